What follows belongs to an exercise in optimizing a design on an open flow for small area, a short achievable clock period and few clock cycles per item; a production flow would make more cautious choices.
Where RTL was checked, it was by simulation tests only, not by an equivalence proof against the original.
Runs are listed by start time; runs that overlapped did not see each other's results, and the first one shown may already differ from the original design.
The series may have gaps, and a smaller design here may also do less where the tests do not look.
Only the layout flow was run in runs 4 and 5; the RTL was not checked for function there.
Power and IR drop assume default switching activity.

==> flow/design.v <==
module HAMMING_IP #(parameter IP_BIT = 8) (
    IN_code,
    OUT_code
);
input [IP_BIT+4-1:0]  IN_code;
output reg [IP_BIT-1:0] OUT_code;
reg [3:0] hamming_code;
reg [IP_BIT+4-1:0] true_IN_code;
generate
    case(IP_BIT)
        5:
        begin: HAMMING_5
            always @ (*)
            begin
                hamming_code[0] = IN_code[0] ^ IN_code[2] ^ IN_code[4] ^ IN_code[6] ^ IN_code[8];
                hamming_code[1] = IN_code[2] ^ IN_code[3] ^ IN_code[6] ^ IN_code[7];
                hamming_code[2] = IN_code[2] ^ IN_code[3] ^ IN_code[4] ^ IN_code[5];
                hamming_code[3] = IN_code[0] ^ IN_code[1];
                true_IN_code = IN_code;
                if(hamming_code != 4'd0)
                begin
                    true_IN_code[9-hamming_code] = !IN_code[9-hamming_code];
                end
                OUT_code = {true_IN_code[6], true_IN_code[4:2], true_IN_code[0]};
            end
        end
        6:
        begin: HAMMING_6
            always @ (*)
            begin
                hamming_code[0] = IN_code[1] ^ IN_code[3] ^ IN_code[5] ^ IN_code[7] ^ IN_code[9];
                hamming_code[1] = IN_code[0] ^ IN_code[3] ^ IN_code[4] ^ IN_code[7] ^ IN_code[8];
                hamming_code[2] = IN_code[3] ^ IN_code[4] ^ IN_code[5] ^ IN_code[6];
                hamming_code[3] = IN_code[0] ^ IN_code[1] ^ IN_code[2];
                true_IN_code = IN_code;
                if(hamming_code != 4'd0)
                begin
                    true_IN_code[10-hamming_code] = !IN_code[10-hamming_code];
                end
                OUT_code = {true_IN_code[7], true_IN_code[5:3], true_IN_code[1:0]};
            end
        end
        7:
        begin: HAMMING_7
            always @ (*)
            begin
                hamming_code[0] = IN_code[0] ^ IN_code[2] ^ IN_code[4] ^ IN_code[6] ^ IN_code[8] ^ IN_code[10];
                hamming_code[1] = IN_code[0] ^ IN_code[1] ^ IN_code[4] ^ IN_code[5] ^ IN_code[8] ^ IN_code[9];
                hamming_code[2] = IN_code[4] ^ IN_code[5] ^ IN_code[6] ^ IN_code[7];
                hamming_code[3] = IN_code[0] ^ IN_code[1] ^ IN_code[2] ^ IN_code[3];
                true_IN_code = IN_code;
                if(hamming_code != 4'd0)
                begin
                    true_IN_code[11-hamming_code] = !IN_code[11-hamming_code];
                end
                OUT_code = {true_IN_code[8], true_IN_code[6:4], true_IN_code[2:0]};
            end
        end
        8:
        begin: HAMMING_8
            always @ (*)
            begin
                hamming_code[0] = IN_code[1] ^ IN_code[3] ^ IN_code[5] ^ IN_code[7] ^ IN_code[9] ^ IN_code[11];
                hamming_code[1] = IN_code[1] ^ IN_code[2] ^ IN_code[5] ^ IN_code[6] ^ IN_code[9] ^ IN_code[10];
                hamming_code[2] = IN_code[0] ^ IN_code[5] ^ IN_code[6] ^ IN_code[7] ^ IN_code[8];
                hamming_code[3] = IN_code[0] ^ IN_code[1] ^ IN_code[2] ^ IN_code[3] ^ IN_code[4];
                true_IN_code = IN_code;
                if(hamming_code != 4'd0)
                begin
                    true_IN_code[12-hamming_code] = !IN_code[12-hamming_code];
                end
                OUT_code = {true_IN_code[9], true_IN_code[7:5], true_IN_code[3:0]};
            end
        end
        9:
        begin: HAMMING_9
            always @ (*)
            begin
                hamming_code[0] = IN_code[0] ^ IN_code[2] ^ IN_code[4] ^ IN_code[6] ^ IN_code[8] ^ IN_code[10] ^ IN_code[12];
                hamming_code[1] = IN_code[2] ^ IN_code[3] ^ IN_code[6] ^ IN_code[7] ^ IN_code[10] ^ IN_code[11];
                hamming_code[2] = IN_code[0] ^ IN_code[1] ^ IN_code[6] ^ IN_code[7] ^ IN_code[8] ^ IN_code[9];
                hamming_code[3] = IN_code[0] ^ IN_code[1] ^ IN_code[2] ^ IN_code[3] ^ IN_code[4] ^ IN_code[5];
                true_IN_code = IN_code;
                if(hamming_code != 4'd0)
                begin
                    true_IN_code[13-hamming_code] = !IN_code[13-hamming_code];
                end
                OUT_code = {true_IN_code[10], true_IN_code[8:6], true_IN_code[4:0]};
            end
        end
        10:
        begin: HAMMING_10
            always @ (*)
            begin
                hamming_code[0] = IN_code[1] ^ IN_code[3] ^ IN_code[5] ^ IN_code[7] ^ IN_code[9] ^ IN_code[11] ^ IN_code[13];
                hamming_code[1] = IN_code[0] ^ IN_code[3] ^ IN_code[4] ^ IN_code[7] ^ IN_code[8] ^ IN_code[11] ^ IN_code[12];
                hamming_code[2] = IN_code[0] ^ IN_code[1] ^ IN_code[2] ^ IN_code[7] ^ IN_code[8] ^ IN_code[9] ^ IN_code[10];
                hamming_code[3] = IN_code[0] ^ IN_code[1] ^ IN_code[2] ^ IN_code[3] ^ IN_code[4] ^ IN_code[5] ^ IN_code[6];
                true_IN_code = IN_code;
                if(hamming_code != 4'd0)
                begin
                    true_IN_code[14-hamming_code] = !IN_code[14-hamming_code];
                end
                OUT_code = {true_IN_code[11], true_IN_code[9:7], true_IN_code[5:0]};
            end
        end
        default:
        begin: HAMMING_11
            always @ (*)
            begin
                hamming_code[0] = IN_code[0] ^ IN_code[2] ^ IN_code[4] ^ IN_code[6] ^ IN_code[8] ^ IN_code[10] ^ IN_code[12] ^ IN_code[14];
                hamming_code[1] = IN_code[0] ^ IN_code[1] ^ IN_code[4] ^ IN_code[5] ^ IN_code[8] ^ IN_code[9] ^ IN_code[12] ^ IN_code[13];
                hamming_code[2] = IN_code[0] ^ IN_code[1] ^ IN_code[2] ^ IN_code[3] ^ IN_code[8] ^ IN_code[9] ^ IN_code[10] ^ IN_code[11];
                hamming_code[3] = IN_code[0] ^ IN_code[1] ^ IN_code[2] ^ IN_code[3] ^ IN_code[4] ^ IN_code[5] ^ IN_code[6] ^ IN_code[7];
                true_IN_code = IN_code;
                if(hamming_code != 4'd0)
                begin
                    true_IN_code[15-hamming_code] = !IN_code[15-hamming_code];
                end
                OUT_code = {true_IN_code[12], true_IN_code[10:8], true_IN_code[6:0]};
            end
        end
    endcase
endgenerate
endmodule
module MDC(
    clk,
	rst_n,
	in_valid,
    in_data, 
	in_mode,
    out_valid, 
	out_data
);
input clk, rst_n, in_valid;
input [8:0] in_mode;
input [14:0] in_data;
output reg out_valid;
output reg [206:0] out_data;
parameter IDLE = 2'd0;
parameter CAL = 2'd1;
parameter WAIT = 2'd2;
parameter OUT = 2'd3;
integer i;
reg [1:0] state;
reg [1:0] next_state;
reg [3:0] counter;
reg [3:0] next_counter;
reg [8:0] in_mode_reg;
reg [8:0] next_in_mode_reg;
reg [14:0] in_data_reg;
reg [14:0] next_in_data_reg;
reg [8:0] in_mode_ip_in;
reg [4:0] in_mode_ip_out;
reg [14:0] in_data_ip_in;
reg [10:0] in_data_ip_out;
reg [4:0] true_in_mode_reg;
reg [4:0] next_true_in_mode_reg;
reg [10:0] true_in_data_reg [15:0];
reg [10:0] next_true_in_data_reg [15:0];
reg [10:0] in_0_0, in_0_1, in_0_2, in_1_0, in_1_1, in_1_2, in_2_0, in_2_1, in_2_2;
reg signed [22:0] z_2;
reg signed [35:0] z_3;
reg [35:0] a_mac;
reg [10:0] b_mac;
reg [48:0] c_mac;
reg [48:0] z_mac;
reg [206:0] out_reg;
reg [206:0] next_out_reg;
HAMMING_IP #(.IP_BIT(5)) HAMMING_IP_1 (.IN_code(in_mode_ip_in), .OUT_code(in_mode_ip_out));
HAMMING_IP #(.IP_BIT(11)) HAMMING_IP_0 (.IN_code(in_data_ip_in), .OUT_code(in_data_ip_out));
DET_3 DET_3(.in_0_0(in_0_0), .in_0_1(in_0_1), .in_0_2(in_0_2), 
            .in_1_0(in_1_0), .in_1_1(in_1_1), .in_1_2(in_1_2), 
            .in_2_0(in_2_0), .in_2_1(in_2_1), .in_2_2(in_2_2), 
            .z_2(z_2), .z_3(z_3));
MAC_4 MAC_4(.a_mac(a_mac), .b_mac(b_mac), .c_mac(c_mac), .z_mac(z_mac));
always @ (posedge clk or negedge rst_n)
begin
    if(!rst_n)
    begin
        state <= IDLE;
        counter <= 4'd0;
        true_in_mode_reg <= 5'd0;
        for(i = 0; i < 16; i = i + 1)
        begin
            true_in_data_reg[i] <= 11'd0;
        end
        out_reg <= 207'd0;
    end
    else
    begin
        state <= next_state;
        counter <= next_counter;
        true_in_mode_reg <= next_true_in_mode_reg;
        for(i = 0; i < 16; i = i + 1)
        begin
            true_in_data_reg[i] <= next_true_in_data_reg[i];
        end
        out_reg <= next_out_reg;
    end
end
always @ (*)
begin
    case(state)
    IDLE:
    begin
        if(in_valid) next_state = CAL;
        else next_state = IDLE;
    end
    CAL:
    begin
        if(counter == 4'd15) next_state = WAIT;
        else next_state = CAL;
    end
    WAIT:
    begin
        next_state = OUT;
    end
    OUT:
    begin
        next_state = IDLE;
    end
    default:
    begin
        next_state = IDLE;
    end
    endcase
end
always @ (*)
begin
    if(in_valid) next_counter = counter + 4'd1;
    else next_counter = 4'd0;
end
always @ (*)
begin
    in_mode_ip_in = in_mode;
end
always @ (*)
begin
    in_data_ip_in = in_data;
end
always @ (*)
begin
    if(in_valid && (counter == 4'd0)) next_true_in_mode_reg = in_mode_ip_out;
    else next_true_in_mode_reg = true_in_mode_reg;
end
always @ (*)
begin
    for(i = 0; i < 16; i = i + 1)
    begin
        next_true_in_data_reg[i] = true_in_data_reg[i];
    end
    if(in_valid)
    begin
        next_true_in_data_reg[counter] = in_data_ip_out;
    end
end
always @ (*)
begin
    if(state == WAIT)
    begin
        if(true_in_mode_reg == 5'b00100)  
        begin
            in_0_0 = true_in_data_reg[10];
            in_0_1 = true_in_data_reg[11];
            in_0_2 = 11'd0;
            in_1_0 = true_in_data_reg[14];
            in_1_1 = true_in_data_reg[15];
            in_1_2 = 11'd0;
            in_2_0 = 11'd0;
            in_2_1 = 11'd0;
            in_2_2 = 11'd0;
        end
        else  
        begin
            in_0_0 = true_in_data_reg[5];
            in_0_1 = true_in_data_reg[6];
            in_0_2 = true_in_data_reg[7];
            in_1_0 = true_in_data_reg[9];
            in_1_1 = true_in_data_reg[10];
            in_1_2 = true_in_data_reg[11];
            in_2_0 = true_in_data_reg[13];
            in_2_1 = true_in_data_reg[14];
            in_2_2 = true_in_data_reg[15];
        end
    end
    else
    begin
        case(counter)
        4'd6:  
        begin
            in_0_0 = true_in_data_reg[0];
            in_0_1 = true_in_data_reg[1];
            in_0_2 = 11'd0;
            in_1_0 = true_in_data_reg[4];
            in_1_1 = true_in_data_reg[5];
            in_1_2 = 11'd0;
            in_2_0 = 11'd0;
            in_2_1 = 11'd0;
            in_2_2 = 11'd0;
        end
        4'd7:  
        begin
            in_0_0 = true_in_data_reg[1];
            in_0_1 = true_in_data_reg[2];
            in_0_2 = 11'd0;
            in_1_0 = true_in_data_reg[5];
            in_1_1 = true_in_data_reg[6];
            in_1_2 = 11'd0;
            in_2_0 = 11'd0;
            in_2_1 = 11'd0;
            in_2_2 = 11'd0;
        end
        4'd8:  
        begin
            in_0_0 = true_in_data_reg[2];
            in_0_1 = true_in_data_reg[3];
            in_0_2 = 11'd0;
            in_1_0 = true_in_data_reg[6];
            in_1_1 = true_in_data_reg[7];
            in_1_2 = 11'd0;
            in_2_0 = 11'd0;
            in_2_1 = 11'd0;
            in_2_2 = 11'd0;
        end
        4'd10:  
        begin
            in_0_0 = true_in_data_reg[4];
            in_0_1 = true_in_data_reg[5];
            in_0_2 = 11'd0;
            in_1_0 = true_in_data_reg[8];
            in_1_1 = true_in_data_reg[9];
            in_1_2 = 11'd0;
            in_2_0 = 11'd0;
            in_2_1 = 11'd0;
            in_2_2 = 11'd0;
        end
        4'd11:
        begin
            if(true_in_mode_reg == 5'b00100)  
            begin
                in_0_0 = true_in_data_reg[5];
                in_0_1 = true_in_data_reg[6];
                in_0_2 = 11'd0;
                in_1_0 = true_in_data_reg[9];
                in_1_1 = true_in_data_reg[10];
                in_1_2 = 11'd0;
                in_2_0 = 11'd0;
                in_2_1 = 11'd0;
                in_2_2 = 11'd0;
            end
            else  
            begin
                in_0_0 = true_in_data_reg[0];
                in_0_1 = true_in_data_reg[1];
                in_0_2 = true_in_data_reg[2];
                in_1_0 = true_in_data_reg[4];
                in_1_1 = true_in_data_reg[5];
                in_1_2 = true_in_data_reg[6];
                in_2_0 = true_in_data_reg[8];
                in_2_1 = true_in_data_reg[9];
                in_2_2 = true_in_data_reg[10];
            end
        end
        4'd12:
        begin
            if(true_in_mode_reg == 5'b00100)  
            begin
                in_0_0 = true_in_data_reg[6];
                in_0_1 = true_in_data_reg[7];
                in_0_2 = 11'd0;
                in_1_0 = true_in_data_reg[10];
                in_1_1 = true_in_data_reg[11];
                in_1_2 = 11'd0;
                in_2_0 = 11'd0;
                in_2_1 = 11'd0;
                in_2_2 = 11'd0;
            end
            else if(true_in_mode_reg == 5'b00110)  
            begin
                in_0_0 = true_in_data_reg[1];
                in_0_1 = true_in_data_reg[2];
                in_0_2 = true_in_data_reg[3];
                in_1_0 = true_in_data_reg[5];
                in_1_1 = true_in_data_reg[6];
                in_1_2 = true_in_data_reg[7];
                in_2_0 = true_in_data_reg[9];
                in_2_1 = true_in_data_reg[10];
                in_2_2 = true_in_data_reg[11];
            end
            else  
            begin
                in_0_0 = true_in_data_reg[1];
                in_0_1 = true_in_data_reg[2];
                in_0_2 = true_in_data_reg[3];
                in_1_0 = true_in_data_reg[5];
                in_1_1 = true_in_data_reg[6];
                in_1_2 = true_in_data_reg[7];
                in_2_0 = true_in_data_reg[9];
                in_2_1 = true_in_data_reg[10];
                in_2_2 = true_in_data_reg[11];
            end
        end
        4'd13:  
        begin
            in_0_0 = true_in_data_reg[0];
            in_0_1 = true_in_data_reg[2];
            in_0_2 = true_in_data_reg[3];
            in_1_0 = true_in_data_reg[4];
            in_1_1 = true_in_data_reg[6];
            in_1_2 = true_in_data_reg[7];
            in_2_0 = true_in_data_reg[8];
            in_2_1 = true_in_data_reg[10];
            in_2_2 = true_in_data_reg[11];
        end
        4'd14:
        begin
            if(true_in_mode_reg == 5'b00100)  
            begin
                in_0_0 = true_in_data_reg[8];
                in_0_1 = true_in_data_reg[9];
                in_0_2 = 11'd0;
                in_1_0 = true_in_data_reg[12];
                in_1_1 = true_in_data_reg[13];
                in_1_2 = 11'd0;
                in_2_0 = 11'd0;
                in_2_1 = 11'd0;
                in_2_2 = 11'd0;
            end
            else  
            begin
                in_0_0 = true_in_data_reg[0];
                in_0_1 = true_in_data_reg[1];
                in_0_2 = true_in_data_reg[3];
                in_1_0 = true_in_data_reg[4];
                in_1_1 = true_in_data_reg[5];
                in_1_2 = true_in_data_reg[7];
                in_2_0 = true_in_data_reg[8];
                in_2_1 = true_in_data_reg[9];
                in_2_2 = true_in_data_reg[11];
            end
        end
        4'd15:
        begin
            if(true_in_mode_reg == 5'b00100)  
            begin
                in_0_0 = true_in_data_reg[9];
                in_0_1 = true_in_data_reg[10];
                in_0_2 = 11'd0;
                in_1_0 = true_in_data_reg[13];
                in_1_1 = true_in_data_reg[14];
                in_1_2 = 11'd0;
                in_2_0 = 11'd0;
                in_2_1 = 11'd0;
                in_2_2 = 11'd0;
            end
            else if(true_in_mode_reg == 5'b00110)  
            begin
                in_0_0 = true_in_data_reg[4];
                in_0_1 = true_in_data_reg[5];
                in_0_2 = true_in_data_reg[6];
                in_1_0 = true_in_data_reg[8];
                in_1_1 = true_in_data_reg[9];
                in_1_2 = true_in_data_reg[10];
                in_2_0 = true_in_data_reg[12];
                in_2_1 = true_in_data_reg[13];
                in_2_2 = true_in_data_reg[14];
            end
            else  
            begin
                in_0_0 = true_in_data_reg[0];
                in_0_1 = true_in_data_reg[1];
                in_0_2 = true_in_data_reg[2];
                in_1_0 = true_in_data_reg[4];
                in_1_1 = true_in_data_reg[5];
                in_1_2 = true_in_data_reg[6];
                in_2_0 = true_in_data_reg[8];
                in_2_1 = true_in_data_reg[9];
                in_2_2 = true_in_data_reg[10];
            end
        end
        default:
        begin
            in_0_0 = 11'd0;
            in_0_1 = 11'd0;
            in_0_2 = 11'd0;
            in_1_0 = 11'd0;
            in_1_1 = 11'd0;
            in_1_2 = 11'd0;
            in_2_0 = 11'd0;
            in_2_1 = 11'd0;
            in_2_2 = 11'd0;
        end
        endcase
    end
end
always @ (*)
begin
    if(state == WAIT)
    begin
        a_mac = out_reg[84:49];
    end
    else if(counter == 4'd13)
    begin
        a_mac = ~out_reg[84:49] + 36'd1;
    end
    else if(counter == 4'd14)
    begin
        a_mac = out_reg[84:49];
    end
    else  
    begin
        a_mac = ~out_reg[84:49] + 36'd1;
    end
end
always @ (*)
begin
    if(state == WAIT)
    begin
        b_mac = true_in_data_reg[15];
    end
    else if(counter == 4'd13)
    begin
        b_mac = true_in_data_reg[12];
    end
    else if(counter == 4'd14)
    begin
        b_mac = true_in_data_reg[13];
    end
    else  
    begin
        b_mac = true_in_data_reg[14];
    end
end
always @ (*)
begin
    c_mac = out_reg[48:0];
end
always @ (*)
begin
    if(next_state == IDLE)
    begin
        next_out_reg = 207'd0;
    end
    else
    begin
        next_out_reg = out_reg;
        if(state == WAIT)
        begin
            if(true_in_mode_reg == 5'b00100)  
            begin
                next_out_reg[22:0] = z_2;
            end
            else if(true_in_mode_reg == 5'b00110)  
            begin
                next_out_reg[50:0] = z_3;
            end
            else  
            begin
                next_out_reg[48:0] = z_mac;
            end
        end
        else
        begin
            case(counter)
            4'd6:  
            begin
                if(true_in_mode_reg == 5'b00100)  
                begin
                    next_out_reg[206:184] = z_2;
                end
            end
            4'd7:  
            begin
                if(true_in_mode_reg == 5'b00100)  
                begin
                    next_out_reg[183:161] = z_2;
                end
            end
            4'd8:  
            begin
                if(true_in_mode_reg == 5'b00100)  
                begin
                    next_out_reg[160:138] = z_2;
                end
            end
            4'd10:  
            begin
                if(true_in_mode_reg == 5'b00100)  
                begin
                    next_out_reg[137:115] = z_2;
                end
            end
            4'd11:
            begin
                if(true_in_mode_reg == 5'b00100)  
                begin
                    next_out_reg[114:92] = z_2;
                end
                else if(true_in_mode_reg == 5'b00110)  
                begin
                    next_out_reg[203:153] = z_3;
                end
            end
            4'd12:
            begin
                if(true_in_mode_reg == 5'b00100)  
                begin
                    next_out_reg[91:69] = z_2;
                end
                else if(true_in_mode_reg == 5'b00110)  
                begin
                    next_out_reg[152:102] = z_3;
                end
                else  
                begin
                    next_out_reg[84:49] = z_3;
                end
            end
            4'd13:  
            begin
                if(true_in_mode_reg == 5'b10110)
                begin
                    next_out_reg[84:49] = z_3;
                    next_out_reg[48:0] = z_mac;
                end
            end
            4'd14:
            begin
                if(true_in_mode_reg == 5'b00100)  
                begin
                    next_out_reg[68:46] = z_2;
                end
                else if(true_in_mode_reg == 5'b10110) 
                begin
                    next_out_reg[84:49] = z_3;
                    next_out_reg[48:0] = z_mac;
                end
            end
            4'd15:
            begin
                if(true_in_mode_reg == 5'b00100)  
                begin
                    next_out_reg[45:23] = z_2;
                end
                else if(true_in_mode_reg == 5'b00110)  
                begin
                    next_out_reg[101:51] = z_3;
                end
                else  
                begin
                    next_out_reg[84:49] = z_3;
                    next_out_reg[48:0] = z_mac;
                end
            end
            endcase
        end
    end
end
always @ (*)
begin
    if(state == OUT) out_valid = 1'b1;
    else out_valid = 1'b0;
end
always @ (*)
begin
    if((state == OUT) && (true_in_mode_reg == 5'b10110)) out_data = {{158{out_reg[48]}}, out_reg[48:0]};
    else if(state == OUT) out_data = out_reg;
    else out_data = 207'd0;
end
endmodule
module DET_2(in_0_0, in_0_1, in_1_0, in_1_1, z_2);
    input signed [10:0] in_0_0, in_0_1, in_1_0, in_1_1;
    output reg signed [22:0] z_2;
    reg signed [21:0] net_2 [1:0];
    always @ (*)
    begin
        net_2[0] = in_0_0 * in_1_1;
        net_2[1] = in_0_1 * in_1_0;
        z_2 = net_2[0] - net_2[1];
    end
endmodule
module DET_3(in_0_0, in_0_1, in_0_2, in_1_0, in_1_1, in_1_2, in_2_0, in_2_1, in_2_2, z_2, z_3);
    input signed [10:0] in_0_0, in_0_1, in_0_2, in_1_0, in_1_1, in_1_2, in_2_0, in_2_1, in_2_2;
    output reg signed [22:0] z_2;
    output reg signed [35:0] z_3;
    reg signed [22:0] z_2_0, z_2_1, z_2_2;
    reg signed [33:0] net_3 [2:0];
    reg signed [35:0] net_3_1;
    DET_2 DET_2_0(.in_0_0(in_0_1), .in_0_1(in_0_2), .in_1_0(in_1_1), .in_1_1(in_1_2), .z_2(z_2_0));
    DET_2 DET_2_1(.in_0_0(in_0_0), .in_0_1(in_0_2), .in_1_0(in_1_0), .in_1_1(in_1_2), .z_2(z_2_1));
    DET_2 DET_2_2(.in_0_0(in_0_0), .in_0_1(in_0_1), .in_1_0(in_1_0), .in_1_1(in_1_1), .z_2(z_2_2));
    always @ (*)
    begin
        z_2 = z_2_2;
        net_3[0] = z_2_0 * in_2_0;
        net_3[1] = z_2_1 * in_2_1;
        net_3[2] = z_2_2 * in_2_2;
        net_3_1 = net_3[0] - net_3[1];
        z_3 = net_3_1 + net_3[2];
    end
endmodule
module MAC_4(a_mac, b_mac, c_mac, z_mac);
    input signed [35:0] a_mac;
    input signed [10:0] b_mac;
    input signed [48:0] c_mac;
    output reg signed [48:0] z_mac;
    reg signed [46:0] net;
    always @ (*)
    begin
        net = a_mac * b_mac;
        z_mac = net + c_mac;
    end
endmodule
==> flow/run.sh <==
#!/bin/bash
# synth_recipe.tcl (not shown) runs the flow's synth.tcl, then flattens the netlist and writes it again
# the make line also repeats each setting of config.mk as NAME=value (left out here)
make -C /OpenROAD-flow-scripts/flow DESIGN_CONFIG=/design/flow/config.mk WORK_HOME=/design/flow/orfs CLKGATE_MAP_FILE= SYNTH_SCRIPT=/design/flow/synth_recipe.tcl finish
==> flow/config.mk <==
export PLATFORM = sky130hd
export DESIGN_NAME = MDC
export DESIGN_NICKNAME = MDC
export VERILOG_FILES = /design/flow/design.v
export SDC_FILE = /design/flow/constraint.sdc
export NUM_CORES = 4
export LEC_CHECK = 0
export CAP_MARGIN = 20
export CORE_MARGIN = 2
export CORE_UTILIZATION = 40
export SLEW_MARGIN = 20
==> flow/constraint.sdc <==
create_clock -name core_clock -period 22.0 [get_ports {clk}]
set_input_delay 4.4000 -clock core_clock [delete_from_list [all_inputs] [get_ports {clk}]]
set_output_delay 4.4000 -clock core_clock [all_outputs]
set_load 0.01 [all_outputs]
==> run_results.csv, run 1 <==
group,metric,value,unit
clock_network,cts_tree,"done",
worst_setup_path,critical_path.most_common_cell,"sky130_fd_sc_hd__fa_1",
synthesis,synthDominantCellAreaShare,40.33,%
global_route,grt_first_pass_wirelength,601900,um
synthesis,post_synthesis_async_set_or_reset_flop_share,100.0,%
synthesis,synth.cell_area,99760,um2
worst_setup_path,worst_path_max_delay_cell,"sky130_fd_sc_hd__fa_1",
worst_setup_path,critical_path.reg2reg.startpoint,"counter[2]",
placed_design,instance_area_at_placement,107100,um2
timing,max_freq,0.04735,GHz
worst_setup_path,cp-start-kind,"register",
synthesis,synth-seq-area-share,9.883,%
power_and_ir_drop,power.ir.vdd_worst,0.1252,mV
worst_setup_path,required,22.54,ns
placed_design,portBuffers,234,
min_path,hold_path.class,"reg -> reg",
timing,fin_crit,21.12,ns
timing,worst_clock_skew,0.07373,ns
synthesis,synth_enable_flop_cells,0,
power_and_ir_drop,power.static_leakage,48.10,nW
route,antenna_violating_nets_post_route,0,
worst_setup_path,worst_setup_path_end_kind,"register",
synthesis,synth_top_cell_by_area,"sky130_fd_sc_hd__fa_1",
synthesis,post_synthesis_share_of_cell_area_spent_on_and_or_nand_and_nor_gates,15.33,%
final_layout,ff_latch_area,9861,um2
synthesis,ys_ff_latch,394,
synthesis,synth.area.mux_share,1.367,%
timing,finalSetupViolCount,0,
placed_design,gp_congestion,1.014,
final_layout,fill_cells,24590,
power_and_ir_drop,fin_total_pwr,6.628,mW
floorplan,die_ar,253400,um2
worst_setup_path,crit_type,"reg -> reg",
power_and_ir_drop,power.share.switching,57.48,%
clock_network,clk-insertion-delay-late,0.69,ns
floorplan,core,248400,um2
clock_network,clock_sinks,394,
synthesis,mappedNetlistNets,14380,
route,drt_first_pass_iters,13,
synthesis,syn_inst,11760,
synthesis,synth-warning-count,10,
synthesis,combinational_family_with_the_most_area_after_synthesis,"adder cells",
timing,hold-worst-slack,0.4819,ns
final_layout,final_cell_area,109200,um2
timing,tns,0,ns
final_layout,largest_register_ff_count,207,
final_layout,syn_to_final_growth,9.500,%
timing,timing_hold_violations_final,0,
clock_network,htreeDepth,2,
placed_design,place_hpwl,325700,um
global_route,vias_in_the_first_global_route,90640,
clock_network,ctsRootBufferMaster,"sky130_fd_sc_hd__clkbuf_16",
worst_setup_path,critPathMaxFanout,34,
min_path,worstHoldStart,"out_reg[140]",
timing,layout_worst_path_cycle_share,95.99,%
power_and_ir_drop,p_int,2.818,mW
synthesis,number_of_different_library_cells_in_the_post_synthesis_netlist,110,
power_and_ir_drop,combPwrFrac,66.5,%
final_layout,fin_nets,14380,
power_and_ir_drop,clock_power_share,14.3,%
timing,worst_slew_margin_rel,17.23,%
route,drt-wirelength-per-cell,26.83,um
final_layout,final_cells,15130,
route,drt_iter0_markers,9012,
power_and_ir_drop,p_seq_share,19.2,%
global_route,grt.total_usage,32.23,%
worst_setup_path,crit_start,"counter[2]",
run_status,outcome,"no timing/DRC/antenna violations",
placed_design,pre_cts_ws,0.5604,ns
global_route,grt_remaining_overflow,0,
route,route.detailed.vias_per_inst,5.684,
power_and_ir_drop,p_switching,3.810,mW
final_layout,multi_input_comb_area,80060,um2
synthesis,synth_xor_area_share,3.268,%
flow_run,drv_cap,0,
floorplan,floorplan.initialDensity,40.16,%
route,vias,86000,
floorplan,placementRows,183,
worst_setup_path,worstPathArrival,21.66,ns
route,drc,0,
final_layout,fraction_of_layout_cells_with_a_size_suffix_above_1,6.044,%
synthesis,synth_area_in_compound_gates,11.72,%
placed_design,post-place-cells,15030,
timing,worst_slew_pin_slew,1.242,ns
synthesis,share_of_synthesized_cell_area_in_full_adder_half_adder_and_majority_cells,47.67,%
synthesis,synthesis.area_per_instance,8.486,um2
worst_setup_path,timing.reg2reg.worst_path_depth,72,
final_layout,fin_util,43.97,%
synthesis,synth-main-ff-cell,"sky130_fd_sc_hd__dfrtp_1",
route,drt_wl_total,405900,um
clock_network,numCtsBuffers,51,
floorplan,floorplan.io_pins,235,
clock_network,clk_path_buf_depth,3,
global_route,grt_max_degree,108,
synthesis,yosys-top-cells-area,"sky130_fd_sc_hd__fa_1 (40%), sky130_fd_sc_hd__dfrtp_1 (9.9%), sky130_fd_sc_hd__inv_1 (8.2%)",
clock_network,clkSlewWorstSetupHoldPaths,0.07,ns
floorplan,chipHeight,503.4,um
min_path,worstHoldPathCells,2,
timing,pnr_worst_setup_slack,0.8817,ns
global_route,grt_antenna_before_repair,5,
timing,drv_slew,0,
worst_setup_path,cpPeakStageDelay,0.59,ns
power_and_ir_drop,cellPowerDensity,60.67,nW/um2
floorplan,die-width,503.4,um
power groups by stage:
stage | Clock [mW] | Combinational, mW | Sequential (mW)
after CTS | 0.949 | 4.28 | 1.24
after global routing | 0.977 | 4.71 | 1.26
final | 0.949 | 4.41 | 1.27
after floorplan | 0 | 2.57 | 0.997
after detailed placement | 0 | 4.25 | 1.25
after global placement | 0 | 4.21 | 1.26
metal layers:
layer	global-route usage (%)	routed length [um]
met5	0	0
met4	19.59	31430
met3	6.739	37410
met2	51.21	182600
met1	40.33	154500
synth_stat cells, types with 35 or more instances:
master / instances
sky130_fd_sc_hd__a211oi_1: 41
sky130_fd_sc_hd__a21o_1: 104
sky130_fd_sc_hd__a21oi_1: 437
sky130_fd_sc_hd__a221o_1: 46
sky130_fd_sc_hd__a221oi_1: 58
sky130_fd_sc_hd__a222oi_1: 104
sky130_fd_sc_hd__and2_1: 135
sky130_fd_sc_hd__buf_1: 53
sky130_fd_sc_hd__buf_2: 57
sky130_fd_sc_hd__clkbuf_1: 530
sky130_fd_sc_hd__dfrtp_1: 394
sky130_fd_sc_hd__fa_1: 2010
sky130_fd_sc_hd__ha_1: 585
sky130_fd_sc_hd__inv_1: 2185
sky130_fd_sc_hd__mux2i_1: 97
sky130_fd_sc_hd__nand2_1: 1563
sky130_fd_sc_hd__nand2b_1: 140
sky130_fd_sc_hd__nand3_1: 67
sky130_fd_sc_hd__nor2_1: 1443
sky130_fd_sc_hd__nor2b_1: 78
sky130_fd_sc_hd__nor3_1: 56
sky130_fd_sc_hd__o21a_1: 66
sky130_fd_sc_hd__o21ai_0: 488
sky130_fd_sc_hd__o21ai_1: 81
sky130_fd_sc_hd__o22ai_1: 35
sky130_fd_sc_hd__o31ai_1: 55
sky130_fd_sc_hd__xnor2_1: 247
sky130_fd_sc_hd__xor2_1: 116
cells in the final DEF (no fill, tap or decap), types with 33 or more instances in the layout:
cell and count:
sky130_fd_sc_hd__a211oi_1 40, sky130_fd_sc_hd__inv_1 2183, sky130_fd_sc_hd__o31ai_1 54, sky130_fd_sc_hd__o21ai_1 79, sky130_fd_sc_hd__o21ai_2 42, sky130_fd_sc_hd__or2_2 34, sky130_fd_sc_hd__fa_1 2009, sky130_fd_sc_hd__dfrtp_1 393
sky130_fd_sc_hd__o21ai_0 444, sky130_fd_sc_hd__clkbuf_16 51, sky130_fd_sc_hd__o21a_1 65, sky130_fd_sc_hd__o22ai_1 33, sky130_fd_sc_hd__nor2_1 1433, sky130_fd_sc_hd__clkdlybuf4s50_1 233, sky130_fd_sc_hd__xor2_1 108, sky130_fd_sc_hd__ha_1 584
sky130_fd_sc_hd__a221o_1 46, sky130_fd_sc_hd__a222oi_1 104, sky130_fd_sc_hd__xnor2_1 228, sky130_fd_sc_hd__buf_4 349, sky130_fd_sc_hd__mux2i_1 97, sky130_fd_sc_hd__a221oi_1 58, sky130_fd_sc_hd__nand2b_1 138, sky130_fd_sc_hd__nor3_1 56
sky130_fd_sc_hd__nand2_1 1557, sky130_fd_sc_hd__and2_1 135, sky130_fd_sc_hd__nand3_1 66, sky130_fd_sc_hd__nor2b_1 77, sky130_fd_sc_hd__a21o_1 104, sky130_fd_sc_hd__a21oi_1 414
critical path: cells and delay by family (launching register included):
kind | cells | cell delay (ns)
DFF | 1 | 0.35
and+or+nand+nor | 14 | 3.54
AOI/OAI and AO/OA | 19 | 3.96
buffers and inverters | 14 | 2.14
adders and majority gates | 22 | 10.12
xor gates and xnor gates | 3 | 0.81
layout make-up:
cell class,instances,share of cell area (%)
antenna,3,0.006872
clock buffer,66,1.330
timing repair buffer,591,4.657
inverter,2186,7.518
sequential,394,9.027
multi-input combinational,8532,73.29
tap,3330,3.814
clock inverter,28,0.3574
final timing paths:
kind,endpoint,slack [ns]
setup / recovery,out_reg[45],0.88
hold / removal,out_reg[140],0.48
setup reg to reg,out_reg[45],0.88
hold reg to reg,out_reg[140],0.48
max in group asynchronous,out_reg[52],16.22
min in group asynchronous,true_in_data_reg[4][4],3.70
cells by family (layout without fill, tap and decap cells):
logic type,Yosys count,in the layout
simple gates,3644,3646
fa+ha+maj,2595,2595
mux,127,127
xor+xnor,368,368
flops,394,394
other cells,0,3
compound gates,1796,1796
buf+inv,2832,2871
repair_timing:
action                                  in CTS  in global routing
resized for setup                            0                 25
hold buffers                                 0                  0
endpoints found under the setup margin       0                 68
setup buffers                                0                  1
Testbench counts, summed over its fixed seeds: cycles 9,216, items 512.
==> inputs of run 2 (changes only) <==
==> flow/design.v (replaced) <==
module bmac #(parameter YW = 23, parameter AW = 34) (
    input  [10:0]   x,
    input  [YW-1:0] y,
    input           sub,
    input  [AW-1:0] acc,
    output [AW-1:0] z
);
    localparam N = YW + 1;
    wire [12:0] xe = {x[10], x, 1'b0};           
    wire [N-1:0] y1 = {y[YW-1], y};
    wire [N-1:0] y2 = {y, 1'b0};
    wire [AW-1:0] u0, u1, u2, u3, u4, u5;
    wire [5:0] ng;
    genvar i;
    generate for (i = 0; i < 6; i = i + 1) begin : g_pp
        wire b0 = xe[2*i];
        wire b1 = xe[2*i+1];
        wire b2 = xe[2*i+2];
        wire one = b1 ^ b0;
        wire two = (b2 & ~b1 & ~b0) | (~b2 & b1 & b0);
        wire neg = b2 ^ sub;
        wire [N-1:0] mag = ({N{one}} & y1) | ({N{two}} & y2);
        wire [N-1:0] v = mag ^ {N{neg}};
        wire [N-1:0] u = {~v[N-1], v[N-2:0]};
        assign ng[i] = neg;
        wire [AW-1:0] ush = {{AW{1'b0}}, u} << (2*i);
        if (i == 0) assign u0 = ush;
        if (i == 1) assign u1 = ush;
        if (i == 2) assign u2 = ush;
        if (i == 3) assign u3 = ush;
        if (i == 4) assign u4 = ush;
        if (i == 5) assign u5 = ush;
    end endgenerate
    wire [AW-1:0] negs = {{AW{1'b0}}, ng[5], 1'b0, ng[4], 1'b0, ng[3], 1'b0, ng[2], 1'b0, ng[1], 1'b0, ng[0]};
    wire [AW+12:0] kfull = ({{(AW+13){1'b0}}} - ({{(AW+13){1'b0}}, 11'd1365} << (N-1)));
    wire [AW-1:0] kc = kfull[AW-1:0];
    assign z = acc + u0 + u1 + u2 + u3 + u4 + u5 + negs + kc;
endmodule
module MDC(
    clk, rst_n, in_valid, in_data, in_mode,
    out_valid, out_data
);
input clk, rst_n, in_valid;
input [8:0] in_mode;
input [14:0] in_data;
output out_valid;
output [206:0] out_data;
reg [3:0] cnt;           
reg       vr;            
reg [3:0] kr;            
reg [1:0] md;            
reg       ov;            
wire [3:0] msyn;
assign msyn[0] = in_mode[8] ^ in_mode[6] ^ in_mode[4] ^ in_mode[2] ^ in_mode[0];
assign msyn[1] = in_mode[7] ^ in_mode[6] ^ in_mode[3] ^ in_mode[2];
assign msyn[2] = in_mode[5] ^ in_mode[4] ^ in_mode[3] ^ in_mode[2];
assign msyn[3] = in_mode[1] ^ in_mode[0];
wire m_d4 = in_mode[6] ^ (msyn == 4'd3);
wire m_d1 = in_mode[2] ^ (msyn == 4'd7);
always @(posedge clk or negedge rst_n) begin
    if (!rst_n) begin
        cnt <= 4'd0;
        vr  <= 1'b0;
        ov  <= 1'b0;
    end else begin
        cnt <= in_valid ? cnt + 4'd1 : 4'd0;
        vr  <= in_valid;
        ov  <= vr && (kr == 4'd15);
    end
end
always @(posedge clk) begin
    kr <= cnt;
    if (in_valid && cnt == 4'd0) md <= m_d4 ? 2'd2 : (m_d1 ? 2'd1 : 2'd0);
end
wire [14:0] cw = in_data;
reg  [3:0]  syn;
reg  [14:0] fixd;
integer p;
always @(*) begin
    syn = 4'd0;
    for (p = 1; p <= 15; p = p + 1)
        if (cw[15 - p]) syn = syn ^ p[3:0];
    fixd = cw;
    for (p = 1; p <= 15; p = p + 1)
        if (syn == p[3:0]) fixd[15 - p] = ~cw[15 - p];
end
wire [10:0] dec = {fixd[12], fixd[10:8], fixd[6:0]};
reg [10:0] xr, dl1, dl2, dl3, dl4, dl5, dl6, dl7;
reg [10:0] R0, R1, R2, R3;
reg [22:0] P01, P02, P03, P12, P13, P23;
reg [206:0] out_reg;
always @(posedge clk) begin
    xr <= dec;
    dl1 <= xr; dl2 <= dl1; dl3 <= dl2; dl4 <= dl3; dl5 <= dl4; dl6 <= dl5; dl7 <= dl6;
end
assign out_valid = ov;
assign out_data = out_reg & {207{ov}};
reg  [10:0] l1_x;
reg  [33:0] l1_y;
reg  [45:0] l1_acc;
reg  l1_sub;
wire [45:0] l1_z;
bmac #(.YW(34), .AW(46)) u_l1 (.x(l1_x), .y(l1_y), .sub(l1_sub), .acc(l1_acc), .z(l1_z));
always @(*) begin
    l1_x = 11'd0; l1_y = 34'd0; l1_acc = 46'd0; l1_sub = 1'b0;
    case ({md, kr})
    {2'd1, 4'd8}: begin l1_x = xr; l1_y = {{23{dl3[10]}}, dl3}; l1_acc = 46'd0; l1_sub = 1'b1; end
    {2'd1, 4'd9}: begin l1_x = xr; l1_y = {{23{dl5[10]}}, dl5}; l1_acc = {{23{P01[22]}}, P01}; l1_sub = 1'b0; end
    {2'd1, 4'd10}: begin l1_x = xr; l1_y = {{23{dl3[10]}}, dl3}; l1_acc = 46'd0; l1_sub = 1'b1; end
    {2'd1, 4'd11}: begin l1_x = xr; l1_y = {{23{dl5[10]}}, dl5}; l1_acc = {{23{P23[22]}}, P23}; l1_sub = 1'b0; end
    {2'd1, 4'd12}: begin l1_x = R3; l1_y = {{11{P12[22]}}, P12}; l1_acc = 46'd0; l1_sub = 1'b0; end
    {2'd1, 4'd13}: begin l1_x = R1; l1_y = {{11{P23[22]}}, P23}; l1_acc = {{12{out_reg[135]}}, out_reg[135:102]}; l1_sub = 1'b0; end
    {2'd1, 4'd14}: begin l1_x = R2; l1_y = {{11{P13[22]}}, P13}; l1_acc = {{12{out_reg[135]}}, out_reg[135:102]}; l1_sub = 1'b1; end
    {2'd2, 4'd4}: begin l1_x = xr; l1_y = {{23{dl3[10]}}, dl3}; l1_acc = 46'd0; l1_sub = 1'b1; end
    {2'd2, 4'd5}: begin l1_x = xr; l1_y = {{23{dl5[10]}}, dl5}; l1_acc = {{23{P01[22]}}, P01}; l1_sub = 1'b0; end
    {2'd2, 4'd6}: begin l1_x = xr; l1_y = {{23{dl3[10]}}, dl3}; l1_acc = 46'd0; l1_sub = 1'b1; end
    {2'd2, 4'd7}: begin l1_x = xr; l1_y = {{23{dl5[10]}}, dl5}; l1_acc = {{23{P23[22]}}, P23}; l1_sub = 1'b0; end
    {2'd2, 4'd8}: begin l1_x = xr; l1_y = {{11{P23[22]}}, P23}; l1_acc = 46'd0; l1_sub = 1'b0; end
    {2'd2, 4'd9}: begin l1_x = xr; l1_y = {{11{P23[22]}}, P23}; l1_acc = 46'd0; l1_sub = 1'b0; end
    {2'd2, 4'd10}: begin l1_x = xr; l1_y = {{11{P03[22]}}, P03}; l1_acc = {{12{out_reg[135]}}, out_reg[135:102]}; l1_sub = 1'b1; end
    {2'd2, 4'd11}: begin l1_x = xr; l1_y = {{11{P02[22]}}, P02}; l1_acc = {{12{out_reg[135]}}, out_reg[135:102]}; l1_sub = 1'b0; end
    {2'd2, 4'd12}: begin l1_x = xr; l1_y = out_reg[186:153]; l1_acc = 46'd0; l1_sub = 1'b1; end
    {2'd2, 4'd13}: begin l1_x = xr; l1_y = out_reg[135:102]; l1_acc = out_reg[198:153]; l1_sub = 1'b0; end
    {2'd2, 4'd14}: begin l1_x = xr; l1_y = out_reg[84:51]; l1_acc = out_reg[198:153]; l1_sub = 1'b1; end
    {2'd2, 4'd15}: begin l1_x = xr; l1_y = out_reg[33:0]; l1_acc = out_reg[198:153]; l1_sub = 1'b0; end
    default: ;
    endcase
end
reg  [10:0] l2_x;
reg  [22:0] l2_y;
reg  [33:0] l2_acc;
reg  l2_sub;
wire [33:0] l2_z;
bmac #(.YW(23), .AW(34)) u_l2 (.x(l2_x), .y(l2_y), .sub(l2_sub), .acc(l2_acc), .z(l2_z));
always @(*) begin
    l2_x = 11'd0; l2_y = 23'd0; l2_acc = 34'd0; l2_sub = 1'b0;
    case ({md, kr})
    {2'd0, 4'd5}: begin l2_x = xr; l2_y = {{12{dl5[10]}}, dl5}; l2_acc = {{11{P01[22]}}, P01}; l2_sub = 1'b0; end
    {2'd0, 4'd6}: begin l2_x = xr; l2_y = {{12{dl5[10]}}, dl5}; l2_acc = {{11{P01[22]}}, P01}; l2_sub = 1'b0; end
    {2'd0, 4'd7}: begin l2_x = xr; l2_y = {{12{dl5[10]}}, dl5}; l2_acc = {{11{P01[22]}}, P01}; l2_sub = 1'b0; end
    {2'd0, 4'd9}: begin l2_x = xr; l2_y = {{12{dl5[10]}}, dl5}; l2_acc = {{11{P01[22]}}, P01}; l2_sub = 1'b0; end
    {2'd0, 4'd10}: begin l2_x = xr; l2_y = {{12{dl5[10]}}, dl5}; l2_acc = {{11{P01[22]}}, P01}; l2_sub = 1'b0; end
    {2'd0, 4'd11}: begin l2_x = xr; l2_y = {{12{dl5[10]}}, dl5}; l2_acc = {{11{P01[22]}}, P01}; l2_sub = 1'b0; end
    {2'd0, 4'd13}: begin l2_x = xr; l2_y = {{12{dl5[10]}}, dl5}; l2_acc = {{11{P01[22]}}, P01}; l2_sub = 1'b0; end
    {2'd0, 4'd14}: begin l2_x = xr; l2_y = {{12{dl5[10]}}, dl5}; l2_acc = {{11{P01[22]}}, P01}; l2_sub = 1'b0; end
    {2'd0, 4'd15}: begin l2_x = xr; l2_y = {{12{dl5[10]}}, dl5}; l2_acc = {{11{P01[22]}}, P01}; l2_sub = 1'b0; end
    {2'd1, 4'd8}: begin l2_x = xr; l2_y = {{12{dl2[10]}}, dl2}; l2_acc = 34'd0; l2_sub = 1'b1; end
    {2'd1, 4'd9}: begin l2_x = xr; l2_y = {{12{dl2[10]}}, dl2}; l2_acc = 34'd0; l2_sub = 1'b1; end
    {2'd1, 4'd10}: begin l2_x = xr; l2_y = {{12{dl6[10]}}, dl6}; l2_acc = {{11{P02[22]}}, P02}; l2_sub = 1'b0; end
    {2'd1, 4'd11}: begin l2_x = xr; l2_y = {{12{dl6[10]}}, dl6}; l2_acc = {{11{P13[22]}}, P13}; l2_sub = 1'b0; end
    {2'd1, 4'd12}: begin l2_x = xr; l2_y = P12; l2_acc = 34'd0; l2_sub = 1'b0; end
    {2'd1, 4'd13}: begin l2_x = R0; l2_y = P12; l2_acc = out_reg[186:153]; l2_sub = 1'b0; end
    {2'd1, 4'd14}: begin l2_x = xr; l2_y = P01; l2_acc = out_reg[84:51]; l2_sub = 1'b0; end
    {2'd1, 4'd15}: begin l2_x = dl2; l2_y = P02; l2_acc = out_reg[84:51]; l2_sub = 1'b1; end
    {2'd2, 4'd4}: begin l2_x = xr; l2_y = {{12{dl2[10]}}, dl2}; l2_acc = 34'd0; l2_sub = 1'b1; end
    {2'd2, 4'd5}: begin l2_x = xr; l2_y = {{12{dl2[10]}}, dl2}; l2_acc = 34'd0; l2_sub = 1'b1; end
    {2'd2, 4'd6}: begin l2_x = xr; l2_y = {{12{dl6[10]}}, dl6}; l2_acc = {{11{P02[22]}}, P02}; l2_sub = 1'b0; end
    {2'd2, 4'd7}: begin l2_x = xr; l2_y = {{12{dl6[10]}}, dl6}; l2_acc = {{11{P13[22]}}, P13}; l2_sub = 1'b0; end
    {2'd2, 4'd8}: begin l2_x = xr; l2_y = P13; l2_acc = 34'd0; l2_sub = 1'b0; end
    {2'd2, 4'd9}: begin l2_x = xr; l2_y = P03; l2_acc = out_reg[84:51]; l2_sub = 1'b1; end
    {2'd2, 4'd10}: begin l2_x = xr; l2_y = P13; l2_acc = out_reg[186:153]; l2_sub = 1'b1; end
    {2'd2, 4'd11}: begin l2_x = xr; l2_y = P01; l2_acc = out_reg[84:51]; l2_sub = 1'b0; end
    default: ;
    endcase
end
reg  [10:0] l3_x;
reg  [22:0] l3_y;
reg  [33:0] l3_acc;
reg  l3_sub;
wire [33:0] l3_z;
bmac #(.YW(23), .AW(34)) u_l3 (.x(l3_x), .y(l3_y), .sub(l3_sub), .acc(l3_acc), .z(l3_z));
always @(*) begin
    l3_x = 11'd0; l3_y = 23'd0; l3_acc = 34'd0; l3_sub = 1'b0;
    case ({md, kr})
    {2'd0, 4'd4}: begin l3_x = xr; l3_y = {{12{dl3[10]}}, dl3}; l3_acc = 34'd0; l3_sub = 1'b1; end
    {2'd0, 4'd5}: begin l3_x = xr; l3_y = {{12{dl3[10]}}, dl3}; l3_acc = 34'd0; l3_sub = 1'b1; end
    {2'd0, 4'd6}: begin l3_x = xr; l3_y = {{12{dl3[10]}}, dl3}; l3_acc = 34'd0; l3_sub = 1'b1; end
    {2'd0, 4'd8}: begin l3_x = xr; l3_y = {{12{dl3[10]}}, dl3}; l3_acc = 34'd0; l3_sub = 1'b1; end
    {2'd0, 4'd9}: begin l3_x = xr; l3_y = {{12{dl3[10]}}, dl3}; l3_acc = 34'd0; l3_sub = 1'b1; end
    {2'd0, 4'd10}: begin l3_x = xr; l3_y = {{12{dl3[10]}}, dl3}; l3_acc = 34'd0; l3_sub = 1'b1; end
    {2'd0, 4'd12}: begin l3_x = xr; l3_y = {{12{dl3[10]}}, dl3}; l3_acc = 34'd0; l3_sub = 1'b1; end
    {2'd0, 4'd13}: begin l3_x = xr; l3_y = {{12{dl3[10]}}, dl3}; l3_acc = 34'd0; l3_sub = 1'b1; end
    {2'd0, 4'd14}: begin l3_x = xr; l3_y = {{12{dl3[10]}}, dl3}; l3_acc = 34'd0; l3_sub = 1'b1; end
    {2'd1, 4'd9}: begin l3_x = xr; l3_y = {{12{dl3[10]}}, dl3}; l3_acc = 34'd0; l3_sub = 1'b1; end
    {2'd1, 4'd10}: begin l3_x = xr; l3_y = {{12{dl5[10]}}, dl5}; l3_acc = {{11{P12[22]}}, P12}; l3_sub = 1'b0; end
    {2'd1, 4'd11}: begin l3_x = R2; l3_y = P01; l3_acc = 34'd0; l3_sub = 1'b0; end
    {2'd1, 4'd12}: begin l3_x = R1; l3_y = P02; l3_acc = out_reg[186:153]; l3_sub = 1'b1; end
    {2'd1, 4'd13}: begin l3_x = xr; l3_y = P23; l3_acc = 34'd0; l3_sub = 1'b0; end
    {2'd1, 4'd14}: begin l3_x = xr; l3_y = P13; l3_acc = out_reg[33:0]; l3_sub = 1'b1; end
    {2'd1, 4'd15}: begin l3_x = xr; l3_y = P12; l3_acc = out_reg[33:0]; l3_sub = 1'b0; end
    {2'd2, 4'd4}: begin l3_x = xr; l3_y = {{12{dl1[10]}}, dl1}; l3_acc = 34'd0; l3_sub = 1'b1; end
    {2'd2, 4'd5}: begin l3_x = xr; l3_y = {{12{dl3[10]}}, dl3}; l3_acc = 34'd0; l3_sub = 1'b1; end
    {2'd2, 4'd6}: begin l3_x = xr; l3_y = {{12{dl5[10]}}, dl5}; l3_acc = {{11{P12[22]}}, P12}; l3_sub = 1'b0; end
    {2'd2, 4'd7}: begin l3_x = xr; l3_y = {{12{dl7[10]}}, dl7}; l3_acc = {{11{P03[22]}}, P03}; l3_sub = 1'b0; end
    {2'd2, 4'd8}: begin l3_x = xr; l3_y = P12; l3_acc = 34'd0; l3_sub = 1'b0; end
    {2'd2, 4'd9}: begin l3_x = xr; l3_y = P02; l3_acc = out_reg[33:0]; l3_sub = 1'b1; end
    {2'd2, 4'd10}: begin l3_x = xr; l3_y = P01; l3_acc = out_reg[33:0]; l3_sub = 1'b0; end
    {2'd2, 4'd11}: begin l3_x = xr; l3_y = P12; l3_acc = out_reg[186:153]; l3_sub = 1'b0; end
    default: ;
    endcase
end
always @(posedge clk) begin
    if (vr) begin
        case ({md, kr})
        {2'd0, 4'd4}: begin P01 <= l3_z[22:0]; end
        {2'd0, 4'd5}: begin out_reg[206:184] <= l2_z[22:0]; P01 <= l3_z[22:0]; end
        {2'd0, 4'd6}: begin out_reg[183:161] <= l2_z[22:0]; P01 <= l3_z[22:0]; end
        {2'd0, 4'd7}: begin out_reg[160:138] <= l2_z[22:0]; end
        {2'd0, 4'd8}: begin P01 <= l3_z[22:0]; end
        {2'd0, 4'd9}: begin out_reg[137:115] <= l2_z[22:0]; P01 <= l3_z[22:0]; end
        {2'd0, 4'd10}: begin out_reg[114:92] <= l2_z[22:0]; P01 <= l3_z[22:0]; end
        {2'd0, 4'd11}: begin out_reg[91:69] <= l2_z[22:0]; end
        {2'd0, 4'd12}: begin P01 <= l3_z[22:0]; end
        {2'd0, 4'd13}: begin out_reg[68:46] <= l2_z[22:0]; P01 <= l3_z[22:0]; end
        {2'd0, 4'd14}: begin out_reg[45:23] <= l2_z[22:0]; P01 <= l3_z[22:0]; end
        {2'd0, 4'd15}: begin out_reg[22:0] <= l2_z[22:0]; end
        {2'd1, 4'd0}: begin R0 <= xr; end
        {2'd1, 4'd1}: begin R1 <= xr; end
        {2'd1, 4'd2}: begin R2 <= xr; end
        {2'd1, 4'd3}: begin R3 <= xr; end
        {2'd1, 4'd8}: begin P01 <= l1_z[22:0]; P02 <= l2_z[22:0]; end
        {2'd1, 4'd9}: begin P01 <= l1_z[22:0]; P13 <= l2_z[22:0]; P12 <= l3_z[22:0]; end
        {2'd1, 4'd10}: begin P23 <= l1_z[22:0]; P02 <= l2_z[22:0]; P12 <= l3_z[22:0]; end
        {2'd1, 4'd11}: begin P23 <= l1_z[22:0]; P13 <= l2_z[22:0]; out_reg[203:153] <= {{17{l3_z[33]}}, l3_z}; end
        {2'd1, 4'd12}: begin out_reg[152:102] <= {{5{l1_z[45]}}, l1_z}; out_reg[101:51] <= {{17{l2_z[33]}}, l2_z}; out_reg[203:153] <= {{17{l3_z[33]}}, l3_z}; end
        {2'd1, 4'd13}: begin out_reg[152:102] <= {{5{l1_z[45]}}, l1_z}; out_reg[50:0] <= {{17{l3_z[33]}}, l3_z}; out_reg[203:153] <= {{17{l2_z[33]}}, l2_z}; end
        {2'd1, 4'd14}: begin out_reg[152:102] <= {{5{l1_z[45]}}, l1_z}; out_reg[101:51] <= {{17{l2_z[33]}}, l2_z}; out_reg[50:0] <= {{17{l3_z[33]}}, l3_z}; end
        {2'd1, 4'd15}: begin out_reg[101:51] <= {{17{l2_z[33]}}, l2_z}; out_reg[50:0] <= {{17{l3_z[33]}}, l3_z}; out_reg[206:204] <= 3'd0; end
        {2'd2, 4'd4}: begin P01 <= l1_z[22:0]; P02 <= l2_z[22:0]; P03 <= l3_z[22:0]; end
        {2'd2, 4'd5}: begin P01 <= l1_z[22:0]; P13 <= l2_z[22:0]; P12 <= l3_z[22:0]; end
        {2'd2, 4'd6}: begin P23 <= l1_z[22:0]; P02 <= l2_z[22:0]; P12 <= l3_z[22:0]; end
        {2'd2, 4'd7}: begin P23 <= l1_z[22:0]; P13 <= l2_z[22:0]; P03 <= l3_z[22:0]; end
        {2'd2, 4'd8}: begin out_reg[152:102] <= {{5{l1_z[45]}}, l1_z}; out_reg[101:51] <= {{17{l2_z[33]}}, l2_z}; out_reg[50:0] <= {{17{l3_z[33]}}, l3_z}; end
        {2'd2, 4'd9}: begin out_reg[203:153] <= {{5{l1_z[45]}}, l1_z}; out_reg[101:51] <= {{17{l2_z[33]}}, l2_z}; out_reg[50:0] <= {{17{l3_z[33]}}, l3_z}; end
        {2'd2, 4'd10}: begin out_reg[203:153] <= {{17{l2_z[33]}}, l2_z}; out_reg[152:102] <= {{5{l1_z[45]}}, l1_z}; out_reg[50:0] <= {{17{l3_z[33]}}, l3_z}; end
        {2'd2, 4'd11}: begin out_reg[203:153] <= {{17{l3_z[33]}}, l3_z}; out_reg[152:102] <= {{5{l1_z[45]}}, l1_z}; out_reg[101:51] <= {{17{l2_z[33]}}, l2_z}; end
        {2'd2, 4'd12}: begin out_reg[203:153] <= {{5{l1_z[45]}}, l1_z}; end
        {2'd2, 4'd13}: begin out_reg[203:153] <= {{5{l1_z[45]}}, l1_z}; end
        {2'd2, 4'd14}: begin out_reg[203:153] <= {{5{l1_z[45]}}, l1_z}; end
        {2'd2, 4'd15}: begin out_reg <= {{161{l1_z[45]}}, l1_z}; end
        default: ;
        endcase
    end
end
endmodule
==> run_results.csv, run 2 <==
group,metric,value,unit
run_status,outcome,"no timing/DRC/antenna violations",
clock_network,clk-insertion-delay-late,0.66,ns
min_path,worstHoldPathCells,0,
power_and_ir_drop,cellPowerDensity,64.22,nW/um2
synthesis,synth-warning-count,1,
floorplan,core,129300,um2
power_and_ir_drop,power.static_leakage,24.47,nW
synthesis,post_synthesis_async_set_or_reset_flop_share,1.227,%
clock_network,number_of_post_cts_setup_repair_buffers,0,
route,drt_wl_total,242000,um
power_and_ir_drop,power.share.switching,43.51,%
final_layout,fraction_of_layout_cells_with_a_size_suffix_above_1,8.141,%
final_layout,largest_register_ff_count,207,
clock_network,post_cts_hold_buffer_count,0,
floorplan,placementRows,132,
clock_network,ctsRootBufferMaster,"sky130_fd_sc_hd__clkbuf_16",
global_route,grt_max_degree,148,
timing,worst_slew_pin_slew,1.392,ns
placed_design,instance_area_at_placement,57120,um2
power_and_ir_drop,fin_total_pwr,3.788,mW
worst_setup_path,cpPeakStageDelay,0.80,ns
min_path,hold_end,"dl5[3]",
worst_setup_path,worstPathArrival,10.96,ns
floorplan,chipHeight,364.6,um
final_layout,layout_commonest_cell,"sky130_fd_sc_hd__nand2_1",
global_route,grt_antenna_before_repair,30,
route,antenna_violating_nets_post_route,0,
worst_setup_path,critPathMaxFanout,40,
floorplan,die-width,364.6,um
timing,max_freq,0.09413,GHz
route,drt_first_pass_iters,13,
synthesis,synth-seq-area-share,26.41,%
flow_run,drv_cap,0,
clock_network,cts_resized,0,
timing,worst_clock_skew,0.04000,ns
synthesis,synth_top_cell_by_area,"sky130_fd_sc_hd__edfxtp_1",
timing,fin_crit,10.62,ns
route,drt_iter0_markers,8456,
timing,rsz0062_at_grt,"false",
synthesis,synth_enable_flop_cells,391,
floorplan,floorplan.initialDensity,40.21,%
clock_network,clock_sinks,489,
worst_setup_path,critical-path-top-delay-family,"simple AND/OR/NAND/NOR gates",
power_and_ir_drop,clock_power_share,24.2,%
worst_setup_path,critical_path_buf_inv_count,7,
synthesis,syn_inst,5647,
timing,tns,0,ns
power_and_ir_drop,power.ir.vdd_worst,0.06394,mV
worst_setup_path,critical_path.reg2reg.startpoint,"kr[3]",
final_layout,fin_nets,6413,
synthesis,synthesis.area_per_instance,9.209,um2
synthesis,mappedNetlistNets,6328,
clock_network,numCtsBuffers,54,
synthesis,yosys-top-cells-area,"sky130_fd_sc_hd__edfxtp_1 (23%), sky130_fd_sc_hd__fa_1 (15%), sky130_fd_sc_hd__xnor2_1 (6.7%)",
worst_setup_path,required,22.33,ns
global_route,grt_remaining_overflow,0,
final_layout,fin_util,45.62,%
clock_network,clk_path_buf_depth,3,
synthesis,number_of_different_library_cells_in_the_post_synthesis_netlist,93,
synthesis,synthDominantCellAreaShare,22.58,%
final_layout,final_cell_area,59000,um2
worst_setup_path,cp-start-kind,"register",
clock_network,htreeDepth,2,
placed_design,portBuffers,234,
timing,drv_slew,0,
timing,finalSetupViolCount,0,
clock_network,clkSlewWorstSetupHoldPaths,0.07,ns
final_layout,most_used_cells_in_the_layout_excluding_fill_and_tap_cells,"sky130_fd_sc_hd__nand2_1 (551), sky130_fd_sc_hd__inv_1 (529), sky130_fd_sc_hd__edfxtp_1 (391)",
timing,hold-worst-slack,0.3246,ns
route,route.detailed.vias_per_inst,6.505,
placed_design,place_hpwl,180400,um
clock_network,cts_tree,"done",
synthesis,synth.cell_area,52000,um2
synthesis,synth_most_common_cell,"sky130_fd_sc_hd__nand2_1",
power_and_ir_drop,p_switching,1.648,mW
worst_setup_path,crit_type,"reg -> reg",
global_route,vias_in_the_first_global_route,47150,
worst_setup_path,worst_path_max_delay_cell,"sky130_fd_sc_hd__o311ai_1",
placed_design,gp_congestion,1.048,
power_and_ir_drop,p_seq_share,30.4,%
route,drt-wirelength-per-cell,32.09,um
global_route,grt_first_pass_wirelength,342500,um
final_layout,syn_to_final_growth,13.44,%
worst_setup_path,timing.reg2reg.worst_path_depth,28,
floorplan,die_ar,132900,um2
min_path,worstHoldStart,"dl4[3]",
synthesis,ys_ff_latch,489,
synthesis,synth_top_cells_by_count,"sky130_fd_sc_hd__nand2_1 (552), sky130_fd_sc_hd__inv_1 (529), sky130_fd_sc_hd__xnor2_1 (396), sky130_fd_sc_hd__edfxtp_1 (391), sky130_fd_sc_hd__fa_1 (388)",
timing,worst_slew_margin_rel,6.528,%
global_route,grt.total_usage,35.59,%
floorplan,floorplan.io_pins,235,
timing,layout_worst_path_cycle_share,48.29,%
route,vias,49040,
worst_setup_path,crit-reg2reg-capture,"out_reg[179]",
min_path,hold_path.class,"reg -> reg",
route,drc,0,
power_and_ir_drop,p_int,2.140,mW
timing,timing_hold_violations_final,0,
synthesis,synth-main-ff-cell,"sky130_fd_sc_hd__edfxtp_1",
worst_setup_path,worst_setup_path_end_kind,"register",
worst_setup_path,setup.reg_to_reg.worst_slack,11.38,ns
power_and_ir_drop,combPwrFrac,45.4,%
run 2: logic make-up (layout without fill, tap and decap cells):
kind of cell / Yosys count / after routing / share of synthesized area [%]
AO/OA/AOI/OAI: 1423 / 1423 / 19.40
XOR/XNOR: 702 / 702 / 11.90
adder cells (fa/ha/maj): 654 / 654 / 21.34
buffers and inverters: 971 / 1097 / 7.240
flip-flops: 489 / 489 / 26.41
multiplexers: 88 / 88 / 1.715
other: 0 / 24 / 0
AND/OR/NAND/NOR: 1320 / 1320 / 11.99
run 2: cell type report:
type	instances	area [um2]
flip-flops and latches	489	13740
clock inverters	29	280.3
repair buffers	469	4114
clock buffers	68	1454
fillers	12530	70320
well taps	1742	2180
diodes	24	60.06
inverters	531	1993
multi-input cells	4187	35180
run 2: power by group through the flow:
stage | combinational [mW] | sequential (mW) | clock, mW
finish | 1.72 | 1.15 | 0.917
global route | 1.80 | 1.16 | 0.944
CTS | 1.63 | 1.15 | 0.908
detailed placement | 1.61 | 1.17 | 0
global placement | 1.61 | 1.17 | 0
floorplan | 0.965 | 1.15 | 0
run 2: worst max path at each step:
stage | start | to | slack [ns] | cells past startpoint
floorplan | md[0] | out_reg[199] | 14.12 | 29
global placement | md[1] | out_reg[194] | 12.01 | 28
detailed placement | md[1] | out_reg[194] | 11.78 | 28
CTS | md[1] | out_reg[194] | 11.73 | 28
global route | kr[3] | out_reg[194] | 11.05 | 28
finish | kr[3] | out_reg[179] | 11.38 | 28
run 2: per-layer routing:
layer	vias up	track usage, %	part of all wire, %
met5	-	2.687	0.32
met2	3858	50.34	40
met1	23980	44.41	36
met3	999	14.19	15
met4	28	23.36	8.5
li1	20180	-	-
run 2: stage by stage:
stage,worst slack [ns],instances
finish,11.38,7539
floorplan,14.12,5647
detailed placement,11.78,7415
global placement,12.01,7413
CTS,11.73,7512
global route,11.05,7515
Testbench counts for the RTL of run 2, summed over its fixed seeds: cycles 9,216, items 512.
==> run 3: too many edits to list; what changed since run 2 <==
flow/design.v: 245 -> 496 lines; modules unchanged: 1
  MDC: edited, 207 -> 458 lines, shown in part
==> module MDC, changes in run 3, first 70 of 591 lines <==
@@ -8,10 +8,9 @@
 output out_valid;
 output [206:0] out_data;
 reg [3:0] cnt;           
-reg       vr;            
-reg [3:0] kr;            
-reg [1:0] md;            
+reg       last;          
 reg       ov;            
+reg [1:0] md;            
 wire [3:0] msyn;
 assign msyn[0] = in_mode[8] ^ in_mode[6] ^ in_mode[4] ^ in_mode[2] ^ in_mode[0];
 assign msyn[1] = in_mode[7] ^ in_mode[6] ^ in_mode[3] ^ in_mode[2];
@@ -21,17 +20,16 @@
 wire m_d1 = in_mode[2] ^ (msyn == 4'd7);
 always @(posedge clk or negedge rst_n) begin
     if (!rst_n) begin
-        cnt <= 4'd0;
-        vr  <= 1'b0;
-        ov  <= 1'b0;
+        cnt  <= 4'd0;
+        last <= 1'b0;
+        ov   <= 1'b0;
     end else begin
-        cnt <= in_valid ? cnt + 4'd1 : 4'd0;
-        vr  <= in_valid;
-        ov  <= vr && (kr == 4'd15);
+        cnt  <= in_valid ? cnt + 4'd1 : 4'd0;
+        last <= in_valid && (cnt == 4'd15);
+        ov   <= last;
     end
 end
 always @(posedge clk) begin
-    kr <= cnt;
     if (in_valid && cnt == 4'd0) md <= m_d4 ? 2'd2 : (m_d1 ? 2'd1 : 2'd0);
 end
 wire [14:0] cw = in_data;
@@ -47,6 +45,172 @@
         if (syn == p[3:0]) fixd[15 - p] = ~cw[15 - p];
 end
 wire [10:0] dec = {fixd[12], fixd[10:8], fixd[6:0]};
+wire [15:0] kh = 16'd1 << cnt;
+wire m2 = (md == 2'd0), m3 = (md == 2'd1), m4 = (md == 2'd2);
+reg c_l1_acc_F0w;
+reg c_l1_acc_F1;
+reg c_l1_acc_P01;
+reg c_l1_acc_P23;
+reg c_l1_sub;
+reg c_l1_x_R1;
+reg c_l1_x_R2;
+reg c_l1_x_R3;
+reg c_l1_x_xr;
+reg c_l1_y_F0;
+reg c_l1_y_F1;
+reg c_l1_y_F2;
+reg c_l1_y_F3;
+reg c_l1_y_P02;
+reg c_l1_y_P03;
+reg c_l1_y_P12;
+reg c_l1_y_P13;
+reg c_l1_y_P23;
+reg c_l1_y_dl3;
+reg c_l1_y_dl5;
+reg c_l2_acc_F0;
+reg c_l2_acc_F2;
+reg c_l2_acc_P02;
+reg c_l2_acc_P03;
+reg c_l2_acc_P13;
+reg c_l2_sub;
+reg c_l2_x_R0;
==> run_results.csv, run 3 <==
group,metric,value,unit
run_status,outcome,"no timing/DRC/antenna violations",
clock_network,clkSlewWorstSetupHoldPaths,0.06,ns
route,drt_iter0_markers,8634,
synthesis,share_of_synthesized_cell_area_in_full_adder_half_adder_and_majority_cells,20.97,%
synthesis,synth_top_cells_by_count,"sky130_fd_sc_hd__inv_1 (494), sky130_fd_sc_hd__xnor2_1 (455), sky130_fd_sc_hd__clkbuf_1 (453), sky130_fd_sc_hd__and2_1 (404), sky130_fd_sc_hd__edfxtp_1 (391)",
timing,worst_slew_margin_rel,7.125,%
global_route,grt.total_usage,34.82,%
clock_network,ctsRootBufferMaster,"sky130_fd_sc_hd__clkbuf_16",
synthesis,synth_most_common_cell,"sky130_fd_sc_hd__inv_1",
worst_setup_path,required,22.51,ns
min_path,worstHoldPathCells,0,
global_route,grt_antenna_before_repair,43,
timing,hold-worst-slack,0.3269,ns
final_layout,layout_commonest_cell,"sky130_fd_sc_hd__inv_1",
global_route,vias_in_the_first_global_route,47270,
worst_setup_path,timing.reg2reg.worst_path_depth,25,
clock_network,clock_sinks,547,
timing,drv_slew,0,
timing,fin_crit,9.493,ns
worst_setup_path,critical_path.reg2reg.startpoint,"c_l3_y_P23",
clock_network,post_cts_hold_buffer_count,0,
min_path,worstHoldStart,"dl4[6]",
route,vias,48920,
placed_design,place_hpwl,178500,um
min_path,hold_end,"dl5[6]",
timing,finalSetupViolCount,0,
floorplan,chipHeight,369.1,um
floorplan,floorplan.initialDensity,40.40,%
route,drt_first_pass_iters,14,
worst_setup_path,critical_path_buf_inv_count,6,
global_route,grt_max_degree,116,
placed_design,gp_congestion,1.035,
timing,worst_slew_pin_slew,1.383,ns
synthesis,post_synthesis_async_set_or_reset_flop_share,1.097,%
final_layout,final_cells,7369,
timing,tns,0,ns
timing,worst_clock_skew,0.07420,ns
final_layout,most_used_cells_in_the_layout_excluding_fill_and_tap_cells,"sky130_fd_sc_hd__inv_1 (494), sky130_fd_sc_hd__xnor2_1 (416), sky130_fd_sc_hd__and2_1 (404)",
placed_design,portBuffers,234,
route,drt-wirelength-per-cell,32.98,um
synthesis,synthDominantCellAreaShare,22.02,%
route,route.detailed.vias_per_inst,6.638,
placed_design,post-place-cells,7235,
worst_setup_path,cp-start-kind,"register",
clock_network,cts_resized,0,
power_and_ir_drop,power.ir.vdd_worst,0.06992,mV
floorplan,core,132000,um2
synthesis,synth-main-ff-cell,"sky130_fd_sc_hd__edfxtp_1",
synthesis,number_of_different_library_cells_in_the_post_synthesis_netlist,68,
final_layout,largest_register_ff_count,207,
min_path,hold_path.class,"reg -> reg",
global_route,grt_remaining_overflow,0,
timing,layout_worst_path_cycle_share,43.15,%
synthesis,synthesis.area_per_instance,9.584,um2
worst_setup_path,worst_path_max_delay_cell,"sky130_fd_sc_hd__nand2_1",
route,drt_wl_total,243100,um
worst_setup_path,worst_setup_path_end_kind,"register",
synthesis,synth_enable_flop_cells,391,
global_route,grt_first_pass_wirelength,345500,um
clock_network,clk_path_buf_depth,3,
synthesis,synth_top_cell_by_area,"sky130_fd_sc_hd__edfxtp_1",
clock_network,numCtsBuffers,60,
synthesis,mappedNetlistNets,6251,
final_layout,fraction_of_layout_cells_with_a_size_suffix_above_1,7.042,%
clock_network,clk-insertion-delay-late,0.72,ns
timing,timing_hold_violations_final,0,
floorplan,die-width,369.1,um
worst_setup_path,worstPathArrival,10.01,ns
clock_network,number_of_post_cts_setup_repair_buffers,0,
clock_network,cts_tree,"done",
power_and_ir_drop,power.static_leakage,24.23,nW
floorplan,placementRows,133,
floorplan,die_ar,136200,um2
timing,rsz0062_at_grt,"false",
synthesis,combinational_family_with_the_most_area_after_synthesis,"adder cells",
synthesis,yosys-top-cells-area,"sky130_fd_sc_hd__edfxtp_1 (22%), sky130_fd_sc_hd__fa_1 (15%), sky130_fd_sc_hd__xnor2_1 (7.5%)",
worst_setup_path,crit_type,"reg -> reg",
worst_setup_path,crit_start,"c_l3_y_P23",
power_and_ir_drop,cellPowerDensity,55.42,nW/um2
flow_run,drv_cap,0,
synthesis,ys_ff_latch,547,
worst_setup_path,crit-reg2reg-capture,"out_reg[197]",
final_layout,fin_nets,6232,
clock_network,htreeDepth,2,
worst_setup_path,critical-path-top-delay-family,"compound AO/OA/AOI/OAI gates",
timing,max_freq,0.1053,GHz
worst_setup_path,setup.reg_to_reg.worst_slack,12.51,ns
worst_setup_path,cpPeakStageDelay,0.82,ns
route,drc,0,
worst_setup_path,critPathMaxFanout,68,
route,antenna_violating_nets_post_route,0,
floorplan,floorplan.io_pins,235,
final_layout,fill_cells,12470,
synthesis,synth-warning-count,1,
synthesis,synth_xor_area_share,11.50,%
synthesis,synth.cell_area,53320,um2
synthesis,syn_inst,5563,
final_layout,syn_to_final_growth,12.77,%
synthesis,post_synthesis_share_of_cell_area_spent_on_and_or_nand_and_nor_gates,11.16,%
synthesis,synth-seq-area-share,27.94,%
synthesis,synth_area_in_compound_gates,20.52,%
synthesis,synth.area.mux_share,0.8636,%
## run 3: routing by layer
layer  global-route usage (%)  part of all wire (%)  up-vias
met2                    49.08                    40     4089
met4                    22.78                   8.4       20
met1                    44.04                    37    23920
met3                    13.56                    15      896
li1                         -                     -    20000
met5                        0                 0.076        -
## run 3: report_power, final
part,switching [mW],internal (mW)
logic,0.697,0.307
clock network,0.470,0.655
registers,0.0585,1.14
total,1.23,2.11
## run 3: area by class of cell
class | instances | area [um2] | share of cell area (%)
antenna | 19 | 47.55 | 0.07908
clock buffer | 85 | 1758 | 2.924
clock inverter | 28 | 434.2 | 0.7221
inverter | 500 | 1877 | 3.122
multi-input combinational | 4021 | 35200 | 58.55
sequential | 547 | 14920 | 24.82
tap | 1755 | 2196 | 3.652
timing repair buffer | 414 | 3690 | 6.137
## run 3: worst max-delay path by stage
| stage | endpoint | slack, ns | depth (start not counted) |
|---|---|---|---|
| 6_report | out_reg[197] | 12.51 | 25 |
| 5_1_grt | out_reg[187] | 12.18 | 25 |
| 4_1_cts | out_reg[197] | 12.78 | 25 |
| 3_5_place_dp | out_reg[197] | 12.93 | 25 |
| 3_3_place_gp | out_reg[197] | 12.99 | 25 |
| 2_1_floorplan | out_reg[186] | 14.57 | 23 |
## run 3: cells by family after synthesis
logic type / Yosys count
buf+inv: 995
mux: 45
fa+ha+maj: 661
xor+xnor: 700
simple gates: 1146
compound gates: 1469
flops: 547
## run 3: through the flow
stage	setup WS (ns)	total power, mW	utilization (%)	cell area, um2
2_1_floorplan	14.57	1.772	-	53320
5_1_grt	12.18	3.417	45.53	60080
3_3_place_gp	12.99	2.163	43.83	57840
4_1_cts	12.78	3.272	45.50	60050
3_5_place_dp	12.93	2.168	43.84	57860
6_report	12.51	3.332	45.56	60120
Testbench counts for the RTL of run 3, summed over its fixed seeds: cycles 9,216, items 512.
==> inputs of run 4 (changes only) <==
==> flow/design.v (replaced) <==
module bmac #(parameter YW = 23, parameter AW = 34) (
    input  [10:0]   x,
    input  [YW-1:0] y,
    input           sub,
    input  [AW-1:0] acc,
    output [AW-1:0] z
);
    localparam N = YW + 1;
    wire [12:0] xe = {x[10], x, 1'b0};           
    wire [N-1:0] y1 = {y[YW-1], y};
    wire [N-1:0] y2 = {y, 1'b0};
    wire [AW-1:0] u0, u1, u2, u3, u4, u5;
    wire [5:0] ng;
    genvar i;
    generate for (i = 0; i < 6; i = i + 1) begin : g_pp
        wire b0 = xe[2*i];
        wire b1 = xe[2*i+1];
        wire b2 = xe[2*i+2];
        wire one = b1 ^ b0;
        wire two = (b2 & ~b1 & ~b0) | (~b2 & b1 & b0);
        wire neg = b2 ^ sub;
        wire [N-1:0] mag = ({N{one}} & y1) | ({N{two}} & y2);
        wire [N-1:0] v = mag ^ {N{neg}};
        wire [N-1:0] u = {~v[N-1], v[N-2:0]};
        assign ng[i] = neg;
        wire [AW-1:0] ush = {{AW{1'b0}}, u} << (2*i);
        if (i == 0) assign u0 = ush;
        if (i == 1) assign u1 = ush;
        if (i == 2) assign u2 = ush;
        if (i == 3) assign u3 = ush;
        if (i == 4) assign u4 = ush;
        if (i == 5) assign u5 = ush;
    end endgenerate
    wire [AW-1:0] negs = {{AW{1'b0}}, ng[5], 1'b0, ng[4], 1'b0, ng[3], 1'b0, ng[2], 1'b0, ng[1], 1'b0, ng[0]};
    wire [AW+12:0] kfull = ({{(AW+13){1'b0}}} - ({{(AW+13){1'b0}}, 11'd1365} << (N-1)));
    wire [AW-1:0] kc = kfull[AW-1:0];
    assign z = acc + u0 + u1 + u2 + u3 + u4 + u5 + negs + kc;
endmodule
module MDC(
    clk, rst_n, in_valid, in_data, in_mode,
    out_valid, out_data
);
input clk, rst_n, in_valid;
input [8:0] in_mode;
input [14:0] in_data;
output out_valid;
output [206:0] out_data;
reg [3:0] cnt;           
reg       last;          
reg       ov;            
reg [1:0] md;            
wire [3:0] msyn;
assign msyn[0] = in_mode[8] ^ in_mode[6] ^ in_mode[4] ^ in_mode[2] ^ in_mode[0];
assign msyn[1] = in_mode[7] ^ in_mode[6] ^ in_mode[3] ^ in_mode[2];
assign msyn[2] = in_mode[5] ^ in_mode[4] ^ in_mode[3] ^ in_mode[2];
assign msyn[3] = in_mode[1] ^ in_mode[0];
wire m_d4 = in_mode[6] ^ (msyn == 4'd3);
wire m_d1 = in_mode[2] ^ (msyn == 4'd7);
always @(posedge clk or negedge rst_n) begin
    if (!rst_n) begin
        cnt  <= 4'd0;
        last <= 1'b0;
        ov   <= 1'b0;
    end else begin
        cnt  <= in_valid ? cnt + 4'd1 : 4'd0;
        last <= in_valid && (cnt == 4'd15);
        ov   <= last;
    end
end
always @(posedge clk) begin
    if (in_valid && cnt == 4'd0) md <= m_d4 ? 2'd2 : (m_d1 ? 2'd1 : 2'd0);
end
wire [14:0] cw = in_data;
reg  [3:0]  syn;
reg  [14:0] fixd;
integer p;
always @(*) begin
    syn = 4'd0;
    for (p = 1; p <= 15; p = p + 1)
        if (cw[15 - p]) syn = syn ^ p[3:0];
    fixd = cw;
    for (p = 1; p <= 15; p = p + 1)
        if (syn == p[3:0]) fixd[15 - p] = ~cw[15 - p];
end
wire [10:0] dec = {fixd[12], fixd[10:8], fixd[6:0]};
wire [15:0] kh = 16'd1 << cnt;
wire m2 = (md == 2'd0), m3 = (md == 2'd1), m4 = (md == 2'd2);
reg c0;
reg c1;
reg c2;
reg c3;
reg c4;
reg c5;
reg c6;
reg c7;
reg c8;
reg c9;
reg c10;
reg c11;
reg c12;
reg c13;
reg c14;
reg c15;
reg c16;
reg c17;
reg c18;
reg c19;
reg c20;
reg c21;
reg c22;
reg c23;
reg c24;
reg c25;
reg c26;
reg c27;
reg c28;
reg c29;
reg c30;
reg c31;
reg c32;
reg c33;
reg c34;
reg c35;
reg c36;
reg c37;
reg c38;
reg c39;
reg c40;
reg c41;
reg c42;
reg c43;
reg c44;
reg c45;
reg c46;
reg c47;
reg c48;
reg c49;
reg c50;
reg c51;
reg c52;
reg c53;
reg c54;
reg c55;
reg c56;
reg c57;
reg c58;
reg c59;
reg c60;
reg c61;
reg c62;
reg c63;
reg c64;
reg c65;
reg c66;
reg c67;
reg c68;
reg c69;
reg c70;
reg c71;
reg c72;
reg c73;
reg c74;
reg c75;
reg c76;
reg c77;
reg c78;
reg c79;
reg c80;
reg c81;
always @(posedge clk) begin
    c0 <= in_valid & ((kh[4] & (m4)) | (kh[5] & (m2 | m4)) | (kh[6] & (m2 | m4)) | (kh[7] & (m2 | m4)) | (kh[8] & (m3 | m4)) | (kh[9] & (m3 | m4)) | (kh[10] & (m3 | m4)) | (kh[11] & (m3 | m4)) | (kh[12] & (m3 | m4)) | kh[13] | kh[14] | kh[15]);
    c1 <= in_valid & ((kh[14] & (m4)));
    c2 <= in_valid & ((kh[15] & (m4)));
    c3 <= in_valid & ((kh[13] & (m4)));
    c4 <= in_valid & ((kh[12] & (m4)));
    c5 <= in_valid & ((kh[8] & (m4)) | (kh[9] & (m4)));
    c6 <= in_valid & ((kh[11] & (m4)) | (kh[12] & (m3)) | (kh[15] & (m3)));
    c7 <= in_valid & ((kh[13] & (m3)));
    c8 <= in_valid & ((kh[10] & (m4)) | (kh[14] & (m3)));
    c9 <= in_valid & ((kh[4] & (m4)) | (kh[5] & (m4)) | (kh[8] & (m3)) | (kh[9] & (m3)));
    c10 <= in_valid & ((kh[5] & (m2)) | (kh[6] & (m2)) | (kh[7] & (m2)) | (kh[13] & (m2)) | (kh[14] & (m2)) | (kh[15] & (m2)));
    c11 <= in_valid & ((kh[6] & (m4)) | (kh[7] & (m4)) | (kh[10] & (m3)) | (kh[11] & (m3)));
    c12 <= in_valid & ((kh[10] & (m4)) | (kh[11] & (m4)) | (kh[14] & (m3)) | (kh[15] & (m3)));
    c13 <= in_valid & ((kh[13] & (m4)) | (kh[14] & (m4)) | (kh[15] & (m4)));
    c14 <= in_valid & ((kh[6] & (m4)) | (kh[10] & (m3)));
    c15 <= in_valid & ((kh[7] & (m4)) | (kh[11] & (m3)));
    c16 <= in_valid & ((kh[4] & (m4)) | (kh[5] & (m4)) | (kh[8] & (m3)) | (kh[9] & (m3)) | (kh[10] & (m4)) | (kh[12] & (m4)) | (kh[14] & (m3 | m4)));
    c17 <= in_valid & ((kh[11] & (m3)));
    c18 <= in_valid & ((kh[12] & (m3)));
    c19 <= in_valid & ((kh[15] & (m3)));
    c20 <= in_valid & ((kh[4] & (m4)) | (kh[5] & (m2 | m4)) | (kh[6] & (m4)) | (kh[7] & (m4)) | (kh[8] & (m3 | m4)) | kh[9] | kh[10] | (kh[11] & (m2 | m4)) | (kh[12] & (m2)) | (kh[14] & (m2 | m3)));
    c21 <= in_valid & ((kh[8] & (m4)) | (kh[12] & (m3)) | (kh[13] & (m3)));
    c22 <= in_valid & ((kh[11] & (m4)) | (kh[15] & (m3)));
    c23 <= in_valid & ((kh[9] & (m4)) | (kh[10] & (m4)) | (kh[11] & (m3)) | (kh[14] & (m3)));
    c24 <= in_valid & ((kh[4] & (m4)));
    c25 <= in_valid & ((kh[5] & (m2 | m4)) | (kh[8] & (m3)) | (kh[12] & (m2)) | (kh[14] & (m2)));
    c26 <= in_valid & ((kh[6] & (m4)) | (kh[9] & (m2 | m3)) | (kh[10] & (m2 | m3)) | (kh[11] & (m2)));
    c27 <= in_valid & ((kh[7] & (m4)));
    c28 <= in_valid & ((kh[9] & (m4)) | (kh[13] & (m3)));
    c29 <= in_valid & ((kh[6] & (m4)) | (kh[9] & (m2)) | (kh[10] & (m2 | m3)) | (kh[11] & (m2)));
    c30 <= in_valid & ((kh[7] & (m4)) | (kh[9] & (m3)));
    c31 <= in_valid & ((kh[4] & (m4)) | (kh[5] & (m2 | m4)) | (kh[8] & (m3)) | (kh[9] & (m4)) | (kh[10] & (m4)) | (kh[12] & (m2)) | (kh[14] & (m2)) | (kh[15] & (m3)));
    c32 <= in_valid & ((kh[12] & (m3)) | (kh[13] & (m3)));
    c33 <= in_valid & ((kh[14] & (m3)));
    c34 <= in_valid & ((kh[4] & (m2 | m4)) | (kh[5] & (m4)) | (kh[6] & (m2 | m4)) | (kh[7] & (m4)) | (kh[8] & (m2 | m4)) | kh[9] | kh[10] | (kh[11] & (m3 | m4)) | (kh[13] & (m2)));
    c35 <= in_valid & ((kh[10] & (m4)) | (kh[11] & (m4)) | (kh[13] & (m3)));
    c36 <= in_valid & ((kh[9] & (m4)) | (kh[12] & (m3)));
    c37 <= in_valid & ((kh[8] & (m4)) | (kh[14] & (m3)));
    c38 <= in_valid & ((kh[4] & (m2 | m4)) | (kh[6] & (m2 | m4)) | (kh[8] & (m2)) | (kh[9] & (m2 | m3)) | (kh[10] & (m2 | m3)) | (kh[13] & (m2)));
    c39 <= in_valid & ((kh[5] & (m4)) | (kh[7] & (m4)) | (kh[11] & (m3)));
    c40 <= in_valid & ((kh[11] & (m4)) | (kh[12] & (m3)));
    c41 <= in_valid & ((kh[9] & (m4)) | (kh[10] & (m4)) | (kh[13] & (m3)) | (kh[14] & (m3)));
    c42 <= in_valid & ((kh[5] & (m4)) | (kh[11] & (m3)));
    c43 <= in_valid & ((kh[4] & (m2 | m4)) | (kh[6] & (m2 | m4)) | (kh[8] & (m2)) | kh[9] | (kh[10] & (m2 | m3)) | (kh[12] & (m3)) | (kh[13] & (m2)) | (kh[14] & (m3)));
    c44 <= in_valid & (kh[0]);
    c45 <= in_valid & (kh[1]);
    c46 <= in_valid & (kh[2]);
    c47 <= in_valid & (kh[3]);
    c48 <= in_valid & ((kh[6] & (m4)) | (kh[7] & (m4)));
    c49 <= in_valid & ((kh[5] & (m2 | m4)) | (kh[6] & (m4)) | (kh[10] & (m3)) | (kh[12] & (m2)) | (kh[14] & (m2)));
    c50 <= in_valid & ((kh[4] & (m2)) | (kh[6] & (m2)) | (kh[8] & (m2)) | (kh[9] & (m2 | m3)) | (kh[10] & (m2)) | (kh[13] & (m2)));
    c51 <= in_valid & ((kh[4] & (m2)) | (kh[5] & (m2 | m4)) | (kh[6] & (m2 | m4)) | (kh[8] & (m2)) | (kh[9] & (m2 | m3)) | (kh[10] & (m2 | m3)) | (kh[12] & (m2)) | (kh[13] & (m2)) | (kh[14] & (m2)));
    c52 <= in_valid & ((kh[4] & (m4)) | (kh[5] & (m4)) | (kh[10] & (m3)) | (kh[11] & (m3)));
    c53 <= in_valid & ((kh[4] & (m4)) | (kh[6] & (m4)) | (kh[8] & (m3)) | (kh[10] & (m3)));
    c54 <= in_valid & ((kh[5] & (m4)) | (kh[7] & (m4)) | (kh[9] & (m3)) | (kh[11] & (m3)));
    c55 <= in_valid & ((kh[4] & (m4)) | (kh[7] & (m4)) | (kh[8] & (m3)) | (kh[9] & (m3)));
    c56 <= in_valid & ((kh[9] & (m4)) | (kh[10] & (m4)) | (kh[11] & (m4)) | (kh[12] & (m4)) | (kh[13] & (m3 | m4)) | (kh[14] & (m3 | m4)) | kh[15]);
    c57 <= in_valid & ((kh[14] & (m2)));
    c58 <= in_valid & ((kh[9] & (m4)) | (kh[10] & (m4)) | (kh[11] & (m4)) | (kh[12] & (m4)) | (kh[13] & (m3 | m4)) | (kh[14] & (m3 | m4)) | (kh[15] & (m3 | m4)));
    c59 <= in_valid & ((kh[9] & (m4)) | (kh[10] & (m4)) | (kh[11] & (m4)) | (kh[12] & (m4)) | (kh[13] & (m3 | m4)) | kh[14] | (kh[15] & (m3 | m4)));
    c60 <= in_valid & ((kh[13] & (m2)));
    c61 <= in_valid & ((kh[9] & (m4)) | (kh[10] & (m4)) | (kh[11] & (m4)) | (kh[12] & (m4)) | kh[13] | (kh[14] & (m3 | m4)) | (kh[15] & (m3 | m4)));
    c62 <= in_valid & ((kh[8] & (m4)) | (kh[12] & (m3)));
    c63 <= in_valid & ((kh[8] & (m4)) | (kh[10] & (m4)) | (kh[11] & (m4)) | (kh[12] & (m3)) | (kh[13] & (m2)) | (kh[14] & (m3)) | (kh[15] & (m3 | m4)));
    c64 <= in_valid & ((kh[11] & (m2)));
    c65 <= in_valid & ((kh[8] & (m4)) | (kh[10] & (m4)) | (kh[11] & (m2 | m4)) | (kh[12] & (m3)) | (kh[14] & (m3)) | (kh[15] & (m3 | m4)));
    c66 <= in_valid & ((kh[10] & (m2)));
    c67 <= in_valid & ((kh[8] & (m4)) | (kh[10] & (m2 | m4)) | (kh[11] & (m4)) | (kh[12] & (m3)) | (kh[14] & (m3)) | (kh[15] & (m3 | m4)));
    c68 <= in_valid & ((kh[8] & (m4)) | (kh[12] & (m3)) | (kh[15] & (m4)));
    c69 <= in_valid & ((kh[8] & (m4)) | (kh[9] & (m4)) | (kh[10] & (m2 | m4)) | (kh[12] & (m3)) | (kh[13] & (m3)) | (kh[14] & (m3)) | (kh[15] & (m4)));
    c70 <= in_valid & ((kh[9] & (m2)));
    c71 <= in_valid & ((kh[8] & (m4)) | (kh[9] & (m2 | m4)) | (kh[10] & (m4)) | (kh[12] & (m3)) | (kh[13] & (m3)) | (kh[14] & (m3)) | (kh[15] & (m4)));
    c72 <= in_valid & ((kh[7] & (m2)));
    c73 <= in_valid & ((kh[7] & (m2)) | (kh[8] & (m4)) | (kh[9] & (m4)) | (kh[10] & (m4)) | (kh[12] & (m3)) | (kh[13] & (m3)) | (kh[14] & (m3)) | (kh[15] & (m4)));
    c74 <= in_valid & ((kh[9] & (m4)) | (kh[11] & (m3)) | (kh[13] & (m3)));
    c75 <= in_valid & ((kh[8] & (m4)) | (kh[11] & (m4)) | (kh[12] & (m3)));
    c76 <= in_valid & ((kh[7] & (m2)) | (kh[8] & (m4)) | (kh[9] & (m4)) | (kh[11] & (m3 | m4)) | (kh[12] & (m3)) | (kh[13] & (m3)) | (kh[15] & (m4)));
    c77 <= in_valid & ((kh[6] & (m2)));
    c78 <= in_valid & ((kh[6] & (m2)) | (kh[8] & (m4)) | (kh[9] & (m4)) | (kh[11] & (m3 | m4)) | (kh[12] & (m3)) | (kh[13] & (m3)) | (kh[15] & (m4)));
    c79 <= in_valid & ((kh[5] & (m2)));
    c80 <= in_valid & ((kh[5] & (m2)) | (kh[8] & (m4)) | (kh[9] & (m4)) | (kh[11] & (m3 | m4)) | (kh[12] & (m3)) | (kh[13] & (m3)) | (kh[15] & (m4)));
    c81 <= in_valid & ((kh[5] & (m2)) | (kh[15] & (m3 | m4)));
end
reg [10:0] xr, dl1, dl2, dl3, dl4, dl5, dl6, dl7;
reg [10:0] R0, R1, R2, R3;
reg [22:0] P0, P1, P2, P3, P4, P5;
reg [206:0] out_reg;
always @(posedge clk) begin
    xr <= dec;
    dl1 <= xr; dl2 <= dl1; dl3 <= dl2; dl4 <= dl3; dl5 <= dl4; dl6 <= dl5; dl7 <= dl6;
end
assign out_valid = ov;
assign out_data = out_reg & {207{ov}};
wire [45:0] l1_z;
wire [10:0] l1_x = ({11{c0}} & xr);
wire [33:0] l1_y = ({34{c1}} & out_reg[186:153]) | ({34{c2}} & out_reg[135:102]) | ({34{c3}} & out_reg[84:51]) | ({34{c4}} & out_reg[33:0]) | ({34{c5}} & {{11{P0[22]}}, P0}) | ({34{c6}} & {{11{P1[22]}}, P1}) | ({34{c7}} & {{11{P2[22]}}, P2}) | ({34{c8}} & {{11{P4[22]}}, P4}) | ({34{c9}} & {{23{dl2[10]}}, dl2}) | ({34{c10}} & {{23{dl5[10]}}, dl5}) | ({34{c11}} & {{23{dl6[10]}}, dl6});
wire [45:0] l1_acc = ({46{c12}} & {{12{out_reg[33]}}, out_reg[33:0]}) | ({46{c13}} & out_reg[45:0]) | ({46{c10}} & {{23{P1[22]}}, P1}) | ({46{c14}} & {{23{P3[22]}}, P3}) | ({46{c15}} & {{23{P4[22]}}, P4});
bmac #(.YW(34), .AW(46)) u_l1 (.x(l1_x), .y(l1_y), .sub(c16), .acc(l1_acc), .z(l1_z));
wire [33:0] l2_z;
wire [10:0] l2_x = ({11{c7}} & R0) | ({11{c17}} & R2) | ({11{c18}} & R3) | ({11{c19}} & dl2) | ({11{c20}} & xr);
wire [22:0] l2_y = ({23{c21}} & P1) | ({23{c22}} & P3) | ({23{c23}} & P5) | ({23{c24}} & {{12{dl1[10]}}, dl1}) | ({23{c25}} & {{12{dl3[10]}}, dl3}) | ({23{c26}} & {{12{dl5[10]}}, dl5}) | ({23{c27}} & {{12{dl7[10]}}, dl7});
wire [33:0] l2_acc = ({34{c28}} & out_reg[186:153]) | ({34{c12}} & out_reg[84:51]) | ({34{c29}} & {{11{P1[22]}}, P1}) | ({34{c30}} & {{11{P5[22]}}, P5});
bmac #(.YW(23), .AW(34)) u_l2 (.x(l2_x), .y(l2_y), .sub(c31), .acc(l2_acc), .z(l2_z));
wire [33:0] l3_z;
wire [10:0] l3_x = ({11{c32}} & R1) | ({11{c33}} & R2) | ({11{c34}} & xr);
wire [22:0] l3_y = ({23{c35}} & P2) | ({23{c36}} & P3) | ({23{c37}} & P4) | ({23{c38}} & {{12{dl3[10]}}, dl3}) | ({23{c39}} & {{12{dl5[10]}}, dl5});
wire [33:0] l3_acc = ({34{c40}} & out_reg[186:153]) | ({34{c41}} & out_reg[135:102]) | ({34{c27}} & {{11{P0[22]}}, P0}) | ({34{c42}} & {{11{P2[22]}}, P2});
bmac #(.YW(23), .AW(34)) u_l3 (.x(l3_x), .y(l3_y), .sub(c43), .acc(l3_acc), .z(l3_z));
always @(posedge clk) begin
    if (c44) R0 <= xr;
    if (c45) R1 <= xr;
    if (c46) R2 <= xr;
    if (c47) R3 <= xr;
    if (c48) P0 <= ({23{c48}} & l3_z[22:0]);
    if (c51) P1 <= ({23{c49}} & l2_z[22:0]) | ({23{c50}} & l3_z[22:0]);
    if (c52) P2 <= ({23{c52}} & l3_z[22:0]);
    if (c53) P3 <= ({23{c53}} & l1_z[22:0]);
    if (c54) P4 <= ({23{c54}} & l1_z[22:0]);
    if (c55) P5 <= ({23{c55}} & l2_z[22:0]);
    if (c56) out_reg[0] <= (c56 & l1_z[0]);
    if (c56) out_reg[1] <= (c56 & l1_z[1]);
    if (c56) out_reg[2] <= (c56 & l1_z[2]);
    if (c56) out_reg[3] <= (c56 & l1_z[3]);
    if (c56) out_reg[4] <= (c56 & l1_z[4]);
    if (c56) out_reg[5] <= (c56 & l1_z[5]);
    if (c56) out_reg[6] <= (c56 & l1_z[6]);
    if (c56) out_reg[7] <= (c56 & l1_z[7]);
    if (c56) out_reg[8] <= (c56 & l1_z[8]);
    if (c56) out_reg[9] <= (c56 & l1_z[9]);
    if (c56) out_reg[10] <= (c56 & l1_z[10]);
    if (c56) out_reg[11] <= (c56 & l1_z[11]);
    if (c56) out_reg[12] <= (c56 & l1_z[12]);
    if (c56) out_reg[13] <= (c56 & l1_z[13]);
    if (c56) out_reg[14] <= (c56 & l1_z[14]);
    if (c56) out_reg[15] <= (c56 & l1_z[15]);
    if (c56) out_reg[16] <= (c56 & l1_z[16]);
    if (c56) out_reg[17] <= (c56 & l1_z[17]);
    if (c56) out_reg[18] <= (c56 & l1_z[18]);
    if (c56) out_reg[19] <= (c56 & l1_z[19]);
    if (c56) out_reg[20] <= (c56 & l1_z[20]);
    if (c56) out_reg[21] <= (c56 & l1_z[21]);
    if (c56) out_reg[22] <= (c56 & l1_z[22]);
    if (c59) out_reg[23] <= (c57 & l1_z[0]) | (c58 & l1_z[23]);
    if (c59) out_reg[24] <= (c57 & l1_z[1]) | (c58 & l1_z[24]);
    if (c59) out_reg[25] <= (c57 & l1_z[2]) | (c58 & l1_z[25]);
    if (c59) out_reg[26] <= (c58 & l1_z[26]) | (c57 & l1_z[3]);
    if (c59) out_reg[27] <= (c58 & l1_z[27]) | (c57 & l1_z[4]);
    if (c59) out_reg[28] <= (c58 & l1_z[28]) | (c57 & l1_z[5]);
    if (c59) out_reg[29] <= (c58 & l1_z[29]) | (c57 & l1_z[6]);
    if (c59) out_reg[30] <= (c58 & l1_z[30]) | (c57 & l1_z[7]);
    if (c59) out_reg[31] <= (c58 & l1_z[31]) | (c57 & l1_z[8]);
    if (c59) out_reg[32] <= (c58 & l1_z[32]) | (c57 & l1_z[9]);
    if (c59) out_reg[33] <= (c57 & l1_z[10]) | (c58 & l1_z[33]);
    if (c59) out_reg[34] <= (c57 & l1_z[11]) | (c58 & l1_z[34]);
    if (c59) out_reg[35] <= (c57 & l1_z[12]) | (c58 & l1_z[35]);
    if (c59) out_reg[36] <= (c57 & l1_z[13]) | (c58 & l1_z[36]);
    if (c59) out_reg[37] <= (c57 & l1_z[14]) | (c58 & l1_z[37]);
    if (c59) out_reg[38] <= (c57 & l1_z[15]) | (c58 & l1_z[38]);
    if (c59) out_reg[39] <= (c57 & l1_z[16]) | (c58 & l1_z[39]);
    if (c59) out_reg[40] <= (c57 & l1_z[17]) | (c58 & l1_z[40]);
    if (c59) out_reg[41] <= (c57 & l1_z[18]) | (c58 & l1_z[41]);
    if (c59) out_reg[42] <= (c57 & l1_z[19]) | (c58 & l1_z[42]);
    if (c59) out_reg[43] <= (c57 & l1_z[20]) | (c58 & l1_z[43]);
    if (c59) out_reg[44] <= (c57 & l1_z[21]) | (c58 & l1_z[44]);
    if (c59) out_reg[45] <= (c57 & l1_z[22]) | (c58 & l1_z[45]);
    if (c61) out_reg[46] <= (c60 & l1_z[0]) | (c58 & l1_z[45]);
    if (c61) out_reg[47] <= (c60 & l1_z[1]) | (c58 & l1_z[45]);
    if (c61) out_reg[48] <= (c60 & l1_z[2]) | (c58 & l1_z[45]);
    if (c61) out_reg[49] <= (c60 & l1_z[3]) | (c58 & l1_z[45]);
    if (c61) out_reg[50] <= (c60 & l1_z[4]) | (c58 & l1_z[45]);
    if (c63) out_reg[51] <= (c62 & l1_z[0]) | (c2 & l1_z[45]) | (c60 & l1_z[5]) | (c12 & l2_z[0]);
    if (c63) out_reg[52] <= (c62 & l1_z[1]) | (c2 & l1_z[45]) | (c60 & l1_z[6]) | (c12 & l2_z[1]);
    if (c63) out_reg[53] <= (c62 & l1_z[2]) | (c2 & l1_z[45]) | (c60 & l1_z[7]) | (c12 & l2_z[2]);
    if (c63) out_reg[54] <= (c62 & l1_z[3]) | (c2 & l1_z[45]) | (c60 & l1_z[8]) | (c12 & l2_z[3]);
    if (c63) out_reg[55] <= (c62 & l1_z[4]) | (c2 & l1_z[45]) | (c60 & l1_z[9]) | (c12 & l2_z[4]);
    if (c63) out_reg[56] <= (c60 & l1_z[10]) | (c2 & l1_z[45]) | (c62 & l1_z[5]) | (c12 & l2_z[5]);
    if (c63) out_reg[57] <= (c60 & l1_z[11]) | (c2 & l1_z[45]) | (c62 & l1_z[6]) | (c12 & l2_z[6]);
    if (c63) out_reg[58] <= (c60 & l1_z[12]) | (c2 & l1_z[45]) | (c62 & l1_z[7]) | (c12 & l2_z[7]);
    if (c63) out_reg[59] <= (c60 & l1_z[13]) | (c2 & l1_z[45]) | (c62 & l1_z[8]) | (c12 & l2_z[8]);
    if (c63) out_reg[60] <= (c60 & l1_z[14]) | (c2 & l1_z[45]) | (c62 & l1_z[9]) | (c12 & l2_z[9]);
    if (c63) out_reg[61] <= (c62 & l1_z[10]) | (c60 & l1_z[15]) | (c2 & l1_z[45]) | (c12 & l2_z[10]);
    if (c63) out_reg[62] <= (c62 & l1_z[11]) | (c60 & l1_z[16]) | (c2 & l1_z[45]) | (c12 & l2_z[11]);
    if (c63) out_reg[63] <= (c62 & l1_z[12]) | (c60 & l1_z[17]) | (c2 & l1_z[45]) | (c12 & l2_z[12]);
    if (c63) out_reg[64] <= (c62 & l1_z[13]) | (c60 & l1_z[18]) | (c2 & l1_z[45]) | (c12 & l2_z[13]);
    if (c63) out_reg[65] <= (c62 & l1_z[14]) | (c60 & l1_z[19]) | (c2 & l1_z[45]) | (c12 & l2_z[14]);
    if (c63) out_reg[66] <= (c62 & l1_z[15]) | (c60 & l1_z[20]) | (c2 & l1_z[45]) | (c12 & l2_z[15]);
    if (c63) out_reg[67] <= (c62 & l1_z[16]) | (c60 & l1_z[21]) | (c2 & l1_z[45]) | (c12 & l2_z[16]);
    if (c63) out_reg[68] <= (c62 & l1_z[17]) | (c60 & l1_z[22]) | (c2 & l1_z[45]) | (c12 & l2_z[17]);
    if (c65) out_reg[69] <= (c62 & l1_z[18]) | (c2 & l1_z[45]) | (c64 & l2_z[0]) | (c12 & l2_z[18]);
    if (c65) out_reg[70] <= (c62 & l1_z[19]) | (c2 & l1_z[45]) | (c64 & l2_z[1]) | (c12 & l2_z[19]);
    if (c65) out_reg[71] <= (c62 & l1_z[20]) | (c2 & l1_z[45]) | (c64 & l2_z[2]) | (c12 & l2_z[20]);
    if (c65) out_reg[72] <= (c62 & l1_z[21]) | (c2 & l1_z[45]) | (c12 & l2_z[21]) | (c64 & l2_z[3]);
    if (c65) out_reg[73] <= (c62 & l1_z[22]) | (c2 & l1_z[45]) | (c12 & l2_z[22]) | (c64 & l2_z[4]);
    if (c65) out_reg[74] <= (c62 & l1_z[23]) | (c2 & l1_z[45]) | (c12 & l2_z[23]) | (c64 & l2_z[5]);
    if (c65) out_reg[75] <= (c62 & l1_z[24]) | (c2 & l1_z[45]) | (c12 & l2_z[24]) | (c64 & l2_z[6]);
    if (c65) out_reg[76] <= (c62 & l1_z[25]) | (c2 & l1_z[45]) | (c12 & l2_z[25]) | (c64 & l2_z[7]);
    if (c65) out_reg[77] <= (c62 & l1_z[26]) | (c2 & l1_z[45]) | (c12 & l2_z[26]) | (c64 & l2_z[8]);
    if (c65) out_reg[78] <= (c62 & l1_z[27]) | (c2 & l1_z[45]) | (c12 & l2_z[27]) | (c64 & l2_z[9]);
    if (c65) out_reg[79] <= (c62 & l1_z[28]) | (c2 & l1_z[45]) | (c64 & l2_z[10]) | (c12 & l2_z[28]);
    if (c65) out_reg[80] <= (c62 & l1_z[29]) | (c2 & l1_z[45]) | (c64 & l2_z[11]) | (c12 & l2_z[29]);
    if (c65) out_reg[81] <= (c62 & l1_z[30]) | (c2 & l1_z[45]) | (c64 & l2_z[12]) | (c12 & l2_z[30]);
    if (c65) out_reg[82] <= (c62 & l1_z[31]) | (c2 & l1_z[45]) | (c64 & l2_z[13]) | (c12 & l2_z[31]);
    if (c65) out_reg[83] <= (c62 & l1_z[32]) | (c2 & l1_z[45]) | (c64 & l2_z[14]) | (c12 & l2_z[32]);
    if (c65) out_reg[84] <= (c62 & l1_z[33]) | (c2 & l1_z[45]) | (c64 & l2_z[15]) | (c12 & l2_z[33]);
    if (c65) out_reg[85] <= (c62 & l1_z[34]) | (c2 & l1_z[45]) | (c64 & l2_z[16]) | (c12 & l2_z[33]);
    if (c65) out_reg[86] <= (c62 & l1_z[35]) | (c2 & l1_z[45]) | (c64 & l2_z[17]) | (c12 & l2_z[33]);
    if (c65) out_reg[87] <= (c62 & l1_z[36]) | (c2 & l1_z[45]) | (c64 & l2_z[18]) | (c12 & l2_z[33]);
    if (c65) out_reg[88] <= (c62 & l1_z[37]) | (c2 & l1_z[45]) | (c64 & l2_z[19]) | (c12 & l2_z[33]);
    if (c65) out_reg[89] <= (c62 & l1_z[38]) | (c2 & l1_z[45]) | (c64 & l2_z[20]) | (c12 & l2_z[33]);
    if (c65) out_reg[90] <= (c62 & l1_z[39]) | (c2 & l1_z[45]) | (c64 & l2_z[21]) | (c12 & l2_z[33]);
    if (c65) out_reg[91] <= (c62 & l1_z[40]) | (c2 & l1_z[45]) | (c64 & l2_z[22]) | (c12 & l2_z[33]);
    if (c67) out_reg[92] <= (c62 & l1_z[41]) | (c2 & l1_z[45]) | (c66 & l2_z[0]) | (c12 & l2_z[33]);
    if (c67) out_reg[93] <= (c62 & l1_z[42]) | (c2 & l1_z[45]) | (c66 & l2_z[1]) | (c12 & l2_z[33]);
    if (c67) out_reg[94] <= (c62 & l1_z[43]) | (c2 & l1_z[45]) | (c66 & l2_z[2]) | (c12 & l2_z[33]);
    if (c67) out_reg[95] <= (c62 & l1_z[44]) | (c2 & l1_z[45]) | (c66 & l2_z[3]) | (c12 & l2_z[33]);
    if (c67) out_reg[96] <= (c68 & l1_z[45]) | (c12 & l2_z[33]) | (c66 & l2_z[4]);
    if (c67) out_reg[97] <= (c68 & l1_z[45]) | (c12 & l2_z[33]) | (c66 & l2_z[5]);
    if (c67) out_reg[98] <= (c68 & l1_z[45]) | (c12 & l2_z[33]) | (c66 & l2_z[6]);
    if (c67) out_reg[99] <= (c68 & l1_z[45]) | (c12 & l2_z[33]) | (c66 & l2_z[7]);
    if (c67) out_reg[100] <= (c68 & l1_z[45]) | (c12 & l2_z[33]) | (c66 & l2_z[8]);
    if (c67) out_reg[101] <= (c68 & l1_z[45]) | (c12 & l2_z[33]) | (c66 & l2_z[9]);
    if (c69) out_reg[102] <= (c2 & l1_z[45]) | (c62 & l2_z[0]) | (c66 & l2_z[10]) | (c41 & l3_z[0]);
    if (c69) out_reg[103] <= (c2 & l1_z[45]) | (c62 & l2_z[1]) | (c66 & l2_z[11]) | (c41 & l3_z[1]);
    if (c69) out_reg[104] <= (c2 & l1_z[45]) | (c66 & l2_z[12]) | (c62 & l2_z[2]) | (c41 & l3_z[2]);
    if (c69) out_reg[105] <= (c2 & l1_z[45]) | (c66 & l2_z[13]) | (c62 & l2_z[3]) | (c41 & l3_z[3]);
    if (c69) out_reg[106] <= (c2 & l1_z[45]) | (c66 & l2_z[14]) | (c62 & l2_z[4]) | (c41 & l3_z[4]);
    if (c69) out_reg[107] <= (c2 & l1_z[45]) | (c66 & l2_z[15]) | (c62 & l2_z[5]) | (c41 & l3_z[5]);
    if (c69) out_reg[108] <= (c2 & l1_z[45]) | (c66 & l2_z[16]) | (c62 & l2_z[6]) | (c41 & l3_z[6]);
    if (c69) out_reg[109] <= (c2 & l1_z[45]) | (c66 & l2_z[17]) | (c62 & l2_z[7]) | (c41 & l3_z[7]);
    if (c69) out_reg[110] <= (c2 & l1_z[45]) | (c66 & l2_z[18]) | (c62 & l2_z[8]) | (c41 & l3_z[8]);
    if (c69) out_reg[111] <= (c2 & l1_z[45]) | (c66 & l2_z[19]) | (c62 & l2_z[9]) | (c41 & l3_z[9]);
    if (c69) out_reg[112] <= (c2 & l1_z[45]) | (c62 & l2_z[10]) | (c66 & l2_z[20]) | (c41 & l3_z[10]);
    if (c69) out_reg[113] <= (c2 & l1_z[45]) | (c62 & l2_z[11]) | (c66 & l2_z[21]) | (c41 & l3_z[11]);
    if (c69) out_reg[114] <= (c2 & l1_z[45]) | (c62 & l2_z[12]) | (c66 & l2_z[22]) | (c41 & l3_z[12]);
    if (c71) out_reg[115] <= (c2 & l1_z[45]) | (c70 & l2_z[0]) | (c62 & l2_z[13]) | (c41 & l3_z[13]);
    if (c71) out_reg[116] <= (c2 & l1_z[45]) | (c70 & l2_z[1]) | (c62 & l2_z[14]) | (c41 & l3_z[14]);
    if (c71) out_reg[117] <= (c2 & l1_z[45]) | (c62 & l2_z[15]) | (c70 & l2_z[2]) | (c41 & l3_z[15]);
    if (c71) out_reg[118] <= (c2 & l1_z[45]) | (c62 & l2_z[16]) | (c70 & l2_z[3]) | (c41 & l3_z[16]);
    if (c71) out_reg[119] <= (c2 & l1_z[45]) | (c62 & l2_z[17]) | (c70 & l2_z[4]) | (c41 & l3_z[17]);
    if (c71) out_reg[120] <= (c2 & l1_z[45]) | (c62 & l2_z[18]) | (c70 & l2_z[5]) | (c41 & l3_z[18]);
    if (c71) out_reg[121] <= (c2 & l1_z[45]) | (c62 & l2_z[19]) | (c70 & l2_z[6]) | (c41 & l3_z[19]);
    if (c71) out_reg[122] <= (c2 & l1_z[45]) | (c62 & l2_z[20]) | (c70 & l2_z[7]) | (c41 & l3_z[20]);
    if (c71) out_reg[123] <= (c2 & l1_z[45]) | (c62 & l2_z[21]) | (c70 & l2_z[8]) | (c41 & l3_z[21]);
    if (c71) out_reg[124] <= (c2 & l1_z[45]) | (c62 & l2_z[22]) | (c70 & l2_z[9]) | (c41 & l3_z[22]);
    if (c71) out_reg[125] <= (c2 & l1_z[45]) | (c70 & l2_z[10]) | (c62 & l2_z[23]) | (c41 & l3_z[23]);
    if (c71) out_reg[126] <= (c2 & l1_z[45]) | (c70 & l2_z[11]) | (c62 & l2_z[24]) | (c41 & l3_z[24]);
    if (c71) out_reg[127] <= (c2 & l1_z[45]) | (c70 & l2_z[12]) | (c62 & l2_z[25]) | (c41 & l3_z[25]);
    if (c71) out_reg[128] <= (c2 & l1_z[45]) | (c70 & l2_z[13]) | (c62 & l2_z[26]) | (c41 & l3_z[26]);
    if (c71) out_reg[129] <= (c2 & l1_z[45]) | (c70 & l2_z[14]) | (c62 & l2_z[27]) | (c41 & l3_z[27]);
    if (c71) out_reg[130] <= (c2 & l1_z[45]) | (c70 & l2_z[15]) | (c62 & l2_z[28]) | (c41 & l3_z[28]);
    if (c71) out_reg[131] <= (c2 & l1_z[45]) | (c70 & l2_z[16]) | (c62 & l2_z[29]) | (c41 & l3_z[29]);
    if (c71) out_reg[132] <= (c2 & l1_z[45]) | (c70 & l2_z[17]) | (c62 & l2_z[30]) | (c41 & l3_z[30]);
    if (c71) out_reg[133] <= (c2 & l1_z[45]) | (c70 & l2_z[18]) | (c62 & l2_z[31]) | (c41 & l3_z[31]);
    if (c71) out_reg[134] <= (c2 & l1_z[45]) | (c70 & l2_z[19]) | (c62 & l2_z[32]) | (c41 & l3_z[32]);
    if (c71) out_reg[135] <= (c2 & l1_z[45]) | (c70 & l2_z[20]) | (c62 & l2_z[33]) | (c41 & l3_z[33]);
    if (c71) out_reg[136] <= (c2 & l1_z[45]) | (c70 & l2_z[21]) | (c62 & l2_z[33]) | (c41 & l3_z[33]);
    if (c71) out_reg[137] <= (c2 & l1_z[45]) | (c70 & l2_z[22]) | (c62 & l2_z[33]) | (c41 & l3_z[33]);
    if (c73) out_reg[138] <= (c72 & l1_z[0]) | (c2 & l1_z[45]) | (c62 & l2_z[33]) | (c41 & l3_z[33]);
    if (c73) out_reg[139] <= (c72 & l1_z[1]) | (c2 & l1_z[45]) | (c62 & l2_z[33]) | (c41 & l3_z[33]);
    if (c73) out_reg[140] <= (c72 & l1_z[2]) | (c2 & l1_z[45]) | (c62 & l2_z[33]) | (c41 & l3_z[33]);
    if (c73) out_reg[141] <= (c72 & l1_z[3]) | (c2 & l1_z[45]) | (c62 & l2_z[33]) | (c41 & l3_z[33]);
    if (c73) out_reg[142] <= (c72 & l1_z[4]) | (c2 & l1_z[45]) | (c62 & l2_z[33]) | (c41 & l3_z[33]);
    if (c73) out_reg[143] <= (c2 & l1_z[45]) | (c72 & l1_z[5]) | (c62 & l2_z[33]) | (c41 & l3_z[33]);
    if (c73) out_reg[144] <= (c2 & l1_z[45]) | (c72 & l1_z[6]) | (c62 & l2_z[33]) | (c41 & l3_z[33]);
    if (c73) out_reg[145] <= (c2 & l1_z[45]) | (c72 & l1_z[7]) | (c62 & l2_z[33]) | (c41 & l3_z[33]);
    if (c73) out_reg[146] <= (c2 & l1_z[45]) | (c72 & l1_z[8]) | (c62 & l2_z[33]) | (c41 & l3_z[33]);
    if (c73) out_reg[147] <= (c2 & l1_z[45]) | (c72 & l1_z[9]) | (c62 & l2_z[33]) | (c41 & l3_z[33]);
    if (c73) out_reg[148] <= (c72 & l1_z[10]) | (c2 & l1_z[45]) | (c62 & l2_z[33]) | (c41 & l3_z[33]);
    if (c73) out_reg[149] <= (c72 & l1_z[11]) | (c2 & l1_z[45]) | (c62 & l2_z[33]) | (c41 & l3_z[33]);
    if (c73) out_reg[150] <= (c72 & l1_z[12]) | (c2 & l1_z[45]) | (c62 & l2_z[33]) | (c41 & l3_z[33]);
    if (c73) out_reg[151] <= (c72 & l1_z[13]) | (c2 & l1_z[45]) | (c62 & l2_z[33]) | (c41 & l3_z[33]);
    if (c73) out_reg[152] <= (c72 & l1_z[14]) | (c2 & l1_z[45]) | (c62 & l2_z[33]) | (c41 & l3_z[33]);
    if (c76) out_reg[153] <= (c72 & l1_z[15]) | (c2 & l1_z[45]) | (c74 & l2_z[0]) | (c75 & l3_z[0]);
    if (c76) out_reg[154] <= (c72 & l1_z[16]) | (c2 & l1_z[45]) | (c74 & l2_z[1]) | (c75 & l3_z[1]);
    if (c76) out_reg[155] <= (c72 & l1_z[17]) | (c2 & l1_z[45]) | (c74 & l2_z[2]) | (c75 & l3_z[2]);
    if (c76) out_reg[156] <= (c72 & l1_z[18]) | (c2 & l1_z[45]) | (c74 & l2_z[3]) | (c75 & l3_z[3]);
    if (c76) out_reg[157] <= (c72 & l1_z[19]) | (c2 & l1_z[45]) | (c74 & l2_z[4]) | (c75 & l3_z[4]);
    if (c76) out_reg[158] <= (c72 & l1_z[20]) | (c2 & l1_z[45]) | (c74 & l2_z[5]) | (c75 & l3_z[5]);
    if (c76) out_reg[159] <= (c72 & l1_z[21]) | (c2 & l1_z[45]) | (c74 & l2_z[6]) | (c75 & l3_z[6]);
    if (c76) out_reg[160] <= (c72 & l1_z[22]) | (c2 & l1_z[45]) | (c74 & l2_z[7]) | (c75 & l3_z[7]);
    if (c78) out_reg[161] <= (c77 & l1_z[0]) | (c2 & l1_z[45]) | (c74 & l2_z[8]) | (c75 & l3_z[8]);
    if (c78) out_reg[162] <= (c77 & l1_z[1]) | (c2 & l1_z[45]) | (c74 & l2_z[9]) | (c75 & l3_z[9]);
    if (c78) out_reg[163] <= (c77 & l1_z[2]) | (c2 & l1_z[45]) | (c74 & l2_z[10]) | (c75 & l3_z[10]);
    if (c78) out_reg[164] <= (c77 & l1_z[3]) | (c2 & l1_z[45]) | (c74 & l2_z[11]) | (c75 & l3_z[11]);
    if (c78) out_reg[165] <= (c77 & l1_z[4]) | (c2 & l1_z[45]) | (c74 & l2_z[12]) | (c75 & l3_z[12]);
    if (c78) out_reg[166] <= (c2 & l1_z[45]) | (c77 & l1_z[5]) | (c74 & l2_z[13]) | (c75 & l3_z[13]);
    if (c78) out_reg[167] <= (c2 & l1_z[45]) | (c77 & l1_z[6]) | (c74 & l2_z[14]) | (c75 & l3_z[14]);
    if (c78) out_reg[168] <= (c2 & l1_z[45]) | (c77 & l1_z[7]) | (c74 & l2_z[15]) | (c75 & l3_z[15]);
    if (c78) out_reg[169] <= (c2 & l1_z[45]) | (c77 & l1_z[8]) | (c74 & l2_z[16]) | (c75 & l3_z[16]);
    if (c78) out_reg[170] <= (c2 & l1_z[45]) | (c77 & l1_z[9]) | (c74 & l2_z[17]) | (c75 & l3_z[17]);
    if (c78) out_reg[171] <= (c77 & l1_z[10]) | (c2 & l1_z[45]) | (c74 & l2_z[18]) | (c75 & l3_z[18]);
    if (c78) out_reg[172] <= (c77 & l1_z[11]) | (c2 & l1_z[45]) | (c74 & l2_z[19]) | (c75 & l3_z[19]);
    if (c78) out_reg[173] <= (c77 & l1_z[12]) | (c2 & l1_z[45]) | (c74 & l2_z[20]) | (c75 & l3_z[20]);
    if (c78) out_reg[174] <= (c77 & l1_z[13]) | (c2 & l1_z[45]) | (c74 & l2_z[21]) | (c75 & l3_z[21]);
    if (c78) out_reg[175] <= (c77 & l1_z[14]) | (c2 & l1_z[45]) | (c74 & l2_z[22]) | (c75 & l3_z[22]);
    if (c78) out_reg[176] <= (c77 & l1_z[15]) | (c2 & l1_z[45]) | (c74 & l2_z[23]) | (c75 & l3_z[23]);
    if (c78) out_reg[177] <= (c77 & l1_z[16]) | (c2 & l1_z[45]) | (c74 & l2_z[24]) | (c75 & l3_z[24]);
    if (c78) out_reg[178] <= (c77 & l1_z[17]) | (c2 & l1_z[45]) | (c74 & l2_z[25]) | (c75 & l3_z[25]);
    if (c78) out_reg[179] <= (c77 & l1_z[18]) | (c2 & l1_z[45]) | (c74 & l2_z[26]) | (c75 & l3_z[26]);
    if (c78) out_reg[180] <= (c77 & l1_z[19]) | (c2 & l1_z[45]) | (c74 & l2_z[27]) | (c75 & l3_z[27]);
    if (c78) out_reg[181] <= (c77 & l1_z[20]) | (c2 & l1_z[45]) | (c74 & l2_z[28]) | (c75 & l3_z[28]);
    if (c78) out_reg[182] <= (c77 & l1_z[21]) | (c2 & l1_z[45]) | (c74 & l2_z[29]) | (c75 & l3_z[29]);
    if (c78) out_reg[183] <= (c77 & l1_z[22]) | (c2 & l1_z[45]) | (c74 & l2_z[30]) | (c75 & l3_z[30]);
    if (c80) out_reg[184] <= (c79 & l1_z[0]) | (c2 & l1_z[45]) | (c74 & l2_z[31]) | (c75 & l3_z[31]);
    if (c80) out_reg[185] <= (c79 & l1_z[1]) | (c2 & l1_z[45]) | (c74 & l2_z[32]) | (c75 & l3_z[32]);
    if (c80) out_reg[186] <= (c79 & l1_z[2]) | (c2 & l1_z[45]) | (c74 & l2_z[33]) | (c75 & l3_z[33]);
    if (c80) out_reg[187] <= (c79 & l1_z[3]) | (c2 & l1_z[45]) | (c74 & l2_z[33]) | (c75 & l3_z[33]);
    if (c80) out_reg[188] <= (c79 & l1_z[4]) | (c2 & l1_z[45]) | (c74 & l2_z[33]) | (c75 & l3_z[33]);
    if (c80) out_reg[189] <= (c2 & l1_z[45]) | (c79 & l1_z[5]) | (c74 & l2_z[33]) | (c75 & l3_z[33]);
    if (c80) out_reg[190] <= (c2 & l1_z[45]) | (c79 & l1_z[6]) | (c74 & l2_z[33]) | (c75 & l3_z[33]);
    if (c80) out_reg[191] <= (c2 & l1_z[45]) | (c79 & l1_z[7]) | (c74 & l2_z[33]) | (c75 & l3_z[33]);
    if (c80) out_reg[192] <= (c2 & l1_z[45]) | (c79 & l1_z[8]) | (c74 & l2_z[33]) | (c75 & l3_z[33]);
    if (c80) out_reg[193] <= (c2 & l1_z[45]) | (c79 & l1_z[9]) | (c74 & l2_z[33]) | (c75 & l3_z[33]);
    if (c80) out_reg[194] <= (c79 & l1_z[10]) | (c2 & l1_z[45]) | (c74 & l2_z[33]) | (c75 & l3_z[33]);
    if (c80) out_reg[195] <= (c79 & l1_z[11]) | (c2 & l1_z[45]) | (c74 & l2_z[33]) | (c75 & l3_z[33]);
    if (c80) out_reg[196] <= (c79 & l1_z[12]) | (c2 & l1_z[45]) | (c74 & l2_z[33]) | (c75 & l3_z[33]);
    if (c80) out_reg[197] <= (c79 & l1_z[13]) | (c2 & l1_z[45]) | (c74 & l2_z[33]) | (c75 & l3_z[33]);
    if (c80) out_reg[198] <= (c79 & l1_z[14]) | (c2 & l1_z[45]) | (c74 & l2_z[33]) | (c75 & l3_z[33]);
    if (c80) out_reg[199] <= (c79 & l1_z[15]) | (c2 & l1_z[45]) | (c74 & l2_z[33]) | (c75 & l3_z[33]);
    if (c80) out_reg[200] <= (c79 & l1_z[16]) | (c2 & l1_z[45]) | (c74 & l2_z[33]) | (c75 & l3_z[33]);
    if (c80) out_reg[201] <= (c79 & l1_z[17]) | (c2 & l1_z[45]) | (c74 & l2_z[33]) | (c75 & l3_z[33]);
    if (c80) out_reg[202] <= (c79 & l1_z[18]) | (c2 & l1_z[45]) | (c74 & l2_z[33]) | (c75 & l3_z[33]);
    if (c80) out_reg[203] <= (c79 & l1_z[19]) | (c2 & l1_z[45]) | (c74 & l2_z[33]) | (c75 & l3_z[33]);
    if (c81) out_reg[204] <= (c79 & l1_z[20]) | (c2 & l1_z[45]);
    if (c81) out_reg[205] <= (c79 & l1_z[21]) | (c2 & l1_z[45]);
    if (c81) out_reg[206] <= (c79 & l1_z[22]) | (c2 & l1_z[45]);
end
endmodule
==> flow/flow/run.sh (new file) <==
#!/bin/bash
# The standard ORFS layout (standard.sh), with repair_timing asked to
# leave 15 ns of setup slack at the design's 22 ns clock, so that it works on
# every register-to-register path longer than 7 ns. The SDC is unchanged.
set -euo pipefail
bash standard.sh SETUP_SLACK_MARGIN=15 finish > orfs_flow.log 2>&1
==> flow/standard.sh (new file) <==
#!/bin/bash
# synth_recipe.tcl (not shown) runs the flow's synth.tcl, then flattens the netlist and writes it again
# the make line also repeats each setting of config.mk as NAME=value (left out here)
make -C /OpenROAD-flow-scripts/flow DESIGN_CONFIG=/design/flow/config.mk WORK_HOME=/design/flow/orfs CLKGATE_MAP_FILE= SYNTH_SCRIPT=/design/flow/synth_recipe.tcl "${@:-finish}"
removed: flow/run.sh
==> run_results.csv, run 4 <==
group,metric,value,unit
synthesis,yosys-top-cells-area,"sky130_fd_sc_hd__edfxtp_1 (22%), sky130_fd_sc_hd__fa_1 (15%), sky130_fd_sc_hd__xnor2_1 (7.7%)",
synthesis,number_of_different_library_cells_in_the_post_synthesis_netlist,81,
route,drc,0,
clock_network,clk-insertion-delay-late,0.72,ns
route,drt_wl_total,247400,um
route,vias,49110,
worst_setup_path,cp-start-kind,"register",
route,drt_first_pass_iters,17,
floorplan,die_ar,134000,um2
floorplan,die-width,366.0,um
synthesis,synth_enable_flop_cells,391,
synthesis,post_synthesis_async_set_or_reset_flop_share,1.058,%
worst_setup_path,worst_path_max_delay_cell,"sky130_fd_sc_hd__a222oi_1",
synthesis,synth-seq-area-share,29.18,%
timing,finalSetupViolCount,0,
worst_setup_path,critical_path.most_common_cell,"sky130_fd_sc_hd__fa_1",
run_status,outcome,"no timing/DRC/antenna violations",
timing,hold-worst-slack,0.3269,ns
worst_setup_path,cpPeakStageDelay,1.10,ns
placed_design,post-place-cells,7128,
route,antenna_violating_nets_post_route,0,
placed_design,place_hpwl,172900,um
timing,rsz0062_at_grt,"true",
global_route,grt.total_usage,34.56,%
placed_design,gp_congestion,1.018,
worst_setup_path,required,22.40,ns
global_route,grt_remaining_overflow,0,
worst_setup_path,worstPathArrival,7.66,ns
final_layout,fin_nets,6356,
floorplan,core,129800,um2
synthesis,synth.cell_area,52420,um2
route,drt-wirelength-per-cell,33.09,um
final_layout,syn_to_final_growth,20.31,%
synthesis,synth_most_common_cell,"sky130_fd_sc_hd__xnor2_1",
timing,layout_worst_path_cycle_share,33.02,%
global_route,grt_first_pass_wirelength,338900,um
clock_network,clkSlewWorstSetupHoldPaths,0.07,ns
worst_setup_path,worst_setup_path_end_kind,"register",
global_route,vias_in_the_first_global_route,46150,
min_path,hold_path.class,"reg -> reg",
clock_network,cts_tree,"done",
final_layout,fill_cells,12160,
route,route.detailed.vias_per_inst,6.570,
floorplan,floorplan.io_pins,235,
final_layout,final_cells,7475,
final_layout,final_cell_area,63060,um2
timing,worst_slew_pin_slew,1.316,ns
synthesis,mappedNetlistNets,6152,
synthesis,synth_top_cell_by_area,"sky130_fd_sc_hd__edfxtp_1",
synthesis,ys_ff_latch,567,
timing,max_freq,0.1377,GHz
synthesis,synth-main-ff-cell,"sky130_fd_sc_hd__edfxtp_1",
global_route,grt_max_degree,131,
clock_network,clk_path_buf_depth,3,
worst_setup_path,critPathMaxFanout,6,
power_and_ir_drop,cellPowerDensity,55.87,nW/um2
power_and_ir_drop,power.ir.vdd_worst,0.06110,mV
power_and_ir_drop,power.static_leakage,24.97,nW
placed_design,portBuffers,234,
final_layout,fraction_of_layout_cells_with_a_size_suffix_above_1,14.64,%
timing,fin_crit,7.263,ns
final_layout,most_used_cells_in_the_layout_excluding_fill_and_tap_cells,"sky130_fd_sc_hd__nand2_1 (429), sky130_fd_sc_hd__inv_1 (424), sky130_fd_sc_hd__xnor2_1 (423)",
timing,timing_hold_violations_final,0,
synthesis,synth-warning-count,1,
final_layout,layout_commonest_cell,"sky130_fd_sc_hd__nand2_1",
timing,drv_slew,0,
synthesis,synthesis.area_per_instance,9.593,um2
synthesis,synth_top_cells_by_count,"sky130_fd_sc_hd__xnor2_1 (461), sky130_fd_sc_hd__nand2_1 (453), sky130_fd_sc_hd__inv_1 (432), sky130_fd_sc_hd__clkbuf_1 (417), sky130_fd_sc_hd__edfxtp_1 (391)",
floorplan,chipHeight,366.0,um
clock_network,htreeDepth,2,
timing,worst_slew_margin_rel,11.85,%
worst_setup_path,worstPathCellList,"a222oi_1 -> and2_4 -> buf_12 -> buf_6 -> o22ai_4 -> xnor2_2 -> fa_1 -> fa_2 -> fa_1 -> inv_1 -> fa_1 -> ha_4 -> nand3_4 -> or3_4 -> nor4_4 -> a22o_4 -> o221ai_4 -> a21oi_4 -> xnor2_4 -> and2_4 -> or2_4 -> a221o_2",
floorplan,floorplan.initialDensity,40.38,%
clock_network,clock_sinks,567,
flow_run,drv_cap,0,
final_layout,largest_register_ff_count,207,
worst_setup_path,crit_type,"reg -> reg",
power_and_ir_drop,fin_total_pwr,3.523,mW
global_route,grt_antenna_before_repair,29,
clock_network,numCtsBuffers,59,
timing,tns,0,ns
placed_design,instance_area_at_placement,56690,um2
synthesis,syn_inst,5464,
floorplan,placementRows,132,
clock_network,ctsRootBufferMaster,"sky130_fd_sc_hd__clkbuf_16",
route,drt_iter0_markers,8806,
timing,worst_clock_skew,0.07893,ns
synthesis,synthDominantCellAreaShare,22.40,%
run 4: cell count changes after synthesis, sizes merged, moves of 22 or more:
cell,change
nand2,+179
a221o,-105
inv,-65
a221oi,-59
clkbuf,-35
xor2,-29
a22oi,+26
o22ai,-26
a222oi,+22
run 4: per-stage QoR:
stage | utilization [%] | setup WS (ns)
2_1_floorplan | - | 15.18
3_3_place_gp | 43.63 | 13.48
3_5_place_dp | 43.67 | 13.35
4_1_cts | 46.46 | 14.98
5_1_grt | 48.55 | 14.80
6_report | 48.58 | 14.74
run 4: kinds of logic after synthesis:
kind of cell               Yosys count  share of synthesized area, %
xor gates and xnor gates           677                         11.31
and+or+nand+nor                   1281                         12.13
adders and majority gates          661                         21.34
muxes                               55                         1.057
buffers and inverters              883                         6.381
DFF                                567                         29.18
AOI/OAI and AO/OA                 1340                         18.60
run 4: final cells by class:
| cell class | instances | area (um2) | share of cell area (%) |
|---|---|---|---|
| clock buffers | 90 | 1852 | 2.937 |
| diodes | 14 | 35.03 | 0.05556 |
| well taps | 1742 | 2180 | 3.456 |
| repair buffers | 572 | 5609 | 8.895 |
| multi-input cells | 4034 | 36090 | 57.24 |
| inverters | 434 | 1629 | 2.583 |
| flip-flops and latches | 567 | 15360 | 24.37 |
| clock inverters | 22 | 297.8 | 0.4722 |
run 4: worst paths after layout:
path | depth (start not counted) | endpoint | start | slack, ns
hold reg to reg | 0 | dl5[8] | dl4[8] | 0.33
setup reg to reg | 22 | out_reg[94] | P3[12] | 14.74
max in group asynchronous | 1 | ov | rst_n | 17.75
min in group asynchronous | 1 | cnt[1] | rst_n | 4.00
setup / recovery | 22 | out_reg[94] | P3[12] | 14.74
hold / removal | 0 | dl5[8] | dl4[8] | 0.33
run 4: repair_timing:
action | CTS | global route
gates cloned | 7 | 24
setup buffers | 54 | 134
pin swaps | 74 | 153
gates resized for setup | 228 | 282
setup endpoints to repair | 370 | 174
endpoints found under the hold margin | 0 | 0
hold buffers | 0 | 0
run 4: power breakdown:
| part | internal, mW | switching [mW] | total [mW] |
|---|---|---|---|
| sequential | 1.19 | 0.0701 | 1.26 |
| combinational | 0.401 | 0.754 | 1.15 |
| clock | 0.625 | 0.486 | 1.11 |
| total | 2.21 | 1.31 | 3.52 |
run 4: critical path, delay by kind of cell (launching register included):
kind                       cells  cell delay (ns)
xor gates and xnor gates       2             0.30
DFF                            1             0.47
and+or+nand+nor                6             1.58
adders and majority gates      5             2.28
buffers and inverters          3             0.30
AOI/OAI and AO/OA              6             2.01
run 4: layer usage:
layer	share of wire, %	global-route usage, %
met2	40	48.01
met3	16	14.24
met1	37	45.47
met5	0.079	0.5698
met4	7.2	18.29
==> inputs of run 5 (changes only) <==
==> flow/design.v (replaced) <==
module bmac #(parameter YW = 23, parameter AW = 34) (
    input  [5:0]    one,
    input  [5:0]    two,
    input  [5:0]    neg,
    input  [YW-1:0] y,
    input  [AW-1:0] acc,
    output [AW-1:0] z
);
    localparam N = YW + 1;
    wire [N-1:0] y1 = {y[YW-1], y};
    wire [N-1:0] y2 = {y, 1'b0};
    wire [AW-1:0] u0, u1, u2, u3, u4, u5;
    genvar i;
    generate for (i = 0; i < 6; i = i + 1) begin : g_pp
        wire [N-1:0] mag = ({N{one[i]}} & y1) | ({N{two[i]}} & y2);
        wire [N-1:0] v = mag ^ {N{neg[i]}};
        wire [N-1:0] u = {~v[N-1], v[N-2:0]};
        wire [AW-1:0] ush = {{AW{1'b0}}, u} << (2*i);
        if (i == 0) assign u0 = ush;
        if (i == 1) assign u1 = ush;
        if (i == 2) assign u2 = ush;
        if (i == 3) assign u3 = ush;
        if (i == 4) assign u4 = ush;
        if (i == 5) assign u5 = ush;
    end endgenerate
    wire [AW-1:0] negs = {{AW{1'b0}}, neg[5], 1'b0, neg[4], 1'b0, neg[3], 1'b0, neg[2], 1'b0, neg[1], 1'b0, neg[0]};
    wire [AW+12:0] kfull = ({{(AW+13){1'b0}}} - ({{(AW+13){1'b0}}, 11'd1365} << (N-1)));
    wire [AW-1:0] kc = kfull[AW-1:0];
    assign z = acc + u0 + u1 + u2 + u3 + u4 + u5 + negs + kc;
endmodule
module MDC(
    clk, rst_n, in_valid, in_data, in_mode,
    out_valid, out_data
);
input clk, rst_n, in_valid;
input [8:0] in_mode;
input [14:0] in_data;
output out_valid;
output [206:0] out_data;
reg [3:0] cnt;           
reg       last;          
reg       ov;            
reg [1:0] md;            
wire [3:0] msyn;
assign msyn[0] = in_mode[8] ^ in_mode[6] ^ in_mode[4] ^ in_mode[2] ^ in_mode[0];
assign msyn[1] = in_mode[7] ^ in_mode[6] ^ in_mode[3] ^ in_mode[2];
assign msyn[2] = in_mode[5] ^ in_mode[4] ^ in_mode[3] ^ in_mode[2];
assign msyn[3] = in_mode[1] ^ in_mode[0];
wire m_d4 = in_mode[6] ^ (msyn == 4'd3);
wire m_d1 = in_mode[2] ^ (msyn == 4'd7);
always @(posedge clk or negedge rst_n) begin
    if (!rst_n) begin
        cnt  <= 4'd0;
        last <= 1'b0;
        ov   <= 1'b0;
    end else begin
        cnt  <= in_valid ? cnt + 4'd1 : 4'd0;
        last <= in_valid && (cnt == 4'd15);
        ov   <= last;
    end
end
always @(posedge clk) begin
    if (in_valid && cnt == 4'd0) md <= m_d4 ? 2'd2 : (m_d1 ? 2'd1 : 2'd0);
end
wire [14:0] cw = in_data;
reg  [3:0]  syn;
reg  [14:0] fixd;
integer p;
always @(*) begin
    syn = 4'd0;
    for (p = 1; p <= 15; p = p + 1)
        if (cw[15 - p]) syn = syn ^ p[3:0];
    fixd = cw;
    for (p = 1; p <= 15; p = p + 1)
        if (syn == p[3:0]) fixd[15 - p] = ~cw[15 - p];
end
wire [10:0] dec = {fixd[12], fixd[10:8], fixd[6:0]};
wire [15:0] kh = 16'd1 << cnt;
wire m2 = (md == 2'd0), m3 = (md == 2'd1), m4 = (md == 2'd2);
reg c0;
reg c1;
reg c2;
reg c3;
reg c4;
reg c5;
reg c6;
reg c7;
reg c8;
reg c9;
reg c10;
reg c11;
reg c12;
reg c13;
reg c14;
reg c15;
reg c16;
reg c17;
reg c18;
reg c19;
reg c20;
reg c21;
reg c22;
reg c23;
reg c24;
reg c25;
reg c26;
reg c27;
reg c28;
reg c29;
reg c30;
reg c31;
reg c32;
reg c33;
reg c34;
reg c35;
reg c36;
reg c37;
reg c38;
reg c39;
reg c40;
reg c41;
reg c42;
reg c43;
reg c44;
reg c45;
reg c46;
reg c47;
reg c48;
reg c49;
reg c50;
reg c51;
reg c52;
reg c53;
reg c54;
reg c55;
reg c56;
reg c57;
reg c58;
reg c59;
reg c60;
reg c61;
reg c62;
reg c63;
reg c64;
reg c65;
reg c66;
reg c67;
reg c68;
reg c69;
reg c70;
reg c71;
reg c72;
reg c73;
reg c74;
reg c75;
reg c76;
always @(posedge clk) begin
    c0 <= in_valid & ((kh[15] & (m4)));
    c1 <= in_valid & ((kh[13] & (m4)));
    c2 <= in_valid & ((kh[14] & (m4)));
    c3 <= in_valid & ((kh[12] & (m4)));
    c4 <= in_valid & ((kh[9] & (m4)) | (kh[13] & (m3)));
    c5 <= in_valid & ((kh[11] & (m4)) | (kh[12] & (m3)) | (kh[15] & (m3)));
    c6 <= in_valid & ((kh[8] & (m4)) | (kh[10] & (m4)) | (kh[14] & (m3)));
    c7 <= in_valid & ((kh[4] & (m4)) | (kh[5] & (m4)) | (kh[8] & (m3)) | (kh[9] & (m3)));
    c8 <= in_valid & ((kh[4] & (m2)) | (kh[5] & (m2)) | (kh[6] & (m4)) | (kh[10] & (m3)) | (kh[13] & (m2)));
    c9 <= in_valid & ((kh[6] & (m2)) | (kh[7] & (m4)) | (kh[9] & (m2)) | (kh[10] & (m2)) | (kh[11] & (m3)) | (kh[14] & (m2)) | (kh[15] & (m2)));
    c10 <= in_valid & ((kh[10] & (m4)) | (kh[11] & (m4)) | (kh[14] & (m3)) | (kh[15] & (m3)));
    c11 <= in_valid & ((kh[13] & (m4)) | (kh[14] & (m4)) | (kh[15] & (m4)));
    c12 <= in_valid & ((kh[6] & (m2)) | (kh[9] & (m2)) | (kh[10] & (m2)) | (kh[14] & (m2)) | (kh[15] & (m2)));
    c13 <= in_valid & ((kh[7] & (m4)) | (kh[11] & (m3)));
    c14 <= in_valid & ((kh[11] & (m4)));
    c15 <= in_valid & ((kh[8] & (m4)) | (kh[13] & (m3)));
    c16 <= in_valid & ((kh[12] & (m3)));
    c17 <= in_valid & ((kh[14] & (m3)));
    c18 <= in_valid & ((kh[9] & (m4)) | (kh[10] & (m4)));
    c19 <= in_valid & ((kh[4] & (m4)) | (kh[6] & (m2)) | (kh[8] & (m2 | m3)) | (kh[9] & (m2)) | (kh[10] & (m2)) | (kh[12] & (m2)) | (kh[14] & (m2)));
    c20 <= in_valid & ((kh[5] & (m2 | m4)) | (kh[7] & (m2)) | (kh[9] & (m3)) | (kh[11] & (m2)) | (kh[13] & (m2)));
    c21 <= in_valid & ((kh[6] & (m4)) | (kh[7] & (m4)) | (kh[10] & (m3)) | (kh[11] & (m3)));
    c22 <= in_valid & ((kh[10] & (m4)) | (kh[11] & (m4)) | (kh[13] & (m3)) | (kh[14] & (m3)));
    c23 <= in_valid & ((kh[9] & (m4)));
    c24 <= in_valid & ((kh[5] & (m2)) | (kh[6] & (m4)) | (kh[7] & (m2)) | (kh[10] & (m3)) | (kh[11] & (m2)) | (kh[13] & (m2)));
    c25 <= in_valid & ((kh[5] & (m4)) | (kh[9] & (m3)));
    c26 <= in_valid & ((kh[9] & (m4)) | (kh[12] & (m3)) | (kh[15] & (m3)));
    c27 <= in_valid & ((kh[10] & (m4)) | (kh[11] & (m3 | m4)) | (kh[14] & (m3)));
    c28 <= in_valid & ((kh[4] & (m4)));
    c29 <= in_valid & ((kh[6] & (m4)) | (kh[10] & (m3)));
    c30 <= in_valid & ((kh[7] & (m4)));
    c31 <= in_valid & ((kh[9] & (m4)) | (kh[10] & (m4)) | (kh[12] & (m3)) | (kh[13] & (m3)));
    c32 <= in_valid & ((kh[11] & (m4)) | (kh[14] & (m3)) | (kh[15] & (m3)));
    c33 <= in_valid & (kh[0]);
    c34 <= in_valid & (kh[1]);
    c35 <= in_valid & (kh[2]);
    c36 <= in_valid & (kh[3]);
    c37 <= in_valid & ((kh[4] & (m2 | m4)) | (kh[5] & (m2)) | (kh[8] & (m3)) | (kh[13] & (m2)));
    c38 <= in_valid & ((kh[6] & (m2 | m4)) | (kh[8] & (m2)) | (kh[9] & (m2)) | (kh[10] & (m2 | m3)) | (kh[12] & (m2)) | (kh[14] & (m2)));
    c39 <= in_valid & ((kh[4] & (m2 | m4)) | (kh[5] & (m2)) | (kh[6] & (m2 | m4)) | (kh[8] & (m2 | m3)) | (kh[9] & (m2)) | (kh[10] & (m2 | m3)) | (kh[12] & (m2)) | (kh[13] & (m2)) | (kh[14] & (m2)));
    c40 <= in_valid & ((kh[5] & (m4)) | (kh[6] & (m4)) | (kh[9] & (m3)) | (kh[10] & (m3)));
    c41 <= in_valid & ((kh[5] & (m4)) | (kh[7] & (m4)) | (kh[9] & (m3)) | (kh[11] & (m3)));
    c42 <= in_valid & ((kh[4] & (m4)) | (kh[7] & (m4)));
    c43 <= in_valid & ((kh[9] & (m4)) | (kh[10] & (m4)) | (kh[11] & (m4)) | (kh[12] & (m4)) | (kh[13] & (m3 | m4)) | (kh[14] & (m3 | m4)) | kh[15]);
    c44 <= in_valid & ((kh[14] & (m2)));
    c45 <= in_valid & ((kh[9] & (m4)) | (kh[10] & (m4)) | (kh[11] & (m4)) | (kh[12] & (m4)) | (kh[13] & (m3 | m4)) | (kh[14] & (m3 | m4)) | (kh[15] & (m3 | m4)));
    c46 <= in_valid & ((kh[9] & (m4)) | (kh[10] & (m4)) | (kh[11] & (m4)) | (kh[12] & (m4)) | (kh[13] & (m3 | m4)) | kh[14] | (kh[15] & (m3 | m4)));
    c47 <= in_valid & ((kh[12] & (m4)) | (kh[13] & (m3 | m4)) | (kh[14] & (m3 | m4)) | (kh[15] & (m3 | m4)));
    c48 <= in_valid & ((kh[12] & (m4)) | (kh[13] & (m3 | m4)) | kh[14] | (kh[15] & (m3 | m4)));
    c49 <= in_valid & ((kh[13] & (m3)) | (kh[14] & (m3)) | (kh[15] & (m3)));
    c50 <= in_valid & ((kh[13] & (m2)));
    c51 <= in_valid & ((kh[13] & (m2 | m3)) | (kh[14] & (m3)) | (kh[15] & (m3 | m4)));
    c52 <= in_valid & ((kh[8] & (m4)) | (kh[12] & (m3)));
    c53 <= in_valid & ((kh[8] & (m4)) | (kh[9] & (m4)) | (kh[11] & (m4)) | (kh[12] & (m3)) | (kh[13] & (m2)) | (kh[14] & (m3)) | (kh[15] & (m3 | m4)));
    c54 <= in_valid & ((kh[11] & (m2)));
    c55 <= in_valid & ((kh[8] & (m4)) | (kh[9] & (m4)) | (kh[11] & (m2 | m4)) | (kh[12] & (m3)) | (kh[14] & (m3)) | (kh[15] & (m3 | m4)));
    c56 <= in_valid & ((kh[14] & (m3)) | (kh[15] & (m3)));
    c57 <= in_valid & ((kh[11] & (m2)) | (kh[12] & (m3)) | (kh[14] & (m3)) | (kh[15] & (m3 | m4)));
    c58 <= in_valid & ((kh[10] & (m2)));
    c59 <= in_valid & ((kh[10] & (m2)) | (kh[12] & (m3)) | (kh[14] & (m3)) | (kh[15] & (m3 | m4)));
    c60 <= in_valid & ((kh[8] & (m4)) | (kh[10] & (m4)) | (kh[11] & (m4)) | (kh[12] & (m3)) | (kh[13] & (m3)) | (kh[14] & (m3)));
    c61 <= in_valid & ((kh[8] & (m4)) | (kh[10] & (m2 | m4)) | (kh[11] & (m4)) | (kh[12] & (m3)) | (kh[13] & (m3)) | (kh[14] & (m3)) | (kh[15] & (m4)));
    c62 <= in_valid & ((kh[9] & (m2)));
    c63 <= in_valid & ((kh[8] & (m4)) | (kh[9] & (m2)) | (kh[10] & (m4)) | (kh[11] & (m4)) | (kh[12] & (m3)) | (kh[13] & (m3)) | (kh[14] & (m3)) | (kh[15] & (m4)));
    c64 <= in_valid & ((kh[12] & (m3)) | (kh[13] & (m3)) | (kh[14] & (m3)));
    c65 <= in_valid & ((kh[9] & (m2)) | (kh[12] & (m3)) | (kh[13] & (m3)) | (kh[14] & (m3)) | (kh[15] & (m4)));
    c66 <= in_valid & ((kh[7] & (m2)));
    c67 <= in_valid & ((kh[7] & (m2)) | (kh[12] & (m3)) | (kh[13] & (m3)) | (kh[14] & (m3)) | (kh[15] & (m4)));
    c68 <= in_valid & ((kh[8] & (m4)) | (kh[9] & (m4)) | (kh[10] & (m4)) | (kh[11] & (m3)) | (kh[12] & (m3)) | (kh[13] & (m3)));
    c69 <= in_valid & ((kh[7] & (m2)) | (kh[8] & (m4)) | (kh[9] & (m4)) | (kh[10] & (m4)) | (kh[11] & (m3)) | (kh[12] & (m3)) | (kh[13] & (m3)) | (kh[15] & (m4)));
    c70 <= in_valid & ((kh[6] & (m2)));
    c71 <= in_valid & ((kh[6] & (m2)) | (kh[8] & (m4)) | (kh[9] & (m4)) | (kh[10] & (m4)) | (kh[11] & (m3)) | (kh[12] & (m3)) | (kh[13] & (m3)) | (kh[15] & (m4)));
    c72 <= in_valid & ((kh[5] & (m2)));
    c73 <= in_valid & ((kh[5] & (m2)) | (kh[8] & (m4)) | (kh[9] & (m4)) | (kh[10] & (m4)) | (kh[11] & (m3)) | (kh[12] & (m3)) | (kh[13] & (m3)) | (kh[15] & (m4)));
    c74 <= in_valid & ((kh[11] & (m3)) | (kh[12] & (m3)) | (kh[13] & (m3)));
    c75 <= in_valid & ((kh[5] & (m2)) | (kh[11] & (m3)) | (kh[12] & (m3)) | (kh[13] & (m3)) | (kh[15] & (m4)));
    c76 <= in_valid & ((kh[5] & (m2)) | (kh[15] & (m3 | m4)));
end
reg [10:0] xr, dl1, dl2, dl3, dl4, dl5, dl6, dl7;
reg [10:0] R0, R1, R2, R3;
reg [22:0] P0, P1, P2, P3, P4, P5;
reg [206:0] out_reg;
always @(posedge clk) begin
    xr <= dec;
    dl1 <= xr; dl2 <= dl1; dl3 <= dl2; dl4 <= dl3; dl5 <= dl4; dl6 <= dl5; dl7 <= dl6;
end
assign out_valid = ov;
wire [45:0] l1_z;
wire [10:0] l1_xn = ({11{((kh[4] & (m2 | m4)) | (kh[5] & (m2 | m4)) | (kh[6] & (m2 | m4)) | (kh[7] & (m4)) | (kh[8] & (m3 | m4)) | kh[9] | kh[10] | (kh[11] & (m3 | m4)) | (kh[12] & (m3 | m4)) | kh[13] | kh[14] | kh[15])}} & dec);
wire l1_subn = ((kh[4] & (m2 | m4)) | (kh[5] & (m2 | m4)) | (kh[6] & (m4)) | (kh[8] & (m3)) | (kh[9] & (m3)) | (kh[10] & (m3 | m4)) | (kh[12] & (m4)) | (kh[13] & (m2)) | (kh[14] & (m3 | m4)));
wire [12:0] l1_xe = {l1_xn[10], l1_xn, 1'b0};
reg  [5:0] l1_one, l1_two, l1_neg;
integer l1_i;
always @(posedge clk) begin
    for (l1_i = 0; l1_i < 6; l1_i = l1_i + 1) begin
        l1_one[l1_i] <= l1_xe[2*l1_i+1] ^ l1_xe[2*l1_i];
        l1_two[l1_i] <= (l1_xe[2*l1_i+2] & ~l1_xe[2*l1_i+1] & ~l1_xe[2*l1_i]) | (~l1_xe[2*l1_i+2] & l1_xe[2*l1_i+1] & l1_xe[2*l1_i]);
        l1_neg[l1_i] <= l1_xe[2*l1_i+2] ^ l1_subn;
    end
end
wire [33:0] l1_y = ({34{c0}} & out_reg[186:153]) | ({34{c1}} & out_reg[135:102]) | ({34{c2}} & out_reg[84:51]) | ({34{c3}} & out_reg[33:0]) | ({34{c4}} & {{11{P1[22]}}, P1}) | ({34{c5}} & {{11{P2[22]}}, P2}) | ({34{c6}} & {{11{P3[22]}}, P3}) | ({34{c7}} & {{23{dl2[10]}}, dl2}) | ({34{c8}} & {{23{dl3[10]}}, dl3}) | ({34{c9}} & {{23{dl5[10]}}, dl5});
wire [45:0] l1_acc = ({46{c10}} & {{12{out_reg[33]}}, out_reg[33:0]}) | ({46{c11}} & out_reg[45:0]) | ({46{c12}} & {{23{P0[22]}}, P0}) | ({46{c13}} & {{23{P1[22]}}, P1});
bmac #(.YW(34), .AW(46)) u_l1 (.one(l1_one), .two(l1_two), .neg(l1_neg), .y(l1_y), .acc(l1_acc), .z(l1_z));
wire [33:0] l2_z;
wire [10:0] l2_xn = ({11{((kh[13] & (m3)))}} & R1) | ({11{((kh[14] & (m3)))}} & R2) | ({11{((kh[12] & (m3)))}} & R3) | ({11{((kh[4] & (m4)) | (kh[5] & (m2 | m4)) | (kh[6] & (m2 | m4)) | (kh[7] & (m2 | m4)) | kh[8] | kh[9] | kh[10] | kh[11] | (kh[12] & (m2)) | (kh[13] & (m2)) | (kh[14] & (m2)))}} & dec);
wire l2_subn = ((kh[4] & (m4)) | (kh[6] & (m2)) | (kh[8] & (m2 | m3)) | (kh[9] & (m2 | m4)) | (kh[10] & (m2 | m4)) | (kh[12] & (m2)) | (kh[14] & (m2 | m3)));
wire [12:0] l2_xe = {l2_xn[10], l2_xn, 1'b0};
reg  [5:0] l2_one, l2_two, l2_neg;
integer l2_i;
always @(posedge clk) begin
    for (l2_i = 0; l2_i < 6; l2_i = l2_i + 1) begin
        l2_one[l2_i] <= l2_xe[2*l2_i+1] ^ l2_xe[2*l2_i];
        l2_two[l2_i] <= (l2_xe[2*l2_i+2] & ~l2_xe[2*l2_i+1] & ~l2_xe[2*l2_i]) | (~l2_xe[2*l2_i+2] & l2_xe[2*l2_i+1] & l2_xe[2*l2_i]);
        l2_neg[l2_i] <= l2_xe[2*l2_i+2] ^ l2_subn;
    end
end
wire [22:0] l2_y = ({23{c14}} & P0) | ({23{c15}} & P1) | ({23{c16}} & P2) | ({23{c17}} & P3) | ({23{c18}} & P5) | ({23{c19}} & {{12{dl3[10]}}, dl3}) | ({23{c20}} & {{12{dl5[10]}}, dl5}) | ({23{c21}} & {{12{dl6[10]}}, dl6});
wire [33:0] l2_acc = ({34{c22}} & out_reg[135:102]) | ({34{c23}} & out_reg[84:51]) | ({34{c24}} & {{11{P0[22]}}, P0}) | ({34{c13}} & {{11{P3[22]}}, P3}) | ({34{c25}} & {{11{P4[22]}}, P4});
bmac #(.YW(23), .AW(34)) u_l2 (.one(l2_one), .two(l2_two), .neg(l2_neg), .y(l2_y), .acc(l2_acc), .z(l2_z));
wire [33:0] l3_z;
wire [10:0] l3_xn = ({11{((kh[13] & (m3)))}} & R0) | ({11{((kh[12] & (m3)))}} & R1) | ({11{((kh[11] & (m3)))}} & R2) | ({11{((kh[15] & (m3)))}} & dl1) | ({11{((kh[4] & (m4)) | (kh[5] & (m4)) | (kh[6] & (m4)) | (kh[7] & (m4)) | (kh[8] & (m4)) | (kh[9] & (m3 | m4)) | (kh[10] & (m3 | m4)) | (kh[11] & (m4)) | (kh[14] & (m3)))}} & dec);
wire l3_subn = ((kh[4] & (m4)) | (kh[5] & (m4)) | (kh[9] & (m3 | m4)) | (kh[12] & (m3)) | (kh[15] & (m3)));
wire [12:0] l3_xe = {l3_xn[10], l3_xn, 1'b0};
reg  [5:0] l3_one, l3_two, l3_neg;
integer l3_i;
always @(posedge clk) begin
    for (l3_i = 0; l3_i < 6; l3_i = l3_i + 1) begin
        l3_one[l3_i] <= l3_xe[2*l3_i+1] ^ l3_xe[2*l3_i];
        l3_two[l3_i] <= (l3_xe[2*l3_i+2] & ~l3_xe[2*l3_i+1] & ~l3_xe[2*l3_i]) | (~l3_xe[2*l3_i+2] & l3_xe[2*l3_i+1] & l3_xe[2*l3_i]);
        l3_neg[l3_i] <= l3_xe[2*l3_i+2] ^ l3_subn;
    end
end
wire [22:0] l3_y = ({23{c26}} & P0) | ({23{c15}} & P2) | ({23{c27}} & P4) | ({23{c28}} & {{12{dl1[10]}}, dl1}) | ({23{c25}} & {{12{dl3[10]}}, dl3}) | ({23{c29}} & {{12{dl5[10]}}, dl5}) | ({23{c30}} & {{12{dl7[10]}}, dl7});
wire [33:0] l3_acc = ({34{c31}} & out_reg[186:153]) | ({34{c32}} & out_reg[84:51]) | ({34{c29}} & {{11{P2[22]}}, P2}) | ({34{c30}} & {{11{P5[22]}}, P5});
bmac #(.YW(23), .AW(34)) u_l3 (.one(l3_one), .two(l3_two), .neg(l3_neg), .y(l3_y), .acc(l3_acc), .z(l3_z));
always @(posedge clk) begin
    if (c33) R0 <= xr;
    if (c34) R1 <= xr;
    if (c35) R2 <= xr;
    if (c36) R3 <= xr;
    if (c39) P0 <= ({23{c37}} & l1_z[22:0]) | ({23{c38}} & l2_z[22:0]);
    if (c21) P1 <= ({23{c21}} & l1_z[22:0]);
    if (c40) P2 <= ({23{c40}} & l3_z[22:0]);
    if (c41) P3 <= ({23{c25}} & l1_z[22:0]) | ({23{c13}} & l2_z[22:0]);
    if (c7) P4 <= ({23{c7}} & l2_z[22:0]);
    if (c42) P5 <= ({23{c42}} & l3_z[22:0]);
    if (c43) out_reg[0] <= (c43 & l1_z[0]);
    if (c43) out_reg[1] <= (c43 & l1_z[1]);
    if (c43) out_reg[2] <= (c43 & l1_z[2]);
    if (c43) out_reg[3] <= (c43 & l1_z[3]);
    if (c43) out_reg[4] <= (c43 & l1_z[4]);
    if (c43) out_reg[5] <= (c43 & l1_z[5]);
    if (c43) out_reg[6] <= (c43 & l1_z[6]);
    if (c43) out_reg[7] <= (c43 & l1_z[7]);
    if (c43) out_reg[8] <= (c43 & l1_z[8]);
    if (c43) out_reg[9] <= (c43 & l1_z[9]);
    if (c43) out_reg[10] <= (c43 & l1_z[10]);
    if (c43) out_reg[11] <= (c43 & l1_z[11]);
    if (c43) out_reg[12] <= (c43 & l1_z[12]);
    if (c43) out_reg[13] <= (c43 & l1_z[13]);
    if (c43) out_reg[14] <= (c43 & l1_z[14]);
    if (c43) out_reg[15] <= (c43 & l1_z[15]);
    if (c43) out_reg[16] <= (c43 & l1_z[16]);
    if (c43) out_reg[17] <= (c43 & l1_z[17]);
    if (c43) out_reg[18] <= (c43 & l1_z[18]);
    if (c43) out_reg[19] <= (c43 & l1_z[19]);
    if (c43) out_reg[20] <= (c43 & l1_z[20]);
    if (c43) out_reg[21] <= (c43 & l1_z[21]);
    if (c43) out_reg[22] <= (c43 & l1_z[22]);
    if (c46) out_reg[23] <= (c44 & l1_z[0]) | (c45 & l1_z[23]);
    if (c46) out_reg[24] <= (c44 & l1_z[1]) | (c45 & l1_z[24]);
    if (c46) out_reg[25] <= (c44 & l1_z[2]) | (c45 & l1_z[25]);
    if (c46) out_reg[26] <= (c45 & l1_z[26]) | (c44 & l1_z[3]);
    if (c46) out_reg[27] <= (c45 & l1_z[27]) | (c44 & l1_z[4]);
    if (c46) out_reg[28] <= (c45 & l1_z[28]) | (c44 & l1_z[5]);
    if (c46) out_reg[29] <= (c45 & l1_z[29]) | (c44 & l1_z[6]);
    if (c46) out_reg[30] <= (c45 & l1_z[30]) | (c44 & l1_z[7]);
    if (c46) out_reg[31] <= (c45 & l1_z[31]) | (c44 & l1_z[8]);
    if (c46) out_reg[32] <= (c45 & l1_z[32]) | (c44 & l1_z[9]);
    if (c46) out_reg[33] <= (c44 & l1_z[10]) | (c45 & l1_z[33]);
    if (c48) out_reg[34] <= (c44 & l1_z[11]) | (c47 & l1_z[34]);
    if (c48) out_reg[35] <= (c44 & l1_z[12]) | (c47 & l1_z[35]);
    if (c48) out_reg[36] <= (c44 & l1_z[13]) | (c47 & l1_z[36]);
    if (c48) out_reg[37] <= (c44 & l1_z[14]) | (c47 & l1_z[37]);
    if (c48) out_reg[38] <= (c44 & l1_z[15]) | (c47 & l1_z[38]);
    if (c48) out_reg[39] <= (c44 & l1_z[16]) | (c47 & l1_z[39]);
    if (c48) out_reg[40] <= (c44 & l1_z[17]) | (c47 & l1_z[40]);
    if (c48) out_reg[41] <= (c44 & l1_z[18]) | (c47 & l1_z[41]);
    if (c48) out_reg[42] <= (c44 & l1_z[19]) | (c47 & l1_z[42]);
    if (c48) out_reg[43] <= (c44 & l1_z[20]) | (c47 & l1_z[43]);
    if (c48) out_reg[44] <= (c44 & l1_z[21]) | (c47 & l1_z[44]);
    if (c48) out_reg[45] <= (c44 & l1_z[22]) | (c47 & l1_z[45]);
    if (c51) out_reg[46] <= (c49 & l1_z[45]) | (c50 & l2_z[0]);
    if (c51) out_reg[47] <= (c49 & l1_z[45]) | (c50 & l2_z[1]);
    if (c51) out_reg[48] <= (c49 & l1_z[45]) | (c50 & l2_z[2]);
    if (c51) out_reg[49] <= (c49 & l1_z[45]) | (c50 & l2_z[3]);
    if (c51) out_reg[50] <= (c49 & l1_z[45]) | (c50 & l2_z[4]);
    if (c53) out_reg[51] <= (c52 & l1_z[0]) | (c23 & l2_z[0]) | (c50 & l2_z[5]) | (c32 & l3_z[0]);
    if (c53) out_reg[52] <= (c52 & l1_z[1]) | (c23 & l2_z[1]) | (c50 & l2_z[6]) | (c32 & l3_z[1]);
    if (c53) out_reg[53] <= (c52 & l1_z[2]) | (c23 & l2_z[2]) | (c50 & l2_z[7]) | (c32 & l3_z[2]);
    if (c53) out_reg[54] <= (c52 & l1_z[3]) | (c23 & l2_z[3]) | (c50 & l2_z[8]) | (c32 & l3_z[3]);
    if (c53) out_reg[55] <= (c52 & l1_z[4]) | (c23 & l2_z[4]) | (c50 & l2_z[9]) | (c32 & l3_z[4]);
    if (c53) out_reg[56] <= (c52 & l1_z[5]) | (c50 & l2_z[10]) | (c23 & l2_z[5]) | (c32 & l3_z[5]);
    if (c53) out_reg[57] <= (c52 & l1_z[6]) | (c50 & l2_z[11]) | (c23 & l2_z[6]) | (c32 & l3_z[6]);
    if (c53) out_reg[58] <= (c52 & l1_z[7]) | (c50 & l2_z[12]) | (c23 & l2_z[7]) | (c32 & l3_z[7]);
    if (c53) out_reg[59] <= (c52 & l1_z[8]) | (c50 & l2_z[13]) | (c23 & l2_z[8]) | (c32 & l3_z[8]);
    if (c53) out_reg[60] <= (c52 & l1_z[9]) | (c50 & l2_z[14]) | (c23 & l2_z[9]) | (c32 & l3_z[9]);
    if (c53) out_reg[61] <= (c52 & l1_z[10]) | (c23 & l2_z[10]) | (c50 & l2_z[15]) | (c32 & l3_z[10]);
    if (c53) out_reg[62] <= (c52 & l1_z[11]) | (c23 & l2_z[11]) | (c50 & l2_z[16]) | (c32 & l3_z[11]);
    if (c53) out_reg[63] <= (c52 & l1_z[12]) | (c23 & l2_z[12]) | (c50 & l2_z[17]) | (c32 & l3_z[12]);
    if (c53) out_reg[64] <= (c52 & l1_z[13]) | (c23 & l2_z[13]) | (c50 & l2_z[18]) | (c32 & l3_z[13]);
    if (c53) out_reg[65] <= (c52 & l1_z[14]) | (c23 & l2_z[14]) | (c50 & l2_z[19]) | (c32 & l3_z[14]);
    if (c53) out_reg[66] <= (c52 & l1_z[15]) | (c23 & l2_z[15]) | (c50 & l2_z[20]) | (c32 & l3_z[15]);
    if (c53) out_reg[67] <= (c52 & l1_z[16]) | (c23 & l2_z[16]) | (c50 & l2_z[21]) | (c32 & l3_z[16]);
    if (c53) out_reg[68] <= (c52 & l1_z[17]) | (c23 & l2_z[17]) | (c50 & l2_z[22]) | (c32 & l3_z[17]);
    if (c55) out_reg[69] <= (c52 & l1_z[18]) | (c54 & l2_z[0]) | (c23 & l2_z[18]) | (c32 & l3_z[18]);
    if (c55) out_reg[70] <= (c52 & l1_z[19]) | (c54 & l2_z[1]) | (c23 & l2_z[19]) | (c32 & l3_z[19]);
    if (c55) out_reg[71] <= (c52 & l1_z[20]) | (c54 & l2_z[2]) | (c23 & l2_z[20]) | (c32 & l3_z[20]);
    if (c55) out_reg[72] <= (c52 & l1_z[21]) | (c23 & l2_z[21]) | (c54 & l2_z[3]) | (c32 & l3_z[21]);
    if (c55) out_reg[73] <= (c52 & l1_z[22]) | (c23 & l2_z[22]) | (c54 & l2_z[4]) | (c32 & l3_z[22]);
    if (c55) out_reg[74] <= (c52 & l1_z[23]) | (c23 & l2_z[23]) | (c54 & l2_z[5]) | (c32 & l3_z[23]);
    if (c55) out_reg[75] <= (c52 & l1_z[24]) | (c23 & l2_z[24]) | (c54 & l2_z[6]) | (c32 & l3_z[24]);
    if (c55) out_reg[76] <= (c52 & l1_z[25]) | (c23 & l2_z[25]) | (c54 & l2_z[7]) | (c32 & l3_z[25]);
    if (c55) out_reg[77] <= (c52 & l1_z[26]) | (c23 & l2_z[26]) | (c54 & l2_z[8]) | (c32 & l3_z[26]);
    if (c55) out_reg[78] <= (c52 & l1_z[27]) | (c23 & l2_z[27]) | (c54 & l2_z[9]) | (c32 & l3_z[27]);
    if (c55) out_reg[79] <= (c52 & l1_z[28]) | (c54 & l2_z[10]) | (c23 & l2_z[28]) | (c32 & l3_z[28]);
    if (c55) out_reg[80] <= (c52 & l1_z[29]) | (c54 & l2_z[11]) | (c23 & l2_z[29]) | (c32 & l3_z[29]);
    if (c55) out_reg[81] <= (c52 & l1_z[30]) | (c54 & l2_z[12]) | (c23 & l2_z[30]) | (c32 & l3_z[30]);
    if (c55) out_reg[82] <= (c52 & l1_z[31]) | (c54 & l2_z[13]) | (c23 & l2_z[31]) | (c32 & l3_z[31]);
    if (c55) out_reg[83] <= (c52 & l1_z[32]) | (c54 & l2_z[14]) | (c23 & l2_z[32]) | (c32 & l3_z[32]);
    if (c55) out_reg[84] <= (c52 & l1_z[33]) | (c54 & l2_z[15]) | (c23 & l2_z[33]) | (c32 & l3_z[33]);
    if (c57) out_reg[85] <= (c16 & l1_z[34]) | (c54 & l2_z[16]) | (c56 & l3_z[33]);
    if (c57) out_reg[86] <= (c16 & l1_z[35]) | (c54 & l2_z[17]) | (c56 & l3_z[33]);
    if (c57) out_reg[87] <= (c16 & l1_z[36]) | (c54 & l2_z[18]) | (c56 & l3_z[33]);
    if (c57) out_reg[88] <= (c16 & l1_z[37]) | (c54 & l2_z[19]) | (c56 & l3_z[33]);
    if (c57) out_reg[89] <= (c16 & l1_z[38]) | (c54 & l2_z[20]) | (c56 & l3_z[33]);
    if (c57) out_reg[90] <= (c16 & l1_z[39]) | (c54 & l2_z[21]) | (c56 & l3_z[33]);
    if (c57) out_reg[91] <= (c16 & l1_z[40]) | (c54 & l2_z[22]) | (c56 & l3_z[33]);
    if (c59) out_reg[92] <= (c58 & l1_z[0]) | (c16 & l1_z[41]) | (c56 & l3_z[33]);
    if (c59) out_reg[93] <= (c58 & l1_z[1]) | (c16 & l1_z[42]) | (c56 & l3_z[33]);
    if (c59) out_reg[94] <= (c58 & l1_z[2]) | (c16 & l1_z[43]) | (c56 & l3_z[33]);
    if (c59) out_reg[95] <= (c58 & l1_z[3]) | (c16 & l1_z[44]) | (c56 & l3_z[33]);
    if (c59) out_reg[96] <= (c58 & l1_z[4]) | (c16 & l1_z[45]) | (c56 & l3_z[33]);
    if (c59) out_reg[97] <= (c16 & l1_z[45]) | (c58 & l1_z[5]) | (c56 & l3_z[33]);
    if (c59) out_reg[98] <= (c16 & l1_z[45]) | (c58 & l1_z[6]) | (c56 & l3_z[33]);
    if (c59) out_reg[99] <= (c16 & l1_z[45]) | (c58 & l1_z[7]) | (c56 & l3_z[33]);
    if (c59) out_reg[100] <= (c16 & l1_z[45]) | (c58 & l1_z[8]) | (c56 & l3_z[33]);
    if (c59) out_reg[101] <= (c16 & l1_z[45]) | (c58 & l1_z[9]) | (c56 & l3_z[33]);
    if (c61) out_reg[102] <= (c58 & l1_z[10]) | (c60 & l2_z[0]);
    if (c61) out_reg[103] <= (c58 & l1_z[11]) | (c60 & l2_z[1]);
    if (c61) out_reg[104] <= (c58 & l1_z[12]) | (c60 & l2_z[2]);
    if (c61) out_reg[105] <= (c58 & l1_z[13]) | (c60 & l2_z[3]);
    if (c61) out_reg[106] <= (c58 & l1_z[14]) | (c60 & l2_z[4]);
    if (c61) out_reg[107] <= (c58 & l1_z[15]) | (c60 & l2_z[5]);
    if (c61) out_reg[108] <= (c58 & l1_z[16]) | (c60 & l2_z[6]);
    if (c61) out_reg[109] <= (c58 & l1_z[17]) | (c60 & l2_z[7]);
    if (c61) out_reg[110] <= (c58 & l1_z[18]) | (c60 & l2_z[8]);
    if (c61) out_reg[111] <= (c58 & l1_z[19]) | (c60 & l2_z[9]);
    if (c61) out_reg[112] <= (c58 & l1_z[20]) | (c60 & l2_z[10]);
    if (c61) out_reg[113] <= (c58 & l1_z[21]) | (c60 & l2_z[11]);
    if (c61) out_reg[114] <= (c58 & l1_z[22]) | (c60 & l2_z[12]);
    if (c63) out_reg[115] <= (c62 & l1_z[0]) | (c60 & l2_z[13]);
    if (c63) out_reg[116] <= (c62 & l1_z[1]) | (c60 & l2_z[14]);
    if (c63) out_reg[117] <= (c62 & l1_z[2]) | (c60 & l2_z[15]);
    if (c63) out_reg[118] <= (c62 & l1_z[3]) | (c60 & l2_z[16]);
    if (c63) out_reg[119] <= (c62 & l1_z[4]) | (c60 & l2_z[17]);
    if (c63) out_reg[120] <= (c62 & l1_z[5]) | (c60 & l2_z[18]);
    if (c63) out_reg[121] <= (c62 & l1_z[6]) | (c60 & l2_z[19]);
    if (c63) out_reg[122] <= (c62 & l1_z[7]) | (c60 & l2_z[20]);
    if (c63) out_reg[123] <= (c62 & l1_z[8]) | (c60 & l2_z[21]);
    if (c63) out_reg[124] <= (c62 & l1_z[9]) | (c60 & l2_z[22]);
    if (c63) out_reg[125] <= (c62 & l1_z[10]) | (c60 & l2_z[23]);
    if (c63) out_reg[126] <= (c62 & l1_z[11]) | (c60 & l2_z[24]);
    if (c63) out_reg[127] <= (c62 & l1_z[12]) | (c60 & l2_z[25]);
    if (c63) out_reg[128] <= (c62 & l1_z[13]) | (c60 & l2_z[26]);
    if (c63) out_reg[129] <= (c62 & l1_z[14]) | (c60 & l2_z[27]);
    if (c63) out_reg[130] <= (c62 & l1_z[15]) | (c60 & l2_z[28]);
    if (c63) out_reg[131] <= (c62 & l1_z[16]) | (c60 & l2_z[29]);
    if (c63) out_reg[132] <= (c62 & l1_z[17]) | (c60 & l2_z[30]);
    if (c63) out_reg[133] <= (c62 & l1_z[18]) | (c60 & l2_z[31]);
    if (c63) out_reg[134] <= (c62 & l1_z[19]) | (c60 & l2_z[32]);
    if (c63) out_reg[135] <= (c62 & l1_z[20]) | (c60 & l2_z[33]);
    if (c65) out_reg[136] <= (c62 & l1_z[21]) | (c64 & l2_z[33]);
    if (c65) out_reg[137] <= (c62 & l1_z[22]) | (c64 & l2_z[33]);
    if (c67) out_reg[138] <= (c66 & l2_z[0]) | (c64 & l2_z[33]);
    if (c67) out_reg[139] <= (c66 & l2_z[1]) | (c64 & l2_z[33]);
    if (c67) out_reg[140] <= (c66 & l2_z[2]) | (c64 & l2_z[33]);
    if (c67) out_reg[141] <= (c66 & l2_z[3]) | (c64 & l2_z[33]);
    if (c67) out_reg[142] <= (c64 & l2_z[33]) | (c66 & l2_z[4]);
    if (c67) out_reg[143] <= (c64 & l2_z[33]) | (c66 & l2_z[5]);
    if (c67) out_reg[144] <= (c64 & l2_z[33]) | (c66 & l2_z[6]);
    if (c67) out_reg[145] <= (c64 & l2_z[33]) | (c66 & l2_z[7]);
    if (c67) out_reg[146] <= (c64 & l2_z[33]) | (c66 & l2_z[8]);
    if (c67) out_reg[147] <= (c64 & l2_z[33]) | (c66 & l2_z[9]);
    if (c67) out_reg[148] <= (c66 & l2_z[10]) | (c64 & l2_z[33]);
    if (c67) out_reg[149] <= (c66 & l2_z[11]) | (c64 & l2_z[33]);
    if (c67) out_reg[150] <= (c66 & l2_z[12]) | (c64 & l2_z[33]);
    if (c67) out_reg[151] <= (c66 & l2_z[13]) | (c64 & l2_z[33]);
    if (c67) out_reg[152] <= (c66 & l2_z[14]) | (c64 & l2_z[33]);
    if (c69) out_reg[153] <= (c66 & l2_z[15]) | (c68 & l3_z[0]);
    if (c69) out_reg[154] <= (c66 & l2_z[16]) | (c68 & l3_z[1]);
    if (c69) out_reg[155] <= (c66 & l2_z[17]) | (c68 & l3_z[2]);
    if (c69) out_reg[156] <= (c66 & l2_z[18]) | (c68 & l3_z[3]);
    if (c69) out_reg[157] <= (c66 & l2_z[19]) | (c68 & l3_z[4]);
    if (c69) out_reg[158] <= (c66 & l2_z[20]) | (c68 & l3_z[5]);
    if (c69) out_reg[159] <= (c66 & l2_z[21]) | (c68 & l3_z[6]);
    if (c69) out_reg[160] <= (c66 & l2_z[22]) | (c68 & l3_z[7]);
    if (c71) out_reg[161] <= (c70 & l1_z[0]) | (c68 & l3_z[8]);
    if (c71) out_reg[162] <= (c70 & l1_z[1]) | (c68 & l3_z[9]);
    if (c71) out_reg[163] <= (c70 & l1_z[2]) | (c68 & l3_z[10]);
    if (c71) out_reg[164] <= (c70 & l1_z[3]) | (c68 & l3_z[11]);
    if (c71) out_reg[165] <= (c70 & l1_z[4]) | (c68 & l3_z[12]);
    if (c71) out_reg[166] <= (c70 & l1_z[5]) | (c68 & l3_z[13]);
    if (c71) out_reg[167] <= (c70 & l1_z[6]) | (c68 & l3_z[14]);
    if (c71) out_reg[168] <= (c70 & l1_z[7]) | (c68 & l3_z[15]);
    if (c71) out_reg[169] <= (c70 & l1_z[8]) | (c68 & l3_z[16]);
    if (c71) out_reg[170] <= (c70 & l1_z[9]) | (c68 & l3_z[17]);
    if (c71) out_reg[171] <= (c70 & l1_z[10]) | (c68 & l3_z[18]);
    if (c71) out_reg[172] <= (c70 & l1_z[11]) | (c68 & l3_z[19]);
    if (c71) out_reg[173] <= (c70 & l1_z[12]) | (c68 & l3_z[20]);
    if (c71) out_reg[174] <= (c70 & l1_z[13]) | (c68 & l3_z[21]);
    if (c71) out_reg[175] <= (c70 & l1_z[14]) | (c68 & l3_z[22]);
    if (c71) out_reg[176] <= (c70 & l1_z[15]) | (c68 & l3_z[23]);
    if (c71) out_reg[177] <= (c70 & l1_z[16]) | (c68 & l3_z[24]);
    if (c71) out_reg[178] <= (c70 & l1_z[17]) | (c68 & l3_z[25]);
    if (c71) out_reg[179] <= (c70 & l1_z[18]) | (c68 & l3_z[26]);
    if (c71) out_reg[180] <= (c70 & l1_z[19]) | (c68 & l3_z[27]);
    if (c71) out_reg[181] <= (c70 & l1_z[20]) | (c68 & l3_z[28]);
    if (c71) out_reg[182] <= (c70 & l1_z[21]) | (c68 & l3_z[29]);
    if (c71) out_reg[183] <= (c70 & l1_z[22]) | (c68 & l3_z[30]);
    if (c73) out_reg[184] <= (c72 & l2_z[0]) | (c68 & l3_z[31]);
    if (c73) out_reg[185] <= (c72 & l2_z[1]) | (c68 & l3_z[32]);
    if (c73) out_reg[186] <= (c72 & l2_z[2]) | (c68 & l3_z[33]);
    if (c75) out_reg[187] <= (c72 & l2_z[3]) | (c74 & l3_z[33]);
    if (c75) out_reg[188] <= (c72 & l2_z[4]) | (c74 & l3_z[33]);
    if (c75) out_reg[189] <= (c72 & l2_z[5]) | (c74 & l3_z[33]);
    if (c75) out_reg[190] <= (c72 & l2_z[6]) | (c74 & l3_z[33]);
    if (c75) out_reg[191] <= (c72 & l2_z[7]) | (c74 & l3_z[33]);
    if (c75) out_reg[192] <= (c72 & l2_z[8]) | (c74 & l3_z[33]);
    if (c75) out_reg[193] <= (c72 & l2_z[9]) | (c74 & l3_z[33]);
    if (c75) out_reg[194] <= (c72 & l2_z[10]) | (c74 & l3_z[33]);
    if (c75) out_reg[195] <= (c72 & l2_z[11]) | (c74 & l3_z[33]);
    if (c75) out_reg[196] <= (c72 & l2_z[12]) | (c74 & l3_z[33]);
    if (c75) out_reg[197] <= (c72 & l2_z[13]) | (c74 & l3_z[33]);
    if (c75) out_reg[198] <= (c72 & l2_z[14]) | (c74 & l3_z[33]);
    if (c75) out_reg[199] <= (c72 & l2_z[15]) | (c74 & l3_z[33]);
    if (c75) out_reg[200] <= (c72 & l2_z[16]) | (c74 & l3_z[33]);
    if (c75) out_reg[201] <= (c72 & l2_z[17]) | (c74 & l3_z[33]);
    if (c75) out_reg[202] <= (c72 & l2_z[18]) | (c74 & l3_z[33]);
    if (c75) out_reg[203] <= (c72 & l2_z[19]) | (c74 & l3_z[33]);
    if (c76) out_reg[204] <= (c72 & l2_z[20]);
    if (c76) out_reg[205] <= (c72 & l2_z[21]);
    if (c76) out_reg[206] <= (c72 & l2_z[22]);
end
reg s4;
always @(posedge clk) s4 <= c0 & l1_z[45];
assign out_data = (out_reg | {{161{s4}}, 46'd0}) & {207{ov}};
endmodule
==> flow/flow/run.sh (replaced) <==
#!/bin/bash
# The standard ORFS layout (standard.sh), with repair_timing asked to
# leave 16 ns of setup slack at the design's 22 ns clock, so that it works on
# every register-to-register path longer than 6 ns. The SDC is unchanged.
set -euo pipefail
bash standard.sh SETUP_SLACK_MARGIN=16 finish > orfs_flow.log 2>&1
==> run_results.csv, run 5 <==
group,metric,value,unit
global_route,vias_in_the_first_global_route,50340,
floorplan,core,133500,um2
power_and_ir_drop,power.ir.vdd_worst,0.06589,mV
floorplan,placementRows,134,
placed_design,portBuffers,234,
placed_design,place_hpwl,176400,um
timing,fin_crit,6.879,ns
clock_network,clk-insertion-delay-late,0.66,ns
worst_setup_path,worst_setup_path_end_kind,"register",
clock_network,clkSlewWorstSetupHoldPaths,0.06,ns
synthesis,yosys-top-cells-area,"sky130_fd_sc_hd__edfxtp_1 (22%), sky130_fd_sc_hd__fa_1 (14%), sky130_fd_sc_hd__a22oi_1 (8.7%)",
global_route,grt_remaining_overflow,0,
final_layout,most_used_cells_in_the_layout_excluding_fill_and_tap_cells,"sky130_fd_sc_hd__a22oi_1 (485), sky130_fd_sc_hd__inv_1 (450), sky130_fd_sc_hd__buf_4 (418)",
timing,timing_hold_violations_final,0,
global_route,grt_first_pass_wirelength,375200,um
run_status,outcome,"no timing/DRC/antenna violations",
clock_network,post_cts_hold_buffer_count,0,
synthesis,synth_most_common_cell,"sky130_fd_sc_hd__a22oi_1",
power_and_ir_drop,power.static_leakage,29.79,nW
timing,tns,0,ns
final_layout,layout_commonest_cell,"sky130_fd_sc_hd__a22oi_1",
final_layout,fraction_of_layout_cells_with_a_size_suffix_above_1,32.10,%
floorplan,die-width,370.8,um
final_layout,largest_register_ff_count,207,
final_layout,fin_nets,6747,
floorplan,floorplan.initialDensity,40.33,%
route,drt_wl_total,273400,um
placed_design,pre_cts_ws,13.85,ns
synthesis,syn_inst,5445,
timing,pnr_worst_setup_slack,15.12,ns
floorplan,chipHeight,370.8,um
power_and_ir_drop,cellPowerDensity,65.11,nW/um2
worst_setup_path,cp-start-kind,"register",
timing,worst_clock_skew,0.03305,ns
route,route.detailed.vias_per_inst,6.625,
clock_network,ctsRootBufferMaster,"sky130_fd_sc_hd__clkbuf_16",
clock_network,htreeDepth,3,
synthesis,synth_top_cells_by_count,"sky130_fd_sc_hd__a22oi_1 (627), sky130_fd_sc_hd__inv_1 (470), sky130_fd_sc_hd__clkbuf_1 (449), sky130_fd_sc_hd__edfxtp_1 (391), sky130_fd_sc_hd__fa_1 (388)",
flow_run,drv_cap,0,
route,drt_iter0_markers,9210,
timing,drv_slew,0,
power_and_ir_drop,fin_total_pwr,4.750,mW
synthesis,mappedNetlistNets,6133,
synthesis,synth-seq-area-share,30.16,%
synthesis,synth_top_cell_by_area,"sky130_fd_sc_hd__edfxtp_1",
placed_design,post-place-cells,7091,
synthesis,synth.cell_area,53830,um2
synthesis,synth-warning-count,1,
clock_network,numCtsBuffers,71,
global_route,grt_antenna_before_repair,26,
placed_design,gp_congestion,1.077,
final_layout,fin_util,54.66,%
timing,max_freq,0.1454,GHz
timing,finalSetupViolCount,0,
timing,worst_slew_margin_rel,4.141,%
timing,worst_slew_pin_slew,1.438,ns
clock_network,clk_path_buf_depth,3,
timing,layout_worst_path_cycle_share,31.27,%
final_layout,final_cells,7902,
worst_setup_path,critPathMaxFanout,34,
final_layout,syn_to_final_growth,35.53,%
route,antenna_violating_nets_post_route,0,
synthesis,synthesis.area_per_instance,9.886,um2
global_route,grt.total_usage,38.12,%
global_route,grt_max_degree,57,
route,drt_first_pass_iters,13,
clock_network,cts_tree,"done",
floorplan,die_ar,137500,um2
synthesis,synthDominantCellAreaShare,21.81,%
timing,rsz0062_at_grt,"true",
synthesis,ys_ff_latch,614,
synthesis,synth-main-ff-cell,"sky130_fd_sc_hd__edfxtp_1",
min_path,hold_path.class,"reg -> reg",
worst_setup_path,required,22.40,ns
worst_setup_path,crit_type,"reg -> reg",
synthesis,synth_enable_flop_cells,391,
synthesis,number_of_different_library_cells_in_the_post_synthesis_netlist,84,
worst_setup_path,worstPathArrival,7.28,ns
route,drt-wirelength-per-cell,34.59,um
placed_design,instance_area_at_placement,58440,um2
route,vias,52350,
final_layout,final_cell_area,72950,um2
timing,hold-worst-slack,0.3264,ns
route,drc,0,
synthesis,post_synthesis_async_set_or_reset_flop_share,0.9772,%
floorplan,floorplan.io_pins,235,
clock_network,clock_sinks,614,
final_layout,fill_cells,11570,
==> run 5: cell types whose count changed after synthesis, sizes merged, moves of 36 or more <==
cell and change:
a22oi +366, mux2i -44, o22ai -326, dfxtp +47
inv +36, a222oi -41, o21a +161, nor2 -84
xnor2 -130, a22o +78, nand2 -105, and2 -208
xor2 +122
==> run 5: final cells by class <==
cell class | count | area, um2 | area share (%)
Antenna cell | 18 | 45.04 | 0.06174
Clock inverter | 31 | 301.5 | 0.4133
Inverter | 471 | 1777 | 2.435
Timing Repair Buffer | 1017 | 10530 | 14.44
Sequential cell | 614 | 16330 | 22.39
Multi-Input combinational cell | 3884 | 39750 | 54.49
Tap cell | 1768 | 2212 | 3.032
Clock buffer | 99 | 1994 | 2.734
==> run 5: timing repair <==
item | CTS | global route
pin swaps | 385 | 295
gates resized for setup | 1731 | 550
gates cloned | 48 | 6
hold endpoints to repair | 0 | 0
setup buffers | 428 | 177
endpoints found under the setup margin | 553 | 499
==> run 5: kinds of logic (layout without fill, tap and decap cells) <==
kind of cell / Yosys count / in the layout / share of synthesized area, %
compound gates: 1618 / 1618 / 22.75
simple gates: 901 / 908 / 8.143
xor+xnor: 670 / 671 / 10.97
mux: 24 / 26 / 0.4835
flops: 614 / 614 / 30.16
other cells: 0 / 18 / 0
fa+ha+maj: 661 / 661 / 20.78
buf+inv: 957 / 1618 / 6.715
==> run 5: layer usage <==
metal,GRT usage [%],wire (um)
met1,47.83,97760
met2,52.90,110000
met3,16.43,41830
met4,24.44,23110
met5,3.531,678
==> run 5: path summary, 6_finish.rpt <==
check	startpoint	slack [ns]	depth (start not counted)	end
setup / recovery	c3	15.12	24	out_reg[79]
hold / removal	dl4[6]	0.33	0	dl5[6]
setup reg to reg	c3	15.12	24	out_reg[79]
hold reg to reg	dl4[6]	0.33	0	dl5[6]
max in group asynchronous	rst_n	17.77	1	ov
min in group asynchronous	rst_n	4.00	1	ov
==> run 5: worst max-delay path, stage by stage (launching register included) <==
cell                       delay (ns)
sky130_fd_sc_hd__dfxtp_1         0.30
sky130_fd_sc_hd__buf_6           0.23
sky130_fd_sc_hd__a22oi_1         0.53
sky130_fd_sc_hd__nand4_1         0.20
sky130_fd_sc_hd__buf_6           0.20
sky130_fd_sc_hd__buf_12          0.15
sky130_fd_sc_hd__a22oi_2         0.13
sky130_fd_sc_hd__xnor2_1         0.11
sky130_fd_sc_hd__fa_1            0.56
sky130_fd_sc_hd__fa_1            0.44
sky130_fd_sc_hd__fa_1            0.50
sky130_fd_sc_hd__fa_1            0.52
sky130_fd_sc_hd__ha_4            0.33
sky130_fd_sc_hd__o211ai_1        0.19
sky130_fd_sc_hd__a211oi_4        0.33
sky130_fd_sc_hd__o41ai_4         0.15
sky130_fd_sc_hd__a21o_4          0.30
sky130_fd_sc_hd__buf_4           0.15
sky130_fd_sc_hd__buf_8           0.13
sky130_fd_sc_hd__a211oi_4        0.30
sky130_fd_sc_hd__buf_4           0.18
sky130_fd_sc_hd__nor2_4          0.05
sky130_fd_sc_hd__xnor2_2         0.17
sky130_fd_sc_hd__a222oi_1        0.31
sky130_fd_sc_hd__nand2_1         0.10
==> run 5: report_power, final <==
group | internal (mW) | switching (mW) | leakage (nW)
Clock | 0.667 | 0.539 | 1.11
Sequential | 1.27 | 0.0556 | 5.53
Combinational | 0.897 | 1.32 | 23.2
==> inputs of run 6 (changes only) <==
==> flow/design.v (replaced) <==
module bmac #(parameter YW = 23, parameter AW = 34) (
    input  [5:0]    one,
    input  [5:0]    two,
    input  [5:0]    neg,
    input  [YW-1:0] y,
    input  [AW-1:0] acc,
    output [AW-1:0] z
);
    localparam N = YW + 1;
    wire [N-1:0] y1 = {y[YW-1], y};
    wire [N-1:0] y2 = {y, 1'b0};
    wire [AW-1:0] u0, u1, u2, u3, u4, u5;
    genvar i;
    generate for (i = 0; i < 6; i = i + 1) begin : g_pp
        wire [N-1:0] mag = ({N{one[i]}} & y1) | ({N{two[i]}} & y2);
        wire [N-1:0] v = mag ^ {N{neg[i]}};
        wire [N-1:0] u = {~v[N-1], v[N-2:0]};
        wire [AW-1:0] ush = {{AW{1'b0}}, u} << (2*i);
        if (i == 0) assign u0 = ush;
        if (i == 1) assign u1 = ush;
        if (i == 2) assign u2 = ush;
        if (i == 3) assign u3 = ush;
        if (i == 4) assign u4 = ush;
        if (i == 5) assign u5 = ush;
    end endgenerate
    wire [AW-1:0] negs = {{AW{1'b0}}, neg[5], 1'b0, neg[4], 1'b0, neg[3], 1'b0, neg[2], 1'b0, neg[1], 1'b0, neg[0]};
    wire [AW+12:0] kfull = ({{(AW+13){1'b0}}} - ({{(AW+13){1'b0}}, 11'd1365} << (N-1)));
    wire [AW-1:0] kc = kfull[AW-1:0];
    assign z = acc + u0 + u1 + u2 + u3 + u4 + u5 + negs + kc;
endmodule
module MDC(
    clk, rst_n, in_valid, in_data, in_mode,
    out_valid, out_data
);
input clk, rst_n, in_valid;
input [8:0] in_mode;
input [14:0] in_data;
output out_valid;
output [206:0] out_data;
reg [3:0] cnt;           
reg       last;          
reg       ov;            
reg [1:0] md;            
wire [3:0] msyn;
assign msyn[0] = in_mode[8] ^ in_mode[6] ^ in_mode[4] ^ in_mode[2] ^ in_mode[0];
assign msyn[1] = in_mode[7] ^ in_mode[6] ^ in_mode[3] ^ in_mode[2];
assign msyn[2] = in_mode[5] ^ in_mode[4] ^ in_mode[3] ^ in_mode[2];
assign msyn[3] = in_mode[1] ^ in_mode[0];
wire m_d4 = in_mode[6] ^ (msyn == 4'd3);
wire m_d1 = in_mode[2] ^ (msyn == 4'd7);
always @(posedge clk or negedge rst_n) begin
    if (!rst_n) begin
        cnt  <= 4'd0;
        last <= 1'b0;
        ov   <= 1'b0;
    end else begin
        cnt  <= in_valid ? cnt + 4'd1 : 4'd0;
        last <= in_valid && (cnt == 4'd15);
        ov   <= last;
    end
end
always @(posedge clk) begin
    if (in_valid && cnt == 4'd0) md <= m_d4 ? 2'd2 : (m_d1 ? 2'd1 : 2'd0);
end
wire [14:0] cw = in_data;
reg  [3:0]  syn;
reg  [14:0] fixd;
integer p;
always @(*) begin
    syn = 4'd0;
    for (p = 1; p <= 15; p = p + 1)
        if (cw[15 - p]) syn = syn ^ p[3:0];
    fixd = cw;
    for (p = 1; p <= 15; p = p + 1)
        if (syn == p[3:0]) fixd[15 - p] = ~cw[15 - p];
end
wire [10:0] dec = {fixd[12], fixd[10:8], fixd[6:0]};
wire [15:0] kh = 16'd1 << cnt;
wire m2 = (md == 2'd0), m3 = (md == 2'd1), m4 = (md == 2'd2);
reg c0;
reg c1;
reg c2;
reg c3;
reg c4;
reg c5;
reg c6;
reg c7;
reg c8;
reg c9;
reg c10;
reg c11;
reg c12;
reg c13;
reg c14;
reg c15;
reg c16;
reg c17;
reg c18;
reg c19;
reg c20;
reg c21;
reg c22;
reg c23;
reg c24;
reg c25;
reg c26;
reg c27;
reg c28;
reg c29;
reg c30;
reg c31;
reg c32;
reg c33;
reg c34;
reg c35;
reg c36;
reg c37;
reg c38;
reg c39;
reg c40;
reg c41;
reg c42;
reg c43;
reg c44;
reg c45;
reg c46;
reg c47;
reg c48;
reg c49;
reg c50;
reg c51;
reg c52;
reg c53;
reg c54;
reg c55;
reg c56;
reg c57;
reg c58;
reg c59;
always @(posedge clk) begin
    c0 <= in_valid & ((kh[15] & (m4)));
    c1 <= in_valid & ((kh[10] & (m4)) | (kh[11] & (m4)) | (kh[14] & (m3)) | (kh[15] & (m3)));
    c2 <= in_valid & ((kh[13] & (m4)) | (kh[14] & (m4)) | (kh[15] & (m4)));
    c3 <= in_valid & ((kh[6] & (m2)) | (kh[9] & (m2)) | (kh[10] & (m2)) | (kh[14] & (m2)) | (kh[15] & (m2)));
    c4 <= in_valid & ((kh[7] & (m4)) | (kh[11] & (m3)));
    c5 <= in_valid & ((kh[10] & (m4)) | (kh[11] & (m4)) | (kh[13] & (m3)) | (kh[14] & (m3)));
    c6 <= in_valid & ((kh[9] & (m4)));
    c7 <= in_valid & ((kh[5] & (m2)) | (kh[6] & (m4)) | (kh[7] & (m2)) | (kh[10] & (m3)) | (kh[11] & (m2)) | (kh[13] & (m2)));
    c8 <= in_valid & ((kh[5] & (m4)) | (kh[9] & (m3)));
    c9 <= in_valid & ((kh[9] & (m4)) | (kh[10] & (m4)) | (kh[12] & (m3)) | (kh[13] & (m3)));
    c10 <= in_valid & ((kh[11] & (m4)) | (kh[14] & (m3)) | (kh[15] & (m3)));
    c11 <= in_valid & ((kh[6] & (m4)) | (kh[10] & (m3)));
    c12 <= in_valid & ((kh[7] & (m4)));
    c13 <= in_valid & (kh[0]);
    c14 <= in_valid & (kh[1]);
    c15 <= in_valid & (kh[2]);
    c16 <= in_valid & (kh[3]);
    c17 <= in_valid & ((kh[4] & (m2 | m4)) | (kh[5] & (m2)) | (kh[8] & (m3)) | (kh[13] & (m2)));
    c18 <= in_valid & ((kh[6] & (m2 | m4)) | (kh[8] & (m2)) | (kh[9] & (m2)) | (kh[10] & (m2 | m3)) | (kh[12] & (m2)) | (kh[14] & (m2)));
    c19 <= in_valid & ((kh[4] & (m2 | m4)) | (kh[5] & (m2)) | (kh[6] & (m2 | m4)) | (kh[8] & (m2 | m3)) | (kh[9] & (m2)) | (kh[10] & (m2 | m3)) | (kh[12] & (m2)) | (kh[13] & (m2)) | (kh[14] & (m2)));
    c20 <= in_valid & ((kh[6] & (m4)) | (kh[7] & (m4)) | (kh[10] & (m3)) | (kh[11] & (m3)));
    c21 <= in_valid & ((kh[5] & (m4)) | (kh[6] & (m4)) | (kh[9] & (m3)) | (kh[10] & (m3)));
    c22 <= in_valid & ((kh[5] & (m4)) | (kh[7] & (m4)) | (kh[9] & (m3)) | (kh[11] & (m3)));
    c23 <= in_valid & ((kh[4] & (m4)) | (kh[5] & (m4)) | (kh[8] & (m3)) | (kh[9] & (m3)));
    c24 <= in_valid & ((kh[4] & (m4)) | (kh[7] & (m4)));
    c25 <= in_valid & ((kh[9] & (m4)) | (kh[10] & (m4)) | (kh[11] & (m4)) | (kh[12] & (m4)) | (kh[13] & (m3 | m4)) | (kh[14] & (m3 | m4)) | kh[15]);
    c26 <= in_valid & ((kh[14] & (m2)));
    c27 <= in_valid & ((kh[9] & (m4)) | (kh[10] & (m4)) | (kh[11] & (m4)) | (kh[12] & (m4)) | (kh[13] & (m3 | m4)) | (kh[14] & (m3 | m4)) | (kh[15] & (m3 | m4)));
    c28 <= in_valid & ((kh[9] & (m4)) | (kh[10] & (m4)) | (kh[11] & (m4)) | (kh[12] & (m4)) | (kh[13] & (m3 | m4)) | kh[14] | (kh[15] & (m3 | m4)));
    c29 <= in_valid & ((kh[12] & (m4)) | (kh[13] & (m3 | m4)) | (kh[14] & (m3 | m4)) | (kh[15] & (m3 | m4)));
    c30 <= in_valid & ((kh[12] & (m4)) | (kh[13] & (m3 | m4)) | kh[14] | (kh[15] & (m3 | m4)));
    c31 <= in_valid & ((kh[13] & (m3)) | (kh[14] & (m3)) | (kh[15] & (m3)));
    c32 <= in_valid & ((kh[13] & (m2)));
    c33 <= in_valid & ((kh[13] & (m2 | m3)) | (kh[14] & (m3)) | (kh[15] & (m3 | m4)));
    c34 <= in_valid & ((kh[8] & (m4)) | (kh[12] & (m3)));
    c35 <= in_valid & ((kh[8] & (m4)) | (kh[9] & (m4)) | (kh[11] & (m4)) | (kh[12] & (m3)) | (kh[13] & (m2)) | (kh[14] & (m3)) | (kh[15] & (m3 | m4)));
    c36 <= in_valid & ((kh[11] & (m2)));
    c37 <= in_valid & ((kh[8] & (m4)) | (kh[9] & (m4)) | (kh[11] & (m2 | m4)) | (kh[12] & (m3)) | (kh[14] & (m3)) | (kh[15] & (m3 | m4)));
    c38 <= in_valid & ((kh[12] & (m3)));
    c39 <= in_valid & ((kh[14] & (m3)) | (kh[15] & (m3)));
    c40 <= in_valid & ((kh[11] & (m2)) | (kh[12] & (m3)) | (kh[14] & (m3)) | (kh[15] & (m3 | m4)));
    c41 <= in_valid & ((kh[10] & (m2)));
    c42 <= in_valid & ((kh[10] & (m2)) | (kh[12] & (m3)) | (kh[14] & (m3)) | (kh[15] & (m3 | m4)));
    c43 <= in_valid & ((kh[8] & (m4)) | (kh[10] & (m4)) | (kh[11] & (m4)) | (kh[12] & (m3)) | (kh[13] & (m3)) | (kh[14] & (m3)));
    c44 <= in_valid & ((kh[8] & (m4)) | (kh[10] & (m2 | m4)) | (kh[11] & (m4)) | (kh[12] & (m3)) | (kh[13] & (m3)) | (kh[14] & (m3)) | (kh[15] & (m4)));
    c45 <= in_valid & ((kh[9] & (m2)));
    c46 <= in_valid & ((kh[8] & (m4)) | (kh[9] & (m2)) | (kh[10] & (m4)) | (kh[11] & (m4)) | (kh[12] & (m3)) | (kh[13] & (m3)) | (kh[14] & (m3)) | (kh[15] & (m4)));
    c47 <= in_valid & ((kh[12] & (m3)) | (kh[13] & (m3)) | (kh[14] & (m3)));
    c48 <= in_valid & ((kh[9] & (m2)) | (kh[12] & (m3)) | (kh[13] & (m3)) | (kh[14] & (m3)) | (kh[15] & (m4)));
    c49 <= in_valid & ((kh[7] & (m2)));
    c50 <= in_valid & ((kh[7] & (m2)) | (kh[12] & (m3)) | (kh[13] & (m3)) | (kh[14] & (m3)) | (kh[15] & (m4)));
    c51 <= in_valid & ((kh[8] & (m4)) | (kh[9] & (m4)) | (kh[10] & (m4)) | (kh[11] & (m3)) | (kh[12] & (m3)) | (kh[13] & (m3)));
    c52 <= in_valid & ((kh[7] & (m2)) | (kh[8] & (m4)) | (kh[9] & (m4)) | (kh[10] & (m4)) | (kh[11] & (m3)) | (kh[12] & (m3)) | (kh[13] & (m3)) | (kh[15] & (m4)));
    c53 <= in_valid & ((kh[6] & (m2)));
    c54 <= in_valid & ((kh[6] & (m2)) | (kh[8] & (m4)) | (kh[9] & (m4)) | (kh[10] & (m4)) | (kh[11] & (m3)) | (kh[12] & (m3)) | (kh[13] & (m3)) | (kh[15] & (m4)));
    c55 <= in_valid & ((kh[5] & (m2)));
    c56 <= in_valid & ((kh[5] & (m2)) | (kh[8] & (m4)) | (kh[9] & (m4)) | (kh[10] & (m4)) | (kh[11] & (m3)) | (kh[12] & (m3)) | (kh[13] & (m3)) | (kh[15] & (m4)));
    c57 <= in_valid & ((kh[11] & (m3)) | (kh[12] & (m3)) | (kh[13] & (m3)));
    c58 <= in_valid & ((kh[5] & (m2)) | (kh[11] & (m3)) | (kh[12] & (m3)) | (kh[13] & (m3)) | (kh[15] & (m4)));
    c59 <= in_valid & ((kh[5] & (m2)) | (kh[15] & (m3 | m4)));
end
reg [10:0] xr, dl1, dl2, dl3, dl4, dl5, dl6, dl7;
reg [10:0] R0, R1, R2, R3;
reg [22:0] P0, P1, P2, P3, P4, P5;
reg [206:0] out_reg;
always @(posedge clk) begin
    xr <= dec;
    dl1 <= xr; dl2 <= dl1; dl3 <= dl2; dl4 <= dl3; dl5 <= dl4; dl6 <= dl5; dl7 <= dl6;
end
assign out_valid = ov;
wire [45:0] l1_z;
wire [10:0] l1_xn = ({11{((kh[4] & (m2 | m4)) | (kh[5] & (m2 | m4)) | (kh[6] & (m2 | m4)) | (kh[7] & (m4)) | (kh[8] & (m3 | m4)) | kh[9] | kh[10] | (kh[11] & (m3 | m4)) | (kh[12] & (m3 | m4)) | kh[13] | kh[14] | kh[15])}} & dec);
wire l1_subn = ((kh[4] & (m2 | m4)) | (kh[5] & (m2 | m4)) | (kh[6] & (m4)) | (kh[8] & (m3)) | (kh[9] & (m3)) | (kh[10] & (m3 | m4)) | (kh[12] & (m4)) | (kh[13] & (m2)) | (kh[14] & (m3 | m4)));
wire [12:0] l1_xe = {l1_xn[10], l1_xn, 1'b0};
reg  [5:0] l1_one, l1_two, l1_neg;
integer l1_i;
always @(posedge clk) begin
    for (l1_i = 0; l1_i < 6; l1_i = l1_i + 1) begin
        l1_one[l1_i] <= l1_xe[2*l1_i+1] ^ l1_xe[2*l1_i];
        l1_two[l1_i] <= (l1_xe[2*l1_i+2] & ~l1_xe[2*l1_i+1] & ~l1_xe[2*l1_i]) | (~l1_xe[2*l1_i+2] & l1_xe[2*l1_i+1] & l1_xe[2*l1_i]);
        l1_neg[l1_i] <= l1_xe[2*l1_i+2] ^ l1_subn;
    end
end
reg  [33:0] l1_y;
always @(posedge clk) l1_y <= ({34{((kh[12] & (m4)))}} & l1_z[33:0]) | ({34{((kh[13] & (m4)))}} & out_reg[135:102]) | ({34{((kh[15] & (m4)))}} & out_reg[186:153]) | ({34{((kh[14] & (m4)))}} & out_reg[84:51]) | ({34{((kh[9] & (m4)) | (kh[13] & (m3)))}} & {{11{P1[22]}}, P1}) | ({34{((kh[11] & (m4)) | (kh[12] & (m3)) | (kh[15] & (m3)))}} & {{11{P2[22]}}, P2}) | ({34{((kh[10] & (m4)) | (kh[14] & (m3)))}} & {{11{P3[22]}}, P3}) | ({34{((kh[8] & (m4)))}} & {{11{l2_z[22]}}, l2_z[22:0]}) | ({34{((kh[4] & (m4)) | (kh[5] & (m4)) | (kh[8] & (m3)) | (kh[9] & (m3)))}} & {{23{dl1[10]}}, dl1}) | ({34{((kh[4] & (m2)) | (kh[5] & (m2)) | (kh[6] & (m4)) | (kh[10] & (m3)) | (kh[13] & (m2)))}} & {{23{dl2[10]}}, dl2}) | ({34{((kh[6] & (m2)) | (kh[7] & (m4)) | (kh[9] & (m2)) | (kh[10] & (m2)) | (kh[11] & (m3)) | (kh[14] & (m2)) | (kh[15] & (m2)))}} & {{23{dl4[10]}}, dl4});
wire [45:0] l1_acc = ({46{c1}} & {{12{out_reg[33]}}, out_reg[33:0]}) | ({46{c2}} & out_reg[45:0]) | ({46{c3}} & {{23{P0[22]}}, P0}) | ({46{c4}} & {{23{P1[22]}}, P1});
bmac #(.YW(34), .AW(46)) u_l1 (.one(l1_one), .two(l1_two), .neg(l1_neg), .y(l1_y), .acc(l1_acc), .z(l1_z));
wire [33:0] l2_z;
wire [10:0] l2_xn = ({11{((kh[13] & (m3)))}} & R1) | ({11{((kh[14] & (m3)))}} & R2) | ({11{((kh[12] & (m3)))}} & R3) | ({11{((kh[4] & (m4)) | (kh[5] & (m2 | m4)) | (kh[6] & (m2 | m4)) | (kh[7] & (m2 | m4)) | kh[8] | kh[9] | kh[10] | kh[11] | (kh[12] & (m2)) | (kh[13] & (m2)) | (kh[14] & (m2)))}} & dec);
wire l2_subn = ((kh[4] & (m4)) | (kh[6] & (m2)) | (kh[8] & (m2 | m3)) | (kh[9] & (m2 | m4)) | (kh[10] & (m2 | m4)) | (kh[12] & (m2)) | (kh[14] & (m2 | m3)));
wire [12:0] l2_xe = {l2_xn[10], l2_xn, 1'b0};
reg  [5:0] l2_one, l2_two, l2_neg;
integer l2_i;
always @(posedge clk) begin
    for (l2_i = 0; l2_i < 6; l2_i = l2_i + 1) begin
        l2_one[l2_i] <= l2_xe[2*l2_i+1] ^ l2_xe[2*l2_i];
        l2_two[l2_i] <= (l2_xe[2*l2_i+2] & ~l2_xe[2*l2_i+1] & ~l2_xe[2*l2_i]) | (~l2_xe[2*l2_i+2] & l2_xe[2*l2_i+1] & l2_xe[2*l2_i]);
        l2_neg[l2_i] <= l2_xe[2*l2_i+2] ^ l2_subn;
    end
end
reg  [22:0] l2_y;
always @(posedge clk) l2_y <= ({23{((kh[11] & (m4)))}} & P0) | ({23{((kh[13] & (m3)))}} & P1) | ({23{((kh[12] & (m3)))}} & P2) | ({23{((kh[14] & (m3)))}} & P3) | ({23{((kh[9] & (m4)) | (kh[10] & (m4)))}} & P5) | ({23{((kh[8] & (m4)))}} & l1_z[22:0]) | ({23{((kh[4] & (m4)) | (kh[6] & (m2)) | (kh[8] & (m2 | m3)) | (kh[9] & (m2)) | (kh[10] & (m2)) | (kh[12] & (m2)) | (kh[14] & (m2)))}} & {{12{dl2[10]}}, dl2}) | ({23{((kh[5] & (m2 | m4)) | (kh[7] & (m2)) | (kh[9] & (m3)) | (kh[11] & (m2)) | (kh[13] & (m2)))}} & {{12{dl4[10]}}, dl4}) | ({23{((kh[6] & (m4)) | (kh[7] & (m4)) | (kh[10] & (m3)) | (kh[11] & (m3)))}} & {{12{dl5[10]}}, dl5});
wire [33:0] l2_acc = ({34{c5}} & out_reg[135:102]) | ({34{c6}} & out_reg[84:51]) | ({34{c7}} & {{11{P0[22]}}, P0}) | ({34{c4}} & {{11{P3[22]}}, P3}) | ({34{c8}} & {{11{P4[22]}}, P4});
bmac #(.YW(23), .AW(34)) u_l2 (.one(l2_one), .two(l2_two), .neg(l2_neg), .y(l2_y), .acc(l2_acc), .z(l2_z));
wire [33:0] l3_z;
wire [10:0] l3_xn = ({11{((kh[13] & (m3)))}} & R0) | ({11{((kh[12] & (m3)))}} & R1) | ({11{((kh[11] & (m3)))}} & R2) | ({11{((kh[15] & (m3)))}} & dl1) | ({11{((kh[4] & (m4)) | (kh[5] & (m4)) | (kh[6] & (m4)) | (kh[7] & (m4)) | (kh[8] & (m4)) | (kh[9] & (m3 | m4)) | (kh[10] & (m3 | m4)) | (kh[11] & (m4)) | (kh[14] & (m3)))}} & dec);
wire l3_subn = ((kh[4] & (m4)) | (kh[5] & (m4)) | (kh[9] & (m3 | m4)) | (kh[12] & (m3)) | (kh[15] & (m3)));
wire [12:0] l3_xe = {l3_xn[10], l3_xn, 1'b0};
reg  [5:0] l3_one, l3_two, l3_neg;
integer l3_i;
always @(posedge clk) begin
    for (l3_i = 0; l3_i < 6; l3_i = l3_i + 1) begin
        l3_one[l3_i] <= l3_xe[2*l3_i+1] ^ l3_xe[2*l3_i];
        l3_two[l3_i] <= (l3_xe[2*l3_i+2] & ~l3_xe[2*l3_i+1] & ~l3_xe[2*l3_i]) | (~l3_xe[2*l3_i+2] & l3_xe[2*l3_i+1] & l3_xe[2*l3_i]);
        l3_neg[l3_i] <= l3_xe[2*l3_i+2] ^ l3_subn;
    end
end
reg  [22:0] l3_y;
always @(posedge clk) l3_y <= ({23{((kh[9] & (m4)) | (kh[12] & (m3)) | (kh[15] & (m3)))}} & P0) | ({23{((kh[8] & (m4)) | (kh[13] & (m3)))}} & P2) | ({23{((kh[10] & (m4)) | (kh[11] & (m3 | m4)) | (kh[14] & (m3)))}} & P4) | ({23{((kh[5] & (m4)) | (kh[9] & (m3)))}} & {{12{dl2[10]}}, dl2}) | ({23{((kh[6] & (m4)) | (kh[10] & (m3)))}} & {{12{dl4[10]}}, dl4}) | ({23{((kh[7] & (m4)))}} & {{12{dl6[10]}}, dl6}) | ({23{((kh[4] & (m4)))}} & {{12{xr[10]}}, xr});
wire [33:0] l3_acc = ({34{c9}} & out_reg[186:153]) | ({34{c10}} & out_reg[84:51]) | ({34{c11}} & {{11{P2[22]}}, P2}) | ({34{c12}} & {{11{P5[22]}}, P5});
bmac #(.YW(23), .AW(34)) u_l3 (.one(l3_one), .two(l3_two), .neg(l3_neg), .y(l3_y), .acc(l3_acc), .z(l3_z));
always @(posedge clk) begin
    if (c13) R0 <= xr;
    if (c14) R1 <= xr;
    if (c15) R2 <= xr;
    if (c16) R3 <= xr;
    if (c19) P0 <= ({23{c17}} & l1_z[22:0]) | ({23{c18}} & l2_z[22:0]);
    if (c20) P1 <= ({23{c20}} & l1_z[22:0]);
    if (c21) P2 <= ({23{c21}} & l3_z[22:0]);
    if (c22) P3 <= ({23{c8}} & l1_z[22:0]) | ({23{c4}} & l2_z[22:0]);
    if (c23) P4 <= ({23{c23}} & l2_z[22:0]);
    if (c24) P5 <= ({23{c24}} & l3_z[22:0]);
    if (c25) out_reg[0] <= (c25 & l1_z[0]);
    if (c25) out_reg[1] <= (c25 & l1_z[1]);
    if (c25) out_reg[2] <= (c25 & l1_z[2]);
    if (c25) out_reg[3] <= (c25 & l1_z[3]);
    if (c25) out_reg[4] <= (c25 & l1_z[4]);
    if (c25) out_reg[5] <= (c25 & l1_z[5]);
    if (c25) out_reg[6] <= (c25 & l1_z[6]);
    if (c25) out_reg[7] <= (c25 & l1_z[7]);
    if (c25) out_reg[8] <= (c25 & l1_z[8]);
    if (c25) out_reg[9] <= (c25 & l1_z[9]);
    if (c25) out_reg[10] <= (c25 & l1_z[10]);
    if (c25) out_reg[11] <= (c25 & l1_z[11]);
    if (c25) out_reg[12] <= (c25 & l1_z[12]);
    if (c25) out_reg[13] <= (c25 & l1_z[13]);
    if (c25) out_reg[14] <= (c25 & l1_z[14]);
    if (c25) out_reg[15] <= (c25 & l1_z[15]);
    if (c25) out_reg[16] <= (c25 & l1_z[16]);
    if (c25) out_reg[17] <= (c25 & l1_z[17]);
    if (c25) out_reg[18] <= (c25 & l1_z[18]);
    if (c25) out_reg[19] <= (c25 & l1_z[19]);
    if (c25) out_reg[20] <= (c25 & l1_z[20]);
    if (c25) out_reg[21] <= (c25 & l1_z[21]);
    if (c25) out_reg[22] <= (c25 & l1_z[22]);
    if (c28) out_reg[23] <= (c26 & l1_z[0]) | (c27 & l1_z[23]);
    if (c28) out_reg[24] <= (c26 & l1_z[1]) | (c27 & l1_z[24]);
    if (c28) out_reg[25] <= (c26 & l1_z[2]) | (c27 & l1_z[25]);
    if (c28) out_reg[26] <= (c27 & l1_z[26]) | (c26 & l1_z[3]);
    if (c28) out_reg[27] <= (c27 & l1_z[27]) | (c26 & l1_z[4]);
    if (c28) out_reg[28] <= (c27 & l1_z[28]) | (c26 & l1_z[5]);
    if (c28) out_reg[29] <= (c27 & l1_z[29]) | (c26 & l1_z[6]);
    if (c28) out_reg[30] <= (c27 & l1_z[30]) | (c26 & l1_z[7]);
    if (c28) out_reg[31] <= (c27 & l1_z[31]) | (c26 & l1_z[8]);
    if (c28) out_reg[32] <= (c27 & l1_z[32]) | (c26 & l1_z[9]);
    if (c28) out_reg[33] <= (c26 & l1_z[10]) | (c27 & l1_z[33]);
    if (c30) out_reg[34] <= (c26 & l1_z[11]) | (c29 & l1_z[34]);
    if (c30) out_reg[35] <= (c26 & l1_z[12]) | (c29 & l1_z[35]);
    if (c30) out_reg[36] <= (c26 & l1_z[13]) | (c29 & l1_z[36]);
    if (c30) out_reg[37] <= (c26 & l1_z[14]) | (c29 & l1_z[37]);
    if (c30) out_reg[38] <= (c26 & l1_z[15]) | (c29 & l1_z[38]);
    if (c30) out_reg[39] <= (c26 & l1_z[16]) | (c29 & l1_z[39]);
    if (c30) out_reg[40] <= (c26 & l1_z[17]) | (c29 & l1_z[40]);
    if (c30) out_reg[41] <= (c26 & l1_z[18]) | (c29 & l1_z[41]);
    if (c30) out_reg[42] <= (c26 & l1_z[19]) | (c29 & l1_z[42]);
    if (c30) out_reg[43] <= (c26 & l1_z[20]) | (c29 & l1_z[43]);
    if (c30) out_reg[44] <= (c26 & l1_z[21]) | (c29 & l1_z[44]);
    if (c30) out_reg[45] <= (c26 & l1_z[22]) | (c29 & l1_z[45]);
    if (c33) out_reg[46] <= (c31 & l1_z[45]) | (c32 & l2_z[0]);
    if (c33) out_reg[47] <= (c31 & l1_z[45]) | (c32 & l2_z[1]);
    if (c33) out_reg[48] <= (c31 & l1_z[45]) | (c32 & l2_z[2]);
    if (c33) out_reg[49] <= (c31 & l1_z[45]) | (c32 & l2_z[3]);
    if (c33) out_reg[50] <= (c31 & l1_z[45]) | (c32 & l2_z[4]);
    if (c35) out_reg[51] <= (c34 & l1_z[0]) | (c6 & l2_z[0]) | (c32 & l2_z[5]) | (c10 & l3_z[0]);
    if (c35) out_reg[52] <= (c34 & l1_z[1]) | (c6 & l2_z[1]) | (c32 & l2_z[6]) | (c10 & l3_z[1]);
    if (c35) out_reg[53] <= (c34 & l1_z[2]) | (c6 & l2_z[2]) | (c32 & l2_z[7]) | (c10 & l3_z[2]);
    if (c35) out_reg[54] <= (c34 & l1_z[3]) | (c6 & l2_z[3]) | (c32 & l2_z[8]) | (c10 & l3_z[3]);
    if (c35) out_reg[55] <= (c34 & l1_z[4]) | (c6 & l2_z[4]) | (c32 & l2_z[9]) | (c10 & l3_z[4]);
    if (c35) out_reg[56] <= (c34 & l1_z[5]) | (c32 & l2_z[10]) | (c6 & l2_z[5]) | (c10 & l3_z[5]);
    if (c35) out_reg[57] <= (c34 & l1_z[6]) | (c32 & l2_z[11]) | (c6 & l2_z[6]) | (c10 & l3_z[6]);
    if (c35) out_reg[58] <= (c34 & l1_z[7]) | (c32 & l2_z[12]) | (c6 & l2_z[7]) | (c10 & l3_z[7]);
    if (c35) out_reg[59] <= (c34 & l1_z[8]) | (c32 & l2_z[13]) | (c6 & l2_z[8]) | (c10 & l3_z[8]);
    if (c35) out_reg[60] <= (c34 & l1_z[9]) | (c32 & l2_z[14]) | (c6 & l2_z[9]) | (c10 & l3_z[9]);
    if (c35) out_reg[61] <= (c34 & l1_z[10]) | (c6 & l2_z[10]) | (c32 & l2_z[15]) | (c10 & l3_z[10]);
    if (c35) out_reg[62] <= (c34 & l1_z[11]) | (c6 & l2_z[11]) | (c32 & l2_z[16]) | (c10 & l3_z[11]);
    if (c35) out_reg[63] <= (c34 & l1_z[12]) | (c6 & l2_z[12]) | (c32 & l2_z[17]) | (c10 & l3_z[12]);
    if (c35) out_reg[64] <= (c34 & l1_z[13]) | (c6 & l2_z[13]) | (c32 & l2_z[18]) | (c10 & l3_z[13]);
    if (c35) out_reg[65] <= (c34 & l1_z[14]) | (c6 & l2_z[14]) | (c32 & l2_z[19]) | (c10 & l3_z[14]);
    if (c35) out_reg[66] <= (c34 & l1_z[15]) | (c6 & l2_z[15]) | (c32 & l2_z[20]) | (c10 & l3_z[15]);
    if (c35) out_reg[67] <= (c34 & l1_z[16]) | (c6 & l2_z[16]) | (c32 & l2_z[21]) | (c10 & l3_z[16]);
    if (c35) out_reg[68] <= (c34 & l1_z[17]) | (c6 & l2_z[17]) | (c32 & l2_z[22]) | (c10 & l3_z[17]);
    if (c37) out_reg[69] <= (c34 & l1_z[18]) | (c36 & l2_z[0]) | (c6 & l2_z[18]) | (c10 & l3_z[18]);
    if (c37) out_reg[70] <= (c34 & l1_z[19]) | (c36 & l2_z[1]) | (c6 & l2_z[19]) | (c10 & l3_z[19]);
    if (c37) out_reg[71] <= (c34 & l1_z[20]) | (c36 & l2_z[2]) | (c6 & l2_z[20]) | (c10 & l3_z[20]);
    if (c37) out_reg[72] <= (c34 & l1_z[21]) | (c6 & l2_z[21]) | (c36 & l2_z[3]) | (c10 & l3_z[21]);
    if (c37) out_reg[73] <= (c34 & l1_z[22]) | (c6 & l2_z[22]) | (c36 & l2_z[4]) | (c10 & l3_z[22]);
    if (c37) out_reg[74] <= (c34 & l1_z[23]) | (c6 & l2_z[23]) | (c36 & l2_z[5]) | (c10 & l3_z[23]);
    if (c37) out_reg[75] <= (c34 & l1_z[24]) | (c6 & l2_z[24]) | (c36 & l2_z[6]) | (c10 & l3_z[24]);
    if (c37) out_reg[76] <= (c34 & l1_z[25]) | (c6 & l2_z[25]) | (c36 & l2_z[7]) | (c10 & l3_z[25]);
    if (c37) out_reg[77] <= (c34 & l1_z[26]) | (c6 & l2_z[26]) | (c36 & l2_z[8]) | (c10 & l3_z[26]);
    if (c37) out_reg[78] <= (c34 & l1_z[27]) | (c6 & l2_z[27]) | (c36 & l2_z[9]) | (c10 & l3_z[27]);
    if (c37) out_reg[79] <= (c34 & l1_z[28]) | (c36 & l2_z[10]) | (c6 & l2_z[28]) | (c10 & l3_z[28]);
    if (c37) out_reg[80] <= (c34 & l1_z[29]) | (c36 & l2_z[11]) | (c6 & l2_z[29]) | (c10 & l3_z[29]);
    if (c37) out_reg[81] <= (c34 & l1_z[30]) | (c36 & l2_z[12]) | (c6 & l2_z[30]) | (c10 & l3_z[30]);
    if (c37) out_reg[82] <= (c34 & l1_z[31]) | (c36 & l2_z[13]) | (c6 & l2_z[31]) | (c10 & l3_z[31]);
    if (c37) out_reg[83] <= (c34 & l1_z[32]) | (c36 & l2_z[14]) | (c6 & l2_z[32]) | (c10 & l3_z[32]);
    if (c37) out_reg[84] <= (c34 & l1_z[33]) | (c36 & l2_z[15]) | (c6 & l2_z[33]) | (c10 & l3_z[33]);
    if (c40) out_reg[85] <= (c38 & l1_z[34]) | (c36 & l2_z[16]) | (c39 & l3_z[33]);
    if (c40) out_reg[86] <= (c38 & l1_z[35]) | (c36 & l2_z[17]) | (c39 & l3_z[33]);
    if (c40) out_reg[87] <= (c38 & l1_z[36]) | (c36 & l2_z[18]) | (c39 & l3_z[33]);
    if (c40) out_reg[88] <= (c38 & l1_z[37]) | (c36 & l2_z[19]) | (c39 & l3_z[33]);
    if (c40) out_reg[89] <= (c38 & l1_z[38]) | (c36 & l2_z[20]) | (c39 & l3_z[33]);
    if (c40) out_reg[90] <= (c38 & l1_z[39]) | (c36 & l2_z[21]) | (c39 & l3_z[33]);
    if (c40) out_reg[91] <= (c38 & l1_z[40]) | (c36 & l2_z[22]) | (c39 & l3_z[33]);
    if (c42) out_reg[92] <= (c41 & l1_z[0]) | (c38 & l1_z[41]) | (c39 & l3_z[33]);
    if (c42) out_reg[93] <= (c41 & l1_z[1]) | (c38 & l1_z[42]) | (c39 & l3_z[33]);
    if (c42) out_reg[94] <= (c41 & l1_z[2]) | (c38 & l1_z[43]) | (c39 & l3_z[33]);
    if (c42) out_reg[95] <= (c41 & l1_z[3]) | (c38 & l1_z[44]) | (c39 & l3_z[33]);
    if (c42) out_reg[96] <= (c41 & l1_z[4]) | (c38 & l1_z[45]) | (c39 & l3_z[33]);
    if (c42) out_reg[97] <= (c38 & l1_z[45]) | (c41 & l1_z[5]) | (c39 & l3_z[33]);
    if (c42) out_reg[98] <= (c38 & l1_z[45]) | (c41 & l1_z[6]) | (c39 & l3_z[33]);
    if (c42) out_reg[99] <= (c38 & l1_z[45]) | (c41 & l1_z[7]) | (c39 & l3_z[33]);
    if (c42) out_reg[100] <= (c38 & l1_z[45]) | (c41 & l1_z[8]) | (c39 & l3_z[33]);
    if (c42) out_reg[101] <= (c38 & l1_z[45]) | (c41 & l1_z[9]) | (c39 & l3_z[33]);
    if (c44) out_reg[102] <= (c41 & l1_z[10]) | (c43 & l2_z[0]);
    if (c44) out_reg[103] <= (c41 & l1_z[11]) | (c43 & l2_z[1]);
    if (c44) out_reg[104] <= (c41 & l1_z[12]) | (c43 & l2_z[2]);
    if (c44) out_reg[105] <= (c41 & l1_z[13]) | (c43 & l2_z[3]);
    if (c44) out_reg[106] <= (c41 & l1_z[14]) | (c43 & l2_z[4]);
    if (c44) out_reg[107] <= (c41 & l1_z[15]) | (c43 & l2_z[5]);
    if (c44) out_reg[108] <= (c41 & l1_z[16]) | (c43 & l2_z[6]);
    if (c44) out_reg[109] <= (c41 & l1_z[17]) | (c43 & l2_z[7]);
    if (c44) out_reg[110] <= (c41 & l1_z[18]) | (c43 & l2_z[8]);
    if (c44) out_reg[111] <= (c41 & l1_z[19]) | (c43 & l2_z[9]);
    if (c44) out_reg[112] <= (c41 & l1_z[20]) | (c43 & l2_z[10]);
    if (c44) out_reg[113] <= (c41 & l1_z[21]) | (c43 & l2_z[11]);
    if (c44) out_reg[114] <= (c41 & l1_z[22]) | (c43 & l2_z[12]);
    if (c46) out_reg[115] <= (c45 & l1_z[0]) | (c43 & l2_z[13]);
    if (c46) out_reg[116] <= (c45 & l1_z[1]) | (c43 & l2_z[14]);
    if (c46) out_reg[117] <= (c45 & l1_z[2]) | (c43 & l2_z[15]);
    if (c46) out_reg[118] <= (c45 & l1_z[3]) | (c43 & l2_z[16]);
    if (c46) out_reg[119] <= (c45 & l1_z[4]) | (c43 & l2_z[17]);
    if (c46) out_reg[120] <= (c45 & l1_z[5]) | (c43 & l2_z[18]);
    if (c46) out_reg[121] <= (c45 & l1_z[6]) | (c43 & l2_z[19]);
    if (c46) out_reg[122] <= (c45 & l1_z[7]) | (c43 & l2_z[20]);
    if (c46) out_reg[123] <= (c45 & l1_z[8]) | (c43 & l2_z[21]);
    if (c46) out_reg[124] <= (c45 & l1_z[9]) | (c43 & l2_z[22]);
    if (c46) out_reg[125] <= (c45 & l1_z[10]) | (c43 & l2_z[23]);
    if (c46) out_reg[126] <= (c45 & l1_z[11]) | (c43 & l2_z[24]);
    if (c46) out_reg[127] <= (c45 & l1_z[12]) | (c43 & l2_z[25]);
    if (c46) out_reg[128] <= (c45 & l1_z[13]) | (c43 & l2_z[26]);
    if (c46) out_reg[129] <= (c45 & l1_z[14]) | (c43 & l2_z[27]);
    if (c46) out_reg[130] <= (c45 & l1_z[15]) | (c43 & l2_z[28]);
    if (c46) out_reg[131] <= (c45 & l1_z[16]) | (c43 & l2_z[29]);
    if (c46) out_reg[132] <= (c45 & l1_z[17]) | (c43 & l2_z[30]);
    if (c46) out_reg[133] <= (c45 & l1_z[18]) | (c43 & l2_z[31]);
    if (c46) out_reg[134] <= (c45 & l1_z[19]) | (c43 & l2_z[32]);
    if (c46) out_reg[135] <= (c45 & l1_z[20]) | (c43 & l2_z[33]);
    if (c48) out_reg[136] <= (c45 & l1_z[21]) | (c47 & l2_z[33]);
    if (c48) out_reg[137] <= (c45 & l1_z[22]) | (c47 & l2_z[33]);
    if (c50) out_reg[138] <= (c49 & l2_z[0]) | (c47 & l2_z[33]);
    if (c50) out_reg[139] <= (c49 & l2_z[1]) | (c47 & l2_z[33]);
    if (c50) out_reg[140] <= (c49 & l2_z[2]) | (c47 & l2_z[33]);
    if (c50) out_reg[141] <= (c49 & l2_z[3]) | (c47 & l2_z[33]);
    if (c50) out_reg[142] <= (c47 & l2_z[33]) | (c49 & l2_z[4]);
    if (c50) out_reg[143] <= (c47 & l2_z[33]) | (c49 & l2_z[5]);
    if (c50) out_reg[144] <= (c47 & l2_z[33]) | (c49 & l2_z[6]);
    if (c50) out_reg[145] <= (c47 & l2_z[33]) | (c49 & l2_z[7]);
    if (c50) out_reg[146] <= (c47 & l2_z[33]) | (c49 & l2_z[8]);
    if (c50) out_reg[147] <= (c47 & l2_z[33]) | (c49 & l2_z[9]);
    if (c50) out_reg[148] <= (c49 & l2_z[10]) | (c47 & l2_z[33]);
    if (c50) out_reg[149] <= (c49 & l2_z[11]) | (c47 & l2_z[33]);
    if (c50) out_reg[150] <= (c49 & l2_z[12]) | (c47 & l2_z[33]);
    if (c50) out_reg[151] <= (c49 & l2_z[13]) | (c47 & l2_z[33]);
    if (c50) out_reg[152] <= (c49 & l2_z[14]) | (c47 & l2_z[33]);
    if (c52) out_reg[153] <= (c49 & l2_z[15]) | (c51 & l3_z[0]);
    if (c52) out_reg[154] <= (c49 & l2_z[16]) | (c51 & l3_z[1]);
    if (c52) out_reg[155] <= (c49 & l2_z[17]) | (c51 & l3_z[2]);
    if (c52) out_reg[156] <= (c49 & l2_z[18]) | (c51 & l3_z[3]);
    if (c52) out_reg[157] <= (c49 & l2_z[19]) | (c51 & l3_z[4]);
    if (c52) out_reg[158] <= (c49 & l2_z[20]) | (c51 & l3_z[5]);
    if (c52) out_reg[159] <= (c49 & l2_z[21]) | (c51 & l3_z[6]);
    if (c52) out_reg[160] <= (c49 & l2_z[22]) | (c51 & l3_z[7]);
    if (c54) out_reg[161] <= (c53 & l1_z[0]) | (c51 & l3_z[8]);
    if (c54) out_reg[162] <= (c53 & l1_z[1]) | (c51 & l3_z[9]);
    if (c54) out_reg[163] <= (c53 & l1_z[2]) | (c51 & l3_z[10]);
    if (c54) out_reg[164] <= (c53 & l1_z[3]) | (c51 & l3_z[11]);
    if (c54) out_reg[165] <= (c53 & l1_z[4]) | (c51 & l3_z[12]);
    if (c54) out_reg[166] <= (c53 & l1_z[5]) | (c51 & l3_z[13]);
    if (c54) out_reg[167] <= (c53 & l1_z[6]) | (c51 & l3_z[14]);
    if (c54) out_reg[168] <= (c53 & l1_z[7]) | (c51 & l3_z[15]);
    if (c54) out_reg[169] <= (c53 & l1_z[8]) | (c51 & l3_z[16]);
    if (c54) out_reg[170] <= (c53 & l1_z[9]) | (c51 & l3_z[17]);
    if (c54) out_reg[171] <= (c53 & l1_z[10]) | (c51 & l3_z[18]);
    if (c54) out_reg[172] <= (c53 & l1_z[11]) | (c51 & l3_z[19]);
    if (c54) out_reg[173] <= (c53 & l1_z[12]) | (c51 & l3_z[20]);
    if (c54) out_reg[174] <= (c53 & l1_z[13]) | (c51 & l3_z[21]);
    if (c54) out_reg[175] <= (c53 & l1_z[14]) | (c51 & l3_z[22]);
    if (c54) out_reg[176] <= (c53 & l1_z[15]) | (c51 & l3_z[23]);
    if (c54) out_reg[177] <= (c53 & l1_z[16]) | (c51 & l3_z[24]);
    if (c54) out_reg[178] <= (c53 & l1_z[17]) | (c51 & l3_z[25]);
    if (c54) out_reg[179] <= (c53 & l1_z[18]) | (c51 & l3_z[26]);
    if (c54) out_reg[180] <= (c53 & l1_z[19]) | (c51 & l3_z[27]);
    if (c54) out_reg[181] <= (c53 & l1_z[20]) | (c51 & l3_z[28]);
    if (c54) out_reg[182] <= (c53 & l1_z[21]) | (c51 & l3_z[29]);
    if (c54) out_reg[183] <= (c53 & l1_z[22]) | (c51 & l3_z[30]);
    if (c56) out_reg[184] <= (c55 & l2_z[0]) | (c51 & l3_z[31]);
    if (c56) out_reg[185] <= (c55 & l2_z[1]) | (c51 & l3_z[32]);
    if (c56) out_reg[186] <= (c55 & l2_z[2]) | (c51 & l3_z[33]);
    if (c58) out_reg[187] <= (c55 & l2_z[3]) | (c57 & l3_z[33]);
    if (c58) out_reg[188] <= (c55 & l2_z[4]) | (c57 & l3_z[33]);
    if (c58) out_reg[189] <= (c55 & l2_z[5]) | (c57 & l3_z[33]);
    if (c58) out_reg[190] <= (c55 & l2_z[6]) | (c57 & l3_z[33]);
    if (c58) out_reg[191] <= (c55 & l2_z[7]) | (c57 & l3_z[33]);
    if (c58) out_reg[192] <= (c55 & l2_z[8]) | (c57 & l3_z[33]);
    if (c58) out_reg[193] <= (c55 & l2_z[9]) | (c57 & l3_z[33]);
    if (c58) out_reg[194] <= (c55 & l2_z[10]) | (c57 & l3_z[33]);
    if (c58) out_reg[195] <= (c55 & l2_z[11]) | (c57 & l3_z[33]);
    if (c58) out_reg[196] <= (c55 & l2_z[12]) | (c57 & l3_z[33]);
    if (c58) out_reg[197] <= (c55 & l2_z[13]) | (c57 & l3_z[33]);
    if (c58) out_reg[198] <= (c55 & l2_z[14]) | (c57 & l3_z[33]);
    if (c58) out_reg[199] <= (c55 & l2_z[15]) | (c57 & l3_z[33]);
    if (c58) out_reg[200] <= (c55 & l2_z[16]) | (c57 & l3_z[33]);
    if (c58) out_reg[201] <= (c55 & l2_z[17]) | (c57 & l3_z[33]);
    if (c58) out_reg[202] <= (c55 & l2_z[18]) | (c57 & l3_z[33]);
    if (c58) out_reg[203] <= (c55 & l2_z[19]) | (c57 & l3_z[33]);
    if (c59) out_reg[204] <= (c55 & l2_z[20]);
    if (c59) out_reg[205] <= (c55 & l2_z[21]);
    if (c59) out_reg[206] <= (c55 & l2_z[22]);
end
reg s4;
always @(posedge clk) s4 <= c0 & l1_z[45];
assign out_data = (out_reg | {{161{s4}}, 46'd0}) & {207{ov}};
endmodule
==> flow/flow/run.sh (replaced) <==
#!/bin/bash
# The standard ORFS layout (standard.sh), with repair_timing asked to
# leave 15.5 ns of setup slack at the design's 22 ns clock, so that it works on
# every register-to-register path longer than 6.5 ns. The SDC is unchanged.
set -euo pipefail
bash standard.sh SETUP_SLACK_MARGIN=15.5 finish > orfs_flow.log 2>&1
==> run_results.csv, run 6 <==
group,metric,value,unit
placed_design,post-place-cells,7226,
timing,timing_hold_violations_final,0,
final_layout,most_used_cells_in_the_layout_excluding_fill_and_tap_cells,"sky130_fd_sc_hd__nand2_1 (504), sky130_fd_sc_hd__a22oi_1 (493), sky130_fd_sc_hd__inv_1 (440)",
placed_design,portBuffers,234,
worst_setup_path,worst_setup_path_end_kind,"register",
global_route,grt_max_degree,60,
synthesis,post_synthesis_async_set_or_reset_flop_share,0.9009,%
synthesis,mappedNetlistNets,6251,
route,drt_wl_total,252300,um
placed_design,pre_cts_ws,14.52,ns
clock_network,numCtsBuffers,75,
floorplan,floorplan.initialDensity,40.16,%
route,route.detailed.vias_per_inst,6.493,
synthesis,ys_ff_latch,666,
clock_network,clkSlewWorstSetupHoldPaths,0.07,ns
worst_setup_path,crit-reg2reg-capture,"out_reg[84]",
synthesis,synthesis.area_per_instance,9.888,um2
route,drt-wirelength-per-cell,33.93,um
floorplan,floorplan.io_pins,235,
worst_setup_path,cp-start-kind,"register",
global_route,grt_remaining_overflow,0,
route,drc,0,
global_route,vias_in_the_first_global_route,46420,
clock_network,clk-insertion-delay-late,0.68,ns
synthesis,syn_inst,5563,
synthesis,synth.cell_area,55010,um2
worst_setup_path,worst_path_max_delay_cell,"sky130_fd_sc_hd__fa_1",
clock_network,post_cts_hold_buffer_count,0,
final_layout,ff_latch_area,17340,um2
clock_network,htreeDepth,3,
synthesis,synth_most_common_cell,"sky130_fd_sc_hd__nand2_1",
timing,finalSetupViolCount,0,
power_and_ir_drop,clock_power_share,29.8,%
final_layout,largest_register_ff_count,207,
timing,fin_crit,6.539,ns
power_and_ir_drop,power.share.switching,40.51,%
floorplan,core,137000,um2
min_path,hold_path.class,"reg -> reg",
floorplan,placementRows,136,
clock_network,cts_tree,"done",
worst_setup_path,crit_start,"c2",
route,drt_iter0_markers,8630,
worst_setup_path,critical_path.reg2reg.startpoint,"c2",
final_layout,final_cells,7436,
global_route,grt_first_pass_wirelength,352500,um
synthesis,number_of_different_library_cells_in_the_post_synthesis_netlist,78,
route,vias,48290,
timing,pnr_worst_setup_slack,15.46,ns
final_layout,multi_input_comb_area,34880,um2
timing,max_freq,0.1529,GHz
final_layout,layout_commonest_cell,"sky130_fd_sc_hd__nand2_1",
worst_setup_path,setup.reg_to_reg.worst_slack,15.46,ns
power_and_ir_drop,combPwrFrac,37.6,%
final_layout,fill_cells,12830,
worst_setup_path,timing.reg2reg.worst_path_depth,17,
worst_setup_path,required,22.46,ns
worst_setup_path,critPathMaxFanout,17,
placed_design,place_hpwl,179800,um
synthesis,synth_top_cells_by_count,"sky130_fd_sc_hd__nand2_1 (505), sky130_fd_sc_hd__a22oi_1 (493), sky130_fd_sc_hd__clkbuf_1 (467), sky130_fd_sc_hd__inv_1 (440), sky130_fd_sc_hd__edfxtp_1 (391)",
power_and_ir_drop,power.ir.vdd_worst,0.06468,mV
worst_setup_path,worstPathCellList,"or2_4 -> a222oi_1 -> fa_1 -> inv_1 -> fa_1 -> fa_1 -> fa_1 -> ha_1 -> and4_1 -> nand2_1 -> a21o_1 -> a41oi_4 -> a31oi_1 -> o31ai_2 -> xor2_2 -> a22o_1 -> a221o_1",
worst_setup_path,cpPeakStageDelay,0.53,ns
power_and_ir_drop,p_switching,1.798,mW
worst_setup_path,critical_path.most_common_cell,"sky130_fd_sc_hd__fa_1",
clock_network,ctsRootBufferMaster,"sky130_fd_sc_hd__clkbuf_16",
synthesis,synth-seq-area-share,31.41,%
clock_network,clock_sinks,666,
timing,worst_slew_margin_rel,10.24,%
synthesis,yosys-top-cells-area,"sky130_fd_sc_hd__edfxtp_1 (21%), sky130_fd_sc_hd__fa_1 (14%), sky130_fd_sc_hd__dfxtp_1 (9.8%)",
timing,worst_slew_pin_slew,1.334,ns
power_and_ir_drop,cellPowerDensity,70.09,nW/um2
worst_setup_path,crit_type,"reg -> reg",
global_route,grt_antenna_before_repair,11,
floorplan,die_ar,140500,um2
clock_network,clk_path_buf_depth,3,
worst_setup_path,worstSetupEndpoint,"out_reg[84]",
timing,tns,0,ns
flow_run,drv_cap,0,
run_status,outcome,"no timing/DRC/antenna violations",
synthesis,synth-main-ff-cell,"sky130_fd_sc_hd__edfxtp_1",
synthesis,synth_top_cell_by_area,"sky130_fd_sc_hd__edfxtp_1",
timing,layout_worst_path_cycle_share,29.72,%
final_layout,syn_to_final_growth,15.11,%
global_route,grt.total_usage,34.73,%
synthesis,synthDominantCellAreaShare,21.34,%
synthesis,synth_enable_flop_cells,391,
final_layout,fraction_of_layout_cells_with_a_size_suffix_above_1,9.570,%
floorplan,die-width,374.8,um
worst_setup_path,worstPathArrival,7.00,ns
timing,drv_slew,0,
route,drt_first_pass_iters,15,
timing,rsz0062_at_grt,"true",
power_and_ir_drop,p_int,2.640,mW
power_and_ir_drop,power.static_leakage,27.62,nW
timing,worst_clock_skew,0.03711,ns
placed_design,gp_congestion,1.029,
floorplan,chipHeight,374.8,um
final_layout,fin_nets,6257,
route,antenna_violating_nets_post_route,0,
power_and_ir_drop,p_seq_share,32.7,%
synthesis,synth-warning-count,1,
## run 6: timing repair
item	4_1_cts	5_1_grt
pin swaps	4	15
gates resized for setup	165	306
setup endpoints to repair	347	320
cloned	14	4
setup buffers	25	17
## run 6: worst min-delay path by stage
| stage | start | end | depth (start not counted) |
|---|---|---|---|
| 5_1_grt | dl5[7] | dl6[7] | 0 |
| 2_1_floorplan | dl3[0] | dl4[0] | 0 |
| 6_report | dl3[5] | dl4[5] | 0 |
| 4_1_cts | dl5[7] | dl6[7] | 0 |
| 3_5_place_dp | dl3[5] | dl4[5] | 0 |
| 3_3_place_gp | dl3[9] | dl4[9] | 0 |
## run 6: metrics by stage
step | hold WS [ns] | util, % | instance area, um2 | power (mW)
floorplan | 0.3096 | - | 55010 | 2.347
global placement | 0.3100 | 43.11 | 59060 | 3.036
detailed placement | 0.3121 | 43.13 | 59080 | 3.035
CTS | 0.3242 | 45.59 | 62450 | 4.345
global route | 0.3282 | 46.21 | 63300 | 4.568
finish | 0.3262 | 46.22 | 63320 | 4.438
## run 6: cell type report
class	count	share of cell area, %
antenna	10	0.03952
tap	1794	3.545
inverter	443	2.626
clock inverter	33	0.6521
clock buffer	107	3.397
timing repair buffer	439	7.264
sequential	666	27.38
multi-input combinational	3944	55.09
## run 6: power by group through the flow
stage	sequential [mW]	combinational (mW)	clock, mW
6_report	1.45	1.67	1.32
5_1_grt	1.45	1.75	1.36
3_3_place_gp	1.47	1.57	0
4_1_cts	1.44	1.58	1.32
2_1_floorplan	1.42	0.925	0
3_5_place_dp	1.47	1.56	0
## run 6: worst max-delay path: cells and delay by family, from the launching register on
kind	cells	cell delay (ns)
AOI/OAI and AO/OA	7	2.30
xor gates and xnor gates	1	0.49
adders and majority gates	5	2.30
buffers and inverters	1	0.12
DFF	1	0.41
and+or+nand+nor	3	0.68
## run 6: per-layer routing
layer / wire length (um) / up-vias / GRT usage (%)
li1: - / 19860 / -
met5: 160 / - / 0.3774
met4: 19850 / 16 / 22.76
met3: 32060 / 838 / 10.27
met2: 106500 / 3611 / 50.72
met1: 93710 / 23960 / 44.53
## run 6: cell families (layout without fill, tap and decap cells)
group / Yosys count / after routing / share of synthesized area [%]
simple gates: 1051 / 1052 / 8.907
xor+xnor: 673 / 673 / 10.94
compound gates: 1534 / 1534 / 21.44
buf+inv: 954 / 1022 / 6.519
other cells: 0 / 10 / 0
fa+ha+maj: 661 / 661 / 20.33
flops: 666 / 666 / 31.41
mux: 24 / 24 / 0.4663
Testbench counts for the RTL of run 6, summed over its fixed seeds: cycles 9,216, items 512.
==> inputs of run 7 (changes only) <==
==> flow/design.v (replaced) <==
module bmac #(parameter YW = 23, parameter AW = 34) (
    input  [5:0]    one,
    input  [5:0]    two,
    input  [5:0]    neg,
    input  [YW-1:0] y,
    input  [AW-1:0] acc,
    output [AW-1:0] z
);
    localparam N = YW + 1;
    wire [N-1:0] y1 = {y[YW-1], y};
    wire [N-1:0] y2 = {y, 1'b0};
    wire [AW-1:0] u0, u1, u2, u3, u4, u5;
    genvar i;
    generate for (i = 0; i < 6; i = i + 1) begin : g_pp
        wire [N-1:0] mag = ({N{one[i]}} & y1) | ({N{two[i]}} & y2);
        wire [N-1:0] v = mag ^ {N{neg[i]}};
        wire [N-1:0] u = {~v[N-1], v[N-2:0]};
        wire [AW-1:0] ush = {{AW{1'b0}}, u} << (2*i);
        if (i == 0) assign u0 = ush;
        if (i == 1) assign u1 = ush;
        if (i == 2) assign u2 = ush;
        if (i == 3) assign u3 = ush;
        if (i == 4) assign u4 = ush;
        if (i == 5) assign u5 = ush;
    end endgenerate
    wire [AW-1:0] negs = {{AW{1'b0}}, neg[5], 1'b0, neg[4], 1'b0, neg[3], 1'b0, neg[2], 1'b0, neg[1], 1'b0, neg[0]};
    wire [AW+12:0] kfull = ({{(AW+13){1'b0}}} - ({{(AW+13){1'b0}}, 11'd1365} << (N-1)));
    wire [AW-1:0] kc = kfull[AW-1:0];
    assign z = acc + u0 + u1 + u2 + u3 + u4 + u5 + negs + kc;
endmodule
module MDC(
    clk, rst_n, in_valid, in_data, in_mode,
    out_valid, out_data
);
input clk, rst_n, in_valid;
input [8:0] in_mode;
input [14:0] in_data;
output out_valid;
output [206:0] out_data;
reg [3:0] cnt;           
reg       last;          
reg       ov;            
reg [1:0] md;            
wire [3:0] msyn;
assign msyn[0] = in_mode[8] ^ in_mode[6] ^ in_mode[4] ^ in_mode[2] ^ in_mode[0];
assign msyn[1] = in_mode[7] ^ in_mode[6] ^ in_mode[3] ^ in_mode[2];
assign msyn[2] = in_mode[5] ^ in_mode[4] ^ in_mode[3] ^ in_mode[2];
assign msyn[3] = in_mode[1] ^ in_mode[0];
wire m_d4 = in_mode[6] ^ (msyn == 4'd3);
wire m_d1 = in_mode[2] ^ (msyn == 4'd7);
always @(posedge clk or negedge rst_n) begin
    if (!rst_n) begin
        cnt  <= 4'd0;
        last <= 1'b0;
        ov   <= 1'b0;
    end else begin
        cnt  <= in_valid ? cnt + 4'd1 : 4'd0;
        last <= in_valid && (cnt == 4'd15);
        ov   <= last;
    end
end
always @(posedge clk) begin
    if (in_valid && cnt == 4'd0) md <= m_d4 ? 2'd2 : (m_d1 ? 2'd1 : 2'd0);
end
wire [14:0] cw = in_data;
reg  [3:0]  syn;
reg  [14:0] fixd;
integer p;
always @(*) begin
    syn = 4'd0;
    for (p = 1; p <= 15; p = p + 1)
        if (cw[15 - p]) syn = syn ^ p[3:0];
    fixd = cw;
    for (p = 1; p <= 15; p = p + 1)
        if (syn == p[3:0]) fixd[15 - p] = ~cw[15 - p];
end
wire [10:0] dec = {fixd[12], fixd[10:8], fixd[6:0]};
wire [15:0] kh = 16'd1 << cnt;
wire m2 = (md == 2'd0), m3 = (md == 2'd1), m4 = (md == 2'd2);
reg c0;
reg c1;
reg c2;
reg c3;
reg c4;
reg c5;
reg c6;
reg c7;
reg c8;
reg c9;
reg c10;
reg c11;
reg c12;
reg c13;
reg c14;
reg c15;
reg c16;
reg c17;
reg c18;
reg c19;
reg c20;
reg c21;
reg c22;
reg c23;
reg c24;
reg c25;
reg c26;
reg c27;
reg c28;
reg c29;
reg c30;
reg c31;
reg c32;
reg c33;
reg c34;
reg c35;
reg c36;
reg c37;
reg c38;
reg c39;
reg c40;
reg c41;
reg c42;
reg c43;
reg c44;
reg c45;
reg c46;
reg c47;
reg c48;
reg c49;
reg c50;
reg c51;
reg c52;
reg c53;
reg c54;
reg c55;
reg c56;
reg c57;
reg c58;
reg c59;
reg c60;
reg c61;
reg c62;
reg c63;
always @(posedge clk) begin
    c0 <= in_valid & ((kh[15] & (m4)));
    c1 <= in_valid & ((kh[10] & (m4)) | (kh[12] & (m3)));
    c2 <= in_valid & ((kh[9] & (m4)) | (kh[11] & (m4)) | (kh[13] & (m3)) | (kh[14] & (m3)));
    c3 <= in_valid & ((kh[13] & (m4)) | (kh[14] & (m4)) | (kh[15] & (m4)));
    c4 <= in_valid & ((kh[6] & (m4)) | (kh[9] & (m3)));
    c5 <= in_valid & ((kh[7] & (m4)) | (kh[11] & (m3)));
    c6 <= in_valid & ((kh[10] & (m4)) | (kh[11] & (m4)) | (kh[14] & (m3)) | (kh[15] & (m3)));
    c7 <= in_valid & ((kh[5] & (m2)) | (kh[6] & (m2)) | (kh[7] & (m2 | m4)) | (kh[9] & (m2)) | (kh[10] & (m2)) | (kh[11] & (m2 | m3)) | (kh[13] & (m2)) | (kh[14] & (m2)) | (kh[15] & (m2)));
    c8 <= in_valid & ((kh[5] & (m4)) | (kh[10] & (m3)));
    c9 <= in_valid & ((kh[11] & (m4)) | (kh[13] & (m3)));
    c10 <= in_valid & ((kh[9] & (m4)) | (kh[10] & (m4)) | (kh[14] & (m3)) | (kh[15] & (m3)));
    c11 <= in_valid & ((kh[6] & (m4)) | (kh[10] & (m3)));
    c12 <= in_valid & ((kh[7] & (m4)));
    c13 <= in_valid & ((kh[4] & (m2)) | (kh[5] & (m2)) | (kh[6] & (m2)) | (kh[8] & (m2)) | (kh[9] & (m2)) | (kh[10] & (m2)) | (kh[13] & (m2)) | (kh[14] & (m2)));
    c14 <= in_valid & ((kh[6] & (m4)) | (kh[7] & (m4)) | (kh[9] & (m3)) | (kh[11] & (m3)) | (kh[12] & (m2)));
    c15 <= in_valid & ((kh[4] & (m2)) | (kh[5] & (m2)) | (kh[6] & (m2 | m4)) | (kh[7] & (m4)) | (kh[8] & (m2)) | (kh[9] & (m2 | m3)) | (kh[10] & (m2)) | (kh[11] & (m3)) | (kh[12] & (m2)) | (kh[13] & (m2)) | (kh[14] & (m2)));
    c16 <= in_valid & ((kh[4] & (m4)) | (kh[6] & (m4)) | (kh[8] & (m3)) | (kh[9] & (m3)));
    c17 <= in_valid & ((kh[5] & (m4)) | (kh[6] & (m4)) | (kh[9] & (m3)) | (kh[10] & (m3)));
    c18 <= in_valid & ((kh[5] & (m4)) | (kh[7] & (m4)) | (kh[10] & (m3)) | (kh[11] & (m3)));
    c19 <= in_valid & ((kh[4] & (m4)) | (kh[5] & (m4)) | (kh[8] & (m3)) | (kh[10] & (m3)));
    c20 <= in_valid & ((kh[4] & (m4)) | (kh[7] & (m4)));
    c21 <= in_valid & ((kh[12] & (m4)) | (kh[13] & (m4)) | (kh[14] & (m4)) | (kh[15] & (m4)));
    c22 <= in_valid & ((kh[9] & (m4)) | (kh[10] & (m4)) | (kh[11] & (m4)) | (kh[13] & (m3)) | (kh[14] & (m3)) | (kh[15] & (m2 | m3)));
    c23 <= in_valid & ((kh[9] & (m4)) | (kh[10] & (m4)) | (kh[11] & (m4)) | (kh[12] & (m4)) | (kh[13] & (m3 | m4)) | (kh[14] & (m3 | m4)) | kh[15]);
    c24 <= in_valid & ((kh[14] & (m2)));
    c25 <= in_valid & ((kh[9] & (m4)) | (kh[10] & (m4)) | (kh[11] & (m4)) | (kh[13] & (m3)) | (kh[14] & (m3)) | (kh[15] & (m3)));
    c26 <= in_valid & ((kh[9] & (m4)) | (kh[10] & (m4)) | (kh[11] & (m4)) | (kh[12] & (m4)) | (kh[13] & (m3 | m4)) | kh[14] | (kh[15] & (m3 | m4)));
    c27 <= in_valid & (kh[2]);
    c28 <= in_valid & ((kh[15] & (m3)));
    c29 <= in_valid & (kh[2] | (kh[12] & (m4)) | (kh[13] & (m4)) | (kh[14] & (m2 | m4)) | (kh[15] & (m3 | m4)));
    c30 <= in_valid & ((kh[12] & (m4)) | (kh[13] & (m4)) | (kh[14] & (m2 | m4)) | (kh[15] & (m3 | m4)));
    c31 <= in_valid & ((kh[13] & (m2)));
    c32 <= in_valid & ((kh[13] & (m2)) | (kh[15] & (m3 | m4)));
    c33 <= in_valid & ((kh[8] & (m4)) | (kh[9] & (m4)) | (kh[10] & (m4)) | (kh[12] & (m3)) | (kh[14] & (m3)) | (kh[15] & (m3)));
    c34 <= in_valid & ((kh[8] & (m4)) | (kh[9] & (m4)) | (kh[10] & (m4)) | (kh[12] & (m3)) | (kh[13] & (m2)) | (kh[14] & (m3)) | (kh[15] & (m3 | m4)));
    c35 <= in_valid & ((kh[11] & (m2)));
    c36 <= in_valid & ((kh[8] & (m4)) | (kh[9] & (m4)) | (kh[10] & (m4)) | (kh[11] & (m2)) | (kh[12] & (m3)) | (kh[14] & (m3)) | (kh[15] & (m3 | m4)));
    c37 <= in_valid & (kh[1]);
    c38 <= in_valid & (kh[1] | (kh[11] & (m2)) | (kh[15] & (m3 | m4)));
    c39 <= in_valid & ((kh[10] & (m2)));
    c40 <= in_valid & (kh[1] | (kh[10] & (m2)) | (kh[15] & (m3 | m4)));
    c41 <= in_valid & ((kh[10] & (m2)) | (kh[15] & (m3 | m4)));
    c42 <= in_valid & ((kh[8] & (m4)) | (kh[12] & (m3)));
    c43 <= in_valid & ((kh[8] & (m4)) | (kh[9] & (m4)) | (kh[10] & (m2)) | (kh[11] & (m4)) | (kh[12] & (m3)) | (kh[13] & (m3)) | (kh[14] & (m3)) | (kh[15] & (m4)));
    c44 <= in_valid & ((kh[9] & (m2)));
    c45 <= in_valid & ((kh[8] & (m4)) | (kh[9] & (m2 | m4)) | (kh[11] & (m4)) | (kh[12] & (m3)) | (kh[13] & (m3)) | (kh[14] & (m3)) | (kh[15] & (m4)));
    c46 <= in_valid & (kh[0]);
    c47 <= in_valid & ((kh[14] & (m3)));
    c48 <= in_valid & (kh[0] | (kh[9] & (m2)) | (kh[14] & (m3)) | (kh[15] & (m4)));
    c49 <= in_valid & ((kh[7] & (m2)));
    c50 <= in_valid & (kh[0] | (kh[7] & (m2)) | (kh[14] & (m3)) | (kh[15] & (m4)));
    c51 <= in_valid & ((kh[7] & (m2)) | (kh[14] & (m3)) | (kh[15] & (m4)));
    c52 <= in_valid & ((kh[8] & (m4)) | (kh[10] & (m4)) | (kh[12] & (m3)));
    c53 <= in_valid & ((kh[11] & (m3 | m4)) | (kh[13] & (m3)));
    c54 <= in_valid & ((kh[7] & (m2)) | (kh[8] & (m4)) | (kh[10] & (m4)) | (kh[11] & (m3 | m4)) | (kh[12] & (m3)) | (kh[13] & (m3)) | (kh[15] & (m4)));
    c55 <= in_valid & ((kh[6] & (m2)));
    c56 <= in_valid & ((kh[6] & (m2)) | (kh[8] & (m4)) | (kh[10] & (m4)) | (kh[11] & (m3 | m4)) | (kh[12] & (m3)) | (kh[13] & (m3)) | (kh[15] & (m4)));
    c57 <= in_valid & ((kh[5] & (m2)));
    c58 <= in_valid & ((kh[5] & (m2)) | (kh[8] & (m4)) | (kh[10] & (m4)) | (kh[11] & (m3 | m4)) | (kh[12] & (m3)) | (kh[13] & (m3)) | (kh[15] & (m4)));
    c59 <= in_valid & (kh[3]);
    c60 <= in_valid & ((kh[13] & (m3)));
    c61 <= in_valid & (kh[3] | (kh[5] & (m2)) | (kh[13] & (m3)) | (kh[15] & (m4)));
    c62 <= in_valid & ((kh[5] & (m2)) | (kh[13] & (m3)) | (kh[15] & (m4)));
    c63 <= in_valid & ((kh[5] & (m2)) | (kh[15] & (m3 | m4)));
end
reg [10:0] xr, dl1, dl2, dl3, dl4, dl5, dl6, dl7;
reg [22:0] P0, P1, P2, P3, P4, P5;
reg [206:0] out_reg;
always @(posedge clk) begin
    xr <= dec;
    dl1 <= xr; dl2 <= dl1; dl3 <= dl2; dl4 <= dl3; dl5 <= dl4; dl6 <= dl5; dl7 <= dl6;
end
assign out_valid = ov;
wire [45:0] l1_z;
wire [10:0] l1_xn = ({11{((kh[12] & (m3)) | (kh[13] & (m3)))}} & out_reg[95:85]) | ({11{((kh[14] & (m3)))}} & out_reg[44:34]) | ({11{((kh[4] & (m2 | m4)) | (kh[5] & (m2 | m4)) | (kh[6] & (m2 | m4)) | (kh[7] & (m4)) | kh[8] | kh[9] | kh[10] | (kh[11] & (m3 | m4)) | (kh[12] & (m4)) | (kh[13] & (m2 | m4)) | (kh[14] & (m2 | m4)) | (kh[15] & (m4)))}} & dec);
wire l1_subn = ((kh[4] & (m2 | m4)) | (kh[5] & (m2 | m4)) | (kh[6] & (m2)) | (kh[8] & (m2 | m3)) | (kh[9] & (m2 | m4)) | kh[10] | (kh[12] & (m3 | m4)) | (kh[13] & (m2)) | kh[14]);
wire [12:0] l1_xe = {l1_xn[10], l1_xn, 1'b0};
reg  [5:0] l1_one, l1_two, l1_neg;
integer l1_i;
always @(posedge clk) begin
    for (l1_i = 0; l1_i < 6; l1_i = l1_i + 1) begin
        l1_one[l1_i] <= l1_xe[2*l1_i+1] ^ l1_xe[2*l1_i];
        l1_two[l1_i] <= (l1_xe[2*l1_i+2] & ~l1_xe[2*l1_i+1] & ~l1_xe[2*l1_i]) | (~l1_xe[2*l1_i+2] & l1_xe[2*l1_i+1] & l1_xe[2*l1_i]);
        l1_neg[l1_i] <= l1_xe[2*l1_i+2] ^ l1_subn;
    end
end
reg  [33:0] l1_y;
always @(posedge clk) l1_y <= ({34{((kh[12] & (m4)))}} & l2_z[33:0]) | ({34{((kh[14] & (m4)))}} & out_reg[135:102]) | ({34{((kh[13] & (m4)))}} & out_reg[186:153]) | ({34{((kh[15] & (m4)))}} & out_reg[84:51]) | ({34{((kh[14] & (m3)))}} & {{11{P0[22]}}, P0}) | ({34{((kh[13] & (m3)))}} & {{11{P3[22]}}, P3}) | ({34{((kh[11] & (m4)) | (kh[12] & (m3)))}} & {{11{P4[22]}}, P4}) | ({34{((kh[9] & (m4)) | (kh[10] & (m4)))}} & {{11{P5[22]}}, P5}) | ({34{((kh[8] & (m4)))}} & {{11{l2_z[22]}}, l2_z[22:0]}) | ({34{((kh[4] & (m4)) | (kh[5] & (m4)))}} & {{23{dl1[10]}}, dl1}) | ({34{((kh[4] & (m2)) | (kh[5] & (m2)) | (kh[6] & (m2)) | (kh[8] & (m2 | m3)) | (kh[9] & (m2)) | (kh[10] & (m2 | m3)) | (kh[13] & (m2)) | (kh[14] & (m2)))}} & {{23{dl2[10]}}, dl2}) | ({34{((kh[9] & (m3)) | (kh[11] & (m3)))}} & {{23{dl4[10]}}, dl4}) | ({34{((kh[6] & (m4)) | (kh[7] & (m4)))}} & {{23{dl5[10]}}, dl5});
wire [45:0] l1_acc = ({46{c1}} & {{12{out_reg[186]}}, out_reg[186:153]}) | ({46{c2}} & {{12{out_reg[135]}}, out_reg[135:102]}) | ({46{c3}} & out_reg[45:0]) | ({46{c4}} & {{23{P1[22]}}, P1}) | ({46{c5}} & {{23{P3[22]}}, P3});
bmac #(.YW(34), .AW(46)) u_l1 (.one(l1_one), .two(l1_two), .neg(l1_neg), .y(l1_y), .acc(l1_acc), .z(l1_z));
wire [33:0] l2_z;
wire [10:0] l2_xn = ({11{((kh[12] & (m3)))}} & out_reg[197:187]) | ({11{((kh[4] & (m4)) | (kh[5] & (m2 | m4)) | (kh[6] & (m2 | m4)) | (kh[7] & (m2 | m4)) | (kh[8] & (m3 | m4)) | kh[9] | kh[10] | kh[11] | (kh[12] & (m2)) | (kh[13] & (m2 | m3)) | (kh[14] & (m2 | m3)) | (kh[15] & (m2 | m3)))}} & dec);
wire l2_subn = ((kh[4] & (m4)) | (kh[6] & (m4)) | (kh[8] & (m3)) | (kh[9] & (m3)) | (kh[10] & (m4)) | (kh[12] & (m2)) | (kh[14] & (m3)));
wire [12:0] l2_xe = {l2_xn[10], l2_xn, 1'b0};
reg  [5:0] l2_one, l2_two, l2_neg;
integer l2_i;
always @(posedge clk) begin
    for (l2_i = 0; l2_i < 6; l2_i = l2_i + 1) begin
        l2_one[l2_i] <= l2_xe[2*l2_i+1] ^ l2_xe[2*l2_i];
        l2_two[l2_i] <= (l2_xe[2*l2_i+2] & ~l2_xe[2*l2_i+1] & ~l2_xe[2*l2_i]) | (~l2_xe[2*l2_i+2] & l2_xe[2*l2_i+1] & l2_xe[2*l2_i]);
        l2_neg[l2_i] <= l2_xe[2*l2_i+2] ^ l2_subn;
    end
end
reg  [22:0] l2_y;
always @(posedge clk) l2_y <= ({23{((kh[9] & (m4)) | (kh[14] & (m3)))}} & P0) | ({23{((kh[11] & (m4)) | (kh[12] & (m3)) | (kh[15] & (m3)))}} & P2) | ({23{((kh[10] & (m4)) | (kh[13] & (m3)))}} & P3) | ({23{((kh[8] & (m4)))}} & l1_z[22:0]) | ({23{((kh[8] & (m3)) | (kh[9] & (m3)))}} & {{12{dl1[10]}}, dl1}) | ({23{((kh[4] & (m4)) | (kh[6] & (m4)) | (kh[12] & (m2)))}} & {{12{dl2[10]}}, dl2}) | ({23{((kh[5] & (m2 | m4)) | (kh[6] & (m2)) | (kh[7] & (m2 | m4)) | (kh[9] & (m2)) | (kh[10] & (m2)) | (kh[11] & (m2)) | (kh[13] & (m2)) | (kh[14] & (m2)) | (kh[15] & (m2)))}} & {{12{dl4[10]}}, dl4}) | ({23{((kh[10] & (m3)) | (kh[11] & (m3)))}} & {{12{dl5[10]}}, dl5});
wire [33:0] l2_acc = ({34{c6}} & out_reg[33:0]) | ({34{c7}} & {{11{P0[22]}}, P0}) | ({34{c8}} & {{11{P4[22]}}, P4});
bmac #(.YW(23), .AW(34)) u_l2 (.one(l2_one), .two(l2_two), .neg(l2_neg), .y(l2_y), .acc(l2_acc), .z(l2_z));
wire [33:0] l3_z;
wire [10:0] l3_xn = ({11{((kh[13] & (m3)))}} & out_reg[146:136]) | ({11{((kh[11] & (m3)))}} & out_reg[44:34]) | ({11{((kh[15] & (m3)))}} & dl1) | ({11{((kh[4] & (m4)) | (kh[5] & (m4)) | (kh[6] & (m4)) | (kh[7] & (m4)) | (kh[8] & (m4)) | (kh[9] & (m3 | m4)) | (kh[10] & (m3 | m4)) | (kh[11] & (m4)) | (kh[12] & (m3)) | (kh[14] & (m3)))}} & dec);
wire l3_subn = ((kh[4] & (m4)) | (kh[5] & (m4)) | (kh[9] & (m3 | m4)) | (kh[15] & (m3)));
wire [12:0] l3_xe = {l3_xn[10], l3_xn, 1'b0};
reg  [5:0] l3_one, l3_two, l3_neg;
integer l3_i;
always @(posedge clk) begin
    for (l3_i = 0; l3_i < 6; l3_i = l3_i + 1) begin
        l3_one[l3_i] <= l3_xe[2*l3_i+1] ^ l3_xe[2*l3_i];
        l3_two[l3_i] <= (l3_xe[2*l3_i+2] & ~l3_xe[2*l3_i+1] & ~l3_xe[2*l3_i]) | (~l3_xe[2*l3_i+2] & l3_xe[2*l3_i+1] & l3_xe[2*l3_i]);
        l3_neg[l3_i] <= l3_xe[2*l3_i+2] ^ l3_subn;
    end
end
reg  [22:0] l3_y;
always @(posedge clk) l3_y <= ({23{((kh[9] & (m4)) | (kh[11] & (m3 | m4)) | (kh[14] & (m3)))}} & P1) | ({23{((kh[8] & (m4)) | (kh[12] & (m3)) | (kh[13] & (m3)))}} & P2) | ({23{((kh[10] & (m4)) | (kh[15] & (m3)))}} & P4) | ({23{((kh[5] & (m4)) | (kh[9] & (m3)))}} & {{12{dl2[10]}}, dl2}) | ({23{((kh[6] & (m4)) | (kh[10] & (m3)))}} & {{12{dl4[10]}}, dl4}) | ({23{((kh[7] & (m4)))}} & {{12{dl6[10]}}, dl6}) | ({23{((kh[4] & (m4)))}} & {{12{xr[10]}}, xr});
wire [33:0] l3_acc = ({34{c9}} & out_reg[186:153]) | ({34{c10}} & out_reg[84:51]) | ({34{c11}} & {{11{P2[22]}}, P2}) | ({34{c12}} & {{11{P5[22]}}, P5});
bmac #(.YW(23), .AW(34)) u_l3 (.one(l3_one), .two(l3_two), .neg(l3_neg), .y(l3_y), .acc(l3_acc), .z(l3_z));
always @(posedge clk) begin
    if (c15) P0 <= ({23{c13}} & l1_z[22:0]) | ({23{c14}} & l2_z[22:0]);
    if (c16) P1 <= ({23{c16}} & l1_z[22:0]);
    if (c17) P2 <= ({23{c17}} & l3_z[22:0]);
    if (c18) P3 <= ({23{c18}} & l1_z[22:0]);
    if (c19) P4 <= ({23{c19}} & l2_z[22:0]);
    if (c20) P5 <= ({23{c20}} & l3_z[22:0]);
    if (c23) out_reg[0] <= (c21 & l1_z[0]) | (c22 & l2_z[0]);
    if (c23) out_reg[1] <= (c21 & l1_z[1]) | (c22 & l2_z[1]);
    if (c23) out_reg[2] <= (c21 & l1_z[2]) | (c22 & l2_z[2]);
    if (c23) out_reg[3] <= (c21 & l1_z[3]) | (c22 & l2_z[3]);
    if (c23) out_reg[4] <= (c21 & l1_z[4]) | (c22 & l2_z[4]);
    if (c23) out_reg[5] <= (c21 & l1_z[5]) | (c22 & l2_z[5]);
    if (c23) out_reg[6] <= (c21 & l1_z[6]) | (c22 & l2_z[6]);
    if (c23) out_reg[7] <= (c21 & l1_z[7]) | (c22 & l2_z[7]);
    if (c23) out_reg[8] <= (c21 & l1_z[8]) | (c22 & l2_z[8]);
    if (c23) out_reg[9] <= (c21 & l1_z[9]) | (c22 & l2_z[9]);
    if (c23) out_reg[10] <= (c21 & l1_z[10]) | (c22 & l2_z[10]);
    if (c23) out_reg[11] <= (c21 & l1_z[11]) | (c22 & l2_z[11]);
    if (c23) out_reg[12] <= (c21 & l1_z[12]) | (c22 & l2_z[12]);
    if (c23) out_reg[13] <= (c21 & l1_z[13]) | (c22 & l2_z[13]);
    if (c23) out_reg[14] <= (c21 & l1_z[14]) | (c22 & l2_z[14]);
    if (c23) out_reg[15] <= (c21 & l1_z[15]) | (c22 & l2_z[15]);
    if (c23) out_reg[16] <= (c21 & l1_z[16]) | (c22 & l2_z[16]);
    if (c23) out_reg[17] <= (c21 & l1_z[17]) | (c22 & l2_z[17]);
    if (c23) out_reg[18] <= (c21 & l1_z[18]) | (c22 & l2_z[18]);
    if (c23) out_reg[19] <= (c21 & l1_z[19]) | (c22 & l2_z[19]);
    if (c23) out_reg[20] <= (c21 & l1_z[20]) | (c22 & l2_z[20]);
    if (c23) out_reg[21] <= (c21 & l1_z[21]) | (c22 & l2_z[21]);
    if (c23) out_reg[22] <= (c21 & l1_z[22]) | (c22 & l2_z[22]);
    if (c26) out_reg[23] <= (c21 & l1_z[23]) | (c24 & l2_z[0]) | (c25 & l2_z[23]);
    if (c26) out_reg[24] <= (c21 & l1_z[24]) | (c24 & l2_z[1]) | (c25 & l2_z[24]);
    if (c26) out_reg[25] <= (c21 & l1_z[25]) | (c24 & l2_z[2]) | (c25 & l2_z[25]);
    if (c26) out_reg[26] <= (c21 & l1_z[26]) | (c25 & l2_z[26]) | (c24 & l2_z[3]);
    if (c26) out_reg[27] <= (c21 & l1_z[27]) | (c25 & l2_z[27]) | (c24 & l2_z[4]);
    if (c26) out_reg[28] <= (c21 & l1_z[28]) | (c25 & l2_z[28]) | (c24 & l2_z[5]);
    if (c26) out_reg[29] <= (c21 & l1_z[29]) | (c25 & l2_z[29]) | (c24 & l2_z[6]);
    if (c26) out_reg[30] <= (c21 & l1_z[30]) | (c25 & l2_z[30]) | (c24 & l2_z[7]);
    if (c26) out_reg[31] <= (c21 & l1_z[31]) | (c25 & l2_z[31]) | (c24 & l2_z[8]);
    if (c26) out_reg[32] <= (c21 & l1_z[32]) | (c25 & l2_z[32]) | (c24 & l2_z[9]);
    if (c26) out_reg[33] <= (c21 & l1_z[33]) | (c24 & l2_z[10]) | (c25 & l2_z[33]);
    if (c29) out_reg[34] <= (c27 & xr[0]) | (c21 & l1_z[34]) | (c24 & l2_z[11]) | (c28 & l2_z[33]);
    if (c29) out_reg[35] <= (c27 & xr[1]) | (c21 & l1_z[35]) | (c24 & l2_z[12]) | (c28 & l2_z[33]);
    if (c29) out_reg[36] <= (c27 & xr[2]) | (c21 & l1_z[36]) | (c24 & l2_z[13]) | (c28 & l2_z[33]);
    if (c29) out_reg[37] <= (c27 & xr[3]) | (c21 & l1_z[37]) | (c24 & l2_z[14]) | (c28 & l2_z[33]);
    if (c29) out_reg[38] <= (c27 & xr[4]) | (c21 & l1_z[38]) | (c24 & l2_z[15]) | (c28 & l2_z[33]);
    if (c29) out_reg[39] <= (c27 & xr[5]) | (c21 & l1_z[39]) | (c24 & l2_z[16]) | (c28 & l2_z[33]);
    if (c29) out_reg[40] <= (c27 & xr[6]) | (c21 & l1_z[40]) | (c24 & l2_z[17]) | (c28 & l2_z[33]);
    if (c29) out_reg[41] <= (c27 & xr[7]) | (c21 & l1_z[41]) | (c24 & l2_z[18]) | (c28 & l2_z[33]);
    if (c29) out_reg[42] <= (c27 & xr[8]) | (c21 & l1_z[42]) | (c24 & l2_z[19]) | (c28 & l2_z[33]);
    if (c29) out_reg[43] <= (c27 & xr[9]) | (c21 & l1_z[43]) | (c24 & l2_z[20]) | (c28 & l2_z[33]);
    if (c29) out_reg[44] <= (c27 & xr[10]) | (c21 & l1_z[44]) | (c24 & l2_z[21]) | (c28 & l2_z[33]);
    if (c30) out_reg[45] <= (c21 & l1_z[45]) | (c24 & l2_z[22]) | (c28 & l2_z[33]);
    if (c32) out_reg[46] <= (c31 & l2_z[0]) | (c28 & l2_z[33]);
    if (c32) out_reg[47] <= (c31 & l2_z[1]) | (c28 & l2_z[33]);
    if (c32) out_reg[48] <= (c31 & l2_z[2]) | (c28 & l2_z[33]);
    if (c32) out_reg[49] <= (c31 & l2_z[3]) | (c28 & l2_z[33]);
    if (c32) out_reg[50] <= (c28 & l2_z[33]) | (c31 & l2_z[4]);
    if (c34) out_reg[51] <= (c31 & l2_z[5]) | (c33 & l3_z[0]);
    if (c34) out_reg[52] <= (c31 & l2_z[6]) | (c33 & l3_z[1]);
    if (c34) out_reg[53] <= (c31 & l2_z[7]) | (c33 & l3_z[2]);
    if (c34) out_reg[54] <= (c31 & l2_z[8]) | (c33 & l3_z[3]);
    if (c34) out_reg[55] <= (c31 & l2_z[9]) | (c33 & l3_z[4]);
    if (c34) out_reg[56] <= (c31 & l2_z[10]) | (c33 & l3_z[5]);
    if (c34) out_reg[57] <= (c31 & l2_z[11]) | (c33 & l3_z[6]);
    if (c34) out_reg[58] <= (c31 & l2_z[12]) | (c33 & l3_z[7]);
    if (c34) out_reg[59] <= (c31 & l2_z[13]) | (c33 & l3_z[8]);
    if (c34) out_reg[60] <= (c31 & l2_z[14]) | (c33 & l3_z[9]);
    if (c34) out_reg[61] <= (c31 & l2_z[15]) | (c33 & l3_z[10]);
    if (c34) out_reg[62] <= (c31 & l2_z[16]) | (c33 & l3_z[11]);
    if (c34) out_reg[63] <= (c31 & l2_z[17]) | (c33 & l3_z[12]);
    if (c34) out_reg[64] <= (c31 & l2_z[18]) | (c33 & l3_z[13]);
    if (c34) out_reg[65] <= (c31 & l2_z[19]) | (c33 & l3_z[14]);
    if (c34) out_reg[66] <= (c31 & l2_z[20]) | (c33 & l3_z[15]);
    if (c34) out_reg[67] <= (c31 & l2_z[21]) | (c33 & l3_z[16]);
    if (c34) out_reg[68] <= (c31 & l2_z[22]) | (c33 & l3_z[17]);
    if (c36) out_reg[69] <= (c35 & l2_z[0]) | (c33 & l3_z[18]);
    if (c36) out_reg[70] <= (c35 & l2_z[1]) | (c33 & l3_z[19]);
    if (c36) out_reg[71] <= (c35 & l2_z[2]) | (c33 & l3_z[20]);
    if (c36) out_reg[72] <= (c35 & l2_z[3]) | (c33 & l3_z[21]);
    if (c36) out_reg[73] <= (c35 & l2_z[4]) | (c33 & l3_z[22]);
    if (c36) out_reg[74] <= (c35 & l2_z[5]) | (c33 & l3_z[23]);
    if (c36) out_reg[75] <= (c35 & l2_z[6]) | (c33 & l3_z[24]);
    if (c36) out_reg[76] <= (c35 & l2_z[7]) | (c33 & l3_z[25]);
    if (c36) out_reg[77] <= (c35 & l2_z[8]) | (c33 & l3_z[26]);
    if (c36) out_reg[78] <= (c35 & l2_z[9]) | (c33 & l3_z[27]);
    if (c36) out_reg[79] <= (c35 & l2_z[10]) | (c33 & l3_z[28]);
    if (c36) out_reg[80] <= (c35 & l2_z[11]) | (c33 & l3_z[29]);
    if (c36) out_reg[81] <= (c35 & l2_z[12]) | (c33 & l3_z[30]);
    if (c36) out_reg[82] <= (c35 & l2_z[13]) | (c33 & l3_z[31]);
    if (c36) out_reg[83] <= (c35 & l2_z[14]) | (c33 & l3_z[32]);
    if (c36) out_reg[84] <= (c35 & l2_z[15]) | (c33 & l3_z[33]);
    if (c38) out_reg[85] <= (c37 & xr[0]) | (c35 & l2_z[16]) | (c28 & l3_z[33]);
    if (c38) out_reg[86] <= (c37 & xr[1]) | (c35 & l2_z[17]) | (c28 & l3_z[33]);
    if (c38) out_reg[87] <= (c37 & xr[2]) | (c35 & l2_z[18]) | (c28 & l3_z[33]);
    if (c38) out_reg[88] <= (c37 & xr[3]) | (c35 & l2_z[19]) | (c28 & l3_z[33]);
    if (c38) out_reg[89] <= (c37 & xr[4]) | (c35 & l2_z[20]) | (c28 & l3_z[33]);
    if (c38) out_reg[90] <= (c37 & xr[5]) | (c35 & l2_z[21]) | (c28 & l3_z[33]);
    if (c38) out_reg[91] <= (c37 & xr[6]) | (c35 & l2_z[22]) | (c28 & l3_z[33]);
    if (c40) out_reg[92] <= (c37 & xr[7]) | (c39 & l2_z[0]) | (c28 & l3_z[33]);
    if (c40) out_reg[93] <= (c37 & xr[8]) | (c39 & l2_z[1]) | (c28 & l3_z[33]);
    if (c40) out_reg[94] <= (c37 & xr[9]) | (c39 & l2_z[2]) | (c28 & l3_z[33]);
    if (c40) out_reg[95] <= (c37 & xr[10]) | (c39 & l2_z[3]) | (c28 & l3_z[33]);
    if (c41) out_reg[96] <= (c39 & l2_z[4]) | (c28 & l3_z[33]);
    if (c41) out_reg[97] <= (c39 & l2_z[5]) | (c28 & l3_z[33]);
    if (c41) out_reg[98] <= (c39 & l2_z[6]) | (c28 & l3_z[33]);
    if (c41) out_reg[99] <= (c39 & l2_z[7]) | (c28 & l3_z[33]);
    if (c41) out_reg[100] <= (c39 & l2_z[8]) | (c28 & l3_z[33]);
    if (c41) out_reg[101] <= (c39 & l2_z[9]) | (c28 & l3_z[33]);
    if (c43) out_reg[102] <= (c2 & l1_z[0]) | (c42 & l2_z[0]) | (c39 & l2_z[10]);
    if (c43) out_reg[103] <= (c2 & l1_z[1]) | (c42 & l2_z[1]) | (c39 & l2_z[11]);
    if (c43) out_reg[104] <= (c2 & l1_z[2]) | (c39 & l2_z[12]) | (c42 & l2_z[2]);
    if (c43) out_reg[105] <= (c2 & l1_z[3]) | (c39 & l2_z[13]) | (c42 & l2_z[3]);
    if (c43) out_reg[106] <= (c2 & l1_z[4]) | (c39 & l2_z[14]) | (c42 & l2_z[4]);
    if (c43) out_reg[107] <= (c2 & l1_z[5]) | (c39 & l2_z[15]) | (c42 & l2_z[5]);
    if (c43) out_reg[108] <= (c2 & l1_z[6]) | (c39 & l2_z[16]) | (c42 & l2_z[6]);
    if (c43) out_reg[109] <= (c2 & l1_z[7]) | (c39 & l2_z[17]) | (c42 & l2_z[7]);
    if (c43) out_reg[110] <= (c2 & l1_z[8]) | (c39 & l2_z[18]) | (c42 & l2_z[8]);
    if (c43) out_reg[111] <= (c2 & l1_z[9]) | (c39 & l2_z[19]) | (c42 & l2_z[9]);
    if (c43) out_reg[112] <= (c2 & l1_z[10]) | (c42 & l2_z[10]) | (c39 & l2_z[20]);
    if (c43) out_reg[113] <= (c2 & l1_z[11]) | (c42 & l2_z[11]) | (c39 & l2_z[21]);
    if (c43) out_reg[114] <= (c2 & l1_z[12]) | (c42 & l2_z[12]) | (c39 & l2_z[22]);
    if (c45) out_reg[115] <= (c2 & l1_z[13]) | (c44 & l2_z[0]) | (c42 & l2_z[13]);
    if (c45) out_reg[116] <= (c2 & l1_z[14]) | (c44 & l2_z[1]) | (c42 & l2_z[14]);
    if (c45) out_reg[117] <= (c2 & l1_z[15]) | (c42 & l2_z[15]) | (c44 & l2_z[2]);
    if (c45) out_reg[118] <= (c2 & l1_z[16]) | (c42 & l2_z[16]) | (c44 & l2_z[3]);
    if (c45) out_reg[119] <= (c2 & l1_z[17]) | (c42 & l2_z[17]) | (c44 & l2_z[4]);
    if (c45) out_reg[120] <= (c2 & l1_z[18]) | (c42 & l2_z[18]) | (c44 & l2_z[5]);
    if (c45) out_reg[121] <= (c2 & l1_z[19]) | (c42 & l2_z[19]) | (c44 & l2_z[6]);
    if (c45) out_reg[122] <= (c2 & l1_z[20]) | (c42 & l2_z[20]) | (c44 & l2_z[7]);
    if (c45) out_reg[123] <= (c2 & l1_z[21]) | (c42 & l2_z[21]) | (c44 & l2_z[8]);
    if (c45) out_reg[124] <= (c2 & l1_z[22]) | (c42 & l2_z[22]) | (c44 & l2_z[9]);
    if (c45) out_reg[125] <= (c2 & l1_z[23]) | (c44 & l2_z[10]) | (c42 & l2_z[23]);
    if (c45) out_reg[126] <= (c2 & l1_z[24]) | (c44 & l2_z[11]) | (c42 & l2_z[24]);
    if (c45) out_reg[127] <= (c2 & l1_z[25]) | (c44 & l2_z[12]) | (c42 & l2_z[25]);
    if (c45) out_reg[128] <= (c2 & l1_z[26]) | (c44 & l2_z[13]) | (c42 & l2_z[26]);
    if (c45) out_reg[129] <= (c2 & l1_z[27]) | (c44 & l2_z[14]) | (c42 & l2_z[27]);
    if (c45) out_reg[130] <= (c2 & l1_z[28]) | (c44 & l2_z[15]) | (c42 & l2_z[28]);
    if (c45) out_reg[131] <= (c2 & l1_z[29]) | (c44 & l2_z[16]) | (c42 & l2_z[29]);
    if (c45) out_reg[132] <= (c2 & l1_z[30]) | (c44 & l2_z[17]) | (c42 & l2_z[30]);
    if (c45) out_reg[133] <= (c2 & l1_z[31]) | (c44 & l2_z[18]) | (c42 & l2_z[31]);
    if (c45) out_reg[134] <= (c2 & l1_z[32]) | (c44 & l2_z[19]) | (c42 & l2_z[32]);
    if (c45) out_reg[135] <= (c2 & l1_z[33]) | (c44 & l2_z[20]) | (c42 & l2_z[33]);
    if (c48) out_reg[136] <= (c46 & xr[0]) | (c47 & l1_z[34]) | (c44 & l2_z[21]);
    if (c48) out_reg[137] <= (c46 & xr[1]) | (c47 & l1_z[35]) | (c44 & l2_z[22]);
    if (c50) out_reg[138] <= (c46 & xr[2]) | (c47 & l1_z[36]) | (c49 & l2_z[0]);
    if (c50) out_reg[139] <= (c46 & xr[3]) | (c47 & l1_z[37]) | (c49 & l2_z[1]);
    if (c50) out_reg[140] <= (c46 & xr[4]) | (c47 & l1_z[38]) | (c49 & l2_z[2]);
    if (c50) out_reg[141] <= (c46 & xr[5]) | (c47 & l1_z[39]) | (c49 & l2_z[3]);
    if (c50) out_reg[142] <= (c46 & xr[6]) | (c47 & l1_z[40]) | (c49 & l2_z[4]);
    if (c50) out_reg[143] <= (c46 & xr[7]) | (c47 & l1_z[41]) | (c49 & l2_z[5]);
    if (c50) out_reg[144] <= (c46 & xr[8]) | (c47 & l1_z[42]) | (c49 & l2_z[6]);
    if (c50) out_reg[145] <= (c46 & xr[9]) | (c47 & l1_z[43]) | (c49 & l2_z[7]);
    if (c50) out_reg[146] <= (c46 & xr[10]) | (c47 & l1_z[44]) | (c49 & l2_z[8]);
    if (c51) out_reg[147] <= (c47 & l1_z[45]) | (c49 & l2_z[9]);
    if (c51) out_reg[148] <= (c47 & l1_z[45]) | (c49 & l2_z[10]);
    if (c51) out_reg[149] <= (c47 & l1_z[45]) | (c49 & l2_z[11]);
    if (c51) out_reg[150] <= (c47 & l1_z[45]) | (c49 & l2_z[12]);
    if (c51) out_reg[151] <= (c47 & l1_z[45]) | (c49 & l2_z[13]);
    if (c51) out_reg[152] <= (c47 & l1_z[45]) | (c49 & l2_z[14]);
    if (c54) out_reg[153] <= (c52 & l1_z[0]) | (c49 & l2_z[15]) | (c53 & l3_z[0]);
    if (c54) out_reg[154] <= (c52 & l1_z[1]) | (c49 & l2_z[16]) | (c53 & l3_z[1]);
    if (c54) out_reg[155] <= (c52 & l1_z[2]) | (c49 & l2_z[17]) | (c53 & l3_z[2]);
    if (c54) out_reg[156] <= (c52 & l1_z[3]) | (c49 & l2_z[18]) | (c53 & l3_z[3]);
    if (c54) out_reg[157] <= (c52 & l1_z[4]) | (c49 & l2_z[19]) | (c53 & l3_z[4]);
    if (c54) out_reg[158] <= (c52 & l1_z[5]) | (c49 & l2_z[20]) | (c53 & l3_z[5]);
    if (c54) out_reg[159] <= (c52 & l1_z[6]) | (c49 & l2_z[21]) | (c53 & l3_z[6]);
    if (c54) out_reg[160] <= (c52 & l1_z[7]) | (c49 & l2_z[22]) | (c53 & l3_z[7]);
    if (c56) out_reg[161] <= (c52 & l1_z[8]) | (c55 & l2_z[0]) | (c53 & l3_z[8]);
    if (c56) out_reg[162] <= (c52 & l1_z[9]) | (c55 & l2_z[1]) | (c53 & l3_z[9]);
    if (c56) out_reg[163] <= (c52 & l1_z[10]) | (c55 & l2_z[2]) | (c53 & l3_z[10]);
    if (c56) out_reg[164] <= (c52 & l1_z[11]) | (c55 & l2_z[3]) | (c53 & l3_z[11]);
    if (c56) out_reg[165] <= (c52 & l1_z[12]) | (c55 & l2_z[4]) | (c53 & l3_z[12]);
    if (c56) out_reg[166] <= (c52 & l1_z[13]) | (c55 & l2_z[5]) | (c53 & l3_z[13]);
    if (c56) out_reg[167] <= (c52 & l1_z[14]) | (c55 & l2_z[6]) | (c53 & l3_z[14]);
    if (c56) out_reg[168] <= (c52 & l1_z[15]) | (c55 & l2_z[7]) | (c53 & l3_z[15]);
    if (c56) out_reg[169] <= (c52 & l1_z[16]) | (c55 & l2_z[8]) | (c53 & l3_z[16]);
    if (c56) out_reg[170] <= (c52 & l1_z[17]) | (c55 & l2_z[9]) | (c53 & l3_z[17]);
    if (c56) out_reg[171] <= (c52 & l1_z[18]) | (c55 & l2_z[10]) | (c53 & l3_z[18]);
    if (c56) out_reg[172] <= (c52 & l1_z[19]) | (c55 & l2_z[11]) | (c53 & l3_z[19]);
    if (c56) out_reg[173] <= (c52 & l1_z[20]) | (c55 & l2_z[12]) | (c53 & l3_z[20]);
    if (c56) out_reg[174] <= (c52 & l1_z[21]) | (c55 & l2_z[13]) | (c53 & l3_z[21]);
    if (c56) out_reg[175] <= (c52 & l1_z[22]) | (c55 & l2_z[14]) | (c53 & l3_z[22]);
    if (c56) out_reg[176] <= (c52 & l1_z[23]) | (c55 & l2_z[15]) | (c53 & l3_z[23]);
    if (c56) out_reg[177] <= (c52 & l1_z[24]) | (c55 & l2_z[16]) | (c53 & l3_z[24]);
    if (c56) out_reg[178] <= (c52 & l1_z[25]) | (c55 & l2_z[17]) | (c53 & l3_z[25]);
    if (c56) out_reg[179] <= (c52 & l1_z[26]) | (c55 & l2_z[18]) | (c53 & l3_z[26]);
    if (c56) out_reg[180] <= (c52 & l1_z[27]) | (c55 & l2_z[19]) | (c53 & l3_z[27]);
    if (c56) out_reg[181] <= (c52 & l1_z[28]) | (c55 & l2_z[20]) | (c53 & l3_z[28]);
    if (c56) out_reg[182] <= (c52 & l1_z[29]) | (c55 & l2_z[21]) | (c53 & l3_z[29]);
    if (c56) out_reg[183] <= (c52 & l1_z[30]) | (c55 & l2_z[22]) | (c53 & l3_z[30]);
    if (c58) out_reg[184] <= (c52 & l1_z[31]) | (c57 & l2_z[0]) | (c53 & l3_z[31]);
    if (c58) out_reg[185] <= (c52 & l1_z[32]) | (c57 & l2_z[1]) | (c53 & l3_z[32]);
    if (c58) out_reg[186] <= (c52 & l1_z[33]) | (c57 & l2_z[2]) | (c53 & l3_z[33]);
    if (c61) out_reg[187] <= (c59 & xr[0]) | (c57 & l2_z[3]) | (c60 & l3_z[33]);
    if (c61) out_reg[188] <= (c59 & xr[1]) | (c57 & l2_z[4]) | (c60 & l3_z[33]);
    if (c61) out_reg[189] <= (c59 & xr[2]) | (c57 & l2_z[5]) | (c60 & l3_z[33]);
    if (c61) out_reg[190] <= (c59 & xr[3]) | (c57 & l2_z[6]) | (c60 & l3_z[33]);
    if (c61) out_reg[191] <= (c59 & xr[4]) | (c57 & l2_z[7]) | (c60 & l3_z[33]);
    if (c61) out_reg[192] <= (c59 & xr[5]) | (c57 & l2_z[8]) | (c60 & l3_z[33]);
    if (c61) out_reg[193] <= (c59 & xr[6]) | (c57 & l2_z[9]) | (c60 & l3_z[33]);
    if (c61) out_reg[194] <= (c59 & xr[7]) | (c57 & l2_z[10]) | (c60 & l3_z[33]);
    if (c61) out_reg[195] <= (c59 & xr[8]) | (c57 & l2_z[11]) | (c60 & l3_z[33]);
    if (c61) out_reg[196] <= (c59 & xr[9]) | (c57 & l2_z[12]) | (c60 & l3_z[33]);
    if (c61) out_reg[197] <= (c59 & xr[10]) | (c57 & l2_z[13]) | (c60 & l3_z[33]);
    if (c62) out_reg[198] <= (c57 & l2_z[14]) | (c60 & l3_z[33]);
    if (c62) out_reg[199] <= (c57 & l2_z[15]) | (c60 & l3_z[33]);
    if (c62) out_reg[200] <= (c57 & l2_z[16]) | (c60 & l3_z[33]);
    if (c62) out_reg[201] <= (c57 & l2_z[17]) | (c60 & l3_z[33]);
    if (c62) out_reg[202] <= (c57 & l2_z[18]) | (c60 & l3_z[33]);
    if (c62) out_reg[203] <= (c57 & l2_z[19]) | (c60 & l3_z[33]);
    if (c63) out_reg[204] <= (c57 & l2_z[20]);
    if (c63) out_reg[205] <= (c57 & l2_z[21]);
    if (c63) out_reg[206] <= (c57 & l2_z[22]);
end
reg s4;
always @(posedge clk) s4 <= c0 & l1_z[45];
assign out_data = (out_reg | {{161{s4}}, 46'd0}) & {207{ov}};
endmodule
==> flow/flow/run.sh (replaced) <==
#!/bin/bash
# The standard ORFS layout (standard.sh) with three changes to how it is
# made; the SDC and the clock period are unchanged:
#  - repair_timing is asked to leave 15.5 ns of setup slack at the 22 ns clock,
#    so it works on every path longer than 6.5 ns;
#  - the port buffers that buffer_ports inserts are buf_4 cells instead of the
#    delay cells it picks by default;
#  - the resizer may swap a cell for one with a different footprint.
set -euo pipefail
bash standard.sh SETUP_SLACK_MARGIN=15.5 MATCH_CELL_FOOTPRINT=0 \
  "BUFFER_PORTS_ARGS=-buffer_cell sky130_fd_sc_hd__buf_4" finish > orfs_flow.log 2>&1
--- a/flow/config.mk
+++ b/flow/config.mk
@@ -7,5 +7,6 @@
 export LEC_CHECK = 0
 export CAP_MARGIN = 20
 export CORE_MARGIN = 2
-export CORE_UTILIZATION = 40
+export CORE_UTILIZATION = 55
+export PLACE_DENSITY = 0.72
 export SLEW_MARGIN = 20
==> run_results.csv, run 7 <==
group,metric,value,unit
synthesis,synth_top_cell_by_area,"sky130_fd_sc_hd__edfxtp_1",
synthesis,synth_xor_area_share,10.81,%
synthesis,synth.cell_area,54170,um2
route,drc,0,
synthesis,synth_enable_flop_cells,347,
timing,layout_worst_path_cycle_share,30.30,%
timing,rsz0062_at_grt,"true",
clock_network,post_cts_hold_buffer_count,0,
run_status,outcome,"no timing/DRC/antenna violations",
power_and_ir_drop,power.static_leakage,25.45,nW
final_layout,most_used_cells_in_the_layout_excluding_fill_and_tap_cells,"sky130_fd_sc_hd__a22oi_1 (545), sky130_fd_sc_hd__inv_1 (480), sky130_fd_sc_hd__nand2_1 (419)",
power_and_ir_drop,fin_total_pwr,4.293,mW
route,drt-wirelength-per-cell,34.83,um
synthesis,share_of_synthesized_cell_area_in_full_adder_half_adder_and_majority_cells,20.64,%
clock_network,ctsRootBufferMaster,"sky130_fd_sc_hd__clkbuf_16",
min_path,hold_path.class,"reg -> reg",
timing,worst_clock_skew,0.04168,ns
floorplan,chipHeight,317.8,um
placed_design,portBuffers,234,
synthesis,synth.area.mux_share,0.6744,%
worst_setup_path,cp-start-kind,"register",
global_route,vias_in_the_first_global_route,48540,
final_layout,fin_nets,6196,
floorplan,die-width,317.8,um
synthesis,synth_area_in_compound_gates,22.58,%
worst_setup_path,crit_start,"c6",
clock_network,clk_path_buf_depth,3,
timing,finalSetupViolCount,0,
worst_setup_path,worstSetupEndpoint,"out_reg[23]",
route,antenna_violating_nets_post_route,0,
synthesis,post_synthesis_share_of_cell_area_spent_on_and_or_nand_and_nor_gates,8.770,%
clock_network,numCtsBuffers,72,
placed_design,instance_area_at_placement,56910,um2
clock_network,clkSlewWorstSetupHoldPaths,0.06,ns
worst_setup_path,setup.reg_to_reg.worst_slack,15.33,ns
synthesis,synthesis.area_per_instance,9.778,um2
synthesis,synth-warning-count,1,
route,drt_first_pass_iters,15,
final_layout,fraction_of_layout_cells_with_a_size_suffix_above_1,12.21,%
worst_setup_path,timing.reg2reg.worst_path_depth,17,
global_route,grt.total_usage,46.27,%
timing,timing_hold_violations_final,0,
timing,hold-worst-slack,0.3256,ns
power_and_ir_drop,power.ir.vdd_worst,0.08435,mV
flow_run,drv_cap,0,
min_path,worstHoldPathCells,0,
route,vias,49830,
timing,worst_slew_pin_slew,1.368,ns
clock_network,htreeDepth,3,
floorplan,floorplan.io_pins,235,
worst_setup_path,worstPathArrival,7.17,ns
synthesis,post_synthesis_async_set_or_reset_flop_share,0.9585,%
synthesis,synth-seq-area-share,29.60,%
worst_setup_path,worst_setup_path_end_kind,"register",
synthesis,mappedNetlistNets,6228,
timing,worst_slew_margin_rel,8.162,%
placed_design,gp_congestion,1.073,
synthesis,synth_most_common_cell,"sky130_fd_sc_hd__a22oi_1",
global_route,grt_first_pass_wirelength,339800,um
power_and_ir_drop,cellPowerDensity,71.18,nW/um2
clock_network,cts_tree,"done",
timing,drv_slew,0,
floorplan,floorplan.initialDensity,55.28,%
route,drt_iter0_markers,9604,
synthesis,synthDominantCellAreaShare,19.24,%
synthesis,combinational_family_with_the_most_area_after_synthesis,"compound AO/OA/AOI/OAI gates",
timing,max_freq,0.1500,GHz
global_route,grt_antenna_before_repair,22,
worst_setup_path,required,22.50,ns
worst_setup_path,critical_path.reg2reg.startpoint,"c6",
final_layout,layout_commonest_cell,"sky130_fd_sc_hd__a22oi_1",
route,drt_wl_total,239500,um
synthesis,number_of_different_library_cells_in_the_post_synthesis_netlist,88,
synthesis,yosys-top-cells-area,"sky130_fd_sc_hd__edfxtp_1 (19%), sky130_fd_sc_hd__fa_1 (14%), sky130_fd_sc_hd__dfxtp_1 (10%)",
route,route.detailed.vias_per_inst,7.247,
worst_setup_path,crit-reg2reg-capture,"out_reg[23]",
placed_design,place_hpwl,169800,um
synthesis,ys_ff_latch,626,
clock_network,clock_sinks,626,
synthesis,synth-main-ff-cell,"sky130_fd_sc_hd__edfxtp_1",
timing,fin_crit,6.666,ns
floorplan,core,97990,um2
clock_network,clk-insertion-delay-late,0.67,ns
synthesis,syn_inst,5540,
worst_setup_path,critPathMaxFanout,22,
timing,tns,0,ns
global_route,grt_max_degree,107,
final_layout,final_cell_area,60310,um2
global_route,grt_remaining_overflow,0,
worst_setup_path,crit_type,"reg -> reg",
final_layout,syn_to_final_growth,11.34,%
synthesis,synth_top_cells_by_count,"sky130_fd_sc_hd__a22oi_1 (545), sky130_fd_sc_hd__inv_1 (480), sky130_fd_sc_hd__clkbuf_1 (446), sky130_fd_sc_hd__nand2_1 (421), sky130_fd_sc_hd__fa_1 (388)",
final_layout,largest_register_ff_count,207,
floorplan,die_ar,101000,um2
floorplan,placementRows,115,
run 7: worst min-delay path by stage:
stage / from / to / slack (ns)
floorplan: dl3[0] / dl4[0] / 0.31
global placement: dl3[8] / dl4[8] / 0.31
detailed placement: dl3[10] / dl4[10] / 0.31
CTS: dl3[7] / dl4[7] / 0.33
global route: dl3[3] / dl4[3] / 0.33
finish: dl3[7] / dl4[7] / 0.33
run 7: cell families (layout without fill, tap and decap cells):
| kind of cell | after synthesis | in the layout |
|---|---|---|
| flops | 626 | 626 |
| fa+ha+maj | 661 | 661 |
| xor+xnor | 663 | 663 |
| compound gates | 1584 | 1584 |
| mux | 34 | 34 |
| buf+inv | 987 | 1014 |
| other cells | 0 | 22 |
| simple gates | 985 | 985 |
run 7: what timing repair did:
item / in CTS / in global routing
cloned: 1 / 1
resized for setup: 40 / 65
endpoints found under the setup margin: 372 / 153
buffers inserted: 13 / 14
pin swaps: 6 / 18
run 7: through the flow:
step	setup slack (ns)	utilization, %	std cells
2_1_floorplan	15.54	-	5540
3_5_place_dp	14.26	58.08	6686
3_3_place_gp	14.40	58.08	6686
6_report	15.33	61.55	6876
5_1_grt	15.35	61.50	6855
4_1_cts	15.47	60.90	6833
run 7: final cells by class:
cell class / instances / area, um2
Sequential cell: 626 / 16090
Clock inverter: 32 / 330.3
Clock buffer: 101 / 2078
Multi-Input combinational cell: 3927 / 35070
Tap cell: 1287 / 1610
Timing Repair Buffer: 398 / 3262
Fill cell: 8164 / 37670
Inverter: 483 / 1813
Antenna cell: 22 / 55.05
run 7: layer usage:
metal  wire length (um)  part of all wire (%)  global-route usage, %
met3              40540                    17                  20.71
met5                260                  0.11                      0
met2              96140                    40                  64.83
met1              80400                    34                  56.34
met4              22130                   9.2                  33.09
run 7: worst max-delay path, stage by stage (launching register included):
cell and delay (ns):
sky130_fd_sc_hd__dfxtp_2 0.40, sky130_fd_sc_hd__buf_6 0.23, sky130_fd_sc_hd__a222oi_1 1.01, sky130_fd_sc_hd__inv_1 0.23, sky130_fd_sc_hd__ha_1 0.38, sky130_fd_sc_hd__fa_1 0.53
sky130_fd_sc_hd__inv_1 0.05, sky130_fd_sc_hd__fa_1 0.48, sky130_fd_sc_hd__inv_1 0.04, sky130_fd_sc_hd__ha_2 0.43, sky130_fd_sc_hd__nand4_1 0.24, sky130_fd_sc_hd__nor2_2 0.23
sky130_fd_sc_hd__a21oi_2 0.14, sky130_fd_sc_hd__a31oi_1 0.47, sky130_fd_sc_hd__a21oi_1 0.16, sky130_fd_sc_hd__xnor2_1 1.08, sky130_fd_sc_hd__a222oi_1 0.24, sky130_fd_sc_hd__inv_1 0.14
run 7: power by group:
| part | internal [mW] | switching, mW | leakage (nW) | total (mW) |
|---|---|---|---|---|
| combinational | 0.527 | 1.11 | 18.8 | 1.63 |
| sequential | 1.28 | 0.118 | 5.48 | 1.40 |
| clock | 0.714 | 0.549 | 1.18 | 1.26 |
| total | 2.52 | 1.77 | 25.4 | 4.29 |
Testbench counts for the RTL of run 7, summed over its fixed seeds: cycles 9,216, items 512.
==> inputs of run 8 (changes only) <==
==> flow/flow/run.sh (replaced) <==
#!/bin/bash
# The standard ORFS layout (standard.sh) with three changes to how it is
# made; the SDC and the clock period are unchanged:
#  - repair_timing is asked to leave 15.5 ns of setup slack at the 22 ns clock,
#    so it works on every path longer than 6.5 ns;
#  - the port buffers that buffer_ports inserts are buf_2 cells instead of the
#    delay cells it picks by default;
#  - the resizer may swap a cell for one with a different footprint.
set -euo pipefail
bash standard.sh SETUP_SLACK_MARGIN=15.5 MATCH_CELL_FOOTPRINT=0 \
  "BUFFER_PORTS_ARGS=-buffer_cell sky130_fd_sc_hd__buf_2" finish > orfs_flow.log 2>&1
--- a/flow/config.mk
+++ b/flow/config.mk
@@ -5,6 +5,7 @@
 export SDC_FILE = /design/flow/constraint.sdc
 export NUM_CORES = 4
 export LEC_CHECK = 0
+export ABC_AREA = 1
 export CAP_MARGIN = 20
 export CORE_MARGIN = 2
 export CORE_UTILIZATION = 55
==> run_results.csv, run 8 <==
group,metric,value,unit
timing,max_freq,0.1485,GHz
synthesis,synth-warning-count,1,
worst_setup_path,worst_setup_path_end_kind,"register",
power_and_ir_drop,cellPowerDensity,71.54,nW/um2
synthesis,share_of_synthesized_cell_area_in_full_adder_half_adder_and_majority_cells,19.96,%
synthesis,post_synthesis_share_of_cell_area_spent_on_and_or_nand_and_nor_gates,16.15,%
worst_setup_path,required,22.46,ns
timing,layout_worst_path_cycle_share,30.60,%
floorplan,die-width,323.2,um
final_layout,fin_nets,7722,
synthesis,yosys-top-cells-area,"sky130_fd_sc_hd__edfxtp_1 (19%), sky130_fd_sc_hd__fa_1 (14%), sky130_fd_sc_hd__dfxtp_1 (9.8%)",
power_and_ir_drop,power.ir.vdd_worst,0.05792,mV
power_and_ir_drop,clock_power_share,29.5,%
worst_setup_path,critPathMaxFanout,10,
clock_network,clkSlewWorstSetupHoldPaths,0.06,ns
clock_network,htreeDepth,3,
route,drt_first_pass_iters,22,
worst_setup_path,crit_start,"l1_y[13]",
clock_network,clock_sinks,626,
global_route,grt_antenna_before_repair,58,
synthesis,synth_area_in_compound_gates,16.56,%
floorplan,chipHeight,323.2,um
worst_setup_path,worstPathCellList,"clkinv_1 -> o22ai_1 -> xor2_1 -> fa_1 -> fa_1 -> fa_1 -> inv_1 -> fa_1 -> ha_1 -> a21oi_1 -> a21boi_0 -> nand2_1 -> nor2_1 -> inv_1 -> or2_2 -> nand2_2 -> o211ai_1",
power_and_ir_drop,fin_total_pwr,4.440,mW
floorplan,die_ar,104400,um2
flow_run,drv_cap,0,
worst_setup_path,cpPeakStageDelay,0.62,ns
route,route.detailed.vias_per_inst,7.128,
power_and_ir_drop,power.static_leakage,27.62,nW
route,antenna_violating_nets_post_route,0,
route,drt-wirelength-per-cell,36.78,um
floorplan,floorplan.io_pins,235,
placed_design,portBuffers,234,
placed_design,instance_area_at_placement,58580,um2
synthesis,synth.cell_area,56030,um2
timing,rsz0062_at_grt,"true",
power_and_ir_drop,p_int,2.483,mW
final_layout,most_used_cells_in_the_layout_excluding_fill_and_tap_cells,"sky130_fd_sc_hd__nand2_1 (1,057), sky130_fd_sc_hd__inv_1 (943), sky130_fd_sc_hd__xor2_1 (544)",
min_path,hold_path.class,"reg -> reg",
run_status,outcome,"no timing/DRC/antenna violations",
worst_setup_path,critical-path-top-delay-family,"adder cells",
timing,fin_crit,6.732,ns
power_and_ir_drop,power.share.switching,44.07,%
route,vias,60590,
timing,worst_clock_skew,0.05375,ns
global_route,grt_remaining_overflow,0,
timing,hold-worst-slack,0.3152,ns
power_and_ir_drop,combPwrFrac,40.9,%
synthesis,synth-seq-area-share,28.62,%
clock_network,post_cts_hold_buffer_count,0,
worst_setup_path,worstPathArrival,7.19,ns
synthesis,syn_inst,6885,
clock_network,cts_tree,"done",
clock_network,clk_path_buf_depth,3,
power_and_ir_drop,p_switching,1.957,mW
timing,worst_slew_pin_slew,1.457,ns
synthesis,synth_top_cell_by_area,"sky130_fd_sc_hd__edfxtp_1",
timing,tns,0,ns
timing,worst_slew_margin_rel,2.471,%
worst_setup_path,worst_path_max_delay_cell,"sky130_fd_sc_hd__dfxtp_1",
power_and_ir_drop,p_seq_share,29.7,%
final_layout,fraction_of_layout_cells_with_a_size_suffix_above_1,10.37,%
worst_setup_path,critical_path.reg2reg.startpoint,"l1_y[13]",
timing,drv_slew,0,
final_layout,syn_to_final_growth,10.76,%
synthesis,synth_most_common_cell,"sky130_fd_sc_hd__nand2_1",
synthesis,synthDominantCellAreaShare,18.60,%
global_route,grt_first_pass_wirelength,421500,um
clock_network,clk-insertion-delay-late,0.72,ns
route,drc,0,
synthesis,synth.area.mux_share,0.1183,%
route,drt_iter0_markers,13720,
synthesis,ys_ff_latch,626,
clock_network,numCtsBuffers,72,
worst_setup_path,critical_path.most_common_cell,"sky130_fd_sc_hd__fa_1",
min_path,worstHoldStart,"dl3[4]",
placed_design,place_hpwl,235100,um
clock_network,ctsRootBufferMaster,"sky130_fd_sc_hd__clkbuf_16",
synthesis,number_of_different_library_cells_in_the_post_synthesis_netlist,64,
floorplan,floorplan.initialDensity,55.23,%
worst_setup_path,crit_type,"reg -> reg",
final_layout,layout_commonest_cell,"sky130_fd_sc_hd__nand2_1",
global_route,grt_max_degree,107,
timing,finalSetupViolCount,0,
placed_design,gp_congestion,1.187,
synthesis,post_synthesis_async_set_or_reset_flop_share,0.9585,%
global_route,grt.total_usage,58.29,%
synthesis,synth-main-ff-cell,"sky130_fd_sc_hd__edfxtp_1",
final_layout,largest_register_ff_count,207,
global_route,vias_in_the_first_global_route,54040,
synthesis,synth_enable_flop_cells,347,
worst_setup_path,cp-start-kind,"register",
final_layout,final_cell_area,62060,um2
floorplan,core,101400,um2
worst_setup_path,critical_path_buf_inv_count,3,
synthesis,synthesis.area_per_instance,8.138,um2
timing,timing_hold_violations_final,0,
floorplan,placementRows,117,
synthesis,combinational_family_with_the_most_area_after_synthesis,"adder cells",
route,drt_wl_total,312700,um
synthesis,synth_top_cells_by_count,"sky130_fd_sc_hd__nand2_1 (1,066), sky130_fd_sc_hd__inv_1 (955), sky130_fd_sc_hd__xor2_1 (551), sky130_fd_sc_hd__o22ai_1 (538), sky130_fd_sc_hd__nor2_1 (461)",
synthesis,mappedNetlistNets,7573,
synthesis,synth_xor_area_share,9.003,%
==> run 8: cell types whose count changed after synthesis, moves of 208 or more <==
cell	previous run	this run
sky130_fd_sc_hd__nand2_1	421	1066
sky130_fd_sc_hd__nor2_1	102	461
sky130_fd_sc_hd__a222oi_1	219	0
sky130_fd_sc_hd__clkbuf_1	446	238
sky130_fd_sc_hd__a22oi_1	545	21
sky130_fd_sc_hd__o22ai_1	11	538
sky130_fd_sc_hd__inv_1	480	955
sky130_fd_sc_hd__nand3_1	94	356
sky130_fd_sc_hd__xnor2_1	277	25
==> run 8: metrics by stage <==
step | utilization, % | setup WS (ns) | instances
floorplan | - | 16.20 | 6885
global placement | 57.68 | 15.09 | 8277
detailed placement | 57.74 | 15.12 | 8280
CTS | 60.30 | 15.52 | 8418
global route | 61.10 | 15.41 | 8469
finish | 61.18 | 15.27 | 8500
==> run 8: cell families (layout without fill, tap and decap cells) <==
| logic type | Yosys count | count (layout) |
|---|---|---|
| adder cells (fa/ha/maj) | 661 | 661 |
| AO/OA/AOI/OAI | 1482 | 1482 |
| AND/OR/NAND/NOR | 2114 | 2114 |
| XOR/XNOR | 576 | 576 |
| buffers and inverters | 1420 | 1626 |
| other | 0 | 41 |
| multiplexers | 6 | 6 |
| flip-flops | 626 | 626 |
==> run 8: power groups by stage <==
stage	logic (mW)	registers (mW)	clock network (mW)
floorplan	0.979	1.30	0
global placement	1.59	1.33	0
detailed placement	1.61	1.33	0
CTS	1.63	1.31	1.27
global route	1.87	1.31	1.32
finish	1.82	1.32	1.31
==> run 8: final timing paths <==
check,cells past startpoint,slack [ns],to
setup / recovery,17,15.27,l2_y[15]
hold / removal,0,0.32,dl4[4]
setup reg to reg,17,15.27,l2_y[15]
hold reg to reg,0,0.32,dl4[4]
max in group asynchronous,1,18.28,ov
min in group asynchronous,1,3.52,cnt[3]
==> run 8: layout make-up <==
cell class	count	area (um2)
Clock buffer	90	1941
Clock inverter	41	479.2
Sequential cell	626	16060
Antenna cell	41	102.6
Timing Repair inverter	7	51.30
Inverter	1100	4227
Multi-Input combinational cell	4839	34890
Tap cell	1368	1712
Fill cell	9112	39390
Timing Repair Buffer	388	2597
==> run 8: worst reg2reg max path, cell delays in order (launching register included) <==
cell                       delay (ns)
sky130_fd_sc_hd__dfxtp_1         0.62
sky130_fd_sc_hd__clkinv_1        0.47
sky130_fd_sc_hd__o22ai_1         0.33
sky130_fd_sc_hd__xor2_1          0.26
sky130_fd_sc_hd__fa_1            0.47
sky130_fd_sc_hd__fa_1            0.51
sky130_fd_sc_hd__fa_1            0.54
sky130_fd_sc_hd__inv_1           0.06
sky130_fd_sc_hd__fa_1            0.46
sky130_fd_sc_hd__ha_1            0.39
sky130_fd_sc_hd__a21oi_1         0.24
sky130_fd_sc_hd__a21boi_0        0.48
sky130_fd_sc_hd__nand2_1         0.21
sky130_fd_sc_hd__nor2_1          0.17
sky130_fd_sc_hd__inv_1           0.11
sky130_fd_sc_hd__or2_2           0.29
sky130_fd_sc_hd__nand2_2         0.43
sky130_fd_sc_hd__o211ai_1        0.46
==> run 8: timing repair <==
action | 4_1_cts | 5_1_grt
buffers inserted | 6 | 25
setup endpoints to repair | 265 | 254
cloned | 1 | 11
gates resized for setup | 30 | 80
pin swaps | 0 | 7
==> run 8: metal layers <==
layer	vias to the layer above	track usage [%]	part of all wire (%)
li1	23540	-	-
met1	28510	69.30	34
met2	6566	74.07	37
met3	1900	35.29	19
met4	77	43.64	10
met5	-	15.00	0.66
==> inputs of run 9 (changes only) <==
--- a/flow/config.mk
+++ b/flow/config.mk
@@ -5,7 +5,6 @@
 export SDC_FILE = /design/flow/constraint.sdc
 export NUM_CORES = 4
 export LEC_CHECK = 0
-export ABC_AREA = 1
 export CAP_MARGIN = 20
 export CORE_MARGIN = 2
 export CORE_UTILIZATION = 55
==> run_results.csv, run 9 <==
group,metric,value,unit
global_route,most_crowded_layer_gr,"met2",
clock_network,post_cts_hold_buffer_count,0,
flow_run,drv_cap,0,
global_route,grt_antenna_before_repair,13,
floorplan,floorplan.io_pins,235,
final_layout,fraction_of_layout_cells_with_a_size_suffix_above_1,11.79,%
power_and_ir_drop,fin_total_pwr,4.296,mW
placed_design,gp_congestion,1.083,
clock_network,clk_path_buf_depth,3,
timing,timing_hold_violations_final,0,
worst_setup_path,critical-path-top-delay-family,"flip-flops",
worst_setup_path,worst_setup_path_end_kind,"output port",
final_layout,fin_nets,6181,
timing,finalSetupViolCount,0,
route,vias,49640,
worst_setup_path,worstPathCellList,"buf_12 -> o21a_1 -> buf_2",
clock_network,clock_sinks,626,
synthesis,syn_inst,5540,
floorplan,core,97990,um2
synthesis,synthesis.area_per_instance,9.778,um2
timing,tns,0,ns
timing,worst_clock_skew,0.03081,ns
route,drt-wirelength-per-cell,34.98,um
floorplan,die-width,317.8,um
worst_setup_path,worstPathArrival,2.13,ns
timing,max_freq,0.1532,GHz
route,drt_iter0_markers,9766,
final_layout,layout_commonest_cell,"sky130_fd_sc_hd__a22oi_1",
floorplan,placementRows,115,
global_route,grt_max_degree,101,
synthesis,synthDominantCellAreaShare,19.24,%
clock_network,numCtsBuffers,74,
final_layout,largest_register_ff_count,207,
power_and_ir_drop,power.static_leakage,25.37,nW
worst_setup_path,required,17.60,ns
global_route,grt_first_pass_wirelength,340500,um
route,drt_wl_total,239900,um
synthesis,synth.cell_area,54170,um2
final_layout,final_cell_area,59570,um2
timing,worst_slew_pin_slew,1.380,ns
worst_setup_path,critPathMaxFanout,90,
worst_setup_path,critical_path_buf_inv_count,2,
synthesis,synth_enable_flop_cells,347,
clock_network,htreeDepth,3,
synthesis,synth_top_cell_by_area,"sky130_fd_sc_hd__edfxtp_1",
route,route.detailed.vias_per_inst,7.240,
timing,layout_worst_path_cycle_share,29.67,%
synthesis,mappedNetlistNets,6228,
timing,hold-worst-slack,0.3189,ns
synthesis,synth_most_common_cell,"sky130_fd_sc_hd__a22oi_1",
floorplan,die_ar,101000,um2
placed_design,portBuffers,234,
power_and_ir_drop,power.ir.vdd_worst,0.08563,mV
clock_network,cts_tree,"done",
placed_design,post-place-cells,6682,
global_route,vias_in_the_first_global_route,48150,
global_route,grtUsageMet3,22.18,%
synthesis,yosys-top-cells-area,"sky130_fd_sc_hd__edfxtp_1 (19%), sky130_fd_sc_hd__fa_1 (14%), sky130_fd_sc_hd__dfxtp_1 (10%)",
min_path,hold_path.class,"reg -> reg",
timing,worst_slew_margin_rel,7.988,%
global_route,grt.total_usage,46.47,%
placed_design,pre_cts_ws,14.24,ns
worst_setup_path,crit_type,"reg -> out",
run_status,outcome,"no timing/DRC/antenna violations",
clock_network,ctsRootBufferMaster,"sky130_fd_sc_hd__clkbuf_16",
worst_setup_path,worst_path_max_delay_cell,"sky130_fd_sc_hd__dfxtp_4",
global_route,gr-usage-met2,64.09,%
final_layout,most_used_cells_in_the_layout_excluding_fill_and_tap_cells,"sky130_fd_sc_hd__a22oi_1 (545), sky130_fd_sc_hd__inv_1 (480), sky130_fd_sc_hd__nand2_1 (419)",
synthesis,synth-warning-count,1,
final_layout,final_cells,6857,
synthesis,number_of_different_library_cells_in_the_post_synthesis_netlist,88,
power_and_ir_drop,cellPowerDensity,72.11,nW/um2
global_route,grt_remaining_overflow,0,
synthesis,synth-seq-area-share,29.60,%
clock_network,clk-insertion-delay-late,0.68,ns
synthesis,post_synthesis_async_set_or_reset_flop_share,0.9585,%
timing,fin_crit,6.528,ns
floorplan,floorplan.initialDensity,55.28,%
synthesis,ys_ff_latch,626,
worst_setup_path,cp-start-kind,"register",
floorplan,chipHeight,317.8,um
route,drc,0,
final_layout,fin_util,60.80,%
global_route,global_route_met1_usage,55.96,%
timing,pnr_worst_setup_slack,15.47,ns
worst_setup_path,cpPeakStageDelay,0.65,ns
synthesis,synth-main-ff-cell,"sky130_fd_sc_hd__edfxtp_1",
placed_design,instance_area_at_placement,56310,um2
clock_network,clkSlewWorstSetupHoldPaths,0.06,ns
timing,rsz0062_at_grt,"false",
final_layout,syn_to_final_growth,9.971,%
synthesis,synth_top_cells_by_count,"sky130_fd_sc_hd__a22oi_1 (545), sky130_fd_sc_hd__inv_1 (480), sky130_fd_sc_hd__clkbuf_1 (446), sky130_fd_sc_hd__nand2_1 (421), sky130_fd_sc_hd__fa_1 (388)",
route,antenna_violating_nets_post_route,0,
placed_design,place_hpwl,167900,um
route,drt_first_pass_iters,17,
timing,drv_slew,0,
run 9: cell types whose count changed after synthesis, sizes merged, moves of 176 or more:
| cell | before | now |
|---|---|---|
| clkbuf | 238 | 447 |
| o22ai | 538 | 11 |
| inv | 1008 | 482 |
| a21oi | 325 | 121 |
| nand2 | 1091 | 421 |
| a222oi | 0 | 219 |
| a22oi | 21 | 546 |
| xnor2 | 25 | 281 |
| nor2 | 480 | 102 |
| and2 | 9 | 185 |
| nand3 | 361 | 94 |
run 9: routing by layer:
metal / part of all wire, % / vias up
met4: 9.6 / 22
met3: 17 / 1256
met2: 40 / 4651
li1: - / 19790
met5: 0.22 / -
met1: 33 / 23930
run 9: worst paths after layout:
path | from | slack [ns] | depth (start not counted) | to
worst max-delay path | s4 | 15.47 | 3 | out_data[204]
max in group asynchronous | rst_n | 18.30 | 1 | ov
worst max register to register | c6 | 15.51 | 18 | out_reg[41]
min in group asynchronous | rst_n | 3.53 | 1 | cnt[2]
worst min register to register | dl3[4] | 0.32 | 0 | dl4[4]
worst min-delay path | dl3[4] | 0.32 | 0 | dl4[4]
run 9: layout make-up:
cell class                      count  area, um2
Fill cell                        8155      38410
Inverter                          483       1813
Antenna cell                       16      40.04
Sequential cell                   626      16090
Clock inverter                     35      421.7
Tap cell                         1287       1610
Timing Repair Buffer              381       2524
Multi-Input combinational cell   3927      35030
Clock buffer                      102       2048
run 9: logic make-up (layout without fill, tap and decap cells):
group,after synthesis,after routing,synth area share [%]
buffers and inverters,987,1001,6.913
adder cells (fa/ha/maj),661,661,20.64
XOR/XNOR,663,663,10.81
multiplexers,34,34,0.6744
other,0,16,0
AO/OA/AOI/OAI,1584,1584,22.58
AND/OR/NAND/NOR,985,985,8.770
flip-flops,626,626,29.60
run 9: timing repair:
| item | in CTS | in global routing |
|---|---|---|
| cloned | 1 | 0 |
| pin swaps | 3 | 14 |
| gates resized for setup | 40 | 56 |
| setup endpoints to repair | 362 | 141 |
| setup buffers | 10 | 8 |
run 9: worst register-to-register path: stages (launching register included):
cell,delay [ns]
sky130_fd_sc_hd__dfxtp_2,0.40
sky130_fd_sc_hd__buf_6,0.22
sky130_fd_sc_hd__a222oi_1,1.10
sky130_fd_sc_hd__inv_1,0.23
sky130_fd_sc_hd__ha_1,0.39
sky130_fd_sc_hd__fa_1,0.54
sky130_fd_sc_hd__inv_1,0.05
sky130_fd_sc_hd__fa_1,0.47
sky130_fd_sc_hd__inv_1,0.04
sky130_fd_sc_hd__ha_2,0.40
sky130_fd_sc_hd__nand4_1,0.20
sky130_fd_sc_hd__nor2_1,0.21
sky130_fd_sc_hd__a21oi_1,0.19
sky130_fd_sc_hd__a311oi_2,0.44
sky130_fd_sc_hd__or2_2,0.23
sky130_fd_sc_hd__a41oi_1,0.22
sky130_fd_sc_hd__o31a_4,0.44
sky130_fd_sc_hd__a221o_1,0.31
sky130_fd_sc_hd__a21o_1,0.16
run 9: power by group:
| part | internal (mW) | total [mW] | switching (mW) |
|---|---|---|---|
| registers | 1.28 | 1.40 | 0.120 |
| clock network | 0.723 | 1.29 | 0.564 |
| logic | 0.508 | 1.61 | 1.10 |
==> inputs of run 10 (changes only) <==
--- a/flow/config.mk
+++ b/flow/config.mk
@@ -8,5 +8,7 @@
 export CAP_MARGIN = 20
 export CORE_MARGIN = 2
 export CORE_UTILIZATION = 55
+export CTS_CLUSTER_DIAMETER = 60
+export CTS_CLUSTER_SIZE = 30
 export PLACE_DENSITY = 0.72
 export SLEW_MARGIN = 20
==> run_results.csv, run 10 <==
group,metric,value,unit
synthesis,synthesis.area_per_instance,9.778,um2
floorplan,core,97990,um2
route,drt_iter0_markers,10090,
power_and_ir_drop,p_switching,1.841,mW
worst_setup_path,cpPeakStageDelay,0.55,ns
global_route,grt.total_usage,46.27,%
run_status,outcome,"no timing/DRC/antenna violations",
min_path,hold_path.class,"reg -> reg",
synthesis,synth-seq-area-share,29.60,%
worst_setup_path,cp-start-kind,"register",
worst_setup_path,critical_path_buf_inv_count,5,
synthesis,synth_top_cell_by_area,"sky130_fd_sc_hd__edfxtp_1",
final_layout,fin_nets,6173,
synthesis,synthDominantCellAreaShare,19.24,%
route,drt-wirelength-per-cell,35.09,um
worst_setup_path,worstPathArrival,6.98,ns
clock_network,clk-insertion-delay-late,0.70,ns
floorplan,die_ar,101000,um2
placed_design,place_hpwl,167900,um
clock_network,clock_sinks,626,
route,antenna_violating_nets_post_route,0,
timing,finalSetupViolCount,0,
synthesis,synth_enable_flop_cells,347,
route,drt_wl_total,240200,um
synthesis,synth.cell_area,54170,um2
global_route,grt_first_pass_wirelength,339300,um
timing,layout_worst_path_cycle_share,29.75,%
power_and_ir_drop,power.share.switching,43.74,%
power_and_ir_drop,power.static_leakage,25.27,nW
timing,max_freq,0.1528,GHz
route,vias,49860,
route,route.detailed.vias_per_inst,7.282,
worst_setup_path,worstPathCellList,"buf_4 -> a22o_1 -> a221oi_1 -> fa_1 -> fa_1 -> inv_1 -> fa_1 -> fa_1 -> ha_1 -> a21o_1 -> a21o_1 -> a21o_1 -> o21ai_1 -> a31oi_1 -> o211ai_1 -> buf_4 -> a311oi_4 -> buf_12 -> mux2i_4 -> buf_12 -> a221o_1",
clock_network,clk_path_buf_depth,3,
final_layout,fraction_of_layout_cells_with_a_size_suffix_above_1,11.89,%
timing,timing_hold_violations_final,0,
timing,worst_clock_skew,0.04428,ns
route,drt_first_pass_iters,15,
synthesis,number_of_different_library_cells_in_the_post_synthesis_netlist,88,
worst_setup_path,crit_type,"reg -> reg",
final_layout,largest_register_ff_count,207,
floorplan,chipHeight,317.8,um
timing,drv_slew,0,
power_and_ir_drop,clock_power_share,28.3,%
synthesis,synth_top_cells_by_count,"sky130_fd_sc_hd__a22oi_1 (545), sky130_fd_sc_hd__inv_1 (480), sky130_fd_sc_hd__clkbuf_1 (446), sky130_fd_sc_hd__nand2_1 (421), sky130_fd_sc_hd__fa_1 (388)",
worst_setup_path,worst_setup_path_end_kind,"register",
synthesis,syn_inst,5540,
placed_design,pre_cts_ws,14.24,ns
floorplan,placementRows,115,
worst_setup_path,critical-path-top-delay-family,"adder cells",
timing,pnr_worst_setup_slack,15.46,ns
placed_design,gp_congestion,1.083,
global_route,grt_remaining_overflow,0,
flow_run,drv_cap,0,
timing,tns,0,ns
global_route,grt_max_degree,101,
final_layout,fin_util,60.62,%
final_layout,most_used_cells_in_the_layout_excluding_fill_and_tap_cells,"sky130_fd_sc_hd__a22oi_1 (545), sky130_fd_sc_hd__inv_1 (480), sky130_fd_sc_hd__nand2_1 (419)",
power_and_ir_drop,fin_total_pwr,4.209,mW
power_and_ir_drop,cellPowerDensity,70.85,nW/um2
global_route,grt_antenna_before_repair,17,
synthesis,post_synthesis_async_set_or_reset_flop_share,0.9585,%
timing,fin_crit,6.544,ns
floorplan,floorplan.initialDensity,55.28,%
clock_network,numCtsBuffers,60,
clock_network,htreeDepth,2,
synthesis,ys_ff_latch,626,
route,drc,0,
clock_network,post_cts_hold_buffer_count,0,
floorplan,floorplan.io_pins,235,
synthesis,yosys-top-cells-area,"sky130_fd_sc_hd__edfxtp_1 (19%), sky130_fd_sc_hd__fa_1 (14%), sky130_fd_sc_hd__dfxtp_1 (10%)",
timing,worst_slew_pin_slew,1.336,ns
global_route,vias_in_the_first_global_route,48010,
clock_network,cts_tree,"done",
final_layout,syn_to_final_growth,9.659,%
worst_setup_path,critPathMaxFanout,22,
synthesis,synth_most_common_cell,"sky130_fd_sc_hd__a22oi_1",
worst_setup_path,worst_path_max_delay_cell,"sky130_fd_sc_hd__fa_1",
timing,worst_slew_margin_rel,10.77,%
final_layout,layout_commonest_cell,"sky130_fd_sc_hd__a22oi_1",
floorplan,die-width,317.8,um
placed_design,portBuffers,234,
synthesis,mappedNetlistNets,6228,
synthesis,synth-main-ff-cell,"sky130_fd_sc_hd__edfxtp_1",
power_and_ir_drop,p_int,2.368,mW
clock_network,clkSlewWorstSetupHoldPaths,0.09,ns
clock_network,ctsRootBufferMaster,"sky130_fd_sc_hd__clkbuf_16",
timing,rsz0062_at_grt,"true",
power_and_ir_drop,p_seq_share,33.2,%
power_and_ir_drop,combPwrFrac,38.6,%
worst_setup_path,critical_path.most_common_cell,"sky130_fd_sc_hd__fa_1",
worst_setup_path,required,22.44,ns
synthesis,synth-warning-count,1,
power_and_ir_drop,power.ir.vdd_worst,0.08873,mV
[run 10: timing repair]
| action | in CTS | in global routing |
|---|---|---|
| resized for setup | 40 | 58 |
| setup endpoints to repair | 363 | 256 |
| gates cloned | 1 | 1 |
| buffers inserted | 13 | 11 |
| pin swaps | 5 | 12 |
[run 10: worst reg2reg max path: stages, from the launching register on]
cell and delay (ns):
sky130_fd_sc_hd__dfxtp_2 0.54, sky130_fd_sc_hd__buf_4 0.44, sky130_fd_sc_hd__a22o_1 0.23, sky130_fd_sc_hd__a221oi_1 0.06, sky130_fd_sc_hd__fa_1 0.55, sky130_fd_sc_hd__fa_1 0.55
sky130_fd_sc_hd__inv_1 0.05, sky130_fd_sc_hd__fa_1 0.45, sky130_fd_sc_hd__fa_1 0.39, sky130_fd_sc_hd__ha_1 0.39, sky130_fd_sc_hd__a21o_1 0.19, sky130_fd_sc_hd__a21o_1 0.17
sky130_fd_sc_hd__a21o_1 0.20, sky130_fd_sc_hd__o21ai_1 0.50, sky130_fd_sc_hd__a31oi_1 0.26, sky130_fd_sc_hd__o211ai_1 0.24, sky130_fd_sc_hd__buf_4 0.17, sky130_fd_sc_hd__a311oi_4 0.11
sky130_fd_sc_hd__buf_12 0.18, sky130_fd_sc_hd__mux2i_4 0.19, sky130_fd_sc_hd__buf_12 0.16, sky130_fd_sc_hd__a221o_1 0.29
[run 10: logic make-up (layout without fill, tap and decap cells)]
group | after synthesis | after routing | synth area share (%)
compound gates | 1584 | 1584 | 22.58
mux | 34 | 34 | 0.6744
buf+inv | 987 | 983 | 6.913
other cells | 0 | 24 | 0
flops | 626 | 626 | 29.60
simple gates | 985 | 985 | 8.770
fa+ha+maj | 661 | 661 | 20.64
xor+xnor | 663 | 663 | 10.81
[run 10: power groups by stage]
stage | clock, mW | sequential, mW | combinational [mW]
CTS | 1.17 | 1.38 | 1.49
detailed placement | 0 | 1.41 | 1.46
finish | 1.19 | 1.40 | 1.62
global route | 1.21 | 1.39 | 1.69
global placement | 0 | 1.41 | 1.44
floorplan | 0 | 1.33 | 0.936
[run 10: final cells by class]
class                           count  area (um2)
Antenna cell                       24       60.06
Sequential cell                   626       16100
Clock buffer                       65        1573
Clock inverter                     48       686.9
Tap cell                         1287        1610
Inverter                          483        1813
Fill cell                        8180       38580
Timing Repair Buffer              387        2556
Multi-Input combinational cell   3927       35010
[run 10: path summary, 6_finish.rpt]
check / from / end / slack, ns / depth (start not counted)
worst max-delay path: c9 / out_reg[196] / 15.46 / 21
worst min-delay path: dl3[7] / dl4[7] / 0.33 / 0
worst max register to register: c9 / out_reg[196] / 15.46 / 21
worst min register to register: dl3[7] / dl4[7] / 0.33 / 0
max in group asynchronous: rst_n / ov / 18.32 / 1
min in group asynchronous: rst_n / cnt[1] / 3.52 / 1
[run 10: per-layer routing]
layer,wire [um],vias to the layer above,track usage [%]
met1,81020,23980,56.26
li1,-,19800,-
met2,95990,4788,64.59
met5,467,-,2.128
met3,40150,1271,20.52
met4,22610,18,33.65
[run 10: stage by stage]
step	area, um2	hold slack, ns	instances
floorplan	54170	0.3096	5540
global placement	56300	0.3096	6682
detailed placement	56310	0.3121	6682
CTS	58950	0.3292	6809
global route	59350	0.3347	6824
finish	59400	0.3288	6847
==> inputs of run 11 (changes only) <==
==> flow/flow/run.sh (replaced) <==
#!/bin/bash
# The standard ORFS layout (standard.sh) with three changes to how it is
# made; the SDC and the clock period are unchanged:
#  - repair_timing is asked to leave 15.75 ns of setup slack at the 22 ns clock,
#    so it works on every path longer than 6.25 ns;
#  - the port buffers that buffer_ports inserts are buf_2 cells instead of the
#    delay cells it picks by default;
#  - the resizer may swap a cell for one with a different footprint.
set -euo pipefail
bash standard.sh SETUP_SLACK_MARGIN=15.75 MATCH_CELL_FOOTPRINT=0 \
  "BUFFER_PORTS_ARGS=-buffer_cell sky130_fd_sc_hd__buf_2" finish > orfs_flow.log 2>&1
--- a/flow/config.mk
+++ b/flow/config.mk
@@ -8,7 +8,5 @@
 export CAP_MARGIN = 20
 export CORE_MARGIN = 2
 export CORE_UTILIZATION = 55
-export CTS_CLUSTER_DIAMETER = 60
-export CTS_CLUSTER_SIZE = 30
 export PLACE_DENSITY = 0.72
 export SLEW_MARGIN = 20
==> run_results.csv, run 11 <==
group,metric,value,unit
route,drt_iter0_markers,11320,
final_layout,final_cells,6906,
flow_run,drv_cap,0,
global_route,grt.total_usage,46.93,%
global_route,grt_max_degree,50,
clock_network,cts_tree,"done",
timing,finalSetupViolCount,0,
clock_network,clk-insertion-delay-late,0.66,ns
worst_setup_path,crit-reg2reg-capture,"out_reg[43]",
worst_setup_path,setup.reg_to_reg.worst_slack,15.69,ns
clock_network,htreeDepth,3,
clock_network,clkSlewWorstSetupHoldPaths,0.07,ns
timing,max_freq,0.1566,GHz
global_route,grt_remaining_overflow,0,
synthesis,synth_top_cells_by_count,"sky130_fd_sc_hd__a22oi_1 (545), sky130_fd_sc_hd__inv_1 (480), sky130_fd_sc_hd__clkbuf_1 (446), sky130_fd_sc_hd__nand2_1 (421), sky130_fd_sc_hd__fa_1 (388)",
synthesis,synth_enable_flop_cells,347,
final_layout,fill_cells,7999,
worst_setup_path,worst_setup_path_end_kind,"output port",
floorplan,placementRows,115,
worst_setup_path,crit_type,"reg -> out",
synthesis,post_synthesis_async_set_or_reset_flop_share,0.9585,%
worst_setup_path,critPathMaxFanout,8,
floorplan,chipHeight,317.8,um
synthesis,synth-seq-area-share,29.60,%
floorplan,die-width,317.8,um
worst_setup_path,worstPathArrival,1.99,ns
worst_setup_path,critical_path.most_common_cell,"sky130_fd_sc_hd__clkbuf_16",
timing,worst_slew_pin_slew,1.341,ns
placed_design,post-place-cells,6680,
timing,fin_crit,6.386,ns
run_status,outcome,"no timing/DRC/antenna violations",
final_layout,layout_commonest_cell,"sky130_fd_sc_hd__a22oi_1",
floorplan,core,97990,um2
floorplan,floorplan.initialDensity,55.28,%
timing,layout_worst_path_cycle_share,29.03,%
power_and_ir_drop,cellPowerDensity,70.78,nW/um2
min_path,hold_end,"dl4[2]",
global_route,vias_in_the_first_global_route,48820,
global_route,grt_first_pass_wirelength,344400,um
placed_design,place_hpwl,163500,um
final_layout,largest_register_ff_count,207,
synthesis,synthDominantCellAreaShare,19.24,%
worst_setup_path,worst_path_max_delay_cell,"sky130_fd_sc_hd__dfrtp_4",
worst_setup_path,required,17.60,ns
final_layout,fin_nets,6221,
clock_network,numCtsBuffers,72,
final_layout,most_used_cells_in_the_layout_excluding_fill_and_tap_cells,"sky130_fd_sc_hd__a22oi_1 (544), sky130_fd_sc_hd__inv_1 (480), sky130_fd_sc_hd__nand2_1 (420)",
route,drt-wirelength-per-cell,35.31,um
clock_network,ctsRootBufferMaster,"sky130_fd_sc_hd__clkbuf_16",
worst_setup_path,cpPeakStageDelay,0.54,ns
worst_setup_path,cp-start-kind,"register",
synthesis,number_of_different_library_cells_in_the_post_synthesis_netlist,88,
synthesis,mappedNetlistNets,6228,
route,drc,0,
synthesis,syn_inst,5540,
synthesis,synth-main-ff-cell,"sky130_fd_sc_hd__edfxtp_1",
power_and_ir_drop,power.ir.vdd_worst,0.08379,mV
route,route.detailed.vias_per_inst,7.365,
synthesis,synth_most_common_cell,"sky130_fd_sc_hd__a22oi_1",
clock_network,clock_sinks,626,
route,antenna_violating_nets_post_route,0,
timing,pnr_worst_setup_slack,15.61,ns
timing,worst_slew_margin_rel,10.63,%
worst_setup_path,critical-path-top-delay-family,"buffers and inverters",
placed_design,pre_cts_ws,14.58,ns
route,drt_wl_total,243900,um
final_layout,fraction_of_layout_cells_with_a_size_suffix_above_1,14.33,%
global_route,grt_antenna_before_repair,24,
floorplan,die_ar,101000,um2
worst_setup_path,critical_path_buf_inv_count,3,
synthesis,ys_ff_latch,626,
worst_setup_path,critical_path.reg2reg.startpoint,"c6",
synthesis,yosys-top-cells-area,"sky130_fd_sc_hd__edfxtp_1 (19%), sky130_fd_sc_hd__fa_1 (14%), sky130_fd_sc_hd__dfxtp_1 (10%)",
synthesis,synth.cell_area,54170,um2
min_path,worstHoldPathCells,0,
timing,tns,0,ns
timing,hold-worst-slack,0.3150,ns
synthesis,synth_top_cell_by_area,"sky130_fd_sc_hd__edfxtp_1",
final_layout,syn_to_final_growth,13.20,%
min_path,hold_path.class,"reg -> reg",
synthesis,synth-warning-count,1,
route,vias,50860,
worst_setup_path,timing.reg2reg.worst_path_depth,17,
min_path,worstHoldStart,"dl3[2]",
power_and_ir_drop,power.static_leakage,25.94,nW
synthesis,synthesis.area_per_instance,9.778,um2
timing,drv_slew,0,
placed_design,gp_congestion,1.060,
route,drt_first_pass_iters,21,
placed_design,portBuffers,234,
worst_setup_path,worstPathCellList,"clkbuf_16 -> clkbuf_16 -> o21a_1 -> buf_2",
timing,worst_clock_skew,0.03701,ns
clock_network,clk_path_buf_depth,3,
timing,rsz0062_at_grt,"true",
floorplan,floorplan.io_pins,235,
timing,timing_hold_violations_final,0,
[run 11: changes by cell type in the layout (fill, tap and decap cells not counted), moves of 21 or more]
cell,previous run,this run
sky130_fd_sc_hd__buf_6,13,77
sky130_fd_sc_hd__buf_2,234,191
sky130_fd_sc_hd__and2_1,180,150
sky130_fd_sc_hd__buf_4,127,104
sky130_fd_sc_hd__clkbuf_16,63,92
sky130_fd_sc_hd__clkbuf_1,2,23
sky130_fd_sc_hd__and2_4,0,30
[run 11: kinds of logic (layout without fill, tap and decap cells)]
kind of cell	count (synthesis)	in the layout	synth area share, %
compound gates	1584	1585	22.58
buf+inv	987	1037	6.913
simple gates	985	985	8.770
xor+xnor	663	663	10.81
fa+ha+maj	661	661	20.64
flops	626	626	29.60
mux	34	34	0.6744
other cells	0	28	0
[run 11: timing repair]
item                                   4_1_cts  5_1_grt
endpoints found under the hold margin        0        0
buffers inserted                            21       13
gates cloned                                18        8
hold buffers                                 0        0
pin swaps                                    6       25
resized for setup                           82      224
setup endpoints to repair                  415      375
[run 11: metrics by stage]
stage / util [%] / instance area (um2) / power [mW]
after detailed placement: 57.56 / 56400 / 2.842
after global placement: 57.55 / 56390 / 2.825
after floorplan: - / 54300 / 2.275
after CTS: 61.09 / 59860 / 4.086
after global routing: 62.52 / 61270 / 4.414
final: 62.58 / 61320 / 4.340
[run 11: how the worst max path moves through the flow]
stage	end	depth (start not counted)	start
6_report	out_data[59]	4	ov
5_1_grt	out_data[168]	5	ov
4_1_cts	out_data[111]	4	ov
3_5_place_dp	l1_y[24]	17	c7
3_3_place_gp	l1_y[32]	17	c7
2_1_floorplan	l3_two[2]	10	in_data[14]
[run 11: area by class of cell]
cell class	count	area [um2]	area share [%]
diodes	28	70.07	0.1143
clock buffers	105	2071	3.377
clock inverters	27	299.0	0.4877
inverters	483	1813	2.957
multi-input cells	3928	35640	58.11
flip-flops and latches	626	16120	26.29
well taps	1287	1610	2.626
repair buffers	422	3700	6.033
[run 11: where the power goes]
group          switching, mW  internal [mW]  leakage, nW
sequential             0.120           1.28         5.49
combinational           1.13          0.552         19.3
clock                  0.539          0.716         1.15
[run 11: per-layer routing]
layer	GRT usage, %	vias up	wire (um)
met5	4.917	-	877
met4	33.96	28	24030
met3	24.11	1411	43740
met2	63.99	5115	94920
met1	56.05	24390	80320
li1	-	19910	-

==> port drivers added, routing unchanged <==
How much do the figures lean on ideal ports? The routed layouts below were timed once more, with nothing changed but the port constraints. Step 1 sets driving cells, clkbuf_16 on the clock port and buf_2 on the other inputs (assumed; they add their load-dependent delay and slew). Step 2 moves the port delays by t, midway between the first and last clock arrival at a register: inputs arrive t later, outputs are due t later. That takes back most of the time a late clock gives input paths. a / b / c = ideal ports / drivers / drivers and shift; a / b = the first two.
| run | shift t [ns] | setup slack, ns | worst setup path at the end |
|---|---|---|---|
| run 1 | 0.736 | 0.882 / 0.882 / 0.882 | register to register |
| run 2 | 0.703 | 11.376 / 11.376 / 11.376 | register to register |
| run 3 | 0.755 | 12.507 / 12.507 / 12.507 | register to register |
| run 4 | 0.747 | 14.737 / 14.737 / 14.737 | register to register |
| run 5 | 0.706 | 15.121 / 15.121 / 15.121 | register to register |
| run 6 | 0.745 | 15.461 / 15.447 / 14.825 | input to register |
| run 7 | 0.724 | 15.334 / 15.334 / 14.888 | input to register |
| run 8 | 0.777 | 15.268 / 15.268 / 14.729 | input to register |
| run 9 | 0.739 | 15.472 / 15.395 / 14.949 | input to register |
| run 10 | 0.764 | 15.456 / 15.406 / 14.915 | input to register |
| run 11 | 0.724 | 15.614 / 15.536 / 15.154 | input to register |
After both steps setup and hold are still met in every run listed. For run 6, which loses most, drivers alone change the setup slack by -0.014 ns; drivers and shift together by -0.636 ns.
